Context: an optimization exercise on an open-source flow, tuned for small area and a short achievable clock period. The choices shown serve that exercise and are no tape-out recipe. At most, simulation tests tie the RTL to the original design; equivalence was not proved. The runs stand in the order in which they began. Some may have run side by side, so a run need not build on the results above it, and the first need not be the original design. Not every run is shown, and edits may drop behaviour that the tests do not exercise. The RTL of runs 2 to 7 and 14 was laid out without a check of its function. In runs 12 to 21 the design's own scripts or RTL, not TritonCTS, make the clock network. The clock input has no modelled driver; a real chip could not lean on it and would need a root buffer or a full tree. No activity file was given, so power comes from the tool's default toggle rates.

<file path="design/flow/design.v">
module BC_FIR(
    input [12:0]                in, 
    input                       clock_s, 
    output logic [12:0]         out 
);
localparam [12*19-1:0] b = {12'd3,12'd0,12'd4075,12'd0,12'd78,12'd0,12'd3859,12'd0,12'd943,12'd1533,12'd943,12'd0,12'd3859,12'd0,12'd78,12'd0,12'd4075,12'd0,12'd3};
logic [12-1:0]       mux_in_large [2*19-1:0];
logic [12-1:0]       next_mux_in_large [2*19-1:0];  
logic [12-1:0]       mux_in [19-1:0];  
always_comb begin
    for (int i = 1; i < 2*19; i = i + 1)
        next_mux_in_large[i] = mux_in_large[i-1];
    next_mux_in_large[0] = in[12-1:0];
end
genvar gi;
for (gi=0; gi<19; gi=gi+1) begin : genbit
    assign mux_in[gi] = mux_in_large[(gi+1)*2-1];
end
    always_comb begin
        out = b[0 +: 12]*mux_in[0];
        for(int i = 1; i < 18/2; i=i+1) begin
            out = out + b[i*12 +: 12]*(mux_in[i]+mux_in[18-i]);
        end
        out = out + b[9*12 +: 12]*mux_in[9];
    end
always_ff @(posedge clock_s) begin
    for (int i = 0; i < 2*19; i = i + 1)
        mux_in_large[i] <= next_mux_in_large[i];
end
endmodule
</file>
<file path="design/flow/run.sh">
#!/bin/bash
# synth_recipe.tcl (not shown) runs the flow's synth.tcl, then flattens the netlist and writes it again
# the make line also repeats each setting of config.mk as NAME=value (left out here)
make -C /OpenROAD-flow-scripts/flow DESIGN_CONFIG=/design/flow/config.mk WORK_HOME=/design/flow/orfs CLKGATE_MAP_FILE= SYNTH_SCRIPT=/design/flow/synth_recipe.tcl finish
</file>
<file path="design/flow/config.mk">
export PLATFORM = sky130hd
export DESIGN_NAME = BC_FIR
export DESIGN_NICKNAME = BC_FIR
export VERILOG_FILES = /design/flow/design.v
export SDC_FILE = /design/flow/constraint.sdc
export NUM_CORES = 4
export LEC_CHECK = 0
export CAP_MARGIN = 20
export CORE_MARGIN = 2
export CORE_UTILIZATION = 40
export SLEW_MARGIN = 20
</file>
<file path="design/flow/constraint.sdc">
create_clock -name core_clock -period 16.0 [get_ports {clock_s}]
set_input_delay 3.2000 -clock core_clock [delete_from_list [all_inputs] [get_ports {clock_s}]]
set_output_delay 3.2000 -clock core_clock [all_outputs]
set_load 0.01 [all_outputs]
</file>
==> run notes, run 1 <==
Setup path:
- The most frequent cell on the critical path is sky130_fd_sc_hd__inv_1.
- The data arrival at the endpoint of the critical path is 12.13 ns.
- At the worst endpoint, the required time is 12.80 ns.
- The library cell contributing the largest single delay on the critical path is sky130_fd_sc_hd__fa_1.
- STA classifies the critical path endpoint as an output pin.
- The worst setup path is launched from a flop.
- The critical path contains buffers and inverters numbering 13 combined.
- The gate family responsible for the most delay along the worst path is adder cells.
- The type of the worst setup path is flop to output pin.
- The maximum net fanout on the critical path is 3.
- On the worst path, the slowest cell contributes a delay of 0.55 ns.

Global routing:
- For this run, the total global-route usage over all layers was measured as 0.154.
- The first global-routing pass estimated 54800 microns of wire.
- The largest net degree at the start of global routing is 16.
- Global routing finished with a remaining overflow of 0.
- The number of global-route vias before repair is 10000.
- The initial antenna violation count came to 0.

Cells and area:
- The proportion of layout cells with a drive suffix above 1 is 0.0511.
- After the last flow step, the layout net total stands at 1956.
- The fill cell total of the finished layout is 4148.
- The number of antenna repair diodes is 0.
- In the final layout, the registers with the most flip-flops are mux_in_large: 408 flops.
- The largest register by flop count is mux_in_large.
- The area growth from synthesis to layout is 12.8%.
- The flip-flop count of the largest register after layout is 408.

Clocking:
- TritonCTS built the clock tree.
- The clock net in this run drives a total of 408 sinks.
- The clock root buffer is sky130_fd_sc_hd__clkbuf_16.
- Hold repair after CTS inserted 0 buffers.
- Clock-pin slew was measured on the worst setup and hold paths at 0.06 ns.
- The H-tree depth is 2.
- Clock latency on the worst-skew pair, taken at its later pin, is 0.53 ns.
- In this run, CTS created clock tree buffers numbering 39.
- The worst-case clock buffer depth is 3.

Floorplan:
- The starting utilization of the core area is 0.405.
- The floorplan step set the die width to 218 microns.
- The initialized floorplan defines 78 standard-cell rows.
- The core outline area is 0.0453 sq mm.
- The die area is 0.0476 sq mm.
- During I/O placement, the number of pins put on the boundary was 27.
- The floorplan step set the die height to 218 microns.

Timing:
- The transition time at the pin with the least slew margin is 0.956 ns.
- The final clock skew is 0.0187 ns.
- The total negative slack for setup checks is 0 ns.
- In the finished design, the share of the clock period the worst path needs comes to 0.958.
- The number of hold violations in the final report is 0.
- Setup repair after global routing left no endpoint under its margin.
- Based on the critical path, the design can be clocked at up to 65.2 MHz.
- Counting I/O delays and the setup requirement, the final critical path takes 15.33 ns.
- The number of setup violations in the final report is 0.
- The final max-slew violation count is 0.
- Measured against its own limit, the worst slew margin works out to 0.361.
- On the final layout, the worst hold slack is 0.310 ns.

Drt:
- The overall routed net length is 34300 microns.
- Across all layers, the routed design uses 9149 vias.
- The detailed-route wire length per cell is 16.0 microns.
- The first routing iteration left 317 violations.
- The detailed-routing iteration count for the pre-antenna-repair pass is 4.
- After detailed routing, the number of remaining DRC violations is 0.
- The final antenna-violating net count is 0.
- The detail-routed via count per cell is 4.26.

Yosys:
- The summed instance area of the synthesized netlist is 0.0183 sq mm.
- The post-synthesis register bit count is 408.
- The sequential cell area fraction in the yosys report is 0.445.
- The flip-flop cell with the highest count after synthesis is sky130_fd_sc_hd__dfxtp_1.
- The cell count after synthesis is 1444.
- The synthesis warning total is 4.
- The async set-or-reset flop fraction in the synthesized netlist is 0.
- The net count of the mapped netlist is 1882.
- A synthesized cell averages 12.7 sq um.
- The number of distinct standard cells referenced by the synthesized netlist is 35.
- The number of enable flip-flop cells after synthesis is 0.

Run status:
- The run finished with no timing, DRC or antenna violations.

Placement:
- The congestion estimate from routability-driven global placement came to 0.838.
- The number of port buffers is 25.
- Detailed placement finished with a half-perimeter wire length of 28500 microns.

Job:
- The tool flagged a number of max-cap violations equal to 0.

Hold path:
- The path class of the lowest-slack min-delay path is flop to flop.
## synthesized netlist by cell type, drive strengths merged (3+ instances only)
cell	count	area [sq um]
xor2	30	263
a21o	18	135
nand3	3	15.0
a21boi	6	45.0
xnor2	86	768
nor2	19	73.8
o21a	9	67.6
nand2b	4	25.0
nor2b	7	43.8
nor3	5	25.0
a21oi	36	188
xnor3	4	90.1
o21ai	15	75.1
dfxtp	408	8170
nand2	10	37.5
inv	341	1280
o21bai	8	60.1
ha	215	2690
fa	209	4180
## layout make-up
cell class	instances	area [sq um]	share of cell area
timing repair buffer	33	310	0.0150
clock buffer	54	1090	0.0529
multi-input combinational	695	8920	0.431
sequential	408	8170	0.395
inverter	341	1280	0.0619
tap	600	751	0.0363
clock inverter	15	161	0.00780
## cell families (layout without fill, tap and decap cells)
group,after synthesis,count (layout),synth area share
XOR/XNOR,121,121,0.0624
AO/OA/AOI/OAI,98,98,0.0340
buffers and inverters,341,443,0.0698
multiplexers,1,1,0.000546
adder cells (fa/ha/maj),424,424,0.375
flip-flops,408,408,0.445
AND/OR/NAND/NOR,51,51,0.0133
## cells in the final DEF (no fill, tap or decap), types with 2 or more instances in the layout
cell type / instances
sky130_fd_sc_hd__a21boi_0: 4
sky130_fd_sc_hd__a21o_1: 18
sky130_fd_sc_hd__a21oi_1: 32
sky130_fd_sc_hd__a21oi_2: 4
sky130_fd_sc_hd__buf_4: 8
sky130_fd_sc_hd__bufinv_16: 2
sky130_fd_sc_hd__clkbuf_1: 10
sky130_fd_sc_hd__clkbuf_16: 40
sky130_fd_sc_hd__clkbuf_8: 4
sky130_fd_sc_hd__clkdlybuf4s50_1: 25
sky130_fd_sc_hd__clkinv_2: 7
sky130_fd_sc_hd__clkinv_4: 2
sky130_fd_sc_hd__clkinv_8: 2
sky130_fd_sc_hd__dfxtp_1: 408
sky130_fd_sc_hd__fa_1: 209
sky130_fd_sc_hd__ha_1: 215
sky130_fd_sc_hd__inv_1: 341
sky130_fd_sc_hd__nand2_1: 10
sky130_fd_sc_hd__nand2b_1: 4
sky130_fd_sc_hd__nand3_1: 3
sky130_fd_sc_hd__nor2_1: 18
sky130_fd_sc_hd__nor2b_1: 7
sky130_fd_sc_hd__nor3_1: 5
sky130_fd_sc_hd__o21a_1: 9
sky130_fd_sc_hd__o21ai_0: 11
sky130_fd_sc_hd__o21ai_1: 4
sky130_fd_sc_hd__o21bai_1: 8
sky130_fd_sc_hd__xnor2_1: 83
sky130_fd_sc_hd__xnor2_2: 3
sky130_fd_sc_hd__xnor3_1: 4
sky130_fd_sc_hd__xor2_1: 29
## layer usage
metal / track usage / wire (microns)
met2: 0.252 / 16400
met1: 0.212 / 16300
met5: 0 / 0
met3: 0.0260 / 1040
met4: 0.0383 / 606
## per-stage QoR
stage               cell area (sq um)  std cells  setup WS, ns  utilization
global placement                19400       2074         0.753        0.428
floorplan                       18300       1444          2.36            -
detailed placement              19400       2074         0.684        0.428
CTS                             20600       2143        0.0838        0.456
global route                    20700       2146        0.0987        0.457
finish                          20700       2146         0.668        0.457
## path summary, 6_finish.rpt
| kind | startpoint | endpoint | slack [ns] | cells after the start |
|---|---|---|---|---|
| worst min register to register | mux_in_large[32][2] | mux_in_large[33][2] | 0.31 | 0 |
| worst min-delay path | mux_in_large[32][2] | mux_in_large[33][2] | 0.31 | 0 |
| worst max register to register | mux_in_large[19][0] | mux_in_large[20][0] | 15.12 | 0 |
| worst max-delay path | mux_in_large[9][0] | out[12] | 0.67 | 49 |
## timing repair
| item | in CTS | in global routing |
|---|---|---|
| endpoints found under the hold margin | 0 | 0 |
| buffers inserted | 0 | 3 |
| setup endpoints to repair | 0 | 1 |
| resized for setup | 0 | 5 |
Power of run 1 is not shown: default switching activity piles up to over one toggle a cycle in this logic, so the estimate is an artifact.
==> inputs of run 2 (changes only) <==
==> design/flow/design.v (replaced) <==
module BC_FIR(
    input  [12:0]      in,
    input              clock_s,
    output logic [12:0] out
);
    logic [11:0] d [0:32];
    always_ff @(posedge clock_s) begin
        d[0] <= in[11:0];
        for (int j = 1; j < 33; j++) d[j] <= d[j-1];
        out <= 13'd3*d[0] + 13'd4075*({1'b0,d[4]}+{1'b0,d[32]}) + 13'd78*({1'b0,d[8]}+{1'b0,d[28]})
             + 13'd3859*({1'b0,d[12]}+{1'b0,d[24]}) + 13'd943*({1'b0,d[16]}+{1'b0,d[20]}) + 13'd1533*d[18];
    end
endmodule
==> run notes, run 2 <==
Setup path:
- The worst path required time came to 16.43 ns (+3.63 ns).
- The data arrival at the endpoint of the critical path is 11.79 ns (-0.34 ns).
- The kind of end point of the critical path is a flop.
- The worst setup path is launched from a flop.
- The library cell contributing the largest single delay on the critical path is sky130_fd_sc_hd__fa_1.
- The delay of the slowest cell on the worst path is 0.55 ns (about the same).
- The maximum net fanout on the critical path is 4 (+1).
- The type of the worst setup path is flop to flop.

Global routing:
- The all-layer global routing usage came to 0.162 (+0.00811).
- The initial antenna violation count is 3 (+3).
- The global-route wire length before repair is 57000 microns (+4.1%).
- The number of global-route vias before repair was 10200 (+1.6%).
- The overflow left after global routing is 0 (unchanged).
- The largest net degree at the start of global routing is 16 (unchanged).

Drt:
- The overall routed net length came to 35900 microns (+4.7%).
- The DRC violation count after routing is 0 (unchanged).
- The detail-routed via count per cell is 4.35 (+2.1%).
- The routed via count was 9379 (+2.5%).
- The detailed-routing iteration count for the pre-antenna-repair pass is 4 (unchanged).
- The final antenna-violating net count was 0 (unchanged).
- The violation count after the first detailed-route iteration was 345 (+8.8%).
- The detailed-route wire length per cell is 16.7 microns (+4.3%).

Floorplan:
- The die area was 0.0479 sq mm (+0.64%).
- The core outline area is 0.0455 sq mm (+0.43%).
- The number of placement rows is 78 (unchanged).
- The number of top-level design ports is 27 (unchanged).
- The x dimension of the die was 219 microns (+0.32%).
- The starting utilization of the core area came to 0.406 (+0.000902).
- The vertical die dimension is 219 microns (+0.32%).

Clocking:
- The number of sinks handled by clock tree synthesis is 409 (+0.25%).
- The total of hold buffers inserted after clock tree synthesis is 0 (unchanged).
- The number of instances resized during post-cts repair is 0 (unchanged).
- The clock root buffer is sky130_fd_sc_hd__clkbuf_16.
- The latest clock arrival within the worst-skew pair is 0.56 ns (+0.03 ns).
- The total CTS buffers is 41 (+5.1%).
- TritonCTS built the clock tree.
- The worst-case clock buffer depth is 3 (unchanged).
- The H-tree depth is 2 (unchanged).
- The clock-pin slew reported for the worst setup and hold paths after clock tree synthesis is 0.06 ns (about the same).
- The post-CTS repair timing setup buffer count is 0 (unchanged).

Timing:
- The tightest slew margin relative to the limit came to 0.273 (-0.0874).
- The final critical path time including I/O delays and setup is 11.36 ns (-3.97 ns).
- The final max-slew violation count came to 0 (unchanged).
- The final critical-path share of the clock period was 0.710 (-0.248).
- The number of setup violations in the final report was 0 (unchanged).
- The transition time at the pin with the least slew margin was 1.09 ns (+0.131 ns).
- The total negative slack for setup checks is 0 ns (unchanged).
- Setup repair after global routing left no endpoint under its margin.
- The final worst slack is 4.64 ns (+3.97 ns).
- The final clock skew is 0.0134 ns (-0.00532 ns).
- The highest attainable clock frequency was 88.0 MHz (+35%).
- The number of hold violations in the final report was 0 (unchanged).

Yosys:
- The most frequent cell after synthesis is sky130_fd_sc_hd__dfxtp_1.
- The number of enable flip-flop cells after synthesis came to 0 (unchanged).
- The cell count after synthesis came to 1454 (+0.69%).
- The net count of the mapped netlist came to 1892 (+0.53%).
- The most used flip-flop cell after synthesis is sky130_fd_sc_hd__dfxtp_1.
- The fraction of post-synthesis cell area in the top cell type by area was 0.443 (-0.00181).
- The summed instance area of the synthesized netlist is 0.0185 sq mm (+0.65%).
- The post-synthesis register bit count was 409 (+0.25%).
- Yosys attributes the largest share of cell area to sky130_fd_sc_hd__dfxtp_1, sky130_fd_sc_hd__fa_1, sky130_fd_sc_hd__ha_1.
- sky130_fd_sc_hd__dfxtp_1 takes more of the synthesized area than any other cell.
- The post-synthesis average cell area was 12.7 sq um (about the same).
- The number of distinct standard cells referenced by the synthesized netlist is 42 (+20%).
- By count the netlist is led by sky130_fd_sc_hd__dfxtp_1, sky130_fd_sc_hd__inv_1, sky130_fd_sc_hd__ha_1.
- The async set-or-reset flop fraction in the synthesized netlist is 0 (unchanged).
- The synthesis warning total came to 2 (-2).
- The sequential cell area fraction in the yosys report is 0.443 (-0.00181).

Placement:
- The HPWL reported at the end of detailed placement is 29500 microns (+3.5%).
- The weighted congestion at the end of routability-driven global placement is 0.868 (+3.6%).
- The number of port buffers was 25 (unchanged).
- The worst slack after detailed placement is 4.55 ns (+3.86 ns).
- The placed instance area is 0.0195 sq mm (+0.46%).

Cells and area:
- The proportion of layout cells with a drive suffix above 1 was 0.0495 (-0.00155).
- The final instance area was 0.0208 sq mm (+0.63%).
- The fill cell total of the finished layout is 4173 (+0.60%).
- In the final layout, the registers with the most flip-flops are d: 396 flops, out: 13 flops.
- The flip-flop count of the largest register after layout was 396 (-2.9%).
- The number of antenna repair diodes is 0 (unchanged).
- Counting flops per register, the top entry is d.
- Leaving out fill and tap cells, the most frequent cell in the layout is sky130_fd_sc_hd__dfxtp_1.
- The final net count was 1961 (+0.26%).
- The share of the core filled with cells was 0.458 (+0.000901).
- The library cells used most frequently in the layout, excluding fill and tap cells, are sky130_fd_sc_hd__dfxtp_1, sky130_fd_sc_hd__inv_1, sky130_fd_sc_hd__ha_1.
- The area growth from synthesis to layout was 12.7% (about the same).

Job:
- The max-cap check violation count is 0 (unchanged).

Hold path:
- The tightest min-delay check is of the flop to flop type.

Run status:
- The flow ran to the end and the layout has no timing, DRC or antenna violations.
==> run 2: cell types whose count changed after synthesis, sizes merged, moves of 3 or more <==
cell    previous run  this run
inv              341       330
nand2             10        18
a21o              18        12
nand2b             4        10
a31oi              0         5
nor2              19        14
o21a               9         4
or3                0         5
xnor2             86        81
o21ai             15        19
a211oi             0         3
a21boi             6         3
o31a               0         3
xnor3              4         7
==> run 2: area by class of cell <==
class	count	area (sq um)	area share
sequential	409	8190	0.393
tap	600	751	0.0361
multi-input combinational	715	9040	0.434
clock inverter	20	198	0.00950
clock buffer	54	1150	0.0551
inverter	330	1240	0.0595
timing repair buffer	26	258	0.0124
==> run 2: layer usage <==
metal,GRT usage,wire (microns),up-vias
met4,0.0563,979,0
li1,-,-,4591
met5,0,0,-
met1,0.228,16900,4599
met3,0.0263,1660,48
met2,0.254,16300,141
==> run 2: kinds of logic after synthesis <==
family,synth area share
AO/OA/AOI/OAI,0.0327
AND/OR/NAND/NOR,0.0209
XOR/XNOR,0.0620
flip-flops,0.443
multiplexers,0.00163
buffers and inverters,0.0671
adder cells (fa/ha/maj),0.372
==> run 2: critical path, delay by kind of cell (launching register included) <==
| kind | cells | cell delay [ns] |
|---|---|---|
| adders and majority gates | 14 | 5.96 |
| xor gates and xnor gates | 11 | 2.69 |
| AOI/OAI and AO/OA | 6 | 1.15 |
| buffers and inverters | 11 | 0.60 |
| and+or+nand+nor | 2 | 0.50 |
| DFF | 1 | 0.31 |
==> run 2: stage by stage <==
stage / hold slack, ns / cells
2_1_floorplan: 0.310 / 1454
3_3_place_gp: 0.310 / 2080
3_5_place_dp: 0.312 / 2080
4_1_cts: 0.320 / 2154
5_1_grt: 0.324 / 2154
6_report: 0.316 / 2154
==> run 2: final timing paths <==
path                   from   endpoint  slack, ns  cells past startpoint
hold reg to reg   d[14][11]  d[15][11]       0.32                      0
setup reg to reg    d[8][0]    out[12]       4.64                     44
hold / removal    d[14][11]  d[15][11]       0.32                      0
setup / recovery    d[8][0]    out[12]       4.64                     44
Power of run 2 is left out for the same reason.
==> inputs of run 3 (changes only) <==
==> design/flow/design.v (replaced) <==
module BC_FIR(
    input  [12:0] in,
    input         clock_s,
    output [12:0] out
);
    reg [11:0] d0;
    reg [11:0] d1;
    reg [11:0] d2;
    reg [11:0] d3;
    reg [11:0] d4;
    reg [11:0] d5;
    reg [11:0] d6;
    reg [11:0] d7;
    reg [11:0] d8;
    reg [11:0] d9;
    reg [11:0] d10;
    reg [11:0] d11;
    reg [11:0] d12;
    reg [11:0] d13;
    reg [11:0] d14;
    reg [11:0] d15;
    reg [11:0] d16;
    reg [11:0] d17;
    reg [11:0] d18;
    reg [11:0] d19;
    reg [11:0] d20;
    reg [11:0] d21;
    reg [11:0] d22;
    reg [11:0] d23;
    reg [11:0] d24;
    reg [11:0] d25;
    reg [11:0] d26;
    reg [11:0] d27;
    reg [11:0] d28;
    reg r4_0;
    reg r4_1;
    reg r4_2;
    reg r4_3;
    reg r4_4;
    reg r4_5;
    reg r4_6;
    reg r4_7;
    reg r4_8;
    reg r4_9;
    reg r4_10;
    reg r4_11;
    reg r4_12;
    reg r4_13;
    reg r4_14;
    reg r3_0;
    reg r3_1;
    reg r3_2;
    reg r3_3;
    reg r3_4;
    reg r3_5;
    reg r3_6;
    reg r3_7;
    reg r3_8;
    reg r3_9;
    reg r3_10;
    reg r3_11;
    reg r3_12;
    reg r2_0;
    reg r2_1;
    reg r2_2;
    reg r2_3;
    reg r2_4;
    reg r2_5;
    reg r2_6;
    reg r2_7;
    reg r2_8;
    reg r2_9;
    reg r2_10;
    reg r2_11;
    reg r2_12;
    reg r2_13;
    reg r1_0;
    reg r1_1;
    reg r1_2;
    reg r1_3;
    reg r1_4;
    reg r1_5;
    reg r1_6;
    reg r1_7;
    reg r1_8;
    reg r1_9;
    reg r1_10;
    reg r1_11;
    reg r1_12;
    reg [12:0] y;
    wire w1;
    wire w2;
    wire w3;
    wire w4;
    wire w5;
    wire w6;
    wire w7;
    wire w8;
    wire w9;
    wire w10;
    wire w11;
    wire w12;
    wire w13;
    wire w14;
    wire w15;
    wire w16;
    wire w17;
    wire w18;
    wire w19;
    wire w20;
    wire w21;
    wire w22;
    wire w23;
    wire w24;
    wire w25;
    wire w26;
    wire w27;
    wire w28;
    wire w29;
    wire w30;
    wire w31;
    wire w32;
    wire w33;
    wire w34;
    wire w35;
    wire w36;
    wire w37;
    wire w38;
    wire w39;
    wire w40;
    wire w41;
    wire w42;
    wire w43;
    wire w44;
    wire w45;
    wire w46;
    wire w47;
    wire w48;
    wire w49;
    wire w50;
    wire w51;
    wire w52;
    wire w53;
    wire w54;
    wire w55;
    wire w56;
    wire w57;
    wire w58;
    wire w59;
    wire w60;
    wire w61;
    wire w62;
    wire w63;
    wire w64;
    wire w65;
    wire w66;
    wire w67;
    wire w68;
    wire w69;
    wire w70;
    wire w71;
    wire w72;
    wire w73;
    wire w74;
    wire w75;
    wire w76;
    wire w77;
    wire w78;
    wire w79;
    wire w80;
    wire w81;
    wire w82;
    wire w83;
    wire w84;
    wire w85;
    wire w86;
    wire w87;
    wire w88;
    wire w89;
    wire w90;
    wire w91;
    wire w92;
    wire w93;
    wire w94;
    wire w95;
    wire w96;
    wire w97;
    wire w98;
    wire w99;
    wire w100;
    wire w101;
    wire w102;
    wire w103;
    wire w104;
    wire w105;
    wire w106;
    wire w107;
    wire w108;
    wire w109;
    wire w110;
    wire w111;
    wire w112;
    wire w113;
    wire w114;
    wire w115;
    wire w116;
    wire w117;
    wire w118;
    wire w119;
    wire w120;
    wire w121;
    wire w122;
    wire w123;
    wire w124;
    wire w125;
    wire w126;
    wire w127;
    wire w128;
    wire w129;
    wire w130;
    wire w131;
    wire w132;
    wire w133;
    wire w134;
    wire w135;
    wire w136;
    wire w137;
    wire w138;
    wire w139;
    wire w140;
    wire w141;
    wire w142;
    wire w143;
    wire w144;
    wire w145;
    wire w146;
    wire w147;
    wire w148;
    wire w149;
    wire w150;
    wire w151;
    wire w152;
    wire w153;
    wire w154;
    wire w155;
    wire w156;
    wire w157;
    wire w158;
    wire w159;
    wire w160;
    wire w161;
    wire w162;
    wire w163;
    wire w164;
    wire w165;
    wire w166;
    wire w167;
    wire w168;
    wire w169;
    wire w170;
    wire w171;
    wire w172;
    wire w173;
    wire w174;
    wire w175;
    wire w176;
    wire w177;
    wire w178;
    wire w179;
    wire w180;
    wire w181;
    wire w182;
    wire w183;
    wire w184;
    wire w185;
    wire w186;
    wire w187;
    wire w188;
    wire w189;
    wire w190;
    wire w191;
    wire w192;
    wire w193;
    wire w194;
    wire w195;
    wire w196;
    wire w197;
    wire w198;
    wire w199;
    wire w200;
    wire w201;
    wire w202;
    wire w203;
    wire w204;
    wire w205;
    wire w206;
    wire w207;
    wire w208;
    wire w209;
    wire w210;
    wire w211;
    wire w212;
    wire w213;
    wire w214;
    wire w215;
    wire w216;
    wire w217;
    wire w218;
    wire w219;
    wire w220;
    wire w221;
    wire w222;
    wire w223;
    wire w224;
    wire w225;
    wire w226;
    wire w227;
    wire w228;
    wire w229;
    wire w230;
    wire w231;
    wire w232;
    wire w233;
    wire w234;
    wire w235;
    wire w236;
    wire w237;
    wire w238;
    wire w239;
    wire w240;
    wire w241;
    wire w242;
    wire w243;
    wire w244;
    wire w245;
    wire w246;
    wire w247;
    wire w248;
    wire w249;
    wire w250;
    wire w251;
    wire w252;
    wire w253;
    wire w254;
    wire w255;
    wire w256;
    wire w257;
    wire w258;
    wire w259;
    wire w260;
    wire w261;
    wire w262;
    wire w263;
    wire w264;
    wire w265;
    wire w266;
    wire w267;
    wire w268;
    wire w269;
    wire w270;
    wire w271;
    wire w272;
    wire w273;
    wire w274;
    wire w275;
    wire w276;
    wire w277;
    wire w278;
    wire w279;
    wire w280;
    wire w281;
    wire w282;
    wire w283;
    wire w284;
    wire w285;
    wire w286;
    wire w287;
    wire w288;
    wire w289;
    wire w290;
    wire w291;
    wire w292;
    wire w293;
    wire w294;
    wire w295;
    wire w296;
    wire w297;
    wire w298;
    wire w299;
    wire w300;
    wire w301;
    wire w302;
    wire w303;
    wire w304;
    wire w305;
    wire w306;
    wire w307;
    wire w308;
    wire w309;
    wire w310;
    wire w311;
    wire w312;
    wire w313;
    wire w314;
    wire w315;
    wire w316;
    wire w317;
    wire w318;
    wire w319;
    wire w320;
    wire w321;
    wire w322;
    wire w323;
    wire w324;
    wire w325;
    wire w326;
    wire w327;
    wire w328;
    wire w329;
    wire w330;
    wire w331;
    wire w332;
    wire w333;
    wire w334;
    wire w335;
    wire w336;
    wire w337;
    wire w338;
    wire w339;
    wire w340;
    wire w341;
    wire w342;
    wire w343;
    wire w344;
    wire w345;
    wire w346;
    wire w347;
    wire w348;
    wire w349;
    wire w350;
    wire w351;
    wire w352;
    wire w353;
    wire w354;
    wire w355;
    wire w356;
    wire w357;
    wire w358;
    wire w359;
    wire w360;
    wire w361;
    wire w362;
    wire w363;
    wire w364;
    wire w365;
    wire w366;
    wire w367;
    wire w368;
    wire w369;
    wire w370;
    wire w371;
    wire w372;
    wire w373;
    wire w374;
    wire w375;
    wire w376;
    wire w377;
    wire w378;
    wire w379;
    wire w380;
    wire w381;
    wire w382;
    wire w383;
    wire w384;
    wire w385;
    wire w386;
    wire w387;
    wire w388;
    wire w389;
    wire w390;
    wire w391;
    wire w392;
    wire w393;
    wire w394;
    wire w395;
    wire w396;
    wire w397;
    wire w398;
    wire w399;
    wire w400;
    wire w401;
    wire w402;
    wire w403;
    wire w404;
    wire w405;
    wire w406;
    wire w407;
    wire w408;
    wire w409;
    wire w410;
    wire w411;
    wire w412;
    wire w413;
    wire w414;
    wire w415;
    wire w416;
    wire w417;
    wire w418;
    wire w419;
    wire w420;
    wire w421;
    wire w422;
    wire w423;
    wire w424;
    wire w425;
    wire w426;
    wire w427;
    wire w428;
    wire w429;
    wire w430;
    wire w431;
    wire w432;
    wire w433;
    wire w434;
    wire w435;
    wire w436;
    wire w437;
    wire w438;
    wire w439;
    wire w440;
    wire w441;
    wire w442;
    wire w443;
    wire w444;
    wire w445;
    wire w446;
    wire w447;
    wire w448;
    wire w449;
    wire w450;
    wire w451;
    wire w452;
    wire w453;
    wire w454;
    wire w455;
    wire w456;
    wire w457;
    wire w458;
    wire w459;
    wire w460;
    wire w461;
    wire w462;
    wire w463;
    wire w464;
    wire w465;
    wire w466;
    wire w467;
    wire w468;
    wire w469;
    wire w470;
    wire w471;
    wire w472;
    wire w473;
    wire w474;
    wire w475;
    wire w476;
    wire w477;
    wire w478;
    wire w479;
    wire w480;
    wire w481;
    wire w482;
    wire w483;
    wire w484;
    wire w485;
    wire w486;
    wire w487;
    wire w488;
    wire w489;
    wire w490;
    wire w491;
    wire w492;
    wire w493;
    wire w494;
    wire w495;
    wire w496;
    wire w497;
    wire w498;
    wire w499;
    wire w500;
    wire w501;
    wire w502;
    wire w503;
    wire w504;
    wire w505;
    wire w506;
    wire w507;
    wire w508;
    wire w509;
    wire w510;
    wire w511;
    wire w512;
    wire w513;
    wire w514;
    wire w515;
    wire w516;
    wire w517;
    wire w518;
    wire w519;
    wire w520;
    wire w521;
    wire w522;
    wire w523;
    wire w524;
    wire w525;
    fa1 u1 (.a(d14[0]), .b(d16[0]), .c(d12[0]), .s(w1), .co(w2));
    fa1 u2 (.a(d8[0]), .b(d28[0]), .c(w1), .s(w3), .co(w4));
    fa1 u3 (.a(d14[1]), .b(d16[1]), .c(d4[0]), .s(w5), .co(w6));
    fa1 u4 (.a(d12[1]), .b(d8[0]), .c(d8[1]), .s(w7), .co(w8));
    fa1 u5 (.a(d28[1]), .b(w2), .c(w5), .s(w9), .co(w10));
    fa1 u6 (.a(w7), .b(w4), .c(w9), .s(w11), .co(w12));
    fa1 u7 (.a(d14[2]), .b(d16[2]), .c(d4[1]), .s(w13), .co(w14));
    fa1 u8 (.a(d12[2]), .b(d8[1]), .c(d8[2]), .s(w15), .co(w16));
    fa1 u9 (.a(d28[0]), .b(d28[2]), .c(w6), .s(w17), .co(w18));
    fa1 u10 (.a(w8), .b(w13), .c(w15), .s(w19), .co(w20));
    fa1 u11 (.a(w10), .b(w17), .c(w19), .s(w21), .co(w22));
    ha1 u12 (.a(w12), .b(w21), .s(w23), .co(w24));
    fa1 u13 (.a(d14[3]), .b(d16[3]), .c(d4[2]), .s(w25), .co(w26));
    fa1 u14 (.a(d12[3]), .b(d8[2]), .c(d8[3]), .s(w27), .co(w28));
    fa1 u15 (.a(d28[1]), .b(d28[3]), .c(w14), .s(w29), .co(w30));
    fa1 u16 (.a(w16), .b(w25), .c(w27), .s(w31), .co(w32));
    fa1 u17 (.a(w18), .b(w29), .c(w20), .s(w33), .co(w34));
    fa1 u18 (.a(w31), .b(w22), .c(w33), .s(w35), .co(w36));
    ha1 u19 (.a(w24), .b(w35), .s(w37), .co(w38));
    fa1 u20 (.a(d14[4]), .b(d16[4]), .c(d4[3]), .s(w39), .co(w40));
    fa1 u21 (.a(d12[0]), .b(d12[4]), .c(d24[0]), .s(w41), .co(w42));
    fa1 u22 (.a(d8[0]), .b(d8[3]), .c(d8[4]), .s(w43), .co(w44));
    fa1 u23 (.a(d28[0]), .b(d28[2]), .c(d28[4]), .s(w45), .co(w46));
    fa1 u24 (.a(w26), .b(w28), .c(w39), .s(w47), .co(w48));
    fa1 u25 (.a(w41), .b(w43), .c(w45), .s(w49), .co(w50));
    fa1 u26 (.a(w30), .b(w32), .c(w47), .s(w51), .co(w52));
    fa1 u27 (.a(w49), .b(w34), .c(w51), .s(w53), .co(w54));
    fa1 u28 (.a(w36), .b(w53), .c(w38), .s(w55), .co(w56));
    fa1 u29 (.a(d14[5]), .b(d16[5]), .c(d4[4]), .s(w57), .co(w58));
    fa1 u30 (.a(d12[1]), .b(d12[5]), .c(d24[1]), .s(w59), .co(w60));
    fa1 u31 (.a(d8[1]), .b(d8[4]), .c(d8[5]), .s(w61), .co(w62));
    fa1 u32 (.a(d28[1]), .b(d28[3]), .c(d28[5]), .s(w63), .co(w64));
    fa1 u33 (.a(w40), .b(w42), .c(w44), .s(w65), .co(w66));
    fa1 u34 (.a(w46), .b(w57), .c(w59), .s(w67), .co(w68));
    fa1 u35 (.a(w61), .b(w63), .c(w48), .s(w69), .co(w70));
    fa1 u36 (.a(w65), .b(w50), .c(w67), .s(w71), .co(w72));
    fa1 u37 (.a(w69), .b(w52), .c(w71), .s(w73), .co(w74));
    fa1 u38 (.a(w54), .b(w73), .c(w56), .s(w75), .co(w76));
    fa1 u39 (.a(d14[6]), .b(d16[6]), .c(d4[5]), .s(w77), .co(w78));
    fa1 u40 (.a(d12[2]), .b(d12[6]), .c(d24[0]), .s(w79), .co(w80));
    fa1 u41 (.a(d24[2]), .b(d8[2]), .c(d8[5]), .s(w81), .co(w82));
    fa1 u42 (.a(d8[6]), .b(d28[2]), .c(d28[4]), .s(w83), .co(w84));
    fa1 u43 (.a(d28[6]), .b(w58), .c(w60), .s(w85), .co(w86));
    fa1 u44 (.a(w62), .b(w64), .c(w77), .s(w87), .co(w88));
    fa1 u45 (.a(w79), .b(w81), .c(w83), .s(w89), .co(w90));
    fa1 u46 (.a(w66), .b(w68), .c(w85), .s(w91), .co(w92));
    fa1 u47 (.a(w87), .b(w89), .c(w70), .s(w93), .co(w94));
    fa1 u48 (.a(w72), .b(w91), .c(w93), .s(w95), .co(w96));
    fa1 u49 (.a(w74), .b(w95), .c(w76), .s(w97), .co(w98));
    fa1 u50 (.a(d14[7]), .b(d16[7]), .c(d4[6]), .s(w99), .co(w100));
    fa1 u51 (.a(d12[3]), .b(d12[7]), .c(d24[1]), .s(w101), .co(w102));
    fa1 u52 (.a(d24[3]), .b(d8[3]), .c(d8[6]), .s(w103), .co(w104));
    fa1 u53 (.a(d8[7]), .b(d28[3]), .c(d28[5]), .s(w105), .co(w106));
    fa1 u54 (.a(d28[7]), .b(w78), .c(w80), .s(w107), .co(w108));
    fa1 u55 (.a(w82), .b(w84), .c(w99), .s(w109), .co(w110));
    fa1 u56 (.a(w101), .b(w103), .c(w105), .s(w111), .co(w112));
    fa1 u57 (.a(w86), .b(w88), .c(w107), .s(w113), .co(w114));
    fa1 u58 (.a(w90), .b(w109), .c(w111), .s(w115), .co(w116));
    fa1 u59 (.a(w92), .b(w113), .c(w115), .s(w117), .co(w118));
    fa1 u60 (.a(w94), .b(w117), .c(w96), .s(w119), .co(w120));
    fa1 u62 (.a(d14[8]), .b(d16[8]), .c(d20[0]), .s(w123), .co(w124));
    fa1 u63 (.a(d4[7]), .b(d12[4]), .c(d12[8]), .s(w125), .co(w126));
    fa1 u64 (.a(d24[2]), .b(d24[4]), .c(d8[4]), .s(w127), .co(w128));
    fa1 u65 (.a(d8[7]), .b(d8[8]), .c(d28[4]), .s(w129), .co(w130));
    fa1 u66 (.a(d28[6]), .b(d28[8]), .c(w100), .s(w131), .co(w132));
    fa1 u67 (.a(w102), .b(w104), .c(w106), .s(w133), .co(w134));
    fa1 u68 (.a(w123), .b(w125), .c(w127), .s(w135), .co(w136));
    fa1 u69 (.a(w129), .b(w108), .c(w110), .s(w137), .co(w138));
    fa1 u70 (.a(w131), .b(w112), .c(w133), .s(w139), .co(w140));
    fa1 u71 (.a(w135), .b(w114), .c(w137), .s(w141), .co(w142));
    fa1 u72 (.a(w116), .b(w139), .c(w141), .s(w143), .co(w144));
    fa1 u73 (.a(w118), .b(w143), .c(w120), .s(w145), .co(w146));
    fa1 u74 (.a(d14[0]), .b(d14[9]), .c(d16[9]), .s(w147), .co(w148));
    fa1 u75 (.a(d20[1]), .b(d4[8]), .c(d12[5]), .s(w149), .co(w150));
    fa1 u76 (.a(d12[9]), .b(d24[3]), .c(d24[5]), .s(w151), .co(w152));
    fa1 u77 (.a(d8[5]), .b(d8[8]), .c(d8[9]), .s(w153), .co(w154));
    fa1 u78 (.a(d28[5]), .b(d28[7]), .c(d28[9]), .s(w155), .co(w156));
    fa1 u79 (.a(w124), .b(w126), .c(w128), .s(w157), .co(w158));
    fa1 u80 (.a(w130), .b(w147), .c(w149), .s(w159), .co(w160));
    fa1 u81 (.a(w151), .b(w153), .c(w155), .s(w161), .co(w162));
    fa1 u82 (.a(w132), .b(w134), .c(w136), .s(w163), .co(w164));
    fa1 u83 (.a(w157), .b(w159), .c(w161), .s(w165), .co(w166));
    fa1 u84 (.a(w138), .b(w140), .c(w163), .s(w167), .co(w168));
    fa1 u85 (.a(w165), .b(w142), .c(w167), .s(w169), .co(w170));
    fa1 u86 (.a(w144), .b(w169), .c(w146), .s(w171), .co(w172));
    fa1 u87 (.a(d14[1]), .b(d14[10]), .c(d16[10]), .s(w173), .co(w174));
    fa1 u88 (.a(d20[2]), .b(d4[9]), .c(d12[6]), .s(w175), .co(w176));
    fa1 u89 (.a(d12[10]), .b(d24[4]), .c(d24[6]), .s(w177), .co(w178));
    fa1 u90 (.a(d8[6]), .b(d8[9]), .c(d8[10]), .s(w179), .co(w180));
    fa1 u91 (.a(d28[6]), .b(d28[8]), .c(d28[10]), .s(w181), .co(w182));
    fa1 u92 (.a(w148), .b(w150), .c(w152), .s(w183), .co(w184));
    fa1 u93 (.a(w154), .b(w156), .c(w173), .s(w185), .co(w186));
    fa1 u94 (.a(w175), .b(w177), .c(w179), .s(w187), .co(w188));
    fa1 u95 (.a(w181), .b(w158), .c(w160), .s(w189), .co(w190));
    fa1 u96 (.a(w183), .b(w162), .c(w185), .s(w191), .co(w192));
    fa1 u97 (.a(w187), .b(w164), .c(w189), .s(w193), .co(w194));
    fa1 u98 (.a(w166), .b(w191), .c(w168), .s(w195), .co(w196));
    fa1 u99 (.a(w193), .b(w170), .c(w195), .s(w197), .co(w198));
    ha1 u100 (.a(w197), .b(w172), .s(w199), .co(w200));
    fa1 u101 (.a(d14[2]), .b(d14[11]), .c(d16[11]), .s(w201), .co(w202));
    fa1 u102 (.a(d20[3]), .b(d4[10]), .c(d12[0]), .s(w203), .co(w204));
    fa1 u103 (.a(d12[7]), .b(d12[11]), .c(d24[5]), .s(w205), .co(w206));
    fa1 u104 (.a(d24[7]), .b(d8[7]), .c(d8[10]), .s(w207), .co(w208));
    fa1 u105 (.a(d8[11]), .b(d28[7]), .c(d28[9]), .s(w209), .co(w210));
    fa1 u106 (.a(d28[11]), .b(w174), .c(w176), .s(w211), .co(w212));
    fa1 u107 (.a(w178), .b(w180), .c(w182), .s(w213), .co(w214));
    fa1 u108 (.a(w201), .b(w203), .c(w205), .s(w215), .co(w216));
    fa1 u109 (.a(w207), .b(w209), .c(w184), .s(w217), .co(w218));
    fa1 u110 (.a(w186), .b(w211), .c(w188), .s(w219), .co(w220));
    fa1 u111 (.a(w213), .b(w215), .c(w190), .s(w221), .co(w222));
    fa1 u112 (.a(w217), .b(w192), .c(w219), .s(w223), .co(w224));
    fa1 u113 (.a(w194), .b(w221), .c(w223), .s(w225), .co(w226));
    fa1 u114 (.a(w196), .b(w225), .c(w198), .s(w227), .co(w228));
    assign w231 = d14[3] ^ d20[4] ^ d4[11];
    assign w232 = d12[1] ^ d12[8] ^ d24[6];
    assign w233 = d24[8] ^ d8[0] ^ d8[8];
    assign w234 = d8[11] ^ d28[0] ^ d28[8];
    assign w235 = d28[10] ^ w231 ^ w202;
    assign w236 = w232 ^ w204 ^ w206;
    assign w237 = w233 ^ w234 ^ w208;
    assign w238 = w210 ^ w235 ^ w212;
    assign w239 = w236 ^ w237 ^ w214;
    assign w240 = w216 ^ w218 ^ w238;
    assign w241 = w239 ^ w220 ^ w240;
    assign w242 = w222 ^ w224 ^ w241;
    assign w243 = w226 ^ w242 ^ w228;
    fa1 u116 (.a(r4_6), .b(d5[0]), .c(d17[0]), .s(w244), .co(w245));
    fa1 u117 (.a(r4_7), .b(r4_8), .c(d5[1]), .s(w246), .co(w247));
    fa1 u118 (.a(d17[1]), .b(w245), .c(w246), .s(w248), .co(w249));
    fa1 u119 (.a(r4_9), .b(d5[2]), .c(d17[2]), .s(w250), .co(w251));
    fa1 u120 (.a(w247), .b(w250), .c(w249), .s(w252), .co(w253));
    fa1 u121 (.a(r4_10), .b(d5[3]), .c(d17[3]), .s(w254), .co(w255));
    fa1 u122 (.a(w251), .b(w254), .c(w253), .s(w256), .co(w257));
    fa1 u123 (.a(r4_11), .b(d5[4]), .c(d17[4]), .s(w258), .co(w259));
    fa1 u124 (.a(w255), .b(w258), .c(w257), .s(w260), .co(w261));
    fa1 u125 (.a(r4_12), .b(r4_13), .c(d5[5]), .s(w262), .co(w263));
    fa1 u126 (.a(d17[5]), .b(d15[0]), .c(w259), .s(w264), .co(w265));
    fa1 u127 (.a(w262), .b(w264), .c(w261), .s(w266), .co(w267));
    assign w268 = r4_14 ^ d5[6] ^ d17[6];
    assign w269 = d15[1] ^ w263 ^ w268;
    assign w270 = w265 ^ w269 ^ w267;
    fa1 u128 (.a(r3_0), .b(d2[0]), .c(d22[0]), .s(w271), .co(w272));
    fa1 u129 (.a(r3_1), .b(d2[1]), .c(d26[0]), .s(w273), .co(w274));
    fa1 u130 (.a(d22[0]), .b(d22[1]), .c(w272), .s(w275), .co(w276));
    ha1 u131 (.a(w273), .b(w275), .s(w277), .co(w278));
    fa1 u132 (.a(r3_2), .b(d2[2]), .c(d26[1]), .s(w279), .co(w280));
    fa1 u133 (.a(d22[1]), .b(d22[2]), .c(w274), .s(w281), .co(w282));
    fa1 u134 (.a(w279), .b(w276), .c(w281), .s(w283), .co(w284));
    ha1 u135 (.a(w278), .b(w283), .s(w285), .co(w286));
    fa1 u136 (.a(r3_3), .b(d2[3]), .c(d26[2]), .s(w287), .co(w288));
    fa1 u137 (.a(d22[2]), .b(d22[3]), .c(w280), .s(w289), .co(w290));
    fa1 u138 (.a(w287), .b(w282), .c(w289), .s(w291), .co(w292));
    fa1 u139 (.a(w284), .b(w291), .c(w286), .s(w293), .co(w294));
    fa1 u140 (.a(r3_4), .b(d2[4]), .c(d26[3]), .s(w295), .co(w296));
    fa1 u141 (.a(d22[3]), .b(d22[4]), .c(w288), .s(w297), .co(w298));
    fa1 u142 (.a(w295), .b(w290), .c(w297), .s(w299), .co(w300));
    fa1 u143 (.a(w292), .b(w299), .c(w294), .s(w301), .co(w302));
    fa1 u144 (.a(r3_5), .b(d2[5]), .c(d26[4]), .s(w303), .co(w304));
    fa1 u145 (.a(d22[4]), .b(d22[5]), .c(w296), .s(w305), .co(w306));
    fa1 u146 (.a(w303), .b(w298), .c(w305), .s(w307), .co(w308));
    fa1 u147 (.a(w300), .b(w307), .c(w302), .s(w309), .co(w310));
    fa1 u148 (.a(r3_6), .b(d2[6]), .c(d26[5]), .s(w311), .co(w312));
    fa1 u149 (.a(d22[5]), .b(d22[6]), .c(w304), .s(w313), .co(w314));
    fa1 u150 (.a(w311), .b(w306), .c(w313), .s(w315), .co(w316));
    fa1 u151 (.a(w308), .b(w315), .c(w310), .s(w317), .co(w318));
    fa1 u152 (.a(r3_7), .b(d2[7]), .c(d26[6]), .s(w319), .co(w320));
    fa1 u153 (.a(d22[6]), .b(d22[7]), .c(w312), .s(w321), .co(w322));
    fa1 u154 (.a(w319), .b(w314), .c(w321), .s(w323), .co(w324));
    fa1 u155 (.a(w316), .b(w323), .c(w318), .s(w325), .co(w326));
    fa1 u156 (.a(r3_8), .b(d2[8]), .c(d26[7]), .s(w327), .co(w328));
    fa1 u157 (.a(d22[7]), .b(d22[8]), .c(w320), .s(w329), .co(w330));
    fa1 u158 (.a(w327), .b(w322), .c(w329), .s(w331), .co(w332));
    ha1 u160 (.a(w324), .b(w331), .s(w335), .co(w336));
    fa1 u162 (.a(r3_9), .b(d2[9]), .c(d26[8]), .s(w339), .co(w340));
    fa1 u163 (.a(d22[8]), .b(d22[9]), .c(w328), .s(w341), .co(w342));
    fa1 u164 (.a(w339), .b(w330), .c(w341), .s(w343), .co(w344));
    fa1 u165 (.a(w332), .b(w343), .c(w336), .s(w345), .co(w346));
    fa1 u166 (.a(r3_10), .b(d2[10]), .c(d26[9]), .s(w347), .co(w348));
    fa1 u167 (.a(d22[9]), .b(d22[10]), .c(w340), .s(w349), .co(w350));
    fa1 u168 (.a(w347), .b(w342), .c(w349), .s(w351), .co(w352));
    fa1 u169 (.a(w344), .b(w351), .c(w346), .s(w353), .co(w354));
    fa1 u170 (.a(r3_11), .b(d2[11]), .c(d26[10]), .s(w355), .co(w356));
    fa1 u171 (.a(d22[10]), .b(d22[11]), .c(d18[0]), .s(w357), .co(w358));
    fa1 u172 (.a(w348), .b(w355), .c(w357), .s(w359), .co(w360));
    fa1 u173 (.a(w350), .b(w359), .c(w352), .s(w361), .co(w362));
    ha1 u174 (.a(w361), .b(w354), .s(w363), .co(w364));
    assign w365 = r3_12 ^ d26[11] ^ d22[11];
    assign w366 = d18[1] ^ w356 ^ w365;
    assign w367 = w358 ^ w366 ^ w360;
    assign w368 = w367 ^ w362 ^ w364;
    fa1 u175 (.a(r2_4), .b(d3[0]), .c(d7[0]), .s(w369), .co(w370));
    fa1 u176 (.a(d23[0]), .b(d19[0]), .c(w369), .s(w371), .co(w372));
    fa1 u177 (.a(r2_5), .b(d3[1]), .c(d7[1]), .s(w373), .co(w374));
    fa1 u178 (.a(d23[1]), .b(d19[1]), .c(w370), .s(w375), .co(w376));
    fa1 u179 (.a(w373), .b(w372), .c(w375), .s(w377), .co(w378));
    fa1 u180 (.a(r2_6), .b(d3[2]), .c(d7[2]), .s(w379), .co(w380));
    fa1 u181 (.a(d23[2]), .b(d19[2]), .c(d15[0]), .s(w381), .co(w382));
    fa1 u182 (.a(w374), .b(w379), .c(w381), .s(w383), .co(w384));
    fa1 u183 (.a(w376), .b(w383), .c(w378), .s(w385), .co(w386));
    fa1 u184 (.a(r2_7), .b(d3[3]), .c(d7[3]), .s(w387), .co(w388));
    fa1 u185 (.a(d23[3]), .b(d19[3]), .c(d15[1]), .s(w389), .co(w390));
    fa1 u186 (.a(w380), .b(w382), .c(w387), .s(w391), .co(w392));
    fa1 u187 (.a(w389), .b(w384), .c(w391), .s(w393), .co(w394));
    ha1 u188 (.a(w393), .b(w386), .s(w395), .co(w396));
    fa1 u189 (.a(r2_8), .b(r2_9), .c(d3[4]), .s(w397), .co(w398));
    fa1 u190 (.a(d7[4]), .b(d11[0]), .c(d23[4]), .s(w399), .co(w400));
    fa1 u191 (.a(d19[4]), .b(d15[2]), .c(w388), .s(w401), .co(w402));
    fa1 u192 (.a(w390), .b(w397), .c(w399), .s(w403), .co(w404));
    fa1 u193 (.a(w392), .b(w401), .c(w403), .s(w405), .co(w406));
    fa1 u194 (.a(w394), .b(w405), .c(w396), .s(w407), .co(w408));
    fa1 u195 (.a(r2_10), .b(d3[5]), .c(d7[5]), .s(w409), .co(w410));
    fa1 u196 (.a(d11[1]), .b(d23[5]), .c(d19[5]), .s(w411), .co(w412));
    fa1 u197 (.a(d15[3]), .b(w398), .c(w400), .s(w413), .co(w414));
    fa1 u198 (.a(w409), .b(w411), .c(w402), .s(w415), .co(w416));
    fa1 u199 (.a(w404), .b(w413), .c(w415), .s(w417), .co(w418));
    fa1 u200 (.a(w406), .b(w417), .c(w408), .s(w419), .co(w420));
    fa1 u201 (.a(r2_11), .b(d3[6]), .c(d7[6]), .s(w421), .co(w422));
    fa1 u202 (.a(d11[2]), .b(d23[6]), .c(d19[0]), .s(w423), .co(w424));
    fa1 u203 (.a(d19[6]), .b(d15[0]), .c(d15[4]), .s(w425), .co(w426));
    fa1 u204 (.a(w410), .b(w412), .c(w421), .s(w427), .co(w428));
    fa1 u205 (.a(w423), .b(w425), .c(w414), .s(w429), .co(w430));
    fa1 u206 (.a(w427), .b(w416), .c(w429), .s(w431), .co(w432));
    fa1 u207 (.a(w418), .b(w431), .c(w420), .s(w433), .co(w434));
    fa1 u208 (.a(r2_12), .b(d3[7]), .c(d7[7]), .s(w435), .co(w436));
    fa1 u209 (.a(d11[3]), .b(d23[7]), .c(d19[1]), .s(w437), .co(w438));
    fa1 u210 (.a(d19[7]), .b(d15[1]), .c(d15[5]), .s(w439), .co(w440));
    fa1 u211 (.a(w422), .b(w424), .c(w426), .s(w441), .co(w442));
    fa1 u212 (.a(w435), .b(w437), .c(w439), .s(w443), .co(w444));
    fa1 u213 (.a(w428), .b(w441), .c(w443), .s(w445), .co(w446));
    fa1 u214 (.a(w430), .b(w445), .c(w432), .s(w447), .co(w448));
    ha1 u215 (.a(w447), .b(w434), .s(w449), .co(w450));
    assign w451 = r2_13 ^ d3[8] ^ d7[8];
    assign w452 = d11[4] ^ d23[8] ^ d19[2];
    assign w453 = d19[8] ^ d15[2] ^ d15[6];
    assign w454 = w436 ^ w438 ^ w451;
    assign w455 = w452 ^ w453 ^ w440;
    assign w456 = w454 ^ w442 ^ w455;
    assign w457 = w444 ^ w456 ^ w446;
    assign w459 = w457 ^ w448;
    assign w460 = w459 ^ w450;
    fa1 u216 (.a(r1_1), .b(d0[0]), .c(d0[1]), .s(w461), .co(w462));
    fa1 u217 (.a(r1_2), .b(d0[1]), .c(d0[2]), .s(w463), .co(w464));
    fa1 u218 (.a(d4[0]), .b(d18[1]), .c(w462), .s(w465), .co(w466));
    fa1 u219 (.a(r1_3), .b(d0[2]), .c(d0[3]), .s(w467), .co(w468));
    fa1 u220 (.a(d4[1]), .b(d18[2]), .c(w464), .s(w469), .co(w470));
    fa1 u221 (.a(w467), .b(w466), .c(w469), .s(w471), .co(w472));
    fa1 u222 (.a(r1_4), .b(d0[3]), .c(d0[4]), .s(w473), .co(w474));
    fa1 u223 (.a(d4[2]), .b(d18[3]), .c(w468), .s(w475), .co(w476));
    fa1 u224 (.a(w473), .b(w470), .c(w475), .s(w477), .co(w478));
    fa1 u225 (.a(r1_5), .b(d0[4]), .c(d0[5]), .s(w479), .co(w480));
    fa1 u226 (.a(d4[3]), .b(d18[4]), .c(w474), .s(w481), .co(w482));
    fa1 u227 (.a(w479), .b(w476), .c(w481), .s(w483), .co(w484));
    fa1 u228 (.a(r1_6), .b(d0[5]), .c(d0[6]), .s(w485), .co(w486));
    fa1 u229 (.a(d4[4]), .b(d18[5]), .c(w480), .s(w487), .co(w488));
    fa1 u230 (.a(w485), .b(w482), .c(w487), .s(w489), .co(w490));
    fa1 u231 (.a(r1_7), .b(d0[6]), .c(d0[7]), .s(w491), .co(w492));
    fa1 u232 (.a(d4[5]), .b(d18[6]), .c(w486), .s(w493), .co(w494));
    fa1 u233 (.a(w491), .b(w488), .c(w493), .s(w495), .co(w496));
    fa1 u234 (.a(r1_8), .b(d0[7]), .c(d0[8]), .s(w497), .co(w498));
    fa1 u235 (.a(d4[6]), .b(d18[7]), .c(w492), .s(w499), .co(w500));
    fa1 u236 (.a(w497), .b(w494), .c(w499), .s(w501), .co(w502));
    fa1 u237 (.a(r1_9), .b(d0[8]), .c(d0[9]), .s(w503), .co(w504));
    fa1 u238 (.a(d4[7]), .b(d18[8]), .c(w498), .s(w505), .co(w506));
    fa1 u239 (.a(w503), .b(w500), .c(w505), .s(w507), .co(w508));
    fa1 u240 (.a(r1_10), .b(d0[9]), .c(d0[10]), .s(w509), .co(w510));
    fa1 u241 (.a(d4[8]), .b(d18[9]), .c(w504), .s(w511), .co(w512));
    fa1 u242 (.a(w509), .b(w506), .c(w511), .s(w513), .co(w514));
    fa1 u243 (.a(r1_11), .b(d0[10]), .c(d0[11]), .s(w515), .co(w516));
    fa1 u244 (.a(d4[9]), .b(d18[10]), .c(w510), .s(w517), .co(w518));
    fa1 u245 (.a(w515), .b(w512), .c(w517), .s(w519), .co(w520));
    assign w521 = r1_12 ^ d0[11] ^ d16[0];
    assign w522 = d20[0] ^ d4[0] ^ d4[10];
    assign w523 = d18[0] ^ d18[11] ^ d24[0];
    assign w524 = w521 ^ w516 ^ w522;
    assign w525 = w523 ^ w518 ^ w524;
    wire [12:0] ra = {w520, w514, w508, w502, w496, w490, w484, w478, w472, w471, w463, d18[0], r1_0};
    wire [12:0] rb = {w525, w519, w513, w507, w501, w495, w489, w483, w477, 1'b0, w465, w461, d0[0]};
    wire [12:0] ysum = ra + rb + 13'd1235;
    always @(posedge clock_s) begin
        d0 <= in[11:0];
        d1 <= ~d0;
        d2 <= d1;
        d3 <= d2;
        d4 <= d3;
        d5 <= ~d4;
        d6 <= d5;
        d7 <= d6;
        d8 <= d7;
        d9 <= ~d8;
        d10 <= d9;
        d11 <= d10;
        d12 <= d11;
        d13 <= d12;
        d14 <= d13;
        d15 <= d14;
        d16 <= d15;
        d17 <= d16;
        d18 <= d17;
        d19 <= d18;
        d20 <= d19;
        d21 <= ~d20;
        d22 <= d21;
        d23 <= d22;
        d24 <= d23;
        d25 <= ~d24;
        d26 <= d25;
        d27 <= d26;
        d28 <= d27;
        r4_0 <= w3;
        r4_1 <= w11;
        r4_2 <= w23;
        r4_3 <= w37;
        r4_4 <= w55;
        r4_5 <= w75;
        r4_6 <= w97;
        r4_7 <= w119;
        r4_8 <= w98;
        r4_9 <= w145;
        r4_10 <= w171;
        r4_11 <= w199;
        r4_12 <= w227;
        r4_13 <= w200;
        r4_14 <= w243;
        r3_0 <= r4_0;
        r3_1 <= r4_1;
        r3_2 <= r4_2;
        r3_3 <= r4_3;
        r3_4 <= r4_4;
        r3_5 <= r4_5;
        r3_6 <= w244;
        r3_7 <= w248;
        r3_8 <= w252;
        r3_9 <= w256;
        r3_10 <= w260;
        r3_11 <= w266;
        r3_12 <= w270;
        r2_0 <= w271;
        r2_1 <= w277;
        r2_2 <= w285;
        r2_3 <= w293;
        r2_4 <= w301;
        r2_5 <= w309;
        r2_6 <= w317;
        r2_7 <= w325;
        r2_8 <= w335;
        r2_9 <= w326;
        r2_10 <= w345;
        r2_11 <= w353;
        r2_12 <= w363;
        r2_13 <= w368;
        r1_0 <= r2_0;
        r1_1 <= r2_1;
        r1_2 <= r2_2;
        r1_3 <= r2_3;
        r1_4 <= w371;
        r1_5 <= w377;
        r1_6 <= w385;
        r1_7 <= w395;
        r1_8 <= w407;
        r1_9 <= w419;
        r1_10 <= w433;
        r1_11 <= w449;
        r1_12 <= w460;
        y <= ysum;
    end
    assign out = y;
endmodule
module fa1(input a, input b, input c, output s, output co);
    assign {co, s} = a + b + c;
endmodule
module ha1(input a, input b, output s, output co);
    assign {co, s} = a + b;
endmodule
--- a/design/flow/config.mk
+++ b/design/flow/config.mk
@@ -10,2 +10,4 @@
 export CORE_UTILIZATION = 40
 export SLEW_MARGIN = 20
+export SYNTH_HIERARCHICAL = 1
+export SYNTH_MINIMUM_KEEP_SIZE = 0
==> run notes, run 3 <==
Run status:
- The run finished with no timing, DRC or antenna violations.

Drt:
- The violation count after the first detailed-route iteration came to 253 (-27%).
- The detailed-route wire length per cell was 19.6 microns (+18%).
- The final antenna-violating net count is 0 (unchanged).
- The detail-routed via count per cell is 4.21 (-3.4%).
- The routed via count is 6073 (-35%).
- The overall routed net length is 28300 microns (-21%).
- The detailed-routing iteration count for the pre-antenna-repair pass came to 4 (unchanged).
- The DRC violation count after routing is 0 (unchanged).

Placement:
- The number of port buffers is 25 (unchanged).
- The HPWL reported at the end of detailed placement is 22300 microns (-24%).
- The number of cells in the design after placement is 1371 (-34%).
- The placed instance area was 0.0154 sq mm (-21%).
- The weighted congestion at the end of routability-driven global placement is 0.782 (-9.9%).

Setup path:
- Grouping stages by cell kind, the critical path spends the most delay in adder cells.
- Counting stages on the worst path, the most repeated cell is sky130_fd_sc_hd__fa_1.
- The delay of the slowest cell on the worst path came to 0.62 ns (+0.07 ns).
- STA classifies the critical path startpoint as a flop.
- The largest individual stage delay along the critical path comes from the cell sky130_fd_sc_hd__dfxtp_1.
- The maximum net fanout on the critical path came to 4 (unchanged).
- The data arrival at the endpoint of the critical path is 5.11 ns (-6.68 ns).
- The critical path in this run is classified as flop to flop.
- Traced cell by cell, the critical path runs through fa_1, fa_1, fa_1, fa_1, fa_1, fa_1, fa_1, xnor2_1, xnor2_1, xnor2_1, xnor2_1, xnor2_1.
- The kind of end point of the critical path is a flop.
- The worst path required time is 16.46 ns (+0.03 ns).
- The buffers plus inverters on the worst setup path is 0 (-11).

Cells and area:
- The final instance area is 0.0168 sq mm (-19%).
- y holds more flip-flops than any other register.
- The most common cell after layout, fill and taps aside is sky130_fd_sc_hd__dfxtp_1.
- Compared with the post-synthesis result, the final layout area differs by 15.1%.
- The number of cells in the finished layout apart from fillers came to 1444 (-33%).
- The flip-flop count of the largest register after layout is 13 (-97%).
- The final net count is 1222 (-38%).
- The proportion of layout cells with a drive suffix above 1 came to 0.0697 (+0.0202).
- In the layout the commonest cells are sky130_fd_sc_hd__dfxtp_1, sky130_fd_sc_hd__fa_1, sky130_fd_sc_hd__inv_1.

Clocking:
- The number of instances resized during post-cts repair is 0 (unchanged).
- The post-CTS repair timing setup buffer count is 0 (unchanged).
- The clock-pin slew reported for the worst setup and hold paths after clock tree synthesis is 0.06 ns (about the same).
- The total of hold buffers inserted after clock tree synthesis is 0 (unchanged).
- The number of sinks handled by clock tree synthesis came to 416 (+1.7%).
- The CTS tree is done.
- The worst-case clock buffer depth is 3 (unchanged).
- The H-tree depth is 2 (unchanged).
- The latest clock arrival within the worst-skew pair is 0.54 ns (-0.02 ns).
- CTS placed an instance of sky130_fd_sc_hd__clkbuf_16 at the clock tree root.
- The total CTS buffers is 40 (-2.4%).

Global routing:
- The number of global-route vias before repair is 7297 (-28%).
- The all-layer global routing usage is 0.163 (+0.000987).
- The initial antenna violation count was 0 (-3).
- The overflow left after global routing is 0 (unchanged).
- The met1 usage in global routing is 0.223 (-0.00463).
- The global-route wire length before repair was 44400 microns (-22%).
- After global routing, the most crowded layer is met2.
- The met3 track utilization from global routing is 0.0273 (+0.000954).
- The largest net degree at the start of global routing is 16 (unchanged).
- The fraction of met2 tracks used by global routing is 0.272 (+0.0177).

Yosys:
- After synthesis, the most frequently instantiated cells are sky130_fd_sc_hd__dfxtp_1, sky130_fd_sc_hd__fa_1, sky130_fd_sc_hd__inv_1.
- The number of enable flip-flop cells after synthesis came to 0 (unchanged).
- The summed instance area of the synthesized netlist is 0.0146 sq mm (-21%).
- The largest family of logic cells by synthesized area is adder cells.
- The flip-flop cell with the highest count after synthesis is sky130_fd_sc_hd__dfxtp_1.
- The post-synthesis register bit count is 416 (+1.7%).
- The fraction of the mapped netlist area in compound gates is 0.00925 (-0.0235).
- The post-synthesis adder-cell area fraction came to 0.345 (-0.0274).
- The post-synthesis average cell area came to 16.6 sq um (+31%).
- The async set-or-reset flop fraction in the synthesized netlist is 0 (unchanged).
- The synthesis warning total came to 7 (+5).
- The simple-gate portion of the synthesized area was 0.00711 (-0.0138).
- The most frequent cell after synthesis is sky130_fd_sc_hd__dfxtp_1.
- The sequential cell area fraction in the yosys report came to 0.570 (+0.127).
- After synthesis, the cell types taking the most area are sky130_fd_sc_hd__dfxtp_1, sky130_fd_sc_hd__fa_1, sky130_fd_sc_hd__xnor2_1.
- The number of distinct standard cells referenced by the synthesized netlist was 30 (-29%).
- The cell count after synthesis is 879 (-40%).
- The multiplexer share of the synthesized area came to 0.00137 (-0.000256).
- The cell type with the largest total area after synthesis is sky130_fd_sc_hd__dfxtp_1.
- The post-synthesis share of cell area spent on xor and xnor gates is 0.0456 (-0.0164).
- The net count of the mapped netlist is 1156 (-39%).
- The fraction of post-synthesis cell area in the top cell type by area is 0.570 (+0.127).

Timing:
- The worst hold slack is 0.316 ns (+0.0000320 ns).
- The highest attainable clock frequency is 215 MHz (+140%).
- The final critical path time including I/O delays and setup is 4.65 ns (-6.72 ns).
- The final max-slew violation count is 0 (unchanged).
- The tightest slew margin relative to the limit is 0.611 (+0.337).
- Setup repair after global routing left no endpoint under its margin.
- The transition time at the pin with the least slew margin was 0.583 ns (-0.503 ns).
- The final clock skew was 0.0188 ns (+0.00539 ns).
- The number of hold violations in the final report is 0 (unchanged).
- The total negative slack for setup checks is 0 ns (unchanged).
- The final critical-path share of the clock period is 0.290 (-0.420).
- The number of setup violations in the final report is 0 (unchanged).

Hold path:
- The path class of the lowest-slack min-delay path is flop to flop.

Floorplan:
- The x dimension of the die is 195 microns (-11%).
- The number of placement rows is 70 (-10%).
- The number of top-level design ports is 27 (unchanged).
- The vertical die dimension is 195 microns (-11%).
- The die area was 0.0381 sq mm (-21%).
- The core outline area is 0.0363 sq mm (-20%).
- The starting utilization of the core area is 0.403 (-0.00305).

Job:
- The max-cap check violation count is 0 (unchanged).
run 3: cell type report:
class,instances,area (sq um)
well taps,468,586
clock buffers,54,1160
clock inverters,18,220
inverters,84,315
flip-flops and latches,416,8330
diodes,1,2.50
fillers,3192,19400
multi-input cells,378,5960
repair buffers,25,250
run 3: cell families (layout without fill, tap and decap cells):
family / count (synthesis) / count (layout)
DFF: 416 / 416
adders and majority gates: 263 / 263
buffers and inverters: 85 / 181
xor gates and xnor gates: 76 / 76
AOI/OAI and AO/OA: 19 / 19
and+or+nand+nor: 18 / 18
muxes: 2 / 2
other: 0 / 1
run 3: worst reg2reg max path: stages (launching register included):
cell	delay, ns
sky130_fd_sc_hd__dfxtp_1	0.62
sky130_fd_sc_hd__fa_1	0.53
sky130_fd_sc_hd__fa_1	0.44
sky130_fd_sc_hd__fa_1	0.43
sky130_fd_sc_hd__fa_1	0.50
sky130_fd_sc_hd__fa_1	0.41
sky130_fd_sc_hd__fa_1	0.42
sky130_fd_sc_hd__fa_1	0.38
sky130_fd_sc_hd__xnor2_1	0.21
sky130_fd_sc_hd__xnor2_1	0.16
sky130_fd_sc_hd__xnor2_1	0.18
sky130_fd_sc_hd__xnor2_1	0.16
sky130_fd_sc_hd__xnor2_1	0.13
run 3: through the flow:
step	utilization	setup WS (ns)
3_5_place_dp	0.426	11.41
3_3_place_gp	0.426	11.39
6_report	0.464	11.35
2_1_floorplan	-	11.75
5_1_grt	0.464	11.18
4_1_cts	0.464	11.37
run 3: final timing paths:
kind                               from      end  slack [ns]  cells past startpoint
worst max-delay path              d8[3]    r4_14       11.35                     12
worst min-delay path            d15[10]  d16[10]        0.32                      0
worst max register to register    d8[3]    r4_14       11.35                     12
worst min register to register  d15[10]  d16[10]        0.32                      0
run 3: per-layer routing:
layer,vias up,part of all wire,wire [microns]
met1,3114,0.45,12700
met4,0,0.021,593
met5,-,0,0
met3,46,0.047,1330
met2,100,0.48,13700
li1,2813,-,-
run 3: Yosys stat by module (local to each module, per instance):
module | cell area (sq um) | flip-flops and latches | cells | times used
fa1 | 20.0 | 0 | 1 | 232
BC_FIR | 9850 | 416 | 638 | 1
ha1 | 12.5 | 0 | 1 | 9
Power of run 3 is not shown: the default activity estimate is doubtful for this run.
==> inputs of run 4 (changes only) <==
--- a/design/flow/config.mk
+++ b/design/flow/config.mk
@@ -9,4 +9,5 @@
 export CORE_MARGIN = 2
 export CORE_UTILIZATION = 40
+export CTS_BUF_LIST = sky130_fd_sc_hd__clkbuf_4
 export SLEW_MARGIN = 20
 export SYNTH_HIERARCHICAL = 1
==> run notes, run 4 <==
Clocking:
- The number of sinks handled by clock tree synthesis is 416 (unchanged).
- The worst-case clock buffer depth was 3 (unchanged).
- The H-tree depth is 3 (+1).
- The latest clock arrival within the worst-skew pair is 0.75 ns (+0.21 ns).
- The total CTS buffers is 99 (+150%).
- The total of hold buffers inserted after clock tree synthesis is 0 (unchanged).
- The clock-pin slew reported for the worst setup and hold paths after clock tree synthesis is 0.07 ns (about the same).
- The CTS tree is done.
- The cell sitting at the root of the clock tree is a sky130_fd_sc_hd__clkbuf_4.
- The number of instances resized during post-cts repair is 0 (unchanged).
- The post-CTS repair timing setup buffer count came to 0 (unchanged).

Cells and area:
- The final net count was 1281 (+4.8%).
- The share of the core filled with cells is 0.459 (-0.00507).
- The area growth from synthesis to layout is 13.9%.
- The flip-flop count of the largest register after layout is 13 (unchanged).
- The fill cell total of the finished layout came to 3271 (+2.5%).
- The largest register by flop count is y.
- The most common cell after layout, fill and taps aside is sky130_fd_sc_hd__dfxtp_1.
- The footprint of the multi-input gates was 0.00596 sq mm (unchanged).
- The proportion of layout cells with a drive suffix above 1 was 0.137 (+0.0674).
- The area occupied by registers is 0.00833 sq mm (unchanged).
- The library cells used most frequently in the layout, excluding fill and tap cells, are sky130_fd_sc_hd__dfxtp_1, sky130_fd_sc_hd__fa_1, sky130_fd_sc_hd__clkbuf_4.

Job:
- The max-cap check violation count is 0 (unchanged).

Drt:
- The detail-routed via count per cell is 4.16 (-1.2%).
- The final antenna-violating net count is 0 (unchanged).
- The DRC violation count after routing came to 0 (unchanged).
- The detailed-routing iteration count for the pre-antenna-repair pass was 6 (+2).
- The violation count after the first detailed-route iteration is 194 (-23%).
- The routed via count is 6405 (+5.5%).
- The detailed-route wire length per cell is 18.6 microns (-5.0%).
- The overall routed net length is 28700 microns (+1.4%).

Setup path:
- The termination of the worst setup path is out[8].
- The type of element launching the critical path is a flop.
- The kind of end point of the critical path is an output pin.
- The setup slack on the worst flop-to-flop path is 11.42 ns (+0.07 ns).
- The number of cell instances on the worst register-to-register path was 12 (unchanged).
- The data arrival at the endpoint of the critical path is 1.60 ns (-3.51 ns).
- The worst path required time came to 12.80 ns (-3.66 ns).
- The endpoint identified for the worst register-to-register timing path is r4_14.
- The critical path goes through clkdlybuf4s50_1.
- The critical path starts at y[8].
- The buffers plus inverters on the worst setup path is 1 (+1).
- The type of the worst setup path is flop to output pin.
- The largest individual stage delay along the critical path comes from the cell sky130_fd_sc_hd__clkdlybuf4s50_1.
- The maximum net fanout on the critical path came to 1 (-3).
- The gate family responsible for the most delay along the worst path is buffers and inverters.
- The beginning of the worst register-to-register path is d8[3].
- The delay of the slowest cell on the worst path was 0.55 ns (-0.07 ns).
- The logic depth of the worst setup path including buffers is 1 (-11).

Global routing:
- The initial antenna violation count came to 1 (+1).
- The all-layer global routing usage is 0.167 (+0.00380).
- The global-route wire length before repair is 45400 microns (+2.3%).
- The number of global-route vias before repair came to 7778 (+6.6%).
- The overflow left after global routing is 0 (unchanged).
- The largest net degree at the start of global routing came to 15 (-1).

Timing:
- The transition time at the pin with the least slew margin is 0.577 ns (-0.00596 ns).
- The final max-slew violation count is 0 (unchanged).
- The final clock skew came to 0.0517 ns (+0.0329 ns).
- The number of setup violations in the final report is 0 (unchanged).
- The highest attainable clock frequency came to 208 MHz (-3.3%).
- Setup repair after global routing left no endpoint under its margin.
- The final critical-path share of the clock period is 0.300 (+0.00981).
- The total negative slack for setup checks is 0 ns (unchanged).
- The number of hold violations in the final report was 0 (unchanged).
- The tightest slew margin relative to the limit is 0.615 (+0.00398).
- The final critical path time including I/O delays and setup was 4.80 ns (+0.157 ns).

Hold path:
- The path class of the lowest-slack min-delay path is flop to flop.

Floorplan:
- The die area is 0.0381 sq mm (unchanged).
- The vertical die dimension came to 195 microns (unchanged).
- The starting utilization of the core area came to 0.403 (unchanged).
- The core outline area is 0.0363 sq mm (unchanged).
- The x dimension of the die is 195 microns (unchanged).
- The number of placement rows is 70 (unchanged).
- The number of top-level design ports was 27 (unchanged).

Yosys:
- For this run, the leading register cell type out of synthesis is sky130_fd_sc_hd__dfxtp_1.
- Counting instances in the post-synthesis netlist gives the leading cell types as sky130_fd_sc_hd__dfxtp_1, sky130_fd_sc_hd__fa_1, sky130_fd_sc_hd__inv_1.
- The summed instance area of the synthesized netlist is 0.0146 sq mm (unchanged).
- Yosys attributes the largest share of cell area to sky130_fd_sc_hd__dfxtp_1, sky130_fd_sc_hd__fa_1, sky130_fd_sc_hd__xnor2_1.
- Of all cell types, the one taking the most synthesized area is sky130_fd_sc_hd__dfxtp_1.
- Yosys instantiated no cell more often than sky130_fd_sc_hd__dfxtp_1.
- The fraction of post-synthesis cell area in the top cell type by area is 0.570 (unchanged).
- The cell count after synthesis came to 879 (unchanged).
- The sequential cell area fraction in the yosys report is 0.570 (unchanged).
- The post-synthesis register bit count is 416 (unchanged).
- The async set-or-reset flop fraction in the synthesized netlist is 0 (unchanged).
- The synthesis warning total is 7 (unchanged).
- The post-synthesis average cell area is 16.6 sq um (unchanged).
- The net count of the mapped netlist came to 1156 (unchanged).
- The number of distinct standard cells referenced by the synthesized netlist was 30 (unchanged).
- The number of enable flip-flop cells after synthesis was 0 (unchanged).

Run status:
- The flow ran to the end and the layout has no timing, DRC or antenna violations.

Placement:
- The weighted congestion at the end of routability-driven global placement is 0.782 (unchanged).
- The HPWL reported at the end of detailed placement was 22300 microns (unchanged).
- The number of port buffers is 25 (unchanged).
## run 4: cell count changes in the layout (fill, tap and decap cells not counted), moves of 6 or more
| cell | previous run | this run |
|---|---|---|
| sky130_fd_sc_hd__clkbuf_8 | 6 | 0 |
| sky130_fd_sc_hd__clkinv_1 | 0 | 24 |
| sky130_fd_sc_hd__clkbuf_4 | 0 | 136 |
| sky130_fd_sc_hd__clkbuf_16 | 42 | 0 |
| sky130_fd_sc_hd__clkbuf_1 | 6 | 0 |
## run 4: how the worst min path moves through the flow
stage	to	slack, ns	cells after the start	from
3_5_place_dp	d10[9]	0.31	0	d9[9]
2_1_floorplan	d10[0]	0.31	0	d9[0]
6_report	d14[4]	0.31	0	d13[4]
3_3_place_gp	d7[1]	0.31	0	d6[1]
4_1_cts	d28[6]	0.31	0	d27[6]
5_1_grt	d28[6]	0.29	0	d27[6]
## run 4: cell type report
class / instances / share of cell area
Sequential cell: 416 / 0.501
Multi-Input combinational cell: 378 / 0.358
Clock buffer: 136 / 0.0614
Tap cell: 468 / 0.0352
Inverter: 84 / 0.0190
Timing Repair Buffer: 25 / 0.0150
Clock inverter: 33 / 0.0103
Antenna cell: 1 / 0.000150
## run 4: through the flow
step	cells	worst slack, ns	hold WS [ns]	instance area (sq um)
global placement	1371	11.39	0.310	15400
floorplan	879	11.75	0.310	14600
detailed placement	1371	11.41	0.312	15400
global route	1541	11.09	0.289	16600
finish	1541	11.20	0.309	16600
CTS	1540	11.15	0.313	16600
## run 4: Yosys stat by module (local to each module, per instance)
module	flops+latches	cells	times used	area, sq um
BC_FIR	416	638	1	9850
fa1	0	1	232	20.0
ha1	0	1	9	12.5
## run 4: kinds of logic (layout without fill, tap and decap cells)
family,after synthesis,count (layout),synth area share
AO/OA/AOI/OAI,19,19,0.00925
flip-flops,416,416,0.570
adder cells (fa/ha/maj),263,263,0.345
XOR/XNOR,76,76,0.0456
multiplexers,2,2,0.00137
buffers and inverters,85,278,0.0218
other,0,1,0
AND/OR/NAND/NOR,18,18,0.00711
## run 4: metal layers
metal	routed length [microns]	up-vias	track usage
li1	-	2990	-
met1	13100	3260	0.222
met2	14100	118	0.272
met3	1050	37	0.0375
met4	464	0	0.0560
met5	0	-	0
Power of run 4 is not shown: the default activity estimate is doubtful for this run.
==> inputs of run 5 (changes only) <==
--- a/design/flow/config.mk
+++ b/design/flow/config.mk
@@ -9,5 +9,7 @@
 export CORE_MARGIN = 2
 export CORE_UTILIZATION = 40
-export CTS_BUF_LIST = sky130_fd_sc_hd__clkbuf_4
+export CTS_BUF_LIST = sky130_fd_sc_hd__clkbuf_8
+export CTS_CLUSTER_DIAMETER = 60
+export CTS_CLUSTER_SIZE = 20
 export SLEW_MARGIN = 20
 export SYNTH_HIERARCHICAL = 1
==> run notes, run 5 <==
Drt:
- The overall routed net length is 27800 microns (-3.0%).
- The DRC violation count after routing is 0 (unchanged).
- The detailed-routing iteration count for the pre-antenna-repair pass is 4 (-2).
- The violation count after the first detailed-route iteration is 185 (-4.6%).
- The detailed-route wire length per cell came to 19.7 microns (+5.8%).
- The routed via count came to 5955 (-7.0%).
- The detail-routed via count per cell is 4.21 (+1.4%).
- The final antenna-violating net count is 0 (unchanged).

Cells and area:
- Leaving out fill and tap cells, the most frequent cell in the layout is sky130_fd_sc_hd__dfxtp_1.
- The area growth from synthesis to layout is 9.50%.
- Ranked by flip-flop count, first place goes to y.
- The fill cell total of the finished layout was 3271 (unchanged).
- The final net count came to 1211 (-5.5%).
- The number of antenna repair diodes came to 0 (-1).
- The proportion of layout cells with a drive suffix above 1 is 0.0466 (-0.0906).
- The top cell types in the final layout, fill and taps aside, are sky130_fd_sc_hd__dfxtp_1, sky130_fd_sc_hd__fa_1, sky130_fd_sc_hd__inv_1.
- The flip-flop count of the largest register after layout is 13 (unchanged).

Hold path:
- The tightest min-delay check is of the flop to flop type.

Global routing:
- The overflow left after global routing is 0 (unchanged).
- The number of global-route vias before repair is 7102 (-8.7%).
- The all-layer global routing usage was 0.159 (-0.00794).
- The largest net degree at the start of global routing is 21 (+6).
- The global-route wire length before repair was 43600 microns (-4.0%).
- The initial antenna violation count is 0 (-1).

Clocking:
- The total of hold buffers inserted after clock tree synthesis came to 0 (unchanged).
- The clock root buffer is sky130_fd_sc_hd__clkbuf_8.
- The post-CTS repair timing setup buffer count is 0 (unchanged).
- TritonCTS built the clock tree.
- The total CTS buffers is 29 (-71%).
- The number of sinks handled by clock tree synthesis is 416 (unchanged).
- The clock-pin slew reported for the worst setup and hold paths after clock tree synthesis is 0.12 ns (+0.05 ns).
- The latest clock arrival within the worst-skew pair is 0.60 ns (-0.15 ns).
- The H-tree depth was 1 (-2).
- The worst-case clock buffer depth is 3 (unchanged).
- The number of instances resized during post-cts repair is 0 (unchanged).

Yosys:
- The number of distinct standard cells referenced by the synthesized netlist is 30 (unchanged).
- The fraction of post-synthesis cell area in the top cell type by area came to 0.570 (unchanged).
- The synthesis warning total is 7 (unchanged).
- The async set-or-reset flop fraction in the synthesized netlist is 0 (unchanged).
- The cell type with the largest total area after synthesis is sky130_fd_sc_hd__dfxtp_1.
- The post-synthesis register bit count is 416 (unchanged).
- The sequential cell area fraction in the yosys report was 0.570 (unchanged).
- The summed instance area of the synthesized netlist is 0.0146 sq mm (unchanged).
- Sorting the synthesized cells by how often they occur yields sky130_fd_sc_hd__dfxtp_1, sky130_fd_sc_hd__fa_1, sky130_fd_sc_hd__inv_1.
- By area the synthesized netlist is led by sky130_fd_sc_hd__dfxtp_1, sky130_fd_sc_hd__fa_1, sky130_fd_sc_hd__xnor2_1.
- The net count of the mapped netlist is 1156 (unchanged).
- The number of enable flip-flop cells after synthesis was 0 (unchanged).
- The most frequent cell after synthesis is sky130_fd_sc_hd__dfxtp_1.
- Among all flip-flop cells after synthesis, the most frequent one is sky130_fd_sc_hd__dfxtp_1.
- The cell count after synthesis is 879 (unchanged).
- The post-synthesis average cell area came to 16.6 sq um (unchanged).

Floorplan:
- The vertical die dimension is 195 microns (unchanged).
- The x dimension of the die is 195 microns (unchanged).
- The number of top-level design ports is 27 (unchanged).
- The starting utilization of the core area is 0.403 (unchanged).
- The die area is 0.0381 sq mm (unchanged).
- The core outline area is 0.0363 sq mm (unchanged).
- The number of placement rows was 70 (unchanged).

Run status:
- The run finished with no timing, DRC or antenna violations.

Setup path:
- The maximum net fanout on the critical path is 1 (unchanged).
- STA classifies the critical path startpoint as a flop.
- The data arrival at the endpoint of the critical path came to 1.46 ns (-0.14 ns).
- Among all stages on the critical path, the largest delay is contributed by sky130_fd_sc_hd__clkdlybuf4s50_1.
- The buffers plus inverters on the worst setup path is 1 (unchanged).
- The cell family contributing the most delay on the critical path is buffers and inverters.
- The kind of end point of the critical path is an output pin.
- Walking the worst path, the cells encountered are clkdlybuf4s50_1.
- The setup path with the least slack is of type flop to output pin.
- The worst path required time is 12.80 ns (about the same).
- The delay of the slowest cell on the worst path came to 0.55 ns (about the same).

Placement:
- The weighted congestion at the end of routability-driven global placement is 0.782 (unchanged).
- The number of port buffers is 25 (unchanged).
- The HPWL reported at the end of detailed placement was 22300 microns (unchanged).

Timing:
- The highest attainable clock frequency came to 215 MHz (+3.1%).
- The final critical path time including I/O delays and setup is 4.66 ns (-0.143 ns).
- The number of setup violations in the final report was 0 (unchanged).
- The final clock skew is 0.0241 ns (-0.0276 ns).
- Setup repair after global routing left no endpoint under its margin.
- The transition time at the pin with the least slew margin is 0.585 ns (+0.00803 ns).
- The total negative slack for setup checks is 0 ns (unchanged).
- The number of hold violations in the final report is 0 (unchanged).
- The final critical-path share of the clock period was 0.291 (-0.00896).
- The tightest slew margin relative to the limit is 0.609 (-0.00536).
- The final max-slew violation count is 0 (unchanged).

Job:
- The max-cap check violation count came to 0 (unchanged).
## run 5: modules after synthesis (local to each module, per instance)
module | area [sq um] | cells inside | copies in the design | flip-flops and latches
fa1 | 20.0 | 1 | 232 | 0
ha1 | 12.5 | 1 | 9 | 0
BC_FIR | 9850 | 638 | 1 | 416
## run 5: final cells by class
type,instances,area (sq um),share of cell area
inverters,84,315,0.0197
repair buffers,25,250,0.0156
well taps,468,586,0.0366
flip-flops and latches,416,8330,0.520
clock inverters,13,158,0.00985
multi-input cells,378,5960,0.373
clock buffers,29,399,0.0249
## run 5: per-stage QoR
step           utilization  instance area [sq um]  hold slack, ns  std cells  worst slack, ns
2_1_floorplan            -                  14600           0.310        879            11.75
3_3_place_gp         0.426                  15400           0.310       1371            11.39
3_5_place_dp         0.426                  15400           0.312       1371            11.41
4_1_cts              0.441                  16000           0.326       1413            11.30
5_1_grt              0.441                  16000           0.335       1413            11.17
6_report             0.441                  16000           0.319       1413            11.34
## run 5: cells by family (layout without fill, tap and decap cells)
logic type                 count (synthesis)  in the layout  synth area share
AOI/OAI and AO/OA                         19             19           0.00925
xor gates and xnor gates                  76             76            0.0456
adders and majority gates                263            263             0.345
buffers and inverters                     85            151            0.0218
DFF                                      416            416             0.570
muxes                                      2              2           0.00137
and+or+nand+nor                           18             18           0.00711
## run 5: per-layer routing
metal / vias to the layer above / track usage / part of all wire
met5: - / 0 / 0
met4: 0 / 0.0348 / 0.022
met3: 41 / 0.0192 / 0.027
met2: 68 / 0.267 / 0.48
met1: 3082 / 0.222 / 0.47
li1: 2764 / - / -
## run 5: final timing paths
check,endpoint,cells after the start,from,slack (ns)
max,out[10],1,y[10],11.34
min,d14[8],0,d13[8],0.32
max reg2reg,r4_14,12,d8[3],11.41
min reg2reg,d14[8],0,d13[8],0.32
Power of run 5 is not shown: the default activity estimate is doubtful for this run.
==> inputs of run 6 (changes only) <==
==> design/flow/flow/run.sh (new file) <==
#!/bin/bash
# Standard ORFS layout, with the port buffers made from a plain buffer cell.
set -euo pipefail
bash standard.sh "BUFFER_PORTS_ARGS=-buffer_cell sky130_fd_sc_hd__buf_2" finish > standard_flow.log 2>&1
==> design/flow/standard.sh (new file) <==
#!/bin/bash
# synth_recipe.tcl (not shown) runs the flow's synth.tcl, then flattens the netlist and writes it again
# the make line also repeats each setting of config.mk as NAME=value (left out here)
make -C /OpenROAD-flow-scripts/flow DESIGN_CONFIG=/design/flow/config.mk WORK_HOME=/design/flow/orfs CLKGATE_MAP_FILE= SYNTH_SCRIPT=/design/flow/synth_recipe.tcl "${@:-finish}"
--- a/design/flow/config.mk
+++ b/design/flow/config.mk
@@ -9,7 +9,4 @@
 export CORE_MARGIN = 2
 export CORE_UTILIZATION = 40
-export CTS_BUF_LIST = sky130_fd_sc_hd__clkbuf_8
-export CTS_CLUSTER_DIAMETER = 60
-export CTS_CLUSTER_SIZE = 20
 export SLEW_MARGIN = 20
 export SYNTH_HIERARCHICAL = 1
removed: design/flow/run.sh
==> run notes, run 6 <==
Cells and area:
- The flip-flop count of the largest register after layout was 13 (unchanged).
- The number of antenna repair diodes is 0 (unchanged).
- The proportion of layout cells with a drive suffix above 1 was 0.0955 (+0.0489).
- Leaving out fill and tap cells, the most frequent cell in the layout is sky130_fd_sc_hd__dfxtp_1.
- The fill cell total of the finished layout is 3191 (-2.4%).
- The final instance area is 0.0167 sq mm (+4.2%).
- Ranked by flip-flop count, first place goes to y.
- The final net count is 1222 (+0.91%).
- From synthesis to final layout, the design area changed by 14.1%.
- The top cell types in the final layout, fill and taps aside, are sky130_fd_sc_hd__dfxtp_1, sky130_fd_sc_hd__fa_1, sky130_fd_sc_hd__inv_1.
- The share of the core filled with cells is 0.460 (+0.0187).

Yosys:
- The fraction of post-synthesis cell area in the top cell type by area is 0.570 (unchanged).
- The cell type with the largest total area after synthesis is sky130_fd_sc_hd__dfxtp_1.
- The most frequent cell after synthesis is sky130_fd_sc_hd__dfxtp_1.
- The post-synthesis average cell area is 16.6 sq um (unchanged).
- The summed instance area of the synthesized netlist is 0.0146 sq mm (unchanged).
- The synthesis warning total is 7 (unchanged).
- The post-synthesis register bit count is 416 (unchanged).
- The flip-flop cell with the highest count after synthesis is sky130_fd_sc_hd__dfxtp_1.
- Sorting the synthesized cells by how often they occur yields sky130_fd_sc_hd__dfxtp_1, sky130_fd_sc_hd__fa_1, sky130_fd_sc_hd__inv_1.
- The number of enable flip-flop cells after synthesis is 0 (unchanged).
- The cell count after synthesis came to 879 (unchanged).
- In the post-synthesis netlist, the biggest area contributors are sky130_fd_sc_hd__dfxtp_1, sky130_fd_sc_hd__fa_1, sky130_fd_sc_hd__xnor2_1.
- The async set-or-reset flop fraction in the synthesized netlist was 0 (unchanged).
- The sequential cell area fraction in the yosys report was 0.570 (unchanged).
- The net count of the mapped netlist is 1156 (unchanged).
- The number of distinct standard cells referenced by the synthesized netlist is 30 (unchanged).

Clocking:
- The worst-case clock buffer depth is 3 (unchanged).
- The number of instances resized during post-cts repair is 0 (unchanged).
- The total of hold buffers inserted after clock tree synthesis was 0 (unchanged).
- The latest clock arrival within the worst-skew pair is 0.54 ns (-0.06 ns).
- The clock root buffer is sky130_fd_sc_hd__clkbuf_16.
- The clock-pin slew reported for the worst setup and hold paths after clock tree synthesis came to 0.07 ns (-0.05 ns).
- The post-CTS repair timing setup buffer count is 0 (unchanged).
- The number of sinks handled by clock tree synthesis is 416 (unchanged).
- The CTS tree is done.
- The H-tree depth is 2 (+1).
- The total CTS buffers is 40 (+38%).

Drt:
- The detail-routed via count per cell came to 4.24 (+0.52%).
- The DRC violation count after routing is 0 (unchanged).
- The met2 routed wirelength was 13600 microns (+0.65%).
- The violation count after the first detailed-route iteration is 234 (+26%).
- The final antenna-violating net count is 0 (unchanged).
- The detailed-routed wire length on met3 is 1410 microns (+88%).
- After detailed routing, no signal wire sits above met4.
- The overall routed net length is 28200 microns (+1.3%).
- The routed via count is 6109 (+2.6%).
- The sum of routed wire segments on met1 is 12500 microns (-3.7%).
- The detailed-route wire length per cell was 19.5 microns (-0.79%).
- The detailed-routing iteration count for the pre-antenna-repair pass came to 4 (unchanged).

Placement:
- The HPWL reported at the end of detailed placement came to 22300 microns (about the same).
- The placed instance area came to 0.0153 sq mm (-0.81%).
- The weighted congestion at the end of routability-driven global placement is 0.797 (+1.9%).
- The number of port buffers is 25 (unchanged).

Hold path:
- The path class of the tightest hold or removal check is flop to flop.

Floorplan:
- The core outline area is 0.0363 sq mm (unchanged).
- The vertical die dimension was 195 microns (unchanged).
- The number of top-level design ports was 27 (unchanged).
- The number of placement rows is 70 (unchanged).
- The die area came to 0.0381 sq mm (unchanged).
- The x dimension of the die was 195 microns (unchanged).
- The starting utilization of the core area is 0.403 (unchanged).

Setup path:
- The data arrival at the endpoint of the critical path is 4.99 ns (+3.53 ns).
- The kind of end point of the critical path is a flop.
- The worst path required time is 16.44 ns (+3.64 ns).
- The type of element launching the critical path is a flop.
- The maximum net fanout on the critical path was 4 (+3).
- The setup path with the least slack is of type flop to flop.

Timing:
- The number of setup violations in the final report is 0 (unchanged).
- The final clock skew is 0.0142 ns (-0.00992 ns).
- The worst hold slack is 0.323 ns (+0.00445 ns).
- The transition time at the pin with the least slew margin is 0.580 ns (-0.00553 ns).
- Setup repair after global routing left no endpoint under its margin.
- The final max-slew violation count was 0 (unchanged).
- The final critical-path share of the clock period is 0.285 (-0.00656).
- The tightest slew margin relative to the limit is 0.613 (+0.00369).
- The total negative slack for setup checks is 0 ns (unchanged).
- The number of hold violations in the final report came to 0 (unchanged).
- The highest attainable clock frequency was 220 MHz (+2.3%).
- The final critical path time including I/O delays and setup is 4.56 ns (-0.105 ns).

Global routing:
- The global-route wire length before repair is 43700 microns (+0.16%).
- The number of global-route vias before repair was 7110 (+0.11%).
- The all-layer global routing usage came to 0.161 (+0.00230).
- The largest net degree at the start of global routing was 17 (-19%).
- The initial antenna violation count was 0 (unchanged).
- The overflow left after global routing came to 0 (unchanged).

Job:
- The max-cap check violation count came to 0 (unchanged).

Run status:
- The flow ran to the end and the layout has no timing, DRC or antenna violations.
## run 6: cell types whose count changed in the layout (fill, tap and decap cells not counted), moves of 3 or more
cell,change
sky130_fd_sc_hd__clkbuf_16,+40
sky130_fd_sc_hd__buf_2,+25
sky130_fd_sc_hd__clkdlybuf4s50_1,-25
sky130_fd_sc_hd__clkbuf_8,-19
sky130_fd_sc_hd__clkbuf_1,+5
sky130_fd_sc_hd__clkinv_2,+3
sky130_fd_sc_hd__clkinvlp_4,+3
## run 6: worst paths after layout
check / startpoint / endpoint / slack [ns] / cells after the start
min: d10[8] / d11[8] / 0.32 / 0
max reg2reg: d8[6] / r4_14 / 11.44 / 12
max: d8[6] / r4_14 / 11.44 / 12
min reg2reg: d10[8] / d11[8] / 0.32 / 0
## run 6: cell type report
class | instances | area [sq um] | area share
sequential | 416 | 8330 | 0.499
multi-input combinational | 378 | 5960 | 0.358
clock buffer | 55 | 1160 | 0.0694
tap | 468 | 586 | 0.0351
inverter | 84 | 315 | 0.0189
clock inverter | 16 | 203 | 0.0122
timing repair buffer | 25 | 125 | 0.00750
## run 6: critical path, cell delays in order (launching register included)
cell,delay (ns)
sky130_fd_sc_hd__dfxtp_1,0.61
sky130_fd_sc_hd__fa_1,0.52
sky130_fd_sc_hd__fa_1,0.43
sky130_fd_sc_hd__fa_1,0.42
sky130_fd_sc_hd__fa_1,0.49
sky130_fd_sc_hd__fa_1,0.42
sky130_fd_sc_hd__fa_1,0.42
sky130_fd_sc_hd__fa_1,0.38
sky130_fd_sc_hd__xnor2_1,0.18
sky130_fd_sc_hd__xnor2_1,0.16
sky130_fd_sc_hd__xnor2_1,0.16
sky130_fd_sc_hd__xnor2_1,0.16
sky130_fd_sc_hd__xnor2_1,0.09
## run 6: cells by family (layout without fill, tap and decap cells)
logic type | after synthesis | in the layout | synth area share
AO/OA/AOI/OAI | 19 | 19 | 0.00925
buffers and inverters | 85 | 180 | 0.0218
XOR/XNOR | 76 | 76 | 0.0456
AND/OR/NAND/NOR | 18 | 18 | 0.00711
flip-flops | 416 | 416 | 0.570
multiplexers | 2 | 2 | 0.00137
adder cells (fa/ha/maj) | 263 | 263 | 0.345
## run 6: metrics by stage
stage          instances  setup WS, ns
6_report            1442         11.44
5_1_grt             1442         11.22
4_1_cts             1442         11.38
3_5_place_dp        1371         11.43
3_3_place_gp        1371         11.43
2_1_floorplan        879         11.75
## run 6: per-module statistics from Yosys (local to each module, per instance)
module | area (sq um) | flops+latches
fa1 | 20.0 | 0
ha1 | 12.5 | 0
BC_FIR | 9850 | 416
## run 6: per-layer routing
| layer | vias up | GRT usage |
|---|---|---|
| met5 | - | 0 |
| met4 | 0 | 0.0483 |
| met3 | 45 | 0.0337 |
| met2 | 104 | 0.264 |
| met1 | 3160 | 0.217 |
| li1 | 2800 | - |
Power of run 6 is not shown: the default activity estimate is doubtful for this run.
==> inputs of run 7 (changes only) <==
==> design/flow/design.v (replaced) <==
module BC_FIR(
    input  [12:0] in,
    input         clock_s,
    output [12:0] out
);
    reg [11:0] d0;
    reg [11:0] d1;
    reg [11:0] d2;
    reg [11:0] d3;
    reg [11:0] d4;
    reg [11:0] d5;
    reg [11:0] d6;
    reg [11:0] d7;
    reg [11:0] d8;
    reg [11:0] d9;
    reg [11:0] d10;
    reg [11:0] d11;
    reg [11:0] d12;
    reg [11:0] d13;
    reg [11:0] d14;
    reg [11:0] d15;
    reg [11:0] d16;
    reg [11:0] d17;
    reg [11:0] d18;
    reg [11:0] d19;
    reg [11:0] d20;
    reg [11:0] d21;
    reg [11:0] d22;
    reg [11:0] d23;
    reg [11:0] d24;
    reg [11:0] d25;
    reg [11:0] d26;
    reg [11:0] d27;
    reg [11:0] d28;
    reg [11:0] d29;
    reg r3_0;
    reg r3_1;
    reg r3_2;
    reg r3_3;
    reg r3_4;
    reg r3_5;
    reg r3_6;
    reg r3_7;
    reg r3_8;
    reg r3_9;
    reg r3_10;
    reg r3_11;
    reg r3_12;
    reg r3_13;
    reg r3_14;
    reg r2_0;
    reg r2_1;
    reg r2_2;
    reg r2_3;
    reg r2_4;
    reg r2_5;
    reg r2_6;
    reg r2_7;
    reg r2_8;
    reg r2_9;
    reg r2_10;
    reg r2_11;
    reg r2_12;
    reg r2_13;
    reg r1_0;
    reg r1_1;
    reg r1_2;
    reg r1_3;
    reg r1_4;
    reg r1_5;
    reg r1_6;
    reg r1_7;
    reg r1_8;
    reg r1_9;
    reg r1_10;
    reg r1_11;
    reg r1_12;
    reg [12:0] y;
    wire w1;
    wire w2;
    wire w3;
    wire w4;
    wire w5;
    wire w6;
    wire w7;
    wire w8;
    wire w9;
    wire w10;
    wire w11;
    wire w12;
    wire w13;
    wire w14;
    wire w15;
    wire w16;
    wire w17;
    wire w18;
    wire w19;
    wire w20;
    wire w21;
    wire w22;
    wire w23;
    wire w24;
    wire w25;
    wire w26;
    wire w27;
    wire w28;
    wire w29;
    wire w30;
    wire w31;
    wire w32;
    wire w33;
    wire w34;
    wire w35;
    wire w36;
    wire w37;
    wire w38;
    wire w39;
    wire w40;
    wire w41;
    wire w42;
    wire w43;
    wire w44;
    wire w45;
    wire w46;
    wire w47;
    wire w48;
    wire w49;
    wire w50;
    wire w51;
    wire w52;
    wire w53;
    wire w54;
    wire w55;
    wire w56;
    wire w57;
    wire w58;
    wire w59;
    wire w60;
    wire w61;
    wire w62;
    wire w63;
    wire w64;
    wire w65;
    wire w66;
    wire w67;
    wire w68;
    wire w69;
    wire w70;
    wire w71;
    wire w72;
    wire w73;
    wire w74;
    wire w75;
    wire w76;
    wire w77;
    wire w78;
    wire w79;
    wire w80;
    wire w81;
    wire w82;
    wire w83;
    wire w84;
    wire w85;
    wire w86;
    wire w87;
    wire w88;
    wire w89;
    wire w90;
    wire w91;
    wire w92;
    wire w93;
    wire w94;
    wire w95;
    wire w96;
    wire w97;
    wire w98;
    wire w99;
    wire w100;
    wire w101;
    wire w102;
    wire w103;
    wire w104;
    wire w105;
    wire w106;
    wire w107;
    wire w108;
    wire w109;
    wire w110;
    wire w111;
    wire w112;
    wire w113;
    wire w114;
    wire w115;
    wire w116;
    wire w117;
    wire w118;
    wire w119;
    wire w120;
    wire w121;
    wire w122;
    wire w123;
    wire w124;
    wire w125;
    wire w126;
    wire w127;
    wire w128;
    wire w129;
    wire w130;
    wire w131;
    wire w132;
    wire w133;
    wire w134;
    wire w135;
    wire w136;
    wire w137;
    wire w138;
    wire w139;
    wire w140;
    wire w141;
    wire w142;
    wire w143;
    wire w144;
    wire w145;
    wire w146;
    wire w147;
    wire w148;
    wire w149;
    wire w150;
    wire w151;
    wire w152;
    wire w153;
    wire w154;
    wire w155;
    wire w156;
    wire w157;
    wire w158;
    wire w159;
    wire w160;
    wire w161;
    wire w162;
    wire w163;
    wire w164;
    wire w165;
    wire w166;
    wire w167;
    wire w168;
    wire w169;
    wire w170;
    wire w171;
    wire w172;
    wire w173;
    wire w174;
    wire w175;
    wire w176;
    wire w177;
    wire w178;
    wire w179;
    wire w180;
    wire w181;
    wire w182;
    wire w183;
    wire w184;
    wire w185;
    wire w186;
    wire w187;
    wire w188;
    wire w189;
    wire w190;
    wire w191;
    wire w192;
    wire w193;
    wire w194;
    wire w195;
    wire w196;
    wire w197;
    wire w198;
    wire w199;
    wire w200;
    wire w201;
    wire w202;
    wire w203;
    wire w204;
    wire w205;
    wire w206;
    wire w207;
    wire w208;
    wire w209;
    wire w210;
    wire w211;
    wire w212;
    wire w213;
    wire w214;
    wire w215;
    wire w216;
    wire w217;
    wire w218;
    wire w219;
    wire w220;
    wire w221;
    wire w222;
    wire w223;
    wire w224;
    wire w225;
    wire w226;
    wire w227;
    wire w228;
    wire w229;
    wire w230;
    wire w231;
    wire w232;
    wire w233;
    wire w234;
    wire w235;
    wire w236;
    wire w237;
    wire w238;
    wire w239;
    wire w240;
    wire w241;
    wire w242;
    wire w243;
    wire w244;
    wire w245;
    wire w246;
    wire w247;
    wire w248;
    wire w249;
    wire w250;
    wire w251;
    wire w252;
    wire w253;
    wire w254;
    wire w255;
    wire w256;
    wire w257;
    wire w258;
    wire w259;
    wire w260;
    wire w261;
    wire w262;
    wire w263;
    wire w264;
    wire w265;
    wire w266;
    wire w267;
    wire w268;
    wire w269;
    wire w270;
    wire w271;
    wire w272;
    wire w273;
    wire w274;
    wire w275;
    wire w276;
    wire w277;
    wire w278;
    wire w279;
    wire w280;
    wire w281;
    wire w282;
    wire w283;
    wire w284;
    wire w285;
    wire w286;
    wire w287;
    wire w288;
    wire w289;
    wire w290;
    wire w291;
    wire w292;
    wire w293;
    wire w294;
    wire w295;
    wire w296;
    wire w297;
    wire w298;
    wire w299;
    wire w300;
    wire w301;
    wire w302;
    wire w303;
    wire w304;
    wire w305;
    wire w306;
    wire w307;
    wire w308;
    wire w309;
    wire w310;
    wire w311;
    wire w312;
    wire w313;
    wire w314;
    wire w315;
    wire w316;
    wire w317;
    wire w318;
    wire w319;
    wire w320;
    wire w321;
    wire w322;
    wire w323;
    wire w324;
    wire w325;
    wire w326;
    wire w327;
    wire w328;
    wire w329;
    wire w330;
    wire w331;
    wire w332;
    wire w333;
    wire w334;
    wire w335;
    wire w336;
    wire w337;
    wire w338;
    wire w339;
    wire w340;
    wire w341;
    wire w342;
    wire w343;
    wire w344;
    wire w345;
    wire w346;
    wire w347;
    wire w348;
    wire w349;
    wire w350;
    wire w351;
    wire w352;
    wire w353;
    wire w354;
    wire w355;
    wire w356;
    wire w357;
    wire w358;
    wire w359;
    wire w360;
    wire w361;
    wire w362;
    wire w363;
    wire w364;
    wire w365;
    wire w366;
    wire w367;
    wire w368;
    wire w369;
    wire w370;
    wire w371;
    wire w372;
    wire w373;
    wire w374;
    wire w375;
    wire w376;
    wire w377;
    wire w378;
    wire w379;
    wire w380;
    wire w381;
    wire w382;
    wire w383;
    wire w384;
    wire w385;
    wire w386;
    wire w387;
    wire w388;
    wire w389;
    wire w390;
    wire w391;
    wire w392;
    wire w393;
    wire w394;
    wire w395;
    wire w396;
    wire w397;
    wire w398;
    wire w399;
    wire w400;
    wire w401;
    wire w402;
    wire w403;
    wire w404;
    wire w405;
    wire w406;
    wire w407;
    wire w408;
    wire w409;
    wire w410;
    wire w411;
    wire w412;
    wire w413;
    wire w414;
    wire w415;
    wire w416;
    wire w417;
    wire w418;
    wire w419;
    wire w420;
    wire w421;
    wire w422;
    wire w423;
    wire w424;
    wire w425;
    wire w426;
    wire w427;
    wire w428;
    wire w429;
    wire w430;
    wire w431;
    wire w432;
    wire w433;
    wire w434;
    wire w435;
    wire w436;
    wire w437;
    wire w438;
    wire w439;
    wire w440;
    wire w441;
    wire w442;
    wire w443;
    wire w444;
    wire w445;
    wire w446;
    wire w447;
    wire w448;
    wire w449;
    wire w450;
    wire w451;
    wire w452;
    wire w453;
    wire w454;
    wire w455;
    wire w456;
    wire w457;
    wire w458;
    wire w459;
    wire w460;
    wire w461;
    wire w462;
    wire w463;
    wire w464;
    wire w465;
    wire w466;
    wire w467;
    wire w468;
    wire w469;
    wire w470;
    wire w471;
    wire w472;
    wire w473;
    wire w474;
    wire w475;
    wire w476;
    wire w477;
    wire w478;
    wire w479;
    wire w480;
    wire w481;
    wire w482;
    wire w483;
    wire w484;
    wire w485;
    wire w486;
    wire w487;
    wire w488;
    wire w489;
    wire w490;
    wire w491;
    wire w492;
    wire w493;
    wire w494;
    wire w495;
    wire w496;
    wire w497;
    wire w498;
    wire w499;
    wire w500;
    wire w501;
    wire w502;
    wire w503;
    wire w504;
    wire w505;
    wire w506;
    wire w507;
    wire w508;
    wire w509;
    wire w510;
    wire w511;
    wire w512;
    wire w513;
    wire w514;
    wire w515;
    wire w516;
    wire w517;
    wire w518;
    wire w519;
    wire w520;
    wire w521;
    wire w522;
    wire w523;
    wire w524;
    wire w525;
    wire w526;
    wire w527;
    wire w528;
    wire w529;
    wire w530;
    wire w531;
    wire w532;
    wire w533;
    wire w534;
    wire w535;
    wire w536;
    wire w537;
    wire w538;
    wire w539;
    wire w540;
    wire w541;
    wire w542;
    wire w543;
    wire w544;
    wire w545;
    wire w546;
    wire w547;
    wire w548;
    wire w549;
    wire w550;
    wire w551;
    wire w552;
    wire w553;
    wire w554;
    wire w555;
    wire w556;
    wire w557;
    wire w558;
    wire w559;
    wire w560;
    wire w561;
    fa1 u1 (.a(d1[0]), .b(d21[0]), .c(d29[0]), .s(w1), .co(w2));
    fa1 u2 (.a(d25[0]), .b(d1[1]), .c(d21[0]), .s(w3), .co(w4));
    fa1 u3 (.a(d21[1]), .b(d29[1]), .c(w2), .s(w5), .co(w6));
    ha1 u4 (.a(w3), .b(w5), .s(w7), .co(w8));
    fa1 u5 (.a(d25[1]), .b(d1[2]), .c(d21[1]), .s(w9), .co(w10));
    fa1 u6 (.a(d21[2]), .b(d29[0]), .c(d29[2]), .s(w11), .co(w12));
    fa1 u7 (.a(w4), .b(w9), .c(w11), .s(w13), .co(w14));
    fa1 u8 (.a(w6), .b(w13), .c(w8), .s(w15), .co(w16));
    fa1 u9 (.a(d25[2]), .b(d1[3]), .c(d21[2]), .s(w17), .co(w18));
    fa1 u10 (.a(d21[3]), .b(d29[1]), .c(d29[3]), .s(w19), .co(w20));
    fa1 u11 (.a(w10), .b(w12), .c(w17), .s(w21), .co(w22));
    fa1 u12 (.a(w19), .b(w14), .c(w21), .s(w23), .co(w24));
    ha1 u13 (.a(w23), .b(w16), .s(w25), .co(w26));
    fa1 u14 (.a(d25[3]), .b(d1[4]), .c(d5[0]), .s(w27), .co(w28));
    fa1 u15 (.a(d13[0]), .b(d21[0]), .c(d21[3]), .s(w29), .co(w30));
    fa1 u16 (.a(d21[4]), .b(d29[0]), .c(d29[2]), .s(w31), .co(w32));
    fa1 u17 (.a(d29[4]), .b(w18), .c(w20), .s(w33), .co(w34));
    fa1 u18 (.a(w27), .b(w29), .c(w31), .s(w35), .co(w36));
    fa1 u19 (.a(w22), .b(w33), .c(w35), .s(w37), .co(w38));
    fa1 u20 (.a(w24), .b(w37), .c(w26), .s(w39), .co(w40));
    fa1 u21 (.a(d25[4]), .b(d1[5]), .c(d5[1]), .s(w41), .co(w42));
    fa1 u22 (.a(d13[1]), .b(d21[1]), .c(d21[4]), .s(w43), .co(w44));
    fa1 u23 (.a(d21[5]), .b(d29[1]), .c(d29[3]), .s(w45), .co(w46));
    fa1 u24 (.a(d29[5]), .b(w28), .c(w30), .s(w47), .co(w48));
    fa1 u25 (.a(w32), .b(w41), .c(w43), .s(w49), .co(w50));
    fa1 u26 (.a(w45), .b(w34), .c(w47), .s(w51), .co(w52));
    fa1 u27 (.a(w36), .b(w49), .c(w51), .s(w53), .co(w54));
    fa1 u28 (.a(w38), .b(w53), .c(w40), .s(w55), .co(w56));
    fa1 u29 (.a(d25[5]), .b(d1[6]), .c(d5[0]), .s(w57), .co(w58));
    fa1 u30 (.a(d5[2]), .b(d13[0]), .c(d13[2]), .s(w59), .co(w60));
    fa1 u31 (.a(d21[2]), .b(d21[5]), .c(d21[6]), .s(w61), .co(w62));
    fa1 u32 (.a(d29[2]), .b(d29[4]), .c(d29[6]), .s(w63), .co(w64));
    fa1 u33 (.a(w42), .b(w44), .c(w46), .s(w65), .co(w66));
    fa1 u34 (.a(w57), .b(w59), .c(w61), .s(w67), .co(w68));
    fa1 u35 (.a(w63), .b(w48), .c(w50), .s(w69), .co(w70));
    fa1 u36 (.a(w65), .b(w67), .c(w52), .s(w71), .co(w72));
    fa1 u37 (.a(w69), .b(w54), .c(w71), .s(w73), .co(w74));
    ha1 u38 (.a(w73), .b(w56), .s(w75), .co(w76));
    fa1 u39 (.a(d25[6]), .b(d1[7]), .c(d5[1]), .s(w77), .co(w78));
    fa1 u40 (.a(d5[3]), .b(d13[1]), .c(d13[3]), .s(w79), .co(w80));
    fa1 u41 (.a(d21[3]), .b(d21[6]), .c(d21[7]), .s(w81), .co(w82));
    fa1 u42 (.a(d29[3]), .b(d29[5]), .c(d29[7]), .s(w83), .co(w84));
    fa1 u43 (.a(w58), .b(w60), .c(w62), .s(w85), .co(w86));
    fa1 u44 (.a(w64), .b(w77), .c(w79), .s(w87), .co(w88));
    fa1 u45 (.a(w81), .b(w83), .c(w66), .s(w89), .co(w90));
    fa1 u46 (.a(w68), .b(w85), .c(w87), .s(w91), .co(w92));
    fa1 u47 (.a(w70), .b(w89), .c(w91), .s(w93), .co(w94));
    fa1 u48 (.a(w72), .b(w93), .c(w74), .s(w95), .co(w96));
    ha1 u49 (.a(w95), .b(w76), .s(w97), .co(w98));
    fa1 u50 (.a(d9[0]), .b(d25[7]), .c(d1[8]), .s(w99), .co(w100));
    fa1 u51 (.a(d5[2]), .b(d5[4]), .c(d13[2]), .s(w101), .co(w102));
    fa1 u52 (.a(d13[4]), .b(d21[4]), .c(d21[7]), .s(w103), .co(w104));
    fa1 u53 (.a(d21[8]), .b(d29[4]), .c(d29[6]), .s(w105), .co(w106));
    fa1 u54 (.a(d29[8]), .b(w78), .c(w80), .s(w107), .co(w108));
    fa1 u55 (.a(w82), .b(w99), .c(w84), .s(w109), .co(w110));
    fa1 u56 (.a(w101), .b(w103), .c(w105), .s(w111), .co(w112));
    fa1 u57 (.a(w86), .b(w88), .c(w107), .s(w113), .co(w114));
    fa1 u58 (.a(w109), .b(w111), .c(w90), .s(w115), .co(w116));
    fa1 u59 (.a(w92), .b(w113), .c(w115), .s(w117), .co(w118));
    fa1 u60 (.a(w94), .b(w117), .c(w96), .s(w119), .co(w120));
    fa1 u61 (.a(d9[1]), .b(d25[8]), .c(d1[9]), .s(w121), .co(w122));
    fa1 u62 (.a(d5[3]), .b(d5[5]), .c(d13[3]), .s(w123), .co(w124));
    fa1 u63 (.a(d13[5]), .b(d21[5]), .c(d21[8]), .s(w125), .co(w126));
    fa1 u64 (.a(d21[9]), .b(d29[5]), .c(d29[7]), .s(w127), .co(w128));
    fa1 u65 (.a(d29[9]), .b(w100), .c(w102), .s(w129), .co(w130));
    fa1 u66 (.a(w104), .b(w121), .c(w106), .s(w131), .co(w132));
    fa1 u67 (.a(w123), .b(w125), .c(w127), .s(w133), .co(w134));
    fa1 u68 (.a(w108), .b(w110), .c(w129), .s(w135), .co(w136));
    fa1 u69 (.a(w112), .b(w131), .c(w133), .s(w137), .co(w138));
    fa1 u70 (.a(w114), .b(w135), .c(w137), .s(w139), .co(w140));
    fa1 u71 (.a(w116), .b(w139), .c(w118), .s(w141), .co(w142));
    ha1 u72 (.a(w141), .b(w120), .s(w143), .co(w144));
    fa1 u73 (.a(d9[2]), .b(d17[0]), .c(d25[9]), .s(w145), .co(w146));
    fa1 u74 (.a(d1[10]), .b(d5[4]), .c(d5[6]), .s(w147), .co(w148));
    fa1 u75 (.a(d13[4]), .b(d13[6]), .c(d21[6]), .s(w149), .co(w150));
    fa1 u76 (.a(d21[9]), .b(d21[10]), .c(d29[6]), .s(w151), .co(w152));
    fa1 u77 (.a(d29[8]), .b(d29[10]), .c(w122), .s(w153), .co(w154));
    fa1 u78 (.a(w124), .b(w126), .c(w145), .s(w155), .co(w156));
    fa1 u79 (.a(w128), .b(w147), .c(w149), .s(w157), .co(w158));
    fa1 u80 (.a(w151), .b(w130), .c(w153), .s(w159), .co(w160));
    fa1 u81 (.a(w132), .b(w134), .c(w155), .s(w161), .co(w162));
    fa1 u82 (.a(w157), .b(w136), .c(w159), .s(w163), .co(w164));
    fa1 u83 (.a(w138), .b(w161), .c(w163), .s(w165), .co(w166));
    fa1 u84 (.a(w140), .b(w165), .c(w142), .s(w167), .co(w168));
    fa1 u85 (.a(d9[3]), .b(d15[0]), .c(d17[1]), .s(w169), .co(w170));
    fa1 u86 (.a(d25[10]), .b(d1[11]), .c(d5[5]), .s(w171), .co(w172));
    fa1 u87 (.a(d5[7]), .b(d13[5]), .c(d13[7]), .s(w173), .co(w174));
    fa1 u88 (.a(d21[7]), .b(d21[10]), .c(d21[11]), .s(w175), .co(w176));
    fa1 u89 (.a(d29[7]), .b(d29[9]), .c(d29[11]), .s(w177), .co(w178));
    fa1 u90 (.a(w146), .b(w148), .c(w150), .s(w179), .co(w180));
    fa1 u91 (.a(w152), .b(w169), .c(w171), .s(w181), .co(w182));
    fa1 u92 (.a(w173), .b(w175), .c(w177), .s(w183), .co(w184));
    fa1 u93 (.a(w154), .b(w156), .c(w158), .s(w185), .co(w186));
    fa1 u94 (.a(w179), .b(w181), .c(w183), .s(w187), .co(w188));
    fa1 u95 (.a(w160), .b(w162), .c(w185), .s(w189), .co(w190));
    fa1 u96 (.a(w187), .b(w164), .c(w189), .s(w191), .co(w192));
    ha1 u97 (.a(w166), .b(w191), .s(w193), .co(w194));
    ha1 u98 (.a(w193), .b(w168), .s(w195), .co(w196));
    assign w197 = d9[4] ^ d15[1];
    assign w198 = d17[2] ^ d25[11];
    assign w199 = d1[0] ^ d5[6];
    assign w200 = d5[8] ^ d13[6];
    assign w201 = d13[8] ^ d21[8];
    assign w202 = d21[11] ^ d29[0];
    assign w203 = d29[8] ^ d29[10];
    assign w204 = w197 ^ w198;
    assign w205 = w199 ^ w200;
    assign w206 = w201 ^ w202;
    assign w207 = w203 ^ w204;
    assign w208 = w205 ^ w170;
    assign w209 = w172 ^ w174;
    assign w210 = w206 ^ w176;
    assign w211 = w178 ^ w207;
    assign w212 = w208 ^ w209;
    assign w213 = w210 ^ w211;
    assign w214 = w212 ^ w180;
    assign w215 = w213 ^ w182;
    assign w216 = w184 ^ w214;
    assign w217 = w215 ^ w216;
    assign w218 = w186 ^ w217;
    assign w219 = w188 ^ w218;
    assign w220 = w219 ^ w190;
    assign w221 = w220 ^ w192;
    assign w222 = w221 ^ w194;
    assign w223 = w222 ^ w196;
    assign w224 = ~r3_0;
    assign w225 = ~r3_1;
    assign w226 = ~r3_2;
    assign w227 = ~r3_3;
    assign w228 = ~r3_4;
    assign w229 = ~r3_5;
    assign w230 = ~r3_6;
    assign w231 = ~r3_7;
    assign w232 = ~r3_8;
    assign w233 = ~r3_9;
    assign w234 = ~r3_10;
    assign w235 = ~r3_11;
    assign w236 = ~r3_12;
    assign w237 = ~r3_13;
    assign w238 = ~r3_14;
    fa1 u99 (.a(d10[0]), .b(d18[0]), .c(w224), .s(w239), .co(w240));
    fa1 u100 (.a(d6[0]), .b(d10[0]), .c(d10[1]), .s(w241), .co(w242));
    fa1 u101 (.a(d18[1]), .b(w225), .c(d16[0]), .s(w243), .co(w244));
    fa1 u102 (.a(w240), .b(w241), .c(w243), .s(w245), .co(w246));
    fa1 u103 (.a(d6[1]), .b(d10[1]), .c(d10[2]), .s(w247), .co(w248));
    fa1 u104 (.a(d18[2]), .b(w226), .c(d16[1]), .s(w249), .co(w250));
    fa1 u105 (.a(w242), .b(w244), .c(w247), .s(w251), .co(w252));
    fa1 u106 (.a(w249), .b(w246), .c(w251), .s(w253), .co(w254));
    fa1 u107 (.a(d6[2]), .b(d10[2]), .c(d10[3]), .s(w255), .co(w256));
    fa1 u108 (.a(d18[3]), .b(w227), .c(d16[2]), .s(w257), .co(w258));
    fa1 u109 (.a(w248), .b(w250), .c(w255), .s(w259), .co(w260));
    fa1 u110 (.a(w257), .b(w252), .c(w259), .s(w261), .co(w262));
    ha1 u111 (.a(w254), .b(w261), .s(w263), .co(w264));
    fa1 u112 (.a(d6[3]), .b(d10[3]), .c(d10[4]), .s(w265), .co(w266));
    fa1 u113 (.a(d18[4]), .b(w228), .c(d16[3]), .s(w267), .co(w268));
    fa1 u114 (.a(w256), .b(w258), .c(w265), .s(w269), .co(w270));
    fa1 u115 (.a(w267), .b(w260), .c(w269), .s(w271), .co(w272));
    fa1 u116 (.a(w262), .b(w271), .c(w264), .s(w273), .co(w274));
    fa1 u117 (.a(d6[4]), .b(d10[4]), .c(d10[5]), .s(w275), .co(w276));
    fa1 u118 (.a(d18[5]), .b(w229), .c(d16[4]), .s(w277), .co(w278));
    fa1 u119 (.a(w266), .b(w268), .c(w275), .s(w279), .co(w280));
    fa1 u120 (.a(w277), .b(w270), .c(w279), .s(w281), .co(w282));
    fa1 u121 (.a(w272), .b(w281), .c(w274), .s(w283), .co(w284));
    fa1 u122 (.a(d6[5]), .b(d10[5]), .c(d10[6]), .s(w285), .co(w286));
    fa1 u123 (.a(d18[6]), .b(w230), .c(d16[5]), .s(w287), .co(w288));
    fa1 u124 (.a(w276), .b(w278), .c(w285), .s(w289), .co(w290));
    fa1 u125 (.a(w287), .b(w280), .c(w289), .s(w291), .co(w292));
    fa1 u126 (.a(w282), .b(w291), .c(w284), .s(w293), .co(w294));
    fa1 u127 (.a(d6[6]), .b(d10[6]), .c(d10[7]), .s(w295), .co(w296));
    fa1 u128 (.a(d18[7]), .b(w231), .c(d16[6]), .s(w297), .co(w298));
    fa1 u129 (.a(w286), .b(w288), .c(w295), .s(w299), .co(w300));
    fa1 u130 (.a(w297), .b(w290), .c(w299), .s(w301), .co(w302));
    fa1 u131 (.a(w292), .b(w301), .c(w294), .s(w303), .co(w304));
    fa1 u132 (.a(d6[7]), .b(d10[7]), .c(d10[8]), .s(w305), .co(w306));
    fa1 u133 (.a(d18[8]), .b(w232), .c(w233), .s(w307), .co(w308));
    fa1 u134 (.a(d16[7]), .b(w296), .c(w298), .s(w309), .co(w310));
    fa1 u135 (.a(w305), .b(w307), .c(w300), .s(w311), .co(w312));
    fa1 u136 (.a(w309), .b(w302), .c(w311), .s(w313), .co(w314));
    fa1 u137 (.a(d6[8]), .b(d10[8]), .c(d10[9]), .s(w315), .co(w316));
    fa1 u138 (.a(d18[9]), .b(w234), .c(d16[0]), .s(w317), .co(w318));
    fa1 u139 (.a(d16[8]), .b(w306), .c(w308), .s(w319), .co(w320));
    fa1 u140 (.a(w315), .b(w317), .c(w310), .s(w321), .co(w322));
    fa1 u141 (.a(w319), .b(w312), .c(w321), .s(w323), .co(w324));
    ha1 u142 (.a(w314), .b(w323), .s(w325), .co(w326));
    fa1 u143 (.a(d6[9]), .b(d14[0]), .c(d10[9]), .s(w327), .co(w328));
    fa1 u144 (.a(d10[10]), .b(d18[10]), .c(w235), .s(w329), .co(w330));
    fa1 u145 (.a(w236), .b(d16[1]), .c(d16[9]), .s(w331), .co(w332));
    fa1 u146 (.a(w316), .b(w318), .c(w327), .s(w333), .co(w334));
    fa1 u147 (.a(w329), .b(w331), .c(w320), .s(w335), .co(w336));
    fa1 u148 (.a(w333), .b(w322), .c(w335), .s(w337), .co(w338));
    fa1 u149 (.a(w324), .b(w337), .c(w326), .s(w339), .co(w340));
    fa1 u150 (.a(d6[10]), .b(d14[1]), .c(d10[10]), .s(w341), .co(w342));
    fa1 u151 (.a(d10[11]), .b(d18[11]), .c(w237), .s(w343), .co(w344));
    fa1 u152 (.a(d16[2]), .b(d16[10]), .c(w328), .s(w345), .co(w346));
    fa1 u153 (.a(w330), .b(w332), .c(w341), .s(w347), .co(w348));
    fa1 u154 (.a(w343), .b(w345), .c(w334), .s(w349), .co(w350));
    fa1 u155 (.a(w347), .b(w336), .c(w349), .s(w351), .co(w352));
    fa1 u156 (.a(w338), .b(w351), .c(w340), .s(w353), .co(w354));
    assign w355 = d6[11] ^ d14[2];
    assign w356 = d10[11] ^ w238;
    assign w357 = d16[3] ^ d16[11];
    assign w358 = w355 ^ w356;
    assign w359 = w357 ^ w342;
    assign w360 = w358 ^ w344;
    assign w361 = w359 ^ w360;
    assign w362 = w346 ^ w361;
    assign w363 = w348 ^ w362;
    assign w364 = w363 ^ w350;
    assign w365 = w364 ^ w352;
    assign w366 = w365 ^ w354;
    fa1 u157 (.a(r2_4), .b(d19[0]), .c(d27[0]), .s(w367), .co(w368));
    fa1 u158 (.a(r2_5), .b(d19[1]), .c(d27[1]), .s(w369), .co(w370));
    ha1 u159 (.a(w368), .b(w369), .s(w371), .co(w372));
    fa1 u160 (.a(r2_6), .b(d19[0]), .c(d19[2]), .s(w373), .co(w374));
    fa1 u161 (.a(d27[0]), .b(d27[2]), .c(w370), .s(w375), .co(w376));
    fa1 u162 (.a(w373), .b(w372), .c(w375), .s(w377), .co(w378));
    fa1 u163 (.a(r2_7), .b(d19[1]), .c(d19[3]), .s(w379), .co(w380));
    fa1 u164 (.a(d27[1]), .b(d27[3]), .c(w374), .s(w381), .co(w382));
    fa1 u165 (.a(w379), .b(w376), .c(w381), .s(w383), .co(w384));
    ha1 u166 (.a(w378), .b(w383), .s(w385), .co(w386));
    fa1 u167 (.a(r2_8), .b(r2_9), .c(d23[0]), .s(w387), .co(w388));
    fa1 u168 (.a(d19[2]), .b(d19[4]), .c(d27[2]), .s(w389), .co(w390));
    fa1 u169 (.a(d27[4]), .b(w380), .c(w387), .s(w391), .co(w392));
    fa1 u170 (.a(w389), .b(w382), .c(w391), .s(w393), .co(w394));
    fa1 u171 (.a(w384), .b(w393), .c(w386), .s(w395), .co(w396));
    fa1 u172 (.a(r2_10), .b(d23[1]), .c(d19[3]), .s(w397), .co(w398));
    fa1 u173 (.a(d19[5]), .b(d27[3]), .c(d27[5]), .s(w399), .co(w400));
    fa1 u174 (.a(w388), .b(w390), .c(w397), .s(w401), .co(w402));
    fa1 u175 (.a(w399), .b(w392), .c(w401), .s(w403), .co(w404));
    fa1 u176 (.a(w394), .b(w403), .c(w396), .s(w405), .co(w406));
    fa1 u177 (.a(r2_11), .b(d23[2]), .c(d19[4]), .s(w407), .co(w408));
    fa1 u178 (.a(d19[6]), .b(d27[4]), .c(d27[6]), .s(w409), .co(w410));
    fa1 u179 (.a(w398), .b(w400), .c(w407), .s(w411), .co(w412));
    fa1 u180 (.a(w409), .b(w402), .c(w411), .s(w413), .co(w414));
    fa1 u181 (.a(w404), .b(w413), .c(w406), .s(w415), .co(w416));
    fa1 u182 (.a(r2_12), .b(d23[3]), .c(d19[5]), .s(w417), .co(w418));
    fa1 u183 (.a(d19[7]), .b(d27[5]), .c(d27[7]), .s(w419), .co(w420));
    fa1 u184 (.a(w408), .b(w410), .c(w417), .s(w421), .co(w422));
    fa1 u185 (.a(w419), .b(w412), .c(w421), .s(w423), .co(w424));
    fa1 u186 (.a(w414), .b(w423), .c(w416), .s(w425), .co(w426));
    assign w427 = r2_13 ^ d23[4];
    assign w428 = d19[6] ^ d19[8];
    assign w429 = d27[6] ^ d27[8];
    assign w430 = w427 ^ w428;
    assign w431 = w429 ^ w430;
    assign w432 = w418 ^ w420;
    assign w433 = w431 ^ w432;
    assign w434 = w433 ^ w422;
    assign w435 = w434 ^ w424;
    assign w436 = w435 ^ w426;
    fa1 u187 (.a(r1_0), .b(d0[0]), .c(d18[0]), .s(w437), .co(w438));
    fa1 u188 (.a(r1_1), .b(d0[0]), .c(d0[1]), .s(w439), .co(w440));
    fa1 u189 (.a(d18[1]), .b(d16[1]), .c(w438), .s(w441), .co(w442));
    fa1 u190 (.a(r1_2), .b(d0[1]), .c(d0[2]), .s(w443), .co(w444));
    fa1 u191 (.a(d4[0]), .b(d18[2]), .c(d16[2]), .s(w445), .co(w446));
    fa1 u192 (.a(w440), .b(w443), .c(w445), .s(w447), .co(w448));
    fa1 u193 (.a(r1_3), .b(d0[2]), .c(d0[3]), .s(w449), .co(w450));
    fa1 u194 (.a(d4[1]), .b(d18[3]), .c(d16[3]), .s(w451), .co(w452));
    fa1 u195 (.a(w444), .b(w446), .c(w449), .s(w453), .co(w454));
    fa1 u196 (.a(w451), .b(w448), .c(w453), .s(w455), .co(w456));
    fa1 u197 (.a(r1_4), .b(d0[3]), .c(d0[4]), .s(w457), .co(w458));
    fa1 u198 (.a(d4[0]), .b(d4[2]), .c(d12[0]), .s(w459), .co(w460));
    fa1 u199 (.a(d18[4]), .b(d16[4]), .c(w450), .s(w461), .co(w462));
    fa1 u200 (.a(w452), .b(w457), .c(w459), .s(w463), .co(w464));
    fa1 u201 (.a(w461), .b(w454), .c(w463), .s(w465), .co(w466));
    fa1 u202 (.a(r1_5), .b(d0[4]), .c(d0[5]), .s(w467), .co(w468));
    fa1 u203 (.a(d4[1]), .b(d4[3]), .c(d12[1]), .s(w469), .co(w470));
    fa1 u204 (.a(d18[5]), .b(d16[5]), .c(w458), .s(w471), .co(w472));
    fa1 u205 (.a(w460), .b(w467), .c(w469), .s(w473), .co(w474));
    fa1 u206 (.a(w462), .b(w471), .c(w464), .s(w475), .co(w476));
    fa1 u207 (.a(w473), .b(w475), .c(w466), .s(w477), .co(w478));
    fa1 u208 (.a(r1_6), .b(d0[5]), .c(d0[6]), .s(w479), .co(w480));
    fa1 u209 (.a(d4[2]), .b(d4[4]), .c(d12[2]), .s(w481), .co(w482));
    fa1 u210 (.a(d18[6]), .b(d16[6]), .c(w468), .s(w483), .co(w484));
    fa1 u211 (.a(w470), .b(w479), .c(w481), .s(w485), .co(w486));
    fa1 u212 (.a(w472), .b(w483), .c(w474), .s(w487), .co(w488));
    fa1 u213 (.a(w485), .b(w476), .c(w487), .s(w489), .co(w490));
    fa1 u214 (.a(r1_7), .b(d0[6]), .c(d0[7]), .s(w491), .co(w492));
    fa1 u215 (.a(d4[3]), .b(d4[5]), .c(d12[3]), .s(w493), .co(w494));
    fa1 u216 (.a(d18[7]), .b(d16[7]), .c(w480), .s(w495), .co(w496));
    fa1 u217 (.a(w482), .b(w491), .c(w493), .s(w497), .co(w498));
    fa1 u218 (.a(w484), .b(w495), .c(w486), .s(w499), .co(w500));
    fa1 u219 (.a(w497), .b(w488), .c(w499), .s(w501), .co(w502));
    fa1 u220 (.a(r1_8), .b(d0[7]), .c(d0[8]), .s(w503), .co(w504));
    fa1 u221 (.a(d4[4]), .b(d4[6]), .c(d12[4]), .s(w505), .co(w506));
    fa1 u222 (.a(d18[8]), .b(d16[8]), .c(w492), .s(w507), .co(w508));
    fa1 u223 (.a(w494), .b(w503), .c(w505), .s(w509), .co(w510));
    fa1 u224 (.a(w496), .b(w507), .c(w498), .s(w511), .co(w512));
    fa1 u225 (.a(w509), .b(w500), .c(w511), .s(w513), .co(w514));
    fa1 u226 (.a(r1_9), .b(d0[8]), .c(d0[9]), .s(w515), .co(w516));
    fa1 u227 (.a(d4[5]), .b(d4[7]), .c(d12[5]), .s(w517), .co(w518));
    fa1 u228 (.a(d18[9]), .b(d16[9]), .c(w504), .s(w519), .co(w520));
    fa1 u229 (.a(w506), .b(w515), .c(w517), .s(w521), .co(w522));
    fa1 u230 (.a(w508), .b(w519), .c(w510), .s(w523), .co(w524));
    fa1 u231 (.a(w521), .b(w512), .c(w523), .s(w525), .co(w526));
    fa1 u232 (.a(r1_10), .b(d0[9]), .c(d0[10]), .s(w527), .co(w528));
    fa1 u233 (.a(d4[6]), .b(d4[8]), .c(d12[6]), .s(w529), .co(w530));
    fa1 u234 (.a(d18[10]), .b(d16[10]), .c(w516), .s(w531), .co(w532));
    fa1 u235 (.a(w518), .b(w527), .c(w529), .s(w533), .co(w534));
    fa1 u236 (.a(w520), .b(w531), .c(w522), .s(w535), .co(w536));
    fa1 u237 (.a(w533), .b(w524), .c(w535), .s(w537), .co(w538));
    fa1 u238 (.a(r1_11), .b(d0[10]), .c(d0[11]), .s(w539), .co(w540));
    fa1 u239 (.a(d4[7]), .b(d4[9]), .c(d12[7]), .s(w541), .co(w542));
    fa1 u240 (.a(d18[11]), .b(d16[11]), .c(w528), .s(w543), .co(w544));
    fa1 u241 (.a(w530), .b(w539), .c(w541), .s(w545), .co(w546));
    fa1 u242 (.a(w532), .b(w543), .c(w534), .s(w547), .co(w548));
    fa1 u243 (.a(w545), .b(w536), .c(w547), .s(w549), .co(w550));
    assign w551 = r1_12 ^ d24[0];
    assign w552 = d0[11] ^ d4[8];
    assign w553 = d4[10] ^ d12[0];
    assign w554 = d12[8] ^ w551;
    assign w555 = w552 ^ w553;
    assign w556 = w554 ^ w555;
    assign w557 = w540 ^ w542;
    assign w558 = w556 ^ w557;
    assign w559 = w558 ^ w544;
    assign w560 = w546 ^ w559;
    assign w561 = w560 ^ w548;
    wire [12:0] ra = {w550, w538, w526, w514, w502, w490, w478, w477, w456, w455, w442, w439, d16[0]};
    wire [12:0] rb = {w561, w549, w537, w525, w513, w501, w489, 1'b0, w465, 1'b0, w447, w441, w437};
    wire [12:0] ysum = ra + rb + 13'd4617;
    always @(posedge clock_s) begin
        d0 <= in[11:0];
        d1 <= d0;
        d2 <= d1;
        d3 <= d2;
        d4 <= ~d3;
        d5 <= d4;
        d6 <= d5;
        d7 <= ~d6;
        d8 <= d7;
        d9 <= d8;
        d10 <= d9;
        d11 <= d10;
        d12 <= d11;
        d13 <= d12;
        d14 <= d13;
        d15 <= ~d14;
        d16 <= d15;
        d17 <= d16;
        d18 <= d17;
        d19 <= d18;
        d20 <= d19;
        d21 <= d20;
        d22 <= d21;
        d23 <= d22;
        d24 <= ~d23;
        d25 <= d24;
        d26 <= d25;
        d27 <= d26;
        d28 <= d27;
        d29 <= d28;
        r3_0 <= w1;
        r3_1 <= w7;
        r3_2 <= w15;
        r3_3 <= w25;
        r3_4 <= w39;
        r3_5 <= w55;
        r3_6 <= w75;
        r3_7 <= w97;
        r3_8 <= w98;
        r3_9 <= w119;
        r3_10 <= w143;
        r3_11 <= w167;
        r3_12 <= w144;
        r3_13 <= w195;
        r3_14 <= w223;
        r2_0 <= w239;
        r2_1 <= w245;
        r2_2 <= w253;
        r2_3 <= w263;
        r2_4 <= w273;
        r2_5 <= w283;
        r2_6 <= w293;
        r2_7 <= w303;
        r2_8 <= w313;
        r2_9 <= w304;
        r2_10 <= w325;
        r2_11 <= w339;
        r2_12 <= w353;
        r2_13 <= w366;
        r1_0 <= r2_0;
        r1_1 <= r2_1;
        r1_2 <= r2_2;
        r1_3 <= r2_3;
        r1_4 <= w367;
        r1_5 <= w371;
        r1_6 <= w377;
        r1_7 <= w385;
        r1_8 <= w395;
        r1_9 <= w405;
        r1_10 <= w415;
        r1_11 <= w425;
        r1_12 <= w436;
        y <= ysum;
    end
    assign out = y;
endmodule
module fa1(input a, input b, input c, output s, output co);
    assign {co, s} = a + b + c;
endmodule
module ha1(input a, input b, output s, output co);
    assign {co, s} = a + b;
endmodule
==> design/flow/flow/run.sh (replaced) <==
#!/bin/bash
# Standard ORFS layout (standard.sh), with the port buffers made from
# sky130_fd_sc_hd__buf_2 instead of the default delay-buffer cell.
set -euo pipefail
bash standard.sh "BUFFER_PORTS_ARGS=-buffer_cell sky130_fd_sc_hd__buf_2" finish > standard_flow.log 2>&1
--- a/design/flow/config.mk
+++ b/design/flow/config.mk
@@ -9,4 +9,7 @@
 export CORE_MARGIN = 2
 export CORE_UTILIZATION = 40
+export CTS_BUF_LIST = sky130_fd_sc_hd__clkbuf_8
+export CTS_CLUSTER_DIAMETER = 60
+export CTS_CLUSTER_SIZE = 20
 export SLEW_MARGIN = 20
 export SYNTH_HIERARCHICAL = 1
==> run notes, run 7 <==
Run status:
- The run finished with no timing, DRC or antenna violations.

Setup path:
- The gate family responsible for the most delay along the worst path is adder cells.
- The signal on the critical path passes through fa_1, fa_1, fa_1, fa_1, fa_1, fa_1, fa_1, ha_1, xnor2_1, xnor2_1, xnor2_1, xnor2_1, xnor2_1.
- The maximum net fanout on the critical path is 3 (-1).
- The worst path required time was 16.54 ns (+0.10 ns).
- The type of the worst setup path is flop to flop.
- The type of element launching the critical path is a flop.
- The data arrival at the endpoint of the critical path was 5.06 ns (+0.07 ns).
- The slowest stage of the critical path belongs to the cell sky130_fd_sc_hd__fa_1.
- The most numerous cell type found on the critical path is sky130_fd_sc_hd__fa_1.
- The delay of the slowest cell on the worst path is 0.51 ns (-0.10 ns).
- The kind of end point of the critical path is a flop.
- The buffers plus inverters on the worst setup path was 0 (unchanged).

Placement:
- The number of port buffers came to 25 (unchanged).
- The weighted congestion at the end of routability-driven global placement is 0.801 (+0.53%).
- The placed instance area is 0.0152 sq mm (-1.0%).
- The HPWL reported at the end of detailed placement is 21500 microns (-3.7%).

Timing:
- Setup repair after global routing left no endpoint under its margin.
- The transition time at the pin with the least slew margin is 0.507 ns (-0.0729 ns).
- The final critical-path share of the clock period came to 0.283 (-0.00215).
- The highest attainable clock frequency is 221 MHz (+0.76%).
- The final max-slew violation count came to 0 (unchanged).
- The worst hold slack is 0.323 ns (-0.000570 ns).
- The number of setup violations in the final report is 0 (unchanged).
- The total negative slack for setup checks is 0 ns (unchanged).
- The tightest slew margin relative to the limit was 0.662 (+0.0487).
- The final clock skew is 0.0179 ns (+0.00370 ns).
- The number of hold violations in the final report is 0 (unchanged).
- The final critical path time including I/O delays and setup is 4.52 ns (-0.0344 ns).

Drt:
- The routed via count was 5844 (-4.3%).
- The overall routed net length is 26400 microns (-6.2%).
- The detail-routed via count per cell came to 4.22 (-0.40%).
- The violation count after the first detailed-route iteration is 218 (-6.8%).
- The final antenna-violating net count is 0 (unchanged).
- The detailed-routing iteration count for the pre-antenna-repair pass is 4 (unchanged).
- The DRC violation count after routing is 0 (unchanged).
- The detailed-route wire length per cell is 19.1 microns (-2.3%).

Floorplan:
- The die area is 0.0377 sq mm (-1.0%).
- The number of top-level design ports is 27 (unchanged).
- The x dimension of the die is 194 microns (-0.50%).
- The number of placement rows is 69 (-1.4%).
- The vertical die dimension is 194 microns (-0.50%).
- The starting utilization of the core area was 0.407 (+0.00364).
- The core outline area came to 0.0356 sq mm (-1.9%).

Clocking:
- The latest clock arrival within the worst-skew pair was 0.61 ns (+0.07 ns).
- The CTS tree is done.
- The total CTS buffers is 28 (-30%).
- The clock root buffer is sky130_fd_sc_hd__clkbuf_8.
- The number of sinks handled by clock tree synthesis is 415 (-0.24%).
- The H-tree depth was 1 (-1).
- The number of instances resized during post-cts repair is 0 (unchanged).
- The worst-case clock buffer depth is 3 (unchanged).
- The clock-pin slew reported for the worst setup and hold paths after clock tree synthesis is 0.12 ns (+0.05 ns).
- The total of hold buffers inserted after clock tree synthesis is 0 (unchanged).
- The post-CTS repair timing setup buffer count is 0 (unchanged).

Yosys:
- The fraction of the mapped netlist area in compound gates is 0.0105 (+0.00122).
- The largest total area in the synthesized netlist belongs to sky130_fd_sc_hd__dfxtp_1.
- The post-synthesis average cell area is 17.0 sq um (+2.0%).
- Among all flip-flop cells after synthesis, the most frequent one is sky130_fd_sc_hd__dfxtp_1.
- The summed instance area of the synthesized netlist was 0.0145 sq mm (-1.0%).
- In the post-synthesis netlist, the cell with the most instances is sky130_fd_sc_hd__dfxtp_1.
- The cell count after synthesis is 853 (-3.0%).
- By area, the combinational part of the netlist is dominated by adder cells.
- The number of enable flip-flop cells after synthesis is 0 (unchanged).
- The number of distinct standard cells referenced by the synthesized netlist came to 26 (-13%).
- The post-synthesis adder-cell area fraction came to 0.349 (+0.00442).
- The simple-gate portion of the synthesized area was 0.00381 (-0.00330).
- The async set-or-reset flop fraction in the synthesized netlist came to 0 (unchanged).
- After synthesis, the cell types taking the most area are sky130_fd_sc_hd__dfxtp_1, sky130_fd_sc_hd__fa_1, sky130_fd_sc_hd__xnor2_1.
- The post-synthesis share of cell area spent on xor and xnor gates came to 0.0430 (-0.00256).
- The synthesis warning total came to 7 (unchanged).
- The multiplexer share of the synthesized area came to 0 (-0.00137).
- By count the netlist is led by sky130_fd_sc_hd__dfxtp_1, sky130_fd_sc_hd__fa_1, sky130_fd_sc_hd__inv_1.
- The fraction of post-synthesis cell area in the top cell type by area is 0.574 (+0.00448).
- The sequential cell area fraction in the yosys report is 0.574 (+0.00448).
- The post-synthesis register bit count is 415 (-0.24%).
- The net count of the mapped netlist is 1131 (-2.2%).

Hold path:
- The min-delay analysis places its worst path in the category flop to flop.

Cells and area:
- The top cell types in the final layout, fill and taps aside, are sky130_fd_sc_hd__dfxtp_1, sky130_fd_sc_hd__fa_1, sky130_fd_sc_hd__inv_1.
- The register with the most flip-flops in the final layout is y.
- The flip-flop count of the largest register after layout was 13 (unchanged).
- The proportion of layout cells with a drive suffix above 1 is 0.0783 (-0.0172).
- The final net count is 1186 (-2.9%).
- The library cell used most frequently in the layout, excluding fill and tap cells, is sky130_fd_sc_hd__dfxtp_1.
- The fill cell total of the finished layout came to 3197 (+0.19%).
- From synthesis to final layout, the design area changed by 8.52%.
- The final instance area was 0.0157 sq mm (-5.9%).

Global routing:
- The initial antenna violation count was 0 (unchanged).
- The overflow left after global routing is 0 (unchanged).
- The all-layer global routing usage came to 0.148 (-0.0131).
- The number of global-route vias before repair is 6598 (-7.2%).
- The largest net degree at the start of global routing is 21 (+4).
- The global-route wire length before repair is 40900 microns (-6.3%).

Job:
- The max-cap check violation count is 0 (unchanged).
[run 7: cell types whose count changed in the layout (fill, tap and decap cells not counted), moves of 3 or more]
| cell | change |
|---|---|
| sky130_fd_sc_hd__clkbuf_16 | -40 |
| sky130_fd_sc_hd__clkbuf_8 | +20 |
| sky130_fd_sc_hd__inv_1 | -10 |
| sky130_fd_sc_hd__clkbuf_1 | -5 |
| sky130_fd_sc_hd__clkinv_2 | -5 |
| sky130_fd_sc_hd__inv_6 | +5 |
| sky130_fd_sc_hd__xor2_1 | -5 |
| sky130_fd_sc_hd__diode_2 | +4 |
| sky130_fd_sc_hd__nand2_1 | -4 |
| sky130_fd_sc_hd__bufinv_16 | -3 |
[run 7: final timing paths]
kind	startpoint	endpoint	slack, ns	cells after the start
max reg2reg	d13[1]	r3_14	11.48	13
min	d8[8]	d9[8]	0.32	0
min reg2reg	d8[8]	d9[8]	0.32	0
max	d13[1]	r3_14	11.48	13
[run 7: metrics by stage]
stage          utilization  setup WS, ns  std cells
3_3_place_gp         0.426         11.51       1339
6_report             0.441         11.48       1385
3_5_place_dp         0.426         11.50       1339
2_1_floorplan            -         11.87        853
5_1_grt              0.441         11.35       1381
4_1_cts              0.441         11.48       1381
[run 7: per-module statistics from Yosys, one instance, submodules excluded]
| module | times used | flip-flops and latches |
|---|---|---|
| fa1 | 232 | 0 |
| BC_FIR | 1 | 415 |
| ha1 | 11 | 0 |
[run 7: layer usage]
metal  vias to the layer above  GRT usage  wire (microns)
met3                        34     0.0204             794
met2                        62      0.245           12900
met4                         0     0.0311             477
li1                       2696          -               -
met1                      3052      0.209           12300
met5                         -          0               0
[run 7: cell type report]
type / instances / area [sq um] / area share
diodes: 4 / 10.0 / 0.000638
clock buffers: 30 / 413 / 0.0263
inverters: 73 / 274 / 0.0175
multi-input cells: 365 / 5880 / 0.375
well taps: 461 / 577 / 0.0368
repair buffers: 25 / 125 / 0.00797
flip-flops and latches: 415 / 8310 / 0.529
clock inverters: 12 / 108 / 0.00686
[run 7: kinds of logic after synthesis]
kind of cell,Yosys count
DFF,415
and+or+nand+nor,10
adders and majority gates,264
xor gates and xnor gates,71
buffers and inverters,73
AOI/OAI and AO/OA,20
[run 7: worst reg2reg max path, cell delays in order, from the launching register on]
cell                      delay, ns
sky130_fd_sc_hd__dfxtp_1       0.47
sky130_fd_sc_hd__fa_1          0.51
sky130_fd_sc_hd__fa_1          0.41
sky130_fd_sc_hd__fa_1          0.39
sky130_fd_sc_hd__fa_1          0.46
sky130_fd_sc_hd__fa_1          0.40
sky130_fd_sc_hd__fa_1          0.39
sky130_fd_sc_hd__fa_1          0.41
sky130_fd_sc_hd__ha_1          0.21
sky130_fd_sc_hd__xnor2_1       0.18
sky130_fd_sc_hd__xnor2_1       0.16
sky130_fd_sc_hd__xnor2_1       0.16
sky130_fd_sc_hd__xnor2_1       0.16
sky130_fd_sc_hd__xnor2_1       0.14
Power of run 7 is not shown: the default activity estimate is doubtful for this run.
==> run 8: too many edits to list; what changed since run 7 <==
design/flow/design.v: 1043 -> 1163 lines; modules unchanged: 2
  BC_FIR: edited, 1037 -> 1144 lines, shown in part
  fa1c: new, 4 lines
  x2: new, 3 lines
  ao1: new, 3 lines
  an1: new, 3 lines
==> module BC_FIR as of run 8, first 114 of 1144 lines <==
module BC_FIR(
    input  [12:0] in,
    input         clock_s,
    output [12:0] out
);
    reg [11:0] d0;
    reg [11:0] d1;
    reg [11:0] d2;
    reg [11:0] d3;
    reg [11:0] d4;
    reg [11:0] d5;
    reg [11:0] d6;
    reg [11:0] d7;
    reg [11:0] d8;
    reg [11:0] d9;
    reg [11:0] d10;
    reg [11:0] d11;
    reg [11:0] d12;
    reg [11:0] d13;
    reg [11:0] d14;
    reg [11:0] d15;
    reg [11:0] d16;
    reg [11:0] d17;
    reg [11:0] d18;
    reg [11:0] d19;
    reg [11:0] d20;
    reg [11:0] d21;
    reg [11:0] d22;
    reg [11:0] d23;
    reg [11:0] d24;
    reg [11:0] d25;
    reg [11:0] d26;
    reg [11:0] d27;
    reg [11:0] d28;
    reg [11:0] d29;
    reg r3_0;
    reg r3_1;
    reg r3_2;
    reg r3_3;
    reg r3_4;
    reg r3_5;
    reg r3_6;
    reg r3_7;
    reg r3_8;
    reg r3_9;
    reg r3_10;
    reg r3_11;
    reg r3_12;
    reg r3_13;
    reg r2_0;
    reg r2_1;
    reg r2_2;
    reg r2_3;
    reg r2_4;
    reg r2_5;
    reg r2_6;
    reg r2_7;
    reg r2_8;
    reg r2_9;
    reg r2_10;
    reg r2_11;
    reg r2_12;
    reg r2_13;
    reg r1_0;
    reg r1_1;
    reg r1_2;
    reg r1_3;
    reg r1_4;
    reg r1_5;
    reg r1_6;
    reg r1_7;
    reg r1_8;
    reg r1_9;
    reg r1_10;
    reg r1_11;
    reg r1_12;
    reg r1_13;
    reg r1_14;
    reg [12:0] y;
    wire w1;
    wire w2;
    wire w3;
    wire w4;
    wire w5;
    wire w6;
    wire w7;
    wire w8;
    wire w9;
    wire w10;
    wire w11;
    wire w12;
    wire w13;
    wire w14;
    wire w15;
    wire w16;
    wire w17;
    wire w18;
    wire w19;
    wire w20;
    wire w21;
    wire w22;
    wire w23;
    wire w24;
    wire w25;
    wire w26;
    wire w27;
    wire w28;
    wire w29;
    wire w30;
    wire w31;
    wire w32;
    wire w33;
    wire w34;
    wire w35;
==> module fa1c as of run 8 <==
module fa1c(input a, input b, output s, output co);
    assign s = ~(a ^ b);
    assign co = a | b;
endmodule
==> module x2 as of run 8 <==
module x2(input a, input b, output y);
    assign y = a ^ b;
endmodule
==> module ao1 as of run 8 <==
module ao1(input a, input b, input c, output y);
    assign y = a | (b & c);
endmodule
==> module an1 as of run 8 <==
module an1(input a, input b, output y);
    assign y = a & b;
endmodule
==> run notes, run 8 <==
Clocking:
- The H-tree depth is 1 (unchanged).
- The clock-pin slew reported for the worst setup and hold paths after clock tree synthesis is 0.11 ns (about the same).
- The latest clock arrival within the worst-skew pair is 0.63 ns (+0.02 ns).
- The worst-case clock buffer depth came to 3 (unchanged).
- The CTS tree is done.
- The number of sinks handled by clock tree synthesis is 416 (+0.24%).
- The total CTS buffers is 28 (unchanged).
- The total of hold buffers inserted after clock tree synthesis is 0 (unchanged).
- The number of instances resized during post-cts repair is 0 (unchanged).
- The clock root buffer is sky130_fd_sc_hd__clkbuf_8.
- The post-CTS repair timing setup buffer count is 0 (unchanged).

Timing:
- The number of setup violations in the final report is 0 (unchanged).
- The final critical path time including I/O delays and setup came to 4.27 ns (-0.252 ns).
- The final critical-path share of the clock period is 0.267 (-0.0157).
- The final clock skew was 0.0259 ns (+0.00802 ns).
- The final max-slew violation count was 0 (unchanged).
- Setup repair after global routing left no endpoint under its margin.
- The tightest slew margin relative to the limit is 0.643 (-0.0185).
- The highest attainable clock frequency came to 234 MHz (+5.9%).
- The total negative slack for setup checks is 0 ns (unchanged).
- The transition time at the pin with the least slew margin is 0.535 ns (+0.0277 ns).
- The number of hold violations in the final report is 0 (unchanged).

Yosys:
- The sequential cell area fraction in the yosys report is 0.584 (+0.00906).
- The number of distinct standard cells referenced by the synthesized netlist was 7 (-73%).
- The async set-or-reset flop fraction in the synthesized netlist came to 0 (unchanged).
- Of all cell types, the one taking the most synthesized area is sky130_fd_sc_hd__dfxtp_1.
- The post-synthesis register bit count is 416 (+0.24%).
- The fraction of post-synthesis cell area in the top cell type by area is 0.584 (+0.00906).
- The post-synthesis average cell area is 17.5 sq um (+3.3%).
- By count the netlist is led by sky130_fd_sc_hd__dfxtp_1, sky130_fd_sc_hd__fa_1, sky130_fd_sc_hd__xor2_1.
- The summed instance area of the synthesized netlist is 0.0143 sq mm (-1.3%).
- For this run, the leading register cell type out of synthesis is sky130_fd_sc_hd__dfxtp_1.
- The net count of the mapped netlist is 1089 (-3.7%).
- By area the synthesized netlist is led by sky130_fd_sc_hd__dfxtp_1, sky130_fd_sc_hd__fa_1, sky130_fd_sc_hd__xor2_1.
- The synthesis warning total is 7 (unchanged).
- The number of enable flip-flop cells after synthesis came to 0 (unchanged).
- The cell count after synthesis was 815 (-4.5%).
- The most frequent cell after synthesis is sky130_fd_sc_hd__dfxtp_1.

Power:
- The analysis attributes to cell leakage a power of 6.48 nW.
- The worst-case IR drop observed on VDD is 0.170 mV.
- The areal power density over the cells is 213 mW/mm^2.

Floorplan:
- The die area is 0.0372 sq mm (-1.3%).
- The vertical die dimension came to 193 microns (-0.65%).
- The number of top-level design ports came to 27 (unchanged).
- The core outline area came to 0.0353 sq mm (-0.73%).
- The number of placement rows is 69 (unchanged).
- The starting utilization of the core area is 0.404 (-0.00240).
- The x dimension of the die was 193 microns (-0.65%).

Cells and area:
- The area occupied by registers was 0.00833 sq mm (+0.24%).
- The share of the core filled with cells is 0.439 (-0.00218).
- The final net count is 1144 (-3.5%).
- The area growth from synthesis to layout came to 8.63% (about the same).
- The proportion of layout cells with a drive suffix above 1 came to 0.0738 (-0.00448).
- The footprint of the multi-input gates was 0.00574 sq mm (-2.4%).
- The flip-flop count of the largest register after layout is 13 (unchanged).
- The largest register by flop count is y.
- The fill cell total of the finished layout came to 3141 (-1.8%).
- Leaving out fill and tap cells, the most frequent cell in the layout is sky130_fd_sc_hd__dfxtp_1.
- In the layout the commonest cells are sky130_fd_sc_hd__dfxtp_1, sky130_fd_sc_hd__fa_1, sky130_fd_sc_hd__xor2_1.

Placement:
- The HPWL reported at the end of detailed placement is 22700 microns (+5.4%).
- The number of port buffers came to 25 (unchanged).
- The weighted congestion at the end of routability-driven global placement is 0.815 (+1.7%).

Drt:
- The final antenna-violating net count is 0 (unchanged).
- The DRC violation count after routing is 0 (unchanged).
- The routed via count is 5600 (-4.2%).
- The violation count after the first detailed-route iteration is 246 (+13%).
- The detail-routed via count per cell is 4.17 (-1.2%).
- The detailed-routing iteration count for the pre-antenna-repair pass is 4 (unchanged).
- The overall routed net length is 27500 microns (+3.9%).
- The detailed-route wire length per cell is 20.5 microns (+7.2%).

Setup path:
- Among all stages on the critical path, the largest delay is contributed by sky130_fd_sc_hd__dfxtp_1.
- The buffers plus inverters on the worst setup path is 1 (+1).
- The gate family responsible for the most delay along the worst path is flip-flops.
- The worst path required time is 12.80 ns (-3.74 ns).
- The beginning of the worst register-to-register path is d19[5].
- The endpoint identified for the worst register-to-register timing path is r1_14.
- The number of cell instances on the worst register-to-register path is 8 (-5).
- The worst setup path is launched from a flop.
- Traced cell by cell, the critical path runs through buf_2.
- The delay of the slowest cell on the worst path is 0.33 ns (-0.18 ns).
- The data arrival at the endpoint of the critical path is 1.07 ns (-3.99 ns).
- The setup slack on the worst flop-to-flop path is 12.12 ns (+0.64 ns).
- The critical path in this run is classified as flop to output pin.
- The maximum net fanout on the critical path is 1 (-2).
- The worst setup path is captured at an output pin.

Global routing:
- The overflow left after global routing is 0 (unchanged).
- The number of global-route vias before repair was 6558 (-0.61%).
- The largest net degree at the start of global routing is 21 (unchanged).
- The global-route wire length before repair is 41900 microns (+2.4%).
- The all-layer global routing usage is 0.163 (+0.0152).
- The initial antenna violation count came to 0 (unchanged).

Hold path:
- The hold path endpoint is d13[6].
- The startpoint of the worst hold path is d12[6].
- The cell depth of the worst hold path was 0 (unchanged).
- The tightest min-delay check is of the flop to flop type.

Run status:
- The run finished with no timing, DRC or antenna violations.

Job:
- The max-cap check violation count is 0 (unchanged).
run 8: where the power goes:
| part | internal (mW) | leakage (nW) | switching, mW | total (mW) |
|---|---|---|---|---|
| sequential | 1.21 | 3.51 | 0.0756 | 1.28 |
| clock | 0.189 | 0.267 | 0.332 | 0.521 |
| combinational | 0.734 | 2.70 | 0.763 | 1.50 |
| total | 2.13 | 6.48 | 1.17 | 3.30 |
run 8: metal layers:
metal  share of wire  track usage  vias to the layer above
met5               0            0                        -
met4           0.027       0.0425                        0
met3           0.050       0.0340                       39
met2            0.48        0.268                       92
met1            0.44        0.222                     2902
li1                -            -                     2567
run 8: worst register-to-register path, delay by kind of cell (launching register included):
family / cells / cell delay (ns)
fa+ha+maj: 7 / 2.95
flops: 1 / 0.59
xor+xnor: 1 / 0.24
run 8: modules after synthesis, one instance, submodules excluded:
module / area, sq um / flops+latches / cells inside
BC_FIR: 8470 / 416 / 454
fa1c: 27.5 / 0 / 5
fa1: 20.0 / 0 / 1
ha1: 12.5 / 0 / 1
x2: 8.76 / 0 / 1
ao1: 7.51 / 0 / 1
an1: 6.26 / 0 / 1
run 8: area by class of cell:
class | count | share of cell area
multi-input cells | 345 | 0.370
clock inverters | 13 | 0.00912
well taps | 461 | 0.0372
repair buffers | 25 | 0.00807
flip-flops and latches | 416 | 0.537
inverters | 54 | 0.0131
clock buffers | 28 | 0.0249
diodes | 1 | 0.000161
run 8: kinds of logic after synthesis:
group	Yosys count	synth area share
DFF	416	0.584
adders and majority gates	260	0.352
xor gates and xnor gates	69	0.0423
buffers and inverters	54	0.0142
AOI/OAI and AO/OA	10	0.00526
and+or+nand+nor	6	0.00263
run 8: per-stage QoR:
step / setup slack (ns) / hold slack [ns] / cells / power, mW / cell area, sq um
floorplan: 12.40 / 0.310 / 815 / 2.44 / 14300
global placement: 12.12 / 0.310 / 1301 / 2.82 / 15000
detailed placement: 12.10 / 0.312 / 1301 / 2.86 / 15000
CTS: 11.68 / 0.329 / 1342 / 3.39 / 15500
global route: 11.65 / 0.324 / 1342 / 3.66 / 15500
finish: 11.73 / 0.313 / 1343 / 3.30 / 15500
run 8: worst max-delay path by stage:
| stage | start | cells past startpoint | to |
|---|---|---|---|
| 5_1_grt | y[4] | 1 | out[4] |
| 4_1_cts | y[10] | 1 | out[10] |
| 6_report | y[9] | 1 | out[9] |
| 2_1_floorplan | d7[5] | 8 | r1_14 |
| 3_5_place_dp | d7[5] | 8 | r1_14 |
| 3_3_place_gp | d7[5] | 8 | r1_14 |
==> inputs of run 9 (changes only) <==
--- a/design/flow/config.mk
+++ b/design/flow/config.mk
@@ -9,5 +9,5 @@
 export CORE_MARGIN = 2
 export CORE_UTILIZATION = 40
-export CTS_BUF_LIST = sky130_fd_sc_hd__clkbuf_8
+export CTS_BUF_LIST = sky130_fd_sc_hd__clkbuf_8 sky130_fd_sc_hd__clkbuf_16
 export CTS_CLUSTER_DIAMETER = 60
 export CTS_CLUSTER_SIZE = 20
==> run notes, run 9 <==
Timing:
- The final clock skew was 0.0291 ns (+0.00325 ns).
- The final critical-path share of the clock period is 0.263 (-0.00356).
- Setup repair after global routing left no endpoint under its margin.
- The total negative slack for setup checks is 0 ns (unchanged).
- The tightest slew margin relative to the limit is 0.665 (+0.0222).
- The transition time at the pin with the least slew margin came to 0.500 ns (-0.0343 ns).
- The final max-slew violation count was 0 (unchanged).
- The number of hold violations in the final report is 0 (unchanged).
- The worst hold slack is 0.305 ns (-0.00812 ns).
- The number of setup violations in the final report is 0 (unchanged).
- The final critical path time including I/O delays and setup was 4.21 ns (-0.0569 ns).
- The highest attainable clock frequency came to 237 MHz (+1.4%).
- The final worst slack is 11.79 ns (+0.0569 ns).

Drt:
- The detail-routed via count per cell is 4.15 (-0.35%).
- The DRC violation count after routing is 0 (unchanged).
- The detailed-route wire length per cell came to 20.5 microns (+0.30%).
- The final antenna-violating net count is 0 (unchanged).
- The violation count after the first detailed-route iteration is 277 (+13%).
- The routed via count came to 5576 (-0.43%).
- The detailed-routing iteration count for the pre-antenna-repair pass is 4 (unchanged).
- The overall routed net length is 27500 microns (+0.23%).

Yosys:
- The cell count after synthesis came to 815 (unchanged).
- The post-synthesis register bit count is 416 (unchanged).
- The net count of the mapped netlist is 1089 (unchanged).
- The synthesis warning total is 7 (unchanged).
- By count the netlist is led by sky130_fd_sc_hd__dfxtp_1, sky130_fd_sc_hd__fa_1, sky130_fd_sc_hd__xor2_1.
- Yosys attributes the largest share of cell area to sky130_fd_sc_hd__dfxtp_1, sky130_fd_sc_hd__fa_1, sky130_fd_sc_hd__xor2_1.
- For this run, the leading register cell type out of synthesis is sky130_fd_sc_hd__dfxtp_1.
- The number of enable flip-flop cells after synthesis is 0 (unchanged).
- The number of distinct standard cells referenced by the synthesized netlist is 7 (unchanged).
- The fraction of post-synthesis cell area in the top cell type by area is 0.584 (unchanged).
- The async set-or-reset flop fraction in the synthesized netlist came to 0 (unchanged).
- The sequential cell area fraction in the yosys report came to 0.584 (unchanged).
- The synthesized design spends more area on one cell type than any other, namely sky130_fd_sc_hd__dfxtp_1.
- The summed instance area of the synthesized netlist is 0.0143 sq mm (unchanged).
- The most frequent cell after synthesis is sky130_fd_sc_hd__dfxtp_1.
- The post-synthesis average cell area was 17.5 sq um (unchanged).

Power:
- The relative contribution of the clock network to total power is 0.201 (+0.043).
- The worst-case vdd ir drop is 0.172 mV (+1.3%).
- The sequential fraction of design power came to 0.368 (-0.020).
- The switching power total is 1.20 mW (+2.7%).
- The share of total power in combinational logic is 0.432 (-0.022).
- The cell-internal power is 2.28 mW (+7.2%).
- The leakage power of the design came to 6.62 nW (+2.3%).
- The overall power is 3.48 mW (+5.6%).
- The areal power density over the cells was 220 mW/mm^2 (+3.5%).
- The net switching fraction of the power is 0.345 (-0.00972).

Placement:
- The placed instance area came to 0.0150 sq mm (unchanged).
- The worst slack after detailed placement was 12.10 ns (unchanged).
- The weighted congestion at the end of routability-driven global placement came to 0.815 (unchanged).
- The number of cells in the design after placement is 1301 (unchanged).
- The HPWL reported at the end of detailed placement is 22700 microns (unchanged).
- The number of port buffers was 25 (unchanged).

Cells and area:
- The final instance area was 0.0158 sq mm (+2.1%).
- The number of cells in the finished layout apart from fillers was 1342 (-0.074%).
- The share of the core filled with cells is 0.448 (+0.00907).
- The proportion of layout cells with a drive suffix above 1 was 0.0738 (unchanged).
- The fill cell total of the finished layout is 3123 (-0.57%).
- The flip-flop count of the largest register after layout is 13 (unchanged).
- The final net count is 1144 (unchanged).
- The number of antenna repair diodes is 0 (-1).
- The library cells used most frequently in the layout, excluding fill and tap cells, are sky130_fd_sc_hd__dfxtp_1, sky130_fd_sc_hd__fa_1, sky130_fd_sc_hd__xor2_1.
- The largest register by flop count is y.
- Leaving out fill and tap cells, the most frequent cell in the layout is sky130_fd_sc_hd__dfxtp_1.
- The area growth from synthesis to layout is 10.9%.

Setup path:
- The termination of the worst setup path is out[10].
- The kind of end point of the critical path is an output pin.
- The worst setup path is launched from a flop.
- The type of the worst setup path is flop to output pin.
- Walking the worst path, the cells encountered are buf_2.
- The launching element of the worst setup path is y[10].
- The delay of the slowest cell on the worst path is 0.31 ns (-0.02 ns).
- The worst path required time is 12.80 ns (about the same).
- The number of cell instances on the worst register-to-register path came to 8 (unchanged).
- The library cell contributing the largest single delay on the critical path is sky130_fd_sc_hd__dfxtp_1.
- The maximum net fanout on the critical path came to 1 (unchanged).
- The buffers plus inverters on the worst setup path is 1 (unchanged).
- The setup slack on the worst flop-to-flop path is 12.09 ns (-0.03 ns).
- The worst register-to-register path ends at r1_14.
- The worst register-to-register path begins at d11[5].
- The data arrival at the endpoint of the critical path is 1.01 ns (-0.06 ns).
- The logic depth of the worst setup path including buffers is 1 (unchanged).
- The gate family responsible for the most delay along the worst path is flip-flops.

Global routing:
- The number of global-route vias before repair is 6563 (+0.076%).
- The global-route wire length before repair is 41900 microns (about the same).
- The initial antenna violation count is 0 (unchanged).
- The all-layer global routing usage is 0.163 (-0.000165).
- The largest net degree at the start of global routing is 21 (unchanged).
- The overflow left after global routing is 0 (unchanged).

Clocking:
- The number of sinks handled by clock tree synthesis is 416 (unchanged).
- The clock root buffer is sky130_fd_sc_hd__clkbuf_16.
- The total of hold buffers inserted after clock tree synthesis is 0 (unchanged).
- The post-CTS repair timing setup buffer count is 0 (unchanged).
- The clock-pin slew reported for the worst setup and hold paths after clock tree synthesis is 0.08 ns (-0.03 ns).
- The H-tree depth was 1 (unchanged).
- The worst-case clock buffer depth is 3 (unchanged).
- The latest clock arrival within the worst-skew pair is 0.58 ns (-0.05 ns).
- The number of instances resized during post-cts repair came to 0 (unchanged).
- The CTS tree is done.
- The total CTS buffers came to 28 (unchanged).

Run status:
- The flow ran to the end and the layout has no timing, DRC or antenna violations.

Hold path:
- In this run the most critical hold path is launched from d12[6].
- The path class of the lowest-slack min-delay path is flop to flop.

Floorplan:
- The vertical die dimension is 193 microns (unchanged).
- The number of top-level design ports was 27 (unchanged).
- The number of placement rows is 69 (unchanged).
- The core outline area came to 0.0353 sq mm (unchanged).
- The die area came to 0.0372 sq mm (unchanged).
- The x dimension of the die was 193 microns (unchanged).
- The starting utilization of the core area is 0.404 (unchanged).

Job:
- The max-cap check violation count came to 0 (unchanged).
run 9: cell counts after synthesis:
Identical to the previous run, type by type.
run 9: Yosys stat by module, one instance, submodules excluded:
| module | cell area [sq um] | cells |
|---|---|---|
| BC_FIR | 8470 | 454 |
| an1 | 6.26 | 1 |
| ao1 | 7.51 | 1 |
| fa1 | 20.0 | 1 |
| fa1c | 27.5 | 5 |
| ha1 | 12.5 | 1 |
| x2 | 8.76 | 1 |
run 9: logic make-up after synthesis:
group           count (synthesis)  share of synthesized area
flops                         416                      0.584
simple gates                    6                    0.00263
fa+ha+maj                     260                      0.352
compound gates                 10                    0.00526
buf+inv                        54                     0.0142
xor+xnor                       69                     0.0423
run 9: how the worst min path moves through the flow:
stage,to,slack [ns],cells past startpoint
global placement,d10[6],0.31,0
CTS,d21[2],0.31,0
detailed placement,d10[11],0.31,0
floorplan,d10[0],0.31,0
finish,d13[6],0.31,0
global route,d21[2],0.33,0
run 9: power by group through the flow:
stage | clock network [mW] | logic (mW) | registers, mW
after floorplan | 0 | 1.16 | 1.29
after global placement | 0 | 1.51 | 1.31
after detailed placement | 0 | 1.56 | 1.31
after CTS | 0.717 | 1.57 | 1.28
after global routing | 0.757 | 1.78 | 1.30
final | 0.699 | 1.50 | 1.28
run 9: final cells by class:
class | instances | area (sq um) | share of cell area
Clock inverter | 13 | 149 | 0.00941
Tap cell | 461 | 577 | 0.0365
Multi-Input combinational cell | 345 | 5740 | 0.363
Timing Repair Buffer | 25 | 125 | 0.00791
Sequential cell | 416 | 8330 | 0.526
Inverter | 54 | 203 | 0.0128
Clock buffer | 28 | 701 | 0.0443
run 9: routing by layer:
metal / up-vias / wire length [microns] / global-route usage
li1: 2565 / - / -
met1: 2879 / 12300 / 0.220
met2: 94 / 13200 / 0.268
met3: 38 / 1230 / 0.0342
met4: 0 / 762 / 0.0437
met5: - / 0 / 0
==> inputs of run 10 (changes only) <==
--- a/design/flow/design.v
+++ b/design/flow/design.v
@@ -1030,11 +1030,11 @@
     x2 u314 (.a(w569), .b(w581), .y(w582));
     x2 u315 (.a(w582), .b(w571), .y(w583));
-    ha1 u316 (.a(w499), .b(w506), .s(w584), .co(w585));
-    ha1 u317 (.a(w507), .b(w516), .s(w586), .co(w587));
+    ha1 u316 (.a(w506), .b(w499), .s(w584), .co(w585));
+    ha1 u317 (.a(w516), .b(w507), .s(w586), .co(w587));
     ha1 u318 (.a(w517), .b(w526), .s(w588), .co(w589));
     ha1 u319 (.a(w527), .b(w536), .s(w590), .co(w591));
-    ha1 u320 (.a(w549), .b(w560), .s(w592), .co(w593));
+    ha1 u320 (.a(w560), .b(w549), .s(w592), .co(w593));
     ha1 u321 (.a(w561), .b(w572), .s(w594), .co(w595));
-    x2 u322 (.a(w573), .b(w583), .y(w596));
+    x2 u322 (.a(w583), .b(w573), .y(w596));
     an1 u323 (.a(w490), .b(w482), .y(w597));
     an1 u324 (.a(w584), .b(w498), .y(w598));
==> design/flow/flow/run.sh (replaced) <==
#!/bin/bash
# Standard ORFS layout (standard.sh), with the port buffers made from
# sky130_fd_sc_hd__buf_2 instead of the default delay-buffer cell.
# All tool output goes to standard_flow.log here and to the ORFS logs under orfs/logs.
set -euo pipefail
# Clock tree: clkbuf_8 leaves under clkbuf_16 root/tree buffers, no dummy loads.
bash standard.sh "BUFFER_PORTS_ARGS=-buffer_cell sky130_fd_sc_hd__buf_2" \
  "CTS_ARGS=-sink_clustering_enable -repair_clock_nets -buf_list sky130_fd_sc_hd__clkbuf_8 -sink_clustering_size 20 -sink_clustering_max_diameter 60 -root_buf sky130_fd_sc_hd__clkbuf_16 -tree_buf sky130_fd_sc_hd__clkbuf_16 -dont_use_dummy_load" \
  finish > standard_flow.log 2>&1
--- a/design/flow/config.mk
+++ b/design/flow/config.mk
@@ -9,5 +9,5 @@
 export CORE_MARGIN = 2
 export CORE_UTILIZATION = 40
-export CTS_BUF_LIST = sky130_fd_sc_hd__clkbuf_8 sky130_fd_sc_hd__clkbuf_16
+export CTS_BUF_LIST = sky130_fd_sc_hd__clkbuf_8
 export CTS_CLUSTER_DIAMETER = 60
 export CTS_CLUSTER_SIZE = 20
==> run notes, run 10 <==
Power:
- The worst-case vdd ir drop was 0.174 mV (+0.91%).
- The areal power density over the cells came to 211 mW/mm^2 (-4.1%).
- The overall power is 3.25 mW (-6.8%).
- The leakage power of the design is 6.42 nW (-3.1%).

Timing:
- The final critical-path share of the clock period is 0.261 (-0.00230).
- The transition time at the pin with the least slew margin was 0.588 ns (+0.0872 ns).
- The final max-slew violation count is 0 (unchanged).
- The number of hold violations in the final report is 0 (unchanged).
- The total negative slack for setup checks is 0 ns (unchanged).
- Setup repair after global routing left no endpoint under its margin.
- The highest attainable clock frequency is 240 MHz (+0.88%).
- The final critical path time including I/O delays and setup came to 4.18 ns (-0.0368 ns).
- The final clock skew is 0.0452 ns (+0.0161 ns).
- The number of setup violations in the final report was 0 (unchanged).
- The final worst slack is 11.82 ns (+0.0368 ns).
- The tightest slew margin relative to the limit is 0.608 (-0.0576).

Cells and area:
- The top cell types in the final layout, fill and taps aside, are sky130_fd_sc_hd__dfxtp_1, sky130_fd_sc_hd__fa_1, sky130_fd_sc_hd__xor2_1.
- The area growth from synthesis to layout is 7.76%.
- The proportion of layout cells with a drive suffix above 1 is 0.0600 (-0.0138).
- The flip-flop count of the largest register after layout was 13 (unchanged).
- The number of antenna repair diodes was 0 (unchanged).
- The final net count is 1143 (-0.087%).
- The largest register by flop count is y.
- The library cell used most frequently in the layout, excluding fill and tap cells, is sky130_fd_sc_hd__dfxtp_1.

Drt:
- The final antenna-violating net count is 0 (unchanged).
- The detail-routed via count per cell came to 4.19 (+0.89%).
- The routed via count was 5567 (-0.16%).
- The violation count after the first detailed-route iteration is 183 (-34%).
- The detailed-routing iteration count for the pre-antenna-repair pass came to 4 (unchanged).
- The DRC violation count after routing is 0 (unchanged).
- The detailed-route wire length per cell came to 20.5 microns (about the same).
- The overall routed net length is 27300 microns (-0.95%).

Yosys:
- The summed instance area of the synthesized netlist is 0.0143 sq mm (unchanged).
- By area the synthesized netlist is led by sky130_fd_sc_hd__dfxtp_1, sky130_fd_sc_hd__fa_1, sky130_fd_sc_hd__xor2_1.
- The synthesis warning total is 7 (unchanged).
- The number of distinct standard cells referenced by the synthesized netlist was 7 (unchanged).
- The post-synthesis average cell area is 17.5 sq um (unchanged).
- Sorting the synthesized cells by how often they occur yields sky130_fd_sc_hd__dfxtp_1, sky130_fd_sc_hd__fa_1, sky130_fd_sc_hd__xor2_1.
- The sequential cell area fraction in the yosys report is 0.584 (unchanged).
- The flip-flop cell with the highest count after synthesis is sky130_fd_sc_hd__dfxtp_1.
- The post-synthesis register bit count is 416 (unchanged).
- The net count of the mapped netlist is 1089 (unchanged).
- The most frequent cell after synthesis is sky130_fd_sc_hd__dfxtp_1.
- The async set-or-reset flop fraction in the synthesized netlist came to 0 (unchanged).
- The cell count after synthesis came to 815 (unchanged).
- The fraction of post-synthesis cell area in the top cell type by area is 0.584 (unchanged).
- The number of enable flip-flop cells after synthesis is 0 (unchanged).
- The biggest area contributor in the post-synthesis netlist is sky130_fd_sc_hd__dfxtp_1.

Clocking:
- The worst-case clock buffer depth is 3 (unchanged).
- The number of sinks handled by clock tree synthesis was 416 (unchanged).
- The total CTS buffers is 27 (-3.6%).
- The latest clock arrival within the worst-skew pair is 0.54 ns (-0.04 ns).
- The total of hold buffers inserted after clock tree synthesis is 0 (unchanged).
- TritonCTS built the clock tree.
- The clock root buffer is sky130_fd_sc_hd__clkbuf_16.
- The clock-pin slew reported for the worst setup and hold paths after clock tree synthesis was 0.11 ns (+0.03 ns).
- The number of instances resized during post-cts repair is 0 (unchanged).
- The post-CTS repair timing setup buffer count is 0 (unchanged).
- The H-tree depth is 1 (unchanged).

Setup path:
- The setup slack on the worst flop-to-flop path came to 12.10 ns (about the same).
- The buffers plus inverters on the worst setup path is 1 (unchanged).
- The kind of end point of the critical path is an output pin.
- The type of the worst setup path is flop to output pin.
- The worst path required time is 12.80 ns (about the same).
- The maximum net fanout on the critical path was 1 (unchanged).
- The slowest stage of the critical path is the sky130_fd_sc_hd__dfxtp_1 cell.
- The data arrival at the endpoint of the critical path is 0.98 ns (-0.03 ns).
- Grouping stages by cell kind, the critical path spends the most delay in flip-flops.
- The signal on the critical path passes through buf_2.
- The type of element launching the critical path is a flop.
- The delay of the slowest cell on the worst path came to 0.31 ns (about the same).

Floorplan:
- The starting utilization of the core area is 0.404 (unchanged).
- The number of top-level design ports is 27 (unchanged).
- The die area is 0.0372 sq mm (unchanged).
- The x dimension of the die was 193 microns (unchanged).
- The number of placement rows was 69 (unchanged).
- The core outline area came to 0.0353 sq mm (unchanged).
- The vertical die dimension is 193 microns (unchanged).

Global routing:
- The largest net degree at the start of global routing is 21 (unchanged).
- The overflow left after global routing is 0 (unchanged).
- The all-layer global routing usage is 0.160 (-0.00322).
- The initial antenna violation count is 0 (unchanged).
- The number of global-route vias before repair is 6453 (-1.7%).
- The global-route wire length before repair came to 41100 microns (-1.9%).

Placement:
- The HPWL reported at the end of detailed placement is 22400 microns (-1.1%).
- The worst slack after detailed placement is 12.08 ns (-0.0216 ns).
- The weighted congestion at the end of routability-driven global placement is 0.828 (+1.6%).
- The number of port buffers is 25 (unchanged).

Job:
- The max-cap check violation count is 0 (unchanged).

Hold path:
- The min-delay analysis places its worst path in the category flop to flop.

Run status:
- The flow ran to the end and the layout has no timing, DRC or antenna violations.
## run 10: cell types whose count changed in the layout (fill, tap and decap cells not counted)
cell and change:
sky130_fd_sc_hd__inv_1 -1, sky130_fd_sc_hd__inv_12 -1, sky130_fd_sc_hd__inv_6 -3, sky130_fd_sc_hd__clkinv_8 -2, sky130_fd_sc_hd__clkinvlp_4 -2, sky130_fd_sc_hd__clkinv_4 -1
sky130_fd_sc_hd__clkbuf_8 +24, sky130_fd_sc_hd__inv_8 -1, sky130_fd_sc_hd__clkinv_2 -1, sky130_fd_sc_hd__clkbuf_16 -25, sky130_fd_sc_hd__bufinv_16 -1
## run 10: report_power, final
part           internal [mW]  switching [mW]
clock                  0.170           0.297
sequential              1.21          0.0758
combinational          0.731           0.769
## run 10: final cells by class
class / count / area [sq um]
Inverter: 54 / 203
Sequential cell: 416 / 8330
Multi-Input combinational cell: 345 / 5740
Timing Repair Buffer: 25 / 125
Clock buffer: 27 / 405
Tap cell: 461 / 577
Fill cell: 3115 / 19900
## run 10: path summary, 6_finish.rpt
path / depth (start not counted) / start / endpoint
max reg2reg: 8 / d7[5] / r1_14
max: 1 / y[1] / out[1]
min reg2reg: 0 / d4[2] / d5[2]
min: 0 / d4[2] / d5[2]
## run 10: cells by family (layout without fill, tap and decap cells)
| kind of cell | after synthesis | count (layout) | synth area share |
|---|---|---|---|
| xor gates and xnor gates | 69 | 69 | 0.0423 |
| DFF | 416 | 416 | 0.584 |
| adders and majority gates | 260 | 260 | 0.352 |
| AOI/OAI and AO/OA | 10 | 10 | 0.00526 |
| buffers and inverters | 54 | 106 | 0.0142 |
| and+or+nand+nor | 6 | 6 | 0.00263 |
## run 10: layer usage
layer / routed length [microns] / track usage / vias to the layer above
met5: 0 / 0 / -
met4: 812 / 0.0449 / 0
met3: 1310 / 0.0306 / 39
met2: 13000 / 0.263 / 93
met1: 12100 / 0.217 / 2894
li1: - / - / 2541
## run 10: modules after synthesis, one instance, submodules excluded
module / copies in the design / cell area (sq um) / cells inside / flops+latches
BC_FIR: 1 / 8470 / 454 / 416
fa1c: 4 / 27.5 / 5 / 0
fa1: 236 / 20.0 / 1 / 0
ha1: 20 / 12.5 / 1 / 0
x2: 69 / 8.76 / 1 / 0
ao1: 10 / 7.51 / 1 / 0
an1: 6 / 6.26 / 1 / 0
## run 10: per-stage QoR
stage / hold slack (ns) / std cells / utilization / instance area, sq um
floorplan: 0.310 / 815 / - / 14300
global route: 0.270 / 1328 / 0.436 / 15400
global placement: 0.310 / 1301 / 0.424 / 15000
finish: 0.284 / 1328 / 0.436 / 15400
detailed placement: 0.312 / 1301 / 0.424 / 15000
CTS: 0.275 / 1328 / 0.436 / 15400
==> inputs of run 11 (changes only) <==
--- a/design/flow/config.mk
+++ b/design/flow/config.mk
@@ -8,8 +8,6 @@
 export CAP_MARGIN = 20
 export CORE_MARGIN = 2
-export CORE_UTILIZATION = 40
-export CTS_BUF_LIST = sky130_fd_sc_hd__clkbuf_8
-export CTS_CLUSTER_DIAMETER = 60
-export CTS_CLUSTER_SIZE = 20
+export CORE_UTILIZATION = 65
+export PLACE_DENSITY = 0.75
 export SLEW_MARGIN = 20
 export SYNTH_HIERARCHICAL = 1
==> run notes, run 11 <==
Drt:
- The detail-routed via count per cell came to 4.97 (+19%).
- The routed via count was 5700 (+2.4%).
- The detailed-route wire length per cell is 23.1 microns (+12%).
- The final antenna-violating net count was 0 (unchanged).
- The detailed-routing iteration count for the pre-antenna-repair pass is 4 (unchanged).
- The DRC violation count after routing is 0 (unchanged).
- The violation count after the first detailed-route iteration was 228 (+25%).
- The overall routed net length is 26500 microns (-3.0%).

Clocking:
- TritonCTS built the clock tree.
- The total CTS buffers is 26 (-3.7%).
- The number of sinks handled by clock tree synthesis came to 416 (unchanged).
- The H-tree depth is 1 (unchanged).
- The worst-case clock buffer depth is 3 (unchanged).
- The latest clock arrival within the worst-skew pair is 0.52 ns (-0.02 ns).
- The number of instances resized during post-cts repair is 0 (unchanged).
- The clock-pin slew reported for the worst setup and hold paths after clock tree synthesis came to 0.11 ns (about the same).
- The clock root buffer is sky130_fd_sc_hd__clkbuf_16.
- The post-CTS repair timing setup buffer count came to 0 (unchanged).
- The total of hold buffers inserted after clock tree synthesis is 0 (unchanged).

Yosys:
- In the synthesized netlist, the cells that appear most often are sky130_fd_sc_hd__dfxtp_1, sky130_fd_sc_hd__fa_1, sky130_fd_sc_hd__xor2_1.
- The cell type with the largest total area after synthesis is sky130_fd_sc_hd__dfxtp_1.
- The number of distinct standard cells referenced by the synthesized netlist is 7 (unchanged).
- The most frequent cell after synthesis is sky130_fd_sc_hd__dfxtp_1.
- The largest family of logic cells by synthesized area is adder cells.
- Among all flip-flop cells after synthesis, the most frequent one is sky130_fd_sc_hd__dfxtp_1.
- The synthesis warning total is 7 (unchanged).
- The post-synthesis register bit count is 416 (unchanged).
- The fraction of post-synthesis cell area in the top cell type by area came to 0.584 (unchanged).
- The summed instance area of the synthesized netlist was 0.0143 sq mm (unchanged).
- The sequential cell area fraction in the yosys report is 0.584 (unchanged).
- The post-synthesis share of cell area spent on xor and xnor gates came to 0.0423 (unchanged).
- The simple-gate portion of the synthesized area is 0.00263 (unchanged).
- After synthesis, the cell types taking the most area are sky130_fd_sc_hd__dfxtp_1, sky130_fd_sc_hd__fa_1, sky130_fd_sc_hd__xor2_1.
- The async set-or-reset flop fraction in the synthesized netlist is 0 (unchanged).
- The fraction of the mapped netlist area in compound gates is 0.00526 (unchanged).
- The post-synthesis adder-cell area fraction was 0.352 (unchanged).
- The number of enable flip-flop cells after synthesis is 0 (unchanged).
- The cell count after synthesis is 815 (unchanged).
- The multiplexer share of the synthesized area is 0 (unchanged).
- The post-synthesis average cell area is 17.5 sq um (unchanged).
- The net count of the mapped netlist is 1089 (unchanged).

Floorplan:
- The x dimension of the die was 152 microns (-21%).
- The core outline area is 0.0217 sq mm (-39%).
- The vertical die dimension is 152 microns (-21%).
- The die area is 0.0232 sq mm (-38%).
- The starting utilization of the core area is 0.658 (+0.254).
- The number of placement rows is 54 (-22%).
- The number of top-level design ports is 27 (unchanged).

Cells and area:
- In the layout the commonest cells are sky130_fd_sc_hd__dfxtp_1, sky130_fd_sc_hd__fa_1, sky130_fd_sc_hd__xor2_1.
- The final net count is 1142 (-0.087%).
- The flip-flop count of the largest register after layout is 13 (unchanged).
- The largest register by flop count is y.
- The share of the core filled with cells is 0.698 (+0.263).
- The proportion of layout cells with a drive suffix above 1 is 0.0589 (-0.00109).
- Compared with the post-synthesis result, the final layout area differs by 6.09%.
- The fill cell total of the finished layout is 1414 (-55%).
- Leaving out fill and tap cells, the most frequent cell in the layout is sky130_fd_sc_hd__dfxtp_1.

Setup path:
- The worst register-to-register path begins at d7[5].
- In this design, the largest share of critical-path delay is due to flip-flops.
- The logic depth of the worst setup path including buffers was 1 (unchanged).
- The data arrival at the endpoint of the critical path came to 0.96 ns (-0.02 ns).
- In this run the worst setup path terminates at out[7].
- The number of cell instances on the worst register-to-register path is 8 (unchanged).
- The launching element of the worst setup path is y[7].
- The worst setup path is launched from a flop.
- The worst path required time came to 12.80 ns (about the same).
- The library cell contributing the largest single delay on the critical path is sky130_fd_sc_hd__dfxtp_1.
- The worst setup path is captured at an output pin.
- The capture instance of the worst register-to-register path is r1_14.
- The critical path is of the flop to output pin type.
- Walking the worst path, the cells encountered are buf_2.
- The buffers plus inverters on the worst setup path is 1 (unchanged).
- The delay of the slowest cell on the worst path is 0.33 ns (+0.02 ns).
- The maximum net fanout on the critical path is 1 (unchanged).
- The setup slack on the worst flop-to-flop path is 12.10 ns (about the same).

Global routing:
- The initial antenna violation count is 2 (+2).
- The all-layer global routing usage came to 0.249 (+0.0886).
- The overflow left after global routing is 0 (unchanged).
- The global-route wire length before repair is 41200 microns (+0.20%).
- The largest net degree at the start of global routing is 21 (unchanged).
- The number of global-route vias before repair was 6726 (+4.2%).

Timing:
- Setup repair after global routing left no endpoint under its margin.
- The tightest slew margin relative to the limit is 0.678 (+0.0704).
- The final critical-path share of the clock period is 0.260 (-0.000669).
- The final max-slew violation count is 0 (unchanged).
- The final worst slack was 11.84 ns (+0.0107 ns).
- The transition time at the pin with the least slew margin is 0.482 ns (-0.105 ns).
- The highest attainable clock frequency is 240 MHz (+0.26%).
- The final critical path time including I/O delays and setup was 4.16 ns (-0.0107 ns).
- The total negative slack for setup checks is 0 ns (unchanged).
- The number of hold violations in the final report is 0 (unchanged).
- The final clock skew is 0.0453 ns (+0.0000431 ns).
- The worst hold slack is 0.299 ns (+0.0152 ns).
- The number of setup violations in the final report was 0 (unchanged).

Job:
- The max-cap check violation count is 0 (unchanged).

Placement:
- The number of port buffers is 25 (unchanged).
- The weighted congestion at the end of routability-driven global placement is 0.869 (+4.9%).
- The worst slack after detailed placement is 12.10 ns (+0.0205 ns).
- The HPWL reported at the end of detailed placement is 21700 microns (-3.3%).

Hold path:
- In this run the worst hold path is classified as flop to flop.

Run status:
- The run finished with no timing, DRC or antenna violations.
## run 11: per-stage QoR
step,area (sq um),std cells
global route,15100,1146
finish,15100,1147
floorplan,14300,815
global placement,14700,1120
CTS,15100,1146
detailed placement,14700,1120
## run 11: metal layers
layer	wire, microns	up-vias	GRT usage
met3	1640	49	0.0575
li1	-	2548	-
met2	13300	121	0.411
met1	10400	2982	0.329
met4	1120	0	0.0899
met5	0	-	0
## run 11: worst min-delay path by stage
stage	from	end	slack, ns	cells past startpoint
after detailed placement	d16[10]	d17[10]	0.31	0
after global routing	d14[6]	d15[6]	0.30	0
final	d25[4]	d26[4]	0.30	0
after floorplan	d9[0]	d10[0]	0.31	0
after global placement	d10[5]	d11[5]	0.31	0
after CTS	d25[4]	d26[4]	0.30	0
## run 11: modules after synthesis (local to each module, per instance)
| module | times used | flops+latches | cell area, sq um |
|---|---|---|---|
| fa1 | 236 | 0 | 20.0 |
| BC_FIR | 1 | 416 | 8470 |
| an1 | 6 | 0 | 6.26 |
| fa1c | 4 | 0 | 27.5 |
| ha1 | 20 | 0 | 12.5 |
| ao1 | 10 | 0 | 7.51 |
| x2 | 69 | 0 | 8.76 |
## run 11: worst register-to-register path, stage by stage, from the launching register on
cell	delay, ns
sky130_fd_sc_hd__dfxtp_1	0.44
sky130_fd_sc_hd__fa_1	0.47
sky130_fd_sc_hd__fa_1	0.53
sky130_fd_sc_hd__fa_1	0.44
sky130_fd_sc_hd__fa_1	0.39
sky130_fd_sc_hd__fa_1	0.52
sky130_fd_sc_hd__fa_1	0.43
sky130_fd_sc_hd__fa_1	0.38
sky130_fd_sc_hd__xor2_1	0.18
## run 11: cell type report
| class | instances | area (sq um) | share of cell area |
|---|---|---|---|
| clock buffer | 26 | 392 | 0.0259 |
| sequential | 416 | 8330 | 0.550 |
| inverter | 54 | 203 | 0.0134 |
| tap | 280 | 350 | 0.0231 |
| antenna | 1 | 2.50 | 0.000165 |
| multi-input combinational | 345 | 5740 | 0.379 |
| timing repair buffer | 25 | 125 | 0.00826 |
## run 11: cell families after synthesis
logic type | after synthesis
AND/OR/NAND/NOR | 6
buffers and inverters | 54
XOR/XNOR | 69
AO/OA/AOI/OAI | 10
flip-flops | 416
adder cells (fa/ha/maj) | 260
Power of run 11 is not shown: the default activity estimate is doubtful for this run.
## Run 12: large edit since run 11, in outline
design/flow/design.v: 1163 -> 1139 lines; modules unchanged: 5
  BC_FIR: edited, 1144 -> 1118 lines, shown in part
  xn1: new, 3 lines
  or1: new, 3 lines
  removed: fa1c
==> module BC_FIR as of run 12, first 114 of 1118 lines <==
module BC_FIR(
    input  [12:0] in,
    input         clock_s,
    output [12:0] out
);
    reg [11:0] d0;
    reg [11:0] d1;
    reg [11:0] d2;
    reg [11:0] d3;
    reg [11:0] d4;
    reg [11:0] d5;
    reg [11:0] d6;
    reg [11:0] d7;
    reg [11:0] d8;
    reg [11:0] d9;
    reg [11:0] d10;
    reg [11:0] d11;
    reg [11:0] d12;
    reg [11:0] d13;
    reg [11:0] d14;
    reg [11:0] d15;
    reg [11:0] d16;
    reg [11:0] d17;
    reg [11:0] d18;
    reg [11:0] d19;
    reg [11:0] d20;
    reg [11:0] d21;
    reg [11:0] d22;
    reg [11:0] d23;
    reg [11:0] d24;
    reg [11:0] d25;
    reg [11:0] d26;
    reg [11:0] d27;
    reg [11:0] d28;
    reg [11:0] d29;
    reg [11:0] d30;
    reg r2_0;
    reg r2_1;
    reg r2_2;
    reg r2_3;
    reg r2_4;
    reg r2_5;
    reg r2_6;
    reg r2_7;
    reg r2_8;
    reg r2_9;
    reg r2_10;
    reg r2_11;
    reg r2_12;
    reg r2_13;
    reg r1_0;
    reg r1_1;
    reg r1_2;
    reg r1_3;
    reg r1_4;
    reg r1_5;
    reg r1_6;
    reg r1_7;
    reg r1_8;
    reg r1_9;
    reg r1_10;
    reg r1_11;
    reg r1_12;
    reg r1_13;
    reg r1_14;
    reg r1_15;
    reg [12:0] y;
    wire w1;
    wire w2;
    wire w3;
    wire w4;
    wire w5;
    wire w6;
    wire w7;
    wire w8;
    wire w9;
    wire w10;
    wire w11;
    wire w12;
    wire w13;
    wire w14;
    wire w15;
    wire w16;
    wire w17;
    wire w18;
    wire w19;
    wire w20;
    wire w21;
    wire w22;
    wire w23;
    wire w24;
    wire w25;
    wire w26;
    wire w27;
    wire w28;
    wire w29;
    wire w30;
    wire w31;
    wire w32;
    wire w33;
    wire w34;
    wire w35;
    wire w36;
    wire w37;
    wire w38;
    wire w39;
    wire w40;
    wire w41;
    wire w42;
    wire w43;
    wire w44;
    wire w45;
    wire w46;
    wire w47;
==> module xn1 as of run 12 <==
module xn1(input a, input b, output y);
    assign y = ~(a ^ b);
endmodule
==> module or1 as of run 12 <==
module or1(input a, input b, output y);
    assign y = a | b;
endmodule
==> design/flow/flow/run.sh (replaced) <==
#!/bin/bash
# Standard ORFS layout (standard.sh) with two changes:
#  - port buffers made from sky130_fd_sc_hd__buf_2 instead of the default delay-buffer cell;
#  - the clock tree built by flow/cts_hook.tcl (PRE_CTS hook): a balanced two-level
#    buffer tree in place of TritonCTS's deeper tree.
# All tool output goes to standard_flow.log here and to the ORFS logs under orfs/logs.
set -euo pipefail
bash standard.sh "BUFFER_PORTS_ARGS=-buffer_cell sky130_fd_sc_hd__buf_2" \
  "PRE_CTS_TCL=$PWD/flow/cts_hook.tcl" \
  finish > standard_flow.log 2>&1
==> design/flow/flow/cts_hook.tcl (new file) <==
# PRE_CTS hook: builds a two-level clock tree by hand, then makes the flow's
# clock_tree_synthesis call a no-op.
#   clock_s -> NROOT root buffers (clkbuf_16) -> NLEAF leaf buffers (clkbuf_8)
#   -> flip-flop clock pins.
# Flip-flops are split into NLEAF balanced clusters (k-means); each leaf buffer
# sits at its cluster's centre, each root buffer at the centre of its leaves.
# Every flip-flop sees the same two buffer levels.
set ::mct_nleaf 24
set ::mct_nroot 4
set ::mct_leaf sky130_fd_sc_hd__clkbuf_8
set ::mct_root sky130_fd_sc_hd__clkbuf_16

proc mct_kmeans {pts k seed} {
  # balanced k-means (greedy capacity-limited assignment); returns {centres assignment}
  set n [llength $pts]
  set cap [expr {int(ceil(double($n) / $k * 1.15))}]
  expr {srand($seed)}
  set best_cost 1e30
  set best {}
  for {set trial 0} {$trial < 8} {incr trial} {
    # initial centres: random distinct points
    set idx {}
    while {[llength $idx] < $k} {
      set r [expr {int(rand() * $n)}]
      if {[lsearch $idx $r] < 0} { lappend idx $r }
    }
    set cent {}
    foreach i $idx { lappend cent [lindex $pts $i] }
    for {set it 0} {$it < 25} {incr it} {
      set pairs {}
      for {set i 0} {$i < $n} {incr i} {
        lassign [lindex $pts $i] x y
        for {set c 0} {$c < $k} {incr c} {
          lassign [lindex $cent $c] cx cy
          lappend pairs [list [expr {abs($x - $cx) + abs($y - $cy)}] $i $c]
        }
      }
      set pairs [lsort -real -index 0 $pairs]
      set asg [lrepeat $n -1]
      set cnt [lrepeat $k 0]
      foreach p $pairs {
        lassign $p d i c
        if {[lindex $asg $i] < 0 && [lindex $cnt $c] < $cap} {
          lset asg $i $c
          lset cnt $c [expr {[lindex $cnt $c] + 1}]
        }
      }
      set sx [lrepeat $k 0.0]; set sy [lrepeat $k 0.0]
      for {set i 0} {$i < $n} {incr i} {
        set c [lindex $asg $i]
        lassign [lindex $pts $i] x y
        lset sx $c [expr {[lindex $sx $c] + $x}]
        lset sy $c [expr {[lindex $sy $c] + $y}]
      }
      set newc {}
      for {set c 0} {$c < $k} {incr c} {
        set m [lindex $cnt $c]
        if {$m > 0} {
          lappend newc [list [expr {[lindex $sx $c] / $m}] [expr {[lindex $sy $c] / $m}]]
        } else {
          lappend newc [lindex $cent $c]
        }
      }
      set cent $newc
    }
    set cost 0.0
    for {set i 0} {$i < $n} {incr i} {
      lassign [lindex $pts $i] x y
      lassign [lindex $cent [lindex $asg $i]] cx cy
      set cost [expr {$cost + abs($x - $cx) + abs($y - $cy)}]
    }
    if {$cost < $best_cost} {
      set best_cost $cost
      set best [list $cent $asg]
    }
  }
  return $best
}

proc mct_build {} {
  set block [ord::get_db_block]
  set db [ord::get_db]
  set clk [$block findNet clock_s]
  set sinks {}
  set pts {}
  foreach it [$clk getITerms] {
    set inst [$it getInst]
    set bb [$inst getBBox]
    lappend sinks $it
    lappend pts [list [expr {([$bb xMin] + [$bb xMax]) / 2}] [expr {([$bb yMin] + [$bb yMax]) / 2}]]
  }
  puts "manual clock tree: [llength $sinks] clock sinks"
  lassign [mct_kmeans $pts $::mct_nleaf 1] lcent lasg
  lassign [mct_kmeans $lcent $::mct_nroot 2] rcent rasg
  set rootm [$db findMaster $::mct_root]
  set leafm [$db findMaster $::mct_leaf]
  set rnets {}
  for {set r 0} {$r < $::mct_nroot} {incr r} {
    set net [odb::dbNet_create $block clknet_root_$r]
    $net setSigType CLOCK
    set inst [odb::dbInst_create $block $rootm clkbuf_root_$r]
    [$inst findITerm A] connect $clk
    [$inst findITerm X] connect $net
    lassign [lindex $rcent $r] x y
    $inst setLocation [expr {int($x)}] [expr {int($y)}]
    $inst setPlacementStatus PLACED
    lappend rnets $net
  }
  set lnets {}
  for {set l 0} {$l < $::mct_nleaf} {incr l} {
    set net [odb::dbNet_create $block clknet_leaf_$l]
    $net setSigType CLOCK
    set inst [odb::dbInst_create $block $leafm clkbuf_leaf_$l]
    [$inst findITerm A] connect [lindex $rnets [lindex $rasg $l]]
    [$inst findITerm X] connect $net
    lassign [lindex $lcent $l] x y
    $inst setLocation [expr {int($x)}] [expr {int($y)}]
    $inst setPlacementStatus PLACED
    lappend lnets $net
  }
  for {set i 0} {$i < [llength $sinks]} {incr i} {
    set it [lindex $sinks $i]
    $it disconnect
    $it connect [lindex $lnets [lindex $lasg $i]]
  }
  puts "manual clock tree: $::mct_nroot root and $::mct_nleaf leaf buffers"
}

mct_build
rename clock_tree_synthesis mct_unused_clock_tree_synthesis
proc clock_tree_synthesis {args} {
  puts "clock_tree_synthesis skipped: the clock tree was built by the PRE_CTS hook"
}
==> run notes, run 12 <==
Setup path:
- The delay of the slowest cell on the worst path is 0.50 ns (+0.17 ns).
- The signal on the critical path passes through fa_1, fa_1, fa_1, fa_1, fa_1, fa_1, fa_1, fa_1.
- The most critical setup path has its startpoint at d19[4].
- The buffers plus inverters on the worst setup path is 0 (-1).
- The number of cell instances on the worst register-to-register path is 8 (unchanged).
- The data arrival at the endpoint of the critical path was 4.21 ns (+3.25 ns).
- The worst setup path is captured at a flop.
- The beginning of the worst register-to-register path is d19[4].
- The type of the worst setup path is flop to flop.
- On the critical path, the stage with the largest delay is an instance of sky130_fd_sc_hd__fa_1.
- The most frequent cell on the critical path is sky130_fd_sc_hd__fa_1.
- On the critical path the largest part of the delay comes from adder cells.
- The worst path required time was 16.17 ns (+3.37 ns).
- The maximum net fanout on the critical path is 3 (+2).
- The logic depth of the worst setup path including buffers came to 8 (+7).
- The type of element launching the critical path is a flop.

Job:
- The max-cap check violation count is 0 (unchanged).

Cells and area:
- The proportion of layout cells with a drive suffix above 1 is 0.0623 (+0.00339).
- The flip-flop count of the largest register after layout is 13 (unchanged).
- The footprint of the multi-input gates is 0.00572 sq mm (-0.33%).
- The fill cell total of the finished layout was 1457 (+3.0%).
- Leaving out fill and tap cells, the most frequent cell in the layout is sky130_fd_sc_hd__dfxtp_1.
- The share of the core filled with cells is 0.697 (-0.000711).
- The largest register by flop count is y.
- The final net count is 1123 (-1.7%).
- Leaving out fill and tap cells, the most frequent cells in the layout are sky130_fd_sc_hd__dfxtp_1, sky130_fd_sc_hd__fa_1, sky130_fd_sc_hd__xor2_1.
- The area occupied by registers is 0.00831 sq mm (-0.24%).
- The area growth from synthesis to layout is 6.39%.
- The number of antenna repair diodes was 0 (-1).

Floorplan:
- The core outline area came to 0.0216 sq mm (-0.31%).
- The x dimension of the die is 152 microns (-0.34%).
- The die area came to 0.0230 sq mm (-0.68%).
- The number of top-level design ports is 27 (unchanged).
- The starting utilization of the core area is 0.656 (-0.00252).
- The vertical die dimension is 152 microns (-0.34%).
- The number of placement rows came to 54 (unchanged).

Timing:
- The total negative slack for setup checks is 0 ns (unchanged).
- The final clock skew was 0.0552 ns (+0.00992 ns).
- The final critical path time including I/O delays and setup is 4.04 ns (-0.121 ns).
- The transition time at the pin with the least slew margin is 0.493 ns (+0.0104 ns).
- The highest attainable clock frequency is 247 MHz (+3.0%).
- The worst hold slack came to 0.300 ns (+0.00145 ns).
- Setup repair after global routing left no endpoint under its margin.
- The number of setup violations in the final report came to 0 (unchanged).
- The final max-slew violation count is 0 (unchanged).
- The number of hold violations in the final report is 0 (unchanged).
- The tightest slew margin relative to the limit came to 0.671 (-0.00692).
- The final critical-path share of the clock period came to 0.253 (-0.00758).
- The final worst slack is 11.96 ns (+0.121 ns).

Hold path:
- The startpoint of the worst hold path is d3[8].
- The cell depth of the worst hold path is 0 (unchanged).
- The path class of the lowest-slack min-delay path is flop to flop.

Global routing:
- The initial antenna violation count was 0 (-2).
- The overflow left after global routing is 0 (unchanged).
- The all-layer global routing usage came to 0.244 (-0.00439).
- The global-route wire length before repair is 39300 microns (-4.5%).
- The number of global-route vias before repair was 6555 (-2.5%).
- The largest net degree at the start of global routing is 21 (unchanged).

Placement:
- The worst slack after detailed placement was 11.95 ns (-0.150 ns).
- The HPWL reported at the end of detailed placement came to 21300 microns (-1.9%).
- The number of port buffers was 25 (unchanged).
- The weighted congestion at the end of routability-driven global placement was 0.904 (+4.1%).

Run status:
- The run finished with no timing, DRC or antenna violations.

Yosys:
- Sorting the synthesized cells by area gives the leading types as sky130_fd_sc_hd__dfxtp_1, sky130_fd_sc_hd__fa_1, sky130_fd_sc_hd__xor2_1.
- The async set-or-reset flop fraction in the synthesized netlist is 0 (unchanged).
- The flip-flop cell with the highest count after synthesis is sky130_fd_sc_hd__dfxtp_1.
- The summed instance area of the synthesized netlist is 0.0142 sq mm (-0.69%).
- The synthesis warning total is 7 (unchanged).
- The cell type with the largest total area after synthesis is sky130_fd_sc_hd__dfxtp_1.
- The cell count after synthesis is 798 (-2.1%).
- The net count of the mapped netlist is 1068 (-1.9%).
- The sequential cell area fraction in the yosys report is 0.586 (+0.00266).
- sky130_fd_sc_hd__dfxtp_1 is the most common cell in the netlist.
- The fraction of post-synthesis cell area in the top cell type by area is 0.586 (+0.00266).
- The number of distinct standard cells referenced by the synthesized netlist came to 9 (+2).
- The post-synthesis average cell area came to 17.8 sq um (+1.4%).
- The post-synthesis register bit count came to 415 (-0.24%).
- Ranked by instance count, the synthesized netlist is headed by sky130_fd_sc_hd__dfxtp_1, sky130_fd_sc_hd__fa_1, sky130_fd_sc_hd__xor2_1.
- The number of enable flip-flop cells after synthesis is 0 (unchanged).

Clocking:
- The post-CTS repair timing setup buffer count came to 0 (unchanged).
- The number of instances resized during post-cts repair was 0 (unchanged).
- The total of hold buffers inserted after clock tree synthesis is 0 (unchanged).
- The latest clock arrival within the worst-skew pair is 0.33 ns (-0.19 ns).
- The clock-pin slew reported for the worst setup and hold paths after clock tree synthesis is 0.10 ns (about the same).

Drt:
- The DRC violation count after routing is 0 (unchanged).
- The detailed-routing iteration count for the pre-antenna-repair pass came to 4 (unchanged).
- The final antenna-violating net count is 0 (unchanged).
- The detailed-route wire length per cell is 22.8 microns (-1.2%).
- The detail-routed via count per cell is 5.00 (+0.61%).
- The violation count after the first detailed-route iteration came to 237 (+3.9%).
- The routed via count is 5655 (-0.79%).
- The overall routed net length came to 25800 microns (-2.6%).
==> run 12: cell types whose count changed after synthesis, sizes merged <==
cell | previous run | this run
inv | 54 | 38
ha | 24 | 20
or2 | 0 | 4
xnor2 | 0 | 4
and2 | 6 | 4
a21o | 10 | 9
dfxtp | 416 | 415
xor2 | 69 | 68
==> run 12: area by class of cell <==
class / instances / share of cell area
repair buffers: 25 / 0.00830
plain buffers: 28 / 0.0285
flip-flops and latches: 415 / 0.551
well taps: 280 / 0.0232
multi-input cells: 345 / 0.380
inverters: 38 / 0.00946
==> run 12: worst paths after layout <==
check                           slack (ns)  endpoint
worst max-delay path                 11.96     r1_12
worst min-delay path                  0.30     d4[8]
worst max register to register       11.96     r1_12
worst min register to register        0.30     d4[8]
==> run 12: cell families (layout without fill, tap and decap cells) <==
family / after synthesis / in the layout / share of synthesized area
adders and majority gates: 256 / 256 / 0.351
xor gates and xnor gates: 72 / 72 / 0.0445
DFF: 415 / 415 / 0.586
buffers and inverters: 38 / 91 / 0.0101
and+or+nand+nor: 8 / 8 / 0.00353
AOI/OAI and AO/OA: 9 / 9 / 0.00477
==> run 12: routing by layer <==
metal | global-route usage | part of all wire
met5 | 0 | 0
met1 | 0.331 | 0.41
met3 | 0.0308 | 0.050
met4 | 0.0792 | 0.042
met2 | 0.417 | 0.50
==> run 12: modules after synthesis (local to each module, per instance) <==
module,cells inside,cell area [sq um],copies in the design
BC_FIR,453,8450,1
an1,1,6.26,4
ao1,1,7.51,9
fa1,1,20.0,236
ha1,1,12.5,20
or1,1,6.26,4
x2,1,8.76,68
xn1,1,8.76,4
==> run 12: metrics by stage <==
stage	cell area [sq um]	instances
4_1_cts	15100	1131
3_3_place_gp	14600	1103
2_1_floorplan	14200	798
3_5_place_dp	14600	1103
5_1_grt	15100	1131
6_report	15100	1131
Power of run 12 is not shown: the default activity estimate is doubtful for this run.
==> run 13: too many edits to list; what changed since run 12 <==
design/flow/design.v: 1139 -> 1184 lines; modules unchanged: 7
  BC_FIR: edited, 1118 -> 1163 lines, shown in part
==> module BC_FIR, changes in run 13, first 50 of 883 lines <==
@@ -34,5 +34,19 @@
     reg [11:0] d28;
     reg [11:0] d29;
-    reg [11:0] d30;
+    reg r3_0;
+    reg r3_1;
+    reg r3_2;
+    reg r3_3;
+    reg r3_4;
+    reg r3_5;
+    reg r3_6;
+    reg r3_7;
+    reg r3_8;
+    reg r3_9;
+    reg r3_10;
+    reg r3_11;
+    reg r3_12;
+    reg r3_13;
+    reg r3_14;
     reg r2_0;
     reg r2_1;
@@ -64,5 +78,4 @@
     reg r1_13;
     reg r1_14;
-    reg r1_15;
     reg [12:0] y;
     wire w1;
@@ -686,369 +699,388 @@
     wire w619;
     wire w620;
-    ha1 u1 (.a(d2[0]), .b(d30[0]), .s(w1), .co(w2));
-    fa1 u2 (.a(d6[0]), .b(d26[0]), .c(d2[1]), .s(w3), .co(w4));
-    fa1 u3 (.a(d30[1]), .b(w2), .c(w3), .s(w5), .co(w6));
-    fa1 u4 (.a(d6[1]), .b(d26[1]), .c(d2[0]), .s(w7), .co(w8));
-    fa1 u5 (.a(d2[2]), .b(d30[0]), .c(d30[2]), .s(w9), .co(w10));
-    fa1 u6 (.a(w4), .b(w7), .c(w9), .s(w11), .co(w12));
-    ha1 u7 (.a(w6), .b(w11), .s(w13), .co(w14));
-    fa1 u8 (.a(d6[2]), .b(d26[2]), .c(d2[1]), .s(w15), .co(w16));
-    fa1 u9 (.a(d2[3]), .b(d30[1]), .c(d30[3]), .s(w17), .co(w18));
-    fa1 u10 (.a(w8), .b(w10), .c(w15), .s(w19), .co(w20));
-    fa1 u11 (.a(w17), .b(w12), .c(w19), .s(w21), .co(w22));
-    ha1 u12 (.a(w14), .b(w21), .s(w23), .co(w24));
-    fa1 u13 (.a(d6[3]), .b(d26[3]), .c(d2[0]), .s(w25), .co(w26));
-    fa1 u14 (.a(d2[2]), .b(d2[4]), .c(d30[0]), .s(w27), .co(w28));
-    fa1 u15 (.a(d30[2]), .b(d30[4]), .c(w16), .s(w29), .co(w30));
-    fa1 u16 (.a(w18), .b(w25), .c(w27), .s(w31), .co(w32));
-    fa1 u17 (.a(w29), .b(w20), .c(w31), .s(w33), .co(w34));
-    fa1 u18 (.a(w22), .b(w33), .c(w24), .s(w35), .co(w36));
-    fa1 u19 (.a(d6[4]), .b(d26[4]), .c(d2[1]), .s(w37), .co(w38));
-    fa1 u20 (.a(d2[3]), .b(d2[5]), .c(d30[1]), .s(w39), .co(w40));
==> run notes, run 13 <==
Timing:
- The number of setup violations in the final report is 0 (unchanged).
- The final max-slew violation count is 0 (unchanged).
- The transition time at the pin with the least slew margin came to 0.496 ns (+0.00362 ns).
- The highest attainable clock frequency is 252 MHz (+2.0%).
- The final critical path time including I/O delays and setup came to 3.96 ns (-0.0809 ns).
- The total negative slack for setup checks is 0 ns (unchanged).
- The final clock skew is 0.0317 ns (-0.0234 ns).
- The number of hold violations in the final report came to 0 (unchanged).
- The worst hold slack is 0.319 ns (+0.0190 ns).
- The final critical-path share of the clock period is 0.248 (-0.00506).
- Setup repair after global routing left no endpoint under its margin.
- The tightest slew margin relative to the limit is 0.668 (-0.00309).

Setup path:
- The library cell contributing the largest single delay on the critical path is sky130_fd_sc_hd__dfxtp_1.
- The worst setup path is launched from a flop.
- The gate family responsible for the most delay along the worst path is flip-flops.
- The data arrival at the endpoint of the critical path came to 0.76 ns (-3.45 ns).
- The worst setup path is captured at an output pin.
- The worst path required time was 12.80 ns (-3.37 ns).
- The buffers plus inverters on the worst setup path is 1 (+1).
- Traced cell by cell, the critical path runs through buf_2.
- The delay of the slowest cell on the worst path is 0.31 ns (-0.19 ns).
- The type of the worst setup path is flop to output pin.
- The maximum net fanout on the critical path came to 1 (-2).

Yosys:
- The post-synthesis average cell area is 17.3 sq um (-2.6%).
- Ranked by instance count, the synthesized netlist is headed by sky130_fd_sc_hd__dfxtp_1, sky130_fd_sc_hd__fa_1, sky130_fd_sc_hd__xor2_1.
- The fraction of post-synthesis cell area in the top cell type by area is 0.585 (-0.00115).
- The sequential cell area fraction in the yosys report is 0.585 (-0.00115).
- The net count of the mapped netlist was 1090 (+2.1%).
- The summed instance area of the synthesized netlist is 0.0143 sq mm (+0.68%).
- The cell count after synthesis is 825 (+3.4%).
- The flip-flop cell with the highest count after synthesis is sky130_fd_sc_hd__dfxtp_1.
- The number of distinct standard cells referenced by the synthesized netlist was 9 (unchanged).
- By area the synthesized netlist is led by sky130_fd_sc_hd__dfxtp_1, sky130_fd_sc_hd__fa_1, sky130_fd_sc_hd__xor2_1.
- The biggest area contributor in the post-synthesis netlist is sky130_fd_sc_hd__dfxtp_1.
- The number of enable flip-flop cells after synthesis is 0 (unchanged).
- Yosys instantiated no cell more often than sky130_fd_sc_hd__dfxtp_1.
- The async set-or-reset flop fraction in the synthesized netlist was 0 (unchanged).
- The post-synthesis register bit count is 417 (+0.48%).
- The synthesis warning total is 7 (unchanged).

Placement:
- The HPWL reported at the end of detailed placement was 21300 microns (+0.41%).
- The number of port buffers came to 25 (unchanged).
- The weighted congestion at the end of routability-driven global placement is 0.844 (-6.6%).

Cells and area:
- The footprint of the multi-input gates was 0.00567 sq mm (-0.85%).
- The flip-flop count of the largest register after layout came to 13 (unchanged).
- The fill cell total of the finished layout is 1439 (-1.2%).
- The proportion of layout cells with a drive suffix above 1 was 0.0604 (-0.00192).
- Leaving out fill and tap cells, the most frequent cells in the layout are sky130_fd_sc_hd__dfxtp_1, sky130_fd_sc_hd__fa_1, sky130_fd_sc_hd__xor2_1.
- The library cell used most frequently in the layout, excluding fill and tap cells, is sky130_fd_sc_hd__dfxtp_1.
- The area growth from synthesis to layout was 6.37% (about the same).
- The area occupied by registers is 0.00835 sq mm (+0.48%).
- The register with the most flip-flops in the final layout is y.
- The final net count was 1145 (+2.0%).

Power:
- The cell-internal power is 2.01 mW.
- After layout, the design draws a total of 3.05 mW.
- Of the total power, combinational logic draws 0.429.
- The areal power density over the cells is 201 mW/mm^2.
- IR analysis of the VDD net gives a maximum drop of 0.117 mV.
- For this design the total switching power over the nets is 1.04 mW.
- The relative contribution of the clock network to total power is 0.151.
- Of the total power, the share spent switching nets is 0.340.
- The leakage power of the design is 6.44 nW.
- The share of total power dissipated in sequential elements is 0.420.

Global routing:
- The number of global-route vias before repair came to 6812 (+3.9%).
- The global-route wire length before repair is 40100 microns (+2.1%).
- The overflow left after global routing came to 0 (unchanged).
- The all-layer global routing usage is 0.237 (-0.00752).
- The largest net degree at the start of global routing is 21 (unchanged).
- The initial antenna violation count came to 1 (+1).

Hold path:
- The path class of the lowest-slack min-delay path is flop to flop.

Drt:
- The detail-routed via count per cell is 4.95 (-0.97%).
- The routed via count is 5739 (+1.5%).
- The DRC violation count after routing is 0 (unchanged).
- The final antenna-violating net count came to 0 (unchanged).
- The violation count after the first detailed-route iteration was 162 (-32%).
- The detailed-route wire length per cell is 22.3 microns (-2.4%).
- The overall routed net length is 25800 microns (about the same).
- The detailed-routing iteration count for the pre-antenna-repair pass is 4 (unchanged).

Clocking:
- The total of hold buffers inserted after clock tree synthesis is 0 (unchanged).
- The number of instances resized during post-cts repair is 0 (unchanged).
- The latest clock arrival within the worst-skew pair is 0.33 ns (about the same).
- The post-CTS repair timing setup buffer count came to 0 (unchanged).
- The clock-pin slew reported for the worst setup and hold paths after clock tree synthesis was 0.10 ns (about the same).

Job:
- The max-cap check violation count is 0 (unchanged).

Floorplan:
- The starting utilization of the core area is 0.658 (+0.00240).
- The vertical die dimension is 152 microns (+0.33%).
- The core outline area is 0.0217 sq mm (+0.31%).
- The number of top-level design ports is 27 (unchanged).
- The number of placement rows is 54 (unchanged).
- The die area is 0.0232 sq mm (+0.66%).
- The x dimension of the die is 152 microns (+0.33%).

Run status:
- The flow ran to the end and the layout has no timing, DRC or antenna violations.
==> run 13: cell count changes in the layout (fill, tap and decap cells not counted), sizes merged <==
cell | previous run | this run
a21o | 9 | 10
and2 | 4 | 6
dfxtp | 415 | 417
diode | 0 | 1
ha | 20 | 15
inv | 38 | 66
or2 | 4 | 3
xnor2 | 4 | 3
xor2 | 68 | 69
==> run 13: Yosys stat by module (local to each module, per instance) <==
| module | copies in the design | area (sq um) | cells | flip-flops and latches |
|---|---|---|---|---|
| ha1 | 15 | 12.5 | 1 | 0 |
| x2 | 69 | 8.76 | 1 | 0 |
| BC_FIR | 1 | 8600 | 483 | 417 |
| ao1 | 10 | 7.51 | 1 | 0 |
| or1 | 3 | 6.26 | 1 | 0 |
| xn1 | 3 | 8.76 | 1 | 0 |
| fa1 | 236 | 20.0 | 1 | 0 |
| an1 | 6 | 6.26 | 1 | 0 |
==> run 13: worst paths after layout <==
check	endpoint	cells after the start	slack, ns	from
max	out[1]	1	12.04	y[1]
min	d13[9]	0	0.32	d12[9]
max reg2reg	r3_10	7	12.20	d13[0]
min reg2reg	d13[9]	0	0.32	d12[9]
==> run 13: metrics by stage <==
stage	instance area, sq um	setup WS [ns]	std cells	utilization
after global placement	14700	12.25	1130	0.680
after detailed placement	14700	12.19	1130	0.680
final	15200	12.04	1159	0.700
after floorplan	14300	12.47	825	-
after CTS	15200	12.19	1158	0.700
after global routing	15200	11.99	1158	0.700
==> run 13: logic make-up (layout without fill, tap and decap cells) <==
| kind of cell | after synthesis | in the layout | share of synthesized area |
|---|---|---|---|
| buffers and inverters | 66 | 119 | 0.0174 |
| AND/OR/NAND/NOR | 9 | 9 | 0.00395 |
| AO/OA/AOI/OAI | 10 | 10 | 0.00526 |
| flip-flops | 417 | 417 | 0.585 |
| XOR/XNOR | 72 | 72 | 0.0442 |
| other | 0 | 1 | 0 |
| adder cells (fa/ha/maj) | 251 | 251 | 0.344 |
==> run 13: power by group through the flow <==
stage               clock network, mW  logic, mW  registers, mW
floorplan                           0      0.938           1.28
global placement                    0       1.26           1.31
detailed placement                  0       1.31           1.31
CTS                             0.360       1.33           1.31
global route                    0.508       1.49           1.30
finish                          0.460       1.31           1.28
==> run 13: final cells by class <==
| class | count | share of cell area |
|---|---|---|
| Buffer | 28 | 0.0284 |
| Timing Repair Buffer | 25 | 0.00824 |
| Antenna cell | 1 | 0.000165 |
| Inverter | 66 | 0.0163 |
| Tap cell | 280 | 0.0231 |
| Multi-Input combinational cell | 342 | 0.374 |
| Sequential cell | 417 | 0.550 |
==> run 13: metal layers <==
metal | global-route usage | vias to the layer above | share of wire
met5 | 0 | - | 0
met4 | 0.0939 | 0 | 0.052
met3 | 0.0276 | 61 | 0.032
met2 | 0.402 | 106 | 0.50
met1 | 0.318 | 3015 | 0.41
li1 | - | 2557 | -
--- run 14: outline of the changes from run 13 ---
design/flow/design.v: 1184 -> 1166 lines; modules unchanged: 7
  BC_FIR: edited, 1163 -> 1145 lines, shown in part
==> module BC_FIR as of run 14, first 114 of 1145 lines <==
module BC_FIR(
    input  [12:0] in,
    input         clock_s,
    output [12:0] out
);
    reg [11:0] d0;
    reg [11:0] d1;
    reg [11:0] d2;
    reg [11:0] d3;
    reg [11:0] d4;
    reg [11:0] d5;
    reg [11:0] d6;
    reg [11:0] d7;
    reg [11:0] d8;
    reg [11:0] d9;
    reg [11:0] d10;
    reg [11:0] d11;
    reg [11:0] d12;
    reg [11:0] d13;
    reg [11:0] d14;
    reg [11:0] d15;
    reg [11:0] d16;
    reg [11:0] d17;
    reg [11:0] d18;
    reg [11:0] d19;
    reg [11:0] d20;
    reg [11:0] d21;
    reg [11:0] d22;
    reg [11:0] d23;
    reg [11:0] d24;
    reg [11:0] d25;
    reg [11:0] d26;
    reg [11:0] d27;
    reg [11:0] d28;
    reg [11:0] d29;
    reg r3_0;
    reg r3_1;
    reg r3_2;
    reg r3_3;
    reg r3_4;
    reg r3_5;
    reg r3_6;
    reg r3_7;
    reg r3_8;
    reg r3_9;
    reg r3_10;
    reg r3_11;
    reg r3_12;
    reg r3_13;
    reg r3_14;
    reg r2_0;
    reg r2_1;
    reg r2_2;
    reg r2_3;
    reg r2_4;
    reg r2_5;
    reg r2_6;
    reg r2_7;
    reg r2_8;
    reg r2_9;
    reg r2_10;
    reg r2_11;
    reg r2_12;
    reg r2_13;
    reg r1_0;
    reg r1_1;
    reg r1_2;
    reg r1_3;
    reg r1_4;
    reg r1_5;
    reg r1_6;
    reg r1_7;
    reg r1_8;
    reg r1_9;
    reg r1_10;
    reg r1_11;
    reg r1_12;
    reg r1_13;
    reg [12:0] y;
    wire w1;
    wire w2;
    wire w3;
    wire w4;
    wire w5;
    wire w6;
    wire w7;
    wire w8;
    wire w9;
    wire w10;
    wire w11;
    wire w12;
    wire w13;
    wire w14;
    wire w15;
    wire w16;
    wire w17;
    wire w18;
    wire w19;
    wire w20;
    wire w21;
    wire w22;
    wire w23;
    wire w24;
    wire w25;
    wire w26;
    wire w27;
    wire w28;
    wire w29;
    wire w30;
    wire w31;
    wire w32;
    wire w33;
    wire w34;
    wire w35;
==> run notes, run 14 <==
Setup path:
- The setup slack on the worst flop-to-flop path is 11.92 ns (-0.28 ns).
- STA classifies the critical path endpoint as a flop.
- The buffers plus inverters on the worst setup path came to 0 (-1).
- The launching element of the worst setup path is d1[7].
- The worst setup path is of the flop to flop kind.
- The number of cell instances on the worst register-to-register path is 8 (+1).
- The type of element launching the critical path is a flop.
- Counting stages on the worst path, the most repeated cell is sky130_fd_sc_hd__fa_1.
- The maximum net fanout on the critical path is 3 (+2).
- The data arrival at the endpoint of the critical path was 4.27 ns (+3.51 ns).
- The gate family responsible for the most delay along the worst path is adder cells.
- The library cell contributing the largest single delay on the critical path is sky130_fd_sc_hd__dfxtp_1.
- The beginning of the worst register-to-register path is d1[7].
- The worst path required time is 16.19 ns (+3.39 ns).
- The delay of the slowest cell on the worst path is 0.58 ns (+0.27 ns).
- The capture instance of the worst register-to-register path is r3_11.
- Traced cell by cell, the critical path runs through fa_1, fa_1, fa_1, fa_1, fa_1, ha_1, fa_1, ha_1.

Placement:
- The number of port buffers is 25 (unchanged).
- The number of cells in the design after placement is 1108 (-1.9%).
- The HPWL reported at the end of detailed placement is 20800 microns (-2.4%).
- The weighted congestion at the end of routability-driven global placement is 0.890 (+5.4%).
- The placed instance area was 0.0147 sq mm (-0.47%).

Power:
- The areal power density over the cells is 212 mW/mm^2 (+5.6%).
- The worst-case vdd ir drop was 0.135 mV (+16%).
- The overall power is 3.21 mW (+5.1%).
- The leakage power of the design came to 6.32 nW (-1.8%).

Cells and area:
- The final instance area was 0.0151 sq mm (-0.47%).
- The area growth from synthesis to layout was 6.38% (about the same).
- The final net count was 1125 (-1.7%).
- The proportion of layout cells with a drive suffix above 1 is 0.0619 (+0.00155).
- More flip-flops sit in one register than any other, and that register is y.
- Leaving out fill and tap cells, the most frequent cells in the layout are sky130_fd_sc_hd__dfxtp_1, sky130_fd_sc_hd__fa_1, sky130_fd_sc_hd__xor2_1.
- The number of cells in the finished layout apart from fillers came to 1136 (-2.0%).
- The flip-flop count of the largest register after layout is 13 (unchanged).
- The number of antenna repair diodes is 0 (-1).
- Leaving out fill and tap cells, the most frequent cell in the layout is sky130_fd_sc_hd__dfxtp_1.

Timing:
- The final max-slew violation count is 0 (unchanged).
- The total negative slack for setup checks is 0 ns (unchanged).
- The final critical path time including I/O delays and setup is 4.08 ns (+0.115 ns).
- The tightest slew margin relative to the limit is 0.636 (-0.0318).
- The highest attainable clock frequency is 245 MHz (-2.8%).
- The final critical-path share of the clock period is 0.255 (+0.00722).
- The worst hold slack is 0.306 ns (-0.0136 ns).
- The number of hold violations in the final report is 0 (unchanged).
- The number of setup violations in the final report is 0 (unchanged).
- The final clock skew is 0.0517 ns (+0.0199 ns).
- The transition time at the pin with the least slew margin is 0.545 ns (+0.0486 ns).
- Setup repair after global routing left no endpoint under its margin.

Global routing:
- The all-layer global routing usage is 0.234 (-0.00288).
- The initial antenna violation count is 0 (-1).
- The largest net degree at the start of global routing came to 21 (unchanged).
- The overflow left after global routing came to 0 (unchanged).
- The number of global-route vias before repair was 6686 (-1.8%).
- The global-route wire length before repair was 39600 microns (-1.4%).

Yosys:
- The synthesis warning total came to 7 (unchanged).
- The post-synthesis register bit count is 416 (-0.24%).
- The number of distinct standard cells referenced by the synthesized netlist was 9 (unchanged).
- By count the netlist is led by sky130_fd_sc_hd__dfxtp_1, sky130_fd_sc_hd__fa_1, sky130_fd_sc_hd__xor2_1.
- By area the synthesized netlist is led by sky130_fd_sc_hd__dfxtp_1, sky130_fd_sc_hd__fa_1, sky130_fd_sc_hd__xor2_1.
- The cell type with the largest total area after synthesis is sky130_fd_sc_hd__dfxtp_1.
- The net count of the mapped netlist was 1070 (-1.8%).
- The summed instance area of the synthesized netlist was 0.0142 sq mm (-0.48%).
- The sequential cell area fraction in the yosys report is 0.586 (+0.00143).
- The flip-flop cell with the highest count after synthesis is sky130_fd_sc_hd__dfxtp_1.
- The cell count after synthesis is 803 (-2.7%).
- By instance count, the leading cell after synthesis is sky130_fd_sc_hd__dfxtp_1.
- The number of enable flip-flop cells after synthesis is 0 (unchanged).
- The async set-or-reset flop fraction in the synthesized netlist came to 0 (unchanged).
- The post-synthesis average cell area is 17.7 sq um (+2.2%).
- The fraction of post-synthesis cell area in the top cell type by area is 0.586 (+0.00143).

Drt:
- The DRC violation count after routing is 0 (unchanged).
- The violation count after the first detailed-route iteration is 268 (+65%).
- The routed via count is 5655 (-1.5%).
- The detail-routed via count per cell is 4.98 (+0.53%).
- The detailed-route wire length per cell was 22.5 microns (+1.1%).
- The overall routed net length is 25500 microns (-0.95%).
- The final antenna-violating net count is 0 (unchanged).
- The detailed-routing iteration count for the pre-antenna-repair pass is 4 (unchanged).

Clocking:
- The post-CTS repair timing setup buffer count was 0 (unchanged).
- The total of hold buffers inserted after clock tree synthesis is 0 (unchanged).
- The clock-pin slew reported for the worst setup and hold paths after clock tree synthesis is 0.10 ns (about the same).
- The latest clock arrival within the worst-skew pair is 0.34 ns (about the same).
- The number of instances resized during post-cts repair was 0 (unchanged).

Floorplan:
- The core outline area is 0.0216 sq mm (-0.31%).
- The vertical die dimension is 152 microns (-0.23%).
- The die area is 0.0230 sq mm (-0.47%).
- The starting utilization of the core area is 0.657 (-0.00113).
- The x dimension of the die is 152 microns (-0.23%).
- The number of placement rows is 54 (unchanged).
- The number of top-level design ports came to 27 (unchanged).

Job:
- The max-cap check violation count was 0 (unchanged).

Hold path:
- The path with the worst hold slack has its endpoint at d6[9].
- The path class of the lowest-slack min-delay path is flop to flop.
- The startpoint of the worst hold path is d5[9].
- The cell depth of the worst hold path is 0 (unchanged).

Run status:
- The run finished with no timing, DRC or antenna violations.
run 14: worst max path at each step:
stage	cells after the start	endpoint	slack [ns]
2_1_floorplan	8	r3_11	12.44
4_1_cts	8	r3_11	11.98
3_3_place_gp	8	r3_11	12.03
5_1_grt	8	r3_11	11.81
3_5_place_dp	8	r3_11	11.98
6_report	8	r3_11	11.92
run 14: final cells by class:
cell class	count	area, sq um
plain buffers	28	430
flip-flops and latches	416	8330
fillers	1434	6510
repair buffers	25	125
multi-input cells	349	5730
well taps	280	350
inverters	38	143
run 14: logic make-up after synthesis:
logic type | Yosys count | share of synthesized area
simple gates | 11 | 0.00485
buf+inv | 38 | 0.0100
fa+ha+maj | 253 | 0.347
compound gates | 10 | 0.00529
xor+xnor | 75 | 0.0463
flops | 416 | 0.586
run 14: report_power, final:
part	switching, mW	leakage [nW]	internal (mW)
combinational	0.759	2.59	0.713
sequential	0.0776	3.51	1.20
clock	0.273	0.222	0.182
total	1.11	6.32	2.10
run 14: per-module statistics from Yosys, one instance, submodules excluded:
module  cells  area (sq um)  times used
BC_FIR    454          8470           1
an1         1          6.26           6
ao1         1          7.51          10
fa1         1          20.0         235
ha1         1          12.5          18
or1         1          6.26           5
x2          1          8.76          70
xn1         1          8.76           5
run 14: through the flow:
step,utilization,setup slack (ns)
after detailed placement,0.679,11.98
after floorplan,-,12.44
final,0.699,11.92
after global routing,0.699,11.81
after global placement,0.679,12.03
after CTS,0.699,11.98
run 14: layer usage:
| metal | track usage | vias to the layer above | routed length (microns) |
|---|---|---|---|
| met5 | 0 | - | 0 |
| met2 | 0.406 | 109 | 13100 |
| met1 | 0.317 | 2981 | 10300 |
| met3 | 0.0339 | 40 | 1340 |
| met4 | 0.0570 | 0 | 746 |
| li1 | - | 2525 | - |
run 14: worst register-to-register path: stages, from the launching register on:
cell                      delay [ns]
sky130_fd_sc_hd__dfxtp_1        0.58
sky130_fd_sc_hd__fa_1           0.52
sky130_fd_sc_hd__fa_1           0.52
sky130_fd_sc_hd__fa_1           0.40
sky130_fd_sc_hd__fa_1           0.52
sky130_fd_sc_hd__fa_1           0.43
sky130_fd_sc_hd__ha_1           0.23
sky130_fd_sc_hd__fa_1           0.43
sky130_fd_sc_hd__ha_1           0.31
==> inputs of run 15 (changes only) <==
==> design/flow/design.v (replaced) <==
module BC_FIR(
    input  [12:0] in,
    input         clock_s,
    output [12:0] out
);
    reg [11:0] d0;
    reg [11:0] d1;
    reg [11:0] d2;
    reg [11:0] d3;
    reg [11:0] d4;
    reg [11:0] d5;
    reg [11:0] d6;
    reg [11:0] d7;
    reg [11:0] d8;
    reg [11:0] d9;
    reg [11:0] d10;
    reg [11:0] d11;
    reg [11:0] d12;
    reg [11:0] d13;
    reg [11:0] d14;
    reg [11:0] d15;
    reg [11:0] d16;
    reg [11:0] d17;
    reg [11:0] d18;
    reg [11:0] d19;
    reg [11:0] d20;
    reg [11:0] d21;
    reg [11:0] d22;
    reg [11:0] d23;
    reg [11:0] d24;
    reg [11:0] d25;
    reg [11:0] d26;
    reg [11:0] d27;
    reg [11:0] d28;
    reg [11:0] d29;
    reg pl0_0;
    reg pl0_1;
    reg pl0_2;
    reg pl0_3;
    reg pl0_4;
    reg pl0_5;
    reg pl0_6;
    reg r3_0;
    reg r3_1;
    reg r3_2;
    reg r3_3;
    reg r3_4;
    reg r3_5;
    reg r3_6;
    reg r3_7;
    reg r3_8;
    reg r3_9;
    reg r3_10;
    reg r3_11;
    reg r3_12;
    reg r3_13;
    reg pl1_0;
    reg pl1_1;
    reg pl1_2;
    reg pl1_3;
    reg pl1_4;
    reg pl1_5;
    reg pl3_0;
    reg pl3_1;
    reg pl3_2;
    reg pl3_3;
    reg pl3_4;
    reg pl3_5;
    reg r2_0;
    reg r2_1;
    reg r2_2;
    reg r2_3;
    reg r2_4;
    reg r2_5;
    reg r2_6;
    reg r2_7;
    reg r2_8;
    reg r2_9;
    reg r2_10;
    reg r2_11;
    reg r2_12;
    reg r2_13;
    reg r2_14;
    reg r2_15;
    reg r2_16;
    reg r2_17;
    reg pl2_0;
    reg pl2_1;
    reg pl2_2;
    reg pl2_3;
    reg pl2_4;
    reg pl2_5;
    reg pl2_6;
    reg r1_0;
    reg r1_1;
    reg r1_2;
    reg r1_3;
    reg r1_4;
    reg r1_5;
    reg r1_6;
    reg r1_7;
    reg r1_8;
    reg r1_9;
    reg r1_10;
    reg r1_11;
    reg r1_12;
    reg r1_13;
    reg r1_14;
    reg [12:0] y;
    wire w1;
    wire w2;
    wire w3;
    wire w4;
    wire w5;
    wire w6;
    wire w7;
    wire w8;
    wire w9;
    wire w10;
    wire w11;
    wire w12;
    wire w13;
    wire w14;
    wire w15;
    wire w16;
    wire w17;
    wire w18;
    wire w19;
    wire w20;
    wire w21;
    wire w22;
    wire w23;
    wire w24;
    wire w25;
    wire w26;
    wire w27;
    wire w28;
    wire w29;
    wire w30;
    wire w31;
    wire w32;
    wire w33;
    wire w34;
    wire w35;
    wire w36;
    wire w37;
    wire w38;
    wire w39;
    wire w40;
    wire w41;
    wire w42;
    wire w43;
    wire w44;
    wire w45;
    wire w46;
    wire w47;
    wire w48;
    wire w49;
    wire w50;
    wire w51;
    wire w52;
    wire w53;
    wire w54;
    wire w55;
    wire w56;
    wire w57;
    wire w58;
    wire w59;
    wire w60;
    wire w61;
    wire w62;
    wire w63;
    wire w64;
    wire w65;
    wire w66;
    wire w67;
    wire w68;
    wire w69;
    wire w70;
    wire w71;
    wire w72;
    wire w73;
    wire w74;
    wire w75;
    wire w76;
    wire w77;
    wire w78;
    wire w79;
    wire w80;
    wire w81;
    wire w82;
    wire w83;
    wire w84;
    wire w85;
    wire w86;
    wire w87;
    wire w88;
    wire w89;
    wire w90;
    wire w91;
    wire w92;
    wire w93;
    wire w94;
    wire w95;
    wire w96;
    wire w97;
    wire w98;
    wire w99;
    wire w100;
    wire w101;
    wire w102;
    wire w103;
    wire w104;
    wire w105;
    wire w106;
    wire w107;
    wire w108;
    wire w109;
    wire w110;
    wire w111;
    wire w112;
    wire w113;
    wire w114;
    wire w115;
    wire w116;
    wire w117;
    wire w118;
    wire w119;
    wire w120;
    wire w121;
    wire w122;
    wire w123;
    wire w124;
    wire w125;
    wire w126;
    wire w127;
    wire w128;
    wire w129;
    wire w130;
    wire w131;
    wire w132;
    wire w133;
    wire w134;
    wire w135;
    wire w136;
    wire w137;
    wire w138;
    wire w139;
    wire w140;
    wire w141;
    wire w142;
    wire w143;
    wire w144;
    wire w145;
    wire w146;
    wire w147;
    wire w148;
    wire w149;
    wire w150;
    wire w151;
    wire w152;
    wire w153;
    wire w154;
    wire w155;
    wire w156;
    wire w157;
    wire w158;
    wire w159;
    wire w160;
    wire w161;
    wire w162;
    wire w163;
    wire w164;
    wire w165;
    wire w166;
    wire w167;
    wire w168;
    wire w169;
    wire w170;
    wire w171;
    wire w172;
    wire w173;
    wire w174;
    wire w175;
    wire w176;
    wire w177;
    wire w178;
    wire w179;
    wire w180;
    wire w181;
    wire w182;
    wire w183;
    wire w184;
    wire w185;
    wire w186;
    wire w187;
    wire w188;
    wire w189;
    wire w190;
    wire w191;
    wire w192;
    wire w193;
    wire w194;
    wire w195;
    wire w196;
    wire w197;
    wire w198;
    wire w199;
    wire w200;
    wire w201;
    wire w202;
    wire w203;
    wire w204;
    wire w205;
    wire w206;
    wire w207;
    wire w208;
    wire w209;
    wire w210;
    wire w211;
    wire w212;
    wire w213;
    wire w214;
    wire w215;
    wire w216;
    wire w217;
    wire w218;
    wire w219;
    wire w220;
    wire w221;
    wire w222;
    wire w223;
    wire w224;
    wire w225;
    wire w226;
    wire w227;
    wire w228;
    wire w229;
    wire w230;
    wire w231;
    wire w232;
    wire w233;
    wire w234;
    wire w235;
    wire w236;
    wire w237;
    wire w238;
    wire w239;
    wire w240;
    wire w241;
    wire w242;
    wire w243;
    wire w244;
    wire w245;
    wire w246;
    wire w247;
    wire w248;
    wire w249;
    wire w250;
    wire w251;
    wire w252;
    wire w253;
    wire w254;
    wire w255;
    wire w256;
    wire w257;
    wire w258;
    wire w259;
    wire w260;
    wire w261;
    wire w262;
    wire w263;
    wire w264;
    wire w265;
    wire w266;
    wire w267;
    wire w268;
    wire w269;
    wire w270;
    wire w271;
    wire w272;
    wire w273;
    wire w274;
    wire w275;
    wire w276;
    wire w277;
    wire w278;
    wire w279;
    wire w280;
    wire w281;
    wire w282;
    wire w283;
    wire w284;
    wire w285;
    wire w286;
    wire w287;
    wire w288;
    wire w289;
    wire w290;
    wire w291;
    wire w292;
    wire w293;
    wire w294;
    wire w295;
    wire w296;
    wire w297;
    wire w298;
    wire w299;
    wire w300;
    wire w301;
    wire w302;
    wire w303;
    wire w304;
    wire w305;
    wire w306;
    wire w307;
    wire w308;
    wire w309;
    wire w310;
    wire w311;
    wire w312;
    wire w313;
    wire w314;
    wire w315;
    wire w316;
    wire w317;
    wire w318;
    wire w319;
    wire w320;
    wire w321;
    wire w322;
    wire w323;
    wire w324;
    wire w325;
    wire w326;
    wire w327;
    wire w328;
    wire w329;
    wire w330;
    wire w331;
    wire w332;
    wire w333;
    wire w334;
    wire w335;
    wire w336;
    wire w337;
    wire w338;
    wire w339;
    wire w340;
    wire w341;
    wire w342;
    wire w343;
    wire w344;
    wire w345;
    wire w346;
    wire w347;
    wire w348;
    wire w349;
    wire w350;
    wire w351;
    wire w352;
    wire w353;
    wire w354;
    wire w355;
    wire w356;
    wire w357;
    wire w358;
    wire w359;
    wire w360;
    wire w361;
    wire w362;
    wire w363;
    wire w364;
    wire w365;
    wire w366;
    wire w367;
    wire w368;
    wire w369;
    wire w370;
    wire w371;
    wire w372;
    wire w373;
    wire w374;
    wire w375;
    wire w376;
    wire w377;
    wire w378;
    wire w379;
    wire w380;
    wire w381;
    wire w382;
    wire w383;
    wire w384;
    wire w385;
    wire w386;
    wire w387;
    wire w388;
    wire w389;
    wire w390;
    wire w391;
    wire w392;
    wire w393;
    wire w394;
    wire w395;
    wire w396;
    wire w397;
    wire w398;
    wire w399;
    wire w400;
    wire w401;
    wire w402;
    wire w403;
    wire w404;
    wire w405;
    wire w406;
    wire w407;
    wire w408;
    wire w409;
    wire w410;
    wire w411;
    wire w412;
    wire w413;
    wire w414;
    wire w415;
    wire w416;
    wire w417;
    wire w418;
    wire w419;
    wire w420;
    wire w421;
    wire w422;
    wire w423;
    wire w424;
    wire w425;
    wire w426;
    wire w427;
    wire w428;
    wire w429;
    wire w430;
    wire w431;
    wire w432;
    wire w433;
    wire w434;
    wire w435;
    wire w436;
    wire w437;
    wire w438;
    wire w439;
    wire w440;
    wire w441;
    wire w442;
    wire w443;
    wire w444;
    wire w445;
    wire w446;
    wire w447;
    wire w448;
    wire w449;
    wire w450;
    wire w451;
    wire w452;
    wire w453;
    wire w454;
    wire w455;
    wire w456;
    wire w457;
    wire w458;
    wire w459;
    wire w460;
    wire w461;
    wire w462;
    wire w463;
    wire w464;
    wire w465;
    wire w466;
    wire w467;
    wire w468;
    wire w469;
    wire w470;
    wire w471;
    wire w472;
    wire w473;
    wire w474;
    wire w475;
    wire w476;
    wire w477;
    wire w478;
    wire w479;
    wire w480;
    wire w481;
    wire w482;
    wire w483;
    wire w484;
    wire w485;
    wire w486;
    wire w487;
    wire w488;
    wire w489;
    wire w490;
    wire w491;
    wire w492;
    wire w493;
    wire w494;
    wire w495;
    wire w496;
    wire w497;
    wire w498;
    wire w499;
    wire w500;
    wire w501;
    wire w502;
    wire w503;
    wire w504;
    wire w505;
    wire w506;
    wire w507;
    wire w508;
    wire w509;
    wire w510;
    wire w511;
    ha1 u1 (.a(d0[0]), .b(d28[0]), .s(w1), .co(w2));
    fa1 u2 (.a(d28[1]), .b(d0[1]), .c(w2), .s(w3), .co(w4));
    fa1 u3 (.a(d28[2]), .b(d0[2]), .c(w4), .s(w5), .co(w6));
    fa1 u4 (.a(d28[3]), .b(d0[3]), .c(w6), .s(w7), .co(w8));
    fa1 u5 (.a(d28[4]), .b(d0[4]), .c(w8), .s(w9), .co(w10));
    fa1 u6 (.a(d28[5]), .b(d0[5]), .c(w10), .s(w11), .co(w12));
    fa1 u7 (.a(d1[6]), .b(d29[6]), .c(pl0_6), .s(w13), .co(w14));
    fa1 u8 (.a(d1[7]), .b(d29[7]), .c(w14), .s(w15), .co(w16));
    fa1 u9 (.a(d1[8]), .b(d29[8]), .c(w16), .s(w17), .co(w18));
    fa1 u10 (.a(d1[9]), .b(d29[9]), .c(w18), .s(w19), .co(w20));
    fa1 u11 (.a(d1[10]), .b(d29[10]), .c(w20), .s(w21), .co(w22));
    fa1 u12 (.a(d1[11]), .b(d29[11]), .c(w22), .s(w23), .co(w24));
    ha1 u13 (.a(pl0_0), .b(pl0_2), .s(w25), .co(w26));
    fa1 u14 (.a(pl0_1), .b(pl0_3), .c(w26), .s(w27), .co(w28));
    fa1 u15 (.a(pl0_0), .b(pl0_2), .c(pl0_4), .s(w29), .co(w30));
    ha1 u16 (.a(w29), .b(w28), .s(w31), .co(w32));
    fa1 u17 (.a(pl0_1), .b(pl0_3), .c(pl0_5), .s(w33), .co(w34));
    fa1 u18 (.a(w30), .b(w33), .c(w32), .s(w35), .co(w36));
    fa1 u19 (.a(pl0_2), .b(pl0_4), .c(w34), .s(w37), .co(w38));
    fa1 u20 (.a(w13), .b(w37), .c(w36), .s(w39), .co(w40));
    fa1 u21 (.a(pl0_3), .b(pl0_5), .c(w38), .s(w41), .co(w42));
    fa1 u22 (.a(w15), .b(w41), .c(w40), .s(w43), .co(w44));
    fa1 u23 (.a(pl0_4), .b(w13), .c(w42), .s(w45), .co(w46));
    fa1 u24 (.a(w17), .b(w45), .c(w44), .s(w47), .co(w48));
    fa1 u25 (.a(pl0_5), .b(w15), .c(w46), .s(w49), .co(w50));
    fa1 u26 (.a(w19), .b(w49), .c(w48), .s(w51), .co(w52));
    fa1 u27 (.a(w13), .b(w17), .c(w50), .s(w53), .co(w54));
    fa1 u28 (.a(w21), .b(w53), .c(w52), .s(w55), .co(w56));
    fa1 u29 (.a(d15[0]), .b(w15), .c(w19), .s(w57), .co(w58));
    fa1 u30 (.a(w57), .b(w54), .c(w23), .s(w59), .co(w60));
    x2 u31 (.a(d15[1]), .b(pl0_0), .y(w61));
    x2 u32 (.a(w61), .b(w17), .y(w62));
    x2 u33 (.a(w62), .b(w21), .y(w63));
    x2 u34 (.a(w58), .b(w63), .y(w64));
    x2 u35 (.a(w24), .b(w64), .y(w65));
    x2 u36 (.a(w65), .b(w60), .y(w66));
    assign w67 = ~r3_0;
    assign w68 = ~r3_1;
    assign w69 = ~r3_2;
    assign w70 = ~r3_3;
    assign w71 = ~r3_4;
    assign w72 = ~r3_5;
    assign w73 = ~r3_6;
    assign w74 = ~r3_7;
    assign w75 = ~r3_8;
    assign w76 = ~r3_9;
    assign w77 = ~r3_10;
    assign w78 = ~r3_11;
    assign w79 = ~r3_12;
    assign w80 = ~r3_13;
    ha1 u37 (.a(d13[0]), .b(d17[0]), .s(w81), .co(w82));
    fa1 u38 (.a(d13[1]), .b(d17[1]), .c(w82), .s(w83), .co(w84));
    fa1 u39 (.a(d13[2]), .b(d17[2]), .c(w84), .s(w85), .co(w86));
    fa1 u40 (.a(d13[3]), .b(d17[3]), .c(w86), .s(w87), .co(w88));
    fa1 u41 (.a(d13[4]), .b(d17[4]), .c(w88), .s(w89), .co(w90));
    fa1 u42 (.a(d14[5]), .b(d18[5]), .c(pl1_5), .s(w91), .co(w92));
    fa1 u43 (.a(d14[6]), .b(d18[6]), .c(w92), .s(w93), .co(w94));
    fa1 u44 (.a(d14[7]), .b(d18[7]), .c(w94), .s(w95), .co(w96));
    fa1 u45 (.a(d14[8]), .b(d18[8]), .c(w96), .s(w97), .co(w98));
    fa1 u46 (.a(d14[9]), .b(d18[9]), .c(w98), .s(w99), .co(w100));
    fa1 u47 (.a(d14[10]), .b(d18[10]), .c(w100), .s(w101), .co(w102));
    fa1 u48 (.a(d14[11]), .b(d18[11]), .c(w102), .s(w103), .co(w104));
    assign w105 = ~pl1_0;
    assign w106 = ~pl1_1;
    assign w107 = ~pl1_2;
    ha1 u49 (.a(d5[0]), .b(d25[0]), .s(w108), .co(w109));
    fa1 u50 (.a(d5[1]), .b(d25[1]), .c(w109), .s(w110), .co(w111));
    fa1 u51 (.a(d5[2]), .b(d25[2]), .c(w111), .s(w112), .co(w113));
    fa1 u52 (.a(d5[3]), .b(d25[3]), .c(w113), .s(w114), .co(w115));
    fa1 u53 (.a(d5[4]), .b(d25[4]), .c(w115), .s(w116), .co(w117));
    fa1 u54 (.a(d6[5]), .b(d26[5]), .c(pl3_5), .s(w118), .co(w119));
    fa1 u55 (.a(d6[6]), .b(d26[6]), .c(w119), .s(w120), .co(w121));
    fa1 u56 (.a(d6[7]), .b(d26[7]), .c(w121), .s(w122), .co(w123));
    fa1 u57 (.a(d6[8]), .b(d26[8]), .c(w123), .s(w124), .co(w125));
    fa1 u58 (.a(d6[9]), .b(d26[9]), .c(w125), .s(w126), .co(w127));
    fa1 u59 (.a(d6[10]), .b(d26[10]), .c(w127), .s(w128), .co(w129));
    fa1 u60 (.a(d6[11]), .b(d26[11]), .c(w129), .s(w130), .co(w131));
    assign w132 = ~pl3_0;
    assign w133 = ~pl3_1;
    assign w134 = ~pl3_2;
    assign w135 = ~pl3_3;
    assign w136 = ~pl3_4;
    assign w137 = ~w118;
    assign w138 = ~w120;
    assign w139 = ~w122;
    assign w140 = ~w124;
    assign w141 = ~w126;
    assign w142 = ~w128;
    assign w143 = ~w130;
    fa1 u61 (.a(d16[0]), .b(pl1_0), .c(w67), .s(w144), .co(w145));
    fa1 u62 (.a(d16[1]), .b(pl1_1), .c(w68), .s(w146), .co(w147));
    fa1 u63 (.a(w132), .b(w145), .c(w146), .s(w148), .co(w149));
    fa1 u64 (.a(d16[2]), .b(pl1_2), .c(w69), .s(w150), .co(w151));
    fa1 u65 (.a(w133), .b(w147), .c(w150), .s(w152), .co(w153));
    ha1 u66 (.a(w149), .b(w152), .s(w154), .co(w155));
    fa1 u67 (.a(d16[3]), .b(pl1_3), .c(w70), .s(w156), .co(w157));
    fa1 u68 (.a(w134), .b(w151), .c(w156), .s(w158), .co(w159));
    fa1 u69 (.a(w153), .b(w158), .c(w155), .s(w160), .co(w161));
    fa1 u70 (.a(d16[4]), .b(pl1_0), .c(pl1_4), .s(w162), .co(w163));
    fa1 u71 (.a(pl3_0), .b(w71), .c(w135), .s(w164), .co(w165));
    fa1 u72 (.a(w157), .b(w162), .c(w164), .s(w166), .co(w167));
    fa1 u73 (.a(w159), .b(w166), .c(w161), .s(w168), .co(w169));
    fa1 u74 (.a(d16[5]), .b(pl1_1), .c(pl3_1), .s(w170), .co(w171));
    fa1 u75 (.a(w72), .b(w136), .c(w163), .s(w172), .co(w173));
    fa1 u76 (.a(w91), .b(w170), .c(w165), .s(w174), .co(w175));
    fa1 u77 (.a(w172), .b(w167), .c(w174), .s(w176), .co(w177));
    ha1 u78 (.a(w176), .b(w169), .s(w178), .co(w179));
    fa1 u79 (.a(d16[6]), .b(pl1_0), .c(pl1_2), .s(w180), .co(w181));
    fa1 u80 (.a(pl3_0), .b(pl3_2), .c(w73), .s(w182), .co(w183));
    fa1 u81 (.a(w171), .b(w180), .c(w182), .s(w184), .co(w185));
    fa1 u82 (.a(w137), .b(w173), .c(w93), .s(w186), .co(w187));
    fa1 u83 (.a(w175), .b(w184), .c(w186), .s(w188), .co(w189));
    fa1 u84 (.a(w177), .b(w188), .c(w179), .s(w190), .co(w191));
    fa1 u85 (.a(d16[7]), .b(pl1_1), .c(pl1_3), .s(w192), .co(w193));
    fa1 u86 (.a(pl3_1), .b(pl3_3), .c(w74), .s(w194), .co(w195));
    fa1 u87 (.a(w181), .b(w183), .c(w192), .s(w196), .co(w197));
    fa1 u88 (.a(w194), .b(w185), .c(w196), .s(w198), .co(w199));
    fa1 u89 (.a(w138), .b(w95), .c(w187), .s(w200), .co(w201));
    fa1 u90 (.a(w198), .b(w189), .c(w200), .s(w202), .co(w203));
    ha1 u91 (.a(w202), .b(w191), .s(w204), .co(w205));
    fa1 u92 (.a(d16[8]), .b(pl1_2), .c(pl1_4), .s(w206), .co(w207));
    fa1 u93 (.a(pl3_2), .b(pl3_4), .c(w75), .s(w208), .co(w209));
    fa1 u94 (.a(w193), .b(w195), .c(w206), .s(w210), .co(w211));
    fa1 u95 (.a(w208), .b(w197), .c(w210), .s(w212), .co(w213));
    fa1 u96 (.a(w139), .b(w199), .c(w212), .s(w214), .co(w215));
    fa1 u97 (.a(w97), .b(w201), .c(w214), .s(w216), .co(w217));
    ha1 u98 (.a(w203), .b(w216), .s(w218), .co(w219));
    ha1 u99 (.a(w218), .b(w205), .s(w220), .co(w221));
    fa1 u100 (.a(d16[9]), .b(pl1_3), .c(pl3_3), .s(w222), .co(w223));
    fa1 u101 (.a(w76), .b(w207), .c(w209), .s(w224), .co(w225));
    fa1 u102 (.a(w91), .b(w118), .c(w222), .s(w226), .co(w227));
    fa1 u103 (.a(w211), .b(w224), .c(w226), .s(w228), .co(w229));
    fa1 u104 (.a(w213), .b(w228), .c(w140), .s(w230), .co(w231));
    fa1 u105 (.a(w215), .b(w99), .c(w230), .s(w232), .co(w233));
    fa1 u106 (.a(w217), .b(w219), .c(w232), .s(w234), .co(w235));
    fa1 u107 (.a(d16[10]), .b(pl1_4), .c(pl3_4), .s(w236), .co(w237));
    fa1 u108 (.a(w77), .b(w105), .c(w223), .s(w238), .co(w239));
    fa1 u109 (.a(w236), .b(w225), .c(w93), .s(w240), .co(w241));
    fa1 u110 (.a(w120), .b(w238), .c(w227), .s(w242), .co(w243));
    fa1 u111 (.a(w229), .b(w240), .c(w242), .s(w244), .co(w245));
    fa1 u112 (.a(w244), .b(w141), .c(w231), .s(w246), .co(w247));
    fa1 u113 (.a(w101), .b(w233), .c(w246), .s(w248), .co(w249));
    fa1 u114 (.a(d16[11]), .b(w78), .c(w79), .s(w250), .co(w251));
    fa1 u115 (.a(w106), .b(w237), .c(w91), .s(w252), .co(w253));
    fa1 u116 (.a(w118), .b(w250), .c(w239), .s(w254), .co(w255));
    fa1 u117 (.a(w252), .b(w95), .c(w122), .s(w256), .co(w257));
    fa1 u118 (.a(w254), .b(w241), .c(w243), .s(w258), .co(w259));
    fa1 u119 (.a(w256), .b(w245), .c(w258), .s(w260), .co(w261));
    fa1 u120 (.a(w260), .b(w142), .c(w247), .s(w262), .co(w263));
    x2 u121 (.a(w80), .b(w107), .y(w264));
    x2 u122 (.a(w264), .b(w251), .y(w265));
    x2 u123 (.a(w265), .b(w253), .y(w266));
    x2 u124 (.a(w93), .b(w120), .y(w267));
    x2 u125 (.a(w266), .b(w267), .y(w268));
    x2 u126 (.a(w255), .b(w268), .y(w269));
    x2 u127 (.a(w269), .b(w97), .y(w270));
    x2 u128 (.a(w124), .b(w257), .y(w271));
    x2 u129 (.a(w259), .b(w270), .y(w272));
    x2 u130 (.a(w271), .b(w272), .y(w273));
    x2 u131 (.a(w273), .b(w261), .y(w274));
    x2 u132 (.a(w274), .b(w104), .y(w275));
    x2 u133 (.a(w143), .b(w275), .y(w276));
    ha1 u134 (.a(d10[0]), .b(d22[0]), .s(w277), .co(w278));
    fa1 u135 (.a(d10[1]), .b(d22[1]), .c(w278), .s(w279), .co(w280));
    fa1 u136 (.a(d10[2]), .b(d22[2]), .c(w280), .s(w281), .co(w282));
    fa1 u137 (.a(d10[3]), .b(d22[3]), .c(w282), .s(w283), .co(w284));
    fa1 u138 (.a(d10[4]), .b(d22[4]), .c(w284), .s(w285), .co(w286));
    fa1 u139 (.a(d10[5]), .b(d22[5]), .c(w286), .s(w287), .co(w288));
    fa1 u140 (.a(d11[6]), .b(d23[6]), .c(pl2_6), .s(w289), .co(w290));
    fa1 u141 (.a(d11[7]), .b(d23[7]), .c(w290), .s(w291), .co(w292));
    fa1 u142 (.a(d11[8]), .b(d23[8]), .c(w292), .s(w293), .co(w294));
    fa1 u143 (.a(d11[9]), .b(d23[9]), .c(w294), .s(w295), .co(w296));
    fa1 u144 (.a(d11[10]), .b(d23[10]), .c(w296), .s(w297), .co(w298));
    fa1 u145 (.a(d11[11]), .b(d23[11]), .c(w298), .s(w299), .co(w300));
    assign w301 = ~pl2_0;
    assign w302 = ~pl2_1;
    assign w303 = ~pl2_2;
    assign w304 = ~pl2_3;
    assign w305 = ~pl2_4;
    ha1 u146 (.a(r2_0), .b(pl2_0), .s(w306), .co(w307));
    fa1 u147 (.a(r2_1), .b(pl2_0), .c(pl2_1), .s(w308), .co(w309));
    fa1 u148 (.a(d17[0]), .b(w307), .c(w308), .s(w310), .co(w311));
    fa1 u149 (.a(r2_2), .b(pl2_1), .c(pl2_2), .s(w312), .co(w313));
    fa1 u150 (.a(d17[1]), .b(w309), .c(w312), .s(w314), .co(w315));
    ha1 u151 (.a(w311), .b(w314), .s(w316), .co(w317));
    fa1 u152 (.a(r2_3), .b(pl2_2), .c(pl2_3), .s(w318), .co(w319));
    fa1 u153 (.a(d17[2]), .b(w313), .c(w318), .s(w320), .co(w321));
    fa1 u154 (.a(w315), .b(w320), .c(w317), .s(w322), .co(w323));
    fa1 u155 (.a(r2_4), .b(pl2_0), .c(pl2_3), .s(w324), .co(w325));
    fa1 u156 (.a(pl2_4), .b(d17[3]), .c(w319), .s(w326), .co(w327));
    fa1 u157 (.a(w324), .b(w321), .c(w326), .s(w328), .co(w329));
    ha1 u158 (.a(w328), .b(w323), .s(w330), .co(w331));
    fa1 u159 (.a(r2_5), .b(pl2_1), .c(pl2_4), .s(w332), .co(w333));
    fa1 u160 (.a(pl2_5), .b(d17[4]), .c(w325), .s(w334), .co(w335));
    fa1 u161 (.a(w332), .b(w327), .c(w334), .s(w336), .co(w337));
    fa1 u162 (.a(w329), .b(w336), .c(w331), .s(w338), .co(w339));
    fa1 u163 (.a(r2_6), .b(pl2_2), .c(pl2_5), .s(w340), .co(w341));
    fa1 u164 (.a(d17[5]), .b(w333), .c(w289), .s(w342), .co(w343));
    fa1 u165 (.a(w340), .b(w335), .c(w342), .s(w344), .co(w345));
    fa1 u166 (.a(w337), .b(w344), .c(w339), .s(w346), .co(w347));
    fa1 u167 (.a(r2_7), .b(pl2_3), .c(d17[6]), .s(w348), .co(w349));
    fa1 u168 (.a(w341), .b(w289), .c(w348), .s(w350), .co(w351));
    fa1 u169 (.a(w343), .b(w291), .c(w350), .s(w352), .co(w353));
    fa1 u170 (.a(w345), .b(w352), .c(w347), .s(w354), .co(w355));
    fa1 u171 (.a(r2_8), .b(pl2_4), .c(w301), .s(w356), .co(w357));
    fa1 u172 (.a(d17[7]), .b(w349), .c(w356), .s(w358), .co(w359));
    fa1 u173 (.a(w291), .b(w351), .c(w358), .s(w360), .co(w361));
    fa1 u174 (.a(w293), .b(w353), .c(w360), .s(w362), .co(w363));
    fa1 u175 (.a(r2_9), .b(r2_10), .c(pl2_5), .s(w364), .co(w365));
    fa1 u176 (.a(w302), .b(d17[0]), .c(d17[8]), .s(w366), .co(w367));
    fa1 u177 (.a(w357), .b(w364), .c(w366), .s(w368), .co(w369));
    fa1 u178 (.a(w359), .b(w368), .c(w293), .s(w370), .co(w371));
    fa1 u179 (.a(w361), .b(w295), .c(w370), .s(w372), .co(w373));
    ha1 u180 (.a(w363), .b(w372), .s(w374), .co(w375));
    fa1 u181 (.a(r2_11), .b(r2_12), .c(w303), .s(w376), .co(w377));
    fa1 u182 (.a(d17[1]), .b(d17[9]), .c(w365), .s(w378), .co(w379));
    fa1 u183 (.a(w289), .b(w376), .c(w367), .s(w380), .co(w381));
    fa1 u184 (.a(w378), .b(w369), .c(w380), .s(w382), .co(w383));
    fa1 u185 (.a(w382), .b(w295), .c(w371), .s(w384), .co(w385));
    fa1 u186 (.a(w297), .b(w373), .c(w384), .s(w386), .co(w387));
    ha1 u187 (.a(w375), .b(w386), .s(w388), .co(w389));
    fa1 u188 (.a(r2_13), .b(r2_14), .c(r2_15), .s(w390), .co(w391));
    fa1 u189 (.a(w304), .b(d17[2]), .c(d17[10]), .s(w392), .co(w393));
    fa1 u190 (.a(w377), .b(w390), .c(w392), .s(w394), .co(w395));
    fa1 u191 (.a(w379), .b(w291), .c(w381), .s(w396), .co(w397));
    fa1 u192 (.a(w394), .b(w383), .c(w396), .s(w398), .co(w399));
    fa1 u193 (.a(w398), .b(w297), .c(w385), .s(w400), .co(w401));
    fa1 u194 (.a(w299), .b(w387), .c(w400), .s(w402), .co(w403));
    x2 u195 (.a(r2_16), .b(r2_17), .y(w404));
    x2 u196 (.a(pl2_0), .b(w305), .y(w405));
    x2 u197 (.a(d17[3]), .b(d17[11]), .y(w406));
    x2 u198 (.a(w404), .b(w405), .y(w407));
    x2 u199 (.a(w406), .b(w391), .y(w408));
    x2 u200 (.a(w407), .b(w393), .y(w409));
    x2 u201 (.a(w408), .b(w409), .y(w410));
    x2 u202 (.a(w410), .b(w395), .y(w411));
    x2 u203 (.a(w411), .b(w293), .y(w412));
    x2 u204 (.a(w397), .b(w412), .y(w413));
    x2 u205 (.a(w413), .b(w399), .y(w414));
    x2 u206 (.a(w414), .b(w300), .y(w415));
    x2 u207 (.a(w299), .b(w401), .y(w416));
    x2 u208 (.a(w415), .b(w416), .y(w417));
    x2 u209 (.a(w417), .b(w403), .y(w418));
    ha1 u210 (.a(r1_0), .b(d0[0]), .s(w419), .co(w420));
    fa1 u211 (.a(r1_1), .b(d0[0]), .c(d0[1]), .s(w421), .co(w422));
    ha1 u212 (.a(w420), .b(w421), .s(w423), .co(w424));
    fa1 u213 (.a(r1_2), .b(d0[1]), .c(d0[2]), .s(w425), .co(w426));
    fa1 u214 (.a(w422), .b(w425), .c(w424), .s(w427), .co(w428));
    xn1 u215 (.a(r1_3), .b(d0[2]), .y(w429));
    or1 u216 (.a(r1_3), .b(d0[2]), .y(w430));
    fa1 u217 (.a(d0[3]), .b(w429), .c(w426), .s(w431), .co(w432));
    ha1 u218 (.a(w431), .b(w428), .s(w433), .co(w434));
    fa1 u219 (.a(r1_4), .b(d0[3]), .c(d0[4]), .s(w435), .co(w436));
    fa1 u220 (.a(w430), .b(w435), .c(w432), .s(w437), .co(w438));
    xn1 u221 (.a(r1_5), .b(d0[4]), .y(w439));
    or1 u222 (.a(r1_5), .b(d0[4]), .y(w440));
    fa1 u223 (.a(d0[5]), .b(w439), .c(w436), .s(w441), .co(w442));
    fa1 u224 (.a(r1_6), .b(d0[5]), .c(d0[6]), .s(w443), .co(w444));
    fa1 u225 (.a(w440), .b(w443), .c(w442), .s(w445), .co(w446));
    xn1 u226 (.a(r1_7), .b(d0[6]), .y(w447));
    or1 u227 (.a(r1_7), .b(d0[6]), .y(w448));
    fa1 u228 (.a(d0[7]), .b(w447), .c(w444), .s(w449), .co(w450));
    xn1 u229 (.a(r1_8), .b(r1_9), .y(w451));
    or1 u230 (.a(r1_8), .b(r1_9), .y(w452));
    fa1 u231 (.a(d0[7]), .b(d0[8]), .c(w451), .s(w453), .co(w454));
    fa1 u232 (.a(w448), .b(w453), .c(w450), .s(w455), .co(w456));
    xn1 u233 (.a(r1_10), .b(d0[8]), .y(w457));
    or1 u234 (.a(r1_10), .b(d0[8]), .y(w458));
    fa1 u235 (.a(d0[9]), .b(w452), .c(w457), .s(w459), .co(w460));
    fa1 u236 (.a(w454), .b(w459), .c(w456), .s(w461), .co(w462));
    xn1 u237 (.a(r1_11), .b(d0[9]), .y(w463));
    or1 u238 (.a(r1_11), .b(d0[9]), .y(w464));
    fa1 u239 (.a(d0[10]), .b(w458), .c(w463), .s(w465), .co(w466));
    fa1 u240 (.a(w460), .b(w465), .c(w462), .s(w467), .co(w468));
    xn1 u241 (.a(r1_12), .b(r1_13), .y(w469));
    or1 u242 (.a(r1_12), .b(r1_13), .y(w470));
    fa1 u243 (.a(d0[10]), .b(d0[11]), .c(w469), .s(w471), .co(w472));
    fa1 u244 (.a(w464), .b(w471), .c(w466), .s(w473), .co(w474));
    assign w475 = ~r1_14;
    x2 u245 (.a(w475), .b(d0[11]), .y(w476));
    x2 u246 (.a(w470), .b(w476), .y(w477));
    x2 u247 (.a(w477), .b(w472), .y(w478));
    x2 u248 (.a(w478), .b(w474), .y(w479));
    ha1 u249 (.a(w437), .b(w434), .s(w480), .co(w481));
    ha1 u250 (.a(w441), .b(w438), .s(w482), .co(w483));
    ha1 u251 (.a(w449), .b(w446), .s(w484), .co(w485));
    ha1 u252 (.a(w473), .b(w468), .s(w486), .co(w487));
    an1 u253 (.a(w433), .b(w427), .y(w488));
    x2 u254 (.a(w482), .b(w481), .y(w489));
    ao1 u255 (.a(w483), .b(w482), .c(w481), .y(w490));
    an1 u256 (.a(w482), .b(w480), .y(w491));
    x2 u257 (.a(w445), .b(w490), .y(w492));
    an1 u258 (.a(w445), .b(w490), .y(w493));
    an1 u259 (.a(w445), .b(w491), .y(w494));
    x2 u260 (.a(w484), .b(w493), .y(w495));
    an1 u261 (.a(w484), .b(w445), .y(w496));
    ao1 u262 (.a(w485), .b(w496), .c(w490), .y(w497));
    an1 u263 (.a(w496), .b(w491), .y(w498));
    x2 u264 (.a(w455), .b(w497), .y(w499));
    an1 u265 (.a(w455), .b(w497), .y(w500));
    x2 u266 (.a(w461), .b(w500), .y(w501));
    an1 u267 (.a(w461), .b(w455), .y(w502));
    an1 u268 (.a(w502), .b(w497), .y(w503));
    x2 u269 (.a(w467), .b(w503), .y(w504));
    an1 u270 (.a(w467), .b(w502), .y(w505));
    an1 u271 (.a(w505), .b(w497), .y(w506));
    x2 u272 (.a(w486), .b(w506), .y(w507));
    an1 u273 (.a(w486), .b(w467), .y(w508));
    an1 u274 (.a(w508), .b(w502), .y(w509));
    ao1 u275 (.a(w487), .b(w509), .c(w497), .y(w510));
    x2 u276 (.a(w479), .b(w510), .y(w511));
    wire [12:0] ysum = {w511, w507, w504, w501, w499, w495, w492, w489, w480, w433, w427, w423, w419};
    always @(posedge clock_s) begin
        d0 <= in[11:0];
        d1 <= d0;
        d2 <= d1;
        d3 <= d2;
        d4 <= d3;
        d5 <= d4;
        d6 <= d5;
        d7 <= d6;
        d8 <= d7;
        d9 <= d8;
        d10 <= d9;
        d11 <= d10;
        d12 <= d11;
        d13 <= ~d12;
        d14 <= d13;
        d15 <= d14;
        d16 <= d15;
        d17 <= d16;
        d18 <= d17;
        d19 <= ~d18;
        d20 <= d19;
        d21 <= d20;
        d22 <= d21;
        d23 <= d22;
        d24 <= d23;
        d25 <= d24;
        d26 <= d25;
        d27 <= d26;
        d28 <= d27;
        d29 <= d28;
        pl0_0 <= w1;
        pl0_1 <= w3;
        pl0_2 <= w5;
        pl0_3 <= w7;
        pl0_4 <= w9;
        pl0_5 <= w11;
        pl0_6 <= w12;
        r3_0 <= pl0_0;
        r3_1 <= pl0_1;
        r3_2 <= w25;
        r3_3 <= w27;
        r3_4 <= w31;
        r3_5 <= w35;
        r3_6 <= w39;
        r3_7 <= w43;
        r3_8 <= w47;
        r3_9 <= w51;
        r3_10 <= w55;
        r3_11 <= w59;
        r3_12 <= w56;
        r3_13 <= w66;
        pl1_0 <= w81;
        pl1_1 <= w83;
        pl1_2 <= w85;
        pl1_3 <= w87;
        pl1_4 <= w89;
        pl1_5 <= w90;
        pl3_0 <= w108;
        pl3_1 <= w110;
        pl3_2 <= w112;
        pl3_3 <= w114;
        pl3_4 <= w116;
        pl3_5 <= w117;
        r2_0 <= w144;
        r2_1 <= w148;
        r2_2 <= w154;
        r2_3 <= w160;
        r2_4 <= w168;
        r2_5 <= w178;
        r2_6 <= w190;
        r2_7 <= w204;
        r2_8 <= w220;
        r2_9 <= w221;
        r2_10 <= w234;
        r2_11 <= w235;
        r2_12 <= w248;
        r2_13 <= w103;
        r2_14 <= w249;
        r2_15 <= w262;
        r2_16 <= w263;
        r2_17 <= w276;
        pl2_0 <= w277;
        pl2_1 <= w279;
        pl2_2 <= w281;
        pl2_3 <= w283;
        pl2_4 <= w285;
        pl2_5 <= w287;
        pl2_6 <= w288;
        r1_0 <= w306;
        r1_1 <= w310;
        r1_2 <= w316;
        r1_3 <= w322;
        r1_4 <= w330;
        r1_5 <= w338;
        r1_6 <= w346;
        r1_7 <= w354;
        r1_8 <= w362;
        r1_9 <= w355;
        r1_10 <= w374;
        r1_11 <= w388;
        r1_12 <= w389;
        r1_13 <= w402;
        r1_14 <= w418;
        y <= ysum;
    end
    assign out = y;
endmodule
module fa1(input a, input b, input c, output s, output co);
    assign {co, s} = a + b + c;
endmodule
module ha1(input a, input b, output s, output co);
    assign {co, s} = a + b;
endmodule
module xn1(input a, input b, output y);
    assign y = ~(a ^ b);
endmodule
module or1(input a, input b, output y);
    assign y = a | b;
endmodule
module x2(input a, input b, output y);
    assign y = a ^ b;
endmodule
module ao1(input a, input b, input c, output y);
    assign y = a | (b & c);
endmodule
module an1(input a, input b, output y);
    assign y = a & b;
endmodule
==> run notes, run 15 <==
Yosys:
- The post-synthesis register bit count is 440 (+5.8%).
- The sequential cell area fraction in the yosys report is 0.655 (+0.0686).
- The flip-flop cell with the highest count after synthesis is sky130_fd_sc_hd__dfxtp_1.
- Among all cell types in the netlist, the one instantiated most often is sky130_fd_sc_hd__dfxtp_1.
- The async set-or-reset flop fraction in the synthesized netlist came to 0 (unchanged).
- The cell count after synthesis came to 771 (-4.0%).
- The cell type with the largest total area after synthesis is sky130_fd_sc_hd__dfxtp_1.
- The number of distinct standard cells referenced by the synthesized netlist is 9 (unchanged).
- The synthesis warning total is 7 (unchanged).
- The fraction of post-synthesis cell area in the top cell type by area was 0.655 (+0.0686).
- The net count of the mapped netlist came to 985 (-7.9%).
- The summed instance area of the synthesized netlist is 0.0134 sq mm (-5.3%).
- By count the netlist is led by sky130_fd_sc_hd__dfxtp_1, sky130_fd_sc_hd__fa_1, sky130_fd_sc_hd__inv_1.
- By area the synthesized netlist is led by sky130_fd_sc_hd__dfxtp_1, sky130_fd_sc_hd__fa_1, sky130_fd_sc_hd__xor2_1.
- The post-synthesis average cell area is 17.4 sq um (-1.4%).
- The number of enable flip-flop cells after synthesis was 0 (unchanged).

Global routing:
- met2 is the most crowded layer.
- The all-layer global routing usage is 0.201 (-0.0326).
- The number of global-route vias before repair is 6012 (-10%).
- The global-route wire length before repair is 33000 microns (-17%).
- The met3 track utilization from global routing is 0.0191 (-0.0148).
- The fraction of met2 tracks used by global routing is 0.350 (-0.0558).
- The met1 usage in global routing came to 0.276 (-0.0409).
- The overflow left after global routing is 0 (unchanged).
- The initial antenna violation count came to 0 (unchanged).
- The largest net degree at the start of global routing is 23 (+9.5%).

Setup path:
- The data arrival at the endpoint of the critical path was 0.78 ns (-3.49 ns).
- The delay of the slowest cell on the worst path is 0.33 ns (-0.25 ns).
- On the critical path, the stage with the largest delay is an instance of sky130_fd_sc_hd__dfxtp_1.
- The critical path is of the flop to output pin type.
- The buffers plus inverters on the worst setup path is 1 (+1).
- The worst path required time is 12.80 ns (-3.39 ns).
- The critical path goes through buf_2.
- The type of element launching the critical path is a flop.
- The kind of end point of the critical path is an output pin.
- The maximum net fanout on the critical path is 1 (-2).
- The gate family responsible for the most delay along the worst path is flip-flops.

Cells and area:
- The final net count was 1040 (-7.6%).
- The area growth from synthesis to layout is 6.64%.
- The fill cell total of the finished layout is 1337 (-6.8%).
- The number of antenna repair diodes is 0 (unchanged).
- y holds more flip-flops than any other register.
- In the layout the commonest cells are sky130_fd_sc_hd__dfxtp_1, sky130_fd_sc_hd__fa_1, sky130_fd_sc_hd__inv_1.
- The proportion of layout cells with a drive suffix above 1 came to 0.0643 (+0.00240).
- The most common cell after layout, fill and taps aside is sky130_fd_sc_hd__dfxtp_1.
- The flip-flop count of the largest register after layout is 13 (unchanged).

Drt:
- The DRC violation count after routing is 0 (unchanged).
- The detailed-route wire length per cell is 18.3 microns (-19%).
- The final antenna-violating net count is 0 (unchanged).
- The detail-routed via count per cell is 4.66 (-6.4%).
- The detailed-routing iteration count for the pre-antenna-repair pass came to 4 (unchanged).
- The routed via count came to 5096 (-9.9%).
- The violation count after the first detailed-route iteration is 164 (-39%).
- The overall routed net length was 20000 microns (-22%).

Floorplan:
- The number of top-level design ports is 27 (unchanged).
- The core outline area is 0.0203 sq mm (-6.1%).
- The number of placement rows is 52 (-3.7%).
- The die area was 0.0219 sq mm (-5.2%).
- The vertical die dimension is 148 microns (-2.6%).
- The x dimension of the die is 148 microns (-2.6%).
- The starting utilization of the core area came to 0.662 (+0.00565).

Timing:
- The final max-slew violation count is 0 (unchanged).
- The highest attainable clock frequency is 251 MHz (+2.4%).
- The final critical path time including I/O delays and setup is 3.98 ns (-0.0967 ns).
- The total negative slack for setup checks is 0 ns (unchanged).
- Setup repair after global routing left no endpoint under its margin.
- The tightest slew margin relative to the limit came to 0.721 (+0.0847).
- The number of setup violations in the final report was 0 (unchanged).
- The number of hold violations in the final report is 0 (unchanged).
- The final critical-path share of the clock period is 0.249 (-0.00604).
- The transition time at the pin with the least slew margin is 0.418 ns (-0.127 ns).
- The final clock skew was 0.0266 ns (-0.0250 ns).

Clocking:
- The latest clock arrival within the worst-skew pair is 0.33 ns (about the same).
- The number of instances resized during post-cts repair came to 0 (unchanged).
- The total of hold buffers inserted after clock tree synthesis is 0 (unchanged).
- The clock-pin slew reported for the worst setup and hold paths after clock tree synthesis is 0.11 ns (about the same).
- The post-CTS repair timing setup buffer count is 0 (unchanged).

Placement:
- The number of port buffers is 25 (unchanged).
- The HPWL reported at the end of detailed placement was 15700 microns (-25%).
- The weighted congestion at the end of routability-driven global placement was 0.825 (-7.3%).

Run status:
- The run finished with no timing, DRC or antenna violations.

Hold path:
- The min-delay analysis places its worst path in the category flop to flop.

Job:
- The max-cap check violation count is 0 (unchanged).
run 15: cell types whose count changed in the layout (fill, tap and decap cells not counted), sizes merged, moves of 5 or more:
cell / delta
xor2: -24
dfxtp: +24
fa: -58
a21o: -7
inv: +21
ha: +5
run 15: routing by layer:
metal / wire length (microns) / vias to the layer above
li1: - / 2393
met1: 8540 / 2578
met2: 10200 / 79
met3: 621 / 46
met4: 691 / 0
met5: 0 / -
run 15: modules after synthesis (local to each module, per instance):
module | cells inside | copies in the design | flops+latches | cell area (sq um)
BC_FIR | 499 | 1 | 440 | 9030
fa1 | 1 | 177 | 0 | 20.0
ha1 | 1 | 23 | 0 | 12.5
x2 | 1 | 46 | 0 | 8.76
xn1 | 1 | 7 | 0 | 8.76
ao1 | 1 | 3 | 0 | 7.51
an1 | 1 | 9 | 0 | 6.26
or1 | 1 | 7 | 0 | 6.26
run 15: logic make-up (layout without fill, tap and decap cells):
family                   after synthesis  count (layout)  synth area share
flip-flops                           440             440             0.655
adder cells (fa/ha/maj)              200             200             0.285
buffers and inverters                 59             112            0.0165
XOR/XNOR                              53              53            0.0345
AND/OR/NAND/NOR                       16              16           0.00744
AO/OA/AOI/OAI                          3               3           0.00167
run 15: area by class of cell:
type                       count  area (sq um)  area share
inverter                      59           221      0.0154
multi-input combinational    272          4420       0.308
tap                          270           338      0.0236
sequential                   440          8810       0.614
timing repair buffer          25           125     0.00872
buffer                        28           430      0.0300
run 15: final timing paths:
path | from | to | slack [ns] | cells past startpoint
worst max-delay path | y[10] | out[10] | 12.02 | 1
worst min register to register | d3[8] | d4[8] | 0.31 | 0
worst max register to register | d11[6] | r1_14 | 12.06 | 8
worst min-delay path | d3[8] | d4[8] | 0.31 | 0
run 15: stage by stage:
step                      area [sq um]  hold WS (ns)  instances  utilization  setup WS, ns
after global routing             14300         0.325       1094        0.706         11.94
after floorplan                  13400         0.310        771            -         12.37
after global placement           13900         0.310       1066        0.685         12.05
final                            14300         0.314       1094        0.706         12.02
after CTS                        14300         0.312       1094        0.706         12.00
after detailed placement         13900         0.312       1066        0.685         11.99
Power of run 15 is not shown: the default activity estimate is doubtful for this run.
==> inputs of run 16 (changes only) <==
==> design/flow/design.v (replaced) <==
module BC_FIR(
    input  [12:0] in,
    input         clock_s,
    output [12:0] out
);
    reg [11:0] d0;
    reg [11:0] d1;
    reg [11:0] d2;
    reg [11:0] d3;
    reg [11:0] d4;
    reg [11:0] d5;
    reg [11:0] d6;
    reg [11:0] d7;
    reg [11:0] d8;
    reg [11:0] d9;
    reg [11:0] d10;
    reg [11:0] d11;
    reg [11:0] d12;
    reg [11:0] d13;
    reg [11:0] d14;
    reg [11:0] d15;
    reg [11:0] d16;
    reg [11:0] d17;
    reg [11:0] d18;
    reg [11:0] d19;
    reg [11:0] d20;
    reg [11:0] d21;
    reg [11:0] d22;
    reg [11:0] d23;
    reg [11:0] d24;
    reg [11:0] d25;
    reg [11:0] d26;
    reg [11:0] d27;
    reg [11:0] d28;
    reg [11:0] d29;
    reg pl1_0;
    reg pl1_1;
    reg pl1_2;
    reg pl1_3;
    reg pl1_4;
    reg pl1_5;
    reg pl3_0;
    reg pl3_1;
    reg pl3_2;
    reg pl3_3;
    reg pl3_4;
    reg pl3_5;
    reg pl3_6;
    reg pl3_7;
    reg pl3_8;
    reg r3_0;
    reg r3_1;
    reg r3_2;
    reg r3_3;
    reg r3_4;
    reg r3_5;
    reg r3_6;
    reg r3_7;
    reg r3_8;
    reg r3_9;
    reg r3_10;
    reg r3_11;
    reg r3_12;
    reg r3_13;
    reg r3_14;
    reg r3_15;
    reg r3_16;
    reg r2_0;
    reg r2_1;
    reg r2_2;
    reg r2_3;
    reg r2_4;
    reg r2_5;
    reg r2_6;
    reg r2_7;
    reg r2_8;
    reg r2_9;
    reg r2_10;
    reg r2_11;
    reg r2_12;
    reg pl0_0;
    reg pl0_1;
    reg pl0_2;
    reg pl0_3;
    reg pl0_4;
    reg pl0_5;
    reg pl0_6;
    reg pl0_7;
    reg pl0_8;
    reg r1_0;
    reg r1_1;
    reg r1_2;
    reg r1_3;
    reg r1_4;
    reg r1_5;
    reg r1_6;
    reg r1_7;
    reg r1_8;
    reg r1_9;
    reg r1_10;
    reg r1_11;
    reg r1_12;
    reg r1_13;
    reg pl2_0;
    reg pl2_1;
    reg pl2_2;
    reg pl2_3;
    reg pl2_4;
    reg pl2_5;
    reg pl2_6;
    reg pl2_7;
    reg pl2_8;
    reg [12:0] y;
    wire w1;
    wire w2;
    wire w3;
    wire w4;
    wire w5;
    wire w6;
    wire w7;
    wire w8;
    wire w9;
    wire w10;
    wire w11;
    wire w12;
    wire w13;
    wire w14;
    wire w15;
    wire w16;
    wire w17;
    wire w18;
    wire w19;
    wire w20;
    wire w21;
    wire w22;
    wire w23;
    wire w24;
    wire w25;
    wire w26;
    wire w27;
    wire w28;
    wire w29;
    wire w30;
    wire w31;
    wire w32;
    wire w33;
    wire w34;
    wire w35;
    wire w36;
    wire w37;
    wire w38;
    wire w39;
    wire w40;
    wire w41;
    wire w42;
    wire w43;
    wire w44;
    wire w45;
    wire w46;
    wire w47;
    wire w48;
    wire w49;
    wire w50;
    wire w51;
    wire w52;
    wire w53;
    wire w54;
    wire w55;
    wire w56;
    wire w57;
    wire w58;
    wire w59;
    wire w60;
    wire w61;
    wire w62;
    wire w63;
    wire w64;
    wire w65;
    wire w66;
    wire w67;
    wire w68;
    wire w69;
    wire w70;
    wire w71;
    wire w72;
    wire w73;
    wire w74;
    wire w75;
    wire w76;
    wire w77;
    wire w78;
    wire w79;
    wire w80;
    wire w81;
    wire w82;
    wire w83;
    wire w84;
    wire w85;
    wire w86;
    wire w87;
    wire w88;
    wire w89;
    wire w90;
    wire w91;
    wire w92;
    wire w93;
    wire w94;
    wire w95;
    wire w96;
    wire w97;
    wire w98;
    wire w99;
    wire w100;
    wire w101;
    wire w102;
    wire w103;
    wire w104;
    wire w105;
    wire w106;
    wire w107;
    wire w108;
    wire w109;
    wire w110;
    wire w111;
    wire w112;
    wire w113;
    wire w114;
    wire w115;
    wire w116;
    wire w117;
    wire w118;
    wire w119;
    wire w120;
    wire w121;
    wire w122;
    wire w123;
    wire w124;
    wire w125;
    wire w126;
    wire w127;
    wire w128;
    wire w129;
    wire w130;
    wire w131;
    wire w132;
    wire w133;
    wire w134;
    wire w135;
    wire w136;
    wire w137;
    wire w138;
    wire w139;
    wire w140;
    wire w141;
    wire w142;
    wire w143;
    wire w144;
    wire w145;
    wire w146;
    wire w147;
    wire w148;
    wire w149;
    wire w150;
    wire w151;
    wire w152;
    wire w153;
    wire w154;
    wire w155;
    wire w156;
    wire w157;
    wire w158;
    wire w159;
    wire w160;
    wire w161;
    wire w162;
    wire w163;
    wire w164;
    wire w165;
    wire w166;
    wire w167;
    wire w168;
    wire w169;
    wire w170;
    wire w171;
    wire w172;
    wire w173;
    wire w174;
    wire w175;
    wire w176;
    wire w177;
    wire w178;
    wire w179;
    wire w180;
    wire w181;
    wire w182;
    wire w183;
    wire w184;
    wire w185;
    wire w186;
    wire w187;
    wire w188;
    wire w189;
    wire w190;
    wire w191;
    wire w192;
    wire w193;
    wire w194;
    wire w195;
    wire w196;
    wire w197;
    wire w198;
    wire w199;
    wire w200;
    wire w201;
    wire w202;
    wire w203;
    wire w204;
    wire w205;
    wire w206;
    wire w207;
    wire w208;
    wire w209;
    wire w210;
    wire w211;
    wire w212;
    wire w213;
    wire w214;
    wire w215;
    wire w216;
    wire w217;
    wire w218;
    wire w219;
    wire w220;
    wire w221;
    wire w222;
    wire w223;
    wire w224;
    wire w225;
    wire w226;
    wire w227;
    wire w228;
    wire w229;
    wire w230;
    wire w231;
    wire w232;
    wire w233;
    wire w234;
    wire w235;
    wire w236;
    wire w237;
    wire w238;
    wire w239;
    wire w240;
    wire w241;
    wire w242;
    wire w243;
    wire w244;
    wire w245;
    wire w246;
    wire w247;
    wire w248;
    wire w249;
    wire w250;
    wire w251;
    wire w252;
    wire w253;
    wire w254;
    wire w255;
    wire w256;
    wire w257;
    wire w258;
    wire w259;
    wire w260;
    wire w261;
    wire w262;
    wire w263;
    wire w264;
    wire w265;
    wire w266;
    wire w267;
    wire w268;
    wire w269;
    wire w270;
    wire w271;
    wire w272;
    wire w273;
    wire w274;
    wire w275;
    wire w276;
    wire w277;
    wire w278;
    wire w279;
    wire w280;
    wire w281;
    wire w282;
    wire w283;
    wire w284;
    wire w285;
    wire w286;
    wire w287;
    wire w288;
    wire w289;
    wire w290;
    wire w291;
    wire w292;
    wire w293;
    wire w294;
    wire w295;
    wire w296;
    wire w297;
    wire w298;
    wire w299;
    wire w300;
    wire w301;
    wire w302;
    wire w303;
    wire w304;
    wire w305;
    wire w306;
    wire w307;
    wire w308;
    wire w309;
    wire w310;
    wire w311;
    wire w312;
    wire w313;
    wire w314;
    wire w315;
    wire w316;
    wire w317;
    wire w318;
    wire w319;
    wire w320;
    wire w321;
    wire w322;
    wire w323;
    wire w324;
    wire w325;
    wire w326;
    wire w327;
    wire w328;
    wire w329;
    wire w330;
    wire w331;
    wire w332;
    wire w333;
    wire w334;
    wire w335;
    wire w336;
    wire w337;
    wire w338;
    wire w339;
    wire w340;
    wire w341;
    wire w342;
    wire w343;
    wire w344;
    wire w345;
    wire w346;
    wire w347;
    wire w348;
    wire w349;
    wire w350;
    wire w351;
    wire w352;
    wire w353;
    wire w354;
    wire w355;
    wire w356;
    wire w357;
    wire w358;
    wire w359;
    wire w360;
    wire w361;
    wire w362;
    wire w363;
    wire w364;
    wire w365;
    wire w366;
    wire w367;
    wire w368;
    wire w369;
    wire w370;
    wire w371;
    wire w372;
    wire w373;
    wire w374;
    wire w375;
    wire w376;
    wire w377;
    wire w378;
    wire w379;
    wire w380;
    wire w381;
    wire w382;
    wire w383;
    wire w384;
    wire w385;
    wire w386;
    wire w387;
    wire w388;
    wire w389;
    wire w390;
    wire w391;
    wire w392;
    wire w393;
    wire w394;
    wire w395;
    wire w396;
    wire w397;
    wire w398;
    wire w399;
    wire w400;
    wire w401;
    wire w402;
    wire w403;
    wire w404;
    wire w405;
    wire w406;
    wire w407;
    wire w408;
    wire w409;
    wire w410;
    wire w411;
    wire w412;
    wire w413;
    wire w414;
    wire w415;
    wire w416;
    wire w417;
    wire w418;
    wire w419;
    wire w420;
    wire w421;
    wire w422;
    wire w423;
    wire w424;
    wire w425;
    wire w426;
    wire w427;
    wire w428;
    wire w429;
    wire w430;
    wire w431;
    wire w432;
    wire w433;
    wire w434;
    wire w435;
    wire w436;
    wire w437;
    wire w438;
    wire w439;
    wire w440;
    wire w441;
    wire w442;
    wire w443;
    wire w444;
    wire w445;
    wire w446;
    wire w447;
    wire w448;
    wire w449;
    wire w450;
    wire w451;
    wire w452;
    wire w453;
    wire w454;
    wire w455;
    wire w456;
    wire w457;
    wire w458;
    wire w459;
    wire w460;
    wire w461;
    wire w462;
    wire w463;
    wire w464;
    wire w465;
    wire w466;
    wire w467;
    wire w468;
    wire w469;
    wire w470;
    wire w471;
    wire w472;
    wire w473;
    wire w474;
    wire w475;
    wire w476;
    wire w477;
    wire w478;
    wire w479;
    wire w480;
    wire w481;
    wire w482;
    wire w483;
    wire w484;
    wire w485;
    wire w486;
    wire w487;
    wire w488;
    wire w489;
    wire w490;
    wire w491;
    wire w492;
    wire w493;
    wire w494;
    wire w495;
    wire w496;
    wire w497;
    wire w498;
    wire w499;
    wire w500;
    wire w501;
    wire w502;
    wire w503;
    wire w504;
    wire w505;
    ha1 u1 (.a(d12[0]), .b(d16[0]), .s(w1), .co(w2));
    fa1 u2 (.a(d12[1]), .b(d16[1]), .c(w2), .s(w3), .co(w4));
    fa1 u3 (.a(d12[2]), .b(d16[2]), .c(w4), .s(w5), .co(w6));
    fa1 u4 (.a(d12[3]), .b(d16[3]), .c(w6), .s(w7), .co(w8));
    fa1 u5 (.a(d12[4]), .b(d16[4]), .c(w8), .s(w9), .co(w10));
    fa1 u6 (.a(d13[5]), .b(pl1_5), .c(d17[5]), .s(w11), .co(w12));
    fa1 u7 (.a(d13[6]), .b(d17[6]), .c(w12), .s(w13), .co(w14));
    fa1 u8 (.a(d13[7]), .b(d17[7]), .c(w14), .s(w15), .co(w16));
    fa1 u9 (.a(d13[8]), .b(d17[8]), .c(w16), .s(w17), .co(w18));
    fa1 u10 (.a(d13[9]), .b(d17[9]), .c(w18), .s(w19), .co(w20));
    fa1 u11 (.a(d13[10]), .b(d17[10]), .c(w20), .s(w21), .co(w22));
    fa1 u12 (.a(d13[11]), .b(d17[11]), .c(w22), .s(w23), .co(w24));
    assign w25 = ~pl1_0;
    assign w26 = ~pl1_1;
    assign w27 = ~pl1_2;
    ha1 u13 (.a(d0[0]), .b(d28[0]), .s(w28), .co(w29));
    fa1 u14 (.a(d28[1]), .b(d0[1]), .c(w29), .s(w30), .co(w31));
    fa1 u15 (.a(d28[2]), .b(d0[2]), .c(w31), .s(w32), .co(w33));
    fa1 u16 (.a(d28[3]), .b(d0[3]), .c(w33), .s(w34), .co(w35));
    fa1 u17 (.a(d28[4]), .b(d0[4]), .c(w35), .s(w36), .co(w37));
    fa1 u18 (.a(d28[5]), .b(d0[5]), .c(w37), .s(w38), .co(w39));
    fa1 u19 (.a(d28[6]), .b(d0[6]), .c(w39), .s(w40), .co(w41));
    fa1 u20 (.a(d28[7]), .b(d0[7]), .c(w41), .s(w42), .co(w43));
    fa1 u21 (.a(d1[8]), .b(d29[8]), .c(pl3_8), .s(w44), .co(w45));
    fa1 u22 (.a(d1[9]), .b(d29[9]), .c(w45), .s(w46), .co(w47));
    fa1 u23 (.a(d1[10]), .b(d29[10]), .c(w47), .s(w48), .co(w49));
    fa1 u24 (.a(d1[11]), .b(d29[11]), .c(w49), .s(w50), .co(w51));
    fa1 u25 (.a(d15[0]), .b(pl1_0), .c(pl3_0), .s(w52), .co(w53));
    fa1 u26 (.a(d15[0]), .b(d15[1]), .c(pl1_1), .s(w54), .co(w55));
    fa1 u27 (.a(pl3_1), .b(w53), .c(w54), .s(w56), .co(w57));
    fa1 u28 (.a(d15[1]), .b(d15[2]), .c(pl1_2), .s(w58), .co(w59));
    fa1 u29 (.a(pl3_0), .b(pl3_2), .c(w55), .s(w60), .co(w61));
    fa1 u30 (.a(w58), .b(w60), .c(w57), .s(w62), .co(w63));
    fa1 u31 (.a(d15[2]), .b(d15[3]), .c(pl1_3), .s(w64), .co(w65));
    fa1 u32 (.a(pl3_1), .b(pl3_3), .c(w59), .s(w66), .co(w67));
    fa1 u33 (.a(w64), .b(w61), .c(w66), .s(w68), .co(w69));
    ha1 u34 (.a(w63), .b(w68), .s(w70), .co(w71));
    fa1 u35 (.a(d15[3]), .b(d15[4]), .c(pl1_0), .s(w72), .co(w73));
    fa1 u36 (.a(pl1_4), .b(pl3_0), .c(pl3_2), .s(w74), .co(w75));
    fa1 u37 (.a(pl3_4), .b(w65), .c(w72), .s(w76), .co(w77));
    fa1 u38 (.a(w74), .b(w67), .c(w76), .s(w78), .co(w79));
    fa1 u39 (.a(w69), .b(w78), .c(w71), .s(w80), .co(w81));
    fa1 u40 (.a(d15[4]), .b(d15[5]), .c(pl1_1), .s(w82), .co(w83));
    fa1 u41 (.a(pl3_1), .b(pl3_3), .c(pl3_5), .s(w84), .co(w85));
    fa1 u42 (.a(w73), .b(w75), .c(w82), .s(w86), .co(w87));
    fa1 u43 (.a(w84), .b(w11), .c(w77), .s(w88), .co(w89));
    fa1 u44 (.a(w86), .b(w79), .c(w88), .s(w90), .co(w91));
    ha1 u45 (.a(w90), .b(w81), .s(w92), .co(w93));
    fa1 u46 (.a(d15[5]), .b(d15[6]), .c(pl1_0), .s(w94), .co(w95));
    fa1 u47 (.a(pl1_2), .b(pl3_2), .c(pl3_4), .s(w96), .co(w97));
    fa1 u48 (.a(pl3_6), .b(w83), .c(w85), .s(w98), .co(w99));
    fa1 u49 (.a(w94), .b(w96), .c(w87), .s(w100), .co(w101));
    fa1 u50 (.a(w13), .b(w98), .c(w89), .s(w102), .co(w103));
    fa1 u51 (.a(w100), .b(w102), .c(w91), .s(w104), .co(w105));
    ha1 u52 (.a(w93), .b(w104), .s(w106), .co(w107));
    fa1 u53 (.a(d15[6]), .b(d15[7]), .c(pl1_1), .s(w108), .co(w109));
    fa1 u54 (.a(pl1_3), .b(pl3_3), .c(pl3_5), .s(w110), .co(w111));
    fa1 u55 (.a(pl3_7), .b(w95), .c(w97), .s(w112), .co(w113));
    fa1 u56 (.a(w108), .b(w110), .c(w99), .s(w114), .co(w115));
    fa1 u57 (.a(w112), .b(w101), .c(w15), .s(w116), .co(w117));
    fa1 u58 (.a(w114), .b(w103), .c(w116), .s(w118), .co(w119));
    fa1 u59 (.a(w105), .b(w118), .c(w107), .s(w120), .co(w121));
    fa1 u60 (.a(d15[7]), .b(d15[8]), .c(pl1_2), .s(w122), .co(w123));
    fa1 u61 (.a(pl1_4), .b(pl3_4), .c(pl3_6), .s(w124), .co(w125));
    fa1 u62 (.a(w109), .b(w111), .c(w122), .s(w126), .co(w127));
    fa1 u63 (.a(w44), .b(w124), .c(w113), .s(w128), .co(w129));
    fa1 u64 (.a(w126), .b(w115), .c(w128), .s(w130), .co(w131));
    fa1 u65 (.a(w17), .b(w117), .c(w130), .s(w132), .co(w133));
    ha1 u66 (.a(w119), .b(w132), .s(w134), .co(w135));
    fa1 u67 (.a(d15[8]), .b(d15[9]), .c(pl1_3), .s(w136), .co(w137));
    fa1 u68 (.a(pl3_5), .b(pl3_7), .c(w123), .s(w138), .co(w139));
    fa1 u69 (.a(w125), .b(w136), .c(w11), .s(w140), .co(w141));
    fa1 u70 (.a(w138), .b(w127), .c(w46), .s(w142), .co(w143));
    fa1 u71 (.a(w140), .b(w129), .c(w142), .s(w144), .co(w145));
    fa1 u72 (.a(w131), .b(w144), .c(w19), .s(w146), .co(w147));
    fa1 u73 (.a(w133), .b(w135), .c(w146), .s(w148), .co(w149));
    fa1 u74 (.a(d15[9]), .b(d15[10]), .c(pl1_4), .s(w150), .co(w151));
    fa1 u75 (.a(pl3_6), .b(w25), .c(w137), .s(w152), .co(w153));
    fa1 u76 (.a(w150), .b(w44), .c(w139), .s(w154), .co(w155));
    fa1 u77 (.a(w152), .b(w13), .c(w141), .s(w156), .co(w157));
    fa1 u78 (.a(w154), .b(w48), .c(w143), .s(w158), .co(w159));
    fa1 u79 (.a(w156), .b(w145), .c(w158), .s(w160), .co(w161));
    fa1 u80 (.a(w160), .b(w21), .c(w147), .s(w162), .co(w163));
    fa1 u81 (.a(d15[0]), .b(d15[10]), .c(d15[11]), .s(w164), .co(w165));
    fa1 u82 (.a(pl3_7), .b(w26), .c(w151), .s(w166), .co(w167));
    fa1 u83 (.a(w164), .b(w11), .c(w153), .s(w168), .co(w169));
    fa1 u84 (.a(w166), .b(w46), .c(w155), .s(w170), .co(w171));
    fa1 u85 (.a(w168), .b(w15), .c(w157), .s(w172), .co(w173));
    fa1 u86 (.a(w170), .b(w50), .c(w159), .s(w174), .co(w175));
    fa1 u87 (.a(w172), .b(w174), .c(w161), .s(w176), .co(w177));
    x2 u88 (.a(d15[1]), .b(d15[11]), .y(w178));
    x2 u89 (.a(pl3_0), .b(w27), .y(w179));
    x2 u90 (.a(w178), .b(w179), .y(w180));
    x2 u91 (.a(w165), .b(w180), .y(w181));
    x2 u92 (.a(w44), .b(w181), .y(w182));
    x2 u93 (.a(w167), .b(w182), .y(w183));
    x2 u94 (.a(w13), .b(w183), .y(w184));
    x2 u95 (.a(w169), .b(w184), .y(w185));
    x2 u96 (.a(w48), .b(w185), .y(w186));
    x2 u97 (.a(w171), .b(w51), .y(w187));
    x2 u98 (.a(w186), .b(w17), .y(w188));
    x2 u99 (.a(w173), .b(w187), .y(w189));
    x2 u100 (.a(w188), .b(w189), .y(w190));
    x2 u101 (.a(w175), .b(w190), .y(w191));
    x2 u102 (.a(w191), .b(w177), .y(w192));
    x2 u103 (.a(w24), .b(w192), .y(w193));
    ha1 u104 (.a(r3_8), .b(r3_9), .s(w194), .co(w195));
    fa1 u105 (.a(r3_10), .b(d16[0]), .c(w195), .s(w196), .co(w197));
    fa1 u106 (.a(r3_11), .b(r3_12), .c(d16[1]), .s(w198), .co(w199));
    ha1 u107 (.a(w198), .b(w197), .s(w200), .co(w201));
    fa1 u108 (.a(r3_13), .b(r3_14), .c(r3_15), .s(w202), .co(w203));
    fa1 u109 (.a(d16[2]), .b(w199), .c(w202), .s(w204), .co(w205));
    ha1 u110 (.a(w201), .b(w204), .s(w206), .co(w207));
    x2 u111 (.a(r3_16), .b(d16[3]), .y(w208));
    x2 u112 (.a(w208), .b(w203), .y(w209));
    x2 u113 (.a(w209), .b(w205), .y(w210));
    x2 u114 (.a(w210), .b(w207), .y(w211));
    assign w212 = ~r2_0;
    assign w213 = ~r2_1;
    assign w214 = ~r2_2;
    assign w215 = ~r2_3;
    assign w216 = ~r2_4;
    assign w217 = ~r2_5;
    assign w218 = ~r2_6;
    assign w219 = ~r2_7;
    assign w220 = ~r2_8;
    assign w221 = ~r2_9;
    assign w222 = ~r2_10;
    assign w223 = ~r2_11;
    assign w224 = ~r2_12;
    ha1 u115 (.a(d10[0]), .b(d22[0]), .s(w225), .co(w226));
    fa1 u116 (.a(d10[1]), .b(d22[1]), .c(w226), .s(w227), .co(w228));
    fa1 u117 (.a(d10[2]), .b(d22[2]), .c(w228), .s(w229), .co(w230));
    fa1 u118 (.a(d10[3]), .b(d22[3]), .c(w230), .s(w231), .co(w232));
    fa1 u119 (.a(d10[4]), .b(d22[4]), .c(w232), .s(w233), .co(w234));
    fa1 u120 (.a(d10[5]), .b(d22[5]), .c(w234), .s(w235), .co(w236));
    fa1 u121 (.a(d10[6]), .b(d22[6]), .c(w236), .s(w237), .co(w238));
    fa1 u122 (.a(d10[7]), .b(d22[7]), .c(w238), .s(w239), .co(w240));
    fa1 u123 (.a(d11[8]), .b(d23[8]), .c(pl0_8), .s(w241), .co(w242));
    fa1 u124 (.a(d11[9]), .b(d23[9]), .c(w242), .s(w243), .co(w244));
    fa1 u125 (.a(d11[10]), .b(d23[10]), .c(w244), .s(w245), .co(w246));
    fa1 u126 (.a(d11[11]), .b(d23[11]), .c(w246), .s(w247), .co(w248));
    assign w249 = ~pl0_0;
    assign w250 = ~pl0_1;
    assign w251 = ~pl0_2;
    assign w252 = ~pl0_3;
    assign w253 = ~pl0_4;
    ha1 u127 (.a(w212), .b(pl0_0), .s(w254), .co(w255));
    fa1 u128 (.a(w213), .b(pl0_0), .c(pl0_1), .s(w256), .co(w257));
    ha1 u129 (.a(w255), .b(w256), .s(w258), .co(w259));
    fa1 u130 (.a(w214), .b(pl0_1), .c(pl0_2), .s(w260), .co(w261));
    fa1 u131 (.a(w257), .b(w260), .c(w259), .s(w262), .co(w263));
    fa1 u132 (.a(w215), .b(pl0_2), .c(pl0_3), .s(w264), .co(w265));
    fa1 u133 (.a(w261), .b(w264), .c(w263), .s(w266), .co(w267));
    fa1 u134 (.a(w216), .b(pl0_0), .c(pl0_3), .s(w268), .co(w269));
    fa1 u135 (.a(pl0_4), .b(w265), .c(w268), .s(w270), .co(w271));
    ha1 u136 (.a(w270), .b(w267), .s(w272), .co(w273));
    fa1 u137 (.a(w217), .b(pl0_1), .c(pl0_4), .s(w274), .co(w275));
    fa1 u138 (.a(pl0_5), .b(w269), .c(w274), .s(w276), .co(w277));
    fa1 u139 (.a(w271), .b(w276), .c(w273), .s(w278), .co(w279));
    fa1 u140 (.a(w218), .b(pl0_2), .c(pl0_5), .s(w280), .co(w281));
    fa1 u141 (.a(pl0_6), .b(w275), .c(w280), .s(w282), .co(w283));
    fa1 u142 (.a(w277), .b(w282), .c(w279), .s(w284), .co(w285));
    fa1 u143 (.a(w219), .b(pl0_3), .c(pl0_6), .s(w286), .co(w287));
    fa1 u144 (.a(pl0_7), .b(w281), .c(w286), .s(w288), .co(w289));
    fa1 u145 (.a(w283), .b(w288), .c(w285), .s(w290), .co(w291));
    fa1 u146 (.a(w220), .b(pl0_4), .c(pl0_7), .s(w292), .co(w293));
    fa1 u147 (.a(w249), .b(w287), .c(w241), .s(w294), .co(w295));
    fa1 u148 (.a(w292), .b(w289), .c(w294), .s(w296), .co(w297));
    fa1 u149 (.a(w221), .b(pl0_5), .c(w250), .s(w298), .co(w299));
    fa1 u150 (.a(w293), .b(w241), .c(w298), .s(w300), .co(w301));
    fa1 u151 (.a(w295), .b(w243), .c(w300), .s(w302), .co(w303));
    ha1 u152 (.a(w297), .b(w302), .s(w304), .co(w305));
    fa1 u153 (.a(w222), .b(pl0_6), .c(w251), .s(w306), .co(w307));
    fa1 u154 (.a(w299), .b(w306), .c(w243), .s(w308), .co(w309));
    fa1 u155 (.a(w301), .b(w245), .c(w308), .s(w310), .co(w311));
    fa1 u156 (.a(w303), .b(w305), .c(w310), .s(w312), .co(w313));
    fa1 u157 (.a(w223), .b(pl0_7), .c(w252), .s(w314), .co(w315));
    fa1 u158 (.a(w307), .b(w314), .c(w245), .s(w316), .co(w317));
    fa1 u159 (.a(w309), .b(w247), .c(w316), .s(w318), .co(w319));
    fa1 u160 (.a(w311), .b(w318), .c(w313), .s(w320), .co(w321));
    x2 u161 (.a(d17[0]), .b(w224), .y(w322));
    x2 u162 (.a(pl0_0), .b(w253), .y(w323));
    x2 u163 (.a(w322), .b(w323), .y(w324));
    x2 u164 (.a(w324), .b(w315), .y(w325));
    x2 u165 (.a(w241), .b(w325), .y(w326));
    x2 u166 (.a(w326), .b(w248), .y(w327));
    x2 u167 (.a(w247), .b(w317), .y(w328));
    x2 u168 (.a(w327), .b(w328), .y(w329));
    x2 u169 (.a(w329), .b(w319), .y(w330));
    x2 u170 (.a(w330), .b(w321), .y(w331));
    ha1 u171 (.a(d7[0]), .b(d27[0]), .s(w332), .co(w333));
    fa1 u172 (.a(d7[1]), .b(d27[1]), .c(w333), .s(w334), .co(w335));
    fa1 u173 (.a(d7[2]), .b(d27[2]), .c(w335), .s(w336), .co(w337));
    fa1 u174 (.a(d7[3]), .b(d27[3]), .c(w337), .s(w338), .co(w339));
    fa1 u175 (.a(d7[4]), .b(d27[4]), .c(w339), .s(w340), .co(w341));
    fa1 u176 (.a(d7[5]), .b(d27[5]), .c(w341), .s(w342), .co(w343));
    fa1 u177 (.a(d7[6]), .b(d27[6]), .c(w343), .s(w344), .co(w345));
    fa1 u178 (.a(d7[7]), .b(d27[7]), .c(w345), .s(w346), .co(w347));
    fa1 u179 (.a(d8[8]), .b(pl2_8), .c(d28[8]), .s(w348), .co(w349));
    fa1 u180 (.a(d8[9]), .b(d28[9]), .c(w349), .s(w350), .co(w351));
    fa1 u181 (.a(d8[10]), .b(d28[10]), .c(w351), .s(w352), .co(w353));
    fa1 u182 (.a(d8[11]), .b(d28[11]), .c(w353), .s(w354), .co(w355));
    assign w356 = ~pl2_0;
    assign w357 = ~pl2_1;
    assign w358 = ~pl2_2;
    assign w359 = ~pl2_3;
    assign w360 = ~pl2_4;
    assign w361 = ~pl2_5;
    assign w362 = ~pl2_6;
    assign w363 = ~pl2_7;
    assign w364 = ~w348;
    assign w365 = ~w350;
    assign w366 = ~w352;
    assign w367 = ~w354;
    xn1 u183 (.a(r1_0), .b(d0[0]), .y(w368));
    or1 u184 (.a(r1_0), .b(d0[0]), .y(w369));
    xn1 u185 (.a(r1_1), .b(d0[0]), .y(w370));
    or1 u186 (.a(r1_1), .b(d0[0]), .y(w371));
    fa1 u187 (.a(d0[1]), .b(w356), .c(w369), .s(w372), .co(w373));
    ha1 u188 (.a(w370), .b(w372), .s(w374), .co(w375));
    fa1 u189 (.a(r1_2), .b(d0[1]), .c(d0[2]), .s(w376), .co(w377));
    fa1 u190 (.a(w357), .b(w371), .c(w376), .s(w378), .co(w379));
    fa1 u191 (.a(w373), .b(w375), .c(w378), .s(w380), .co(w381));
    fa1 u192 (.a(r1_3), .b(d0[2]), .c(d0[3]), .s(w382), .co(w383));
    fa1 u193 (.a(w358), .b(w377), .c(w382), .s(w384), .co(w385));
    fa1 u194 (.a(w379), .b(w384), .c(w381), .s(w386), .co(w387));
    fa1 u195 (.a(r1_4), .b(d0[3]), .c(d0[4]), .s(w388), .co(w389));
    fa1 u196 (.a(pl2_0), .b(w359), .c(w383), .s(w390), .co(w391));
    fa1 u197 (.a(w388), .b(w385), .c(w390), .s(w392), .co(w393));
    fa1 u198 (.a(r1_5), .b(d0[4]), .c(d0[5]), .s(w394), .co(w395));
    fa1 u199 (.a(pl2_1), .b(w360), .c(w389), .s(w396), .co(w397));
    fa1 u200 (.a(w394), .b(w391), .c(w396), .s(w398), .co(w399));
    fa1 u201 (.a(r1_6), .b(d0[5]), .c(d0[6]), .s(w400), .co(w401));
    fa1 u202 (.a(pl2_0), .b(pl2_2), .c(w361), .s(w402), .co(w403));
    fa1 u203 (.a(w395), .b(w400), .c(w402), .s(w404), .co(w405));
    fa1 u204 (.a(w397), .b(w404), .c(w399), .s(w406), .co(w407));
    fa1 u205 (.a(r1_7), .b(d0[6]), .c(d0[7]), .s(w408), .co(w409));
    fa1 u206 (.a(pl2_1), .b(pl2_3), .c(w362), .s(w410), .co(w411));
    fa1 u207 (.a(w401), .b(w403), .c(w408), .s(w412), .co(w413));
    fa1 u208 (.a(w410), .b(w405), .c(w412), .s(w414), .co(w415));
    xn1 u209 (.a(r1_8), .b(r1_9), .y(w416));
    or1 u210 (.a(r1_8), .b(r1_9), .y(w417));
    fa1 u211 (.a(d0[7]), .b(d0[8]), .c(pl2_2), .s(w418), .co(w419));
    fa1 u212 (.a(pl2_4), .b(w363), .c(w416), .s(w420), .co(w421));
    fa1 u213 (.a(w409), .b(w411), .c(w418), .s(w422), .co(w423));
    fa1 u214 (.a(w420), .b(w413), .c(w422), .s(w424), .co(w425));
    fa1 u215 (.a(r1_10), .b(d0[8]), .c(d0[9]), .s(w426), .co(w427));
    fa1 u216 (.a(pl2_3), .b(pl2_5), .c(w417), .s(w428), .co(w429));
    fa1 u217 (.a(w419), .b(w426), .c(w421), .s(w430), .co(w431));
    fa1 u218 (.a(w428), .b(w364), .c(w423), .s(w432), .co(w433));
    fa1 u219 (.a(w430), .b(w425), .c(w432), .s(w434), .co(w435));
    xn1 u220 (.a(r1_11), .b(d0[9]), .y(w436));
    or1 u221 (.a(r1_11), .b(d0[9]), .y(w437));
    fa1 u222 (.a(d0[10]), .b(pl2_4), .c(pl2_6), .s(w438), .co(w439));
    fa1 u223 (.a(w436), .b(w427), .c(w429), .s(w440), .co(w441));
    fa1 u224 (.a(w438), .b(w431), .c(w440), .s(w442), .co(w443));
    fa1 u225 (.a(w365), .b(w433), .c(w442), .s(w444), .co(w445));
    xn1 u226 (.a(r1_12), .b(d0[10]), .y(w446));
    or1 u227 (.a(r1_12), .b(d0[10]), .y(w447));
    fa1 u228 (.a(d0[11]), .b(pl2_5), .c(pl2_7), .s(w448), .co(w449));
    fa1 u229 (.a(w437), .b(w446), .c(w439), .s(w450), .co(w451));
    fa1 u230 (.a(w448), .b(w441), .c(w450), .s(w452), .co(w453));
    fa1 u231 (.a(w366), .b(w443), .c(w452), .s(w454), .co(w455));
    assign w456 = ~r1_13;
    x2 u232 (.a(w456), .b(d0[11]), .y(w457));
    x2 u233 (.a(pl2_6), .b(w457), .y(w458));
    x2 u234 (.a(w447), .b(w458), .y(w459));
    x2 u235 (.a(w449), .b(w348), .y(w460));
    x2 u236 (.a(w459), .b(w460), .y(w461));
    x2 u237 (.a(w451), .b(w461), .y(w462));
    x2 u238 (.a(w462), .b(w453), .y(w463));
    x2 u239 (.a(w463), .b(w367), .y(w464));
    ha1 u240 (.a(w392), .b(w387), .s(w465), .co(w466));
    ha1 u241 (.a(w393), .b(w398), .s(w467), .co(w468));
    ha1 u242 (.a(w414), .b(w407), .s(w469), .co(w470));
    ha1 u243 (.a(w415), .b(w424), .s(w471), .co(w472));
    ha1 u244 (.a(w435), .b(w444), .s(w473), .co(w474));
    ha1 u245 (.a(w445), .b(w454), .s(w475), .co(w476));
    x2 u246 (.a(w455), .b(w464), .y(w477));
    an1 u247 (.a(w386), .b(w380), .y(w478));
    x2 u248 (.a(w467), .b(w466), .y(w479));
    ao1 u249 (.a(w468), .b(w467), .c(w466), .y(w480));
    an1 u250 (.a(w467), .b(w465), .y(w481));
    x2 u251 (.a(w406), .b(w480), .y(w482));
    an1 u252 (.a(w406), .b(w480), .y(w483));
    an1 u253 (.a(w406), .b(w481), .y(w484));
    x2 u254 (.a(w469), .b(w483), .y(w485));
    an1 u255 (.a(w469), .b(w406), .y(w486));
    ao1 u256 (.a(w470), .b(w486), .c(w480), .y(w487));
    an1 u257 (.a(w486), .b(w481), .y(w488));
    x2 u258 (.a(w471), .b(w487), .y(w489));
    ao1 u259 (.a(w472), .b(w471), .c(w487), .y(w490));
    x2 u260 (.a(w434), .b(w490), .y(w491));
    an1 u261 (.a(w434), .b(w472), .y(w492));
    an1 u262 (.a(w434), .b(w471), .y(w493));
    ao1 u263 (.a(w492), .b(w493), .c(w487), .y(w494));
    x2 u264 (.a(w473), .b(w494), .y(w495));
    ao1 u265 (.a(w474), .b(w473), .c(w492), .y(w496));
    an1 u266 (.a(w473), .b(w493), .y(w497));
    ao1 u267 (.a(w496), .b(w497), .c(w487), .y(w498));
    x2 u268 (.a(w475), .b(w498), .y(w499));
    ao1 u269 (.a(w476), .b(w475), .c(w474), .y(w500));
    an1 u270 (.a(w475), .b(w473), .y(w501));
    ao1 u271 (.a(w500), .b(w501), .c(w492), .y(w502));
    an1 u272 (.a(w501), .b(w493), .y(w503));
    ao1 u273 (.a(w502), .b(w503), .c(w487), .y(w504));
    x2 u274 (.a(w477), .b(w504), .y(w505));
    wire [12:0] ysum = {w505, w499, w495, w491, w489, w485, w482, w479, w465, w386, w380, w374, w368};
    always @(posedge clock_s) begin
        d0 <= in[11:0];
        d1 <= d0;
        d2 <= d1;
        d3 <= d2;
        d4 <= d3;
        d5 <= d4;
        d6 <= d5;
        d7 <= d6;
        d8 <= d7;
        d9 <= d8;
        d10 <= d9;
        d11 <= d10;
        d12 <= d11;
        d13 <= d12;
        d14 <= d13;
        d15 <= d14;
        d16 <= d15;
        d17 <= d16;
        d18 <= d17;
        d19 <= d18;
        d20 <= d19;
        d21 <= d20;
        d22 <= d21;
        d23 <= d22;
        d24 <= d23;
        d25 <= d24;
        d26 <= d25;
        d27 <= d26;
        d28 <= d27;
        d29 <= d28;
        pl1_0 <= w1;
        pl1_1 <= w3;
        pl1_2 <= w5;
        pl1_3 <= w7;
        pl1_4 <= w9;
        pl1_5 <= w10;
        pl3_0 <= w28;
        pl3_1 <= w30;
        pl3_2 <= w32;
        pl3_3 <= w34;
        pl3_4 <= w36;
        pl3_5 <= w38;
        pl3_6 <= w40;
        pl3_7 <= w42;
        pl3_8 <= w43;
        r3_0 <= w52;
        r3_1 <= w56;
        r3_2 <= w62;
        r3_3 <= w70;
        r3_4 <= w80;
        r3_5 <= w92;
        r3_6 <= w106;
        r3_7 <= w120;
        r3_8 <= w134;
        r3_9 <= w121;
        r3_10 <= w148;
        r3_11 <= w149;
        r3_12 <= w162;
        r3_13 <= w176;
        r3_14 <= w23;
        r3_15 <= w163;
        r3_16 <= w193;
        r2_0 <= r3_0;
        r2_1 <= r3_1;
        r2_2 <= r3_2;
        r2_3 <= r3_3;
        r2_4 <= r3_4;
        r2_5 <= r3_5;
        r2_6 <= r3_6;
        r2_7 <= r3_7;
        r2_8 <= w194;
        r2_9 <= w196;
        r2_10 <= w200;
        r2_11 <= w206;
        r2_12 <= w211;
        pl0_0 <= w225;
        pl0_1 <= w227;
        pl0_2 <= w229;
        pl0_3 <= w231;
        pl0_4 <= w233;
        pl0_5 <= w235;
        pl0_6 <= w237;
        pl0_7 <= w239;
        pl0_8 <= w240;
        r1_0 <= w254;
        r1_1 <= w258;
        r1_2 <= w262;
        r1_3 <= w266;
        r1_4 <= w272;
        r1_5 <= w278;
        r1_6 <= w284;
        r1_7 <= w290;
        r1_8 <= w296;
        r1_9 <= w291;
        r1_10 <= w304;
        r1_11 <= w312;
        r1_12 <= w320;
        r1_13 <= w331;
        pl2_0 <= w332;
        pl2_1 <= w334;
        pl2_2 <= w336;
        pl2_3 <= w338;
        pl2_4 <= w340;
        pl2_5 <= w342;
        pl2_6 <= w344;
        pl2_7 <= w346;
        pl2_8 <= w347;
        y <= ysum;
    end
    assign out = y;
endmodule
module fa1(input a, input b, input c, output s, output co);
    assign {co, s} = a + b + c;
endmodule
module ha1(input a, input b, output s, output co);
    assign {co, s} = a + b;
endmodule
module xn1(input a, input b, output y);
    assign y = ~(a ^ b);
endmodule
module or1(input a, input b, output y);
    assign y = a | b;
endmodule
module x2(input a, input b, output y);
    assign y = a ^ b;
endmodule
module ao1(input a, input b, input c, output y);
    assign y = a | (b & c);
endmodule
module an1(input a, input b, output y);
    assign y = a & b;
endmodule
==> run notes, run 16 <==
Run status:
- The flow ran to the end and the layout has no timing, DRC or antenna violations.

Floorplan:
- The die area is 0.0217 sq mm (-0.69%).
- The number of top-level design ports is 27 (unchanged).
- The vertical die dimension came to 147 microns (-0.34%).
- The starting utilization of the core area came to 0.662 (about the same).
- The x dimension of the die came to 147 microns (-0.34%).
- The number of placement rows is 52 (unchanged).
- The core outline area is 0.0202 sq mm (-0.64%).

Yosys:
- The number of enable flip-flop cells after synthesis is 0 (unchanged).
- The async set-or-reset flop fraction in the synthesized netlist is 0 (unchanged).
- Ranked by instance count, the synthesized netlist is headed by sky130_fd_sc_hd__dfxtp_1, sky130_fd_sc_hd__fa_1, sky130_fd_sc_hd__xor2_1.
- The post-synthesis register bit count is 442 (+0.45%).
- The number of distinct standard cells referenced by the synthesized netlist is 9 (unchanged).
- The cell count after synthesis is 746 (-3.2%).
- The most frequent cell after synthesis is sky130_fd_sc_hd__dfxtp_1.
- The sequential cell area fraction in the yosys report is 0.663 (+0.00766).
- The post-synthesis average cell area is 17.9 sq um (+2.6%).
- Ranked by total cell area, the synthesized netlist is headed by sky130_fd_sc_hd__dfxtp_1, sky130_fd_sc_hd__fa_1, sky130_fd_sc_hd__xor2_1.
- The summed instance area of the synthesized netlist came to 0.0134 sq mm (-0.71%).
- The net count of the mapped netlist is 957 (-2.8%).
- The flip-flop cell with the highest count after synthesis is sky130_fd_sc_hd__dfxtp_1.
- The fraction of post-synthesis cell area in the top cell type by area is 0.663 (+0.00766).
- The cell type with the largest total area after synthesis is sky130_fd_sc_hd__dfxtp_1.
- The synthesis warning total is 7 (unchanged).

Global routing:
- The all-layer global routing usage is 0.186 (-0.0148).
- The largest net degree at the start of global routing was 23 (unchanged).
- The overflow left after global routing was 0 (unchanged).
- The number of global-route vias before repair is 5906 (-1.8%).
- The initial antenna violation count is 0 (unchanged).
- The global-route wire length before repair was 30900 microns (-6.2%).

Job:
- The max-cap check violation count is 0 (unchanged).

Setup path:
- The data arrival at the endpoint of the critical path is 0.77 ns (about the same).
- The worst setup path is launched from a flop.
- The worst path required time came to 12.80 ns (about the same).
- The gate family responsible for the most delay along the worst path is flip-flops.
- The critical path goes through buf_2.
- The delay of the slowest cell on the worst path is 0.32 ns (about the same).
- The buffers plus inverters on the worst setup path is 1 (unchanged).
- The maximum net fanout on the critical path is 1 (unchanged).
- STA classifies the critical path endpoint as an output pin.
- The type of the worst setup path is flop to output pin.
- The slowest stage of the critical path is the sky130_fd_sc_hd__dfxtp_1 cell.

Timing:
- The final max-slew violation count is 0 (unchanged).
- The number of hold violations in the final report came to 0 (unchanged).
- Setup repair after global routing left no endpoint under its margin.
- The total negative slack for setup checks was 0 ns (unchanged).
- The final critical-path share of the clock period was 0.248 (-0.000581).
- The final clock skew is 0.0459 ns (+0.0192 ns).
- The highest attainable clock frequency is 252 MHz (+0.23%).
- The tightest slew margin relative to the limit is 0.743 (+0.0222).
- The final critical path time including I/O delays and setup is 3.97 ns (-0.00930 ns).
- The final worst slack is 12.03 ns (+0.00930 ns).
- The transition time at the pin with the least slew margin is 0.385 ns (-0.0333 ns).
- The number of setup violations in the final report is 0 (unchanged).

Drt:
- The routed via count was 5029 (-1.3%).
- The overall routed net length is 18600 microns (-7.3%).
- The detailed-route wire length per cell is 17.4 microns (-5.1%).
- The detailed-routing iteration count for the pre-antenna-repair pass is 6 (+2).
- The violation count after the first detailed-route iteration is 144 (-12%).
- The DRC violation count after routing is 0 (unchanged).
- The detail-routed via count per cell was 4.70 (+0.99%).
- The final antenna-violating net count is 0 (unchanged).

Placement:
- The weighted congestion at the end of routability-driven global placement is 0.853 (+3.5%).
- The worst slack after detailed placement was 12.35 ns (+0.356 ns).
- The number of port buffers is 25 (unchanged).
- The HPWL reported at the end of detailed placement is 14300 microns (-8.6%).

Cells and area:
- The proportion of layout cells with a drive suffix above 1 is 0.0663 (+0.00201).
- The area growth from synthesis to layout is 6.69% (about the same).
- More flip-flops sit in one register than any other, and that register is y.
- The number of antenna repair diodes is 0 (unchanged).
- The flip-flop count of the largest register after layout was 13 (unchanged).
- In the layout the commonest cells are sky130_fd_sc_hd__dfxtp_1, sky130_fd_sc_hd__fa_1, sky130_fd_sc_hd__xor2_1.
- The final net count is 1012 (-2.7%).
- The most common cell after layout, fill and taps aside is sky130_fd_sc_hd__dfxtp_1.

Hold path:
- The path class of the lowest-slack min-delay path is flop to flop.

Clocking:
- The clock-pin slew reported for the worst setup and hold paths after clock tree synthesis is 0.12 ns (about the same).
- The total of hold buffers inserted after clock tree synthesis is 0 (unchanged).
- The post-CTS repair timing setup buffer count is 0 (unchanged).
- The latest clock arrival within the worst-skew pair is 0.33 ns (about the same).
- The number of instances resized during post-cts repair is 0 (unchanged).
## run 16: cell count changes after synthesis
| cell | delta |
|---|---|
| sky130_fd_sc_hd__fa_1 | -2 |
| sky130_fd_sc_hd__a21o_1 | +6 |
| sky130_fd_sc_hd__xnor2_1 | -2 |
| sky130_fd_sc_hd__or2_1 | -2 |
| sky130_fd_sc_hd__inv_1 | -25 |
| sky130_fd_sc_hd__dfxtp_1 | +2 |
| sky130_fd_sc_hd__and2_1 | -2 |
| sky130_fd_sc_hd__ha_1 | -1 |
| sky130_fd_sc_hd__xor2_1 | +1 |
## run 16: final timing paths
kind	start	to	slack, ns	depth (start not counted)
hold / removal	d7[8]	d8[8]	0.31	0
hold reg to reg	d7[8]	d8[8]	0.31	0
setup reg to reg	d0[0]	pl3_7	12.36	8
setup / recovery	y[12]	out[12]	12.03	1
## run 16: layer usage
metal | track usage | up-vias | wire (microns)
met2 | 0.321 | 69 | 9250
li1 | - | 2353 | -
met3 | 0.0202 | 41 | 580
met4 | 0.0471 | 0 | 562
met1 | 0.259 | 2566 | 8180
met5 | 0 | - | 0
## run 16: modules after synthesis, one instance, submodules excluded
module | flops+latches | cell area, sq um
BC_FIR | 442 | 8980
ha1 | 0 | 12.5
x2 | 0 | 8.76
an1 | 0 | 6.26
xn1 | 0 | 8.76
ao1 | 0 | 7.51
or1 | 0 | 6.26
fa1 | 0 | 20.0
## run 16: worst register-to-register path, cell delays in order, from the launching register on
cell	delay (ns)
sky130_fd_sc_hd__dfxtp_1	0.39
sky130_fd_sc_hd__ha_1	0.24
sky130_fd_sc_hd__fa_1	0.38
sky130_fd_sc_hd__fa_1	0.41
sky130_fd_sc_hd__fa_1	0.43
sky130_fd_sc_hd__fa_1	0.40
sky130_fd_sc_hd__fa_1	0.44
sky130_fd_sc_hd__fa_1	0.41
sky130_fd_sc_hd__fa_1	0.44
## run 16: through the flow
stage	util	hold WS, ns	std cells	area, sq um
after detailed placement	0.685	0.312	1041	13800
after floorplan	-	0.310	746	13400
final	0.706	0.312	1069	14200
after global placement	0.685	0.311	1041	13800
after global routing	0.706	0.310	1069	14200
after CTS	0.706	0.312	1069	14200
## run 16: cell families (layout without fill, tap and decap cells)
kind of cell	count (synthesis)	in the layout	share of synthesized area
compound gates	9	9	0.00506
xor+xnor	52	52	0.0341
fa+ha+maj	197	197	0.283
buf+inv	34	87	0.00956
flops	442	442	0.663
simple gates	12	12	0.00562
## run 16: layout make-up
type | instances | area [sq um]
flip-flops and latches | 442 | 8850
well taps | 270 | 338
fillers | 1320 | 5920
multi-input cells | 270 | 4380
repair buffers | 25 | 125
plain buffers | 28 | 430
inverters | 34 | 128
Power of run 16 is not shown: the default activity estimate is doubtful for this run.
==> inputs of run 17 (changes only) <==
==> design/flow/design.v (replaced) <==
module BC_FIR(
    input  [12:0] in,
    input         clock_s,
    output [12:0] out
);
    reg [11:0] d0;
    reg [11:0] d1;
    reg [11:0] d2;
    reg [11:0] d3;
    reg [11:0] d4;
    reg [11:0] d5;
    reg [11:0] d6;
    reg [11:0] d7;
    reg [11:0] d8;
    reg [11:0] d9;
    reg [11:0] d10;
    reg [11:0] d11;
    reg [11:0] d12;
    reg [11:0] d13;
    reg [11:0] d14;
    reg [11:0] d15;
    reg [11:0] d16;
    reg [11:0] d17;
    reg [11:0] d18;
    reg [11:0] d19;
    reg [11:0] d20;
    reg [11:0] d21;
    reg [11:0] d22;
    reg [11:0] d23;
    reg [11:0] d24;
    reg [11:0] d25;
    reg [11:0] d26;
    reg [11:0] d27;
    reg [11:0] d28;
    reg [11:0] d29;
    reg pl3_0;
    reg pl3_1;
    reg pl3_2;
    reg pl3_3;
    reg pl3_4;
    reg pl3_5;
    reg pl3_6;
    reg r3_0;
    reg r3_1;
    reg r3_2;
    reg r3_3;
    reg r3_4;
    reg r3_5;
    reg r3_6;
    reg r3_7;
    reg r3_8;
    reg r3_9;
    reg r3_10;
    reg r3_11;
    reg r3_12;
    reg r3_13;
    reg pl1_0;
    reg pl1_1;
    reg pl1_2;
    reg pl1_3;
    reg pl1_4;
    reg pl1_5;
    reg pl1_6;
    reg r2_0;
    reg r2_1;
    reg r2_2;
    reg r2_3;
    reg r2_4;
    reg r2_5;
    reg r2_6;
    reg r2_7;
    reg r2_8;
    reg r2_9;
    reg r2_10;
    reg r2_11;
    reg r2_12;
    reg r2_13;
    reg pl0_0;
    reg pl0_1;
    reg pl0_2;
    reg pl0_3;
    reg pl0_4;
    reg pl0_5;
    reg pl0_6;
    reg pl0_7;
    reg pl0_8;
    reg pl2_0;
    reg pl2_1;
    reg pl2_2;
    reg pl2_3;
    reg pl2_4;
    reg r1_0;
    reg r1_1;
    reg r1_2;
    reg r1_3;
    reg r1_4;
    reg r1_5;
    reg r1_6;
    reg r1_7;
    reg r1_8;
    reg r1_9;
    reg r1_10;
    reg r1_11;
    reg r1_12;
    reg r1_13;
    reg r1_14;
    reg r1_15;
    reg r1_16;
    reg [12:0] y;
    wire w1;
    wire w2;
    wire w3;
    wire w4;
    wire w5;
    wire w6;
    wire w7;
    wire w8;
    wire w9;
    wire w10;
    wire w11;
    wire w12;
    wire w13;
    wire w14;
    wire w15;
    wire w16;
    wire w17;
    wire w18;
    wire w19;
    wire w20;
    wire w21;
    wire w22;
    wire w23;
    wire w24;
    wire w25;
    wire w26;
    wire w27;
    wire w28;
    wire w29;
    wire w30;
    wire w31;
    wire w32;
    wire w33;
    wire w34;
    wire w35;
    wire w36;
    wire w37;
    wire w38;
    wire w39;
    wire w40;
    wire w41;
    wire w42;
    wire w43;
    wire w44;
    wire w45;
    wire w46;
    wire w47;
    wire w48;
    wire w49;
    wire w50;
    wire w51;
    wire w52;
    wire w53;
    wire w54;
    wire w55;
    wire w56;
    wire w57;
    wire w58;
    wire w59;
    wire w60;
    wire w61;
    wire w62;
    wire w63;
    wire w64;
    wire w65;
    wire w66;
    wire w67;
    wire w68;
    wire w69;
    wire w70;
    wire w71;
    wire w72;
    wire w73;
    wire w74;
    wire w75;
    wire w76;
    wire w77;
    wire w78;
    wire w79;
    wire w80;
    wire w81;
    wire w82;
    wire w83;
    wire w84;
    wire w85;
    wire w86;
    wire w87;
    wire w88;
    wire w89;
    wire w90;
    wire w91;
    wire w92;
    wire w93;
    wire w94;
    wire w95;
    wire w96;
    wire w97;
    wire w98;
    wire w99;
    wire w100;
    wire w101;
    wire w102;
    wire w103;
    wire w104;
    wire w105;
    wire w106;
    wire w107;
    wire w108;
    wire w109;
    wire w110;
    wire w111;
    wire w112;
    wire w113;
    wire w114;
    wire w115;
    wire w116;
    wire w117;
    wire w118;
    wire w119;
    wire w120;
    wire w121;
    wire w122;
    wire w123;
    wire w124;
    wire w125;
    wire w126;
    wire w127;
    wire w128;
    wire w129;
    wire w130;
    wire w131;
    wire w132;
    wire w133;
    wire w134;
    wire w135;
    wire w136;
    wire w137;
    wire w138;
    wire w139;
    wire w140;
    wire w141;
    wire w142;
    wire w143;
    wire w144;
    wire w145;
    wire w146;
    wire w147;
    wire w148;
    wire w149;
    wire w150;
    wire w151;
    wire w152;
    wire w153;
    wire w154;
    wire w155;
    wire w156;
    wire w157;
    wire w158;
    wire w159;
    wire w160;
    wire w161;
    wire w162;
    wire w163;
    wire w164;
    wire w165;
    wire w166;
    wire w167;
    wire w168;
    wire w169;
    wire w170;
    wire w171;
    wire w172;
    wire w173;
    wire w174;
    wire w175;
    wire w176;
    wire w177;
    wire w178;
    wire w179;
    wire w180;
    wire w181;
    wire w182;
    wire w183;
    wire w184;
    wire w185;
    wire w186;
    wire w187;
    wire w188;
    wire w189;
    wire w190;
    wire w191;
    wire w192;
    wire w193;
    wire w194;
    wire w195;
    wire w196;
    wire w197;
    wire w198;
    wire w199;
    wire w200;
    wire w201;
    wire w202;
    wire w203;
    wire w204;
    wire w205;
    wire w206;
    wire w207;
    wire w208;
    wire w209;
    wire w210;
    wire w211;
    wire w212;
    wire w213;
    wire w214;
    wire w215;
    wire w216;
    wire w217;
    wire w218;
    wire w219;
    wire w220;
    wire w221;
    wire w222;
    wire w223;
    wire w224;
    wire w225;
    wire w226;
    wire w227;
    wire w228;
    wire w229;
    wire w230;
    wire w231;
    wire w232;
    wire w233;
    wire w234;
    wire w235;
    wire w236;
    wire w237;
    wire w238;
    wire w239;
    wire w240;
    wire w241;
    wire w242;
    wire w243;
    wire w244;
    wire w245;
    wire w246;
    wire w247;
    wire w248;
    wire w249;
    wire w250;
    wire w251;
    wire w252;
    wire w253;
    wire w254;
    wire w255;
    wire w256;
    wire w257;
    wire w258;
    wire w259;
    wire w260;
    wire w261;
    wire w262;
    wire w263;
    wire w264;
    wire w265;
    wire w266;
    wire w267;
    wire w268;
    wire w269;
    wire w270;
    wire w271;
    wire w272;
    wire w273;
    wire w274;
    wire w275;
    wire w276;
    wire w277;
    wire w278;
    wire w279;
    wire w280;
    wire w281;
    wire w282;
    wire w283;
    wire w284;
    wire w285;
    wire w286;
    wire w287;
    wire w288;
    wire w289;
    wire w290;
    wire w291;
    wire w292;
    wire w293;
    wire w294;
    wire w295;
    wire w296;
    wire w297;
    wire w298;
    wire w299;
    wire w300;
    wire w301;
    wire w302;
    wire w303;
    wire w304;
    wire w305;
    wire w306;
    wire w307;
    wire w308;
    wire w309;
    wire w310;
    wire w311;
    wire w312;
    wire w313;
    wire w314;
    wire w315;
    wire w316;
    wire w317;
    wire w318;
    wire w319;
    wire w320;
    wire w321;
    wire w322;
    wire w323;
    wire w324;
    wire w325;
    wire w326;
    wire w327;
    wire w328;
    wire w329;
    wire w330;
    wire w331;
    wire w332;
    wire w333;
    wire w334;
    wire w335;
    wire w336;
    wire w337;
    wire w338;
    wire w339;
    wire w340;
    wire w341;
    wire w342;
    wire w343;
    wire w344;
    wire w345;
    wire w346;
    wire w347;
    wire w348;
    wire w349;
    wire w350;
    wire w351;
    wire w352;
    wire w353;
    wire w354;
    wire w355;
    wire w356;
    wire w357;
    wire w358;
    wire w359;
    wire w360;
    wire w361;
    wire w362;
    wire w363;
    wire w364;
    wire w365;
    wire w366;
    wire w367;
    wire w368;
    wire w369;
    wire w370;
    wire w371;
    wire w372;
    wire w373;
    wire w374;
    wire w375;
    wire w376;
    wire w377;
    wire w378;
    wire w379;
    wire w380;
    wire w381;
    wire w382;
    wire w383;
    wire w384;
    wire w385;
    wire w386;
    wire w387;
    wire w388;
    wire w389;
    wire w390;
    wire w391;
    wire w392;
    wire w393;
    wire w394;
    wire w395;
    wire w396;
    wire w397;
    wire w398;
    wire w399;
    wire w400;
    wire w401;
    wire w402;
    wire w403;
    wire w404;
    wire w405;
    wire w406;
    wire w407;
    wire w408;
    wire w409;
    wire w410;
    wire w411;
    wire w412;
    wire w413;
    wire w414;
    wire w415;
    wire w416;
    wire w417;
    wire w418;
    wire w419;
    wire w420;
    wire w421;
    wire w422;
    wire w423;
    wire w424;
    wire w425;
    wire w426;
    wire w427;
    wire w428;
    wire w429;
    wire w430;
    wire w431;
    wire w432;
    wire w433;
    wire w434;
    wire w435;
    wire w436;
    wire w437;
    wire w438;
    wire w439;
    wire w440;
    wire w441;
    wire w442;
    wire w443;
    wire w444;
    wire w445;
    wire w446;
    wire w447;
    wire w448;
    wire w449;
    wire w450;
    wire w451;
    wire w452;
    wire w453;
    wire w454;
    wire w455;
    wire w456;
    wire w457;
    wire w458;
    wire w459;
    wire w460;
    wire w461;
    wire w462;
    wire w463;
    wire w464;
    wire w465;
    wire w466;
    wire w467;
    wire w468;
    wire w469;
    wire w470;
    wire w471;
    wire w472;
    wire w473;
    wire w474;
    wire w475;
    wire w476;
    wire w477;
    wire w478;
    wire w479;
    wire w480;
    wire w481;
    wire w482;
    wire w483;
    wire w484;
    wire w485;
    wire w486;
    wire w487;
    wire w488;
    wire w489;
    wire w490;
    wire w491;
    wire w492;
    wire w493;
    wire w494;
    wire w495;
    wire w496;
    wire w497;
    wire w498;
    wire w499;
    wire w500;
    assign w1 = ~d15[0];
    assign w2 = ~d15[1];
    ha1 u1 (.a(d0[0]), .b(d28[0]), .s(w3), .co(w4));
    fa1 u2 (.a(d28[1]), .b(d0[1]), .c(w4), .s(w5), .co(w6));
    fa1 u3 (.a(d28[2]), .b(d0[2]), .c(w6), .s(w7), .co(w8));
    fa1 u4 (.a(d28[3]), .b(d0[3]), .c(w8), .s(w9), .co(w10));
    fa1 u5 (.a(d28[4]), .b(d0[4]), .c(w10), .s(w11), .co(w12));
    fa1 u6 (.a(d28[5]), .b(d0[5]), .c(w12), .s(w13), .co(w14));
    fa1 u7 (.a(d1[6]), .b(d29[6]), .c(pl3_6), .s(w15), .co(w16));
    fa1 u8 (.a(d1[7]), .b(d29[7]), .c(w16), .s(w17), .co(w18));
    fa1 u9 (.a(d1[8]), .b(d29[8]), .c(w18), .s(w19), .co(w20));
    fa1 u10 (.a(d1[9]), .b(d29[9]), .c(w20), .s(w21), .co(w22));
    fa1 u11 (.a(d1[10]), .b(d29[10]), .c(w22), .s(w23), .co(w24));
    fa1 u12 (.a(d1[11]), .b(d29[11]), .c(w24), .s(w25), .co(w26));
    ha1 u13 (.a(pl3_0), .b(pl3_2), .s(w27), .co(w28));
    fa1 u14 (.a(pl3_1), .b(pl3_3), .c(w28), .s(w29), .co(w30));
    fa1 u15 (.a(pl3_0), .b(pl3_2), .c(pl3_4), .s(w31), .co(w32));
    ha1 u16 (.a(w31), .b(w30), .s(w33), .co(w34));
    fa1 u17 (.a(pl3_1), .b(pl3_3), .c(pl3_5), .s(w35), .co(w36));
    fa1 u18 (.a(w32), .b(w35), .c(w34), .s(w37), .co(w38));
    fa1 u19 (.a(pl3_2), .b(pl3_4), .c(w36), .s(w39), .co(w40));
    fa1 u20 (.a(w15), .b(w39), .c(w38), .s(w41), .co(w42));
    fa1 u21 (.a(pl3_3), .b(pl3_5), .c(w40), .s(w43), .co(w44));
    fa1 u22 (.a(w17), .b(w43), .c(w42), .s(w45), .co(w46));
    fa1 u23 (.a(pl3_4), .b(w15), .c(w44), .s(w47), .co(w48));
    fa1 u24 (.a(w19), .b(w47), .c(w46), .s(w49), .co(w50));
    fa1 u25 (.a(pl3_5), .b(w17), .c(w48), .s(w51), .co(w52));
    fa1 u26 (.a(w21), .b(w51), .c(w50), .s(w53), .co(w54));
    fa1 u27 (.a(w15), .b(w19), .c(w52), .s(w55), .co(w56));
    fa1 u28 (.a(w23), .b(w55), .c(w54), .s(w57), .co(w58));
    fa1 u29 (.a(w1), .b(w17), .c(w21), .s(w59), .co(w60));
    fa1 u30 (.a(w59), .b(w56), .c(w25), .s(w61), .co(w62));
    x2 u31 (.a(w2), .b(pl3_0), .y(w63));
    x2 u32 (.a(w63), .b(w19), .y(w64));
    x2 u33 (.a(w64), .b(w23), .y(w65));
    x2 u34 (.a(w60), .b(w65), .y(w66));
    x2 u35 (.a(w26), .b(w66), .y(w67));
    x2 u36 (.a(w67), .b(w62), .y(w68));
    ha1 u37 (.a(d13[0]), .b(d17[0]), .s(w69), .co(w70));
    fa1 u38 (.a(d13[1]), .b(d17[1]), .c(w70), .s(w71), .co(w72));
    fa1 u39 (.a(d13[2]), .b(d17[2]), .c(w72), .s(w73), .co(w74));
    fa1 u40 (.a(d13[3]), .b(d17[3]), .c(w74), .s(w75), .co(w76));
    fa1 u41 (.a(d13[4]), .b(d17[4]), .c(w76), .s(w77), .co(w78));
    fa1 u42 (.a(d13[5]), .b(d17[5]), .c(w78), .s(w79), .co(w80));
    fa1 u43 (.a(d14[6]), .b(d18[6]), .c(pl1_6), .s(w81), .co(w82));
    fa1 u44 (.a(d14[7]), .b(d18[7]), .c(w82), .s(w83), .co(w84));
    fa1 u45 (.a(d14[8]), .b(d18[8]), .c(w84), .s(w85), .co(w86));
    fa1 u46 (.a(d14[9]), .b(d18[9]), .c(w86), .s(w87), .co(w88));
    fa1 u47 (.a(d14[10]), .b(d18[10]), .c(w88), .s(w89), .co(w90));
    fa1 u48 (.a(d14[11]), .b(d18[11]), .c(w90), .s(w91), .co(w92));
    assign w93 = ~pl1_0;
    assign w94 = ~pl1_1;
    assign w95 = ~pl1_2;
    fa1 u49 (.a(r3_0), .b(d16[0]), .c(pl1_0), .s(w96), .co(w97));
    fa1 u50 (.a(r3_1), .b(d16[0]), .c(d16[1]), .s(w98), .co(w99));
    fa1 u51 (.a(pl1_1), .b(w97), .c(w98), .s(w100), .co(w101));
    fa1 u52 (.a(r3_2), .b(d16[1]), .c(d16[2]), .s(w102), .co(w103));
    fa1 u53 (.a(pl1_2), .b(w99), .c(w102), .s(w104), .co(w105));
    ha1 u54 (.a(w101), .b(w104), .s(w106), .co(w107));
    fa1 u55 (.a(r3_3), .b(d16[2]), .c(d16[3]), .s(w108), .co(w109));
    fa1 u56 (.a(pl1_3), .b(w103), .c(w108), .s(w110), .co(w111));
    fa1 u57 (.a(w105), .b(w110), .c(w107), .s(w112), .co(w113));
    fa1 u58 (.a(r3_4), .b(d16[3]), .c(d16[4]), .s(w114), .co(w115));
    fa1 u59 (.a(pl1_0), .b(pl1_4), .c(w109), .s(w116), .co(w117));
    fa1 u60 (.a(w114), .b(w111), .c(w116), .s(w118), .co(w119));
    ha1 u61 (.a(w118), .b(w113), .s(w120), .co(w121));
    fa1 u62 (.a(r3_5), .b(d16[4]), .c(d16[5]), .s(w122), .co(w123));
    fa1 u63 (.a(pl1_1), .b(pl1_5), .c(w115), .s(w124), .co(w125));
    fa1 u64 (.a(w122), .b(w117), .c(w124), .s(w126), .co(w127));
    fa1 u65 (.a(w119), .b(w126), .c(w121), .s(w128), .co(w129));
    fa1 u66 (.a(r3_6), .b(d16[5]), .c(d16[6]), .s(w130), .co(w131));
    fa1 u67 (.a(pl1_0), .b(pl1_2), .c(w123), .s(w132), .co(w133));
    fa1 u68 (.a(w130), .b(w81), .c(w125), .s(w134), .co(w135));
    fa1 u69 (.a(w132), .b(w127), .c(w134), .s(w136), .co(w137));
    ha1 u70 (.a(w136), .b(w129), .s(w138), .co(w139));
    fa1 u71 (.a(r3_7), .b(d16[6]), .c(d16[7]), .s(w140), .co(w141));
    fa1 u72 (.a(pl1_1), .b(pl1_3), .c(w131), .s(w142), .co(w143));
    fa1 u73 (.a(w140), .b(w133), .c(w142), .s(w144), .co(w145));
    fa1 u74 (.a(w83), .b(w135), .c(w144), .s(w146), .co(w147));
    fa1 u75 (.a(w137), .b(w146), .c(w139), .s(w148), .co(w149));
    fa1 u76 (.a(r3_8), .b(d16[7]), .c(d16[8]), .s(w150), .co(w151));
    fa1 u77 (.a(pl1_2), .b(pl1_4), .c(w141), .s(w152), .co(w153));
    fa1 u78 (.a(w150), .b(w143), .c(w152), .s(w154), .co(w155));
    fa1 u79 (.a(w145), .b(w85), .c(w154), .s(w156), .co(w157));
    fa1 u80 (.a(w147), .b(w156), .c(w149), .s(w158), .co(w159));
    fa1 u81 (.a(r3_9), .b(d16[0]), .c(d16[8]), .s(w160), .co(w161));
    fa1 u82 (.a(d16[9]), .b(pl1_3), .c(pl1_5), .s(w162), .co(w163));
    fa1 u83 (.a(w151), .b(w160), .c(w162), .s(w164), .co(w165));
    fa1 u84 (.a(w153), .b(w164), .c(w155), .s(w166), .co(w167));
    fa1 u85 (.a(w87), .b(w166), .c(w157), .s(w168), .co(w169));
    fa1 u86 (.a(r3_10), .b(d16[1]), .c(d16[9]), .s(w170), .co(w171));
    fa1 u87 (.a(d16[10]), .b(pl1_4), .c(w93), .s(w172), .co(w173));
    fa1 u88 (.a(w161), .b(w163), .c(w170), .s(w174), .co(w175));
    fa1 u89 (.a(w81), .b(w172), .c(w165), .s(w176), .co(w177));
    fa1 u90 (.a(w174), .b(w176), .c(w167), .s(w178), .co(w179));
    fa1 u91 (.a(w89), .b(w178), .c(w169), .s(w180), .co(w181));
    fa1 u92 (.a(r3_11), .b(r3_12), .c(d16[2]), .s(w182), .co(w183));
    fa1 u93 (.a(d16[10]), .b(d16[11]), .c(pl1_5), .s(w184), .co(w185));
    fa1 u94 (.a(w94), .b(w171), .c(w182), .s(w186), .co(w187));
    fa1 u95 (.a(w173), .b(w184), .c(w175), .s(w188), .co(w189));
    fa1 u96 (.a(w186), .b(w83), .c(w177), .s(w190), .co(w191));
    fa1 u97 (.a(w188), .b(w190), .c(w179), .s(w192), .co(w193));
    fa1 u98 (.a(w91), .b(w192), .c(w181), .s(w194), .co(w195));
    x2 u99 (.a(r3_13), .b(d16[3]), .y(w196));
    x2 u100 (.a(d16[11]), .b(w95), .y(w197));
    x2 u101 (.a(w196), .b(w197), .y(w198));
    x2 u102 (.a(w183), .b(w185), .y(w199));
    x2 u103 (.a(w198), .b(w81), .y(w200));
    x2 u104 (.a(w199), .b(w200), .y(w201));
    x2 u105 (.a(w187), .b(w201), .y(w202));
    x2 u106 (.a(w202), .b(w189), .y(w203));
    x2 u107 (.a(w85), .b(w203), .y(w204));
    x2 u108 (.a(w204), .b(w191), .y(w205));
    x2 u109 (.a(w205), .b(w92), .y(w206));
    x2 u110 (.a(w193), .b(w206), .y(w207));
    x2 u111 (.a(w207), .b(w195), .y(w208));
    assign w209 = ~r2_0;
    assign w210 = ~r2_1;
    assign w211 = ~r2_2;
    assign w212 = ~r2_3;
    assign w213 = ~r2_4;
    assign w214 = ~r2_5;
    assign w215 = ~r2_6;
    assign w216 = ~r2_7;
    assign w217 = ~r2_8;
    assign w218 = ~r2_9;
    assign w219 = ~r2_10;
    assign w220 = ~r2_11;
    assign w221 = ~r2_12;
    assign w222 = ~r2_13;
    ha1 u112 (.a(d10[0]), .b(d22[0]), .s(w223), .co(w224));
    fa1 u113 (.a(d10[1]), .b(d22[1]), .c(w224), .s(w225), .co(w226));
    fa1 u114 (.a(d10[2]), .b(d22[2]), .c(w226), .s(w227), .co(w228));
    fa1 u115 (.a(d10[3]), .b(d22[3]), .c(w228), .s(w229), .co(w230));
    fa1 u116 (.a(d10[4]), .b(d22[4]), .c(w230), .s(w231), .co(w232));
    fa1 u117 (.a(d10[5]), .b(d22[5]), .c(w232), .s(w233), .co(w234));
    fa1 u118 (.a(d10[6]), .b(d22[6]), .c(w234), .s(w235), .co(w236));
    fa1 u119 (.a(d10[7]), .b(d22[7]), .c(w236), .s(w237), .co(w238));
    fa1 u120 (.a(d11[8]), .b(d23[8]), .c(pl0_8), .s(w239), .co(w240));
    fa1 u121 (.a(d11[9]), .b(d23[9]), .c(w240), .s(w241), .co(w242));
    fa1 u122 (.a(d11[10]), .b(d23[10]), .c(w242), .s(w243), .co(w244));
    fa1 u123 (.a(d11[11]), .b(d23[11]), .c(w244), .s(w245), .co(w246));
    assign w247 = ~pl0_0;
    assign w248 = ~pl0_1;
    assign w249 = ~pl0_2;
    assign w250 = ~pl0_3;
    assign w251 = ~pl0_4;
    ha1 u124 (.a(d6[0]), .b(d26[0]), .s(w252), .co(w253));
    fa1 u125 (.a(d6[1]), .b(d26[1]), .c(w253), .s(w254), .co(w255));
    fa1 u126 (.a(d6[2]), .b(d26[2]), .c(w255), .s(w256), .co(w257));
    fa1 u127 (.a(d6[3]), .b(d26[3]), .c(w257), .s(w258), .co(w259));
    fa1 u128 (.a(d7[4]), .b(d27[4]), .c(pl2_4), .s(w260), .co(w261));
    fa1 u129 (.a(d7[5]), .b(d27[5]), .c(w261), .s(w262), .co(w263));
    fa1 u130 (.a(d7[6]), .b(d27[6]), .c(w263), .s(w264), .co(w265));
    fa1 u131 (.a(d7[7]), .b(d27[7]), .c(w265), .s(w266), .co(w267));
    fa1 u132 (.a(d7[8]), .b(d27[8]), .c(w267), .s(w268), .co(w269));
    fa1 u133 (.a(d7[9]), .b(d27[9]), .c(w269), .s(w270), .co(w271));
    fa1 u134 (.a(d7[10]), .b(d27[10]), .c(w271), .s(w272), .co(w273));
    fa1 u135 (.a(d7[11]), .b(d27[11]), .c(w273), .s(w274), .co(w275));
    assign w276 = ~pl2_0;
    assign w277 = ~pl2_1;
    assign w278 = ~pl2_2;
    assign w279 = ~pl2_3;
    assign w280 = ~w260;
    assign w281 = ~w262;
    assign w282 = ~w264;
    assign w283 = ~w266;
    assign w284 = ~w268;
    assign w285 = ~w270;
    assign w286 = ~w272;
    assign w287 = ~w274;
    ha1 u136 (.a(w209), .b(pl0_0), .s(w288), .co(w289));
    fa1 u137 (.a(w210), .b(w276), .c(pl0_0), .s(w290), .co(w291));
    fa1 u138 (.a(pl0_1), .b(w289), .c(w290), .s(w292), .co(w293));
    fa1 u139 (.a(w211), .b(w277), .c(pl0_1), .s(w294), .co(w295));
    fa1 u140 (.a(pl0_2), .b(w291), .c(w294), .s(w296), .co(w297));
    ha1 u141 (.a(w293), .b(w296), .s(w298), .co(w299));
    fa1 u142 (.a(w212), .b(w278), .c(pl0_2), .s(w300), .co(w301));
    fa1 u143 (.a(pl0_3), .b(w295), .c(w300), .s(w302), .co(w303));
    fa1 u144 (.a(w297), .b(w302), .c(w299), .s(w304), .co(w305));
    fa1 u145 (.a(w213), .b(pl2_0), .c(w279), .s(w306), .co(w307));
    fa1 u146 (.a(pl0_0), .b(pl0_3), .c(pl0_4), .s(w308), .co(w309));
    fa1 u147 (.a(w301), .b(w306), .c(w308), .s(w310), .co(w311));
    fa1 u148 (.a(w303), .b(w310), .c(w305), .s(w312), .co(w313));
    fa1 u149 (.a(w214), .b(pl2_1), .c(pl0_1), .s(w314), .co(w315));
    fa1 u150 (.a(pl0_4), .b(pl0_5), .c(w307), .s(w316), .co(w317));
    fa1 u151 (.a(w309), .b(w314), .c(w280), .s(w318), .co(w319));
    fa1 u152 (.a(w316), .b(w311), .c(w318), .s(w320), .co(w321));
    ha1 u153 (.a(w320), .b(w313), .s(w322), .co(w323));
    fa1 u154 (.a(w215), .b(pl2_0), .c(pl2_2), .s(w324), .co(w325));
    fa1 u155 (.a(pl0_2), .b(pl0_5), .c(pl0_6), .s(w326), .co(w327));
    fa1 u156 (.a(w315), .b(w324), .c(w326), .s(w328), .co(w329));
    fa1 u157 (.a(w317), .b(w281), .c(w319), .s(w330), .co(w331));
    fa1 u158 (.a(w328), .b(w321), .c(w330), .s(w332), .co(w333));
    ha1 u159 (.a(w332), .b(w323), .s(w334), .co(w335));
    fa1 u160 (.a(w216), .b(pl2_1), .c(pl2_3), .s(w336), .co(w337));
    fa1 u161 (.a(pl0_3), .b(pl0_6), .c(pl0_7), .s(w338), .co(w339));
    fa1 u162 (.a(w325), .b(w336), .c(w327), .s(w340), .co(w341));
    fa1 u163 (.a(w338), .b(w329), .c(w340), .s(w342), .co(w343));
    fa1 u164 (.a(w282), .b(w331), .c(w342), .s(w344), .co(w345));
    fa1 u165 (.a(w333), .b(w344), .c(w335), .s(w346), .co(w347));
    fa1 u166 (.a(w217), .b(pl2_2), .c(pl0_4), .s(w348), .co(w349));
    fa1 u167 (.a(pl0_7), .b(w247), .c(w337), .s(w350), .co(w351));
    fa1 u168 (.a(w260), .b(w339), .c(w348), .s(w352), .co(w353));
    fa1 u169 (.a(w239), .b(w350), .c(w341), .s(w354), .co(w355));
    fa1 u170 (.a(w352), .b(w354), .c(w343), .s(w356), .co(w357));
    fa1 u171 (.a(w283), .b(w345), .c(w356), .s(w358), .co(w359));
    ha1 u172 (.a(w358), .b(w347), .s(w360), .co(w361));
    fa1 u173 (.a(w218), .b(w219), .c(pl2_3), .s(w362), .co(w363));
    fa1 u174 (.a(pl0_5), .b(w248), .c(w362), .s(w364), .co(w365));
    fa1 u175 (.a(w349), .b(w239), .c(w351), .s(w366), .co(w367));
    fa1 u176 (.a(w262), .b(w364), .c(w353), .s(w368), .co(w369));
    fa1 u177 (.a(w241), .b(w366), .c(w355), .s(w370), .co(w371));
    fa1 u178 (.a(w368), .b(w370), .c(w357), .s(w372), .co(w373));
    fa1 u179 (.a(w284), .b(w359), .c(w372), .s(w374), .co(w375));
    fa1 u180 (.a(w220), .b(pl0_6), .c(w249), .s(w376), .co(w377));
    fa1 u181 (.a(w363), .b(w260), .c(w376), .s(w378), .co(w379));
    fa1 u182 (.a(w365), .b(w241), .c(w378), .s(w380), .co(w381));
    fa1 u183 (.a(w367), .b(w264), .c(w369), .s(w382), .co(w383));
    fa1 u184 (.a(w243), .b(w380), .c(w371), .s(w384), .co(w385));
    fa1 u185 (.a(w382), .b(w384), .c(w373), .s(w386), .co(w387));
    fa1 u186 (.a(w285), .b(w386), .c(w375), .s(w388), .co(w389));
    fa1 u187 (.a(w221), .b(pl0_7), .c(w250), .s(w390), .co(w391));
    fa1 u188 (.a(w377), .b(w390), .c(w262), .s(w392), .co(w393));
    fa1 u189 (.a(w379), .b(w392), .c(w243), .s(w394), .co(w395));
    fa1 u190 (.a(w381), .b(w266), .c(w383), .s(w396), .co(w397));
    fa1 u191 (.a(w245), .b(w394), .c(w385), .s(w398), .co(w399));
    fa1 u192 (.a(w396), .b(w398), .c(w387), .s(w400), .co(w401));
    x2 u193 (.a(w222), .b(pl0_0), .y(w402));
    x2 u194 (.a(w251), .b(w402), .y(w403));
    x2 u195 (.a(w403), .b(w391), .y(w404));
    x2 u196 (.a(w239), .b(w404), .y(w405));
    x2 u197 (.a(w405), .b(w264), .y(w406));
    x2 u198 (.a(w393), .b(w406), .y(w407));
    x2 u199 (.a(w407), .b(w246), .y(w408));
    x2 u200 (.a(w245), .b(w395), .y(w409));
    x2 u201 (.a(w408), .b(w409), .y(w410));
    x2 u202 (.a(w268), .b(w397), .y(w411));
    x2 u203 (.a(w410), .b(w411), .y(w412));
    x2 u204 (.a(w399), .b(w412), .y(w413));
    x2 u205 (.a(w413), .b(w401), .y(w414));
    xn1 u206 (.a(r1_0), .b(d0[0]), .y(w415));
    or1 u207 (.a(r1_0), .b(d0[0]), .y(w416));
    xn1 u208 (.a(r1_1), .b(d0[0]), .y(w417));
    or1 u209 (.a(r1_1), .b(d0[0]), .y(w418));
    fa1 u210 (.a(d0[1]), .b(w416), .c(w417), .s(w419), .co(w420));
    fa1 u211 (.a(r1_2), .b(d0[1]), .c(d0[2]), .s(w421), .co(w422));
    fa1 u212 (.a(w418), .b(w421), .c(w420), .s(w423), .co(w424));
    fa1 u213 (.a(r1_3), .b(d0[2]), .c(d0[3]), .s(w425), .co(w426));
    fa1 u214 (.a(w422), .b(w425), .c(w424), .s(w427), .co(w428));
    fa1 u215 (.a(r1_4), .b(d0[3]), .c(d0[4]), .s(w429), .co(w430));
    fa1 u216 (.a(w426), .b(w429), .c(w428), .s(w431), .co(w432));
    fa1 u217 (.a(r1_5), .b(d0[4]), .c(d0[5]), .s(w433), .co(w434));
    fa1 u218 (.a(w430), .b(w433), .c(w432), .s(w435), .co(w436));
    fa1 u219 (.a(r1_6), .b(d0[5]), .c(d0[6]), .s(w437), .co(w438));
    ha1 u220 (.a(w434), .b(w437), .s(w439), .co(w440));
    fa1 u221 (.a(r1_7), .b(d0[6]), .c(d0[7]), .s(w441), .co(w442));
    fa1 u222 (.a(w438), .b(w441), .c(w440), .s(w443), .co(w444));
    xn1 u223 (.a(r1_8), .b(d0[7]), .y(w445));
    or1 u224 (.a(r1_8), .b(d0[7]), .y(w446));
    fa1 u225 (.a(d0[8]), .b(w445), .c(w442), .s(w447), .co(w448));
    xn1 u226 (.a(r1_9), .b(r1_10), .y(w449));
    or1 u227 (.a(r1_9), .b(r1_10), .y(w450));
    fa1 u228 (.a(d0[8]), .b(d0[9]), .c(w449), .s(w451), .co(w452));
    fa1 u229 (.a(w446), .b(w451), .c(w448), .s(w453), .co(w454));
    fa1 u230 (.a(r1_11), .b(d0[9]), .c(d0[10]), .s(w455), .co(w456));
    fa1 u231 (.a(w450), .b(w452), .c(w455), .s(w457), .co(w458));
    fa1 u232 (.a(r1_12), .b(r1_13), .c(r1_14), .s(w459), .co(w460));
    fa1 u233 (.a(d0[10]), .b(d0[11]), .c(w459), .s(w461), .co(w462));
    fa1 u234 (.a(w456), .b(w461), .c(w458), .s(w463), .co(w464));
    assign w465 = ~r1_15;
    x2 u235 (.a(r1_16), .b(w465), .y(w466));
    x2 u236 (.a(d0[11]), .b(w466), .y(w467));
    x2 u237 (.a(w460), .b(w467), .y(w468));
    x2 u238 (.a(w468), .b(w462), .y(w469));
    ha1 u239 (.a(w439), .b(w436), .s(w470), .co(w471));
    ha1 u240 (.a(w447), .b(w444), .s(w472), .co(w473));
    ha1 u241 (.a(w457), .b(w454), .s(w474), .co(w475));
    x2 u242 (.a(w469), .b(w464), .y(w476));
    an1 u243 (.a(w427), .b(w423), .y(w477));
    an1 u244 (.a(w435), .b(w431), .y(w478));
    an1 u245 (.a(w470), .b(w478), .y(w479));
    x2 u246 (.a(w443), .b(w471), .y(w480));
    an1 u247 (.a(w443), .b(w471), .y(w481));
    an1 u248 (.a(w443), .b(w470), .y(w482));
    an1 u249 (.a(w482), .b(w478), .y(w483));
    x2 u250 (.a(w472), .b(w481), .y(w484));
    ao1 u251 (.a(w473), .b(w472), .c(w481), .y(w485));
    x2 u252 (.a(w453), .b(w485), .y(w486));
    an1 u253 (.a(w453), .b(w473), .y(w487));
    an1 u254 (.a(w453), .b(w472), .y(w488));
    ao1 u255 (.a(w487), .b(w488), .c(w481), .y(w489));
    x2 u256 (.a(w474), .b(w489), .y(w490));
    ao1 u257 (.a(w475), .b(w474), .c(w487), .y(w491));
    an1 u258 (.a(w474), .b(w488), .y(w492));
    ao1 u259 (.a(w491), .b(w492), .c(w481), .y(w493));
    x2 u260 (.a(w463), .b(w493), .y(w494));
    an1 u261 (.a(w463), .b(w475), .y(w495));
    an1 u262 (.a(w463), .b(w474), .y(w496));
    ao1 u263 (.a(w495), .b(w496), .c(w487), .y(w497));
    an1 u264 (.a(w496), .b(w488), .y(w498));
    ao1 u265 (.a(w497), .b(w498), .c(w481), .y(w499));
    x2 u266 (.a(w476), .b(w499), .y(w500));
    wire [12:0] ysum = {w500, w494, w490, w486, w484, w480, w470, w435, w431, w427, w423, w419, w415};
    always @(posedge clock_s) begin
        d0 <= in[11:0];
        d1 <= d0;
        d2 <= d1;
        d3 <= d2;
        d4 <= d3;
        d5 <= d4;
        d6 <= d5;
        d7 <= d6;
        d8 <= d7;
        d9 <= d8;
        d10 <= d9;
        d11 <= d10;
        d12 <= d11;
        d13 <= d12;
        d14 <= d13;
        d15 <= d14;
        d16 <= d15;
        d17 <= d16;
        d18 <= d17;
        d19 <= d18;
        d20 <= d19;
        d21 <= d20;
        d22 <= d21;
        d23 <= d22;
        d24 <= d23;
        d25 <= d24;
        d26 <= d25;
        d27 <= d26;
        d28 <= d27;
        d29 <= d28;
        pl3_0 <= w3;
        pl3_1 <= w5;
        pl3_2 <= w7;
        pl3_3 <= w9;
        pl3_4 <= w11;
        pl3_5 <= w13;
        pl3_6 <= w14;
        r3_0 <= pl3_0;
        r3_1 <= pl3_1;
        r3_2 <= w27;
        r3_3 <= w29;
        r3_4 <= w33;
        r3_5 <= w37;
        r3_6 <= w41;
        r3_7 <= w45;
        r3_8 <= w49;
        r3_9 <= w53;
        r3_10 <= w57;
        r3_11 <= w61;
        r3_12 <= w58;
        r3_13 <= w68;
        pl1_0 <= w69;
        pl1_1 <= w71;
        pl1_2 <= w73;
        pl1_3 <= w75;
        pl1_4 <= w77;
        pl1_5 <= w79;
        pl1_6 <= w80;
        r2_0 <= w96;
        r2_1 <= w100;
        r2_2 <= w106;
        r2_3 <= w112;
        r2_4 <= w120;
        r2_5 <= w128;
        r2_6 <= w138;
        r2_7 <= w148;
        r2_8 <= w158;
        r2_9 <= w168;
        r2_10 <= w159;
        r2_11 <= w180;
        r2_12 <= w194;
        r2_13 <= w208;
        pl0_0 <= w223;
        pl0_1 <= w225;
        pl0_2 <= w227;
        pl0_3 <= w229;
        pl0_4 <= w231;
        pl0_5 <= w233;
        pl0_6 <= w235;
        pl0_7 <= w237;
        pl0_8 <= w238;
        pl2_0 <= w252;
        pl2_1 <= w254;
        pl2_2 <= w256;
        pl2_3 <= w258;
        pl2_4 <= w259;
        r1_0 <= w288;
        r1_1 <= w292;
        r1_2 <= w298;
        r1_3 <= w304;
        r1_4 <= w312;
        r1_5 <= w322;
        r1_6 <= w334;
        r1_7 <= w346;
        r1_8 <= w360;
        r1_9 <= w374;
        r1_10 <= w361;
        r1_11 <= w388;
        r1_12 <= w286;
        r1_13 <= w400;
        r1_14 <= w389;
        r1_15 <= w414;
        r1_16 <= w287;
        y <= ysum;
    end
    assign out = y;
endmodule
module fa1(input a, input b, input c, output s, output co);
    assign {co, s} = a + b + c;
endmodule
module ha1(input a, input b, output s, output co);
    assign {co, s} = a + b;
endmodule
module xn1(input a, input b, output y);
    assign y = ~(a ^ b);
endmodule
module or1(input a, input b, output y);
    assign y = a | b;
endmodule
module x2(input a, input b, output y);
    assign y = a ^ b;
endmodule
module ao1(input a, input b, input c, output y);
    assign y = a | (b & c);
endmodule
module an1(input a, input b, output y);
    assign y = a & b;
endmodule
==> run notes, run 17 <==
Setup path:
- The kind of end point of the critical path is an output pin.
- The gate family responsible for the most delay along the worst path is flip-flops.
- The delay of the slowest cell on the worst path is 0.32 ns (about the same).
- The buffers plus inverters on the worst setup path was 1 (unchanged).
- The worst setup path is of the flop to output pin kind.
- The library cell contributing the largest single delay on the critical path is sky130_fd_sc_hd__dfxtp_1.
- The data arrival at the endpoint of the critical path is 0.77 ns (about the same).
- The worst path required time is 12.80 ns (about the same).
- The maximum net fanout on the critical path came to 1 (unchanged).
- Traced cell by cell, the critical path runs through buf_2.
- The worst setup path is launched from a flop.

Timing:
- The final critical-path share of the clock period is 0.248 (-0.000269).
- The number of setup violations in the final report is 0 (unchanged).
- Setup repair after global routing left no endpoint under its margin.
- The number of hold violations in the final report is 0 (unchanged).
- The tightest slew margin relative to the limit was 0.734 (-0.00903).
- The final clock skew is 0.0469 ns (+0.00102 ns).
- The final max-slew violation count is 0 (unchanged).
- The transition time at the pin with the least slew margin is 0.398 ns (+0.0135 ns).
- The final worst slack came to 12.03 ns (+0.00430 ns).
- The worst hold slack is 0.300 ns (-0.0120 ns).
- The highest attainable clock frequency is 252 MHz (+0.11%).
- The final critical path time including I/O delays and setup is 3.97 ns (-0.00430 ns).
- The total negative slack for setup checks was 0 ns (unchanged).

Yosys:
- The fraction of post-synthesis cell area in the top cell type by area is 0.663 (about the same).
- The cell count after synthesis is 738 (-1.1%).
- The synthesis warning total came to 7 (unchanged).
- The number of enable flip-flop cells after synthesis is 0 (unchanged).
- sky130_fd_sc_hd__dfxtp_1 is the most common cell in the netlist.
- The post-synthesis register bit count is 440 (-0.45%).
- Sorting the synthesized cells by how often they occur yields sky130_fd_sc_hd__dfxtp_1, sky130_fd_sc_hd__fa_1, sky130_fd_sc_hd__xor2_1.
- Yosys attributes the largest share of cell area to sky130_fd_sc_hd__dfxtp_1, sky130_fd_sc_hd__fa_1, sky130_fd_sc_hd__xor2_1.
- The net count of the mapped netlist is 949 (-0.84%).
- The post-synthesis average cell area is 18.0 sq um (+0.54%).
- The largest total area in the synthesized netlist belongs to sky130_fd_sc_hd__dfxtp_1.
- The flip-flop cell with the highest count after synthesis is sky130_fd_sc_hd__dfxtp_1.
- The async set-or-reset flop fraction in the synthesized netlist came to 0 (unchanged).
- The sequential cell area fraction in the yosys report is 0.663 (about the same).
- The number of distinct standard cells referenced by the synthesized netlist is 9 (unchanged).
- The summed instance area of the synthesized netlist came to 0.0133 sq mm (-0.53%).

Drt:
- The routed via count came to 4938 (-1.8%).
- The DRC violation count after routing is 0 (unchanged).
- The detailed-routing iteration count for the pre-antenna-repair pass is 4 (-2).
- The overall routed net length is 18800 microns (+1.2%).
- The final antenna-violating net count is 0 (unchanged).
- The detailed-route wire length per cell is 17.7 microns (+1.9%).
- The violation count after the first detailed-route iteration is 149 (+3.5%).
- The detail-routed via count per cell is 4.65 (-1.1%).

Floorplan:
- The x dimension of the die is 147 microns (-0.26%).
- The die area came to 0.0216 sq mm (-0.52%).
- The number of placement rows is 52 (unchanged).
- The core outline area was 0.0202 sq mm (unchanged).
- The number of top-level design ports is 27 (unchanged).
- The vertical die dimension is 147 microns (-0.26%).
- The starting utilization of the core area is 0.658 (-0.00354).

Cells and area:
- The largest register by flop count is y.
- The area occupied by registers is 0.00881 sq mm (-0.45%).
- The fill cell total of the finished layout is 1315 (-0.38%).
- The final instance area was 0.0142 sq mm (-0.50%).
- In the layout the commonest cells are sky130_fd_sc_hd__dfxtp_1, sky130_fd_sc_hd__fa_1, sky130_fd_sc_hd__xor2_1.
- The flip-flop count of the largest register after layout is 13 (unchanged).
- The proportion of layout cells with a drive suffix above 1 is 0.0670 (+0.000671).
- The final net count was 1004 (-0.79%).
- The footprint of the multi-input gates is 0.00433 sq mm (-0.97%).
- The most common cell after layout, fill and taps aside is sky130_fd_sc_hd__dfxtp_1.
- The area growth from synthesis to layout is 6.73% (about the same).
- The number of antenna repair diodes was 0 (unchanged).

Clocking:
- The total of hold buffers inserted after clock tree synthesis is 0 (unchanged).
- The clock-pin slew reported for the worst setup and hold paths after clock tree synthesis was 0.11 ns (about the same).
- The post-CTS repair timing setup buffer count is 0 (unchanged).
- The latest clock arrival within the worst-skew pair is 0.34 ns (about the same).
- The number of instances resized during post-cts repair is 0 (unchanged).

Global routing:
- The largest net degree at the start of global routing is 23 (unchanged).
- The number of global-route vias before repair is 5834 (-1.2%).
- The global-route wire length before repair is 31500 microns (+1.9%).
- The all-layer global routing usage is 0.189 (+0.00312).
- The overflow left after global routing came to 0 (unchanged).
- The initial antenna violation count came to 0 (unchanged).

Placement:
- The weighted congestion at the end of routability-driven global placement is 0.826 (-3.2%).
- The placed instance area is 0.0137 sq mm (-0.52%).
- The worst slack after detailed placement was 12.15 ns (-0.198 ns).
- The HPWL reported at the end of detailed placement came to 14600 microns (+2.2%).
- The number of port buffers is 25 (unchanged).

Run status:
- The flow ran to the end and the layout has no timing, DRC or antenna violations.

Job:
- The max-cap check violation count is 0 (unchanged).

Hold path:
- The path class of the lowest-slack min-delay path is flop to flop.
[run 17: final cells by class]
type | count | share of cell area
inverter | 37 | 0.00980
multi-input combinational | 261 | 0.306
tap | 270 | 0.0238
sequential | 440 | 0.621
buffer | 28 | 0.0304
timing repair buffer | 25 | 0.00883
[run 17: per-layer routing]
| layer | wire length, microns | track usage |
|---|---|---|
| met5 | 0 | 0 |
| met2 | 9650 | 0.329 |
| met3 | 587 | 0.0217 |
| met4 | 265 | 0.0260 |
| met1 | 8290 | 0.271 |
[run 17: cell families (layout without fill, tap and decap cells)]
logic type               Yosys count  count (layout)  share of synthesized area
buffers and inverters             37              90                     0.0105
adder cells (fa/ha/maj)          197             197                      0.287
AND/OR/NAND/NOR                   11              11                    0.00518
AO/OA/AOI/OAI                      6               6                    0.00339
flip-flops                       440             440                      0.663
XOR/XNOR                          47              47                     0.0310
[run 17: final timing paths]
path	cells after the start	from	slack, ns	endpoint
setup reg to reg	9	d7[4]	12.13	r1_16
setup / recovery	1	y[4]	12.03	out[4]
hold reg to reg	0	d8[1]	0.30	d9[1]
hold / removal	0	d8[1]	0.30	d9[1]
[run 17: per-stage QoR]
step / std cells / utilization
2_1_floorplan: 738 / -
3_3_place_gp: 1033 / 0.681
3_5_place_dp: 1033 / 0.681
4_1_cts: 1061 / 0.703
5_1_grt: 1061 / 0.703
6_report: 1061 / 0.703
[run 17: per-module statistics from Yosys (local to each module, per instance)]
| module | copies in the design | cells |
|---|---|---|
| ao1 | 6 | 1 |
| or1 | 4 | 1 |
| ha1 | 18 | 1 |
| an1 | 7 | 1 |
| fa1 | 179 | 1 |
| BC_FIR | 1 | 477 |
| x2 | 43 | 1 |
| xn1 | 4 | 1 |
Power of run 17 is not shown: the default activity estimate is doubtful for this run.
==> inputs of run 18 (changes only) <==
==> design/flow/design.v (replaced) <==
module BC_FIR(
    input  [12:0] in,
    input         clock_s,
    output [12:0] out
);
    reg [11:0] d0;
    reg [11:0] d1;
    reg [11:0] d2;
    reg [11:0] d3;
    reg [11:0] d4;
    reg [11:0] d5;
    reg [11:0] d6;
    reg [11:0] d7;
    reg [11:0] d8;
    reg [11:0] d9;
    reg [11:0] d10;
    reg [11:0] d11;
    reg [11:0] d12;
    reg [11:0] d13;
    reg [11:0] d14;
    reg [11:0] d15;
    reg [11:0] d16;
    reg [11:0] d17;
    reg [11:0] d18;
    reg [11:0] d19;
    reg [11:0] d20;
    reg [11:0] d21;
    reg [11:0] d22;
    reg [11:0] d23;
    reg [11:0] d24;
    reg [11:0] d25;
    reg [11:0] d26;
    reg [11:0] d27;
    reg [11:0] d28;
    reg [11:0] d29;
    reg pl3_0;
    reg pl3_1;
    reg pl3_2;
    reg pl3_3;
    reg pl3_4;
    reg pl3_5;
    reg pl3_6;
    reg r3_0;
    reg r3_1;
    reg r3_2;
    reg r3_3;
    reg r3_4;
    reg r3_5;
    reg r3_6;
    reg r3_7;
    reg r3_8;
    reg r3_9;
    reg r3_10;
    reg r3_11;
    reg r3_12;
    reg r3_13;
    reg pl1_0;
    reg pl1_1;
    reg pl1_2;
    reg pl1_3;
    reg pl1_4;
    reg pl1_5;
    reg pl1_6;
    reg r2_0;
    reg r2_1;
    reg r2_2;
    reg r2_3;
    reg r2_4;
    reg r2_5;
    reg r2_6;
    reg r2_7;
    reg r2_8;
    reg r2_9;
    reg r2_10;
    reg r2_11;
    reg r2_12;
    reg r2_13;
    reg pl0_0;
    reg pl0_1;
    reg pl0_2;
    reg pl0_3;
    reg pl0_4;
    reg pl0_5;
    reg pl0_6;
    reg r1_0;
    reg r1_1;
    reg r1_2;
    reg r1_3;
    reg r1_4;
    reg r1_5;
    reg r1_6;
    reg r1_7;
    reg r1_8;
    reg r1_9;
    reg r1_10;
    reg r1_11;
    reg r1_12;
    reg r1_13;
    reg r1_14;
    reg pl2_0;
    reg pl2_1;
    reg pl2_2;
    reg pl2_3;
    reg pl2_4;
    reg pl2_5;
    reg pl2_6;
    reg pl2_7;
    reg [12:0] y;
    wire w1;
    wire w2;
    wire w3;
    wire w4;
    wire w5;
    wire w6;
    wire w7;
    wire w8;
    wire w9;
    wire w10;
    wire w11;
    wire w12;
    wire w13;
    wire w14;
    wire w15;
    wire w16;
    wire w17;
    wire w18;
    wire w19;
    wire w20;
    wire w21;
    wire w22;
    wire w23;
    wire w24;
    wire w25;
    wire w26;
    wire w27;
    wire w28;
    wire w29;
    wire w30;
    wire w31;
    wire w32;
    wire w33;
    wire w34;
    wire w35;
    wire w36;
    wire w37;
    wire w38;
    wire w39;
    wire w40;
    wire w41;
    wire w42;
    wire w43;
    wire w44;
    wire w45;
    wire w46;
    wire w47;
    wire w48;
    wire w49;
    wire w50;
    wire w51;
    wire w52;
    wire w53;
    wire w54;
    wire w55;
    wire w56;
    wire w57;
    wire w58;
    wire w59;
    wire w60;
    wire w61;
    wire w62;
    wire w63;
    wire w64;
    wire w65;
    wire w66;
    wire w67;
    wire w68;
    wire w69;
    wire w70;
    wire w71;
    wire w72;
    wire w73;
    wire w74;
    wire w75;
    wire w76;
    wire w77;
    wire w78;
    wire w79;
    wire w80;
    wire w81;
    wire w82;
    wire w83;
    wire w84;
    wire w85;
    wire w86;
    wire w87;
    wire w88;
    wire w89;
    wire w90;
    wire w91;
    wire w92;
    wire w93;
    wire w94;
    wire w95;
    wire w96;
    wire w97;
    wire w98;
    wire w99;
    wire w100;
    wire w101;
    wire w102;
    wire w103;
    wire w104;
    wire w105;
    wire w106;
    wire w107;
    wire w108;
    wire w109;
    wire w110;
    wire w111;
    wire w112;
    wire w113;
    wire w114;
    wire w115;
    wire w116;
    wire w117;
    wire w118;
    wire w119;
    wire w120;
    wire w121;
    wire w122;
    wire w123;
    wire w124;
    wire w125;
    wire w126;
    wire w127;
    wire w128;
    wire w129;
    wire w130;
    wire w131;
    wire w132;
    wire w133;
    wire w134;
    wire w135;
    wire w136;
    wire w137;
    wire w138;
    wire w139;
    wire w140;
    wire w141;
    wire w142;
    wire w143;
    wire w144;
    wire w145;
    wire w146;
    wire w147;
    wire w148;
    wire w149;
    wire w150;
    wire w151;
    wire w152;
    wire w153;
    wire w154;
    wire w155;
    wire w156;
    wire w157;
    wire w158;
    wire w159;
    wire w160;
    wire w161;
    wire w162;
    wire w163;
    wire w164;
    wire w165;
    wire w166;
    wire w167;
    wire w168;
    wire w169;
    wire w170;
    wire w171;
    wire w172;
    wire w173;
    wire w174;
    wire w175;
    wire w176;
    wire w177;
    wire w178;
    wire w179;
    wire w180;
    wire w181;
    wire w182;
    wire w183;
    wire w184;
    wire w185;
    wire w186;
    wire w187;
    wire w188;
    wire w189;
    wire w190;
    wire w191;
    wire w192;
    wire w193;
    wire w194;
    wire w195;
    wire w196;
    wire w197;
    wire w198;
    wire w199;
    wire w200;
    wire w201;
    wire w202;
    wire w203;
    wire w204;
    wire w205;
    wire w206;
    wire w207;
    wire w208;
    wire w209;
    wire w210;
    wire w211;
    wire w212;
    wire w213;
    wire w214;
    wire w215;
    wire w216;
    wire w217;
    wire w218;
    wire w219;
    wire w220;
    wire w221;
    wire w222;
    wire w223;
    wire w224;
    wire w225;
    wire w226;
    wire w227;
    wire w228;
    wire w229;
    wire w230;
    wire w231;
    wire w232;
    wire w233;
    wire w234;
    wire w235;
    wire w236;
    wire w237;
    wire w238;
    wire w239;
    wire w240;
    wire w241;
    wire w242;
    wire w243;
    wire w244;
    wire w245;
    wire w246;
    wire w247;
    wire w248;
    wire w249;
    wire w250;
    wire w251;
    wire w252;
    wire w253;
    wire w254;
    wire w255;
    wire w256;
    wire w257;
    wire w258;
    wire w259;
    wire w260;
    wire w261;
    wire w262;
    wire w263;
    wire w264;
    wire w265;
    wire w266;
    wire w267;
    wire w268;
    wire w269;
    wire w270;
    wire w271;
    wire w272;
    wire w273;
    wire w274;
    wire w275;
    wire w276;
    wire w277;
    wire w278;
    wire w279;
    wire w280;
    wire w281;
    wire w282;
    wire w283;
    wire w284;
    wire w285;
    wire w286;
    wire w287;
    wire w288;
    wire w289;
    wire w290;
    wire w291;
    wire w292;
    wire w293;
    wire w294;
    wire w295;
    wire w296;
    wire w297;
    wire w298;
    wire w299;
    wire w300;
    wire w301;
    wire w302;
    wire w303;
    wire w304;
    wire w305;
    wire w306;
    wire w307;
    wire w308;
    wire w309;
    wire w310;
    wire w311;
    wire w312;
    wire w313;
    wire w314;
    wire w315;
    wire w316;
    wire w317;
    wire w318;
    wire w319;
    wire w320;
    wire w321;
    wire w322;
    wire w323;
    wire w324;
    wire w325;
    wire w326;
    wire w327;
    wire w328;
    wire w329;
    wire w330;
    wire w331;
    wire w332;
    wire w333;
    wire w334;
    wire w335;
    wire w336;
    wire w337;
    wire w338;
    wire w339;
    wire w340;
    wire w341;
    wire w342;
    wire w343;
    wire w344;
    wire w345;
    wire w346;
    wire w347;
    wire w348;
    wire w349;
    wire w350;
    wire w351;
    wire w352;
    wire w353;
    wire w354;
    wire w355;
    wire w356;
    wire w357;
    wire w358;
    wire w359;
    wire w360;
    wire w361;
    wire w362;
    wire w363;
    wire w364;
    wire w365;
    wire w366;
    wire w367;
    wire w368;
    wire w369;
    wire w370;
    wire w371;
    wire w372;
    wire w373;
    wire w374;
    wire w375;
    wire w376;
    wire w377;
    wire w378;
    wire w379;
    wire w380;
    wire w381;
    wire w382;
    wire w383;
    wire w384;
    wire w385;
    wire w386;
    wire w387;
    wire w388;
    wire w389;
    wire w390;
    wire w391;
    wire w392;
    wire w393;
    wire w394;
    wire w395;
    wire w396;
    wire w397;
    wire w398;
    wire w399;
    wire w400;
    wire w401;
    wire w402;
    wire w403;
    wire w404;
    wire w405;
    wire w406;
    wire w407;
    wire w408;
    wire w409;
    wire w410;
    wire w411;
    wire w412;
    wire w413;
    wire w414;
    wire w415;
    wire w416;
    wire w417;
    wire w418;
    wire w419;
    wire w420;
    wire w421;
    wire w422;
    wire w423;
    wire w424;
    wire w425;
    wire w426;
    wire w427;
    wire w428;
    wire w429;
    wire w430;
    wire w431;
    wire w432;
    wire w433;
    wire w434;
    wire w435;
    wire w436;
    wire w437;
    wire w438;
    wire w439;
    wire w440;
    wire w441;
    wire w442;
    wire w443;
    wire w444;
    wire w445;
    wire w446;
    wire w447;
    wire w448;
    wire w449;
    wire w450;
    wire w451;
    wire w452;
    wire w453;
    wire w454;
    wire w455;
    wire w456;
    wire w457;
    wire w458;
    wire w459;
    wire w460;
    wire w461;
    wire w462;
    wire w463;
    wire w464;
    wire w465;
    wire w466;
    wire w467;
    wire w468;
    wire w469;
    wire w470;
    wire w471;
    wire w472;
    wire w473;
    wire w474;
    wire w475;
    wire w476;
    wire w477;
    wire w478;
    wire w479;
    wire w480;
    wire w481;
    wire w482;
    wire w483;
    wire w484;
    wire w485;
    wire w486;
    wire w487;
    wire w488;
    wire w489;
    wire w490;
    wire w491;
    wire w492;
    wire w493;
    wire w494;
    wire w495;
    wire w496;
    wire w497;
    wire w498;
    wire w499;
    wire w500;
    ha1 u1 (.a(d0[0]), .b(d28[0]), .s(w1), .co(w2));
    fa1 u2 (.a(d28[1]), .b(d0[1]), .c(w2), .s(w3), .co(w4));
    fa1 u3 (.a(d28[2]), .b(d0[2]), .c(w4), .s(w5), .co(w6));
    fa1 u4 (.a(d28[3]), .b(d0[3]), .c(w6), .s(w7), .co(w8));
    fa1 u5 (.a(d28[4]), .b(d0[4]), .c(w8), .s(w9), .co(w10));
    fa1 u6 (.a(d28[5]), .b(d0[5]), .c(w10), .s(w11), .co(w12));
    fa1 u7 (.a(d1[6]), .b(d29[6]), .c(pl3_6), .s(w13), .co(w14));
    fa1 u8 (.a(d1[7]), .b(d29[7]), .c(w14), .s(w15), .co(w16));
    fa1 u9 (.a(d1[8]), .b(d29[8]), .c(w16), .s(w17), .co(w18));
    fa1 u10 (.a(d1[9]), .b(d29[9]), .c(w18), .s(w19), .co(w20));
    fa1 u11 (.a(d1[10]), .b(d29[10]), .c(w20), .s(w21), .co(w22));
    fa1 u12 (.a(d1[11]), .b(d29[11]), .c(w22), .s(w23), .co(w24));
    ha1 u13 (.a(pl3_0), .b(pl3_2), .s(w25), .co(w26));
    fa1 u14 (.a(pl3_1), .b(pl3_3), .c(w26), .s(w27), .co(w28));
    fa1 u15 (.a(pl3_0), .b(pl3_2), .c(pl3_4), .s(w29), .co(w30));
    ha1 u16 (.a(w29), .b(w28), .s(w31), .co(w32));
    fa1 u17 (.a(pl3_1), .b(pl3_3), .c(pl3_5), .s(w33), .co(w34));
    fa1 u18 (.a(w30), .b(w33), .c(w32), .s(w35), .co(w36));
    fa1 u19 (.a(pl3_2), .b(pl3_4), .c(w34), .s(w37), .co(w38));
    fa1 u20 (.a(w13), .b(w37), .c(w36), .s(w39), .co(w40));
    fa1 u21 (.a(pl3_3), .b(pl3_5), .c(w38), .s(w41), .co(w42));
    fa1 u22 (.a(w15), .b(w41), .c(w40), .s(w43), .co(w44));
    fa1 u23 (.a(pl3_4), .b(w13), .c(w42), .s(w45), .co(w46));
    fa1 u24 (.a(w17), .b(w45), .c(w44), .s(w47), .co(w48));
    fa1 u25 (.a(pl3_5), .b(w15), .c(w46), .s(w49), .co(w50));
    fa1 u26 (.a(w19), .b(w49), .c(w48), .s(w51), .co(w52));
    fa1 u27 (.a(w13), .b(w17), .c(w50), .s(w53), .co(w54));
    fa1 u28 (.a(w21), .b(w53), .c(w52), .s(w55), .co(w56));
    fa1 u29 (.a(d15[0]), .b(w15), .c(w19), .s(w57), .co(w58));
    fa1 u30 (.a(w57), .b(w54), .c(w23), .s(w59), .co(w60));
    x2 u31 (.a(d15[1]), .b(pl3_0), .y(w61));
    x2 u32 (.a(w61), .b(w17), .y(w62));
    x2 u33 (.a(w62), .b(w21), .y(w63));
    x2 u34 (.a(w58), .b(w63), .y(w64));
    x2 u35 (.a(w24), .b(w64), .y(w65));
    x2 u36 (.a(w65), .b(w60), .y(w66));
    ha1 u37 (.a(d13[0]), .b(d17[0]), .s(w67), .co(w68));
    fa1 u38 (.a(d13[1]), .b(d17[1]), .c(w68), .s(w69), .co(w70));
    fa1 u39 (.a(d13[2]), .b(d17[2]), .c(w70), .s(w71), .co(w72));
    fa1 u40 (.a(d13[3]), .b(d17[3]), .c(w72), .s(w73), .co(w74));
    fa1 u41 (.a(d13[4]), .b(d17[4]), .c(w74), .s(w75), .co(w76));
    fa1 u42 (.a(d13[5]), .b(d17[5]), .c(w76), .s(w77), .co(w78));
    fa1 u43 (.a(d14[6]), .b(d18[6]), .c(pl1_6), .s(w79), .co(w80));
    fa1 u44 (.a(d14[7]), .b(d18[7]), .c(w80), .s(w81), .co(w82));
    fa1 u45 (.a(d14[8]), .b(d18[8]), .c(w82), .s(w83), .co(w84));
    fa1 u46 (.a(d14[9]), .b(d18[9]), .c(w84), .s(w85), .co(w86));
    fa1 u47 (.a(d14[10]), .b(d18[10]), .c(w86), .s(w87), .co(w88));
    fa1 u48 (.a(d14[11]), .b(d18[11]), .c(w88), .s(w89), .co(w90));
    assign w91 = ~pl1_0;
    assign w92 = ~pl1_1;
    assign w93 = ~pl1_2;
    fa1 u49 (.a(r3_0), .b(d16[0]), .c(pl1_0), .s(w94), .co(w95));
    fa1 u50 (.a(r3_1), .b(d16[0]), .c(d16[1]), .s(w96), .co(w97));
    fa1 u51 (.a(pl1_1), .b(w95), .c(w96), .s(w98), .co(w99));
    fa1 u52 (.a(r3_2), .b(d16[1]), .c(d16[2]), .s(w100), .co(w101));
    fa1 u53 (.a(pl1_2), .b(w97), .c(w100), .s(w102), .co(w103));
    ha1 u54 (.a(w99), .b(w102), .s(w104), .co(w105));
    fa1 u55 (.a(r3_3), .b(d16[2]), .c(d16[3]), .s(w106), .co(w107));
    fa1 u56 (.a(pl1_3), .b(w101), .c(w106), .s(w108), .co(w109));
    fa1 u57 (.a(w103), .b(w108), .c(w105), .s(w110), .co(w111));
    fa1 u58 (.a(r3_4), .b(d16[3]), .c(d16[4]), .s(w112), .co(w113));
    fa1 u59 (.a(pl1_0), .b(pl1_4), .c(w107), .s(w114), .co(w115));
    fa1 u60 (.a(w112), .b(w109), .c(w114), .s(w116), .co(w117));
    ha1 u61 (.a(w116), .b(w111), .s(w118), .co(w119));
    fa1 u62 (.a(r3_5), .b(d16[4]), .c(d16[5]), .s(w120), .co(w121));
    fa1 u63 (.a(pl1_1), .b(pl1_5), .c(w113), .s(w122), .co(w123));
    fa1 u64 (.a(w120), .b(w115), .c(w122), .s(w124), .co(w125));
    fa1 u65 (.a(w117), .b(w124), .c(w119), .s(w126), .co(w127));
    fa1 u66 (.a(r3_6), .b(d16[5]), .c(d16[6]), .s(w128), .co(w129));
    fa1 u67 (.a(pl1_0), .b(pl1_2), .c(w121), .s(w130), .co(w131));
    fa1 u68 (.a(w128), .b(w79), .c(w123), .s(w132), .co(w133));
    fa1 u69 (.a(w130), .b(w125), .c(w132), .s(w134), .co(w135));
    ha1 u70 (.a(w134), .b(w127), .s(w136), .co(w137));
    fa1 u71 (.a(r3_7), .b(d16[6]), .c(d16[7]), .s(w138), .co(w139));
    fa1 u72 (.a(pl1_1), .b(pl1_3), .c(w129), .s(w140), .co(w141));
    fa1 u73 (.a(w138), .b(w131), .c(w140), .s(w142), .co(w143));
    fa1 u74 (.a(w81), .b(w133), .c(w142), .s(w144), .co(w145));
    fa1 u75 (.a(w135), .b(w144), .c(w137), .s(w146), .co(w147));
    fa1 u76 (.a(r3_8), .b(d16[7]), .c(d16[8]), .s(w148), .co(w149));
    fa1 u77 (.a(pl1_2), .b(pl1_4), .c(w139), .s(w150), .co(w151));
    fa1 u78 (.a(w148), .b(w141), .c(w150), .s(w152), .co(w153));
    fa1 u79 (.a(w143), .b(w83), .c(w152), .s(w154), .co(w155));
    fa1 u80 (.a(w145), .b(w154), .c(w147), .s(w156), .co(w157));
    fa1 u81 (.a(r3_9), .b(d16[0]), .c(d16[8]), .s(w158), .co(w159));
    fa1 u82 (.a(d16[9]), .b(pl1_3), .c(pl1_5), .s(w160), .co(w161));
    fa1 u83 (.a(w149), .b(w158), .c(w160), .s(w162), .co(w163));
    fa1 u84 (.a(w151), .b(w162), .c(w153), .s(w164), .co(w165));
    fa1 u85 (.a(w85), .b(w164), .c(w155), .s(w166), .co(w167));
    fa1 u86 (.a(r3_10), .b(d16[1]), .c(d16[9]), .s(w168), .co(w169));
    fa1 u87 (.a(d16[10]), .b(pl1_4), .c(w91), .s(w170), .co(w171));
    fa1 u88 (.a(w159), .b(w161), .c(w168), .s(w172), .co(w173));
    fa1 u89 (.a(w79), .b(w170), .c(w163), .s(w174), .co(w175));
    fa1 u90 (.a(w172), .b(w174), .c(w165), .s(w176), .co(w177));
    fa1 u91 (.a(w87), .b(w176), .c(w167), .s(w178), .co(w179));
    fa1 u92 (.a(r3_11), .b(r3_12), .c(d16[2]), .s(w180), .co(w181));
    fa1 u93 (.a(d16[10]), .b(d16[11]), .c(pl1_5), .s(w182), .co(w183));
    fa1 u94 (.a(w92), .b(w169), .c(w180), .s(w184), .co(w185));
    fa1 u95 (.a(w171), .b(w182), .c(w173), .s(w186), .co(w187));
    fa1 u96 (.a(w184), .b(w81), .c(w175), .s(w188), .co(w189));
    fa1 u97 (.a(w186), .b(w188), .c(w177), .s(w190), .co(w191));
    fa1 u98 (.a(w89), .b(w190), .c(w179), .s(w192), .co(w193));
    x2 u99 (.a(r3_13), .b(d16[3]), .y(w194));
    x2 u100 (.a(d16[11]), .b(w93), .y(w195));
    x2 u101 (.a(w194), .b(w195), .y(w196));
    x2 u102 (.a(w181), .b(w183), .y(w197));
    x2 u103 (.a(w196), .b(w79), .y(w198));
    x2 u104 (.a(w197), .b(w198), .y(w199));
    x2 u105 (.a(w185), .b(w199), .y(w200));
    x2 u106 (.a(w200), .b(w187), .y(w201));
    x2 u107 (.a(w83), .b(w201), .y(w202));
    x2 u108 (.a(w202), .b(w189), .y(w203));
    x2 u109 (.a(w203), .b(w90), .y(w204));
    x2 u110 (.a(w191), .b(w204), .y(w205));
    x2 u111 (.a(w205), .b(w193), .y(w206));
    assign w207 = ~r2_0;
    assign w208 = ~r2_1;
    assign w209 = ~r2_2;
    assign w210 = ~r2_3;
    assign w211 = ~r2_4;
    assign w212 = ~r2_5;
    assign w213 = ~r2_6;
    assign w214 = ~r2_7;
    assign w215 = ~r2_8;
    assign w216 = ~r2_9;
    assign w217 = ~r2_10;
    assign w218 = ~r2_11;
    assign w219 = ~r2_12;
    assign w220 = ~r2_13;
    ha1 u112 (.a(d10[0]), .b(d22[0]), .s(w221), .co(w222));
    fa1 u113 (.a(d10[1]), .b(d22[1]), .c(w222), .s(w223), .co(w224));
    fa1 u114 (.a(d10[2]), .b(d22[2]), .c(w224), .s(w225), .co(w226));
    fa1 u115 (.a(d10[3]), .b(d22[3]), .c(w226), .s(w227), .co(w228));
    fa1 u116 (.a(d10[4]), .b(d22[4]), .c(w228), .s(w229), .co(w230));
    fa1 u117 (.a(d10[5]), .b(d22[5]), .c(w230), .s(w231), .co(w232));
    fa1 u118 (.a(d11[6]), .b(d23[6]), .c(pl0_6), .s(w233), .co(w234));
    fa1 u119 (.a(d11[7]), .b(d23[7]), .c(w234), .s(w235), .co(w236));
    fa1 u120 (.a(d11[8]), .b(d23[8]), .c(w236), .s(w237), .co(w238));
    fa1 u121 (.a(d11[9]), .b(d23[9]), .c(w238), .s(w239), .co(w240));
    fa1 u122 (.a(d11[10]), .b(d23[10]), .c(w240), .s(w241), .co(w242));
    fa1 u123 (.a(d11[11]), .b(d23[11]), .c(w242), .s(w243), .co(w244));
    assign w245 = ~pl0_0;
    assign w246 = ~pl0_1;
    assign w247 = ~pl0_2;
    assign w248 = ~pl0_3;
    assign w249 = ~pl0_4;
    ha1 u124 (.a(w207), .b(pl0_0), .s(w250), .co(w251));
    fa1 u125 (.a(w208), .b(pl0_0), .c(pl0_1), .s(w252), .co(w253));
    ha1 u126 (.a(w251), .b(w252), .s(w254), .co(w255));
    fa1 u127 (.a(w209), .b(pl0_1), .c(pl0_2), .s(w256), .co(w257));
    fa1 u128 (.a(w253), .b(w256), .c(w255), .s(w258), .co(w259));
    fa1 u129 (.a(w210), .b(pl0_2), .c(pl0_3), .s(w260), .co(w261));
    fa1 u130 (.a(w257), .b(w260), .c(w259), .s(w262), .co(w263));
    fa1 u131 (.a(w211), .b(pl0_0), .c(pl0_3), .s(w264), .co(w265));
    fa1 u132 (.a(pl0_4), .b(w261), .c(w264), .s(w266), .co(w267));
    ha1 u133 (.a(w266), .b(w263), .s(w268), .co(w269));
    fa1 u134 (.a(w212), .b(pl0_1), .c(pl0_4), .s(w270), .co(w271));
    fa1 u135 (.a(pl0_5), .b(w265), .c(w270), .s(w272), .co(w273));
    fa1 u136 (.a(w267), .b(w272), .c(w269), .s(w274), .co(w275));
    fa1 u137 (.a(w213), .b(pl0_2), .c(pl0_5), .s(w276), .co(w277));
    fa1 u138 (.a(w271), .b(w233), .c(w276), .s(w278), .co(w279));
    fa1 u139 (.a(w273), .b(w278), .c(w275), .s(w280), .co(w281));
    fa1 u140 (.a(w214), .b(pl0_3), .c(w277), .s(w282), .co(w283));
    fa1 u141 (.a(w233), .b(w235), .c(w282), .s(w284), .co(w285));
    fa1 u142 (.a(w279), .b(w284), .c(w281), .s(w286), .co(w287));
    fa1 u143 (.a(w215), .b(pl0_4), .c(w245), .s(w288), .co(w289));
    fa1 u144 (.a(w288), .b(w283), .c(w235), .s(w290), .co(w291));
    fa1 u145 (.a(w237), .b(w285), .c(w290), .s(w292), .co(w293));
    ha1 u146 (.a(w292), .b(w287), .s(w294), .co(w295));
    fa1 u147 (.a(w216), .b(w217), .c(pl0_5), .s(w296), .co(w297));
    fa1 u148 (.a(w246), .b(w289), .c(w296), .s(w298), .co(w299));
    fa1 u149 (.a(w298), .b(w237), .c(w291), .s(w300), .co(w301));
    fa1 u150 (.a(w239), .b(w300), .c(w293), .s(w302), .co(w303));
    fa1 u151 (.a(w218), .b(w247), .c(w297), .s(w304), .co(w305));
    fa1 u152 (.a(w233), .b(w304), .c(w299), .s(w306), .co(w307));
    fa1 u153 (.a(w306), .b(w239), .c(w301), .s(w308), .co(w309));
    fa1 u154 (.a(w241), .b(w308), .c(w303), .s(w310), .co(w311));
    fa1 u155 (.a(w219), .b(w248), .c(w305), .s(w312), .co(w313));
    fa1 u156 (.a(w235), .b(w312), .c(w307), .s(w314), .co(w315));
    fa1 u157 (.a(w314), .b(w241), .c(w309), .s(w316), .co(w317));
    fa1 u158 (.a(w243), .b(w316), .c(w311), .s(w318), .co(w319));
    x2 u159 (.a(d17[0]), .b(w220), .y(w320));
    x2 u160 (.a(pl0_0), .b(w249), .y(w321));
    x2 u161 (.a(w320), .b(w321), .y(w322));
    x2 u162 (.a(w322), .b(w313), .y(w323));
    x2 u163 (.a(w237), .b(w323), .y(w324));
    x2 u164 (.a(w324), .b(w315), .y(w325));
    x2 u165 (.a(w325), .b(w244), .y(w326));
    x2 u166 (.a(w243), .b(w317), .y(w327));
    x2 u167 (.a(w326), .b(w327), .y(w328));
    ha1 u168 (.a(d7[0]), .b(d27[0]), .s(w329), .co(w330));
    fa1 u169 (.a(d7[1]), .b(d27[1]), .c(w330), .s(w331), .co(w332));
    fa1 u170 (.a(d7[2]), .b(d27[2]), .c(w332), .s(w333), .co(w334));
    fa1 u171 (.a(d7[3]), .b(d27[3]), .c(w334), .s(w335), .co(w336));
    fa1 u172 (.a(d7[4]), .b(d27[4]), .c(w336), .s(w337), .co(w338));
    fa1 u173 (.a(d7[5]), .b(d27[5]), .c(w338), .s(w339), .co(w340));
    fa1 u174 (.a(d7[6]), .b(d27[6]), .c(w340), .s(w341), .co(w342));
    fa1 u175 (.a(d8[7]), .b(pl2_7), .c(d28[7]), .s(w343), .co(w344));
    fa1 u176 (.a(d8[8]), .b(d28[8]), .c(w344), .s(w345), .co(w346));
    fa1 u177 (.a(d8[9]), .b(d28[9]), .c(w346), .s(w347), .co(w348));
    fa1 u178 (.a(d8[10]), .b(d28[10]), .c(w348), .s(w349), .co(w350));
    fa1 u179 (.a(d8[11]), .b(d28[11]), .c(w350), .s(w351), .co(w352));
    assign w353 = ~pl2_0;
    assign w354 = ~pl2_1;
    assign w355 = ~pl2_2;
    assign w356 = ~pl2_3;
    assign w357 = ~pl2_4;
    assign w358 = ~pl2_5;
    assign w359 = ~pl2_6;
    assign w360 = ~w343;
    assign w361 = ~w345;
    assign w362 = ~w347;
    assign w363 = ~w349;
    assign w364 = ~w351;
    xn1 u180 (.a(r1_0), .b(d0[0]), .y(w365));
    or1 u181 (.a(r1_0), .b(d0[0]), .y(w366));
    xn1 u182 (.a(r1_1), .b(d0[0]), .y(w367));
    or1 u183 (.a(r1_1), .b(d0[0]), .y(w368));
    fa1 u184 (.a(d0[1]), .b(w353), .c(w366), .s(w369), .co(w370));
    ha1 u185 (.a(w367), .b(w369), .s(w371), .co(w372));
    fa1 u186 (.a(r1_2), .b(d0[1]), .c(d0[2]), .s(w373), .co(w374));
    fa1 u187 (.a(w354), .b(w368), .c(w373), .s(w375), .co(w376));
    fa1 u188 (.a(w370), .b(w372), .c(w375), .s(w377), .co(w378));
    fa1 u189 (.a(r1_3), .b(d0[2]), .c(d0[3]), .s(w379), .co(w380));
    fa1 u190 (.a(w355), .b(w374), .c(w379), .s(w381), .co(w382));
    fa1 u191 (.a(w376), .b(w381), .c(w378), .s(w383), .co(w384));
    fa1 u192 (.a(r1_4), .b(d0[3]), .c(d0[4]), .s(w385), .co(w386));
    fa1 u193 (.a(pl2_0), .b(w356), .c(w380), .s(w387), .co(w388));
    fa1 u194 (.a(w385), .b(w382), .c(w387), .s(w389), .co(w390));
    fa1 u195 (.a(r1_5), .b(d0[4]), .c(d0[5]), .s(w391), .co(w392));
    fa1 u196 (.a(pl2_1), .b(w357), .c(w386), .s(w393), .co(w394));
    fa1 u197 (.a(w391), .b(w388), .c(w393), .s(w395), .co(w396));
    fa1 u198 (.a(r1_6), .b(d0[5]), .c(d0[6]), .s(w397), .co(w398));
    fa1 u199 (.a(pl2_0), .b(pl2_2), .c(w358), .s(w399), .co(w400));
    fa1 u200 (.a(w392), .b(w397), .c(w399), .s(w401), .co(w402));
    fa1 u201 (.a(w394), .b(w401), .c(w396), .s(w403), .co(w404));
    fa1 u202 (.a(r1_7), .b(d0[6]), .c(d0[7]), .s(w405), .co(w406));
    fa1 u203 (.a(pl2_1), .b(pl2_3), .c(w359), .s(w407), .co(w408));
    fa1 u204 (.a(w398), .b(w400), .c(w405), .s(w409), .co(w410));
    fa1 u205 (.a(w407), .b(w402), .c(w409), .s(w411), .co(w412));
    xn1 u206 (.a(r1_8), .b(d0[7]), .y(w413));
    or1 u207 (.a(r1_8), .b(d0[7]), .y(w414));
    fa1 u208 (.a(d0[8]), .b(pl2_2), .c(pl2_4), .s(w415), .co(w416));
    fa1 u209 (.a(w413), .b(w406), .c(w408), .s(w417), .co(w418));
    fa1 u210 (.a(w415), .b(w360), .c(w410), .s(w419), .co(w420));
    fa1 u211 (.a(w417), .b(w419), .c(w412), .s(w421), .co(w422));
    xn1 u212 (.a(r1_9), .b(r1_10), .y(w423));
    or1 u213 (.a(r1_9), .b(r1_10), .y(w424));
    fa1 u214 (.a(d0[8]), .b(d0[9]), .c(pl2_3), .s(w425), .co(w426));
    fa1 u215 (.a(pl2_5), .b(w423), .c(w414), .s(w427), .co(w428));
    fa1 u216 (.a(w416), .b(w425), .c(w427), .s(w429), .co(w430));
    fa1 u217 (.a(w418), .b(w361), .c(w429), .s(w431), .co(w432));
    fa1 u218 (.a(w420), .b(w431), .c(w422), .s(w433), .co(w434));
    fa1 u219 (.a(r1_11), .b(d0[9]), .c(d0[10]), .s(w435), .co(w436));
    fa1 u220 (.a(pl2_4), .b(pl2_6), .c(w424), .s(w437), .co(w438));
    fa1 u221 (.a(w426), .b(w435), .c(w437), .s(w439), .co(w440));
    fa1 u222 (.a(w428), .b(w439), .c(w430), .s(w441), .co(w442));
    fa1 u223 (.a(w362), .b(w432), .c(w441), .s(w443), .co(w444));
    xn1 u224 (.a(r1_12), .b(d0[10]), .y(w445));
    or1 u225 (.a(r1_12), .b(d0[10]), .y(w446));
    fa1 u226 (.a(d0[11]), .b(pl2_5), .c(w445), .s(w447), .co(w448));
    fa1 u227 (.a(w436), .b(w438), .c(w343), .s(w449), .co(w450));
    fa1 u228 (.a(w447), .b(w440), .c(w449), .s(w451), .co(w452));
    fa1 u229 (.a(w451), .b(w442), .c(w363), .s(w453), .co(w454));
    assign w455 = ~r1_13;
    x2 u230 (.a(r1_14), .b(w455), .y(w456));
    x2 u231 (.a(d0[11]), .b(pl2_6), .y(w457));
    x2 u232 (.a(w456), .b(w457), .y(w458));
    x2 u233 (.a(w446), .b(w458), .y(w459));
    x2 u234 (.a(w459), .b(w448), .y(w460));
    x2 u235 (.a(w460), .b(w345), .y(w461));
    x2 u236 (.a(w450), .b(w461), .y(w462));
    x2 u237 (.a(w462), .b(w452), .y(w463));
    x2 u238 (.a(w463), .b(w364), .y(w464));
    ha1 u239 (.a(w389), .b(w384), .s(w465), .co(w466));
    ha1 u240 (.a(w390), .b(w395), .s(w467), .co(w468));
    ha1 u241 (.a(w411), .b(w404), .s(w469), .co(w470));
    ha1 u242 (.a(w443), .b(w434), .s(w471), .co(w472));
    ha1 u243 (.a(w444), .b(w453), .s(w473), .co(w474));
    x2 u244 (.a(w454), .b(w464), .y(w475));
    an1 u245 (.a(w383), .b(w377), .y(w476));
    x2 u246 (.a(w467), .b(w466), .y(w477));
    ao1 u247 (.a(w468), .b(w467), .c(w466), .y(w478));
    an1 u248 (.a(w467), .b(w465), .y(w479));
    x2 u249 (.a(w403), .b(w478), .y(w480));
    an1 u250 (.a(w403), .b(w478), .y(w481));
    an1 u251 (.a(w403), .b(w479), .y(w482));
    x2 u252 (.a(w469), .b(w481), .y(w483));
    an1 u253 (.a(w469), .b(w403), .y(w484));
    ao1 u254 (.a(w470), .b(w484), .c(w478), .y(w485));
    an1 u255 (.a(w484), .b(w479), .y(w486));
    x2 u256 (.a(w421), .b(w485), .y(w487));
    an1 u257 (.a(w421), .b(w485), .y(w488));
    x2 u258 (.a(w433), .b(w488), .y(w489));
    an1 u259 (.a(w433), .b(w421), .y(w490));
    an1 u260 (.a(w490), .b(w485), .y(w491));
    x2 u261 (.a(w471), .b(w491), .y(w492));
    an1 u262 (.a(w471), .b(w490), .y(w493));
    ao1 u263 (.a(w472), .b(w493), .c(w485), .y(w494));
    x2 u264 (.a(w473), .b(w494), .y(w495));
    ao1 u265 (.a(w474), .b(w473), .c(w472), .y(w496));
    an1 u266 (.a(w473), .b(w471), .y(w497));
    an1 u267 (.a(w497), .b(w490), .y(w498));
    ao1 u268 (.a(w496), .b(w498), .c(w485), .y(w499));
    x2 u269 (.a(w475), .b(w499), .y(w500));
    wire [12:0] ysum = {w500, w495, w492, w489, w487, w483, w480, w477, w465, w383, w377, w371, w365};
    always @(posedge clock_s) begin
        d0 <= in[11:0];
        d1 <= d0;
        d2 <= d1;
        d3 <= d2;
        d4 <= d3;
        d5 <= d4;
        d6 <= d5;
        d7 <= d6;
        d8 <= d7;
        d9 <= d8;
        d10 <= d9;
        d11 <= d10;
        d12 <= d11;
        d13 <= d12;
        d14 <= d13;
        d15 <= d14;
        d16 <= d15;
        d17 <= d16;
        d18 <= d17;
        d19 <= d18;
        d20 <= d19;
        d21 <= d20;
        d22 <= d21;
        d23 <= d22;
        d24 <= d23;
        d25 <= d24;
        d26 <= d25;
        d27 <= d26;
        d28 <= d27;
        d29 <= d28;
        pl3_0 <= w1;
        pl3_1 <= w3;
        pl3_2 <= w5;
        pl3_3 <= w7;
        pl3_4 <= w9;
        pl3_5 <= w11;
        pl3_6 <= w12;
        r3_0 <= pl3_0;
        r3_1 <= pl3_1;
        r3_2 <= w25;
        r3_3 <= w27;
        r3_4 <= w31;
        r3_5 <= w35;
        r3_6 <= w39;
        r3_7 <= w43;
        r3_8 <= w47;
        r3_9 <= w51;
        r3_10 <= w55;
        r3_11 <= w59;
        r3_12 <= w56;
        r3_13 <= w66;
        pl1_0 <= w67;
        pl1_1 <= w69;
        pl1_2 <= w71;
        pl1_3 <= w73;
        pl1_4 <= w75;
        pl1_5 <= w77;
        pl1_6 <= w78;
        r2_0 <= w94;
        r2_1 <= w98;
        r2_2 <= w104;
        r2_3 <= w110;
        r2_4 <= w118;
        r2_5 <= w126;
        r2_6 <= w136;
        r2_7 <= w146;
        r2_8 <= w156;
        r2_9 <= w166;
        r2_10 <= w157;
        r2_11 <= w178;
        r2_12 <= w192;
        r2_13 <= w206;
        pl0_0 <= w221;
        pl0_1 <= w223;
        pl0_2 <= w225;
        pl0_3 <= w227;
        pl0_4 <= w229;
        pl0_5 <= w231;
        pl0_6 <= w232;
        r1_0 <= w250;
        r1_1 <= w254;
        r1_2 <= w258;
        r1_3 <= w262;
        r1_4 <= w268;
        r1_5 <= w274;
        r1_6 <= w280;
        r1_7 <= w286;
        r1_8 <= w294;
        r1_9 <= w302;
        r1_10 <= w295;
        r1_11 <= w310;
        r1_12 <= w318;
        r1_13 <= w328;
        r1_14 <= w319;
        pl2_0 <= w329;
        pl2_1 <= w331;
        pl2_2 <= w333;
        pl2_3 <= w335;
        pl2_4 <= w337;
        pl2_5 <= w339;
        pl2_6 <= w341;
        pl2_7 <= w342;
        y <= ysum;
    end
    assign out = y;
endmodule
module fa1(input a, input b, input c, output s, output co);
    assign {co, s} = a + b + c;
endmodule
module ha1(input a, input b, output s, output co);
    assign {co, s} = a + b;
endmodule
module xn1(input a, input b, output y);
    assign y = ~(a ^ b);
endmodule
module or1(input a, input b, output y);
    assign y = a | b;
endmodule
module x2(input a, input b, output y);
    assign y = a ^ b;
endmodule
module ao1(input a, input b, input c, output y);
    assign y = a | (b & c);
endmodule
module an1(input a, input b, output y);
    assign y = a & b;
endmodule
--- a/design/flow/config.mk
+++ b/design/flow/config.mk
@@ -8,6 +8,6 @@
 export CAP_MARGIN = 20
 export CORE_MARGIN = 2
-export CORE_UTILIZATION = 65
-export PLACE_DENSITY = 0.75
+export CORE_UTILIZATION = 80
+export PLACE_DENSITY = 0.9
 export SLEW_MARGIN = 20
 export SYNTH_HIERARCHICAL = 1
==> run notes, run 18 <==
Run status:
- The run finished with no timing, DRC or antenna violations.

Timing:
- The final max-slew violation count is 0 (unchanged).
- The final critical path time including I/O delays and setup was 3.97 ns (+0.00210 ns).
- The number of hold violations in the final report is 0 (unchanged).
- The total negative slack for setup checks is 0 ns (unchanged).
- Setup repair after global routing left no endpoint under its margin.
- The final clock skew is 0.0377 ns (-0.00923 ns).
- The tightest slew margin relative to the limit is 0.733 (-0.000737).
- The number of setup violations in the final report came to 0 (unchanged).
- The transition time at the pin with the least slew margin is 0.399 ns (+0.00120 ns).
- The highest attainable clock frequency is 252 MHz (about the same).
- The final critical-path share of the clock period is 0.248 (about the same).
- The worst hold slack was 0.288 ns (-0.0124 ns).

Drt:
- The detail-routed via count per cell is 5.21 (+12%).
- The detailed-route wire length per cell is 22.8 microns (+29%).
- The final antenna-violating net count is 0 (unchanged).
- The detailed-routing iteration count for the pre-antenna-repair pass came to 4 (unchanged).
- The routed via count was 5272 (+6.8%).
- The DRC violation count after routing came to 0 (unchanged).
- The violation count after the first detailed-route iteration was 254 (+70%).
- The overall routed net length came to 23000 microns (+23%).

Yosys:
- The most frequent cell after synthesis is sky130_fd_sc_hd__dfxtp_1.
- The sequential cell area fraction in the yosys report was 0.662 (-0.000758).
- The net count of the mapped netlist came to 949 (unchanged).
- The fraction of post-synthesis cell area in the top cell type by area is 0.662 (-0.000758).
- The summed instance area of the synthesized netlist is 0.0133 sq mm (-0.11%).
- The post-synthesis register bit count is 439 (-0.23%).
- By area the synthesized netlist is led by sky130_fd_sc_hd__dfxtp_1, sky130_fd_sc_hd__fa_1, sky130_fd_sc_hd__xor2_1.
- The number of distinct standard cells referenced by the synthesized netlist came to 9 (unchanged).
- The number of enable flip-flop cells after synthesis came to 0 (unchanged).
- The post-synthesis average cell area was 18.0 sq um (-0.25%).
- The synthesis warning total is 7 (unchanged).
- The cell type with the largest total area after synthesis is sky130_fd_sc_hd__dfxtp_1.
- Counting instances in the post-synthesis netlist gives the leading cell types as sky130_fd_sc_hd__dfxtp_1, sky130_fd_sc_hd__fa_1, sky130_fd_sc_hd__xor2_1.
- In the synthesized netlist the dominant register cell turns out to be sky130_fd_sc_hd__dfxtp_1.
- The async set-or-reset flop fraction in the synthesized netlist is 0 (unchanged).
- The cell count after synthesis is 739 (+0.14%).

Floorplan:
- The die area is 0.0176 sq mm (-18%).
- The core outline area is 0.0164 sq mm (-19%).
- The number of top-level design ports is 27 (unchanged).
- The starting utilization of the core area is 0.809 (+0.150).
- The x dimension of the die is 133 microns (-9.6%).
- The vertical die dimension is 133 microns (-9.6%).
- The number of placement rows was 47 (-9.6%).

Cells and area:
- The final net count is 1004 (unchanged).
- Leaving out fill and tap cells, the most frequent cell in the layout is sky130_fd_sc_hd__dfxtp_1.
- The area occupied by registers is 0.00879 sq mm (-0.23%).
- The number of antenna repair diodes is 0 (unchanged).
- The top cell types in the final layout, fill and taps aside, are sky130_fd_sc_hd__dfxtp_1, sky130_fd_sc_hd__fa_1, sky130_fd_sc_hd__xor2_1.
- The footprint of the multi-input gates is 0.00435 sq mm (+0.29%).
- The area growth from synthesis to layout is 6.26%.
- y holds more flip-flops than any other register.
- The proportion of layout cells with a drive suffix above 1 came to 0.0669 (-0.0000846).
- The flip-flop count of the largest register after layout is 13 (unchanged).
- The number of cells in the finished layout apart from fillers is 1012 (-4.6%).
- The fill cell total of the finished layout is 600 (-54%).

Hold path:
- The cell depth of the worst hold path is 0 (unchanged).
- The min-delay analysis places its worst path in the category flop to flop.
- The startpoint identified for the worst hold timing path is d24[8].
- The worst hold path terminates at d25[8].

Placement:
- The weighted congestion at the end of routability-driven global placement came to 0.860 (+4.1%).
- The number of port buffers is 25 (unchanged).
- The HPWL reported at the end of detailed placement was 17200 microns (+17%).
- The number of cells in the design after placement is 984 (-4.7%).

Global routing:
- The global-route wire length before repair is 35800 microns (+14%).
- The initial antenna violation count is 0 (unchanged).
- The all-layer global routing usage is 0.281 (+0.0911).
- The overflow left after global routing is 0 (unchanged).
- The number of global-route vias before repair is 6272 (+7.5%).
- The largest net degree at the start of global routing is 23 (unchanged).

Setup path:
- The worst path required time was 12.80 ns (about the same).
- Walking the worst path, the cells encountered are buf_2.
- The number of cell instances on the worst register-to-register path came to 11 (+2).
- The buffers plus inverters on the worst setup path is 1 (unchanged).
- The capture instance of the worst register-to-register path is y[12].
- The delay of the slowest cell on the worst path is 0.33 ns (about the same).
- The worst setup path is captured at an output pin.
- The largest individual stage delay along the critical path comes from the cell sky130_fd_sc_hd__dfxtp_1.
- The type of element launching the critical path is a flop.
- The data arrival at the endpoint of the critical path is 0.77 ns (about the same).
- The maximum net fanout on the critical path is 1 (unchanged).
- The startpoint identified for the worst register-to-register timing path is pl2_5.
- The type of the worst setup path is flop to output pin.
- The setup slack on the worst flop-to-flop path was 12.05 ns (-0.08 ns).
- The gate family responsible for the most delay along the worst path is flip-flops.

Clocking:
- The clock-pin slew reported for the worst setup and hold paths after clock tree synthesis came to 0.12 ns (about the same).
- The number of instances resized during post-cts repair is 0 (unchanged).
- The total of hold buffers inserted after clock tree synthesis is 0 (unchanged).
- The post-CTS repair timing setup buffer count came to 0 (unchanged).
- The latest clock arrival within the worst-skew pair is 0.33 ns (about the same).

Job:
- The max-cap check violation count is 0 (unchanged).
[run 18: cell types whose count changed after synthesis]
cell and change:
sky130_fd_sc_hd__ha_1 +1, sky130_fd_sc_hd__and2_1 +1, sky130_fd_sc_hd__xor2_1 +3, sky130_fd_sc_hd__dfxtp_1 -1, sky130_fd_sc_hd__or2_1 +1, sky130_fd_sc_hd__fa_1 -2, sky130_fd_sc_hd__xnor2_1 +1, sky130_fd_sc_hd__inv_1 -2
sky130_fd_sc_hd__a21o_1 -1
[run 18: per-module statistics from Yosys (local to each module, per instance)]
module / cell area [sq um] / cells / copies in the design / flip-flops and latches
ha1: 12.5 / 1 / 19 / 0
an1: 6.26 / 1 / 8 / 0
BC_FIR: 8920 / 474 / 1 / 439
or1: 6.26 / 1 / 5 / 0
ao1: 7.51 / 1 / 5 / 0
fa1: 20.0 / 1 / 177 / 0
xn1: 8.76 / 1 / 5 / 0
x2: 8.76 / 1 / 46 / 0
[run 18: layer usage]
metal,up-vias,share of wire,GRT usage
met3,77,0.051,0.0494
met2,156,0.52,0.492
li1,2323,-,-
met4,0,0.044,0.104
met1,2716,0.39,0.357
met5,-,0,0
[run 18: stage by stage]
step / instance area (sq um) / worst slack, ns / util
final: 14100 / 12.03 / 0.859
after floorplan: 13300 / 12.47 / -
after CTS: 14100 / 12.04 / 0.859
after global routing: 14100 / 11.89 / 0.859
after detailed placement: 13700 / 12.15 / 0.833
after global placement: 13700 / 12.27 / 0.833
[run 18: layout make-up]
class / instances / area share
buffer: 28 / 0.0305
inverter: 35 / 0.00932
tap: 220 / 0.0195
timing repair buffer: 25 / 0.00888
multi-input combinational: 265 / 0.308
sequential: 439 / 0.623
[run 18: logic make-up (layout without fill, tap and decap cells)]
kind of cell               after synthesis  after routing  synth area share
DFF                                    439            439             0.662
xor gates and xnor gates                51             51            0.0337
and+or+nand+nor                         13             13           0.00613
buffers and inverters                   35             88           0.00990
adders and majority gates              196            196             0.285
AOI/OAI and AO/OA                        5              5           0.00283
[run 18: worst max-delay path by stage]
stage | slack, ns | startpoint | depth (start not counted) | endpoint
after floorplan | 12.47 | y[0] | 0 | out[0]
after global placement | 12.27 | pl0_0 | 9 | r1_8
after detailed placement | 12.15 | d11[6] | 7 | r1_12
after CTS | 12.04 | pl2_5 | 11 | y[12]
after global routing | 11.89 | pl2_5 | 11 | y[12]
final | 12.03 | y[11] | 1 | out[11]
Power of run 18 is not shown: the default activity estimate is doubtful for this run.
==> inputs of run 19 (changes only) <==
--- a/design/flow/config.mk
+++ b/design/flow/config.mk
@@ -8,6 +8,6 @@
 export CAP_MARGIN = 20
 export CORE_MARGIN = 2
-export CORE_UTILIZATION = 80
-export PLACE_DENSITY = 0.9
+export CORE_UTILIZATION = 65
+export PLACE_DENSITY = 0.75
 export SLEW_MARGIN = 20
 export SYNTH_HIERARCHICAL = 1
==> run notes, run 19 <==
Floorplan:
- The x dimension of the die is 147 microns (+11%).
- The core outline area is 0.0201 sq mm (+23%).
- The number of placement rows is 52 (+11%).
- The number of top-level design ports is 27 (unchanged).
- The die area is 0.0216 sq mm (+22%).
- The vertical die dimension is 147 microns (+11%).
- The starting utilization of the core area is 0.660 (-0.149).

Timing:
- Setup repair after global routing left no endpoint under its margin.
- The final critical path time including I/O delays and setup came to 3.95 ns (-0.0158 ns).
- The transition time at the pin with the least slew margin came to 0.351 ns (-0.0482 ns).
- The final critical-path share of the clock period is 0.247 (-0.000987).
- The tightest slew margin relative to the limit came to 0.766 (+0.0321).
- The final max-slew violation count is 0 (unchanged).
- The total negative slack for setup checks is 0 ns (unchanged).
- The highest attainable clock frequency is 253 MHz (+0.40%).
- The final clock skew came to 0.0359 ns (-0.00179 ns).
- The number of setup violations in the final report is 0 (unchanged).
- The number of hold violations in the final report is 0 (unchanged).

Yosys:
- The synthesis warning total is 7 (unchanged).
- The number of enable flip-flop cells after synthesis was 0 (unchanged).
- The simple-gate portion of the synthesized area is 0.00613 (unchanged).
- The fraction of the mapped netlist area in compound gates was 0.00283 (unchanged).
- In the synthesized netlist the dominant register cell turns out to be sky130_fd_sc_hd__dfxtp_1.
- The largest total area in the synthesized netlist belongs to sky130_fd_sc_hd__dfxtp_1.
- The async set-or-reset flop fraction in the synthesized netlist is 0 (unchanged).
- The fraction of post-synthesis cell area in the top cell type by area is 0.662 (unchanged).
- The post-synthesis average cell area is 18.0 sq um (unchanged).
- Yosys attributes the largest share of cell area to sky130_fd_sc_hd__dfxtp_1, sky130_fd_sc_hd__fa_1, sky130_fd_sc_hd__xor2_1.
- The sequential cell area fraction in the yosys report was 0.662 (unchanged).
- The multiplexer share of the synthesized area came to 0 (unchanged).
- The summed instance area of the synthesized netlist is 0.0133 sq mm (unchanged).
- The net count of the mapped netlist is 949 (unchanged).
- After synthesis, the largest family of logic cells by area is adder cells.
- The number of distinct standard cells referenced by the synthesized netlist is 9 (unchanged).
- The post-synthesis adder-cell area fraction was 0.285 (unchanged).
- The commonest cells after synthesis are sky130_fd_sc_hd__dfxtp_1, sky130_fd_sc_hd__fa_1, sky130_fd_sc_hd__xor2_1.
- The cell count after synthesis is 739 (unchanged).
- The post-synthesis register bit count is 439 (unchanged).
- The post-synthesis share of cell area spent on xor and xnor gates was 0.0337 (unchanged).
- The most frequent cell after synthesis is sky130_fd_sc_hd__dfxtp_1.

Global routing:
- The all-layer global routing usage was 0.184 (-0.0970).
- The overflow left after global routing is 0 (unchanged).
- The initial antenna violation count came to 0 (unchanged).
- The global-route wire length before repair is 30200 microns (-15%).
- The number of global-route vias before repair is 5656 (-9.8%).
- The largest net degree at the start of global routing came to 23 (unchanged).

Clocking:
- The clock-pin slew reported for the worst setup and hold paths after clock tree synthesis is 0.10 ns (-0.02 ns).
- The total of hold buffers inserted after clock tree synthesis is 0 (unchanged).
- The latest clock arrival within the worst-skew pair was 0.33 ns (about the same).
- The number of instances resized during post-cts repair came to 0 (unchanged).
- The post-CTS repair timing setup buffer count is 0 (unchanged).

Drt:
- The overall routed net length is 18600 microns (-19%).
- The final antenna-violating net count is 0 (unchanged).
- The violation count after the first detailed-route iteration is 160 (-37%).
- The detailed-routing iteration count for the pre-antenna-repair pass was 4 (unchanged).
- The detailed-route wire length per cell is 17.5 microns (-23%).
- The DRC violation count after routing is 0 (unchanged).
- The routed via count is 4913 (-6.8%).
- The detail-routed via count per cell is 4.63 (-11%).

Setup path:
- The critical path goes through buf_2.
- STA classifies the critical path startpoint as a flop.
- Grouping stages by cell kind, the critical path spends the most delay in flip-flops.
- The maximum net fanout on the critical path was 1 (unchanged).
- The worst path required time is 12.80 ns (about the same).
- The logic depth of the worst setup path including buffers is 1 (unchanged).
- The number of cell instances on the worst register-to-register path is 11 (unchanged).
- The delay of the slowest cell on the worst path was 0.32 ns (about the same).
- The buffers plus inverters on the worst setup path was 1 (unchanged).
- The largest individual stage delay along the critical path comes from the cell sky130_fd_sc_hd__dfxtp_1.
- The data arrival at the endpoint of the critical path was 0.75 ns (-0.02 ns).
- The worst setup path is captured at an output pin.
- The type of the worst setup path is flop to output pin.

Cells and area:
- From synthesis to final layout, the design area changed by 6.73%.
- The final net count is 1004 (unchanged).
- The largest register by flop count is y.
- The library cell used most frequently in the layout, excluding fill and tap cells, is sky130_fd_sc_hd__dfxtp_1.
- The proportion of layout cells with a drive suffix above 1 is 0.0669 (unchanged).
- The flip-flop count of the largest register after layout is 13 (unchanged).
- In the layout the commonest cells are sky130_fd_sc_hd__dfxtp_1, sky130_fd_sc_hd__fa_1, sky130_fd_sc_hd__xor2_1.
- The number of antenna repair diodes is 0 (unchanged).

Run status:
- The run finished with no timing, DRC or antenna violations.

Placement:
- The HPWL reported at the end of detailed placement is 14400 microns (-16%).
- The number of port buffers came to 25 (unchanged).
- The weighted congestion at the end of routability-driven global placement was 0.815 (-5.2%).

Hold path:
- The min-delay analysis places its worst path in the category flop to flop.
- The cell depth of the worst hold path was 0 (unchanged).

Job:
- The max-cap check violation count came to 0 (unchanged).
run 19: cell counts after synthesis:
No cell type changed its count.
run 19: through the flow:
step	instance area (sq um)	cells	setup slack, ns	utilization	hold WS, ns
global route	14200	1062	11.99	0.704	0.325
floorplan	13300	739	12.47	-	0.310
CTS	14200	1062	12.20	0.704	0.312
detailed placement	13700	1034	12.21	0.683	0.312
global placement	13700	1034	12.25	0.683	0.310
finish	14200	1062	12.05	0.704	0.315
run 19: layout make-up:
class / instances / area [sq um]
plain buffers: 28 / 430
fillers: 1280 / 5940
inverters: 35 / 131
multi-input cells: 265 / 4350
flip-flops and latches: 439 / 8790
well taps: 270 / 338
repair buffers: 25 / 125
run 19: Yosys stat by module, one instance, submodules excluded:
module	area, sq um	flops+latches	times used	cells inside
ha1	12.5	0	19	1
ao1	7.51	0	5	1
x2	8.76	0	46	1
xn1	8.76	0	5	1
or1	6.26	0	5	1
BC_FIR	8920	439	1	474
fa1	20.0	0	177	1
an1	6.26	0	8	1
run 19: final timing paths:
path                            startpoint  endpoint  slack, ns
worst max register to register       pl2_5     y[12]      12.24
worst max-delay path                 y[10]   out[10]      12.05
worst min register to register       d3[9]     d4[9]       0.31
worst min-delay path                 d3[9]     d4[9]       0.31
run 19: metal layers:
metal,GRT usage,wire (microns)
met2,0.312,9100
met4,0.0320,368
met3,0.0227,700
met1,0.264,8460
met5,0,0
run 19: kinds of logic (layout without fill, tap and decap cells):
kind of cell / Yosys count / count (layout)
adders and majority gates: 196 / 196
xor gates and xnor gates: 51 / 51
DFF: 439 / 439
and+or+nand+nor: 13 / 13
AOI/OAI and AO/OA: 5 / 5
buffers and inverters: 35 / 88
Power of run 19 is not shown: the default activity estimate is doubtful for this run.
==> inputs of run 20 (changes only) <==
--- a/design/flow/flow/run.sh
+++ b/design/flow/flow/run.sh
@@ -6,5 +6,5 @@
 # All tool output goes to standard_flow.log here and to the ORFS logs under orfs/logs.
 set -euo pipefail
-bash standard.sh "BUFFER_PORTS_ARGS=-buffer_cell sky130_fd_sc_hd__buf_2" \
+bash standard.sh "BUFFER_PORTS_ARGS=-buffer_cell sky130_fd_sc_hd__buf_1" \
   "PRE_CTS_TCL=$PWD/flow/cts_hook.tcl" \
   finish > standard_flow.log 2>&1
--- a/design/flow/flow/cts_hook.tcl
+++ b/design/flow/flow/cts_hook.tcl
@@ -1,4 +1,4 @@
-# PRE_CTS hook: builds a two-level clock tree by hand, then makes the flow's
-# clock_tree_synthesis call a no-op.
+# PRE_CTS hook: sizes up the output port buffers, builds a two-level clock tree
+# by hand, then makes the flow's clock_tree_synthesis call a no-op.
 #   clock_s -> NROOT root buffers (clkbuf_16) -> NLEAF leaf buffers (clkbuf_8)
 #   -> flip-flop clock pins.
@@ -127,4 +127,18 @@
 }
 
+# The port buffers were made from buf_1 (BUFFER_PORTS_ARGS); the output ports,
+# which drive the external load, get buf_2. detailed_placement in cts.tcl legalizes.
+proc mct_upsize_outputs {} {
+  set n 0
+  foreach inst [[ord::get_db_block] getInsts] {
+    if {[string match output* [$inst getName]] && [[$inst getMaster] getName] eq "sky130_fd_sc_hd__buf_1"} {
+      replace_cell [$inst getName] sky130_fd_sc_hd__buf_2
+      incr n
+    }
+  }
+  puts "output port buffers sized up to buf_2: $n"
+}
+
+mct_upsize_outputs
 mct_build
 rename clock_tree_synthesis mct_unused_clock_tree_synthesis
==> run notes, run 20 <==
Yosys:
- The cell count after synthesis is 739 (unchanged).
- Of all cell types, the one taking the most synthesized area is sky130_fd_sc_hd__dfxtp_1.
- The post-synthesis register bit count is 439 (unchanged).
- The most frequent cell after synthesis is sky130_fd_sc_hd__dfxtp_1.
- The number of distinct standard cells referenced by the synthesized netlist is 9 (unchanged).
- The fraction of post-synthesis cell area in the top cell type by area came to 0.662 (unchanged).
- The async set-or-reset flop fraction in the synthesized netlist is 0 (unchanged).
- The sequential cell area fraction in the yosys report was 0.662 (unchanged).
- By count the netlist is led by sky130_fd_sc_hd__dfxtp_1, sky130_fd_sc_hd__fa_1, sky130_fd_sc_hd__xor2_1.
- The summed instance area of the synthesized netlist is 0.0133 sq mm (unchanged).
- The post-synthesis average cell area is 18.0 sq um (unchanged).
- By area the synthesized netlist is led by sky130_fd_sc_hd__dfxtp_1, sky130_fd_sc_hd__fa_1, sky130_fd_sc_hd__xor2_1.
- The flip-flop cell with the highest count after synthesis is sky130_fd_sc_hd__dfxtp_1.
- The net count of the mapped netlist is 949 (unchanged).
- The number of enable flip-flop cells after synthesis was 0 (unchanged).
- The synthesis warning total came to 7 (unchanged).

Placement:
- The worst slack after detailed placement was 12.22 ns (+0.0108 ns).
- The weighted congestion at the end of routability-driven global placement is 0.821 (+0.65%).
- The number of port buffers is 25 (unchanged).
- The placed instance area is 0.0137 sq mm (-0.23%).
- The HPWL reported at the end of detailed placement was 13900 microns (-3.1%).

Floorplan:
- The number of placement rows is 52 (unchanged).
- The starting utilization of the core area is 0.660 (unchanged).
- The number of top-level design ports is 27 (unchanged).
- The vertical die dimension is 147 microns (unchanged).
- The core outline area came to 0.0201 sq mm (unchanged).
- The die area came to 0.0216 sq mm (unchanged).
- The x dimension of the die is 147 microns (unchanged).

Timing:
- The final critical path time including I/O delays and setup is 3.97 ns (+0.0160 ns).
- The final max-slew violation count is 0 (unchanged).
- The highest attainable clock frequency came to 252 MHz (-0.40%).
- The final clock skew is 0.0353 ns (-0.000614 ns).
- The number of hold violations in the final report is 0 (unchanged).
- The tightest slew margin relative to the limit is 0.769 (+0.00331).
- The total negative slack for setup checks was 0 ns (unchanged).
- The transition time at the pin with the least slew margin is 0.346 ns (-0.00488 ns).
- The number of setup violations in the final report was 0 (unchanged).
- The final worst slack is 12.03 ns (-0.0160 ns).
- Setup repair after global routing left no endpoint under its margin.
- The worst hold slack is 0.305 ns (-0.00955 ns).
- The final critical-path share of the clock period is 0.248 (+0.00100).

Hold path:
- The cell depth of the worst hold path was 0 (unchanged).
- The startpoint of the worst hold path is d25[6].
- The hold path endpoint is d26[6].
- The path class of the lowest-slack min-delay path is flop to flop.

Clocking:
- The post-CTS repair timing setup buffer count was 0 (unchanged).
- The latest clock arrival within the worst-skew pair was 0.32 ns (about the same).
- The number of instances resized during post-cts repair is 0 (unchanged).
- The clock-pin slew reported for the worst setup and hold paths after clock tree synthesis is 0.10 ns (about the same).
- The total of hold buffers inserted after clock tree synthesis is 0 (unchanged).

Cells and area:
- Leaving out fill and tap cells, the most frequent cell in the layout is sky130_fd_sc_hd__dfxtp_1.
- The final net count is 1004 (unchanged).
- The proportion of layout cells with a drive suffix above 1 is 0.0518 (-0.0152).
- Leaving out fill and tap cells, the most frequent cells in the layout are sky130_fd_sc_hd__dfxtp_1, sky130_fd_sc_hd__fa_1, sky130_fd_sc_hd__xor2_1.
- The number of antenna repair diodes is 0 (unchanged).
- The area growth from synthesis to layout is 6.62%.
- The final instance area came to 0.0141 sq mm (-0.11%).
- The flip-flop count of the largest register after layout came to 13 (unchanged).
- The largest register by flop count is y.

Setup path:
- The setup slack on the worst flop-to-flop path is 12.24 ns (about the same).
- The worst setup path is launched from a flop.
- On the critical path the largest part of the delay comes from flip-flops.
- The capture instance of the worst register-to-register path is r3_10.
- The signal on the critical path passes through buf_2.
- The startpoint identified for the worst register-to-register timing path is pl3_4.
- The data arrival at the endpoint of the critical path was 0.77 ns (+0.02 ns).
- Tracing the worst setup path back leads to its startpoint at y[4].
- The library cell contributing the largest single delay on the critical path is sky130_fd_sc_hd__dfxtp_1.
- The buffers plus inverters on the worst setup path came to 1 (unchanged).
- The worst path required time was 12.80 ns (about the same).
- STA classifies the critical path endpoint as an output pin.
- The number of cell instances on the worst register-to-register path came to 8 (-3).
- The maximum net fanout on the critical path is 1 (unchanged).
- The delay of the slowest cell on the worst path came to 0.33 ns (about the same).
- The worst setup path is of the flop to output pin kind.

Drt:
- The detailed-routing iteration count for the pre-antenna-repair pass is 4 (unchanged).
- The overall routed net length is 18100 microns (-2.8%).
- The routed via count was 4870 (-0.88%).
- The detailed-route wire length per cell is 17.0 microns (-2.8%).
- The detail-routed via count per cell is 4.59 (-0.88%).
- The DRC violation count after routing is 0 (unchanged).
- The final antenna-violating net count is 0 (unchanged).
- The violation count after the first detailed-route iteration is 176 (+10%).

Global routing:
- The initial antenna violation count came to 0 (unchanged).
- The global-route wire length before repair came to 29200 microns (-3.3%).
- The number of global-route vias before repair is 5439 (-3.8%).
- The largest net degree at the start of global routing came to 23 (unchanged).
- The all-layer global routing usage is 0.177 (-0.00621).
- The overflow left after global routing is 0 (unchanged).

Run status:
- The flow ran to the end and the layout has no timing, DRC or antenna violations.

Job:
- The max-cap check violation count is 0 (unchanged).
run 20: worst max path at each step:
stage,end,slack [ns],depth (start not counted)
final,out[4],12.03,1
after floorplan,out[0],12.47,0
after detailed placement,r1_8,12.22,9
after CTS,r1_8,12.24,9
after global placement,r1_8,12.25,9
after global routing,out[8],11.99,1
run 20: cell type report:
cell class	count	area (sq um)
Sequential cell	439	8790
Fill cell	1313	5960
Multi-Input combinational cell	265	4350
Buffer	28	430
Tap cell	270	338
Inverter	35	131
Timing Repair Buffer	25	110
run 20: modules after synthesis, one instance, submodules excluded:
module / copies in the design / flip-flops and latches
ao1: 5 / 0
or1: 5 / 0
BC_FIR: 1 / 439
xn1: 5 / 0
fa1: 177 / 0
ha1: 19 / 0
x2: 46 / 0
an1: 8 / 0
run 20: kinds of logic after synthesis:
group           after synthesis  share of synthesized area
simple gates                 13                    0.00613
xor+xnor                     51                     0.0337
buf+inv                      35                    0.00990
flops                       439                      0.662
fa+ha+maj                   196                      0.285
compound gates                5                    0.00283
run 20: metrics by stage:
stage,instances,utilization
global route,1062,0.704
finish,1062,0.704
detailed placement,1034,0.681
CTS,1062,0.704
floorplan,739,-
global placement,1034,0.681
run 20: per-layer routing:
| metal | GRT usage | wire length (microns) | vias up | share of wire |
|---|---|---|---|---|
| met1 | 0.264 | 8460 | 2451 | 0.47 |
| li1 | - | - | 2322 | - |
| met2 | 0.289 | 8560 | 70 | 0.47 |
| met4 | 0.0354 | 388 | 0 | 0.021 |
| met3 | 0.0227 | 694 | 27 | 0.038 |
| met5 | 0 | 0 | - | 0 |
Power of run 20 is not shown: the default activity estimate is doubtful for this run.
==> inputs of run 21 (changes only) <==
--- a/design/flow/flow/run.sh
+++ b/design/flow/flow/run.sh
@@ -6,5 +6,5 @@
 # All tool output goes to standard_flow.log here and to the ORFS logs under orfs/logs.
 set -euo pipefail
-bash standard.sh "BUFFER_PORTS_ARGS=-buffer_cell sky130_fd_sc_hd__buf_1" \
+bash standard.sh "BUFFER_PORTS_ARGS=-buffer_cell sky130_fd_sc_hd__buf_2" \
   "PRE_CTS_TCL=$PWD/flow/cts_hook.tcl" \
   finish > standard_flow.log 2>&1
--- a/design/flow/flow/cts_hook.tcl
+++ b/design/flow/flow/cts_hook.tcl
@@ -1,4 +1,4 @@
-# PRE_CTS hook: sizes up the output port buffers, builds a two-level clock tree
-# by hand, then makes the flow's clock_tree_synthesis call a no-op.
+# PRE_CTS hook: builds a two-level clock tree by hand, then makes the flow's
+# clock_tree_synthesis call a no-op.
 #   clock_s -> NROOT root buffers (clkbuf_16) -> NLEAF leaf buffers (clkbuf_8)
 #   -> flip-flop clock pins.
@@ -6,7 +6,7 @@
 # sits at its cluster's centre, each root buffer at the centre of its leaves.
 # Every flip-flop sees the same two buffer levels.
-set ::mct_nleaf 24
+set ::mct_nleaf 16
 set ::mct_nroot 4
-set ::mct_leaf sky130_fd_sc_hd__clkbuf_8
+set ::mct_leaf sky130_fd_sc_hd__clkbuf_16
 set ::mct_root sky130_fd_sc_hd__clkbuf_16
 
@@ -127,18 +127,4 @@
 }
 
-# The port buffers were made from buf_1 (BUFFER_PORTS_ARGS); the output ports,
-# which drive the external load, get buf_2. detailed_placement in cts.tcl legalizes.
-proc mct_upsize_outputs {} {
-  set n 0
-  foreach inst [[ord::get_db_block] getInsts] {
-    if {[string match output* [$inst getName]] && [[$inst getMaster] getName] eq "sky130_fd_sc_hd__buf_1"} {
-      replace_cell [$inst getName] sky130_fd_sc_hd__buf_2
-      incr n
-    }
-  }
-  puts "output port buffers sized up to buf_2: $n"
-}
-
-mct_upsize_outputs
 mct_build
 rename clock_tree_synthesis mct_unused_clock_tree_synthesis
==> run notes, run 21 <==
Run status:
- The flow ran to the end and the layout has no timing, DRC or antenna violations.

Clocking:
- The latest clock arrival within the worst-skew pair is 0.32 ns (about the same).
- The clock-pin slew reported for the worst setup and hold paths after clock tree synthesis was 0.10 ns (about the same).
- The post-CTS repair timing setup buffer count is 0 (unchanged).
- The total of hold buffers inserted after clock tree synthesis is 0 (unchanged).
- The number of instances resized during post-cts repair is 0 (unchanged).

Setup path:
- The launching element of the worst setup path is y[1].
- The delay of the slowest cell on the worst path is 0.32 ns (about the same).
- The worst path required time is 12.80 ns (about the same).
- The gate family responsible for the most delay along the worst path is flip-flops.
- The type of the worst setup path is flop to output pin.
- The largest individual stage delay along the critical path comes from the cell sky130_fd_sc_hd__dfxtp_1.
- The data arrival at the endpoint of the critical path is 0.76 ns (about the same).
- The buffers plus inverters on the worst setup path is 1 (unchanged).
- The signal on the critical path passes through buf_2.
- STA classifies the critical path startpoint as a flop.
- The maximum net fanout on the critical path came to 1 (unchanged).
- STA classifies the critical path endpoint as an output pin.
- The startpoint identified for the worst register-to-register timing path is d16[1].

Drt:
- The detailed-route wire length per cell is 18.0 microns (+5.4%).
- The DRC violation count after routing is 0 (unchanged).
- The routed via count is 4875 (+0.10%).
- The violation count after the first detailed-route iteration is 197 (+12%).
- The detailed-routing iteration count for the pre-antenna-repair pass is 4 (unchanged).
- The overall routed net length is 18900 microns (+4.6%).
- The final antenna-violating net count is 0 (unchanged).
- The detail-routed via count per cell was 4.63 (+0.86%).

Placement:
- The number of port buffers is 25 (unchanged).
- The weighted congestion at the end of routability-driven global placement is 0.815 (-0.65%).
- The HPWL reported at the end of detailed placement came to 14400 microns (+3.2%).

Cells and area:
- The flip-flop count of the largest register after layout was 13 (unchanged).
- Leaving out fill and tap cells, the most frequent cell in the layout is sky130_fd_sc_hd__dfxtp_1.
- The largest register by flop count is y.
- The number of antenna repair diodes is 0 (unchanged).
- The top cell types in the final layout, fill and taps aside, are sky130_fd_sc_hd__dfxtp_1, sky130_fd_sc_hd__fa_1, sky130_fd_sc_hd__xor2_1.
- The proportion of layout cells with a drive suffix above 1 is 0.0574 (+0.00563).
- The final net count is 996 (-0.80%).
- The area growth from synthesis to layout is 7.26%.
- The fill cell total of the finished layout was 1261 (-4.0%).

Floorplan:
- The die area was 0.0216 sq mm (unchanged).
- The starting utilization of the core area is 0.660 (unchanged).
- The number of placement rows is 52 (unchanged).
- The number of top-level design ports is 27 (unchanged).
- The x dimension of the die is 147 microns (unchanged).
- The core outline area is 0.0201 sq mm (unchanged).
- The vertical die dimension is 147 microns (unchanged).

Timing:
- The worst hold slack came to 0.305 ns (-0.0000420 ns).
- The transition time at the pin with the least slew margin is 0.380 ns (+0.0332 ns).
- The final max-slew violation count came to 0 (unchanged).
- Setup repair after global routing left no endpoint under its margin.
- The total negative slack for setup checks is 0 ns (unchanged).
- The number of hold violations in the final report is 0 (unchanged).
- The final critical-path share of the clock period came to 0.248 (-0.000400).
- The highest attainable clock frequency was 252 MHz (+0.16%).
- The final clock skew is 0.0271 ns (-0.00818 ns).
- The number of setup violations in the final report came to 0 (unchanged).
- The tightest slew margin relative to the limit is 0.747 (-0.0222).
- The final critical path time including I/O delays and setup is 3.96 ns (-0.00640 ns).

Yosys:
- The fraction of post-synthesis cell area in the top cell type by area came to 0.662 (unchanged).
- The async set-or-reset flop fraction in the synthesized netlist is 0 (unchanged).
- The summed instance area of the synthesized netlist is 0.0133 sq mm (unchanged).
- After synthesis, the cell types taking the most area are sky130_fd_sc_hd__dfxtp_1, sky130_fd_sc_hd__fa_1, sky130_fd_sc_hd__xor2_1.
- The number of enable flip-flop cells after synthesis is 0 (unchanged).
- The sequential cell area fraction in the yosys report is 0.662 (unchanged).
- The synthesis warning total came to 7 (unchanged).
- The cell count after synthesis is 739 (unchanged).
- The flip-flop cell with the highest count after synthesis is sky130_fd_sc_hd__dfxtp_1.
- The cell type with the largest total area after synthesis is sky130_fd_sc_hd__dfxtp_1.
- The most frequent cell after synthesis is sky130_fd_sc_hd__dfxtp_1.
- The net count of the mapped netlist is 949 (unchanged).
- The post-synthesis average cell area came to 18.0 sq um (unchanged).
- The number of distinct standard cells referenced by the synthesized netlist is 9 (unchanged).
- The post-synthesis register bit count is 439 (unchanged).
- By count the netlist is led by sky130_fd_sc_hd__dfxtp_1, sky130_fd_sc_hd__fa_1, sky130_fd_sc_hd__xor2_1.

Hold path:
- The worst hold path begins at d15[4].
- The min-delay analysis places its worst path in the category flop to flop.

Global routing:
- The global-route wire length before repair is 30500 microns (+4.3%).
- The largest net degree at the start of global routing was 33 (+43%).
- The initial antenna violation count is 0 (unchanged).
- The overflow left after global routing is 0 (unchanged).
- The all-layer global routing usage is 0.185 (+0.00798).
- The number of global-route vias before repair is 5612 (+3.2%).

Job:
- The max-cap check violation count is 0 (unchanged).
## run 21: cells by family (layout without fill, tap and decap cells)
family,Yosys count,after routing,synth area share
buffers and inverters,35,80,0.00990
AOI/OAI and AO/OA,5,5,0.00283
and+or+nand+nor,13,13,0.00613
adders and majority gates,196,196,0.285
xor gates and xnor gates,51,51,0.0337
DFF,439,439,0.662
## run 21: metal layers
metal  wire (microns)  vias to the layer above  track usage
met5                0                        -            0
met4              331                        0       0.0277
met3              595                       24       0.0211
met2             9300                       64        0.316
met1             8710                     2483        0.269
li1                 -                     2304            -
## run 21: final cells by class
cell class                 instances  area (sq um)  area share
multi-input combinational        265          4350       0.305
tap                              270           338      0.0237
inverter                          35           131     0.00923
timing repair buffer              25           125     0.00879
sequential                       439          8790       0.618
buffer                            20           500      0.0352
## run 21: final timing paths
kind / end / cells past startpoint / slack, ns
setup / recovery: out[1] / 1 / 12.04
hold / removal: d16[4] / 0 / 0.31
setup reg to reg: r2_8 / 9 / 12.22
hold reg to reg: d16[4] / 0 / 0.31
## run 21: worst register-to-register path: cells and delay by family (launching register included)
family     cells  cell delay, ns
fa+ha+maj      9            3.13
flops          1            0.52
## run 21: modules after synthesis, one instance, submodules excluded, a selection
module,area [sq um],flops+latches,copies in the design,cells
an1,6.26,0,8,1
ha1,12.5,0,19,1
x2,8.76,0,46,1
or1,6.26,0,5,1
fa1,20.0,0,177,1
BC_FIR,8920,439,1,474
## run 21: through the flow
stage               setup slack, ns  area [sq um]  utilization  instances
floorplan                     12.47         13300            -        739
global placement              12.25         13700        0.683       1034
detailed placement            12.21         13700        0.683       1034
CTS                           12.20         14200        0.708       1054
global route                  11.99         14200        0.708       1054
finish                        12.04         14200        0.708       1054
Power of run 21 is not shown: the default activity estimate is doubtful for this run.

-- afterwards: timing with drivers on the ports --
No port has a modelled driver above. Below, the same layouts with a new extraction and two added sets of constraints.
Step 1, drivers: a clkbuf_16 drives clock_s and a buf_2 each remaining input, both assumed.
Step 2 moves the port delays by t, midway between the first and last clock arrival at a register: inputs arrive t later, outputs are due t later. That takes back most of the time a late clock gives input paths.
Slacks: no drivers / after step 1 / after step 2; pairs: no drivers / after step 1.
run | t, ns | setup slack, ns | worst data-port slew with drivers (ns)
run 1 | 0.575 | 0.668 / 0.616 / 1.190 | 0.03
run 2 | 0.609 | 4.635 / 4.635 / 4.635 | 0.04
run 3 | 0.583 | 11.353 / 11.350 / 11.353 | 0.03
run 4 | 0.777 | 11.196 / 11.148 / 11.422 | 0.03
run 5 | 0.637 | 11.340 / 11.292 / 11.411 | 0.03
run 6 | 0.587 | 11.445 / 11.445 / 11.445 | 0.03
run 7 | 0.647 | 11.479 / 11.479 / 11.479 | 0.03
run 8 | 0.659 | 11.731 / 11.684 / 12.124 | 0.03
run 9 | 0.613 | 11.788 / 11.737 / 12.088 | 0.03
run 10 | 0.564 | 11.825 / 11.777 / 12.099 | 0.03
run 11 | 0.538 | 11.835 / 11.790 / 12.100 | 0.03
run 12 | 0.411 | 11.957 / 11.925 / 11.957 | 0.03
run 13 | 0.415 | 12.038 / 11.937 / 12.204 | 0.03
run 14 | 0.412 | 11.922 / 11.922 / 11.922 | 0.03
run 15 | 0.417 | 12.019 / 11.917 / 12.062 | 0.03
run 16 | 0.398 | 12.028 / 11.939 / 12.337 | 0.03
run 17 | 0.413 | 12.032 / 11.931 / 12.132 | 0.03
run 18 | 0.406 | 12.030 / 11.933 / 12.048 | 0.04
run 19 | 0.408 | 12.046 / 11.952 / 12.238 | 0.03
run 20 | 0.409 | 12.030 / 11.932 / 12.239 | 0.03
run 21 | 0.404 | 12.036 / 11.944 / 12.222 | 0.03
After both steps every run listed still meets setup and hold.
